Context: an optimization exercise on an open-source flow, tuned for small area, a short achievable clock period and few clock cycles per item. The choices shown serve that exercise and are no tape-out recipe. At most, simulation tests tie the RTL to the original design; equivalence was not proved. Order is by start time. A run may have started before the one above it ended, and the first run may already hold edits. Some runs may be left out. An edit can pass the tests and still lose a function that they never use. No functional check of the RTL was part of runs 2 to 6, 8, 10, 11, 13 to 16, 18 to 20, 22 to 25 and 32. Power and IR drop assume default switching activity.

[flow/run.sh]
#!/bin/bash
# synth_recipe.tcl (not shown) runs the flow's synth.tcl, then flattens the netlist and writes it again
# the make line also repeats each setting of config.mk as NAME=value (left out here)
make -C /OpenROAD-flow-scripts/flow DESIGN_CONFIG=/design/flow/config.mk WORK_HOME=/design/flow/orfs CLKGATE_MAP_FILE= SYNTH_SCRIPT=/design/flow/synth_recipe.tcl finish
[flow/config.mk]
export PLATFORM = sky130hd
export DESIGN_NAME = jenc_backend
export DESIGN_NICKNAME = jenc_backend
export VERILOG_FILES = /design/flow/design.v
export SDC_FILE = /design/flow/constraint.sdc
export NUM_CORES = 4
export LEC_CHECK = 0
export CAP_MARGIN = 20
export CORE_MARGIN = 2
export CORE_UTILIZATION = 40
export PLACE_DENSITY = 0.6
export SLEW_MARGIN = 20
[flow/constraint.sdc]
create_clock -name core_clock -period 9.5 [get_ports {clk}]
set_input_delay 1.9000 -clock core_clock [delete_from_list [all_inputs] [get_ports {clk}]]
set_output_delay 1.9000 -clock core_clock [all_outputs]
set_load 0.01 [all_outputs]
[flow/design.v]
module huff_tables  (
    input   logic               clk,
    input   logic [1:0][3:0]    rl_p,
    input   logic [1:0][3:0]    coeff_length_p,
    input   logic               re,
    input   logic               chroma,
    input   logic [1:0]         ac,
    output  logic [1:0][4:0]    len_p,
    output  logic [1:0][15:0]   code_p
);
logic [3:0]         rl[1:0];
logic [3:0]         coeff_length[1:0];
logic [4:0]         len[1:0];
logic [15:0]        code[1:0];
always_comb for (int i=0; i<2; i++) begin
    rl[i] = rl_p[i];
    coeff_length[i] = coeff_length_p[i];
    len_p[i] = len[i];
    code_p[i] = code[i];
end
localparam N_ENTRIES = 2*(1 + 'h bb);  
logic [19:0] rom[N_ENTRIES-1:0]  ;  
logic [8:0] addr[1:0];
always @(*) for (int i=0; i<2; i++) begin
    if (ac[i])  addr[i] = {coeff_length[i],           rl[i], chroma};  
    else        addr[i] = {           4'hb, coeff_length[i], chroma};  
end
always @(posedge clk) for (int i=0; i<2; i++) begin
    if (re) len[i] <= rom[addr[i]][19:16] + 1;
    if (re) code[i] <= rom[addr[i]][15:0];
end
always_comb begin
    for (int a=0; a<N_ENTRIES; a++) rom[a] = '0;  
    rom[{4'h b, 4'h 0, 1'b0}] = {4'd  1, 12'b 00_0000000000, 4'h0};
    rom[{4'h b, 4'h 1, 1'b0}] = {4'd  2, 12'b 010_000000000, 4'h0};
    rom[{4'h b, 4'h 2, 1'b0}] = {4'd  2, 12'b 011_000000000, 4'h0};
    rom[{4'h b, 4'h 3, 1'b0}] = {4'd  2, 12'b 100_000000000, 4'h0};
    rom[{4'h b, 4'h 4, 1'b0}] = {4'd  2, 12'b 101_000000000, 4'h0};
    rom[{4'h b, 4'h 5, 1'b0}] = {4'd  2, 12'b 110_000000000, 4'h0};
    rom[{4'h b, 4'h 6, 1'b0}] = {4'd  3, 12'b 1110_00000000, 4'h0};
    rom[{4'h b, 4'h 7, 1'b0}] = {4'd  4, 12'b 11110_0000000, 4'h0};
    rom[{4'h b, 4'h 8, 1'b0}] = {4'd  5, 12'b 111110_000000, 4'h0};
    rom[{4'h b, 4'h 9, 1'b0}] = {4'd  6, 12'b 1111110_00000, 4'h0};
    rom[{4'h b, 4'h a, 1'b0}] = {4'd  7, 12'b 11111110_0000, 4'h0};
    rom[{4'h b, 4'h b, 1'b0}] = {4'd  8, 12'b 111111110_000, 4'h0};  
    rom[{4'h b, 4'h 0, 1'b1}] = {4'd  1, 12'b 00_0000000000, 4'h0};
    rom[{4'h b, 4'h 1, 1'b1}] = {4'd  1, 12'b 01_0000000000, 4'h0};
    rom[{4'h b, 4'h 2, 1'b1}] = {4'd  1, 12'b 10_0000000000, 4'h0};
    rom[{4'h b, 4'h 3, 1'b1}] = {4'd  2, 12'b 110_000000000, 4'h0};
    rom[{4'h b, 4'h 4, 1'b1}] = {4'd  3, 12'b 1110_00000000, 4'h0};
    rom[{4'h b, 4'h 5, 1'b1}] = {4'd  4, 12'b 11110_0000000, 4'h0};
    rom[{4'h b, 4'h 6, 1'b1}] = {4'd  5, 12'b 111110_000000, 4'h0};
    rom[{4'h b, 4'h 7, 1'b1}] = {4'd  6, 12'b 1111110_00000, 4'h0};
    rom[{4'h b, 4'h 8, 1'b1}] = {4'd  7, 12'b 11111110_0000, 4'h0};
    rom[{4'h b, 4'h 9, 1'b1}] = {4'd  8, 12'b 111111110_000, 4'h0};
    rom[{4'h b, 4'h a, 1'b1}] = {4'd  9, 12'b 1111111110_00, 4'h0};
    rom[{4'h b, 4'h b, 1'b1}] = {4'd 10, 12'b 11111111110_0, 4'h0};  
    rom[{8'h 10, 1'b0}] = {4'd  1, 16'b 00_00000000000000};
    rom[{8'h 20, 1'b0}] = {4'd  1, 16'b 01_00000000000000};
    rom[{8'h 30, 1'b0}] = {4'd  2, 16'b 100_0000000000000};
    rom[{8'h 00, 1'b0}] = {4'd  3, 16'b 1010_000000000000};
    rom[{8'h 40, 1'b0}] = {4'd  3, 16'b 1011_000000000000};
    rom[{8'h 11, 1'b0}] = {4'd  3, 16'b 1100_000000000000};
    rom[{8'h 50, 1'b0}] = {4'd  4, 16'b 11010_00000000000};
    rom[{8'h 21, 1'b0}] = {4'd  4, 16'b 11011_00000000000};
    rom[{8'h 12, 1'b0}] = {4'd  4, 16'b 11100_00000000000};
    rom[{8'h 13, 1'b0}] = {4'd  5, 16'b 111010_0000000000};
    rom[{8'h 14, 1'b0}] = {4'd  5, 16'b 111011_0000000000};
    rom[{8'h 60, 1'b0}] = {4'd  6, 16'b 1111000_000000000};
    rom[{8'h 31, 1'b0}] = {4'd  6, 16'b 1111001_000000000};
    rom[{8'h 15, 1'b0}] = {4'd  6, 16'b 1111010_000000000};
    rom[{8'h 16, 1'b0}] = {4'd  6, 16'b 1111011_000000000};
    rom[{8'h 70, 1'b0}] = {4'd  7, 16'b 11111000_00000000};
    rom[{8'h 22, 1'b0}] = {4'd  7, 16'b 11111001_00000000};
    rom[{8'h 17, 1'b0}] = {4'd  7, 16'b 11111010_00000000};
    rom[{8'h 41, 1'b0}] = {4'd  8, 16'b 111110110_0000000};
    rom[{8'h 23, 1'b0}] = {4'd  8, 16'b 111110111_0000000};
    rom[{8'h 18, 1'b0}] = {4'd  8, 16'b 111111000_0000000};
    rom[{8'h 19, 1'b0}] = {4'd  8, 16'b 111111001_0000000};
    rom[{8'h 1a, 1'b0}] = {4'd  8, 16'b 111111010_0000000};
    rom[{8'h 80, 1'b0}] = {4'd  9, 16'b 1111110110_000000};
    rom[{8'h 32, 1'b0}] = {4'd  9, 16'b 1111110111_000000};
    rom[{8'h 24, 1'b0}] = {4'd  9, 16'b 1111111000_000000};
    rom[{8'h 1b, 1'b0}] = {4'd  9, 16'b 1111111001_000000};
    rom[{8'h 1c, 1'b0}] = {4'd  9, 16'b 1111111010_000000};
    rom[{8'h 51, 1'b0}] = {4'd 10, 16'b 11111110110_00000};
    rom[{8'h 25, 1'b0}] = {4'd 10, 16'b 11111110111_00000};
    rom[{8'h 1d, 1'b0}] = {4'd 10, 16'b 11111111000_00000};
    rom[{8'h 0f, 1'b0}] = {4'd 10, 16'b 11111111001_00000};
    rom[{8'h 42, 1'b0}] = {4'd 11, 16'b 111111110100_0000};
    rom[{8'h 33, 1'b0}] = {4'd 11, 16'b 111111110101_0000};
    rom[{8'h 26, 1'b0}] = {4'd 11, 16'b 111111110110_0000};
    rom[{8'h 27, 1'b0}] = {4'd 11, 16'b 111111110111_0000};
    rom[{8'h 28, 1'b0}] = {4'd 14, 16'b 111111111000000_0};
    rom[{8'h 90, 1'b0}] = {4'd 15, 16'b 1111111110000010};
    rom[{8'h a0, 1'b0}] = {4'd 15, 16'b 1111111110000011};
    rom[{8'h 61, 1'b0}] = {4'd 15, 16'b 1111111110000100};
    rom[{8'h 71, 1'b0}] = {4'd 15, 16'b 1111111110000101};
    rom[{8'h 81, 1'b0}] = {4'd 15, 16'b 1111111110000110};
    rom[{8'h 91, 1'b0}] = {4'd 15, 16'b 1111111110000111};
    rom[{8'h a1, 1'b0}] = {4'd 15, 16'b 1111111110001000};
    rom[{8'h 52, 1'b0}] = {4'd 15, 16'b 1111111110001001};
    rom[{8'h 62, 1'b0}] = {4'd 15, 16'b 1111111110001010};
    rom[{8'h 72, 1'b0}] = {4'd 15, 16'b 1111111110001011};
    rom[{8'h 82, 1'b0}] = {4'd 15, 16'b 1111111110001100};
    rom[{8'h 92, 1'b0}] = {4'd 15, 16'b 1111111110001101};
    rom[{8'h a2, 1'b0}] = {4'd 15, 16'b 1111111110001110};
    rom[{8'h 43, 1'b0}] = {4'd 15, 16'b 1111111110001111};
    rom[{8'h 53, 1'b0}] = {4'd 15, 16'b 1111111110010000};
    rom[{8'h 63, 1'b0}] = {4'd 15, 16'b 1111111110010001};
    rom[{8'h 73, 1'b0}] = {4'd 15, 16'b 1111111110010010};
    rom[{8'h 83, 1'b0}] = {4'd 15, 16'b 1111111110010011};
    rom[{8'h 93, 1'b0}] = {4'd 15, 16'b 1111111110010100};
    rom[{8'h a3, 1'b0}] = {4'd 15, 16'b 1111111110010101};
    rom[{8'h 34, 1'b0}] = {4'd 15, 16'b 1111111110010110};
    rom[{8'h 44, 1'b0}] = {4'd 15, 16'b 1111111110010111};
    rom[{8'h 54, 1'b0}] = {4'd 15, 16'b 1111111110011000};
    rom[{8'h 64, 1'b0}] = {4'd 15, 16'b 1111111110011001};
    rom[{8'h 74, 1'b0}] = {4'd 15, 16'b 1111111110011010};
    rom[{8'h 84, 1'b0}] = {4'd 15, 16'b 1111111110011011};
    rom[{8'h 94, 1'b0}] = {4'd 15, 16'b 1111111110011100};
    rom[{8'h a4, 1'b0}] = {4'd 15, 16'b 1111111110011101};
    rom[{8'h 35, 1'b0}] = {4'd 15, 16'b 1111111110011110};
    rom[{8'h 45, 1'b0}] = {4'd 15, 16'b 1111111110011111};
    rom[{8'h 55, 1'b0}] = {4'd 15, 16'b 1111111110100000};
    rom[{8'h 65, 1'b0}] = {4'd 15, 16'b 1111111110100001};
    rom[{8'h 75, 1'b0}] = {4'd 15, 16'b 1111111110100010};
    rom[{8'h 85, 1'b0}] = {4'd 15, 16'b 1111111110100011};
    rom[{8'h 95, 1'b0}] = {4'd 15, 16'b 1111111110100100};
    rom[{8'h a5, 1'b0}] = {4'd 15, 16'b 1111111110100101};
    rom[{8'h 36, 1'b0}] = {4'd 15, 16'b 1111111110100110};
    rom[{8'h 46, 1'b0}] = {4'd 15, 16'b 1111111110100111};
    rom[{8'h 56, 1'b0}] = {4'd 15, 16'b 1111111110101000};
    rom[{8'h 66, 1'b0}] = {4'd 15, 16'b 1111111110101001};
    rom[{8'h 76, 1'b0}] = {4'd 15, 16'b 1111111110101010};
    rom[{8'h 86, 1'b0}] = {4'd 15, 16'b 1111111110101011};
    rom[{8'h 96, 1'b0}] = {4'd 15, 16'b 1111111110101100};
    rom[{8'h a6, 1'b0}] = {4'd 15, 16'b 1111111110101101};
    rom[{8'h 37, 1'b0}] = {4'd 15, 16'b 1111111110101110};
    rom[{8'h 47, 1'b0}] = {4'd 15, 16'b 1111111110101111};
    rom[{8'h 57, 1'b0}] = {4'd 15, 16'b 1111111110110000};
    rom[{8'h 67, 1'b0}] = {4'd 15, 16'b 1111111110110001};
    rom[{8'h 77, 1'b0}] = {4'd 15, 16'b 1111111110110010};
    rom[{8'h 87, 1'b0}] = {4'd 15, 16'b 1111111110110011};
    rom[{8'h 97, 1'b0}] = {4'd 15, 16'b 1111111110110100};
    rom[{8'h a7, 1'b0}] = {4'd 15, 16'b 1111111110110101};
    rom[{8'h 38, 1'b0}] = {4'd 15, 16'b 1111111110110110};
    rom[{8'h 48, 1'b0}] = {4'd 15, 16'b 1111111110110111};
    rom[{8'h 58, 1'b0}] = {4'd 15, 16'b 1111111110111000};
    rom[{8'h 68, 1'b0}] = {4'd 15, 16'b 1111111110111001};
    rom[{8'h 78, 1'b0}] = {4'd 15, 16'b 1111111110111010};
    rom[{8'h 88, 1'b0}] = {4'd 15, 16'b 1111111110111011};
    rom[{8'h 98, 1'b0}] = {4'd 15, 16'b 1111111110111100};
    rom[{8'h a8, 1'b0}] = {4'd 15, 16'b 1111111110111101};
    rom[{8'h 29, 1'b0}] = {4'd 15, 16'b 1111111110111110};
    rom[{8'h 39, 1'b0}] = {4'd 15, 16'b 1111111110111111};
    rom[{8'h 49, 1'b0}] = {4'd 15, 16'b 1111111111000000};
    rom[{8'h 59, 1'b0}] = {4'd 15, 16'b 1111111111000001};
    rom[{8'h 69, 1'b0}] = {4'd 15, 16'b 1111111111000010};
    rom[{8'h 79, 1'b0}] = {4'd 15, 16'b 1111111111000011};
    rom[{8'h 89, 1'b0}] = {4'd 15, 16'b 1111111111000100};
    rom[{8'h 99, 1'b0}] = {4'd 15, 16'b 1111111111000101};
    rom[{8'h a9, 1'b0}] = {4'd 15, 16'b 1111111111000110};
    rom[{8'h 2a, 1'b0}] = {4'd 15, 16'b 1111111111000111};
    rom[{8'h 3a, 1'b0}] = {4'd 15, 16'b 1111111111001000};
    rom[{8'h 4a, 1'b0}] = {4'd 15, 16'b 1111111111001001};
    rom[{8'h 5a, 1'b0}] = {4'd 15, 16'b 1111111111001010};
    rom[{8'h 6a, 1'b0}] = {4'd 15, 16'b 1111111111001011};
    rom[{8'h 7a, 1'b0}] = {4'd 15, 16'b 1111111111001100};
    rom[{8'h 8a, 1'b0}] = {4'd 15, 16'b 1111111111001101};
    rom[{8'h 9a, 1'b0}] = {4'd 15, 16'b 1111111111001110};
    rom[{8'h aa, 1'b0}] = {4'd 15, 16'b 1111111111001111};
    rom[{8'h 2b, 1'b0}] = {4'd 15, 16'b 1111111111010000};
    rom[{8'h 3b, 1'b0}] = {4'd 15, 16'b 1111111111010001};
    rom[{8'h 4b, 1'b0}] = {4'd 15, 16'b 1111111111010010};
    rom[{8'h 5b, 1'b0}] = {4'd 15, 16'b 1111111111010011};
    rom[{8'h 6b, 1'b0}] = {4'd 15, 16'b 1111111111010100};
    rom[{8'h 7b, 1'b0}] = {4'd 15, 16'b 1111111111010101};
    rom[{8'h 8b, 1'b0}] = {4'd 15, 16'b 1111111111010110};
    rom[{8'h 9b, 1'b0}] = {4'd 15, 16'b 1111111111010111};
    rom[{8'h ab, 1'b0}] = {4'd 15, 16'b 1111111111011000};
    rom[{8'h 2c, 1'b0}] = {4'd 15, 16'b 1111111111011001};
    rom[{8'h 3c, 1'b0}] = {4'd 15, 16'b 1111111111011010};
    rom[{8'h 4c, 1'b0}] = {4'd 15, 16'b 1111111111011011};
    rom[{8'h 5c, 1'b0}] = {4'd 15, 16'b 1111111111011100};
    rom[{8'h 6c, 1'b0}] = {4'd 15, 16'b 1111111111011101};
    rom[{8'h 7c, 1'b0}] = {4'd 15, 16'b 1111111111011110};
    rom[{8'h 8c, 1'b0}] = {4'd 15, 16'b 1111111111011111};
    rom[{8'h 9c, 1'b0}] = {4'd 15, 16'b 1111111111100000};
    rom[{8'h ac, 1'b0}] = {4'd 15, 16'b 1111111111100001};
    rom[{8'h 2d, 1'b0}] = {4'd 15, 16'b 1111111111100010};
    rom[{8'h 3d, 1'b0}] = {4'd 15, 16'b 1111111111100011};
    rom[{8'h 4d, 1'b0}] = {4'd 15, 16'b 1111111111100100};
    rom[{8'h 5d, 1'b0}] = {4'd 15, 16'b 1111111111100101};
    rom[{8'h 6d, 1'b0}] = {4'd 15, 16'b 1111111111100110};
    rom[{8'h 7d, 1'b0}] = {4'd 15, 16'b 1111111111100111};
    rom[{8'h 8d, 1'b0}] = {4'd 15, 16'b 1111111111101000};
    rom[{8'h 9d, 1'b0}] = {4'd 15, 16'b 1111111111101001};
    rom[{8'h ad, 1'b0}] = {4'd 15, 16'b 1111111111101010};
    rom[{8'h 1e, 1'b0}] = {4'd 15, 16'b 1111111111101011};
    rom[{8'h 2e, 1'b0}] = {4'd 15, 16'b 1111111111101100};
    rom[{8'h 3e, 1'b0}] = {4'd 15, 16'b 1111111111101101};
    rom[{8'h 4e, 1'b0}] = {4'd 15, 16'b 1111111111101110};
    rom[{8'h 5e, 1'b0}] = {4'd 15, 16'b 1111111111101111};
    rom[{8'h 6e, 1'b0}] = {4'd 15, 16'b 1111111111110000};
    rom[{8'h 7e, 1'b0}] = {4'd 15, 16'b 1111111111110001};
    rom[{8'h 8e, 1'b0}] = {4'd 15, 16'b 1111111111110010};
    rom[{8'h 9e, 1'b0}] = {4'd 15, 16'b 1111111111110011};
    rom[{8'h ae, 1'b0}] = {4'd 15, 16'b 1111111111110100};
    rom[{8'h 1f, 1'b0}] = {4'd 15, 16'b 1111111111110101};
    rom[{8'h 2f, 1'b0}] = {4'd 15, 16'b 1111111111110110};
    rom[{8'h 3f, 1'b0}] = {4'd 15, 16'b 1111111111110111};
    rom[{8'h 4f, 1'b0}] = {4'd 15, 16'b 1111111111111000};
    rom[{8'h 5f, 1'b0}] = {4'd 15, 16'b 1111111111111001};
    rom[{8'h 6f, 1'b0}] = {4'd 15, 16'b 1111111111111010};
    rom[{8'h 7f, 1'b0}] = {4'd 15, 16'b 1111111111111011};
    rom[{8'h 8f, 1'b0}] = {4'd 15, 16'b 1111111111111100};
    rom[{8'h 9f, 1'b0}] = {4'd 15, 16'b 1111111111111101};
    rom[{8'h af, 1'b0}] = {4'd 15, 16'b 1111111111111110};
    rom[{8'h 00, 1'b1}] = {4'd  1, 16'b 00_00000000000000};
    rom[{8'h 10, 1'b1}] = {4'd  1, 16'b 01_00000000000000};
    rom[{8'h 20, 1'b1}] = {4'd  2, 16'b 100_0000000000000};
    rom[{8'h 30, 1'b1}] = {4'd  3, 16'b 1010_000000000000};
    rom[{8'h 11, 1'b1}] = {4'd  3, 16'b 1011_000000000000};
    rom[{8'h 40, 1'b1}] = {4'd  4, 16'b 11000_00000000000};
    rom[{8'h 50, 1'b1}] = {4'd  4, 16'b 11001_00000000000};
    rom[{8'h 12, 1'b1}] = {4'd  4, 16'b 11010_00000000000};
    rom[{8'h 13, 1'b1}] = {4'd  4, 16'b 11011_00000000000};
    rom[{8'h 60, 1'b1}] = {4'd  5, 16'b 111000_0000000000};
    rom[{8'h 21, 1'b1}] = {4'd  5, 16'b 111001_0000000000};
    rom[{8'h 14, 1'b1}] = {4'd  5, 16'b 111010_0000000000};
    rom[{8'h 15, 1'b1}] = {4'd  5, 16'b 111011_0000000000};
    rom[{8'h 70, 1'b1}] = {4'd  6, 16'b 1111000_000000000};
    rom[{8'h 16, 1'b1}] = {4'd  6, 16'b 1111001_000000000};
    rom[{8'h 17, 1'b1}] = {4'd  6, 16'b 1111010_000000000};
    rom[{8'h 31, 1'b1}] = {4'd  7, 16'b 11110110_00000000};
    rom[{8'h 22, 1'b1}] = {4'd  7, 16'b 11110111_00000000};
    rom[{8'h 23, 1'b1}] = {4'd  7, 16'b 11111000_00000000};
    rom[{8'h 18, 1'b1}] = {4'd  7, 16'b 11111001_00000000};
    rom[{8'h 80, 1'b1}] = {4'd  8, 16'b 111110100_0000000};
    rom[{8'h 41, 1'b1}] = {4'd  8, 16'b 111110101_0000000};
    rom[{8'h 24, 1'b1}] = {4'd  8, 16'b 111110110_0000000};
    rom[{8'h 19, 1'b1}] = {4'd  8, 16'b 111110111_0000000};
    rom[{8'h 1a, 1'b1}] = {4'd  8, 16'b 111111000_0000000};
    rom[{8'h 1b, 1'b1}] = {4'd  8, 16'b 111111001_0000000};
    rom[{8'h 1c, 1'b1}] = {4'd  8, 16'b 111111010_0000000};
    rom[{8'h 90, 1'b1}] = {4'd  9, 16'b 1111110110_000000};
    rom[{8'h 32, 1'b1}] = {4'd  9, 16'b 1111110111_000000};
    rom[{8'h 33, 1'b1}] = {4'd  9, 16'b 1111111000_000000};
    rom[{8'h 25, 1'b1}] = {4'd  9, 16'b 1111111001_000000};
    rom[{8'h 0f, 1'b1}] = {4'd  9, 16'b 1111111010_000000};
    rom[{8'h 51, 1'b1}] = {4'd 10, 16'b 11111110110_00000};
    rom[{8'h 26, 1'b1}] = {4'd 10, 16'b 11111110111_00000};
    rom[{8'h 27, 1'b1}] = {4'd 10, 16'b 11111111000_00000};
    rom[{8'h 1d, 1'b1}] = {4'd 10, 16'b 11111111001_00000};
    rom[{8'h a0, 1'b1}] = {4'd 11, 16'b 111111110100_0000};
    rom[{8'h 61, 1'b1}] = {4'd 11, 16'b 111111110101_0000};
    rom[{8'h 42, 1'b1}] = {4'd 11, 16'b 111111110110_0000};
    rom[{8'h 43, 1'b1}] = {4'd 11, 16'b 111111110111_0000};
    rom[{8'h 1e, 1'b1}] = {4'd 13, 16'b 11111111100000_00};
    rom[{8'h 52, 1'b1}] = {4'd 14, 16'b 111111111000010_0};
    rom[{8'h 1f, 1'b1}] = {4'd 14, 16'b 111111111000011_0};
    rom[{8'h 71, 1'b1}] = {4'd 15, 16'b 1111111110001000};
    rom[{8'h 81, 1'b1}] = {4'd 15, 16'b 1111111110001001};
    rom[{8'h 91, 1'b1}] = {4'd 15, 16'b 1111111110001010};
    rom[{8'h a1, 1'b1}] = {4'd 15, 16'b 1111111110001011};
    rom[{8'h 62, 1'b1}] = {4'd 15, 16'b 1111111110001100};
    rom[{8'h 72, 1'b1}] = {4'd 15, 16'b 1111111110001101};
    rom[{8'h 82, 1'b1}] = {4'd 15, 16'b 1111111110001110};
    rom[{8'h 92, 1'b1}] = {4'd 15, 16'b 1111111110001111};
    rom[{8'h a2, 1'b1}] = {4'd 15, 16'b 1111111110010000};
    rom[{8'h 53, 1'b1}] = {4'd 15, 16'b 1111111110010001};
    rom[{8'h 63, 1'b1}] = {4'd 15, 16'b 1111111110010010};
    rom[{8'h 73, 1'b1}] = {4'd 15, 16'b 1111111110010011};
    rom[{8'h 83, 1'b1}] = {4'd 15, 16'b 1111111110010100};
    rom[{8'h 93, 1'b1}] = {4'd 15, 16'b 1111111110010101};
    rom[{8'h a3, 1'b1}] = {4'd 15, 16'b 1111111110010110};
    rom[{8'h 34, 1'b1}] = {4'd 15, 16'b 1111111110010111};
    rom[{8'h 44, 1'b1}] = {4'd 15, 16'b 1111111110011000};
    rom[{8'h 54, 1'b1}] = {4'd 15, 16'b 1111111110011001};
    rom[{8'h 64, 1'b1}] = {4'd 15, 16'b 1111111110011010};
    rom[{8'h 74, 1'b1}] = {4'd 15, 16'b 1111111110011011};
    rom[{8'h 84, 1'b1}] = {4'd 15, 16'b 1111111110011100};
    rom[{8'h 94, 1'b1}] = {4'd 15, 16'b 1111111110011101};
    rom[{8'h a4, 1'b1}] = {4'd 15, 16'b 1111111110011110};
    rom[{8'h 35, 1'b1}] = {4'd 15, 16'b 1111111110011111};
    rom[{8'h 45, 1'b1}] = {4'd 15, 16'b 1111111110100000};
    rom[{8'h 55, 1'b1}] = {4'd 15, 16'b 1111111110100001};
    rom[{8'h 65, 1'b1}] = {4'd 15, 16'b 1111111110100010};
    rom[{8'h 75, 1'b1}] = {4'd 15, 16'b 1111111110100011};
    rom[{8'h 85, 1'b1}] = {4'd 15, 16'b 1111111110100100};
    rom[{8'h 95, 1'b1}] = {4'd 15, 16'b 1111111110100101};
    rom[{8'h a5, 1'b1}] = {4'd 15, 16'b 1111111110100110};
    rom[{8'h 36, 1'b1}] = {4'd 15, 16'b 1111111110100111};
    rom[{8'h 46, 1'b1}] = {4'd 15, 16'b 1111111110101000};
    rom[{8'h 56, 1'b1}] = {4'd 15, 16'b 1111111110101001};
    rom[{8'h 66, 1'b1}] = {4'd 15, 16'b 1111111110101010};
    rom[{8'h 76, 1'b1}] = {4'd 15, 16'b 1111111110101011};
    rom[{8'h 86, 1'b1}] = {4'd 15, 16'b 1111111110101100};
    rom[{8'h 96, 1'b1}] = {4'd 15, 16'b 1111111110101101};
    rom[{8'h a6, 1'b1}] = {4'd 15, 16'b 1111111110101110};
    rom[{8'h 37, 1'b1}] = {4'd 15, 16'b 1111111110101111};
    rom[{8'h 47, 1'b1}] = {4'd 15, 16'b 1111111110110000};
    rom[{8'h 57, 1'b1}] = {4'd 15, 16'b 1111111110110001};
    rom[{8'h 67, 1'b1}] = {4'd 15, 16'b 1111111110110010};
    rom[{8'h 77, 1'b1}] = {4'd 15, 16'b 1111111110110011};
    rom[{8'h 87, 1'b1}] = {4'd 15, 16'b 1111111110110100};
    rom[{8'h 97, 1'b1}] = {4'd 15, 16'b 1111111110110101};
    rom[{8'h a7, 1'b1}] = {4'd 15, 16'b 1111111110110110};
    rom[{8'h 28, 1'b1}] = {4'd 15, 16'b 1111111110110111};
    rom[{8'h 38, 1'b1}] = {4'd 15, 16'b 1111111110111000};
    rom[{8'h 48, 1'b1}] = {4'd 15, 16'b 1111111110111001};
    rom[{8'h 58, 1'b1}] = {4'd 15, 16'b 1111111110111010};
    rom[{8'h 68, 1'b1}] = {4'd 15, 16'b 1111111110111011};
    rom[{8'h 78, 1'b1}] = {4'd 15, 16'b 1111111110111100};
    rom[{8'h 88, 1'b1}] = {4'd 15, 16'b 1111111110111101};
    rom[{8'h 98, 1'b1}] = {4'd 15, 16'b 1111111110111110};
    rom[{8'h a8, 1'b1}] = {4'd 15, 16'b 1111111110111111};
    rom[{8'h 29, 1'b1}] = {4'd 15, 16'b 1111111111000000};
    rom[{8'h 39, 1'b1}] = {4'd 15, 16'b 1111111111000001};
    rom[{8'h 49, 1'b1}] = {4'd 15, 16'b 1111111111000010};
    rom[{8'h 59, 1'b1}] = {4'd 15, 16'b 1111111111000011};
    rom[{8'h 69, 1'b1}] = {4'd 15, 16'b 1111111111000100};
    rom[{8'h 79, 1'b1}] = {4'd 15, 16'b 1111111111000101};
    rom[{8'h 89, 1'b1}] = {4'd 15, 16'b 1111111111000110};
    rom[{8'h 99, 1'b1}] = {4'd 15, 16'b 1111111111000111};
    rom[{8'h a9, 1'b1}] = {4'd 15, 16'b 1111111111001000};
    rom[{8'h 2a, 1'b1}] = {4'd 15, 16'b 1111111111001001};
    rom[{8'h 3a, 1'b1}] = {4'd 15, 16'b 1111111111001010};
    rom[{8'h 4a, 1'b1}] = {4'd 15, 16'b 1111111111001011};
    rom[{8'h 5a, 1'b1}] = {4'd 15, 16'b 1111111111001100};
    rom[{8'h 6a, 1'b1}] = {4'd 15, 16'b 1111111111001101};
    rom[{8'h 7a, 1'b1}] = {4'd 15, 16'b 1111111111001110};
    rom[{8'h 8a, 1'b1}] = {4'd 15, 16'b 1111111111001111};
    rom[{8'h 9a, 1'b1}] = {4'd 15, 16'b 1111111111010000};
    rom[{8'h aa, 1'b1}] = {4'd 15, 16'b 1111111111010001};
    rom[{8'h 2b, 1'b1}] = {4'd 15, 16'b 1111111111010010};
    rom[{8'h 3b, 1'b1}] = {4'd 15, 16'b 1111111111010011};
    rom[{8'h 4b, 1'b1}] = {4'd 15, 16'b 1111111111010100};
    rom[{8'h 5b, 1'b1}] = {4'd 15, 16'b 1111111111010101};
    rom[{8'h 6b, 1'b1}] = {4'd 15, 16'b 1111111111010110};
    rom[{8'h 7b, 1'b1}] = {4'd 15, 16'b 1111111111010111};
    rom[{8'h 8b, 1'b1}] = {4'd 15, 16'b 1111111111011000};
    rom[{8'h 9b, 1'b1}] = {4'd 15, 16'b 1111111111011001};
    rom[{8'h ab, 1'b1}] = {4'd 15, 16'b 1111111111011010};
    rom[{8'h 2c, 1'b1}] = {4'd 15, 16'b 1111111111011011};
    rom[{8'h 3c, 1'b1}] = {4'd 15, 16'b 1111111111011100};
    rom[{8'h 4c, 1'b1}] = {4'd 15, 16'b 1111111111011101};
    rom[{8'h 5c, 1'b1}] = {4'd 15, 16'b 1111111111011110};
    rom[{8'h 6c, 1'b1}] = {4'd 15, 16'b 1111111111011111};
    rom[{8'h 7c, 1'b1}] = {4'd 15, 16'b 1111111111100000};
    rom[{8'h 8c, 1'b1}] = {4'd 15, 16'b 1111111111100001};
    rom[{8'h 9c, 1'b1}] = {4'd 15, 16'b 1111111111100010};
    rom[{8'h ac, 1'b1}] = {4'd 15, 16'b 1111111111100011};
    rom[{8'h 2d, 1'b1}] = {4'd 15, 16'b 1111111111100100};
    rom[{8'h 3d, 1'b1}] = {4'd 15, 16'b 1111111111100101};
    rom[{8'h 4d, 1'b1}] = {4'd 15, 16'b 1111111111100110};
    rom[{8'h 5d, 1'b1}] = {4'd 15, 16'b 1111111111100111};
    rom[{8'h 6d, 1'b1}] = {4'd 15, 16'b 1111111111101000};
    rom[{8'h 7d, 1'b1}] = {4'd 15, 16'b 1111111111101001};
    rom[{8'h 8d, 1'b1}] = {4'd 15, 16'b 1111111111101010};
    rom[{8'h 9d, 1'b1}] = {4'd 15, 16'b 1111111111101011};
    rom[{8'h ad, 1'b1}] = {4'd 15, 16'b 1111111111101100};
    rom[{8'h 2e, 1'b1}] = {4'd 15, 16'b 1111111111101101};
    rom[{8'h 3e, 1'b1}] = {4'd 15, 16'b 1111111111101110};
    rom[{8'h 4e, 1'b1}] = {4'd 15, 16'b 1111111111101111};
    rom[{8'h 5e, 1'b1}] = {4'd 15, 16'b 1111111111110000};
    rom[{8'h 6e, 1'b1}] = {4'd 15, 16'b 1111111111110001};
    rom[{8'h 7e, 1'b1}] = {4'd 15, 16'b 1111111111110010};
    rom[{8'h 8e, 1'b1}] = {4'd 15, 16'b 1111111111110011};
    rom[{8'h 9e, 1'b1}] = {4'd 15, 16'b 1111111111110100};
    rom[{8'h ae, 1'b1}] = {4'd 15, 16'b 1111111111110101};
    rom[{8'h 2f, 1'b1}] = {4'd 15, 16'b 1111111111110110};
    rom[{8'h 3f, 1'b1}] = {4'd 15, 16'b 1111111111110111};
    rom[{8'h 4f, 1'b1}] = {4'd 15, 16'b 1111111111111000};
    rom[{8'h 5f, 1'b1}] = {4'd 15, 16'b 1111111111111001};
    rom[{8'h 6f, 1'b1}] = {4'd 15, 16'b 1111111111111010};
    rom[{8'h 7f, 1'b1}] = {4'd 15, 16'b 1111111111111011};
    rom[{8'h 8f, 1'b1}] = {4'd 15, 16'b 1111111111111100};
    rom[{8'h 9f, 1'b1}] = {4'd 15, 16'b 1111111111111101};
    rom[{8'h af, 1'b1}] = {4'd 15, 16'b 1111111111111110};
end
endmodule
module entropy (
    input   logic [1:0][10:0]       q_p,
    input   logic                   q_valid,
    output  logic                   q_hold,
    input   logic [4:0]             q_cnt,
    input   logic [1:0]             q_chroma,
    input   logic                   q_last_mcu,
    output  logic [5:0]             out_codecoeff_length,
    output  logic [51:0]            out_codecoeff,
    output  logic                   out_tlast,
    output  logic                   out_valid,
    input   logic                   out_hold,
    input   logic                   clk,
    input   logic                   resetn
);
always_comb q_hold = out_hold;
logic signed[10:0]          q[1:0];
always_comb for (int i=0; i<2; i++) q[i] = q_p[i];
function automatic [3:0] bit_length(input logic[11:0] coeff);
    bit_length = 0;
    for (int k = 0; k < 12; k++)
        if (coeff[k])
            bit_length = k + 1;
endfunction
logic signed[10:0]          previousDC[2:0];
always @(posedge clk)
if (!resetn)
    for (int c=0; c<3; c++)
        previousDC[c] <= '0;
else if (q_valid & !q_hold)
    if (q_last_mcu & &q_cnt)   
        for (int c=0; c<3; c++)
            previousDC[c] <= '0;
    else if (q_cnt == 0)
        previousDC[q_chroma] <= q[0];
logic unsigned[3:0]     rl[1:0], next_rl[1:0], rl_stored;
logic unsigned[1:0]     rl16[1:0], next_rl16[1:0], rl16_stored;
logic                   rl_valid[1:0];
always @(posedge clk)
if (!resetn) begin
    rl_stored <= 0;
    rl16_stored <= 0;
end
else if (q_valid & !q_hold) begin
    rl_stored <= next_rl[1];
    rl16_stored <= next_rl16[1];
end
always_comb
    for (int i=0; i<2; i++) begin
        rl[i] = i==0 ? rl_stored : next_rl[i-1];
        rl16[i] = i==0 ? rl16_stored : next_rl16[i-1];
        if (i==0 & q_cnt==0 || q[i] != 0) begin  
            rl_valid[i] = 1;
            next_rl[i] = 0;
            next_rl16[i] = 0;
        end
        else if(i==1 & &q_cnt) begin         
            rl_valid[i] = 1;
            next_rl[1] = 0;                  
            next_rl[0] = 0;                  
            next_rl16[1] = 0;
            next_rl16[0] = 0;
        end
        else if(rl[i]==15) begin             
            rl_valid[i] = 0;
            next_rl[i] = 0;
            next_rl16[i] = rl16[i] + 1;
        end
        else begin                           
            rl_valid[i] = 0;
            next_rl[i] = rl[i] + 1;
            next_rl16[i] = rl16[i];
        end
    end
logic signed[11:0]          tmp_coeff[1:0];      
logic unsigned[10:0]        coeff[1:0];          
logic unsigned[3:0]         coeff_length[1:0];
always_comb
    for (int i=0; i<2; i++) begin
        tmp_coeff[i] = (i==0 & q_cnt==0) ? q[i] - previousDC[q_chroma] : q[i];
        coeff_length[i] = bit_length(tmp_coeff[i] < 0 ? -tmp_coeff[i] : tmp_coeff[i]);
        if (tmp_coeff[i] < 0)
            coeff[i] = tmp_coeff[i] + ~('1 << coeff_length[i]);
        else 
            coeff[i] = tmp_coeff[i];
    end
logic [7:0]         ht_symbol[1:0];   
logic [3:0]         ht_rl[1:0], ht_coeff_length[1:0];
logic [1:0]         ht_re;
logic               ht_chroma;
logic [1:0]         ht_ac;
logic [4:0]         code_length0[1:0];
logic [15:0]        code0[1:0];
always_comb for (int i=0; i<2; i++) begin
    ht_rl[i]            =  rl_valid[i] ? ((q[i]==0 & i==1 & &q_cnt) ?  4'h0 :           rl[i]) : 8'hf;
    ht_coeff_length[i]  =  rl_valid[i] ? ((q[i]==0 & i==1 & &q_cnt) ?  4'h0 : coeff_length[i]) : 4'h0;
    ht_symbol[i] = {ht_rl[i], ht_coeff_length[i]};  
    ht_re[i] = q_valid & !q_hold & (rl_valid[i] | rl[i]==13-i | rl[i]==12-i);  
    ht_ac[i] = ~(i==0 & q_cnt==0);
end
always_comb ht_chroma = |q_chroma;
logic [1:0][3:0]    ht_rl_p, ht_coeff_length_p;
logic [1:0][4:0]    code_length0_p;
logic [1:0][15:0]   code0_p;
always_comb for (int i=0; i<2; i++) begin
    ht_rl_p[i] = ht_rl[i];
    ht_coeff_length_p[i] = ht_coeff_length[i];
    code_length0[i] = code_length0_p[i];
    code0[i] = code0_p[i];
end
huff_tables ht (
    .rl_p       (ht_rl_p),
    .coeff_length_p (ht_coeff_length_p),
    .re         (~out_hold),
    .chroma     (ht_chroma),
    .ac         (ht_ac),
    .len_p      (code_length0_p),
    .code_p     (code0_p),
    .clk
);
logic unsigned[10:0]        coeff0[1:0];         
logic unsigned[10:0]        coeff1[1:0];         
logic unsigned[10:0]        coeff2[1:0];         
logic unsigned[3:0]         coeff_length0[1:0];
logic unsigned[3:0]         coeff_length1[1:0];
logic unsigned[3:0]         coeff_length2[1:0];
logic unsigned[15:0]        code1[1:0];
logic unsigned[15:0]        code2[1:0];
logic unsigned[4:0]         code_length1[1:0];
logic unsigned[4:0]         code_length2[1:0];
logic [4:0]                 codecoeff_length3[1:0];
logic [25:0]                codecoeff3[1:0];
logic [1:0]                 out_valid0, out_valid1, out_valid2, out_valid3;
logic [3:0]                 last_mcu;
logic [4:0]                 tmp_codecoeff_length2[1:0];
always_comb for (int i=0; i<2; i++) tmp_codecoeff_length2[i] = code_length2[i] + coeff_length2[i];
always @(posedge clk)
for (int i=0; i<2; i++)
    if (!out_hold) begin
        if(q_valid & rl_valid[i]) begin
            coeff0[i] <= coeff[i];
            coeff_length0[i] <= coeff_length[i];
        end    
        if(out_valid0[i]) begin
            coeff1[i] <= coeff0[i];
            coeff_length1[i] <= coeff_length0[i];
        end else if (q_valid & (rl_valid[0] & q[0]!=0 & rl16[0][1]) | (rl_valid[1] & q[1]!=0 & rl16[1][1]))
            coeff_length1[i] <= 0;  
        if(out_valid1[i]) begin
            coeff2[i] <= coeff1[i];
            coeff_length2[i] <= coeff_length1[i];
        end else if (i==1 & q_valid & (rl_valid[0] & q[0]!=0 & rl16[0][0]) | (rl_valid[1] & q[1]!=0 & rl16[1][0]))
            coeff_length2[i] <= 0;  
        if (out_valid0[i] | (q_valid & (rl_valid[0] & q[0]!=0 & rl16[0][1]) | (rl_valid[1] & q[1]!=0 & rl16[1][1]))) begin   
            code1[i] <= code0[i];
            code_length1[i] <= code_length0[i];
        end
        if(out_valid1[i]) begin
            code2[i] <= code1[i];
            code_length2[i] <= code_length1[i];
        end
        else if(i==1 & q_valid & (rl_valid[0] & q[0]!=0 & rl16[0][0]) | (rl_valid[1] & q[1]!=0 & rl16[1][0])) begin  
            code2[i] <= code0[i];
            code_length2[i] <= code_length0[i];
        end
        if (out_valid2[i]) begin
            codecoeff_length3[i] <= tmp_codecoeff_length2[i];
            if (tmp_codecoeff_length2[i] > 26 | tmp_codecoeff_length2[i] < 1)
                codecoeff3[i] <= '0;
            else
                codecoeff3[i] <= (code_length2[i] != 0 ? (code2[i] << 10) : 0) | (coeff_length2[i] != 0 ? (coeff2[i] << (26 - tmp_codecoeff_length2[i])) : 0);
        end
    end
logic [4:0] tmp_codecoeff_length0;
logic [4:0] tmp_codecoeff_length1;
logic [5:0] tmp_codecoeff_length;
always_comb tmp_codecoeff_length0 = out_valid3[0] ? codecoeff_length3[0] : 0;
always_comb tmp_codecoeff_length1 = out_valid3[1] ? codecoeff_length3[1] : 0;
always_comb tmp_codecoeff_length = tmp_codecoeff_length0 + tmp_codecoeff_length1;
always @(posedge clk)
if (|out_valid3 & !out_hold) begin
    out_codecoeff_length <= tmp_codecoeff_length;
    if (tmp_codecoeff_length > 52 | tmp_codecoeff_length < 2)
        out_codecoeff <= '0;
    else
        out_codecoeff <= 
            (out_valid3[0] ? (codecoeff3[0] << 26) : 0) | 
            (out_valid3[1] ? (codecoeff3[1] << (26 - tmp_codecoeff_length0)) : 0);
end
always @(posedge clk)
if (!out_hold) begin
    if (q_valid) last_mcu[0] <= q_last_mcu & &q_cnt;
    if (out_valid0) last_mcu[1] <= last_mcu[0];
    if (out_valid1) last_mcu[2] <= last_mcu[1];
    if (out_valid2) last_mcu[3] <= last_mcu[2];
    if (out_valid3) out_tlast <= last_mcu[3];
end
always @(posedge clk)
if (!resetn)  begin
    out_valid0 <= 0;
    out_valid1 <= 0;
    out_valid2 <= 0;
    out_valid3 <= 0;
    out_valid <= 0;
end
else if (!out_hold) begin
    out_valid0[0] <= q_valid & rl_valid[0];
    out_valid0[1] <= q_valid & rl_valid[1];
    if (q_valid & ((rl_valid[0] & q[0]!=0 & rl16[0][1]) | (rl_valid[1] & q[1]!=0 & rl16[1][1])))  
        out_valid1 <= {1'b1, 1'b1};
    else
        out_valid1 <= out_valid0;
    if (q_valid & ((rl_valid[0] & q[0]!=0 & rl16[0][0]) | (rl_valid[1] & q[1]!=0 & rl16[1][0])))  
        out_valid2[1] <= '1;
    else
        out_valid2 <= out_valid1;
    out_valid3 <= out_valid2;
    out_valid <= |out_valid3;
end
endmodule
module bit_pack (
    input   logic [63:0]            in_data,
    input   logic [6:0]             in_nbits,
    input   logic                   in_tlast,
    input   logic                   in_valid,
    output  logic                   in_hold,
    output  logic [31:0]            out_data,
    output  logic [2:0]             out_nbytes,
    output  logic                   out_tlast,
    output  logic                   out_valid,
    input   logic                   out_hold,
    input   logic                   clk,
    input   logic                   resetn
);
logic [31:0]            in32_data;
logic [5:0]             in32_nbits;
logic                   in32_tlast;
logic                   in32_valid;
logic                   in32_hold;
logic                   long_in; 
always @(posedge clk)
if (!resetn) begin
    in32_valid <= 0;
    long_in <= 0;
end
else if (~(in32_hold & in32_valid)) begin
    in32_valid <= in_valid;
    if (long_in)
        long_in <= 0;
    else if (in_valid & in_nbits > 32)
        long_in <= 1;
end
always @(posedge clk)
if (~(in32_hold & in32_valid))
    if (long_in) begin
        in32_nbits <= in_nbits - 32;
        in32_data <= in_data;
        in32_tlast <= in_tlast;
    end
    else if (in_valid)
        if (in_nbits > 32)  begin
            in32_nbits <= 32;
            in32_data <= in_data >> 32;
            in32_tlast <= 0;
        end
        else begin
            in32_nbits <= in_nbits;
            in32_data <= in_data >> 32;
            in32_tlast <= in_tlast;
        end
always_comb in_hold = (in32_hold & in32_valid) | (~long_in & in_nbits > 32);  
logic [5:0]             bit_count, next_bit_count, next_bit_count_incr, next_bit_count_decr;
logic [63:0]            bit_packer, next_bit_packer, next_bit_packer_load;
logic [5:0]             next_bit_packer_shift;
logic                   tlast_cycle, next_tlast_cycle;
logic                   next_out_tlast;
always_comb out_data = (bit_packer >> 32) | (out_tlast ? (32'hffffffff >> bit_count) : 0);
always_comb next_bit_count = bit_count + next_bit_count_incr - next_bit_count_decr;
always_comb next_bit_packer = (out_tlast ? 64'h0 : (bit_packer << next_bit_packer_shift)) | (next_bit_packer_load << (32 + next_bit_count_decr - bit_count));
always_comb begin
    if (out_tlast) begin
        next_bit_count_decr = bit_count;
        next_bit_packer_shift = 32;
    end
    else if (bit_count >= 32) begin
        next_bit_count_decr = 32;
        next_bit_packer_shift = 32;
    end
    else begin
        next_bit_count_decr = 0;
        next_bit_packer_shift = 0;
    end
    if (in32_valid & ~in32_hold) begin
        next_bit_count_incr = in32_nbits;
        next_bit_packer_load = in32_data;
    end
    else begin
        next_bit_count_incr = 0;
        next_bit_packer_load = 0;
    end
    if (tlast_cycle)
        next_tlast_cycle = ~out_tlast | (in32_valid & ~in32_hold & in32_tlast);
    else if (in32_valid)
        next_tlast_cycle = in32_tlast;
    else
        next_tlast_cycle = tlast_cycle;
end
always @(posedge clk)
if (!resetn) begin
    bit_count <= 0;
    tlast_cycle <= 0;
    out_tlast <= 0;
    out_valid <= 0;
    bit_packer <= 0;
end
else if (~(out_hold & out_valid)) begin   
    bit_count <= next_bit_count;
    tlast_cycle <= next_tlast_cycle;
    out_tlast <= next_tlast_cycle & next_bit_count <= 32;
    out_valid <= (next_tlast_cycle & next_bit_count <= 32) | next_bit_count >= 32;  
    bit_packer <= next_bit_packer;
end
always @(posedge clk)
if (~(out_hold & out_valid))
    out_nbytes <= (next_tlast_cycle & next_bit_count <= 32) ? (next_bit_count + 7) >> 3 : 4;  
always_comb in32_hold = (out_hold & out_valid) | (tlast_cycle & ~out_tlast);
endmodule
module ff00 ( 
    input   logic [31:0]            in_data,
    input   logic [2:0]             in_nbytes,
    input   logic                   in_tlast,
    input   logic                   in_valid,
    output  logic                   in_hold,
    output  logic [63:0]            out_data,
    output  logic [3:0]             out_nbytes,
    output  logic                   out_tlast,
    output  logic                   out_valid,
    input   logic                   out_hold,
    input   logic                   clk,
    input   logic                   resetn
);
logic [3:0]             s_ff;
logic [63:0]            mask, data_0, data_1, data_2, data_3;
always_comb
    for (int i=0; i <= 3; i++)
        if (3 - i < in_nbytes)
            s_ff[i] = in_data[8*i +: 8] == 8'hff;
        else
            s_ff[i] = 0;
always_comb mask = '1 << 32;
always_comb data_0 = {in_data, 32'h0};
always_comb data_1 = s_ff[1] ? (data_0 & (mask <<  8)) | ((data_0 & ~(mask <<  8)) >> 8) : data_0;
always_comb data_2 = s_ff[2] ? (data_1 & (mask << 16)) | ((data_1 & ~(mask << 16)) >> 8) : data_1;
always_comb data_3 = s_ff[3] ? (data_2 & (mask << 24)) | ((data_2 & ~(mask << 24)) >> 8) : data_2;
always @(posedge clk)
if (!resetn)
    out_valid <= 0;
else if (~in_hold)
    out_valid <= in_valid;
always @(posedge clk)
if (~in_hold & in_valid) begin
        out_data <= data_3;
        out_nbytes <= in_nbytes + s_ff[0] + s_ff[1] + s_ff[2] + s_ff[3];
        out_tlast <= in_tlast;
end
always_comb in_hold = (out_hold & out_valid);
endmodule
module byte_pack (
    input   logic [5:0]             codecoeff_length,
    input   logic [51:0]            codecoeff,
    input   logic                   codecoeff_tlast,
    input   logic                   codecoeff_valid,
    output  logic                   codecoeff_hold,
    output  logic [31:0]            out_data,
    output  logic                   out_tlast,
    output  logic                   out_valid,
    input   logic                   out_hold,
    input   logic                   clk,
    input   logic                   resetn
);
logic [31:0]            data_0;
logic [2:0]             nbytes_0;
logic                   tlast_0;
logic                   valid_0;
logic                   hold_0;
bit_pack bit_pack_0 (
    .in_data                ({codecoeff, 12'h0}),
    .in_nbits               ({1'b0, codecoeff_length}),
    .in_tlast               (codecoeff_tlast),
    .in_valid               (codecoeff_valid),
    .in_hold                (codecoeff_hold),
    .out_data               (data_0),
    .out_nbytes             (nbytes_0),
    .out_tlast              (tlast_0),
    .out_valid              (valid_0),
    .out_hold               (hold_0 & valid_0),
    .*
);
logic [63:0]            data_1;
logic [3:0]             nbytes_1;
logic                   tlast_1;
logic                   valid_1;
logic                   hold_1;
ff00 ff00 ( 
    .in_data                (data_0),
    .in_nbytes              (nbytes_0),
    .in_tlast               (tlast_0),
    .in_valid               (valid_0),
    .in_hold                (hold_0),
    .out_data               (data_1),
    .out_nbytes             (nbytes_1),
    .out_tlast              (tlast_1),
    .out_valid              (valid_1),
    .out_hold               (hold_1 & valid_1),
    .*
);
bit_pack bit_pack_1 (
    .in_data                (data_1),
    .in_nbits               ({nbytes_1, 3'h0}),      
    .in_tlast               (tlast_1),
    .in_valid               (valid_1),
    .in_hold                (hold_1),
    .out_nbytes             ( ),     
    .out_hold               (out_hold & out_valid),
    .*
);
endmodule
module jenc_backend (
    input  logic               clk,
    input  logic               resetn,
    input  logic signed [10:0] q0,
    input  logic signed [10:0] q1,
    input  logic               q_valid,
    output logic               q_hold,
    input  logic [4:0]         q_cnt,
    input  logic [1:0]         q_chroma,
    input  logic               q_last_mcu,
    output logic [31:0]        out_data,
    output logic               out_tlast,
    output logic               out_valid,
    input  logic               out_hold
);
logic [5:0]             codecoeff_length;
logic [51:0]            codecoeff;
logic                   codecoeff_tlast;
logic                   codecoeff_valid;
logic                   codecoeff_hold;
entropy entropy(
    .q_p                    ({q1, q0}),
    .q_valid                (q_valid),
    .q_hold                 (q_hold),
    .q_cnt                  (q_cnt),
    .q_chroma               (q_chroma),
    .q_last_mcu             (q_last_mcu),
    .out_codecoeff_length   (codecoeff_length),
    .out_codecoeff          (codecoeff),
    .out_tlast              (codecoeff_tlast),
    .out_valid              (codecoeff_valid),
    .out_hold               (codecoeff_hold & codecoeff_valid),
    .clk                    (clk),
    .resetn                 (resetn)
);
byte_pack byte_pack(
    .codecoeff_length       (codecoeff_length),
    .codecoeff              (codecoeff),
    .codecoeff_tlast        (codecoeff_tlast),
    .codecoeff_valid        (codecoeff_valid),
    .codecoeff_hold         (codecoeff_hold),
    .out_data               (out_data),
    .out_tlast              (out_tlast),
    .out_valid              (out_valid),
    .out_hold               (out_hold & out_valid),
    .clk                    (clk),
    .resetn                 (resetn)
);
endmodule
==> key figures, run 1 <==
Die
  – Io pins: 69
  – Die height: 349.4 um
  – # rows: 126
  – Initial Utilization: 40.36%
  – Total die area: 122100 um^2
  – Die Wd: 349.4 um
  – Core ar.: 118200 um^2

Worst setup path
  – Worst EP arrival: 9.17 ns
  – Critical Path Source Type: input pin
  – Required time of the worst setup path: 9.91 ns
  – WS Path Type: in -> reg
  – Crit. End Element: flip-flop
  – Crit-path max FO: 12

Clocking
  – CTS tree: built
  – H-Tree Depth: 3
  – Inserted Clock Buffers: 79
  – Setup Fix Bufs, Post-CTS: 0
  – Max clock buf depth: 3
  – Clock sink count: 690
  – Clock network latency to the later pin of the worst-skew pair: 0.68 ns
  – # hold bufs at CTS: 0
  – Clock Pin Slew Worst Setup and Hold Paths: 0.06 ns
  – Clock root cell: clkbuf_16
  – Post_cts resized: 0

Pwr
  – Comb pwr share: 35.7%
  – Net Switching: 0.004137 W
  – LEAKAGE: 20.51 nW
  – Cell internal pwr: 0.006779 W
  – Clock share of power: 28.0%
  – Max VDD drop: 167.4 uV
  – Total power: 0.01092 W
  – Flop pwr share: 36.3%
  – Switching Share: 37.90%
  – Pwr Density: 198.0 nW/um^2

Finish
  – Most common cell after layout, fill and taps aside: nor2_1
  – Most frequent cells in the layout: nor2_1 (721), nand2_1 (540), edfxtp_1 (524), a21oi_1 (425), buf_4 (423)
  – Final Non-Filler Cells: 7294
  – Layout cells sized above 1: 14.09%
  – Nets: 5820
  – Synthesis-to-layout area growth: 15.52%
  – Design area: 55130 um^2

Synth
  – Yosys reg bits: 690
  – Post-synthesis sequential area ratio: 39.93%
  – Top FF cell, synth: edfxtp_1
  – Area leader, netlist: edfxtp_1
  – Synth warn: 37
  – Share of the synthesized area in the top cell type: 32.97%
  – Mapped Area: 47720 um^2
  – Post-synth EDFFs: 524
  – Main area contributors after synthesis: edfxtp_1 (33%), dfxtp_1 (7.0%), mux2i_1 (6.3%)
  – Synth unique cells: 118
  – Asr flop ratio synth: 0%
  – Avg Inst Size Synth: 8.718 um^2
  – Cells after synthesis: 5474

STA
  – Tcrit/Tclk final: 92.13%
  – Final hold vios: 0
  – Finish-stage setup viols: 0
  – RSZ-0062 raised after global routing: false
  – Worst slew pin tran: 1.109 ns
  – Min Tclk post-route: 8.752 ns
  – Final Skew: 0.04870 ns
  – Max-slew violation count: 0
  – Slew headroom: 25.28%
  – Fmax: 114.3 MHz

GRT
  – GRT Total Usage: 32.73%
  – Initial antenna violation count: 8
  – Largest net degree at the start of global routing: 72
  – Total gr overflow: 0
  – First-pass GRT wire length: 299.3 mm
  – Number of global-route vias before repair: 44.19k

Placed design
  – PortBufs: 68
  – DP Wirelength: 158.0 mm
  – Dpl cell area: 52450 um^2
  – GP Congestion: 1.058
  – Placed cells: 7145

Outcome
  – Status: timing/DRC/antenna clean

Routing
  – DRT antenna net count: 0
  – Detailed-route DRC error count: 0
  – Final WL: 205.1 mm
  – Initial DRC count: 5328
  – Pre-antenna DRT Iters: 6
  – Vias per inst: 6.329
  – Wire length per cell: 28.12 um
  – Vias: 46.16k

Job
  – Max-cap violation count: 0

Hold path
  – Worst Hold Class: reg -> reg
-- flip-flops by register name (all words and copies together) (netlist names), 44 cells and up --
signal	flops
entropy.out_codecoeff	52
byte_pack.ff00.out_data	56
byte_pack.bit_pack_0.bit_packer	64
byte_pack.bit_pack_1.bit_packer	64
entropy.previousDC	44
entropy.codecoeff3	52
-- stage by stage --
stage          TNS (ns)  util, %  hold WS, ns  setup slack (ns)
2_1_floorplan         0        -       0.4003            0.5738
3_3_place_gp          0    44.35       0.4044           0.05671
3_5_place_dp    -0.3155    44.36       0.4045          -0.09246
4_1_cts               0    46.54       0.4108            0.6573
5_1_grt               0    46.62       0.4220            0.4970
6_report              0    46.63       0.4117            0.7478
-- final timing paths --
path | cells after the start | slack [ns] | end | from
max reg2reg | 26 | 2.19 | entropy.ht.len[0][3] | entropy.previousDC[0][0]
min reg2reg | 0 | 0.41 | entropy.coeff1[1][7] | entropy.coeff0[1][7]
min | 0 | 0.41 | entropy.coeff1[1][7] | entropy.coeff0[1][7]
max | 27 | 0.75 | entropy.ht.len[0][3] | q_chroma[0]
-- per-layer routing --
layer | vias to the layer above | track usage [%] | part of all wire, %
met5 | - | 0 | 0.019
met4 | 6 | 17.29 | 5.8
met3 | 524 | 5.076 | 7.2
met2 | 2176 | 52.46 | 46
met1 | 22490 | 42.61 | 41
li1 | 20970 | - | -
-- synthesized netlist by cell type (all sizes together), types with 60 or more instances --
cell type / n
a21oi: 428
o21ai: 335
dfxtp: 166
clkbuf: 283
mux2: 99
nor3: 176
buf: 85
mux2i: 303
xnor2: 60
and2: 86
a21o: 64
and3: 61
inv: 103
nor2: 729
ha: 80
nor4: 65
nand3: 218
nand4: 63
o22ai: 119
a22oi: 133
nand2: 546
edfxtp: 524
-- critical path: stages --
cell and delay, ns:
clkdlybuf4s50_1 0.55, mux4_2 0.53, ha_1 0.24, fa_1 0.59, o21ai_0 0.16, inv_1 0.11
ha_1 0.16, nor4b_1 0.36, a41o_1 0.24, nand4_1 0.14, or3_1 0.44, o211a_2 0.33
buf_4 0.18, nor4_1 0.48, nand3_1 0.32, buf_4 0.23, nor3_1 0.64, buf_4 0.29
nand2_1 0.08, o221a_2 0.19, nand4_1 0.22, buf_4 0.16, nor2_1 0.05, nand3_1 0.13
nor4_4 0.07, a211oi_2 0.28, xnor2_1 0.11
-- cells by family after synthesis --
| family | Yosys count | share of synthesized area [%] |
|---|---|---|
| buffers and inverters | 474 | 3.969 |
| flip-flops | 690 | 39.93 |
| XOR/XNOR | 93 | 1.707 |
| multiplexers | 427 | 9.879 |
| AO/OA/AOI/OAI | 1505 | 20.30 |
| adder cells (fa/ha/maj) | 93 | 2.622 |
| AND/OR/NAND/NOR | 2190 | 21.57 |
| other | 2 | 0.01574 |
-- power groups by stage --
stage | Sequential, W | Combinational [W] | Clock (W)
after floorplan | 0.00390 | 0.00261 | 0
final | 0.00396 | 0.00390 | 0.00306
after detailed placement | 0.00402 | 0.00381 | 0
after global placement | 0.00401 | 0.00381 | 0
after CTS | 0.00396 | 0.00383 | 0.00312
after global routing | 0.00399 | 0.00423 | 0.00324
-- cell type report --
| type | instances | area, um^2 |
|---|---|---|
| sequential | 690 | 19060 |
| clock inverter | 45 | 480.5 |
| tap | 1536 | 1922 |
| inverter | 106 | 402.9 |
| timing repair buffer | 502 | 4050 |
| multi-input combinational | 4315 | 27110 |
| fill | 11500 | 63110 |
| clock buffer | 97 | 2098 |
| antenna | 3 | 7.507 |
Testbench counts, summed over its fixed seeds: cycles 24,894, blocks 768.
==> run 2: changes to the inputs <==
==> flow/design.v (replaced) <==
module huff_tables (
    input  logic [9:0]  addr,
    output logic [4:0]  len,
    output logic [15:0] code
);
always_comb begin
    case (addr)
    10'b1_0_0000_0000: begin len = 5'd2; code = 16'b0000000000000000; end
    10'b1_0_0000_0001: begin len = 5'd3; code = 16'b0000000000000010; end
    10'b1_0_0000_0010: begin len = 5'd3; code = 16'b0000000000000011; end
    10'b1_0_0000_0011: begin len = 5'd3; code = 16'b0000000000000100; end
    10'b1_0_0000_0100: begin len = 5'd3; code = 16'b0000000000000101; end
    10'b1_0_0000_0101: begin len = 5'd3; code = 16'b0000000000000110; end
    10'b1_0_0000_0110: begin len = 5'd4; code = 16'b0000000000001110; end
    10'b1_0_0000_0111: begin len = 5'd5; code = 16'b0000000000011110; end
    10'b1_0_0000_1000: begin len = 5'd6; code = 16'b0000000000111110; end
    10'b1_0_0000_1001: begin len = 5'd7; code = 16'b0000000001111110; end
    10'b1_0_0000_1010: begin len = 5'd8; code = 16'b0000000011111110; end
    10'b1_0_0000_1011: begin len = 5'd9; code = 16'b0000000111111110; end
    10'b0_0_0000_0000: begin len = 5'd4; code = 16'b0000000000001010; end
    10'b0_0_0000_0001: begin len = 5'd2; code = 16'b0000000000000000; end
    10'b0_0_0000_0010: begin len = 5'd2; code = 16'b0000000000000001; end
    10'b0_0_0000_0011: begin len = 5'd3; code = 16'b0000000000000100; end
    10'b0_0_0000_0100: begin len = 5'd4; code = 16'b0000000000001011; end
    10'b0_0_0000_0101: begin len = 5'd5; code = 16'b0000000000011010; end
    10'b0_0_0000_0110: begin len = 5'd7; code = 16'b0000000001111000; end
    10'b0_0_0000_0111: begin len = 5'd8; code = 16'b0000000011111000; end
    10'b0_0_0000_1000: begin len = 5'd10; code = 16'b0000001111110110; end
    10'b0_0_0000_1001: begin len = 5'd16; code = 16'b1111111110000010; end
    10'b0_0_0000_1010: begin len = 5'd16; code = 16'b1111111110000011; end
    10'b0_0_0001_0001: begin len = 5'd4; code = 16'b0000000000001100; end
    10'b0_0_0001_0010: begin len = 5'd5; code = 16'b0000000000011011; end
    10'b0_0_0001_0011: begin len = 5'd7; code = 16'b0000000001111001; end
    10'b0_0_0001_0100: begin len = 5'd9; code = 16'b0000000111110110; end
    10'b0_0_0001_0101: begin len = 5'd11; code = 16'b0000011111110110; end
    10'b0_0_0001_0110: begin len = 5'd16; code = 16'b1111111110000100; end
    10'b0_0_0001_0111: begin len = 5'd16; code = 16'b1111111110000101; end
    10'b0_0_0001_1000: begin len = 5'd16; code = 16'b1111111110000110; end
    10'b0_0_0001_1001: begin len = 5'd16; code = 16'b1111111110000111; end
    10'b0_0_0001_1010: begin len = 5'd16; code = 16'b1111111110001000; end
    10'b0_0_0010_0001: begin len = 5'd5; code = 16'b0000000000011100; end
    10'b0_0_0010_0010: begin len = 5'd8; code = 16'b0000000011111001; end
    10'b0_0_0010_0011: begin len = 5'd10; code = 16'b0000001111110111; end
    10'b0_0_0010_0100: begin len = 5'd12; code = 16'b0000111111110100; end
    10'b0_0_0010_0101: begin len = 5'd16; code = 16'b1111111110001001; end
    10'b0_0_0010_0110: begin len = 5'd16; code = 16'b1111111110001010; end
    10'b0_0_0010_0111: begin len = 5'd16; code = 16'b1111111110001011; end
    10'b0_0_0010_1000: begin len = 5'd16; code = 16'b1111111110001100; end
    10'b0_0_0010_1001: begin len = 5'd16; code = 16'b1111111110001101; end
    10'b0_0_0010_1010: begin len = 5'd16; code = 16'b1111111110001110; end
    10'b0_0_0011_0001: begin len = 5'd6; code = 16'b0000000000111010; end
    10'b0_0_0011_0010: begin len = 5'd9; code = 16'b0000000111110111; end
    10'b0_0_0011_0011: begin len = 5'd12; code = 16'b0000111111110101; end
    10'b0_0_0011_0100: begin len = 5'd16; code = 16'b1111111110001111; end
    10'b0_0_0011_0101: begin len = 5'd16; code = 16'b1111111110010000; end
    10'b0_0_0011_0110: begin len = 5'd16; code = 16'b1111111110010001; end
    10'b0_0_0011_0111: begin len = 5'd16; code = 16'b1111111110010010; end
    10'b0_0_0011_1000: begin len = 5'd16; code = 16'b1111111110010011; end
    10'b0_0_0011_1001: begin len = 5'd16; code = 16'b1111111110010100; end
    10'b0_0_0011_1010: begin len = 5'd16; code = 16'b1111111110010101; end
    10'b0_0_0100_0001: begin len = 5'd6; code = 16'b0000000000111011; end
    10'b0_0_0100_0010: begin len = 5'd10; code = 16'b0000001111111000; end
    10'b0_0_0100_0011: begin len = 5'd16; code = 16'b1111111110010110; end
    10'b0_0_0100_0100: begin len = 5'd16; code = 16'b1111111110010111; end
    10'b0_0_0100_0101: begin len = 5'd16; code = 16'b1111111110011000; end
    10'b0_0_0100_0110: begin len = 5'd16; code = 16'b1111111110011001; end
    10'b0_0_0100_0111: begin len = 5'd16; code = 16'b1111111110011010; end
    10'b0_0_0100_1000: begin len = 5'd16; code = 16'b1111111110011011; end
    10'b0_0_0100_1001: begin len = 5'd16; code = 16'b1111111110011100; end
    10'b0_0_0100_1010: begin len = 5'd16; code = 16'b1111111110011101; end
    10'b0_0_0101_0001: begin len = 5'd7; code = 16'b0000000001111010; end
    10'b0_0_0101_0010: begin len = 5'd11; code = 16'b0000011111110111; end
    10'b0_0_0101_0011: begin len = 5'd16; code = 16'b1111111110011110; end
    10'b0_0_0101_0100: begin len = 5'd16; code = 16'b1111111110011111; end
    10'b0_0_0101_0101: begin len = 5'd16; code = 16'b1111111110100000; end
    10'b0_0_0101_0110: begin len = 5'd16; code = 16'b1111111110100001; end
    10'b0_0_0101_0111: begin len = 5'd16; code = 16'b1111111110100010; end
    10'b0_0_0101_1000: begin len = 5'd16; code = 16'b1111111110100011; end
    10'b0_0_0101_1001: begin len = 5'd16; code = 16'b1111111110100100; end
    10'b0_0_0101_1010: begin len = 5'd16; code = 16'b1111111110100101; end
    10'b0_0_0110_0001: begin len = 5'd7; code = 16'b0000000001111011; end
    10'b0_0_0110_0010: begin len = 5'd12; code = 16'b0000111111110110; end
    10'b0_0_0110_0011: begin len = 5'd16; code = 16'b1111111110100110; end
    10'b0_0_0110_0100: begin len = 5'd16; code = 16'b1111111110100111; end
    10'b0_0_0110_0101: begin len = 5'd16; code = 16'b1111111110101000; end
    10'b0_0_0110_0110: begin len = 5'd16; code = 16'b1111111110101001; end
    10'b0_0_0110_0111: begin len = 5'd16; code = 16'b1111111110101010; end
    10'b0_0_0110_1000: begin len = 5'd16; code = 16'b1111111110101011; end
    10'b0_0_0110_1001: begin len = 5'd16; code = 16'b1111111110101100; end
    10'b0_0_0110_1010: begin len = 5'd16; code = 16'b1111111110101101; end
    10'b0_0_0111_0001: begin len = 5'd8; code = 16'b0000000011111010; end
    10'b0_0_0111_0010: begin len = 5'd12; code = 16'b0000111111110111; end
    10'b0_0_0111_0011: begin len = 5'd16; code = 16'b1111111110101110; end
    10'b0_0_0111_0100: begin len = 5'd16; code = 16'b1111111110101111; end
    10'b0_0_0111_0101: begin len = 5'd16; code = 16'b1111111110110000; end
    10'b0_0_0111_0110: begin len = 5'd16; code = 16'b1111111110110001; end
    10'b0_0_0111_0111: begin len = 5'd16; code = 16'b1111111110110010; end
    10'b0_0_0111_1000: begin len = 5'd16; code = 16'b1111111110110011; end
    10'b0_0_0111_1001: begin len = 5'd16; code = 16'b1111111110110100; end
    10'b0_0_0111_1010: begin len = 5'd16; code = 16'b1111111110110101; end
    10'b0_0_1000_0001: begin len = 5'd9; code = 16'b0000000111111000; end
    10'b0_0_1000_0010: begin len = 5'd15; code = 16'b0111111111000000; end
    10'b0_0_1000_0011: begin len = 5'd16; code = 16'b1111111110110110; end
    10'b0_0_1000_0100: begin len = 5'd16; code = 16'b1111111110110111; end
    10'b0_0_1000_0101: begin len = 5'd16; code = 16'b1111111110111000; end
    10'b0_0_1000_0110: begin len = 5'd16; code = 16'b1111111110111001; end
    10'b0_0_1000_0111: begin len = 5'd16; code = 16'b1111111110111010; end
    10'b0_0_1000_1000: begin len = 5'd16; code = 16'b1111111110111011; end
    10'b0_0_1000_1001: begin len = 5'd16; code = 16'b1111111110111100; end
    10'b0_0_1000_1010: begin len = 5'd16; code = 16'b1111111110111101; end
    10'b0_0_1001_0001: begin len = 5'd9; code = 16'b0000000111111001; end
    10'b0_0_1001_0010: begin len = 5'd16; code = 16'b1111111110111110; end
    10'b0_0_1001_0011: begin len = 5'd16; code = 16'b1111111110111111; end
    10'b0_0_1001_0100: begin len = 5'd16; code = 16'b1111111111000000; end
    10'b0_0_1001_0101: begin len = 5'd16; code = 16'b1111111111000001; end
    10'b0_0_1001_0110: begin len = 5'd16; code = 16'b1111111111000010; end
    10'b0_0_1001_0111: begin len = 5'd16; code = 16'b1111111111000011; end
    10'b0_0_1001_1000: begin len = 5'd16; code = 16'b1111111111000100; end
    10'b0_0_1001_1001: begin len = 5'd16; code = 16'b1111111111000101; end
    10'b0_0_1001_1010: begin len = 5'd16; code = 16'b1111111111000110; end
    10'b0_0_1010_0001: begin len = 5'd9; code = 16'b0000000111111010; end
    10'b0_0_1010_0010: begin len = 5'd16; code = 16'b1111111111000111; end
    10'b0_0_1010_0011: begin len = 5'd16; code = 16'b1111111111001000; end
    10'b0_0_1010_0100: begin len = 5'd16; code = 16'b1111111111001001; end
    10'b0_0_1010_0101: begin len = 5'd16; code = 16'b1111111111001010; end
    10'b0_0_1010_0110: begin len = 5'd16; code = 16'b1111111111001011; end
    10'b0_0_1010_0111: begin len = 5'd16; code = 16'b1111111111001100; end
    10'b0_0_1010_1000: begin len = 5'd16; code = 16'b1111111111001101; end
    10'b0_0_1010_1001: begin len = 5'd16; code = 16'b1111111111001110; end
    10'b0_0_1010_1010: begin len = 5'd16; code = 16'b1111111111001111; end
    10'b0_0_1011_0001: begin len = 5'd10; code = 16'b0000001111111001; end
    10'b0_0_1011_0010: begin len = 5'd16; code = 16'b1111111111010000; end
    10'b0_0_1011_0011: begin len = 5'd16; code = 16'b1111111111010001; end
    10'b0_0_1011_0100: begin len = 5'd16; code = 16'b1111111111010010; end
    10'b0_0_1011_0101: begin len = 5'd16; code = 16'b1111111111010011; end
    10'b0_0_1011_0110: begin len = 5'd16; code = 16'b1111111111010100; end
    10'b0_0_1011_0111: begin len = 5'd16; code = 16'b1111111111010101; end
    10'b0_0_1011_1000: begin len = 5'd16; code = 16'b1111111111010110; end
    10'b0_0_1011_1001: begin len = 5'd16; code = 16'b1111111111010111; end
    10'b0_0_1011_1010: begin len = 5'd16; code = 16'b1111111111011000; end
    10'b0_0_1100_0001: begin len = 5'd10; code = 16'b0000001111111010; end
    10'b0_0_1100_0010: begin len = 5'd16; code = 16'b1111111111011001; end
    10'b0_0_1100_0011: begin len = 5'd16; code = 16'b1111111111011010; end
    10'b0_0_1100_0100: begin len = 5'd16; code = 16'b1111111111011011; end
    10'b0_0_1100_0101: begin len = 5'd16; code = 16'b1111111111011100; end
    10'b0_0_1100_0110: begin len = 5'd16; code = 16'b1111111111011101; end
    10'b0_0_1100_0111: begin len = 5'd16; code = 16'b1111111111011110; end
    10'b0_0_1100_1000: begin len = 5'd16; code = 16'b1111111111011111; end
    10'b0_0_1100_1001: begin len = 5'd16; code = 16'b1111111111100000; end
    10'b0_0_1100_1010: begin len = 5'd16; code = 16'b1111111111100001; end
    10'b0_0_1101_0001: begin len = 5'd11; code = 16'b0000011111111000; end
    10'b0_0_1101_0010: begin len = 5'd16; code = 16'b1111111111100010; end
    10'b0_0_1101_0011: begin len = 5'd16; code = 16'b1111111111100011; end
    10'b0_0_1101_0100: begin len = 5'd16; code = 16'b1111111111100100; end
    10'b0_0_1101_0101: begin len = 5'd16; code = 16'b1111111111100101; end
    10'b0_0_1101_0110: begin len = 5'd16; code = 16'b1111111111100110; end
    10'b0_0_1101_0111: begin len = 5'd16; code = 16'b1111111111100111; end
    10'b0_0_1101_1000: begin len = 5'd16; code = 16'b1111111111101000; end
    10'b0_0_1101_1001: begin len = 5'd16; code = 16'b1111111111101001; end
    10'b0_0_1101_1010: begin len = 5'd16; code = 16'b1111111111101010; end
    10'b0_0_1110_0001: begin len = 5'd16; code = 16'b1111111111101011; end
    10'b0_0_1110_0010: begin len = 5'd16; code = 16'b1111111111101100; end
    10'b0_0_1110_0011: begin len = 5'd16; code = 16'b1111111111101101; end
    10'b0_0_1110_0100: begin len = 5'd16; code = 16'b1111111111101110; end
    10'b0_0_1110_0101: begin len = 5'd16; code = 16'b1111111111101111; end
    10'b0_0_1110_0110: begin len = 5'd16; code = 16'b1111111111110000; end
    10'b0_0_1110_0111: begin len = 5'd16; code = 16'b1111111111110001; end
    10'b0_0_1110_1000: begin len = 5'd16; code = 16'b1111111111110010; end
    10'b0_0_1110_1001: begin len = 5'd16; code = 16'b1111111111110011; end
    10'b0_0_1110_1010: begin len = 5'd16; code = 16'b1111111111110100; end
    10'b0_0_1111_0000: begin len = 5'd11; code = 16'b0000011111111001; end
    10'b0_0_1111_0001: begin len = 5'd16; code = 16'b1111111111110101; end
    10'b0_0_1111_0010: begin len = 5'd16; code = 16'b1111111111110110; end
    10'b0_0_1111_0011: begin len = 5'd16; code = 16'b1111111111110111; end
    10'b0_0_1111_0100: begin len = 5'd16; code = 16'b1111111111111000; end
    10'b0_0_1111_0101: begin len = 5'd16; code = 16'b1111111111111001; end
    10'b0_0_1111_0110: begin len = 5'd16; code = 16'b1111111111111010; end
    10'b0_0_1111_0111: begin len = 5'd16; code = 16'b1111111111111011; end
    10'b0_0_1111_1000: begin len = 5'd16; code = 16'b1111111111111100; end
    10'b0_0_1111_1001: begin len = 5'd16; code = 16'b1111111111111101; end
    10'b0_0_1111_1010: begin len = 5'd16; code = 16'b1111111111111110; end
    10'b1_1_0000_0000: begin len = 5'd2; code = 16'b0000000000000000; end
    10'b1_1_0000_0001: begin len = 5'd2; code = 16'b0000000000000001; end
    10'b1_1_0000_0010: begin len = 5'd2; code = 16'b0000000000000010; end
    10'b1_1_0000_0011: begin len = 5'd3; code = 16'b0000000000000110; end
    10'b1_1_0000_0100: begin len = 5'd4; code = 16'b0000000000001110; end
    10'b1_1_0000_0101: begin len = 5'd5; code = 16'b0000000000011110; end
    10'b1_1_0000_0110: begin len = 5'd6; code = 16'b0000000000111110; end
    10'b1_1_0000_0111: begin len = 5'd7; code = 16'b0000000001111110; end
    10'b1_1_0000_1000: begin len = 5'd8; code = 16'b0000000011111110; end
    10'b1_1_0000_1001: begin len = 5'd9; code = 16'b0000000111111110; end
    10'b1_1_0000_1010: begin len = 5'd10; code = 16'b0000001111111110; end
    10'b1_1_0000_1011: begin len = 5'd11; code = 16'b0000011111111110; end
    10'b0_1_0000_0000: begin len = 5'd2; code = 16'b0000000000000000; end
    10'b0_1_0000_0001: begin len = 5'd2; code = 16'b0000000000000001; end
    10'b0_1_0000_0010: begin len = 5'd3; code = 16'b0000000000000100; end
    10'b0_1_0000_0011: begin len = 5'd4; code = 16'b0000000000001010; end
    10'b0_1_0000_0100: begin len = 5'd5; code = 16'b0000000000011000; end
    10'b0_1_0000_0101: begin len = 5'd5; code = 16'b0000000000011001; end
    10'b0_1_0000_0110: begin len = 5'd6; code = 16'b0000000000111000; end
    10'b0_1_0000_0111: begin len = 5'd7; code = 16'b0000000001111000; end
    10'b0_1_0000_1000: begin len = 5'd9; code = 16'b0000000111110100; end
    10'b0_1_0000_1001: begin len = 5'd10; code = 16'b0000001111110110; end
    10'b0_1_0000_1010: begin len = 5'd12; code = 16'b0000111111110100; end
    10'b0_1_0001_0001: begin len = 5'd4; code = 16'b0000000000001011; end
    10'b0_1_0001_0010: begin len = 5'd6; code = 16'b0000000000111001; end
    10'b0_1_0001_0011: begin len = 5'd8; code = 16'b0000000011110110; end
    10'b0_1_0001_0100: begin len = 5'd9; code = 16'b0000000111110101; end
    10'b0_1_0001_0101: begin len = 5'd11; code = 16'b0000011111110110; end
    10'b0_1_0001_0110: begin len = 5'd12; code = 16'b0000111111110101; end
    10'b0_1_0001_0111: begin len = 5'd16; code = 16'b1111111110001000; end
    10'b0_1_0001_1000: begin len = 5'd16; code = 16'b1111111110001001; end
    10'b0_1_0001_1001: begin len = 5'd16; code = 16'b1111111110001010; end
    10'b0_1_0001_1010: begin len = 5'd16; code = 16'b1111111110001011; end
    10'b0_1_0010_0001: begin len = 5'd5; code = 16'b0000000000011010; end
    10'b0_1_0010_0010: begin len = 5'd8; code = 16'b0000000011110111; end
    10'b0_1_0010_0011: begin len = 5'd10; code = 16'b0000001111110111; end
    10'b0_1_0010_0100: begin len = 5'd12; code = 16'b0000111111110110; end
    10'b0_1_0010_0101: begin len = 5'd15; code = 16'b0111111111000010; end
    10'b0_1_0010_0110: begin len = 5'd16; code = 16'b1111111110001100; end
    10'b0_1_0010_0111: begin len = 5'd16; code = 16'b1111111110001101; end
    10'b0_1_0010_1000: begin len = 5'd16; code = 16'b1111111110001110; end
    10'b0_1_0010_1001: begin len = 5'd16; code = 16'b1111111110001111; end
    10'b0_1_0010_1010: begin len = 5'd16; code = 16'b1111111110010000; end
    10'b0_1_0011_0001: begin len = 5'd5; code = 16'b0000000000011011; end
    10'b0_1_0011_0010: begin len = 5'd8; code = 16'b0000000011111000; end
    10'b0_1_0011_0011: begin len = 5'd10; code = 16'b0000001111111000; end
    10'b0_1_0011_0100: begin len = 5'd12; code = 16'b0000111111110111; end
    10'b0_1_0011_0101: begin len = 5'd16; code = 16'b1111111110010001; end
    10'b0_1_0011_0110: begin len = 5'd16; code = 16'b1111111110010010; end
    10'b0_1_0011_0111: begin len = 5'd16; code = 16'b1111111110010011; end
    10'b0_1_0011_1000: begin len = 5'd16; code = 16'b1111111110010100; end
    10'b0_1_0011_1001: begin len = 5'd16; code = 16'b1111111110010101; end
    10'b0_1_0011_1010: begin len = 5'd16; code = 16'b1111111110010110; end
    10'b0_1_0100_0001: begin len = 5'd6; code = 16'b0000000000111010; end
    10'b0_1_0100_0010: begin len = 5'd9; code = 16'b0000000111110110; end
    10'b0_1_0100_0011: begin len = 5'd16; code = 16'b1111111110010111; end
    10'b0_1_0100_0100: begin len = 5'd16; code = 16'b1111111110011000; end
    10'b0_1_0100_0101: begin len = 5'd16; code = 16'b1111111110011001; end
    10'b0_1_0100_0110: begin len = 5'd16; code = 16'b1111111110011010; end
    10'b0_1_0100_0111: begin len = 5'd16; code = 16'b1111111110011011; end
    10'b0_1_0100_1000: begin len = 5'd16; code = 16'b1111111110011100; end
    10'b0_1_0100_1001: begin len = 5'd16; code = 16'b1111111110011101; end
    10'b0_1_0100_1010: begin len = 5'd16; code = 16'b1111111110011110; end
    10'b0_1_0101_0001: begin len = 5'd6; code = 16'b0000000000111011; end
    10'b0_1_0101_0010: begin len = 5'd10; code = 16'b0000001111111001; end
    10'b0_1_0101_0011: begin len = 5'd16; code = 16'b1111111110011111; end
    10'b0_1_0101_0100: begin len = 5'd16; code = 16'b1111111110100000; end
    10'b0_1_0101_0101: begin len = 5'd16; code = 16'b1111111110100001; end
    10'b0_1_0101_0110: begin len = 5'd16; code = 16'b1111111110100010; end
    10'b0_1_0101_0111: begin len = 5'd16; code = 16'b1111111110100011; end
    10'b0_1_0101_1000: begin len = 5'd16; code = 16'b1111111110100100; end
    10'b0_1_0101_1001: begin len = 5'd16; code = 16'b1111111110100101; end
    10'b0_1_0101_1010: begin len = 5'd16; code = 16'b1111111110100110; end
    10'b0_1_0110_0001: begin len = 5'd7; code = 16'b0000000001111001; end
    10'b0_1_0110_0010: begin len = 5'd11; code = 16'b0000011111110111; end
    10'b0_1_0110_0011: begin len = 5'd16; code = 16'b1111111110100111; end
    10'b0_1_0110_0100: begin len = 5'd16; code = 16'b1111111110101000; end
    10'b0_1_0110_0101: begin len = 5'd16; code = 16'b1111111110101001; end
    10'b0_1_0110_0110: begin len = 5'd16; code = 16'b1111111110101010; end
    10'b0_1_0110_0111: begin len = 5'd16; code = 16'b1111111110101011; end
    10'b0_1_0110_1000: begin len = 5'd16; code = 16'b1111111110101100; end
    10'b0_1_0110_1001: begin len = 5'd16; code = 16'b1111111110101101; end
    10'b0_1_0110_1010: begin len = 5'd16; code = 16'b1111111110101110; end
    10'b0_1_0111_0001: begin len = 5'd7; code = 16'b0000000001111010; end
    10'b0_1_0111_0010: begin len = 5'd11; code = 16'b0000011111111000; end
    10'b0_1_0111_0011: begin len = 5'd16; code = 16'b1111111110101111; end
    10'b0_1_0111_0100: begin len = 5'd16; code = 16'b1111111110110000; end
    10'b0_1_0111_0101: begin len = 5'd16; code = 16'b1111111110110001; end
    10'b0_1_0111_0110: begin len = 5'd16; code = 16'b1111111110110010; end
    10'b0_1_0111_0111: begin len = 5'd16; code = 16'b1111111110110011; end
    10'b0_1_0111_1000: begin len = 5'd16; code = 16'b1111111110110100; end
    10'b0_1_0111_1001: begin len = 5'd16; code = 16'b1111111110110101; end
    10'b0_1_0111_1010: begin len = 5'd16; code = 16'b1111111110110110; end
    10'b0_1_1000_0001: begin len = 5'd8; code = 16'b0000000011111001; end
    10'b0_1_1000_0010: begin len = 5'd16; code = 16'b1111111110110111; end
    10'b0_1_1000_0011: begin len = 5'd16; code = 16'b1111111110111000; end
    10'b0_1_1000_0100: begin len = 5'd16; code = 16'b1111111110111001; end
    10'b0_1_1000_0101: begin len = 5'd16; code = 16'b1111111110111010; end
    10'b0_1_1000_0110: begin len = 5'd16; code = 16'b1111111110111011; end
    10'b0_1_1000_0111: begin len = 5'd16; code = 16'b1111111110111100; end
    10'b0_1_1000_1000: begin len = 5'd16; code = 16'b1111111110111101; end
    10'b0_1_1000_1001: begin len = 5'd16; code = 16'b1111111110111110; end
    10'b0_1_1000_1010: begin len = 5'd16; code = 16'b1111111110111111; end
    10'b0_1_1001_0001: begin len = 5'd9; code = 16'b0000000111110111; end
    10'b0_1_1001_0010: begin len = 5'd16; code = 16'b1111111111000000; end
    10'b0_1_1001_0011: begin len = 5'd16; code = 16'b1111111111000001; end
    10'b0_1_1001_0100: begin len = 5'd16; code = 16'b1111111111000010; end
    10'b0_1_1001_0101: begin len = 5'd16; code = 16'b1111111111000011; end
    10'b0_1_1001_0110: begin len = 5'd16; code = 16'b1111111111000100; end
    10'b0_1_1001_0111: begin len = 5'd16; code = 16'b1111111111000101; end
    10'b0_1_1001_1000: begin len = 5'd16; code = 16'b1111111111000110; end
    10'b0_1_1001_1001: begin len = 5'd16; code = 16'b1111111111000111; end
    10'b0_1_1001_1010: begin len = 5'd16; code = 16'b1111111111001000; end
    10'b0_1_1010_0001: begin len = 5'd9; code = 16'b0000000111111000; end
    10'b0_1_1010_0010: begin len = 5'd16; code = 16'b1111111111001001; end
    10'b0_1_1010_0011: begin len = 5'd16; code = 16'b1111111111001010; end
    10'b0_1_1010_0100: begin len = 5'd16; code = 16'b1111111111001011; end
    10'b0_1_1010_0101: begin len = 5'd16; code = 16'b1111111111001100; end
    10'b0_1_1010_0110: begin len = 5'd16; code = 16'b1111111111001101; end
    10'b0_1_1010_0111: begin len = 5'd16; code = 16'b1111111111001110; end
    10'b0_1_1010_1000: begin len = 5'd16; code = 16'b1111111111001111; end
    10'b0_1_1010_1001: begin len = 5'd16; code = 16'b1111111111010000; end
    10'b0_1_1010_1010: begin len = 5'd16; code = 16'b1111111111010001; end
    10'b0_1_1011_0001: begin len = 5'd9; code = 16'b0000000111111001; end
    10'b0_1_1011_0010: begin len = 5'd16; code = 16'b1111111111010010; end
    10'b0_1_1011_0011: begin len = 5'd16; code = 16'b1111111111010011; end
    10'b0_1_1011_0100: begin len = 5'd16; code = 16'b1111111111010100; end
    10'b0_1_1011_0101: begin len = 5'd16; code = 16'b1111111111010101; end
    10'b0_1_1011_0110: begin len = 5'd16; code = 16'b1111111111010110; end
    10'b0_1_1011_0111: begin len = 5'd16; code = 16'b1111111111010111; end
    10'b0_1_1011_1000: begin len = 5'd16; code = 16'b1111111111011000; end
    10'b0_1_1011_1001: begin len = 5'd16; code = 16'b1111111111011001; end
    10'b0_1_1011_1010: begin len = 5'd16; code = 16'b1111111111011010; end
    10'b0_1_1100_0001: begin len = 5'd9; code = 16'b0000000111111010; end
    10'b0_1_1100_0010: begin len = 5'd16; code = 16'b1111111111011011; end
    10'b0_1_1100_0011: begin len = 5'd16; code = 16'b1111111111011100; end
    10'b0_1_1100_0100: begin len = 5'd16; code = 16'b1111111111011101; end
    10'b0_1_1100_0101: begin len = 5'd16; code = 16'b1111111111011110; end
    10'b0_1_1100_0110: begin len = 5'd16; code = 16'b1111111111011111; end
    10'b0_1_1100_0111: begin len = 5'd16; code = 16'b1111111111100000; end
    10'b0_1_1100_1000: begin len = 5'd16; code = 16'b1111111111100001; end
    10'b0_1_1100_1001: begin len = 5'd16; code = 16'b1111111111100010; end
    10'b0_1_1100_1010: begin len = 5'd16; code = 16'b1111111111100011; end
    10'b0_1_1101_0001: begin len = 5'd11; code = 16'b0000011111111001; end
    10'b0_1_1101_0010: begin len = 5'd16; code = 16'b1111111111100100; end
    10'b0_1_1101_0011: begin len = 5'd16; code = 16'b1111111111100101; end
    10'b0_1_1101_0100: begin len = 5'd16; code = 16'b1111111111100110; end
    10'b0_1_1101_0101: begin len = 5'd16; code = 16'b1111111111100111; end
    10'b0_1_1101_0110: begin len = 5'd16; code = 16'b1111111111101000; end
    10'b0_1_1101_0111: begin len = 5'd16; code = 16'b1111111111101001; end
    10'b0_1_1101_1000: begin len = 5'd16; code = 16'b1111111111101010; end
    10'b0_1_1101_1001: begin len = 5'd16; code = 16'b1111111111101011; end
    10'b0_1_1101_1010: begin len = 5'd16; code = 16'b1111111111101100; end
    10'b0_1_1110_0001: begin len = 5'd14; code = 16'b0011111111100000; end
    10'b0_1_1110_0010: begin len = 5'd16; code = 16'b1111111111101101; end
    10'b0_1_1110_0011: begin len = 5'd16; code = 16'b1111111111101110; end
    10'b0_1_1110_0100: begin len = 5'd16; code = 16'b1111111111101111; end
    10'b0_1_1110_0101: begin len = 5'd16; code = 16'b1111111111110000; end
    10'b0_1_1110_0110: begin len = 5'd16; code = 16'b1111111111110001; end
    10'b0_1_1110_0111: begin len = 5'd16; code = 16'b1111111111110010; end
    10'b0_1_1110_1000: begin len = 5'd16; code = 16'b1111111111110011; end
    10'b0_1_1110_1001: begin len = 5'd16; code = 16'b1111111111110100; end
    10'b0_1_1110_1010: begin len = 5'd16; code = 16'b1111111111110101; end
    10'b0_1_1111_0000: begin len = 5'd10; code = 16'b0000001111111010; end
    10'b0_1_1111_0001: begin len = 5'd15; code = 16'b0111111111000011; end
    10'b0_1_1111_0010: begin len = 5'd16; code = 16'b1111111111110110; end
    10'b0_1_1111_0011: begin len = 5'd16; code = 16'b1111111111110111; end
    10'b0_1_1111_0100: begin len = 5'd16; code = 16'b1111111111111000; end
    10'b0_1_1111_0101: begin len = 5'd16; code = 16'b1111111111111001; end
    10'b0_1_1111_0110: begin len = 5'd16; code = 16'b1111111111111010; end
    10'b0_1_1111_0111: begin len = 5'd16; code = 16'b1111111111111011; end
    10'b0_1_1111_1000: begin len = 5'd16; code = 16'b1111111111111100; end
    10'b0_1_1111_1001: begin len = 5'd16; code = 16'b1111111111111101; end
    10'b0_1_1111_1010: begin len = 5'd16; code = 16'b1111111111111110; end
    default: begin len = 5'd0; code = 16'd0; end
    endcase
end
endmodule
module entropy #(
    parameter int DEPTH = 4                 
) (
    input  logic signed [10:0]  q0,
    input  logic signed [10:0]  q1,
    input  logic                q_valid,
    output logic                q_hold,
    input  logic [4:0]          q_cnt,
    input  logic [1:0]          q_chroma,
    input  logic                q_last_mcu,
    output logic [25:0]         out_chunk,      
    output logic [4:0]          out_len,        
    output logic                out_last,       
    output logic                out_valid,
    input  logic                out_take,       
    input  logic                clk,
    input  logic                resetn
);
localparam int AW = $clog2(DEPTH);
typedef struct packed {
    logic               last;
    logic               dc;
    logic [1:0]         chroma;
    logic [1:0]         zrl;
    logic [3:0]         run;
    logic [10:0]        val;
} entry_t;
logic [5:0]     run_r;            
logic           take;
logic           is_dc, is_end, nz0, nz1;
logic           e0, e1;
logic [5:0]     run1;
entry_t         ent0, ent1;
always_comb begin
    take   = q_valid & ~q_hold;
    is_dc  = q_cnt == 5'd0;
    is_end = &q_cnt;
    nz0    = |q0;
    nz1    = |q1;
    e0     = is_dc | nz0;
    e1     = is_end | nz1;
    run1   = e0 ? 6'd0 : run_r + 6'd1;
    ent0.last   = 1'b0;
    ent0.dc     = is_dc;
    ent0.chroma = q_chroma;
    ent0.zrl    = is_dc ? 2'd0 : run_r[5:4];
    ent0.run    = is_dc ? 4'd0 : run_r[3:0];
    ent0.val    = q0;
    ent1.last   = is_end & q_last_mcu;
    ent1.dc     = 1'b0;
    ent1.chroma = q_chroma;
    ent1.zrl    = nz1 ? run1[5:4] : 2'd0;       
    ent1.run    = nz1 ? run1[3:0] : 4'd0;
    ent1.val    = q1;
end
always_ff @(posedge clk)
    if (take)
        run_r <= nz1 ? 6'd0 : run1 + 6'd1;
entry_t         mem [DEPTH];
logic [AW-1:0]  wp, rp;
logic [AW:0]    cnt, cnt_next;
logic           pop;
logic [1:0]     npush;
entry_t         first;
entry_t         head;
always_comb begin
    npush    = take ? {1'b0, e0} + {1'b0, e1} : 2'd0;
    first    = e0 ? ent0 : ent1;
    head     = mem[rp];
    cnt_next = cnt + {{(AW-1){1'b0}}, npush} - {{AW{1'b0}}, pop};
end
always_ff @(posedge clk) begin
    for (int i = 0; i < DEPTH; i++) begin
        if (take & (e0 | e1) & wp == AW'(i))
            mem[i] <= first;
        else if (take & e0 & e1 & wp + AW'(1) == AW'(i))
            mem[i] <= ent1;
    end
end
always_ff @(posedge clk)
    if (!resetn) begin
        wp     <= '0;
        rp     <= '0;
        cnt    <= '0;
        q_hold <= 1'b0;
    end else begin
        wp     <= wp + AW'(npush);
        rp     <= rp + AW'(pop);
        cnt    <= cnt_next;
        q_hold <= cnt_next > (AW+1)'(DEPTH - 2);
    end
function automatic [3:0] bit_length(input logic [10:0] m);
    bit_length = 0;
    for (int k = 0; k < 11; k++)
        if (m[k])
            bit_length = 4'(k + 1);
endfunction
logic signed [10:0] pred [3];
logic [1:0]         zc;           
logic               s_valid, s_ready;
logic               s_dc, s_chroma, s_last;
logic [3:0]         s_run, s_size;
logic [10:0]        s_amp;
logic               h_valid, h_zrl;
logic signed [11:0] v;
logic signed [10:0] p;
logic [10:0]        mag, smear;
logic [3:0]         size;
logic               c_ready;
always_comb begin
    h_valid = cnt != '0;
    h_zrl   = head.zrl != zc;
    p       = head.dc ? pred[head.chroma] : 11'sd0;
    v       = {head.val[10], head.val} - {p[10], p};
    mag     = v[11] ? 11'(-v) : v[10:0];
    size    = bit_length(mag);
    smear   = mag;
    for (int k = 9; k >= 0; k--)
        smear[k] = smear[k] | smear[k+1];
    s_ready = ~s_valid | c_ready;
    pop     = h_valid & s_ready & ~h_zrl;
end
always_ff @(posedge clk)
    if (!resetn) begin
        s_valid <= 1'b0;
        zc      <= 2'd0;
        for (int c = 0; c < 3; c++)
            pred[c] <= '0;
    end else if (s_ready) begin
        s_valid <= h_valid;
        if (h_valid) begin
            if (h_zrl)
                zc <= zc + 2'd1;
            else begin
                zc <= 2'd0;
                if (head.last)
                    for (int c = 0; c < 3; c++)
                        pred[c] <= '0;
                else if (head.dc)
                    pred[head.chroma] <= head.val;
            end
        end
    end
always_ff @(posedge clk)
    if (s_ready & h_valid) begin
        s_dc     <= head.dc;
        s_chroma <= |head.chroma;
        s_last   <= head.last & ~h_zrl;
        s_run    <= h_zrl ? 4'hf : head.run;
        s_size   <= h_zrl ? 4'h0 : size;
        s_amp    <= h_zrl ? 11'h0 : (v[11] ? mag ^ smear : mag);
    end
logic [4:0]     code_len;
logic [15:0]    code;
huff_tables ht (
    .addr   ({s_dc, s_chroma, s_run, s_size}),
    .len    (code_len),
    .code   (code)
);
always_comb c_ready = ~out_valid | out_take;
always_ff @(posedge clk)
    if (!resetn)
        out_valid <= 1'b0;
    else if (c_ready)
        out_valid <= s_valid;
always_ff @(posedge clk)
    if (c_ready & s_valid) begin
        out_chunk <= (26'(code) << s_size) | 26'(s_amp);
        out_len   <= code_len + 5'(s_size);
        out_last  <= s_last;
    end
endmodule
module byte_pack #(
    parameter int W = 33                    
) (
    input  logic [25:0]         chunk,          
    input  logic [4:0]          chunk_len,
    input  logic                chunk_last,
    input  logic                chunk_valid,
    output logic                chunk_take,
    output logic [31:0]         out_data,
    output logic                out_tlast,
    output logic                out_valid,
    input  logic                out_hold,
    input  logic                clk,
    input  logic                resetn
);
localparam int NW = $clog2(W + 1);
logic [W-1:0]   acc;             
logic [NW-1:0]  n;               
logic           flush;           
logic           stuffp;          
logic [23:0]    asm_r;           
logic [1:0]     k;               
logic [NW-4:0]  full;
logic           part;
logic [1:0]     avail;           
logic [15:0]    pad, tb;
logic [7:0]     b0, b1;
logic           ff0, ff1;
always_comb begin
    full  = n[NW-1:3];
    part  = flush & (n[2:0] != 3'd0);
    avail = (full >= 2) ? 2'd2 : 2'(full) + 2'(part);
    if (avail > 2'd2) avail = 2'd2;
    pad   = (flush && n < NW'(16)) ? (16'hffff >> n[3:0]) : 16'h0;
    tb    = acc[W-1 -: 16] | pad;
    b0    = tb[15:8];
    b1    = tb[7:0];
    ff0   = &b0;
    ff1   = &b1;
end
logic [1:0]     e;               
logic [1:0]     d;               
logic [7:0]     x0, x1;
logic           stuffp_n;
always_comb begin
    x0 = 8'h00; x1 = 8'h00; e = 2'd0; d = 2'd0; stuffp_n = 1'b0;
    if (stuffp) begin
        x0 = 8'h00;
        if (avail != 2'd0) begin
            x1 = b0; e = 2'd2; d = 2'd1; stuffp_n = ff0;
        end else begin
            e = 2'd1;
        end
    end else if (avail != 2'd0) begin
        x0 = b0;
        if (ff0) begin
            x1 = 8'h00; e = 2'd2; d = 2'd1;
        end else if (avail == 2'd2) begin
            x1 = b1; e = 2'd2; d = 2'd2; stuffp_n = ff1;
        end else begin
            e = 2'd1; d = 2'd1;
        end
    end
end
logic [NW-1:0]  n_d;
logic [2:0]     t;
logic           done, push, go;
logic [31:0]    word;
logic [3:0]     left_after;
always_comb begin
    n_d   = (n > NW'(8 * d)) ? n - NW'(8 * d) : '0;
    t     = {1'b0, k} + {1'b0, e};
    done  = flush & (n_d == '0) & ~stuffp_n;
    push  = (t >= 3'd4) | (done & (t != 3'd0));
    go    = ~(push & out_valid);
    case (k)
        2'd0: word = {x0, x1, 16'hffff};
        2'd1: word = {asm_r[23:16], x0, x1, 8'hff};
        2'd2: word = {asm_r[23:8], x0, x1};
        default: word = {asm_r, x0};
    endcase
    if (t < 3'd4) begin
        if (t <= 3'd1) word[23:16] = 8'hff;
        if (t <= 3'd2) word[15:8]  = 8'hff;
        if (t <= 3'd3) word[7:0]   = 8'hff;
    end
end
logic [W+15:0]  ext, ext_d;
logic           fit;
logic [NW:0]    nl;
always_comb begin
    nl    = (NW+1)'(n) + (NW+1)'(chunk_len);
    case (d)
        2'd0: fit = nl <= (NW+1)'(W);
        2'd1: fit = nl <= (NW+1)'(W + 8);
        default: fit = nl <= (NW+1)'(W + 16);
    endcase
    chunk_take = chunk_valid & ~flush & go & fit;
    ext   = {acc, 16'h0};
    if (chunk_take)
        ext = ext | ((W+16)'(chunk) << (W + 16 - nl));
    case (go ? d : 2'd0)
        2'd0: ext_d = ext;
        2'd1: ext_d = ext << 8;
        default: ext_d = ext << 16;
    endcase
end
always_ff @(posedge clk)
    if (!resetn) begin
        acc       <= '0;
        n         <= '0;
        flush     <= 1'b0;
        stuffp    <= 1'b0;
        k         <= 2'd0;
        out_valid <= 1'b0;
    end else begin
        if (out_valid & ~out_hold)
            out_valid <= 1'b0;
        if (go) begin
            acc    <= ext_d[W+15 -: W];
            n      <= n_d + (chunk_take ? NW'(chunk_len) : '0);
            stuffp <= stuffp_n;
            if (chunk_take & chunk_last)
                flush <= 1'b1;
            else if (done & (t <= 3'd4))
                flush <= 1'b0;
            if (push) begin
                out_valid <= 1'b1;
                k         <= (t == 3'd5) ? 2'd1 : 2'd0;
            end else
                k         <= t[1:0];
        end
    end
always_ff @(posedge clk)
    if (go) begin
        if (push) begin
            out_data  <= word;
            out_tlast <= done & (t <= 3'd4);
            asm_r[23:16] <= x1;           
        end else
            case (k)
                2'd0: asm_r[23:8] <= {x0, x1};
                2'd1: asm_r[15:0] <= {x0, x1};
                2'd2: asm_r[7:0] <= x0;
                default: ;
            endcase
    end
endmodule
module jenc_backend (
    input  logic               clk,
    input  logic               resetn,
    input  logic signed [10:0] q0,
    input  logic signed [10:0] q1,
    input  logic               q_valid,
    output logic               q_hold,
    input  logic [4:0]         q_cnt,
    input  logic [1:0]         q_chroma,
    input  logic               q_last_mcu,
    output logic [31:0]        out_data,
    output logic               out_tlast,
    output logic               out_valid,
    input  logic               out_hold
);
logic [25:0]    chunk;
logic [4:0]     chunk_len;
logic           chunk_last;
logic           chunk_valid;
logic           chunk_take;
entropy entropy (
    .q0             (q0),
    .q1             (q1),
    .q_valid        (q_valid),
    .q_hold         (q_hold),
    .q_cnt          (q_cnt),
    .q_chroma       (q_chroma),
    .q_last_mcu     (q_last_mcu),
    .out_chunk      (chunk),
    .out_len        (chunk_len),
    .out_last       (chunk_last),
    .out_valid      (chunk_valid),
    .out_take       (chunk_take),
    .clk            (clk),
    .resetn         (resetn)
);
byte_pack byte_pack (
    .chunk          (chunk),
    .chunk_len      (chunk_len),
    .chunk_last     (chunk_last),
    .chunk_valid    (chunk_valid),
    .chunk_take     (chunk_take),
    .out_data       (out_data),
    .out_tlast      (out_tlast),
    .out_valid      (out_valid),
    .out_hold       (out_hold),
    .clk            (clk),
    .resetn         (resetn)
);
endmodule
==> run 2 against run 1 <==
The flow now stops in 1_2_yosys.
==> key figures, run 2 <==
Outcome
  – Status: did not finish
  – Stop stage: 1_2_yosys
  – Log Error: ERROR: TCL interpreter returned an error: Source files actually used in the design:

Synth
  – Synth warn: 3 (-92%)
--- run 3: outline of the changes from run 2 ---
flow/design.v: 729 -> 797 lines; modules unchanged: 2
  huff_tables: edited, 359 -> 424 lines, shown in part
  entropy: edited, 172 -> 175 lines
==> module huff_tables, changes in run 3, first 30 of 775 lines <==
@@ -1,358 +1,423 @@
 module huff_tables (
-    input  logic [9:0]  addr,
+    input  logic        dc,
+    input  logic        chroma,
+    input  logic [3:0]  run,
+    input  logic [3:0]  size,
     output logic [4:0]  len,
     output logic [15:0] code
 );
 always_comb begin
-    case (addr)
-    10'b1_0_0000_0000: begin len = 5'd2; code = 16'b0000000000000000; end
-    10'b1_0_0000_0001: begin len = 5'd3; code = 16'b0000000000000010; end
-    10'b1_0_0000_0010: begin len = 5'd3; code = 16'b0000000000000011; end
-    10'b1_0_0000_0011: begin len = 5'd3; code = 16'b0000000000000100; end
-    10'b1_0_0000_0100: begin len = 5'd3; code = 16'b0000000000000101; end
-    10'b1_0_0000_0101: begin len = 5'd3; code = 16'b0000000000000110; end
-    10'b1_0_0000_0110: begin len = 5'd4; code = 16'b0000000000001110; end
-    10'b1_0_0000_0111: begin len = 5'd5; code = 16'b0000000000011110; end
-    10'b1_0_0000_1000: begin len = 5'd6; code = 16'b0000000000111110; end
-    10'b1_0_0000_1001: begin len = 5'd7; code = 16'b0000000001111110; end
-    10'b1_0_0000_1010: begin len = 5'd8; code = 16'b0000000011111110; end
-    10'b1_0_0000_1011: begin len = 5'd9; code = 16'b0000000111111110; end
-    10'b0_0_0000_0000: begin len = 5'd4; code = 16'b0000000000001010; end
-    10'b0_0_0000_0001: begin len = 5'd2; code = 16'b0000000000000000; end
-    10'b0_0_0000_0010: begin len = 5'd2; code = 16'b0000000000000001; end
-    10'b0_0_0000_0011: begin len = 5'd3; code = 16'b0000000000000100; end
-    10'b0_0_0000_0100: begin len = 5'd4; code = 16'b0000000000001011; end
-    10'b0_0_0000_0101: begin len = 5'd5; code = 16'b0000000000011010; end
==> module entropy, changes in run 3 <==
@@ -154,5 +154,8 @@
 logic [15:0]    code;
 huff_tables ht (
-    .addr   ({s_dc, s_chroma, s_run, s_size}),
+    .dc     (s_dc),
+    .chroma (s_chroma),
+    .run    (s_run),
+    .size   (s_size),
     .len    (code_len),
     .code   (code)
==> run 3 against run 2 <==
The run now finishes clean.
==> key figures, run 3 <==
Clocking
  – Clock root cell: clkbuf_16
  – Clock sink count: 137
  – Setup Fix Bufs, Post-CTS: 0
  – Max clock buf depth: 2
  – Inserted Clock Buffers: 17
  – CTS tree: built
  – # hold bufs at CTS: 0
  – Clock network latency to the later pin of the worst-skew pair: 0.44 ns
  – Post_cts resized: 0
  – Clock Pin Slew Worst Setup and Hold Paths: 0.07 ns
  – H-Tree Depth: 4

STA
  – Final hold vios: 0
  – RSZ-0062 raised after global routing: false
  – Tcrit/Tclk final: 57.54%
  – Slew headroom: 32.24%
  – Min Tclk post-route: 5.466 ns
  – Worst slew pin tran: 1.013 ns
  – Finish-stage setup viols: 0
  – Final Skew: 0.01679 ns
  – Setup TNS: 0 ns
  – Fmax: 182.9 MHz
  – Max-slew violation count: 0

Worst setup path
  – Required time of the worst setup path: 9.85 ns
  – Top delay family on crit path: compound AO/OA/AOI/OAI gates
  – Worst EP arrival: 5.82 ns
  – Worst path bufs/invs: 1
  – Crit. End Element: flip-flop
  – CP max stage delay: 0.80 ns
  – Slowest-stage cell, CP: fa_1
  – Critical Path Source Type: flip-flop
  – Reg2reg start: byte_pack.acc[29]
  – Crit-path max FO: 37
  – CP cell instances: nand4_1 -> o21bai_1 -> nand2_1 -> nand2_1 -> nor2_1 -> ha_1 -> fa_1 -> nand2_1 -> buf_4 -> nand3_2 -> a311o_4 -> nor2_1 -> ha_1 -> a21o_1 -> a21o_1 -> a21o_1 -> a21oi_1 -> xnor2_1 -> a21oi_1 -> a311oi_1
  – CP Launch Point: byte_pack.acc[29]
  – WS Path Type: reg -> reg

Routing
  – Vias: 8454
  – DRT antenna net count: 0
  – Detailed-route DRC error count: 0
  – Pre-antenna DRT Iters: 5
  – Wire length per cell: 20.04 um
  – Initial DRC count: 1084
  – Final WL: 27.42 mm
  – Vias per inst: 6.180

Die
  – Die height: 155.7 um
  – # rows: 55
  – Core ar.: 22640 um^2
  – Die Wd: 155.7 um
  – Total die area: 24240 um^2
  – Initial Utilization: 40.65%
  – Io pins: 69

GRT
  – Largest net degree at the start of global routing: 44
  – GRT Total Usage: 22.94%
  – First-pass GRT wire length: 43.80 mm
  – Initial antenna violation count: 0
  – Number of global-route vias before repair: 7774
  – Total gr overflow: 0

Job
  – Max-cap violation count: 0

Placed design
  – PortBufs: 64
  – GP Congestion: 0.9427
  – DP Wirelength: 19.70 mm

Finish
  – Largest regs: byte_pack.acc: 33 flops, byte_pack.out_data: 32 flops, byte_pack.asm_r: 24 flops
  – Most flops, register: byte_pack.acc
  – FILL cells: 2165
  – Nets: 1134
  – Max FFs per register: 33
  – Most common cell after layout, fill and taps aside: nand2_1
  – Synthesis-to-layout area growth: 16.17%
  – Diodes inserted: 0
  – Most frequent cells in the layout: nand2_1 (110), nor2_1 (96), edfxtp_1 (78), o21ai_0 (73), a21oi_1 (72)
  – Layout cells sized above 1: 9.049%

Synth
  – Share of the synthesized area in the top cell type: 25.45%
  – Post-synthesis sequential area ratio: 38.29%
  – Largest family of logic cells by synthesized area: compound AO/OA/AOI/OAI gates
  – Cells after synthesis: 1040
  – Post-synth top cells: nand2_1 (110), nor2_1 (97), edfxtp_1 (78)
  – Main area contributors after synthesis: edfxtp_1 (25%), dfxtp_1 (13%), nand2_1 (4.5%)
  – Most numerous cell in the Yosys netlist: nand2_1
  – Top FF cell, synth: edfxtp_1
  – Compound-cell area share of the yosys netlist: 27.29%
  – Area share of fa/ha/maj cells after synthesis: 4.487%
  – Asr flop ratio synth: 0%
  – Synth warn: 20 (+17)
  – XOR/XNOR Fraction of Synth Area: 1.713%
  – Post-synth EDFFs: 78
  – Mapped Area: 9203 um^2
  – Area leader, netlist: edfxtp_1
  – Avg Inst Size Synth: 8.849 um^2
  – Mux contribution to synthesized area: 4.963%
  – Synth unique cells: 85
  – Yosys reg bits: 137
  – Simple-Gate Fraction of Synth Area: 18.35%

Hold path
  – Worst Hold Class: reg -> reg
  – Hold_sp: byte_pack.acc[10]

Outcome
  – Status: timing/DRC/antenna clean
[run 3: final timing paths]
kind                            cells past startpoint  slack [ns]                 to
worst max-delay path                               20        4.03     byte_pack.n[5]
worst min-delay path                                2        0.46  byte_pack.acc[10]
worst max register to register                     20        4.03     byte_pack.n[5]
worst min register to register                      2        0.46  byte_pack.acc[10]
[run 3: cells by family after synthesis]
family                   Yosys count
buffers and inverters            114
adder cells (fa/ha/maj)           30
flip-flops                       137
AO/OA/AOI/OAI                    351
multiplexers                      36
XOR/XNOR                          14
other                              1
AND/OR/NAND/NOR                  357
[run 3: worst register-to-register path, stage by stage (launching register included)]
cell      delay [ns]
dfxtp_1         0.65
nand4_1         0.21
o21bai_1        0.22
nand2_1         0.07
nand2_1         0.12
nor2_1          0.06
ha_1            0.21
fa_1            0.80
nand2_1         0.17
buf_4           0.39
nand3_2         0.31
a311o_4         0.47
nor2_1          0.16
ha_1            0.26
a21o_1          0.17
a21o_1          0.19
a21o_1          0.19
a21oi_1         0.26
xnor2_1         0.16
a21oi_1         0.08
a311oi_1        0.24
[run 3: metal layers]
metal  global-route usage (%)  up-vias  wire length (um)
met5                        0        -                 0
met4                    9.742        0               899
met3                    3.722       72              2095
met2                    35.19      384             12420
met1                    32.13     3995             12000
li1                         -     4003                 -
[run 3: cell type report]
| cell class | count | area, um^2 | area share, % |
|---|---|---|---|
| sequential | 137 | 3523 | 32.96 |
| tap | 285 | 356.6 | 3.336 |
| multi-input combinational | 789 | 5234 | 48.96 |
| clock inverter | 15 | 198.9 | 1.861 |
| inverter | 39 | 146.4 | 1.369 |
| clock buffer | 17 | 425.4 | 3.979 |
| timing repair buffer | 86 | 805.8 | 7.537 |
[run 3: stage by stage]
stage / cell area, um^2 / hold WS, ns / std cells / util [%] / setup WS (ns)
floorplan: 9203 / 0.4244 / 1040 / - / 5.142
global placement: 10070 / 0.4436 / 1336 / 44.46 / 4.180
detailed placement: 10070 / 0.4497 / 1336 / 44.46 / 4.074
CTS: 10690 / 0.4595 / 1368 / 47.22 / 4.038
global route: 10690 / 0.4867 / 1368 / 47.22 / 3.613
finish: 10690 / 0.4633 / 1368 / 47.22 / 4.034
Power of run 3 is not shown: the default activity estimate is doubtful for this run.
==> run 4: changes to the inputs <==
--- a/flow/design.v
+++ b/flow/design.v
@@ -441,5 +441,5 @@
     input  logic                resetn
 );
-localparam int AW = $clog2(DEPTH);
+localparam int AW = 2;                   
 typedef struct packed {
     logic               last;
@@ -483,5 +483,6 @@
 entry_t         mem [DEPTH];
 logic [AW-1:0]  wp, rp;
-logic [AW:0]    cnt, cnt_next;
+logic [AW:0]    cnt, cnt_next, cnt_push, cnt_pop;
+logic           hold_next;
 logic           pop;
 logic [1:0]     npush;
@@ -492,5 +493,8 @@
     first    = e0 ? ent0 : ent1;
     head     = mem[rp];
-    cnt_next = cnt + {{(AW-1){1'b0}}, npush} - {{AW{1'b0}}, pop};
+    cnt_push = cnt + {{(AW-1){1'b0}}, npush};
+    cnt_pop  = cnt_push - (AW+1)'(1);
+    cnt_next = pop ? cnt_pop : cnt_push;
+    hold_next = pop ? (cnt_pop > (AW+1)'(DEPTH - 2)) : (cnt_push > (AW+1)'(DEPTH - 2));
 end
 always_ff @(posedge clk) begin
@@ -512,5 +516,5 @@
         rp     <= rp + AW'(pop);
         cnt    <= cnt_next;
-        q_hold <= cnt_next > (AW+1)'(DEPTH - 2);
+        q_hold <= hold_next;
     end
 function automatic [3:0] bit_length(input logic [10:0] m);
@@ -527,5 +531,5 @@
 logic [10:0]        s_amp;
 logic               h_valid, h_zrl;
-logic signed [11:0] v;
+logic signed [11:0] v, vn;
 logic signed [10:0] p;
 logic [10:0]        mag, smear;
@@ -537,5 +541,6 @@
     p       = head.dc ? pred[head.chroma] : 11'sd0;
     v       = {head.val[10], head.val} - {p[10], p};
-    mag     = v[11] ? 11'(-v) : v[10:0];
+    vn      = {p[10], p} - {head.val[10], head.val};
+    mag     = v[11] ? vn[10:0] : v[10:0];
     size    = bit_length(mag);
     smear   = mag;
@@ -613,5 +618,5 @@
     input  logic                resetn
 );
-localparam int NW = $clog2(W + 1);
+localparam int NW = 6;                   
 logic [W-1:0]   acc;             
 logic [NW-1:0]  n;               
@@ -666,7 +671,10 @@
 logic           done, push, go;
 logic [31:0]    word;
-logic [3:0]     left_after;
 always_comb begin
-    n_d   = (n > NW'(8 * d)) ? n - NW'(8 * d) : '0;
+    case (d)
+        2'd0: n_d = n;
+        2'd1: n_d = (n > NW'(8))  ? n - NW'(8)  : '0;
+        default: n_d = (n > NW'(16)) ? n - NW'(16) : '0;
+    endcase
     t     = {1'b0, k} + {1'b0, e};
     done  = flush & (n_d == '0) & ~stuffp_n;
@@ -685,18 +693,26 @@
     end
 end
-logic [W+15:0]  ext, ext_d;
+logic [W+15:0]  ext, ext_d, ins;
 logic           fit;
 logic [NW:0]    nl;
+logic [NW-1:0]  n_new;
+logic           fit0, fit1, fit2;
+logic [NW-1:0]  nl0, nl1, nl2;
 always_comb begin
     nl    = (NW+1)'(n) + (NW+1)'(chunk_len);
+    fit0  = nl <= (NW+1)'(W);
+    fit1  = nl <= (NW+1)'(W + 8);
+    fit2  = nl <= (NW+1)'(W + 16);
+    nl0   = NW'(nl);
+    nl1   = NW'(nl - (NW+1)'(8));
+    nl2   = NW'(nl - (NW+1)'(16));
     case (d)
-        2'd0: fit = nl <= (NW+1)'(W);
-        2'd1: fit = nl <= (NW+1)'(W + 8);
-        default: fit = nl <= (NW+1)'(W + 16);
+        2'd0: fit = fit0;
+        2'd1: fit = fit1;
+        default: fit = fit2;
     endcase
     chunk_take = chunk_valid & ~flush & go & fit;
-    ext   = {acc, 16'h0};
-    if (chunk_take)
-        ext = ext | ((W+16)'(chunk) << (W + 16 - nl));
+    ins   = (W+16)'(chunk) << (W + 16 - nl);
+    ext   = {acc, 16'h0} | (chunk_take ? ins : '0);
     case (go ? d : 2'd0)
         2'd0: ext_d = ext;
@@ -704,4 +720,12 @@
         default: ext_d = ext << 16;
     endcase
+    if (chunk_take)
+        case (d)
+            2'd0: n_new = nl0;
+            2'd1: n_new = nl1;
+            default: n_new = nl2;
+        endcase
+    else
+        n_new = n_d;
 end
 always_ff @(posedge clk)
@@ -718,5 +742,5 @@
         if (go) begin
             acc    <= ext_d[W+15 -: W];
-            n      <= n_d + (chunk_take ? NW'(chunk_len) : '0);
+            n      <= n_new;
             stuffp <= stuffp_n;
             if (chunk_take & chunk_last)
==> run 4 against run 3 <==
Critical path depth shrank 5; routed wire length down 2.2%; global-route usage decreased by 0.85 points; still clean; highest routed layer unchanged; cell count down 1.3%; clock-buffer cell count stayed put; largest cell class unchanged; setup slack gained 0.51 ns; register-to-register slack improved by 0.51 ns; die area rose by 0.94%; via count fell by 2.2%; first-iteration DRC count is 20% lower; critical endpoint is now byte_pack.acc[3].
==> key figures, run 4 <==
Outcome
  – Status: timing/DRC/antenna clean

GRT
  – First-pass GRT wire length: 42.26 mm (-3.5%)
  – Initial antenna violation count: 0 (unchanged)
  – Total gr overflow: 0 (unchanged)
  – Largest net degree at the start of global routing: 44 (unchanged)
  – GRT Total Usage: 22.10% (-0.85 points)
  – Number of global-route vias before repair: 7419 (-4.6%)

Finish
  – Most common cell after layout, fill and taps aside: nor2_1
  – FILL cells: 2177 (+0.55%)
  – Layout cells sized above 1: 11.36% (+2.3 points)
  – Synthesis-to-layout area growth: 14.48%
  – Most flops, register: byte_pack.acc
  – Nets: 1121 (-1.1%)
  – Diodes inserted: 0 (unchanged)
  – Register Area: 3523 um^2 (unchanged)
  – Largest regs: byte_pack.acc: 33 flops, byte_pack.out_data: 32 flops, byte_pack.asm_r: 24 flops
  – Max FFs per register: 33 (unchanged)
  – Multi-input logic area: 5325 um^2 (+1.7%)
  – Most frequent cells in the layout: nor2_1 (102), nand2_1 (83), a21oi_1 (78), edfxtp_1 (78), o21ai_0 (72)

Synth
  – Most numerous cell in the Yosys netlist: nor2_1
  – Synth unique cells: 96 (+13%)
  – Synth warn: 20 (unchanged)
  – Avg Inst Size Synth: 9.021 um^2 (+1.9%)
  – Cells after synthesis: 1030 (-0.96%)
  – Top FF cell, synth: edfxtp_1
  – Mapped Area: 9291 um^2 (+0.97%)
  – Yosys reg bits: 137 (unchanged)
  – Share of the synthesized area in the top cell type: 25.21% (-0.24 points)
  – Post-synthesis sequential area ratio: 37.92% (-0.37 points)
  – Post-synth EDFFs: 78 (unchanged)
  – Main area contributors after synthesis: edfxtp_1 (25%), dfxtp_1 (13%), ha_1 (4.3%)
  – Asr flop ratio synth: 0% (unchanged)
  – Post-synth top cells: nor2_1 (103), nand2_1 (83), a21oi_1 (78), edfxtp_1 (78), o21ai_0 (73)
  – Area leader, netlist: edfxtp_1

Job
  – Max-cap violation count: 0 (unchanged)

Clocking
  – Setup Fix Bufs, Post-CTS: 0 (unchanged)
  – Clock network latency to the later pin of the worst-skew pair: 0.43 ns (about the same)
  – Clock root cell: clkbuf_16
  – # hold bufs at CTS: 0 (unchanged)
  – CTS tree: built
  – Max clock buf depth: 2 (unchanged)
  – H-Tree Depth: 4 (unchanged)
  – Post_cts resized: 0 (unchanged)
  – Inserted Clock Buffers: 17 (unchanged)
  – Clock sink count: 137 (unchanged)
  – Clock Pin Slew Worst Setup and Hold Paths: 0.07 ns (about the same)

Die
  – # rows: 55 (unchanged)
  – Io pins: 69 (unchanged)
  – Die Wd: 156.4 um (+0.47%)
  – Core ar.: 22710 um^2 (+0.30%)
  – Initial Utilization: 40.91% (+0.27 points)
  – Die height: 156.4 um (+0.47%)
  – Total die area: 24460 um^2 (+0.94%)

STA
  – Final Skew: 0.01226 ns (-0.004529 ns)
  – Slew headroom: 25.95% (-6.3 points)
  – Final hold vios: 0 (unchanged)
  – Worst slew pin tran: 1.111 ns (+0.09723 ns)
  – Min Tclk post-route: 4.954 ns (-0.5120 ns)
  – Tcrit/Tclk final: 52.15% (-5.4 points)
  – RSZ-0062 raised after global routing: false
  – Finish-stage setup viols: 0 (unchanged)
  – Setup TNS: 0 ns (unchanged)
  – Fmax: 201.9 MHz (+10%)
  – Max-slew violation count: 0 (unchanged)

Placed design
  – DP Wirelength: 18.64 mm (-5.4%)
  – GP Congestion: 0.9919 (+5.2%)
  – PortBufs: 64 (unchanged)

Worst setup path
  – Top delay family on crit path: compound AO/OA/AOI/OAI gates
  – WS Path Type: reg -> reg
  – Required time of the worst setup path: 9.82 ns (-0.03 ns)
  – Worst path bufs/invs: 1 (unchanged)
  – Slowest-stage cell, CP: a211oi_1
  – Critical Path Source Type: flip-flop
  – Crit. End Element: flip-flop
  – CP max stage delay: 0.62 ns (-0.18 ns)
  – Crit-path max FO: 35 (-5.4%)
  – Worst EP arrival: 5.27 ns (-0.55 ns)
  – CP Launch Point: byte_pack.n[3]
  – CP cell instances: inv_1 -> ha_1 -> or3_1 -> a21oi_1 -> ha_1 -> fa_2 -> nand2_1 -> nand2_1 -> a311oi_4 -> and3_4 -> a31oi_4 -> nor2_2 -> a211oi_1 -> o32ai_1 -> o221a_2
  – Reg2reg start: byte_pack.n[3]

Routing
  – Final WL: 26.81 mm (-2.2%)
  – Vias per inst: 6.127 (-0.85%)
  – Vias: 8272 (-2.2%)
  – Detailed-route DRC error count: 0 (unchanged)
  – DRT antenna net count: 0 (unchanged)
  – Wire length per cell: 19.86 um (-0.89%)
  – Pre-antenna DRT Iters: 5 (unchanged)
  – Initial DRC count: 867 (-20%)

Hold path
  – Worst Hold Class: reg -> reg
  – Hold_sp: byte_pack.acc[8]
==> run 4: cells by family after synthesis <==
logic type,synth area share [%]
other,0.04036
AOI/OAI and AO/OA,26.69
adders and majority gates,4.956
xor gates and xnor gates,1.899
and+or+nand+nor,18.57
DFF,37.92
muxes,4.902
buffers and inverters,5.023
==> run 4: path summary, 6_finish.rpt <==
check                     endpoint  slack (ns)  depth (start not counted)
setup reg to reg  byte_pack.acc[3]        4.55                         15
hold reg to reg   byte_pack.acc[8]        0.48                          1
setup / recovery  byte_pack.acc[3]        4.55                         15
hold / removal    byte_pack.acc[8]        0.48                          1
==> run 4: per-layer routing <==
metal,vias to the layer above,global-route usage [%],wire [um]
met2,366,33.42,12220
met1,3901,32.55,12220
met4,0,5.941,439
met3,45,3.739,1935
li1,3960,-,-
met5,-,0,0
==> run 4: layout make-up <==
type | count | share of cell area, %
clock buffers | 17 | 4.000
clock inverters | 15 | 1.270
inverters | 35 | 1.247
multi-input cells | 784 | 50.06
flip-flops and latches | 137 | 33.13
well taps | 285 | 3.353
repair buffers | 77 | 6.940
==> run 4: worst reg2reg max path: cells and delay by family, from the launching register on <==
kind / cells / cell delay (ns)
fa+ha+maj: 3 / 1.09
compound gates: 6 / 1.80
buf+inv: 1 / 0.18
simple gates: 5 / 1.19
flops: 1 / 0.60
==> run 4: metrics by stage <==
| stage | cells | util [%] | area [um^2] | worst slack, ns | hold WS [ns] |
|---|---|---|---|---|---|
| 6_report | 1350 | 46.84 | 10640 | 4.546 | 0.4836 |
| 5_1_grt | 1350 | 46.84 | 10640 | 4.179 | 0.5153 |
| 4_1_cts | 1350 | 46.76 | 10620 | 4.286 | 0.4883 |
| 3_5_place_dp | 1318 | 44.29 | 10060 | 4.102 | 0.4653 |
| 3_3_place_gp | 1318 | 44.29 | 10060 | 4.097 | 0.4618 |
| 2_1_floorplan | 1031 | - | 9295 | 4.931 | 0.4256 |
Power of run 4 is not shown: the default activity estimate is doubtful for this run.
==> run 5: changes to the inputs <==
--- a/flow/design.v
+++ b/flow/design.v
@@ -481,5 +481,5 @@
     if (take)
         run_r <= nz1 ? 6'd0 : run1 + 6'd1;
-entry_t         mem [DEPTH];
+logic [DEPTH-1:0][20:0] mem;      
 logic [AW-1:0]  wp, rp;
 logic [AW:0]    cnt, cnt_next, cnt_push, cnt_pop;
==> run 5 against run 4 <==
Still clean on timing, DRC and antenna; clock-buffer cell count increased by 54; setup slack got worse by 2.4 ns; cell count rose to 2.8 times the previous value; register-to-register slack got worse by 2.4 ns; sequential share of layout area up 4.3 points; die area increased to 2.9 times the previous value.
==> key figures, run 5 <==
Outcome
  – Status: timing/DRC/antenna clean

GRT
  – Initial antenna violation count: 4 (+4)
  – GRT Total Usage: 24.49% (+2.4 points)
  – Total gr overflow: 0 (unchanged)
  – Number of global-route vias before repair: 22.52k (+200%)
  – First-pass GRT wire length: 136.5 mm (+220%)
  – Largest net degree at the start of global routing: 55 (+25%)

Worst setup path
  – Worst path bufs/invs: 4 (+3)
  – CP max stage delay: 0.80 ns (+0.18 ns)
  – Crit. End Element: flip-flop
  – Required time of the worst setup path: 9.96 ns (+0.14 ns)
  – Top delay family on crit path: simple AND/OR/NAND/NOR gates
  – WS Path Type: reg -> reg
  – Worst EP arrival: 7.86 ns (+2.59 ns)
  – Critical Path Source Type: flip-flop
  – Slowest-stage cell, CP: o311ai_0
  – CP cell instances: ha_1 -> o21ai_0 -> or4b_2 -> and3_1 -> inv_2 -> ha_1 -> nand3_1 -> o311ai_0 -> o41a_1 -> nand3_4 -> inv_2 -> mux2i_2 -> ha_1 -> buf_4 -> clkinv_1 -> nor2_1 -> o31ai_1
  – CP most frequent cell: ha_1
  – Crit-path max FO: 24 (-31%)

Synth
  – XOR/XNOR Fraction of Synth Area: 1.235% (-0.66 points)
  – Compound-cell area share of the yosys netlist: 20.57% (-6.1 points)
  – Simple-Gate Fraction of Synth Area: 17.35% (-1.2 points)
  – Post-synth EDFFs: 245 (+210%)
  – Largest family of logic cells by synthesized area: compound AO/OA/AOI/OAI gates
  – Main area contributors after synthesis: edfxtp_1 (27%), dfxtp_1 (15%), mux4_2 (4.8%)
  – Post-synth top cells: nand2_1 (257), edfxtp_1 (245), dfxtp_1 (201)
  – Avg Inst Size Synth: 9.617 um^2 (+6.6%)
  – Area share of fa/ha/maj cells after synthesis: 3.596% (-1.4 points)
  – Most numerous cell in the Yosys netlist: nand2_1
  – Synth unique cells: 98 (+2.1%)
  – Top FF cell, synth: edfxtp_1
  – Yosys reg bits: 446 (+230%)
  – Asr flop ratio synth: 0% (unchanged)
  – Post-synthesis sequential area ratio: 41.61% (+3.7 points)
  – Area leader, netlist: edfxtp_1
  – Mapped Area: 27350 um^2 (+190%)
  – Mux contribution to synthesized area: 11.06% (+6.2 points)
  – Cells after synthesis: 2844 (+180%)
  – Synth warn: 3 (-85%)
  – Share of the synthesized area in the top cell type: 26.90% (+1.7 points)

Clocking
  – Clock sink count: 446 (+230%)
  – Clock root cell: clkbuf_16
  – Post_cts resized: 0 (unchanged)
  – Inserted Clock Buffers: 50 (+33)
  – H-Tree Depth: 2 (-2)
  – Clock Pin Slew Worst Setup and Hold Paths: 0.06 ns (about the same)
  – Setup Fix Bufs, Post-CTS: 0 (unchanged)
  – Clock network latency to the later pin of the worst-skew pair: 0.62 ns (+0.19 ns)
  – Max clock buf depth: 3 (+1)
  – CTS tree: built
  – # hold bufs at CTS: 0 (unchanged)

Routing
  – Vias: 23.58k (+190%)
  – DRT antenna net count: 0 (unchanged)
  – Pre-antenna DRT Iters: 8 (+3)
  – Wire length per cell: 23.78 um (+20%)
  – Detailed-route DRC error count: 0 (unchanged)
  – Final WL: 88.47 mm (+230%)
  – Vias per inst: 6.339 (+3.5%)
  – Initial DRC count: 2621 (+200%)

Finish
  – Layout cells sized above 1: 11.45% (+0.089 points)
  – Nets: 2915 (+160%)
  – Synthesis-to-layout area growth: 11.30%
  – Diodes inserted: 0 (unchanged)
  – Design area: 30440 um^2 (+190%)
  – Multi-input logic area: 14780 um^2 (+180%)
  – FILL cells: 6368 (+190%)
  – Most common cell after layout, fill and taps aside: nand2_1
  – Register Area: 11380 um^2 (+220%)
  – Most frequent cells in the layout: nand2_1 (257), edfxtp_1 (245), dfxtp_1 (201), nor2_1 (180), a21oi_1 (163)

Die
  – # rows: 95 (+73%)
  – Total die area: 70480 um^2 (+190%)
  – Die height: 265.5 um (+70%)
  – Initial Utilization: 40.58% (-0.33 points)
  – Io pins: 69 (unchanged)
  – Die Wd: 265.5 um (+70%)
  – Core ar.: 67400 um^2 (+200%)

STA
  – Fmax: 135.2 MHz (-33%)
  – Max-slew violation count: 0 (unchanged)
  – RSZ-0062 raised after global routing: false
  – Min Tclk post-route: 7.397 ns (+2.443 ns)
  – Final Skew: 0.02594 ns (+0.01368 ns)
  – Final worst slack: 2.103 ns (-2.443 ns)
  – Tcrit/Tclk final: 77.86% (+26 points)
  – Setup TNS: 0 ns (unchanged)
  – Slew headroom: 26.25% (+0.29 points)
  – Worst slew pin tran: 1.106 ns (-0.004357 ns)
  – Final hold vios: 0 (unchanged)
  – Finish-stage setup viols: 0 (unchanged)

Placed design
  – Dpl cell area: 28700 um^2 (+190%)
  – GP Congestion: 0.9548 (-3.7%)
  – DP Wirelength: 62.50 mm (+240%)
  – PortBufs: 68 (+6.3%)
  – Pre-CTS setup slack: 2.087 ns (-2.015 ns)

Job
  – Max-cap violation count: 0 (unchanged)

Hold path
  – Worst Hold Class: reg -> reg
==> run 5: changes by cell type after synthesis, sizes merged, moves of 65 or more <==
| cell | delta |
|---|---|
| a21oi | +84 |
| inv | +65 |
| dfxtp | +142 |
| nor2 | +78 |
| edfxtp | +167 |
| nand2 | +172 |
| clkbuf | +111 |
| mux2i | +74 |
==> run 5: final timing paths <==
kind	slack [ns]	endpoint	depth (start not counted)	from
setup / recovery	2.10	flip-flop	17	byte_pack.n[3]
hold / removal	0.46	byte_pack.acc[5]	2	byte_pack.acc[5]
setup reg to reg	2.10	flip-flop	17	byte_pack.n[3]
hold reg to reg	0.46	byte_pack.acc[5]	2	byte_pack.acc[5]
==> run 5: final cells by class <==
type,count,area share [%]
Multi-Input combinational cell,2082,48.56
Inverter,104,1.282
Tap cell,873,3.588
Clock inverter,22,1.040
Clock buffer,71,4.567
Sequential cell,446,37.39
Timing Repair Buffer,122,3.580
==> run 5: kinds of logic after synthesis <==
kind of cell / after synthesis
XOR/XNOR: 37
buffers and inverters: 316
multiplexers: 219
AND/OR/NAND/NOR: 935
flip-flops: 446
AO/OA/AOI/OAI: 816
adder cells (fa/ha/maj): 75
==> run 5: metal layers <==
layer,global-route usage [%],wire (um),up-vias
met1,33.43,37220,11530
met3,3.981,7046,203
met4,9.498,3354,4
li1,-,-,10730
met5,0,23,-
met2,38.94,40820,1118
==> run 5: through the flow <==
step / hold WS, ns / std cells / utilization, %
after global placement: 0.4415 / 3626 / 42.58
after detailed placement: 0.4530 / 3626 / 42.59
final: 0.4621 / 3720 / 45.17
after floorplan: 0.4003 / 2844 / -
after global routing: 0.4870 / 3720 / 45.17
after CTS: 0.4590 / 3719 / 45.12
==> run 5: worst register-to-register path: stages, from the launching register on <==
cell	delay (ns)
dfxtp_1	0.67
ha_1	0.52
o21ai_0	0.25
or4b_2	0.64
and3_1	0.42
inv_2	0.29
ha_1	0.21
nand3_1	0.08
o311ai_0	0.80
o41a_1	0.48
nand3_4	0.37
inv_2	0.20
mux2i_2	0.71
ha_1	0.27
buf_4	0.30
clkinv_1	0.40
nor2_1	0.51
o31ai_1	0.15
Power of run 5 is not shown: the default activity estimate is doubtful for this run.
==> run 6: changes to the inputs <==
--- a/flow/design.v
+++ b/flow/design.v
@@ -623,5 +623,4 @@
 logic           flush;           
 logic           stuffp;          
-logic [23:0]    asm_r;           
 logic [1:0]     k;               
 logic [NW-4:0]  full;
@@ -647,9 +646,13 @@
 logic [7:0]     x0, x1;
 logic           stuffp_n;
+logic           one;             
 always_comb begin
+    one = &k;
     x0 = 8'h00; x1 = 8'h00; e = 2'd0; d = 2'd0; stuffp_n = 1'b0;
-    if (stuffp) begin
+    if (out_valid) begin
+        stuffp_n = stuffp;
+    end else if (stuffp) begin
         x0 = 8'h00;
-        if (avail != 2'd0) begin
+        if (avail != 2'd0 && !one) begin
             x1 = b0; e = 2'd2; d = 2'd1; stuffp_n = ff0;
         end else begin
@@ -658,7 +661,9 @@
     end else if (avail != 2'd0) begin
         x0 = b0;
-        if (ff0) begin
+        if (ff0 & one) begin
+            e = 2'd1; d = 2'd1; stuffp_n = 1'b1;
+        end else if (ff0) begin
             x1 = 8'h00; e = 2'd2; d = 2'd1;
-        end else if (avail == 2'd2) begin
+        end else if (avail == 2'd2 && !one) begin
             x1 = b1; e = 2'd2; d = 2'd2; stuffp_n = ff1;
         end else begin
@@ -680,12 +685,13 @@
     done  = flush & (n_d == '0) & ~stuffp_n;
     push  = (t >= 3'd4) | (done & (t != 3'd0));
-    go    = ~(push & out_valid);
+    go    = 1'b1;
+    word  = out_data;
     case (k)
-        2'd0: word = {x0, x1, 16'hffff};
-        2'd1: word = {asm_r[23:16], x0, x1, 8'hff};
-        2'd2: word = {asm_r[23:8], x0, x1};
-        default: word = {asm_r, x0};
+        2'd0: word[31:16] = {x0, x1};
+        2'd1: word[23:8]  = {x0, x1};
+        2'd2: word[15:0]  = {x0, x1};
+        default: word[7:0] = x0;
     endcase
-    if (t < 3'd4) begin
+    if (push & (t < 3'd4)) begin
         if (t <= 3'd1) word[23:16] = 8'hff;
         if (t <= 3'd2) word[15:8]  = 8'hff;
@@ -750,5 +756,5 @@
             if (push) begin
                 out_valid <= 1'b1;
-                k         <= (t == 3'd5) ? 2'd1 : 2'd0;
+                k         <= 2'd0;
             end else
                 k         <= t[1:0];
@@ -756,16 +762,7 @@
     end
 always_ff @(posedge clk)
-    if (go) begin
-        if (push) begin
-            out_data  <= word;
-            out_tlast <= done & (t <= 3'd4);
-            asm_r[23:16] <= x1;           
-        end else
-            case (k)
-                2'd0: asm_r[23:8] <= {x0, x1};
-                2'd1: asm_r[15:0] <= {x0, x1};
-                2'd2: asm_r[7:0] <= x0;
-                default: ;
-            endcase
+    if (e != 2'd0) begin
+        out_data  <= word;
+        out_tlast <= done;
     end
 endmodule
==> run 6 against run 5 <==
Clock-buffer cell count fell by 11; fmax rose by 2.8%; first-iteration DRC count fell by 5.7%; register-to-register slack improved by 0.20 ns; sequential cell count fell by 24; still clean; critical path depth rose by 5; non-clock buffer count fell by 8; cell count fell by 4.1%.
==> key figures, run 6 <==
Die
  – Die height: 256.0 um (-3.6%)
  – Total die area: 65530 um^2 (-7.0%)
  – Core ar.: 62970 um^2 (-6.6%)
  – Io pins: 69 (unchanged)
  – # rows: 92 (-3.2%)
  – Initial Utilization: 40.34% (-0.24 points)
  – Die Wd: 256.0 um (-3.6%)

Clocking
  – Post_cts resized: 0 (unchanged)
  – Clock network latency to the later pin of the worst-skew pair: 0.61 ns (about the same)
  – Clock root cell: clkbuf_16
  – Clock sink count: 422 (-5.4%)
  – Setup Fix Bufs, Post-CTS: 0 (unchanged)
  – Clock Pin Slew Worst Setup and Hold Paths: 0.06 ns (about the same)
  – CTS tree: built
  – # hold bufs at CTS: 0 (unchanged)
  – H-Tree Depth: 2 (unchanged)
  – Max clock buf depth: 3 (unchanged)
  – Inserted Clock Buffers: 48 (-4.0%)

Synth
  – Share of the synthesized area in the top cell type: 26.13% (-0.77 points)
  – Top FF cell, synth: edfxtp_1
  – Mux contribution to synthesized area: 9.262% (-1.8 points)
  – Compound-cell area share of the yosys netlist: 20.49% (-0.075 points)
  – Synth warn: 3 (unchanged)
  – Post-synth EDFFs: 221 (-9.8%)
  – Simple-Gate Fraction of Synth Area: 18.15% (+0.81 points)
  – Mapped Area: 25400 um^2 (-7.1%)
  – Asr flop ratio synth: 0% (unchanged)
  – Synth unique cells: 98 (unchanged)
  – Most numerous cell in the Yosys netlist: nand2_1
  – Area share of fa/ha/maj cells after synthesis: 4.118% (+0.52 points)
  – Avg Inst Size Synth: 9.344 um^2 (-2.8%)
  – Area leader, netlist: edfxtp_1
  – Cells after synthesis: 2718 (-4.4%)
  – Post-synthesis sequential area ratio: 41.97% (+0.36 points)
  – Yosys reg bits: 422 (-5.4%)
  – Largest family of logic cells by synthesized area: compound AO/OA/AOI/OAI gates
  – Main area contributors after synthesis: edfxtp_1 (26%), dfxtp_1 (16%), mux2i_1 (4.3%)
  – XOR/XNOR Fraction of Synth Area: 1.498% (+0.26 points)
  – Post-synth top cells: nand2_1 (288), edfxtp_1 (221), nor2_1 (205)

Worst setup path
  – Reg2reg start: byte_pack.n[0]
  – Crit. End Element: flip-flop
  – CP cell instances: ha_1 -> inv_1 -> fa_1 -> nand2b_1 -> a21oi_2 -> xor2_2 -> ha_1 -> nand3_1 -> a211o_1 -> o311a_1 -> or2_2 -> and3_1 -> a211oi_4 -> o21ai_4 -> inv_4 -> mux2i_1 -> buf_4 -> inv_1 -> ha_1 -> a21oi_1 -> or3_1 -> o21ai_1
  – Worst EP arrival: 7.73 ns (-0.13 ns)
  – Slowest-stage cell, CP: ha_1
  – CP most frequent cell: ha_1
  – CP max stage delay: 0.96 ns (+0.16 ns)
  – Required time of the worst setup path: 10.03 ns (+0.07 ns)
  – Top delay family on crit path: adder cells
  – WS Path Type: reg -> reg
  – Crit-path max FO: 39 (+63%)
  – Worst path bufs/invs: 4 (unchanged)
  – Critical Path Source Type: flip-flop
  – Reg2reg path depth: 22 (+5)
  – R2R Setup Slk: 2.31 ns (+0.20 ns)

Outcome
  – Status: timing/DRC/antenna clean

Finish
  – Register Area: 10660 um^2 (-6.3%)
  – Layout cells sized above 1: 10.11% (-1.3 points)
  – Synthesis-to-layout area growth: 11.85%
  – Diodes inserted: 0 (unchanged)
  – Nets: 2796 (-4.1%)
  – Multi-input logic area: 13640 um^2 (-7.7%)
  – Most common cell after layout, fill and taps aside: nand2_1
  – Most frequent cells in the layout: nand2_1 (288), edfxtp_1 (221), nor2_1 (203), dfxtp_1 (201), a21oi_1 (148)
  – FILL cells: 5977 (-6.1%)

STA
  – Slew headroom: 31.46% (+5.2 points)
  – Final Skew: 0.05052 ns (+0.02458 ns)
  – Min Tclk post-route: 7.194 ns (-0.2028 ns)
  – Fmax: 139.0 MHz (+2.8%)
  – Worst slew pin tran: 0.9995 ns (-0.1069 ns)
  – WHS: 0.4731 ns (+0.01096 ns)
  – Max-slew violation count: 0 (unchanged)
  – RSZ-0062 raised after global routing: false
  – Tcrit/Tclk final: 75.73% (-2.1 points)
  – Finish-stage setup viols: 0 (unchanged)
  – Setup TNS: 0 ns (unchanged)
  – Final hold vios: 0 (unchanged)

Routing
  – Detailed-route DRC error count: 0 (unchanged)
  – DRT antenna net count: 0 (unchanged)
  – Vias: 21.69k (-8.0%)
  – Pre-antenna DRT Iters: 6 (-2)
  – Wire length per cell: 22.98 um (-3.4%)
  – Initial DRC count: 2471 (-5.7%)
  – Final WL: 81.96 mm (-7.4%)
  – Vias per inst: 6.081 (-4.1%)

Hold path
  – Worst Hold Class: reg -> reg
  – Hold EP: entropy.out_last
  – Hold Path Depth: 0 (-2)
  – Hold_sp: entropy.s_last

GRT
  – Initial antenna violation count: 0 (-4)
  – Number of global-route vias before repair: 20.93k (-7.0%)
  – First-pass GRT wire length: 125.8 mm (-7.8%)
  – Total gr overflow: 0 (unchanged)
  – GRT Total Usage: 24.18% (-0.31 points)
  – Largest net degree at the start of global routing: 56 (+1.8%)

Placed design
  – DP Wirelength: 58.67 mm (-6.1%)
  – GP Congestion: 0.9697 (+1.6%)
  – PortBufs: 68 (unchanged)

Job
  – Max-cap violation count: 0 (unchanged)
run 6: logic make-up after synthesis:
logic type	after synthesis
AO/OA/AOI/OAI	760
AND/OR/NAND/NOR	936
XOR/XNOR	41
flip-flops	422
adder cells (fa/ha/maj)	80
buffers and inverters	283
multiplexers	196
run 6: per-stage QoR:
stage	setup WS, ns	area, um^2	utilization (%)	cells
finish	2.306	28410	45.12	3566
global route	1.876	28410	45.12	3566
CTS	2.414	28380	45.08	3564
detailed placement	2.476	26670	42.36	3476
global placement	2.680	26670	42.36	3476
floorplan	3.854	25400	-	2718
run 6: layout make-up:
type                    count  share of cell area, %
flip-flops and latches    422                  37.53
clock buffers              60                  4.563
multi-input cells        2013                  48.00
well taps                 846                  3.726
clock inverters            28                  1.453
repair buffers            114                  3.612
inverters                  83                  1.114
run 6: worst max path at each step:
stage | slack [ns] | start | endpoint | cells past startpoint
after CTS | 2.41 | byte_pack.n[0] | flip-flop | 22
final | 2.31 | byte_pack.n[0] | flip-flop | 22
after global routing | 1.88 | byte_pack.n[0] | flip-flop | 22
after global placement | 2.68 | byte_pack.n[0] | flip-flop | 22
after floorplan | 3.85 | byte_pack.n[1] | flip-flop | 21
after detailed placement | 2.48 | byte_pack.n[0] | flip-flop | 22
run 6: per-layer routing:
metal | track usage [%] | part of all wire (%)
met5 | 0 | 0
met1 | 32.44 | 42
met4 | 8.934 | 3.6
met3 | 3.951 | 7.3
met2 | 39.29 | 47
Power of run 6 is not shown: default switching activity piles up to over one toggle a cycle in this logic, so the estimate is an artifact.
==> run 7: changes to the inputs <==
--- a/flow/design.v
+++ b/flow/design.v
@@ -524,8 +524,9 @@
             bit_length = 4'(k + 1);
 endfunction
-logic signed [10:0] pred [3];
+logic signed [10:0] pred0, pred1, pred2;    
 logic [1:0]         zc;           
 logic               s_valid, s_ready;
-logic               s_dc, s_chroma, s_last;
+logic               s_dc, s_chroma, s_last, s_zrl;
+logic [3:0]         a_run, a_size;
 logic [3:0]         s_run, s_size;
 logic [10:0]        s_amp;
@@ -539,5 +540,10 @@
     h_valid = cnt != '0;
     h_zrl   = head.zrl != zc;
-    p       = head.dc ? pred[head.chroma] : 11'sd0;
+    case (head.dc ? head.chroma : 2'd3)
+        2'd0: p = pred0;
+        2'd1: p = pred1;
+        2'd2: p = pred2;
+        default: p = 11'sd0;
+    endcase
     v       = {head.val[10], head.val} - {p[10], p};
     vn      = {p[10], p} - {head.val[10], head.val};
@@ -554,6 +560,7 @@
         s_valid <= 1'b0;
         zc      <= 2'd0;
-        for (int c = 0; c < 3; c++)
-            pred[c] <= '0;
+        pred0   <= '0;
+        pred1   <= '0;
+        pred2   <= '0;
     end else if (s_ready) begin
         s_valid <= h_valid;
@@ -563,9 +570,14 @@
             else begin
                 zc <= 2'd0;
-                if (head.last)
-                    for (int c = 0; c < 3; c++)
-                        pred[c] <= '0;
-                else if (head.dc)
-                    pred[head.chroma] <= head.val;
+                if (head.last) begin
+                    pred0 <= '0;
+                    pred1 <= '0;
+                    pred2 <= '0;
+                end else if (head.dc)
+                    case (head.chroma)
+                        2'd0: pred0 <= head.val;
+                        2'd1: pred1 <= head.val;
+                        default: pred2 <= head.val;
+                    endcase
             end
         end
@@ -576,15 +588,20 @@
         s_chroma <= |head.chroma;
         s_last   <= head.last & ~h_zrl;
-        s_run    <= h_zrl ? 4'hf : head.run;
-        s_size   <= h_zrl ? 4'h0 : size;
+        s_zrl    <= h_zrl;
+        s_run    <= head.run;
+        s_size   <= size;
         s_amp    <= h_zrl ? 11'h0 : (v[11] ? mag ^ smear : mag);
     end
 logic [4:0]     code_len;
 logic [15:0]    code;
+always_comb begin
+    a_run  = s_zrl ? 4'hf : s_run;
+    a_size = s_zrl ? 4'h0 : s_size;
+end
 huff_tables ht (
     .dc     (s_dc),
     .chroma (s_chroma),
-    .run    (s_run),
-    .size   (s_size),
+    .run    (a_run),
+    .size   (a_size),
     .len    (code_len),
     .code   (code)
@@ -598,6 +615,6 @@
 always_ff @(posedge clk)
     if (c_ready & s_valid) begin
-        out_chunk <= (26'(code) << s_size) | 26'(s_amp);
-        out_len   <= code_len + 5'(s_size);
+        out_chunk <= (26'(code) << a_size) | 26'(s_amp);
+        out_len   <= code_len + 5'(a_size);
         out_last  <= s_last;
     end
==> run 7 against run 6 <==
Cell count is 9.6% lower; still clean; sequential cell count fell by 155; via count down 2.4%; highest routed layer unchanged; sequential share of layout area is 8.1 points lower.
==> key figures, run 7 <==
Synth
  – Avg Inst Size Synth: 8.615 um^2 (-7.8%)
  – Share of the synthesized area in the top cell type: 24.33% (-1.8 points)
  – Most numerous cell in the Yosys netlist: nor2_1
  – Mapped Area: 21970 um^2 (-14%)
  – Top FF cell, synth: edfxtp_1
  – Area leader, netlist: edfxtp_1
  – Synth warn: 3 (unchanged)
  – Post-synth top cells: nor2_1 (248), nand2_1 (227), edfxtp_1 (178)
  – Synth unique cells: 93 (-5.1%)
  – Cells after synthesis: 2550 (-6.2%)
  – Yosys reg bits: 267 (-37%)
  – Post-synthesis sequential area ratio: 32.44% (-9.5 points)
  – Main area contributors after synthesis: edfxtp_1 (24%), dfxtp_1 (8.1%), mux2i_1 (5.5%)
  – Asr flop ratio synth: 0% (unchanged)
  – Post-synth EDFFs: 178 (-19%)

STA
  – Slew headroom: 14.44% (-17 points)
  – Setup TNS: 0 ns (unchanged)
  – Final hold vios: 0 (unchanged)
  – Final Skew: 0.01224 ns (-0.03828 ns)
  – RSZ-0062 raised after global routing: false
  – Worst slew pin tran: 1.272 ns (+0.2725 ns)
  – Max-slew violation count: 0 (unchanged)
  – Min Tclk post-route: 6.240 ns (-0.9539 ns)
  – Fmax: 160.3 MHz (+15%)
  – Tcrit/Tclk final: 65.69% (-10 points)
  – Finish-stage setup viols: 0 (unchanged)

Placed design
  – PortBufs: 68 (unchanged)
  – GP Congestion: 1.026 (+5.8%)
  – DP Wirelength: 59.63 mm (+1.6%)

Routing
  – DRT antenna net count: 0 (unchanged)
  – Wire length per cell: 25.60 um (+11%)
  – Detailed-route DRC error count: 0 (unchanged)
  – Final WL: 82.55 mm (+0.73%)
  – Vias per inst: 6.561 (+7.9%)
  – Initial DRC count: 2459 (-0.49%)
  – Pre-antenna DRT Iters: 6 (unchanged)
  – Vias: 21.16k (-2.4%)

Worst setup path
  – Worst path bufs/invs: 2 (-2)
  – Crit-path max FO: 22 (-44%)
  – Crit. End Element: flip-flop
  – Top delay family on crit path: simple AND/OR/NAND/NOR gates
  – CP max stage delay: 0.79 ns (-0.17 ns)
  – CP cell instances: buf_4 -> mux4_2 -> nor2b_1 -> nand2_1 -> o21ai_0 -> nand2_1 -> inv_1 -> ha_1 -> nor2b_1 -> o31ai_1 -> a211oi_1 -> o31ai_4 -> mux2i_1 -> xor2_1 -> nand4b_1 -> nor3_1 -> a311oi_1
  – Slowest-stage cell, CP: mux4_2
  – WS Path Type: reg -> reg
  – Worst EP arrival: 6.54 ns (-1.19 ns)
  – R2R Setup Slk: 3.26 ns (+0.95 ns)
  – Critical Path Source Type: flip-flop
  – Required time of the worst setup path: 9.80 ns (-0.23 ns)

Finish
  – Synthesis-to-layout area growth: 10.09%
  – Most common cell after layout, fill and taps aside: nor2_1
  – Max FFs per register: 84
  – Layout cells sized above 1: 10.40% (+0.29 points)
  – Nets: 2617 (-6.4%)
  – Most flops, register: entropy.mem
  – Most frequent cells in the layout: nor2_1 (245), nand2_1 (227), edfxtp_1 (178), o21ai_0 (167), a21oi_1 (159)
  – Largest regs: entropy.mem: 84 flops, byte_pack.acc: 33 flops, byte_pack.out_data: 32 flops

GRT
  – Grt met1 use: 39.03% (+6.6 points)
  – Routing usage on met3: 5.599% (+1.6 points)
  – GR peak layer: met2
  – Largest net degree at the start of global routing: 62 (+11%)
  – Number of global-route vias before repair: 20.20k (-3.5%)
  – Initial antenna violation count: 0 (unchanged)
  – First-pass GRT wire length: 125.4 mm (-0.34%)
  – Total gr overflow: 0 (unchanged)
  – GRT Total Usage: 28.35% (+4.2 points)
  – Met2 Use GR: 44.65% (+5.4 points)

Clocking
  – Setup Fix Bufs, Post-CTS: 0 (unchanged)
  – Post_cts resized: 0 (unchanged)
  – Max clock buf depth: 3 (unchanged)
  – H-Tree Depth: 1 (-1)
  – Clock Pin Slew Worst Setup and Hold Paths: 0.06 ns (about the same)
  – CTS tree: built
  – Clock network latency to the later pin of the worst-skew pair: 0.58 ns (-0.03 ns)
  – Clock sink count: 267 (-37%)
  – Clock root cell: clkbuf_16
  – # hold bufs at CTS: 0 (unchanged)
  – Inserted Clock Buffers: 29 (-40%)

Hold path
  – Worst Hold Class: reg -> reg

Die
  – # rows: 85 (-7.6%)
  – Die Wd: 238.3 um (-6.9%)
  – Total die area: 56810 um^2 (-13%)
  – Core ar.: 54030 um^2 (-14%)
  – Die height: 238.3 um (-6.9%)
  – Initial Utilization: 40.66% (+0.32 points)
  – Io pins: 69 (unchanged)

Outcome
  – Status: timing/DRC/antenna clean

Job
  – Max-cap violation count: 0 (unchanged)
-- run 7: cells by family (layout without fill, tap and decap cells) --
| kind of cell | after synthesis | count (layout) | share of synthesized area [%] |
|---|---|---|---|
| other | 0 | 1 | 0 |
| adders and majority gates | 78 | 78 | 4.648 |
| xor gates and xnor gates | 47 | 47 | 1.999 |
| DFF | 267 | 267 | 32.44 |
| AOI/OAI and AO/OA | 800 | 800 | 24.87 |
| muxes | 207 | 207 | 11.82 |
| and+or+nand+nor | 857 | 857 | 18.93 |
| buffers and inverters | 294 | 272 | 5.291 |
-- run 7: layer usage --
metal,up-vias,wire length (um),part of all wire [%]
met2,1088,37010,45
li1,9559,-,-
met1,10310,35180,43
met5,-,0,0
met3,206,7228,8.8
met4,0,3139,3.8
-- run 7: final cells by class --
cell class / count / area [um^2]
repair buffers: 125 / 1109
fillers: 5299 / 29840
diodes: 1 / 2.502
clock buffers: 42 / 818.3
flip-flops and latches: 267 / 7127
well taps: 696 / 870.8
multi-input cells: 1989 / 13780
clock inverters: 12 / 132.6
inverters: 93 / 349.1
-- run 7: through the flow --
step                      instance area [um^2]  cells  hold WS, ns  setup WS, ns  util (%)
after CTS                                24160   3224       0.4406         2.944     44.73
after global placement                   23210   3170       0.4068         3.106     42.96
after global routing                     24180   3224       0.4422         2.734     44.76
after floorplan                          21970   2550       0.4003         3.513         -
final                                    24180   3225       0.4299         3.260     44.76
after detailed placement                 23210   3170       0.4227         2.965     42.97
-- run 7: path summary, 6_finish.rpt --
| path | endpoint | from | depth (start not counted) |
|---|---|---|---|
| setup reg to reg | entropy.s_amp[1] | entropy.rp[0] | 17 |
| setup / recovery | entropy.s_amp[1] | entropy.rp[0] | 17 |
| hold reg to reg | entropy.out_last | entropy.s_last | 0 |
| hold / removal | entropy.out_last | entropy.s_last | 0 |
Testbench counts for the RTL of run 7, summed over its fixed seeds: cycles 25,848, blocks 768.
Power of run 7 is not shown: the default activity estimate is doubtful for this run.
==> run 8: changes to the inputs <==
--- a/flow/design.v
+++ b/flow/design.v
@@ -640,4 +640,5 @@
 logic           flush;           
 logic           stuffp;          
+logic [23:0]    asm_r;           
 logic [1:0]     k;               
 logic [NW-4:0]  full;
@@ -663,13 +664,9 @@
 logic [7:0]     x0, x1;
 logic           stuffp_n;
-logic           one;             
 always_comb begin
-    one = &k;
     x0 = 8'h00; x1 = 8'h00; e = 2'd0; d = 2'd0; stuffp_n = 1'b0;
-    if (out_valid) begin
-        stuffp_n = stuffp;
-    end else if (stuffp) begin
+    if (stuffp) begin
         x0 = 8'h00;
-        if (avail != 2'd0 && !one) begin
+        if (avail != 2'd0) begin
             x1 = b0; e = 2'd2; d = 2'd1; stuffp_n = ff0;
         end else begin
@@ -678,9 +675,7 @@
     end else if (avail != 2'd0) begin
         x0 = b0;
-        if (ff0 & one) begin
-            e = 2'd1; d = 2'd1; stuffp_n = 1'b1;
-        end else if (ff0) begin
+        if (ff0) begin
             x1 = 8'h00; e = 2'd2; d = 2'd1;
-        end else if (avail == 2'd2 && !one) begin
+        end else if (avail == 2'd2) begin
             x1 = b1; e = 2'd2; d = 2'd2; stuffp_n = ff1;
         end else begin
@@ -702,13 +697,12 @@
     done  = flush & (n_d == '0) & ~stuffp_n;
     push  = (t >= 3'd4) | (done & (t != 3'd0));
-    go    = 1'b1;
-    word  = out_data;
+    go    = ~(push & out_valid);
     case (k)
-        2'd0: word[31:16] = {x0, x1};
-        2'd1: word[23:8]  = {x0, x1};
-        2'd2: word[15:0]  = {x0, x1};
-        default: word[7:0] = x0;
+        2'd0: word = {x0, x1, 16'hffff};
+        2'd1: word = {asm_r[23:16], x0, x1, 8'hff};
+        2'd2: word = {asm_r[23:8], x0, x1};
+        default: word = {asm_r, x0};
     endcase
-    if (push & (t < 3'd4)) begin
+    if (t < 3'd4) begin
         if (t <= 3'd1) word[23:16] = 8'hff;
         if (t <= 3'd2) word[15:8]  = 8'hff;
@@ -773,5 +767,5 @@
             if (push) begin
                 out_valid <= 1'b1;
-                k         <= 2'd0;
+                k         <= (t == 3'd5) ? 2'd1 : 2'd0;
             end else
                 k         <= t[1:0];
@@ -779,7 +773,16 @@
     end
 always_ff @(posedge clk)
-    if (e != 2'd0) begin
-        out_data  <= word;
-        out_tlast <= done;
+    if (go) begin
+        if (push) begin
+            out_data  <= word;
+            out_tlast <= done & (t <= 3'd4);
+            asm_r[23:16] <= x1;           
+        end else
+            case (k)
+                2'd0: asm_r[23:8] <= {x0, x1};
+                2'd1: asm_r[15:0] <= {x0, x1};
+                2'd2: asm_r[7:0] <= x0;
+                default: ;
+            endcase
     end
 endmodule
==> run 8 against run 7 <==
Worst hold slack gained 0.0055 ns; setup slack better by 0.23 ns; global-route usage about the same; critical path type unchanged; critical endpoint is now entropy.out_chunk[7]; highest routed layer unchanged.
==> key figures, run 8 <==
Finish
  – Nets: 2786 (+6.5%)
  – Most flops, register: entropy.mem
  – Core Util, Final: 44.65% (-0.12 points)
  – Synthesis-to-layout area growth: 10.11% (about the same)
  – Most common cell after layout, fill and taps aside: nand2_1
  – Layout cells sized above 1: 10.03% (-0.37 points)
  – Largest regs: entropy.mem: 84 flops, byte_pack.acc: 33 flops, byte_pack.out_data: 32 flops
  – Diodes inserted: 0 (-1)
  – Most frequent cells in the layout: nand2_1 (316), nor2_1 (211), edfxtp_1 (202), a21oi_1 (183), o21ai_0 (175)
  – Max FFs per register: 84 (unchanged)

GRT
  – Total gr overflow: 0 (unchanged)
  – GRT Total Usage: 28.36% (about the same)
  – Number of global-route vias before repair: 21.80k (+7.9%)
  – Initial antenna violation count: 1 (+1)
  – Largest net degree at the start of global routing: 77 (+24%)
  – First-pass GRT wire length: 133.6 mm (+6.5%)

Hold path
  – Worst Hold Class: reg -> reg

Synth
  – Top FF cell, synth: edfxtp_1
  – Yosys reg bits: 291 (+9.0%)
  – Post-synthesis sequential area ratio: 33.42% (+0.97 points)
  – Post-synth top cells: nand2_1 (316), nor2_1 (215), edfxtp_1 (202)
  – Most numerous cell in the Yosys netlist: nand2_1
  – Asr flop ratio synth: 0% (unchanged)
  – Share of the synthesized area in the top cell type: 25.83% (+1.5 points)
  – Synth warn: 3 (unchanged)
  – Post-synth EDFFs: 202 (+13%)
  – Synth unique cells: 95 (+2.2%)
  – Avg Inst Size Synth: 8.580 um^2 (-0.40%)
  – Mapped Area: 23480 um^2 (+6.9%)
  – Cells after synthesis: 2737 (+7.3%)
  – Area leader, netlist: edfxtp_1
  – Main area contributors after synthesis: edfxtp_1 (26%), dfxtp_1 (7.6%), nand2_1 (5.1%)

Clocking
  – Clock root cell: clkbuf_16
  – # hold bufs at CTS: 0 (unchanged)
  – Inserted Clock Buffers: 34 (+17%)
  – Clock Pin Slew Worst Setup and Hold Paths: 0.06 ns (about the same)
  – Post_cts resized: 0 (unchanged)
  – Clock sink count: 291 (+9.0%)
  – Clock network latency to the later pin of the worst-skew pair: 0.56 ns (-0.02 ns)
  – Max clock buf depth: 3 (unchanged)
  – CTS tree: built
  – Setup Fix Bufs, Post-CTS: 0 (unchanged)
  – H-Tree Depth: 2 (+1)

Job
  – Max-cap violation count: 0 (unchanged)

Routing
  – DRT antenna net count: 0 (unchanged)
  – Vias per inst: 6.657 (+1.5%)
  – Final WL: 88.23 mm (+6.9%)
  – Vias: 23.07k (+9.0%)
  – Detailed-route DRC error count: 0 (unchanged)
  – Wire length per cell: 25.46 um (-0.55%)
  – Initial DRC count: 2967 (+21%)
  – Pre-antenna DRT Iters: 6 (unchanged)

Worst setup path
  – Crit. End Element: flip-flop
  – Required time of the worst setup path: 9.80 ns (about the same)
  – Critical Path Source Type: flip-flop
  – WS Path Type: reg -> reg
  – Worst EP arrival: 6.31 ns (-0.23 ns)
  – Crit-path max FO: 34 (+55%)

STA
  – Max-slew violation count: 0 (unchanged)
  – Worst slew pin tran: 1.187 ns (-0.08510 ns)
  – Slew headroom: 20.67% (+6.2 points)
  – Final hold vios: 0 (unchanged)
  – Finish-stage setup viols: 0 (unchanged)
  – Final Skew: 0.02764 ns (+0.01540 ns)
  – Fmax: 166.3 MHz (+3.7%)
  – Tcrit/Tclk final: 63.31% (-2.4 points)
  – RSZ-0062 raised after global routing: false
  – Setup TNS: 0 ns (unchanged)
  – Final worst slack: 3.485 ns (+0.2254 ns)
  – Min Tclk post-route: 6.015 ns (-0.2254 ns)
  – WHS: 0.4354 ns (+0.005523 ns)

Die
  – Die height: 246.3 um (+3.3%)
  – # rows: 88 (+3.5%)
  – Total die area: 60660 um^2 (+6.8%)
  – Core ar.: 57920 um^2 (+7.2%)
  – Die Wd: 246.3 um (+3.3%)
  – Io pins: 69 (unchanged)
  – Initial Utilization: 40.55% (-0.11 points)

Placed design
  – DP Wirelength: 61.87 mm (+3.7%)
  – PortBufs: 68 (unchanged)
  – GP Congestion: 0.9876 (-3.7%)
  – Pre-CTS setup slack: 3.216 ns (+0.2507 ns)

Outcome
  – Status: timing/DRC/antenna clean
-- run 8: cell count changes in the layout (fill, tap and decap cells not counted), sizes merged, moves of 21 or more --
cell    previous run  this run
a21oi            162       183
mux2i            121        89
nand3             62        86
o22a              24         3
nand2            227       316
edfxtp           178       202
nor2             249       216
inv               91        65
-- run 8: cell type report --
type	count	area (um^2)
clock inverter	17	128.9
sequential	291	7848
fill	5684	32060
multi-input combinational	2149	14580
inverter	67	251.5
clock buffer	45	933.4
timing repair buffer	132	1156
tap	765	957.2
-- run 8: critical path, cell delays in order (launching register included) --
cell	delay, ns
edfxtp_1	0.36
buf_4	0.28
or2_2	0.44
inv_1	0.27
ha_1	0.65
buf_4	0.39
and2_1	0.17
o21ai_0	0.18
nand2_1	0.41
or4_1	0.17
a41oi_1	0.22
o41ai_1	1.10
a2bb2oi_1	0.35
mux2_2	0.39
a221o_1	0.34
-- run 8: per-layer routing --
layer | track usage [%] | share of wire (%)
met2 | 44.82 | 45
met1 | 37.53 | 41
met3 | 5.251 | 9.0
met5 | 0 | 0
met4 | 13.18 | 5.1
-- run 8: path summary, 6_finish.rpt --
path | startpoint | cells after the start | endpoint | slack [ns]
worst min register to register | entropy.s_last | 0 | entropy.out_last | 0.44
worst max register to register | entropy.s_zrl | 14 | entropy.out_chunk[7] | 3.49
worst min-delay path | entropy.s_last | 0 | entropy.out_last | 0.44
worst max-delay path | entropy.s_zrl | 14 | entropy.out_chunk[7] | 3.49
-- run 8: cells by family (layout without fill, tap and decap cells) --
logic type / count (synthesis) / count (layout) / share of synthesized area (%)
simple gates: 969 / 969 / 20.02
compound gates: 882 / 882 / 25.62
buf+inv: 297 / 261 / 4.870
flops: 291 / 291 / 33.42
mux: 183 / 183 / 10.36
fa+ha+maj: 78 / 78 / 4.337
xor+xnor: 37 / 37 / 1.380
-- run 8: through the flow --
step           cells  instance area (um^2)
2_1_floorplan   2737                 23480
3_3_place_gp    3404                 24790
3_5_place_dp    3404                 24790
4_1_cts         3466                 25850
5_1_grt         3466                 25860
6_report        3466                 25860
Power of run 8 is not shown: the default activity estimate is doubtful for this run.
==> run 9: changes to the inputs <==
==> flow/design.v: back to that of run 7 <==
--- a/flow/config.mk
+++ b/flow/config.mk
@@ -10,3 +10,4 @@
 export CORE_UTILIZATION = 40
 export PLACE_DENSITY = 0.6
+export SETUP_SLACK_MARGIN = 4
 export SLEW_MARGIN = 20
==> run 9 against run 8 <==
Critical path depth fell by 3; routed wire length shrank 6.0%; clock-buffer cell count is 3 lower; highest routed layer is now met5; non-clock buffer count fell by 3; clock skew fell by 0.0060 ns; core utilization rose by 0.38 points; register-to-register slack better by 0.52 ns; via count down 6.8%; first-iteration DRC count is 13% lower; critical path type unchanged; setup slack improved by 0.52 ns.
==> key figures, run 9 <==
Synth
  – Synth warn: 3 (unchanged)
  – Asr flop ratio synth: 0% (unchanged)
  – Synth unique cells: 93 (-2.1%)
  – Share of the synthesized area in the top cell type: 24.33% (-1.5 points)
  – Avg Inst Size Synth: 8.615 um^2 (+0.40%)
  – Main area contributors after synthesis: edfxtp_1 (24%), dfxtp_1 (8.1%), mux2i_1 (5.5%)
  – Post-synthesis sequential area ratio: 32.44% (-0.97 points)
  – Most numerous cell in the Yosys netlist: nor2_1
  – Yosys reg bits: 267 (-8.2%)
  – Area leader, netlist: edfxtp_1
  – Post-synth EDFFs: 178 (-12%)
  – Cells after synthesis: 2550 (-6.8%)
  – Top FF cell, synth: edfxtp_1
  – Post-synth top cells: nor2_1 (248), nand2_1 (227), edfxtp_1 (178)
  – Mapped Area: 21970 um^2 (-6.5%)

Die
  – Total die area: 56810 um^2 (-6.4%)
  – Core ar.: 54030 um^2 (-6.7%)
  – Die Wd: 238.3 um (-3.2%)
  – # rows: 85 (-3.4%)
  – Initial Utilization: 40.66% (+0.11 points)
  – Io pins: 69 (unchanged)
  – Die height: 238.3 um (-3.2%)

Worst setup path
  – Slowest-stage cell, CP: edfxtp_1
  – Crit-path max FO: 20 (-41%)
  – Required time of the worst setup path: 9.83 ns (+0.03 ns)
  – Top delay family on crit path: compound AO/OA/AOI/OAI gates
  – Worst path bufs/invs: 1 (-2)
  – CP cell instances: nor2_1 -> inv_1 -> ha_1 -> o211a_1 -> a21boi_0 -> o311ai_0 -> nor4_2 -> a221oi_1 -> a211oi_1 -> a31oi_1 -> a221o_1
  – CP max stage delay: 0.76 ns (-0.34 ns)
  – CP Launch Point: entropy.s_run[1]
  – Critical Path Source Type: flip-flop
  – Reg2reg start: entropy.s_run[1]
  – Worst EP arrival: 5.82 ns (-0.49 ns)
  – Crit. End Element: flip-flop
  – WS Path Type: reg -> reg

Finish
  – Most common cell after layout, fill and taps aside: nor2_1
  – Most frequent cells in the layout: nor2_1 (245), nand2_1 (227), edfxtp_1 (178), o21ai_0 (167), a21oi_1 (159)
  – FILL cells: 5249 (-7.7%)
  – Largest regs: entropy.mem: 84 flops, byte_pack.acc: 33 flops, byte_pack.out_data: 32 flops
  – Synthesis-to-layout area growth: 10.75%
  – Most flops, register: entropy.mem
  – Nets: 2622 (-5.9%)
  – Max FFs per register: 84 (unchanged)
  – Layout cells sized above 1: 11.09% (+1.1 points)

STA
  – Min Tclk post-route: 5.493 ns (-0.5220 ns)
  – Tcrit/Tclk final: 57.82% (-5.5 points)
  – RSZ-0062 raised after global routing: true
  – Fmax: 182.1 MHz (+9.5%)
  – Slew headroom: 23.23% (+2.6 points)
  – Final hold vios: 0 (unchanged)
  – Worst slew pin tran: 1.123 ns (-0.06437 ns)
  – Finish-stage setup viols: 0 (unchanged)
  – Final Skew: 0.02162 ns (-0.006020 ns)
  – Setup TNS: 0 ns (unchanged)
  – Max-slew violation count: 0 (unchanged)

Hold path
  – Hold_sp: entropy.s_last
  – Worst Hold Class: reg -> reg

Clocking
  – Clock sink count: 267 (-8.2%)
  – # hold bufs at CTS: 0 (unchanged)
  – CTS tree: built
  – Clock root cell: clkbuf_16
  – Clock Pin Slew Worst Setup and Hold Paths: 0.06 ns (about the same)
  – Inserted Clock Buffers: 29 (-15%)
  – H-Tree Depth: 1 (-1)
  – Clock network latency to the later pin of the worst-skew pair: 0.59 ns (+0.03 ns)
  – Max clock buf depth: 3 (unchanged)

Outcome
  – Status: timing/DRC/antenna clean

Routing
  – Pre-antenna DRT Iters: 5 (-1)
  – Initial DRC count: 2590 (-13%)
  – Wire length per cell: 25.65 um (+0.76%)
  – Detailed-route DRC error count: 0 (unchanged)
  – Final WL: 82.90 mm (-6.0%)
  – Vias per inst: 6.654 (about the same)
  – DRT antenna net count: 0 (unchanged)
  – Vias: 21.51k (-6.8%)

Job
  – Max-cap violation count: 0 (unchanged)

Placed design
  – DP Wirelength: 58.72 mm (-5.1%)
  – GP Congestion: 1.034 (+4.7%)
  – PortBufs: 68 (unchanged)

GRT
  – Total gr overflow: 0 (unchanged)
  – First-pass GRT wire length: 125.2 mm (-6.3%)
  – Largest net degree at the start of global routing: 69 (-10%)
  – Initial antenna violation count: 2 (+1)
  – Number of global-route vias before repair: 20.33k (-6.7%)
  – GRT Total Usage: 28.18% (-0.18 points)
[run 9: path summary, 6_finish.rpt]
path | to | slack [ns] | cells after the start
worst min register to register | entropy.out_last | 0.45 | 0
worst min-delay path | entropy.out_last | 0.45 | 0
worst max register to register | entropy.out_chunk[8] | 4.01 | 11
worst max-delay path | entropy.out_chunk[8] | 4.01 | 11
[run 9: repair_timing]
action,CTS,global route
setup buffers,4,2
pin swaps,2,1
hold endpoints to repair,0,0
gates resized for setup,6,10
setup endpoints to repair,23,62
gates cloned,0,1
[run 9: layout make-up]
class                           count  area [um^2]  area share (%)
Timing Repair inverter              1        7.507         0.03086
Inverter                           93        352.8           1.450
Multi-Input combinational cell   1989        13830           56.83
Antenna cell                        3        7.507         0.03086
Clock buffer                       42        872.1           3.584
Clock inverter                     12        103.9          0.4268
Timing Repair Buffer              129         1162           4.778
Tap cell                          696        870.8           3.579
Sequential cell                   267         7127           29.29
[run 9: metrics by stage]
| stage | utilization [%] | instances | area (um^2) | hold slack (ns) | setup WS (ns) |
|---|---|---|---|---|---|
| after floorplan | - | 2550 | 21970 | 0.4003 | 4.354 |
| after global placement | 42.91 | 3167 | 23180 | 0.4083 | 3.180 |
| after detailed placement | 42.91 | 3167 | 23180 | 0.4190 | 2.951 |
| after CTS | 44.83 | 3225 | 24220 | 0.4418 | 4.035 |
| after global routing | 45.02 | 3229 | 24320 | 0.4608 | 3.985 |
| final | 45.03 | 3232 | 24330 | 0.4490 | 4.007 |
[run 9: layer usage]
metal,global-route usage [%],wire (um)
met1,38.94,35180
met2,44.31,37180
met3,5.530,7393
met4,9.072,3135
met5,0,19
[run 9: cell families after synthesis]
family	count (synthesis)	share of synthesized area (%)
and+or+nand+nor	857	18.93
AOI/OAI and AO/OA	800	24.87
buffers and inverters	294	5.291
DFF	267	32.44
muxes	207	11.82
adders and majority gates	78	4.648
xor gates and xnor gates	47	1.999
Testbench counts for the RTL of run 9, summed over its fixed seeds: cycles 25,848, blocks 768.
Power of run 9 is not shown: the default activity estimate is doubtful for this run.
==> run 10: changes to the inputs <==
--- a/flow/design.v
+++ b/flow/design.v
@@ -518,22 +518,13 @@
         q_hold <= hold_next;
     end
-function automatic [3:0] bit_length(input logic [10:0] m);
-    bit_length = 0;
-    for (int k = 0; k < 11; k++)
-        if (m[k])
-            bit_length = 4'(k + 1);
-endfunction
 logic signed [10:0] pred0, pred1, pred2;    
 logic [1:0]         zc;           
 logic               s_valid, s_ready;
-logic               s_dc, s_chroma, s_last, s_zrl;
-logic [3:0]         a_run, a_size;
-logic [3:0]         s_run, s_size;
-logic [10:0]        s_amp;
+logic               s_dc, s_chroma, s_last, s_zrl, s_neg;
+logic [3:0]         s_run;
+logic [10:0]        s_mag;
 logic               h_valid, h_zrl;
 logic signed [11:0] v, vn;
 logic signed [10:0] p;
-logic [10:0]        mag, smear;
-logic [3:0]         size;
 logic               c_ready;
 always_comb begin
@@ -548,9 +539,4 @@
     v       = {head.val[10], head.val} - {p[10], p};
     vn      = {p[10], p} - {head.val[10], head.val};
-    mag     = v[11] ? vn[10:0] : v[10:0];
-    size    = bit_length(mag);
-    smear   = mag;
-    for (int k = 9; k >= 0; k--)
-        smear[k] = smear[k] | smear[k+1];
     s_ready = ~s_valid | c_ready;
     pop     = h_valid & s_ready & ~h_zrl;
@@ -590,12 +576,24 @@
         s_zrl    <= h_zrl;
         s_run    <= head.run;
-        s_size   <= size;
-        s_amp    <= h_zrl ? 11'h0 : (v[11] ? mag ^ smear : mag);
+        s_neg    <= v[11];
+        s_mag    <= h_zrl ? 11'h0 : (v[11] ? vn[10:0] : v[10:0]);
     end
+function automatic [3:0] bit_length(input logic [10:0] m);
+    bit_length = 0;
+    for (int k = 0; k < 11; k++)
+        if (m[k])
+            bit_length = 4'(k + 1);
+endfunction
+logic [3:0]     size, a_run;
+logic [10:0]    smear, amp;
 logic [4:0]     code_len;
 logic [15:0]    code;
 always_comb begin
-    a_run  = s_zrl ? 4'hf : s_run;
-    a_size = s_zrl ? 4'h0 : s_size;
+    size  = bit_length(s_mag);
+    smear = s_mag;
+    for (int k = 9; k >= 0; k--)
+        smear[k] = smear[k] | smear[k+1];
+    amp   = s_neg ? s_mag ^ smear : s_mag;
+    a_run = s_zrl ? 4'hf : s_run;
 end
 huff_tables ht (
@@ -603,5 +601,5 @@
     .chroma (s_chroma),
     .run    (a_run),
-    .size   (a_size),
+    .size   (size),
     .len    (code_len),
     .code   (code)
@@ -615,11 +613,11 @@
 always_ff @(posedge clk)
     if (c_ready & s_valid) begin
-        out_chunk <= (26'(code) << a_size) | 26'(s_amp);
-        out_len   <= code_len + 5'(a_size);
+        out_chunk <= (26'(code) << size) | 26'(amp);
+        out_len   <= code_len + 5'(size);
         out_last  <= s_last;
     end
 endmodule
 module byte_pack #(
-    parameter int W = 33                    
+    parameter int W = 40                    
 ) (
     input  logic [25:0]         chunk,          
@@ -636,22 +634,29 @@
 );
 localparam int NW = 6;                   
-logic [W-1:0]   acc;             
+logic [W-1:0]   acc;
 logic [NW-1:0]  n;               
 logic           flush;           
 logic           stuffp;          
 logic [1:0]     k;               
+logic [W+15:0]  accx;
+logic [15:0]    win, pad, tb;
 logic [NW-4:0]  full;
 logic           part;
 logic [1:0]     avail;           
-logic [15:0]    pad, tb;
 logic [7:0]     b0, b1;
 logic           ff0, ff1;
 always_comb begin
+    accx  = {acc, 16'h0};
+    win   = accx[n +: 16];
     full  = n[NW-1:3];
     part  = flush & (n[2:0] != 3'd0);
-    avail = (full >= 2) ? 2'd2 : 2'(full) + 2'(part);
-    if (avail > 2'd2) avail = 2'd2;
+    if (full >= 2)
+        avail = 2'd2;
+    else if (full == 1)
+        avail = part ? 2'd2 : 2'd1;
+    else
+        avail = {1'b0, part};
     pad   = (flush && n < NW'(16)) ? (16'hffff >> n[3:0]) : 16'h0;
-    tb    = acc[W-1 -: 16] | pad;
+    tb    = win | pad;
     b0    = tb[15:8];
     b1    = tb[7:0];
@@ -659,6 +664,5 @@
     ff1   = &b1;
 end
-logic [1:0]     e;               
-logic [1:0]     d;               
+logic [1:0]     e, d;
 logic [7:0]     x0, x1;
 logic           stuffp_n;
@@ -666,31 +670,28 @@
 always_comb begin
     one = &k;
-    x0 = 8'h00; x1 = 8'h00; e = 2'd0; d = 2'd0; stuffp_n = 1'b0;
+    x0 = 8'h00; x1 = 8'h00; e = 2'd0; d = 2'd0; stuffp_n = stuffp;
     if (out_valid) begin
-        stuffp_n = stuffp;
     end else if (stuffp) begin
-        x0 = 8'h00;
+        x0 = 8'h00; e = 2'd1; stuffp_n = 1'b0;
         if (avail != 2'd0 && !one) begin
             x1 = b0; e = 2'd2; d = 2'd1; stuffp_n = ff0;
-        end else begin
-            e = 2'd1;
         end
     end else if (avail != 2'd0) begin
-        x0 = b0;
+        x0 = b0; e = 2'd1; d = 2'd1;
         if (ff0 & one) begin
-            e = 2'd1; d = 2'd1; stuffp_n = 1'b1;
+            stuffp_n = 1'b1;
         end else if (ff0) begin
-            x1 = 8'h00; e = 2'd2; d = 2'd1;
+            x1 = 8'h00; e = 2'd2;
         end else if (avail == 2'd2 && !one) begin
             x1 = b1; e = 2'd2; d = 2'd2; stuffp_n = ff1;
-        end else begin
-            e = 2'd1; d = 2'd1;
         end
     end
 end
-logic [NW-1:0]  n_d;
+logic [NW-1:0]  n_d, n_new;
 logic [2:0]     t;
-logic           done, push, go;
+logic           done, push;
 logic [31:0]    word;
+logic [NW:0]    nl;
+logic           fit;
 always_comb begin
     case (d)
@@ -702,5 +703,4 @@
     done  = flush & (n_d == '0) & ~stuffp_n;
     push  = (t >= 3'd4) | (done & (t != 3'd0));
-    go    = 1'b1;
     word  = out_data;
     case (k)
@@ -715,44 +715,14 @@
         if (t <= 3'd3) word[7:0]   = 8'hff;
     end
+    nl         = (NW+1)'(n) + (NW+1)'(chunk_len);
+    fit        = nl <= (NW+1)'(W);
+    chunk_take = chunk_valid & ~flush & fit;
+    n_new      = chunk_take ? NW'(nl - (NW+1)'(8 * d)) : n_d;
 end
-logic [W+15:0]  ext, ext_d, ins;
-logic           fit;
-logic [NW:0]    nl;
-logic [NW-1:0]  n_new;
-logic           fit0, fit1, fit2;
-logic [NW-1:0]  nl0, nl1, nl2;
-always_comb begin
-    nl    = (NW+1)'(n) + (NW+1)'(chunk_len);
-    fit0  = nl <= (NW+1)'(W);
-    fit1  = nl <= (NW+1)'(W + 8);
-    fit2  = nl <= (NW+1)'(W + 16);
-    nl0   = NW'(nl);
-    nl1   = NW'(nl - (NW+1)'(8));
-    nl2   = NW'(nl - (NW+1)'(16));
-    case (d)
-        2'd0: fit = fit0;
-        2'd1: fit = fit1;
-        default: fit = fit2;
-    endcase
-    chunk_take = chunk_valid & ~flush & go & fit;
-    ins   = (W+16)'(chunk) << (W + 16 - nl);
-    ext   = {acc, 16'h0} | (chunk_take ? ins : '0);
-    case (go ? d : 2'd0)
-        2'd0: ext_d = ext;
-        2'd1: ext_d = ext << 8;
-        default: ext_d = ext << 16;
-    endcase
+always_ff @(posedge clk)
     if (chunk_take)
-        case (d)
-            2'd0: n_new = nl0;
-            2'd1: n_new = nl1;
-            default: n_new = nl2;
-        endcase
-    else
-        n_new = n_d;
-end
+        acc <= (acc << chunk_len) | W'(chunk);
 always_ff @(posedge clk)
     if (!resetn) begin
-        acc       <= '0;
         n         <= '0;
         flush     <= 1'b0;
@@ -763,18 +733,15 @@
         if (out_valid & ~out_hold)
             out_valid <= 1'b0;
-        if (go) begin
-            acc    <= ext_d[W+15 -: W];
-            n      <= n_new;
-            stuffp <= stuffp_n;
-            if (chunk_take & chunk_last)
-                flush <= 1'b1;
-            else if (done & (t <= 3'd4))
-                flush <= 1'b0;
-            if (push) begin
-                out_valid <= 1'b1;
-                k         <= 2'd0;
-            end else
-                k         <= t[1:0];
-        end
+        n      <= n_new;
+        stuffp <= stuffp_n;
+        if (chunk_take & chunk_last)
+            flush <= 1'b1;
+        else if (done & push)
+            flush <= 1'b0;
+        if (push) begin
+            out_valid <= 1'b1;
+            k         <= 2'd0;
+        end else
+            k         <= t[1:0];
     end
 always_ff @(posedge clk)
--- a/flow/config.mk
+++ b/flow/config.mk
@@ -6,4 +6,5 @@
 export NUM_CORES = 4
 export LEC_CHECK = 0
+export ABC_AREA = 1
 export CAP_MARGIN = 20
 export CORE_MARGIN = 2
==> run 10 against run 9 <==
Critical path depth grew 4; cell count is 23% higher; routed wire length fell by 2.0%; global-route usage down 0.10 points; via count up 7.2%; sequential share of layout area up 1.8 points; die area is essentially flat; register-to-register slack improved by 0.39 ns; final area barely moved; sequential cell count up 4; clock-buffer cell count fell by 8; largest cell class unchanged.
==> key figures, run 10 <==
Pwr
  – LEAKAGE: 10.68 nW
  – Max VDD drop: 149.9 uV
  – Clock share of power: 14.2%
  – Comb pwr share: 61.9%
  – Switching Share: 52.25%
  – Net Switching: 0.004758 W
  – Pwr Density: 374.3 nW/um^2
  – Flop pwr share: 23.9%
  – Cell internal pwr: 0.004349 W

Worst setup path
  – Worst EP arrival: 5.74 ns (-0.08 ns)
  – Crit path depth: 15 (+4)
  – CP cell instances: clkdlybuf4s50_1 -> or4_1 -> nor4_2 -> inv_2 -> nor2_1 -> ha_1 -> inv_1 -> nor2_1 -> ha_1 -> fa_1 -> ha_1 -> or2_2 -> o22ai_1 -> nand2_1 -> nand2_1
  – CP most frequent cell: ha_1
  – Reg2reg start: entropy.s_run[3]
  – Critical Path Source Type: input pin
  – Reg2reg path depth: 18 (+7)
  – Crit-path max FO: 10 (-50%)
  – Top delay family on crit path: simple AND/OR/NAND/NOR gates
  – Required time of the worst setup path: 10.01 ns (+0.18 ns)
  – CP Launch Point: q1[5]
  – Critical R2R Capture: entropy.out_chunk[13]
  – CP max stage delay: 0.60 ns (-0.16 ns)
  – R2R Setup Slk: 4.40 ns (+0.39 ns)
  – WS Path Type: in -> reg
  – Slowest-stage cell, CP: or4_1
  – Crit. End Element: flip-flop
  – Worst path bufs/invs: 3 (+2)
  – Worst Setup EP: entropy.q_hold

Finish
  – Diodes inserted: 0 (-3)
  – Synthesis-to-layout area growth: 10.70% (about the same)
  – Most common cell after layout, fill and taps aside: nand2_1
  – Layout cells sized above 1: 5.566% (-5.5 points)
  – Max FFs per register: 84 (unchanged)
  – Most flops, register: entropy.mem
  – Final Non-Filler Cells: 3966 (+23%)
  – FILL cells: 5616 (+7.0%)
  – Largest regs: entropy.mem: 84 flops, byte_pack.acc: 40 flops, byte_pack.out_data: 32 flops
  – Nets: 3355 (+28%)
  – Most frequent cells in the layout: nand2_1 (834), nand3_1 (395), nor2_1 (349), inv_1 (308), o21ai_0 (298)

Routing
  – Wire length per cell: 20.49 um (-20%)
  – DRT antenna net count: 0 (unchanged)
  – Vias: 23.05k (+7.2%)
  – Final WL: 81.26 mm (-2.0%)
  – Pre-antenna DRT Iters: 8 (+3)
  – Detailed-route DRC error count: 0 (unchanged)
  – Initial DRC count: 2121 (-18%)
  – Vias per inst: 5.812 (-13%)

Synth
  – Synth unique cells: 67 (-28%)
  – Post-synth top cells: nand2_1 (835), nand3_1 (395), nor2_1 (355)
  – Main area contributors after synthesis: edfxtp_1 (29%), nand2_1 (14%), nand3_1 (9.0%)
  – Most numerous cell in the Yosys netlist: nand2_1
  – Synth warn: 3 (unchanged)
  – Area leader, netlist: edfxtp_1
  – Avg Inst Size Synth: 6.754 um^2 (-22%)
  – Post-synthesis sequential area ratio: 34.48% (+2.0 points)
  – Mapped Area: 21980 um^2 (about the same)
  – Cells after synthesis: 3254 (+28%)
  – Share of the synthesized area in the top cell type: 29.37% (+5.0 points)
  – Top FF cell, synth: edfxtp_1
  – Post-synth EDFFs: 215 (+21%)
  – Yosys reg bits: 271 (+1.5%)
  – Asr flop ratio synth: 0% (unchanged)

STA
  – Final Skew: 0.02008 ns (-0.001533 ns)
  – Max-slew violation count: 0 (unchanged)
  – Final hold vios: 0 (unchanged)
  – Fmax: 190.9 MHz (+4.9%)
  – Min Tclk post-route: 5.238 ns (-0.2553 ns)
  – Slew headroom: 25.22% (+2.0 points)
  – Worst slew pin tran: 1.118 ns (-0.004868 ns)
  – Setup TNS: 0 ns (unchanged)
  – Tcrit/Tclk final: 55.13% (-2.7 points)
  – Finish-stage setup viols: 0 (unchanged)
  – RSZ-0062 raised after global routing: false

Clocking
  – Inserted Clock Buffers: 31 (+6.9%)
  – # hold bufs at CTS: 0 (unchanged)
  – Clock Pin Slew Worst Setup and Hold Paths: 0.06 ns (about the same)
  – Clock root cell: clkbuf_16
  – H-Tree Depth: 1 (unchanged)
  – CTS tree: built
  – Clock sink count: 271 (+1.5%)
  – Max clock buf depth: 3 (unchanged)
  – Clock network latency to the later pin of the worst-skew pair: 0.58 ns (about the same)

Die
  – Die Wd: 238.4 um (about the same)
  – Io pins: 69 (unchanged)
  – Die height: 238.4 um (about the same)
  – Core ar.: 54030 um^2 (unchanged)
  – Initial Utilization: 40.68% (about the same)
  – # rows: 85 (unchanged)
  – Total die area: 56840 um^2 (about the same)

Outcome
  – Status: timing/DRC/antenna clean

Placed design
  – GP Congestion: 1.036 (+0.27%)
  – PortBufs: 68 (unchanged)
  – Placed cells: 3908 (+23%)
  – DP Wirelength: 61.06 mm (+4.0%)

GRT
  – GRT Total Usage: 28.08% (-0.10 points)
  – Total gr overflow: 0 (unchanged)
  – First-pass GRT wire length: 125.5 mm (+0.19%)
  – Initial antenna violation count: 0 (-2)
  – Number of global-route vias before repair: 21.77k (+7.1%)
  – Largest net degree at the start of global routing: 50 (-28%)

Job
  – Max-cap violation count: 0 (unchanged)

Hold path
  – Worst Hold Class: reg -> reg
## run 10: cell types whose count changed in the layout (fill, tap and decap cells not counted), sizes merged, moves of 113 or more
cell	previous run	this run
nor2	249	372
mux2i	121	8
inv	90	327
o21ai	169	312
nand3	62	400
nand2	227	858
## run 10: cells by family (layout without fill, tap and decap cells)
logic type | count (synthesis) | count (layout) | share of synthesized area [%]
buffers and inverters | 478 | 494 | 8.579
multiplexers | 8 | 8 | 0.3644
AO/OA/AOI/OAI | 670 | 670 | 17.42
adder cells (fa/ha/maj) | 74 | 74 | 4.452
XOR/XNOR | 19 | 19 | 0.7571
flip-flops | 271 | 271 | 34.48
AND/OR/NAND/NOR | 1734 | 1734 | 33.95
## run 10: how the worst min path moves through the flow
stage | start | end | slack (ns) | cells past startpoint
5_1_grt | entropy.s_last | entropy.out_last | 0.44 | 0
2_1_floorplan | entropy.s_last | entropy.out_last | 0.40 | 0
6_report | entropy.s_last | entropy.out_last | 0.43 | 0
3_5_place_dp | entropy.s_last | entropy.out_last | 0.42 | 0
3_3_place_gp | entropy.s_last | entropy.out_last | 0.43 | 0
4_1_cts | entropy.s_last | entropy.out_last | 0.43 | 0
## run 10: stage by stage
stage          worst slack [ns]  hold WS (ns)  total power [W]  instance area (um^2)  util (%)
2_1_floorplan             4.317        0.4003         0.005963                 21980         -
3_3_place_gp              3.298        0.4315         0.007691                 23200     42.94
3_5_place_dp              3.195        0.4177         0.007724                 23210     42.96
4_1_cts                   4.049        0.4320         0.009034                 24310     45.00
5_1_grt                   3.993        0.4379         0.009847                 24330     45.03
6_report                  4.262        0.4294         0.009107                 24330     45.03
## run 10: worst register-to-register path: stages, from the launching register on
cell,delay [ns]
edfxtp_1,0.53
nor2_2,0.15
buf_4,0.41
inv_1,0.09
buf_4,0.32
nor2_2,0.54
inv_2,0.26
nor2_1,0.75
inv_1,0.40
nand2_1,0.16
nand4_1,0.09
nor2_1,0.17
nand2_1,0.14
nor2_1,0.18
nand3_1,0.09
nand2_1,0.15
nand3_1,0.14
nand3_1,0.13
o211ai_1,0.14
## run 10: cell type report
type,instances,area (um^2),area share [%]
Multi-Input combinational cell,2505,12570,51.66
Sequential cell,271,7577,31.14
Tap cell,696,870.8,3.579
Timing Repair inverter,1,5.005,0.02057
Clock inverter,22,300.3,1.234
Timing Repair Buffer,107,977.2,4.016
Inverter,330,1244,5.112
Clock buffer,34,787.0,3.235
## run 10: per-layer routing
metal | global-route usage (%) | vias to the layer above | share of wire, %
li1 | - | 11070 | -
met1 | 36.68 | 10780 | 42
met2 | 47.03 | 974 | 46
met3 | 3.864 | 230 | 7.0
met4 | 11.00 | 0 | 4.3
met5 | 0 | - | 0
## run 10: power by group through the flow
stage	clock network, W	logic [W]	registers (W)
after floorplan	0	0.00384	0.00213
after global placement	0	0.00550	0.00219
after detailed placement	0	0.00552	0.00220
after CTS	0.00131	0.00555	0.00218
after global routing	0.00135	0.00628	0.00222
final	0.00129	0.00564	0.00218
## run 10: what timing repair did
action                     4_1_cts  5_1_grt
gates cloned                     1        0
resized for setup                3        6
setup endpoints to repair        7       13
pin swaps                        0        0
setup buffers                    0        1
==> run 11: changes to the inputs <==
--- a/flow/config.mk
+++ b/flow/config.mk
@@ -10,4 +10,6 @@
 export CORE_MARGIN = 2
 export CORE_UTILIZATION = 40
+export CTS_BUF_LIST = sky130_fd_sc_hd__clkbuf_4 sky130_fd_sc_hd__clkbuf_8
+export CTS_CLUSTER_SIZE = 30
 export PLACE_DENSITY = 0.6
 export SETUP_SLACK_MARGIN = 4
==> run 11 against run 10 <==
Area after synthesis did not move; global-route usage rose by 0.29 points; critical path depth did not move; clock power fell by 9%; largest cell class unchanged; setup slack improved by 0.048 ns; sequential cell count did not move.
==> key figures, run 11 <==
Outcome
  – Status: timing/DRC/antenna clean

Routing
  – Final WL: 81.87 mm (+0.75%)
  – M1 WL: 34.64 mm (+0.74%)
  – Initial DRC count: 2081 (-1.9%)
  – Vias per inst: 5.818 (+0.11%)
  – Uppermost layer routed: met5
  – Pre-antenna DRT Iters: 6 (-2)
  – DR WL met2: 38.24 mm (+1.4%)
  – DRT antenna net count: 0 (unchanged)
  – Vias: 23.27k (+0.95%)
  – Detailed-route DRC error count: 0 (unchanged)
  – DR WL met3: 5.513 mm (-2.8%)
  – Wire length per cell: 20.47 um (about the same)

Worst setup path
  – WS Path Type: in -> reg
  – Critical Path Source Type: input pin
  – Crit. End Element: flip-flop
  – Worst EP arrival: 5.74 ns (about the same)
  – Required time of the worst setup path: 10.05 ns (+0.04 ns)
  – Crit-path max FO: 10 (unchanged)

Clocking
  – Max clock buf depth: 3 (unchanged)
  – Inserted Clock Buffers: 49 (+58%)
  – H-Tree Depth: 2 (+1)
  – CTS tree: built
  – Clock root cell: clkbuf_8
  – Clock network latency to the later pin of the worst-skew pair: 0.62 ns (+0.04 ns)
  – Clock sink count: 271 (unchanged)
  – Clock Pin Slew Worst Setup and Hold Paths: 0.06 ns (about the same)

Finish
  – Max FFs per register: 84 (unchanged)
  – Layout cells sized above 1: 6.451% (+0.88 points)
  – Multi-input logic area: 12570 um^2 (unchanged)
  – Most common cell after layout, fill and taps aside: nand2_1
  – Synthesis-to-layout area growth: 10.51%
  – Largest regs: entropy.mem: 84 flops, byte_pack.acc: 40 flops, byte_pack.out_data: 32 flops
  – FILL cells: 5641 (+0.45%)
  – Most flops, register: entropy.mem
  – Register Area: 7577 um^2 (unchanged)
  – Nets: 3373 (+0.54%)
  – Most frequent cells in the layout: nand2_1 (834), nand3_1 (395), nor2_1 (349), inv_1 (308), o21ai_0 (298)

Synth
  – Post-synth EDFFs: 215 (unchanged)
  – Mapped Area: 21980 um^2 (unchanged)
  – Share of the synthesized area in the top cell type: 29.37% (unchanged)
  – Synth warn: 3 (unchanged)
  – Avg Inst Size Synth: 6.754 um^2 (unchanged)
  – Post-synth top cells: nand2_1 (835), nand3_1 (395), nor2_1 (355)
  – Post-synthesis sequential area ratio: 34.48% (unchanged)
  – Main area contributors after synthesis: edfxtp_1 (29%), nand2_1 (14%), nand3_1 (9.0%)
  – Most numerous cell in the Yosys netlist: nand2_1
  – Synth unique cells: 67 (unchanged)
  – Top FF cell, synth: edfxtp_1
  – Asr flop ratio synth: 0% (unchanged)
  – Cells after synthesis: 3254 (unchanged)
  – Area leader, netlist: edfxtp_1
  – Yosys reg bits: 271 (unchanged)

STA
  – Tcrit/Tclk final: 54.62% (-0.51 points)
  – Final Skew: 0.02317 ns (+0.003085 ns)
  – Min Tclk post-route: 5.189 ns (-0.04828 ns)
  – Worst slew pin tran: 1.155 ns (+0.03722 ns)
  – Slew headroom: 22.72% (-2.5 points)
  – Setup TNS: 0 ns (unchanged)
  – Max-slew violation count: 0 (unchanged)
  – Fmax: 192.7 MHz (+0.93%)
  – Final hold vios: 0 (unchanged)
  – Finish-stage setup viols: 0 (unchanged)
  – RSZ-0062 raised after global routing: false
  – WHS: 0.4271 ns (-0.002317 ns)

Die
  – Die height: 238.4 um (unchanged)
  – Die Wd: 238.4 um (unchanged)
  – Io pins: 69 (unchanged)
  – Initial Utilization: 40.68% (unchanged)
  – Core ar.: 54030 um^2 (unchanged)
  – Total die area: 56840 um^2 (unchanged)
  – # rows: 85 (unchanged)

GRT
  – First-pass GRT wire length: 126.1 mm (+0.51%)
  – GRT Total Usage: 28.37% (+0.29 points)
  – Largest net degree at the start of global routing: 50 (unchanged)
  – Total gr overflow: 0 (unchanged)
  – Initial antenna violation count: 3 (+3)
  – Number of global-route vias before repair: 21.95k (+0.84%)

Pwr
  – Max VDD drop: 141.4 uV (-5.7%)
  – LEAKAGE: 10.70 nW (+0.18%)
  – Pwr Density: 371.3 nW/um^2 (-0.80%)

Job
  – Max-cap violation count: 0 (unchanged)

Placed design
  – PortBufs: 68 (unchanged)
  – GP Congestion: 1.036 (unchanged)
  – DP Wirelength: 61.06 mm (unchanged)

Hold path
  – Worst Hold Class: reg -> reg
run 11: cell count changes in the layout (fill, tap and decap cells not counted), sizes merged:
cell	previous run	this run
clkbuf	34	72
clkinvlp	4	3
clkinv	15	16
inv	327	325
bufinv	7	3
diode	0	1
run 11: metal layers:
metal | up-vias | track usage, %
met2 | 1022 | 47.37
li1 | 11110 | -
met1 | 10900 | 36.87
met5 | - | 0
met3 | 230 | 4.014
met4 | 4 | 11.76
run 11: through the flow:
stage | total power [W] | util, % | cells | setup slack, ns | cell area (um^2)
6_report | 0.009018 | 44.96 | 3999 | 4.311 | 24290
5_1_grt | 0.009753 | 44.96 | 3999 | 3.997 | 24290
4_1_cts | 0.008935 | 44.92 | 3997 | 4.150 | 24270
3_5_place_dp | 0.007724 | 42.96 | 3908 | 3.195 | 23210
3_3_place_gp | 0.007691 | 42.94 | 3908 | 3.298 | 23200
2_1_floorplan | 0.005963 | - | 3254 | 4.317 | 21980
run 11: power by group:
part | switching, W | internal [W]
Combinational | 0.00400 | 0.00166
Clock | 0.000501 | 0.000680
Sequential | 0.000273 | 0.00191
Total | 0.00477 | 0.00424
run 11: cell families (layout without fill, tap and decap cells):
group	after synthesis	count (layout)	synth area share, %
simple gates	1734	1734	33.95
mux	8	8	0.3644
compound gates	670	670	17.42
buf+inv	478	526	8.579
xor+xnor	19	19	0.7571
fa+ha+maj	74	74	4.452
flops	271	271	34.48
other cells	0	1	0
run 11: final cells by class:
type,count,area share (%)
Timing Repair Buffer,107,4.023
Clock inverter,16,0.6233
Sequential cell,271,31.20
Timing Repair inverter,1,0.02061
Clock buffer,72,3.668
Multi-Input combinational cell,2505,51.75
Inverter,330,5.121
Tap cell,696,3.585
Antenna cell,1,0.01030
run 11: what timing repair did:
action / 4_1_cts / 5_1_grt
cloned: 1 / 0
gates resized for setup: 4 / 5
setup buffers: 0 / 1
hold buffers: 0 / 0
endpoints found under the setup margin: 6 / 9
run 11: critical path: stages:
cell and delay, ns:
clkdlybuf4s50_1 0.50, or4_1 0.61, nor4_2 0.39, inv_2 0.20, nor2_1 0.18, ha_1 0.25, inv_1 0.06, nor2_1 0.06
ha_1 0.20, fa_1 0.57, ha_1 0.24, or2_2 0.30, o22ai_1 0.13, nand2_1 0.07, nand2_1 0.08
run 11: final timing paths:
| path | from | to | slack, ns | depth (start not counted) |
|---|---|---|---|---|
| worst max-delay path | q1[5] | entropy.q_hold | 4.31 | 15 |
| worst min register to register | entropy.s_last | entropy.out_last | 0.43 | 0 |
| worst min-delay path | entropy.s_last | entropy.out_last | 0.43 | 0 |
| worst max register to register | entropy.s_run[3] | entropy.out_chunk[13] | 4.35 | 18 |
==> run 12: changes to the inputs <==
==> flow/design.v: back to that of run 7 <==
--- a/flow/config.mk
+++ b/flow/config.mk
@@ -10,6 +10,4 @@
 export CORE_MARGIN = 2
 export CORE_UTILIZATION = 40
-export CTS_BUF_LIST = sky130_fd_sc_hd__clkbuf_4 sky130_fd_sc_hd__clkbuf_8
-export CTS_CLUSTER_SIZE = 30
 export PLACE_DENSITY = 0.6
 export SETUP_SLACK_MARGIN = 4
==> run 12 against run 11 <==
Worst hold slack improved by 0.0042 ns; sequential share of layout area decreased by 0.29 points; routed wire length shrank 6.8%; synthesized cell count shrank 6.1%; via count is 6.3% lower; sequential cell count down 4; fmax grew 0.14%; setup slack better by 0.0073 ns; clock-buffer cell count decreased by 33; global-route usage decreased by 0.32 points; cell count down 6.1%; core utilization is essentially flat; critical path type unchanged; highest routed layer is now met4.
==> key figures, run 12 <==
Outcome
  – Status: timing/DRC/antenna clean

Placed design
  – PortBufs: 68 (unchanged)
  – DP Wirelength: 57.04 mm (-6.6%)
  – GP Congestion: 1.006 (-2.9%)
  – Dpl cell area: 21990 um^2 (-5.2%)

Hold path
  – Worst Hold Class: reg -> reg

Worst setup path
  – Worst EP arrival: 5.59 ns (-0.15 ns)
  – WS Path Type: in -> reg
  – Crit-path max FO: 9 (-1)
  – Critical Path Source Type: input pin
  – Crit. End Element: flip-flop
  – Required time of the worst setup path: 9.91 ns (-0.14 ns)

STA
  – Final Skew: 0.04696 ns (+0.02379 ns)
  – Finish-stage setup viols: 0 (unchanged)
  – Slew headroom: 26.73% (+4.0 points)
  – Setup TNS: 0 ns (unchanged)
  – WHS: 0.4313 ns (+0.004175 ns)
  – Fmax: 193.0 MHz (+0.14%)
  – Max-slew violation count: 0 (unchanged)
  – RSZ-0062 raised after global routing: false
  – Tcrit/Tclk final: 54.55% (-0.076 points)
  – Min Tclk post-route: 5.182 ns (-0.007260 ns)
  – Worst slew pin tran: 1.095 ns (-0.05982 ns)
  – Final hold vios: 0 (unchanged)

GRT
  – Total gr overflow: 0 (unchanged)
  – First-pass GRT wire length: 118.6 mm (-5.9%)
  – Number of global-route vias before repair: 20.89k (-4.8%)
  – GRT Total Usage: 28.05% (-0.32 points)
  – Largest net degree at the start of global routing: 64 (+28%)
  – Initial antenna violation count: 1 (-2)

Finish
  – Max FFs per register: 84 (unchanged)
  – Nets: 3162 (-6.3%)
  – Register Area: 7128 um^2 (-5.9%)
  – Diodes inserted: 0 (-1)
  – Most frequent cells in the layout: nand2_1 (727), nand3_1 (361), inv_1 (341), nor2_1 (283), o21ai_0 (219)
  – Design area: 23060 um^2 (-5.0%)
  – FILL cells: 5327 (-5.6%)
  – Core Util, Final: 44.95% (about the same)
  – Layout cells sized above 1: 5.496% (-0.95 points)
  – Most flops, register: entropy.mem
  – Synthesis-to-layout area growth: 10.96%
  – Multi-input logic area: 11790 um^2 (-6.2%)
  – Most common cell after layout, fill and taps aside: nand2_1
  – Largest regs: entropy.mem: 84 flops, byte_pack.acc: 33 flops, byte_pack.out_data: 32 flops

Die
  – Die height: 231.9 um (-2.7%)
  – Io pins: 69 (unchanged)
  – Die Wd: 231.9 um (-2.7%)
  – Initial Utilization: 40.51% (-0.17 points)
  – Total die area: 53800 um^2 (-5.3%)
  – Core ar.: 51300 um^2 (-5.0%)
  – # rows: 83 (-2.4%)

Synth
  – Top FF cell, synth: edfxtp_1
  – Post-synthesis sequential area ratio: 34.29% (-0.19 points)
  – Mapped Area: 20780 um^2 (-5.4%)
  – Asr flop ratio synth: 0% (unchanged)
  – Yosys reg bits: 267 (-1.5%)
  – Post-synth top cells: nand2_1 (730), nand3_1 (361), inv_1 (342)
  – Synth warn: 3 (unchanged)
  – Cells after synthesis: 3057 (-6.1%)
  – Most numerous cell in the Yosys netlist: nand2_1
  – Avg Inst Size Synth: 6.799 um^2 (+0.66%)
  – Synth unique cells: 70 (+4.5%)
  – Post-synth EDFFs: 178 (-17%)
  – Area leader, netlist: edfxtp_1
  – Share of the synthesized area in the top cell type: 25.72% (-3.7 points)
  – Main area contributors after synthesis: edfxtp_1 (26%), nand2_1 (13%), nand3_1 (8.7%)

Routing
  – Vias per inst: 5.809 (-0.16%)
  – Wire length per cell: 20.33 um (-0.69%)
  – Vias: 21.81k (-6.3%)
  – Initial DRC count: 2464 (+18%)
  – DRT antenna net count: 0 (unchanged)
  – Final WL: 76.35 mm (-6.8%)
  – Pre-antenna DRT Iters: 6 (unchanged)
  – Detailed-route DRC error count: 0 (unchanged)

Clocking
  – Max clock buf depth: 3 (unchanged)
  – # hold bufs at CTS: 0 (unchanged)
  – Clock sink count: 267 (-1.5%)
  – Clock root cell: clkbuf_16
  – Clock network latency to the later pin of the worst-skew pair: 0.60 ns (-0.02 ns)
  – H-Tree Depth: 1 (-1)
  – Clock Pin Slew Worst Setup and Hold Paths: 0.06 ns (about the same)
  – CTS tree: built
  – Inserted Clock Buffers: 31 (-37%)

Job
  – Max-cap violation count: 0 (unchanged)
## run 12: cell families after synthesis
kind of cell | synth area share, %
AO/OA/AOI/OAI | 16.90
adder cells (fa/ha/maj) | 4.912
AND/OR/NAND/NOR | 33.30
flip-flops | 34.29
XOR/XNOR | 1.138
buffers and inverters | 9.458
## run 12: worst max-delay path, cell delays in order
cell and delay [ns]:
clkdlybuf4s50_1 0.48, or4_1 0.62, nor4_4 0.28, inv_2 0.15
nor2_1 0.18, inv_1 0.08, ha_1 0.28, inv_1 0.06
nor2_1 0.06, ha_1 0.22, fa_1 0.58, inv_1 0.07
ha_1 0.20, xor2_1 0.18, o21ai_0 0.11, nand2_1 0.07
a21oi_1 0.06
## run 12: worst paths after layout
path                                        from                    end  slack (ns)  cells after the start
worst max-delay path                       q1[5]         entropy.q_hold        4.32                     17
worst max register to register  entropy.s_run[3]  entropy.out_chunk[16]        4.50                     16
worst min register to register    entropy.s_last       entropy.out_last        0.43                      0
worst min-delay path              entropy.s_last       entropy.out_last        0.43                      0
## run 12: what timing repair did
action                                  in CTS  in global routing
cloned                                       0                  0
endpoints found under the setup margin      41                 45
pin swaps                                    0                  0
resized for setup                            6                 19
buffers inserted                             0                  0
## run 12: cell type report
type	instances	area share (%)
multi-input cells	2283	51.12
flip-flops and latches	267	30.91
repair buffers	99	4.036
clock inverters	19	0.4937
inverters	368	6.033
clock buffers	39	3.716
well taps	680	3.689
## run 12: per-layer routing
metal / track usage (%) / wire length, um
met5: 0 / 0
met4: 12.28 / 3603
met3: 4.015 / 5171
met2: 46.49 / 35220
met1: 36.35 / 32350
## run 12: per-stage QoR
stage | setup WS (ns) | instances
final | 4.318 | 3755
after global routing | 4.023 | 3755
after detailed placement | 3.046 | 3696
after global placement | 3.012 | 3696
after CTS | 4.032 | 3754
after floorplan | 4.265 | 3057
Testbench counts for the RTL of run 12, summed over its fixed seeds: cycles 25,848, blocks 768.
Power of run 12 is not shown: the default activity estimate is doubtful for this run.
==> run 13: changes to the inputs <==
--- a/flow/design.v
+++ b/flow/design.v
@@ -518,22 +518,13 @@
         q_hold <= hold_next;
     end
-function automatic [3:0] bit_length(input logic [10:0] m);
-    bit_length = 0;
-    for (int k = 0; k < 11; k++)
-        if (m[k])
-            bit_length = 4'(k + 1);
-endfunction
 logic signed [10:0] pred0, pred1, pred2;    
 logic [1:0]         zc;           
 logic               s_valid, s_ready;
-logic               s_dc, s_chroma, s_last, s_zrl;
-logic [3:0]         a_run, a_size;
-logic [3:0]         s_run, s_size;
-logic [10:0]        s_amp;
+logic               s_dc, s_chroma, s_last, s_zrl, s_neg;
+logic [3:0]         s_run;
+logic [10:0]        s_mag;
 logic               h_valid, h_zrl;
 logic signed [11:0] v, vn;
 logic signed [10:0] p;
-logic [10:0]        mag, smear;
-logic [3:0]         size;
 logic               c_ready;
 always_comb begin
@@ -548,9 +539,4 @@
     v       = {head.val[10], head.val} - {p[10], p};
     vn      = {p[10], p} - {head.val[10], head.val};
-    mag     = v[11] ? vn[10:0] : v[10:0];
-    size    = bit_length(mag);
-    smear   = mag;
-    for (int k = 9; k >= 0; k--)
-        smear[k] = smear[k] | smear[k+1];
     s_ready = ~s_valid | c_ready;
     pop     = h_valid & s_ready & ~h_zrl;
@@ -590,12 +576,24 @@
         s_zrl    <= h_zrl;
         s_run    <= head.run;
-        s_size   <= size;
-        s_amp    <= h_zrl ? 11'h0 : (v[11] ? mag ^ smear : mag);
+        s_neg    <= v[11];
+        s_mag    <= h_zrl ? 11'h0 : (v[11] ? vn[10:0] : v[10:0]);
     end
+function automatic [3:0] bit_length(input logic [10:0] m);
+    bit_length = 0;
+    for (int k = 0; k < 11; k++)
+        if (m[k])
+            bit_length = 4'(k + 1);
+endfunction
+logic [3:0]     size, a_run;
+logic [10:0]    smear, amp;
 logic [4:0]     code_len;
 logic [15:0]    code;
 always_comb begin
-    a_run  = s_zrl ? 4'hf : s_run;
-    a_size = s_zrl ? 4'h0 : s_size;
+    size  = bit_length(s_mag);
+    smear = s_mag;
+    for (int k = 9; k >= 0; k--)
+        smear[k] = smear[k] | smear[k+1];
+    amp   = s_neg ? s_mag ^ smear : s_mag;
+    a_run = s_zrl ? 4'hf : s_run;
 end
 huff_tables ht (
@@ -603,5 +601,5 @@
     .chroma (s_chroma),
     .run    (a_run),
-    .size   (a_size),
+    .size   (size),
     .len    (code_len),
     .code   (code)
@@ -615,6 +613,6 @@
 always_ff @(posedge clk)
     if (c_ready & s_valid) begin
-        out_chunk <= (26'(code) << a_size) | 26'(s_amp);
-        out_len   <= code_len + 5'(a_size);
+        out_chunk <= (26'(code) << size) | 26'(amp);
+        out_len   <= code_len + 5'(size);
         out_last  <= s_last;
     end
==> run 13 against run 12 <==
Clock-buffer cell count is the same; core utilization grew 0.39 points; register-to-register slack lost 0.02 ns; die area is essentially flat; first-iteration DRC count shrank 3.7%; clock skew shrank 0.023 ns; via count grew 1.1%; largest cell class unchanged.
==> key figures, run 13 <==
STA
  – Fmax: 190.1 MHz (-1.5%)
  – Tcrit/Tclk final: 55.38% (+0.83 points)
  – Finish-stage setup viols: 0 (unchanged)
  – Min Tclk post-route: 5.261 ns (+0.07886 ns)
  – Slew headroom: 21.11% (-5.6 points)
  – RSZ-0062 raised after global routing: true
  – Final Skew: 0.02419 ns (-0.02277 ns)
  – Final hold vios: 0 (unchanged)
  – Max-slew violation count: 0 (unchanged)
  – Worst slew pin tran: 1.179 ns (+0.08395 ns)
  – Setup TNS: 0 ns (unchanged)

Synth
  – Cells after synthesis: 3154 (+3.2%)
  – Post-synth EDFFs: 175 (-1.7%)
  – Avg Inst Size Synth: 6.595 um^2 (-3.0%)
  – Synth warn: 3 (unchanged)
  – Main area contributors after synthesis: edfxtp_1 (25%), nand2_1 (15%), dfxtp_1 (8.6%)
  – Synth unique cells: 65 (-7.1%)
  – Asr flop ratio synth: 0% (unchanged)
  – Post-synth top cells: nand2_1 (806), nor2_1 (391), inv_1 (370)
  – Post-synthesis sequential area ratio: 33.83% (-0.46 points)
  – Top FF cell, synth: edfxtp_1
  – Area leader, netlist: edfxtp_1
  – Mapped Area: 20800 um^2 (about the same)
  – Share of the synthesized area in the top cell type: 25.26% (-0.45 points)
  – Yosys reg bits: 264 (-1.1%)
  – Most numerous cell in the Yosys netlist: nand2_1

Placed design
  – DP Wirelength: 57.70 mm (+1.2%)
  – GP Congestion: 0.9973 (-0.90%)
  – PortBufs: 68 (unchanged)

Clocking
  – Inserted Clock Buffers: 31 (unchanged)
  – H-Tree Depth: 1 (unchanged)
  – Clock sink count: 264 (-1.1%)
  – Clock network latency to the later pin of the worst-skew pair: 0.59 ns (about the same)
  – # hold bufs at CTS: 0 (unchanged)
  – Clock root cell: clkbuf_16
  – CTS tree: built
  – Max clock buf depth: 3 (unchanged)
  – Clock Pin Slew Worst Setup and Hold Paths: 0.06 ns (about the same)

Worst setup path
  – Critical Path Source Type: input pin
  – Required time of the worst setup path: 9.93 ns (+0.02 ns)
  – Crit-path max FO: 7 (-2)
  – WS Path Type: in -> reg
  – Worst EP arrival: 5.70 ns (+0.11 ns)
  – Crit. End Element: flip-flop

Routing
  – Vias: 22.05k (+1.1%)
  – DRT antenna net count: 0 (unchanged)
  – Initial DRC count: 2374 (-3.7%)
  – Vias per inst: 5.688 (-2.1%)
  – Detailed-route DRC error count: 0 (unchanged)
  – Pre-antenna DRT Iters: 6 (unchanged)
  – Final WL: 77.58 mm (+1.6%)
  – Wire length per cell: 20.02 um (-1.5%)

GRT
  – Largest net degree at the start of global routing: 56 (-13%)
  – GRT Total Usage: 28.25% (+0.20 points)
  – Initial antenna violation count: 2 (+1)
  – Number of global-route vias before repair: 21.06k (+0.80%)
  – First-pass GRT wire length: 119.0 mm (+0.30%)
  – Total gr overflow: 0 (unchanged)

Finish
  – Layout cells sized above 1: 5.194% (-0.30 points)
  – Most frequent cells in the layout: nand2_1 (805), nor2_1 (385), inv_1 (369), nand3_1 (345), o21ai_0 (234)
  – Nets: 3285 (+3.9%)
  – Synthesis-to-layout area growth: 12.05%
  – Diodes inserted: 0 (unchanged)
  – Most flops, register: entropy.mem
  – Max FFs per register: 84 (unchanged)
  – Largest regs: entropy.mem: 84 flops, byte_pack.acc: 33 flops, byte_pack.out_data: 32 flops
  – Most common cell after layout, fill and taps aside: nand2_1

Job
  – Max-cap violation count: 0 (unchanged)

Die
  – Initial Utilization: 40.46% (-0.048 points)
  – Io pins: 69 (unchanged)
  – Total die area: 53840 um^2 (about the same)
  – Die Wd: 232.0 um (about the same)
  – Die height: 232.0 um (about the same)
  – # rows: 83 (unchanged)
  – Core ar.: 51410 um^2 (+0.20%)

Hold path
  – Worst Hold Class: reg -> reg

Outcome
  – Status: timing/DRC/antenna clean
## run 13: stage by stage
stage | utilization, % | hold slack, ns | cell area [um^2] | std cells | worst slack (ns)
after floorplan | - | 0.4003 | 20800 | 3154 | 4.435
after CTS | 45.14 | 0.4164 | 23200 | 3870 | 4.021
after global placement | 43.01 | 0.4063 | 22110 | 3813 | 3.312
final | 45.34 | 0.4186 | 23310 | 3876 | 4.239
after global routing | 45.34 | 0.4220 | 23310 | 3876 | 3.988
after detailed placement | 43.01 | 0.4045 | 22110 | 3813 | 3.339
## run 13: kinds of logic (layout without fill, tap and decap cells)
group / after synthesis / after routing / share of synthesized area [%]
multiplexers: 2 / 2 / 0.09624
buffers and inverters: 514 / 556 / 9.504
AO/OA/AOI/OAI: 578 / 578 / 15.72
AND/OR/NAND/NOR: 1697 / 1697 / 35.04
adder cells (fa/ha/maj): 79 / 79 / 4.968
flip-flops: 264 / 264 / 33.83
XOR/XNOR: 20 / 20 / 0.8421
## run 13: cell type report
class	count	area, um^2
clock inverter	18	214.0
timing repair buffer	108	985.9
fill	5329	28100
multi-input combinational	2376	11870
sequential	264	7038
inverter	391	1484
clock buffer	39	868.3
tap	680	850.8
## run 13: repair_timing
action                                  CTS  global route
buffers inserted                          0             6
gates resized for setup                   2            17
endpoints found under the setup margin    2            14
## run 13: critical path: stages
cell,delay [ns]
clkdlybuf4s50_1,0.48
or4_4,0.59
nor4_4,0.19
and3_4,0.27
clkinvlp_4,0.15
nor2_2,0.13
inv_1,0.06
ha_1,0.26
inv_1,0.05
nor2_1,0.05
ha_1,0.21
fa_1,0.60
inv_1,0.08
ha_1,0.22
inv_1,0.08
xor2_1,0.13
o21ai_0,0.09
nand2_1,0.07
a21oi_1,0.06
## run 13: final timing paths
| check | end | start | cells past startpoint | slack [ns] |
|---|---|---|---|---|
| max | entropy.q_hold | q1[5] | 19 | 4.24 |
| min | entropy.out_last | entropy.s_last | 0 | 0.42 |
| min reg2reg | entropy.out_last | entropy.s_last | 0 | 0.42 |
| max reg2reg | entropy.out_len[4] | entropy.s_mag[3] | 18 | 4.48 |
## run 13: routing by layer
metal  share of wire [%]  up-vias  global-route usage, %
li1                    -    10570                      -
met2                  47      961                  47.33
met3                 6.4      220                  3.119
met4                 4.4        4                  11.56
met5               0.039        -                      0
met1                  43    10290                  37.06
Power of run 13 is not shown: the default activity estimate is doubtful for this run.
==> run 14: changes to the inputs <==
--- a/flow/design.v
+++ b/flow/design.v
@@ -500,7 +500,7 @@
 always_ff @(posedge clk) begin
     for (int i = 0; i < DEPTH; i++) begin
-        if (take & (e0 | e1) & wp == AW'(i))
+        if (take & wp == AW'(i))
             mem[i] <= first;
-        else if (take & e0 & e1 & wp + AW'(1) == AW'(i))
+        else if (take & wp + AW'(1) == AW'(i))
             mem[i] <= ent1;
     end
@@ -718,5 +718,5 @@
 logic [NW:0]    nl;
 logic [NW-1:0]  n_new;
-logic           fit0, fit1, fit2;
+logic           fit0, fit1, fit2, dge1;
 logic [NW-1:0]  nl0, nl1, nl2;
 always_comb begin
@@ -725,12 +725,9 @@
     fit1  = nl <= (NW+1)'(W + 8);
     fit2  = nl <= (NW+1)'(W + 16);
+    dge1  = ~out_valid & (avail != 2'd0) & ~(stuffp & one);
     nl0   = NW'(nl);
     nl1   = NW'(nl - (NW+1)'(8));
     nl2   = NW'(nl - (NW+1)'(16));
-    case (d)
-        2'd0: fit = fit0;
-        2'd1: fit = fit1;
-        default: fit = fit2;
-    endcase
+    fit   = fit0 | (dge1 & fit1);
     chunk_take = chunk_valid & ~flush & go & fit;
     ins   = (W+16)'(chunk) << (W + 16 - nl);
==> run 14 against run 13 <==
Still clean; worst hold slack improved by 0.012 ns; sequential share of layout area is 0.061 points higher; non-clock buffer count shrank 2; area after synthesis barely moved; register-to-register slack worse by 0.09 ns; final area down 0.22%; first-iteration DRC count up 9.5%; sequential cell count stayed put; critical endpoint unchanged.
==> key figures, run 14 <==
Clocking
  – Clock sink count: 264 (unchanged)
  – # hold bufs at CTS: 0 (unchanged)
  – Clock root cell: clkbuf_16
  – Clock Pin Slew Worst Setup and Hold Paths: 0.06 ns (about the same)
  – Clock network latency to the later pin of the worst-skew pair: 0.58 ns (about the same)
  – H-Tree Depth: 1 (unchanged)
  – CTS tree: built
  – Max clock buf depth: 3 (unchanged)
  – Inserted Clock Buffers: 31 (unchanged)

Worst setup path
  – Reg2reg start: entropy.s_zrl
  – WS Path Type: in -> reg
  – Required time of the worst setup path: 10.00 ns (+0.07 ns)
  – Reg2reg path depth: 17 (-1)
  – Worst EP arrival: 5.67 ns (-0.03 ns)
  – Critical R2R Capture: entropy.out_len[4]
  – Worst Setup EP: entropy.q_hold
  – R2R Setup Slk: 4.39 ns (-0.09 ns)
  – Slowest-stage cell, CP: or4_1
  – Critical Path Source Type: input pin
  – CP max stage delay: 0.59 ns (about the same)
  – CP most frequent cell: ha_1
  – CP Launch Point: q1[5]
  – Crit-path max FO: 6 (-1)
  – CP cell instances: clkdlybuf4s50_1 -> or4_1 -> nor4_2 -> o21ai_0 -> ha_1 -> inv_1 -> nor2_1 -> ha_1 -> fa_1 -> ha_1 -> or2_1 -> o22ai_1 -> nand2_1 -> nand2_1
  – Crit. End Element: flip-flop

Finish
  – Max FFs per register: 84 (unchanged)
  – Layout cells sized above 1: 5.924% (+0.73 points)
  – Largest regs: entropy.mem: 84 flops, byte_pack.acc: 33 flops, byte_pack.out_data: 32 flops
  – Multi-input logic area: 12000 um^2 (+1.1%)
  – Most flops, register: entropy.mem
  – Most frequent cells in the layout: nand2_1 (755), nand3_1 (382), nor2_1 (360), inv_1 (325), o21ai_0 (231)
  – Register Area: 7037 um^2 (about the same)
  – FILL cells: 5220 (-2.0%)
  – Most common cell after layout, fill and taps aside: nand2_1
  – Nets: 3235 (-1.5%)
  – Diodes inserted: 0 (unchanged)
  – Synthesis-to-layout area growth: 11.88%
  – Core Util, Final: 45.33% (about the same)

Placed design
  – PortBufs: 68 (unchanged)
  – Pre-CTS setup slack: 3.372 ns (+0.03369 ns)
  – DP Wirelength: 58.16 mm (+0.80%)
  – GP Congestion: 1.004 (+0.67%)

Routing
  – Vias: 22.05k (+0.018%)
  – Detailed-route DRC error count: 0 (unchanged)
  – Vias per inst: 5.772 (+1.5%)
  – DRT antenna net count: 0 (unchanged)
  – Final WL: 77.59 mm (about the same)
  – Wire length per cell: 20.31 um (+1.5%)
  – Initial DRC count: 2599 (+9.5%)
  – Pre-antenna DRT Iters: 8 (+2)

Die
  – Die Wd: 232.0 um (about the same)
  – Total die area: 53810 um^2 (about the same)
  – Die height: 232.0 um (about the same)
  – Initial Utilization: 40.52% (+0.053 points)
  – Core ar.: 51300 um^2 (-0.20%)
  – Io pins: 69 (unchanged)
  – # rows: 83 (unchanged)

GRT
  – Initial antenna violation count: 0 (-2)
  – First-pass GRT wire length: 119.9 mm (+0.77%)
  – Number of global-route vias before repair: 20.62k (-2.1%)
  – GRT Total Usage: 28.36% (+0.11 points)
  – Largest net degree at the start of global routing: 55 (-1.8%)
  – Total gr overflow: 0 (unchanged)

Synth
  – Post-synthesis sequential area ratio: 33.85% (about the same)
  – Mapped Area: 20790 um^2 (about the same)
  – Post-synth top cells: nand2_1 (757), nand3_1 (382), nor2_1 (367)
  – Most numerous cell in the Yosys netlist: nand2_1
  – Main area contributors after synthesis: edfxtp_1 (25%), nand2_1 (14%), nand3_1 (9.2%)
  – Avg Inst Size Synth: 6.718 um^2 (+1.9%)
  – Asr flop ratio synth: 0% (unchanged)
  – Post-synth EDFFs: 175 (unchanged)
  – Area leader, netlist: edfxtp_1
  – Cells after synthesis: 3094 (-1.9%)
  – Synth unique cells: 65 (unchanged)
  – Share of the synthesized area in the top cell type: 25.28% (about the same)
  – Yosys reg bits: 264 (unchanged)
  – Top FF cell, synth: edfxtp_1
  – Synth warn: 3 (unchanged)

STA
  – RSZ-0062 raised after global routing: false
  – Setup TNS: 0 ns (unchanged)
  – Tcrit/Tclk final: 54.43% (-0.95 points)
  – Finish-stage setup viols: 0 (unchanged)
  – Worst slew pin tran: 1.110 ns (-0.06926 ns)
  – Final Skew: 0.03067 ns (+0.006480 ns)
  – Fmax: 193.4 MHz (+1.7%)
  – Min Tclk post-route: 5.171 ns (-0.09037 ns)
  – WHS: 0.4302 ns (+0.01160 ns)
  – Final worst slack: 4.329 ns (+0.09037 ns)
  – Slew headroom: 25.74% (+4.6 points)
  – Final hold vios: 0 (unchanged)
  – Max-slew violation count: 0 (unchanged)

Outcome
  – Status: timing/DRC/antenna clean

Job
  – Max-cap violation count: 0 (unchanged)

Hold path
  – Worst Hold Class: reg -> reg
## run 14: cell types whose count changed after synthesis, moves of 17 or more
cell / delta
inv_1: -43
nor2_1: -24
nor3_1: -17
nand2_1: -49
nand3_1: +37
## run 14: cells by family after synthesis
group / count (synthesis) / share of synthesized area (%)
adders and majority gates: 86 / 5.393
muxes: 1 / 0.04816
DFF: 264 / 33.85
and+or+nand+nor: 1674 / 35.35
buffers and inverters: 475 / 8.800
xor gates and xnor gates: 20 / 0.8789
AOI/OAI and AO/OA: 574 / 15.67
## run 14: through the flow
step / cell area [um^2] / std cells
final: 23260 / 3820
after global routing: 23260 / 3820
after CTS: 23130 / 3814
after detailed placement: 22100 / 3756
after global placement: 22100 / 3756
after floorplan: 20790 / 3094
## run 14: what timing repair did
item	CTS	global route
hold endpoints to repair	0	0
pin swaps	0	0
gates cloned	0	0
endpoints found under the setup margin	7	11
setup buffers	0	5
resized for setup	3	12
## run 14: worst min-delay path by stage
| stage | start | to | cells after the start |
|---|---|---|---|
| floorplan | entropy.s_last | entropy.out_last | 0 |
| global placement | entropy.s_last | entropy.out_last | 0 |
| detailed placement | entropy.s_last | entropy.out_last | 0 |
| CTS | entropy.s_last | entropy.out_last | 0 |
| global route | entropy.s_last | entropy.out_last | 0 |
| finish | entropy.s_last | entropy.out_last | 0 |
## run 14: layout make-up
class | instances | share of cell area [%]
Inverter | 357 | 5.832
Tap cell | 680 | 3.658
Sequential cell | 264 | 30.26
Multi-Input combinational cell | 2355 | 51.60
Timing Repair Buffer | 106 | 4.283
Clock buffer | 40 | 3.739
Clock inverter | 18 | 0.6349
## run 14: metal layers
metal	track usage, %	vias to the layer above	routed length, um
li1	-	10520	-
met1	37.85	10350	33100
met2	46.92	999	36140
met3	3.671	182	5387
met4	10.34	0	2964
met5	0	-	0
## run 14: worst max-delay path: cells and delay by family
kind            cells  cell delay (ns)
buf+inv             2             0.52
compound gates      2             0.36
fa+ha+maj           4             1.30
simple gates        6             1.58
Power of run 14 is not shown: the default activity estimate is doubtful for this run.
==> run 15: changes to the inputs <==
--- a/flow/design.v
+++ b/flow/design.v
@@ -619,5 +619,5 @@
 endmodule
 module byte_pack #(
-    parameter int W = 33                    
+    parameter int W = 40                    
 ) (
     input  logic [25:0]         chunk,          
==> run 15 against run 14 <==
Still clean; area after synthesis is 2.0% higher; fmax is 2.1% lower; sequential share of layout area is 0.14 points lower; critical endpoint unchanged.
==> key figures, run 15 <==
Outcome
  – Status: timing/DRC/antenna clean

Synth
  – Asr flop ratio synth: 0% (unchanged)
  – Cells after synthesis: 3180 (+2.8%)
  – Top FF cell, synth: edfxtp_1
  – Most numerous cell in the Yosys netlist: nand2_1
  – Post-synthesis sequential area ratio: 33.85% (about the same)
  – Share of the synthesized area in the top cell type: 24.79% (-0.49 points)
  – Synth unique cells: 67 (+3.1%)
  – Yosys reg bits: 271 (+2.7%)
  – Post-synth EDFFs: 175 (unchanged)
  – Mapped Area: 21200 um^2 (+2.0%)
  – Avg Inst Size Synth: 6.667 um^2 (-0.77%)
  – Synth warn: 3 (unchanged)
  – Area leader, netlist: edfxtp_1
  – Post-synth top cells: nand2_1 (761), nand3_1 (419), nor2_1 (368)
  – Main area contributors after synthesis: edfxtp_1 (25%), nand2_1 (13%), nand3_1 (9.9%)

Worst setup path
  – Required time of the worst setup path: 9.98 ns (-0.02 ns)
  – Critical Path Source Type: input pin
  – Slowest-stage cell, CP: or4_1
  – Worst path bufs/invs: 2 (unchanged)
  – WS Path Type: in -> reg
  – Worst EP arrival: 5.76 ns (+0.09 ns)
  – R2R Setup Slk: 4.32 ns (-0.07 ns)
  – CP cell instances: clkdlybuf4s50_1 -> or4_1 -> nor4_4 -> o21ai_0 -> ha_1 -> inv_1 -> nor2_1 -> ha_1 -> fa_1 -> ha_1 -> or2_2 -> o22ai_1 -> a21o_1
  – Crit-path max FO: 6 (unchanged)
  – CP max stage delay: 0.60 ns (about the same)
  – Reg2reg path depth: 16 (-1)
  – Reg2reg start: byte_pack.n[0]
  – Crit. End Element: flip-flop
  – Critical R2R Capture: byte_pack.acc[18]
  – CP most frequent cell: ha_1
  – Crit path depth: 13 (-1)
  – Top delay family on crit path: simple AND/OR/NAND/NOR gates

Hold path
  – Worst Hold Class: reg -> reg
  – Hold Path Depth: 0 (unchanged)
  – Hold EP: entropy.out_last
  – Hold_sp: entropy.s_last

Die
  – Initial Utilization: 40.42% (-0.094 points)
  – Core ar.: 52450 um^2 (+2.2%)
  – Die height: 234.2 um (+0.97%)
  – # rows: 84 (+1.2%)
  – Total die area: 54860 um^2 (+2.0%)
  – Io pins: 69 (unchanged)
  – Die Wd: 234.2 um (+0.97%)

Routing
  – Final WL: 82.48 mm (+6.3%)
  – Pre-antenna DRT Iters: 8 (unchanged)
  – DRT antenna net count: 0 (unchanged)
  – Detailed-route DRC error count: 0 (unchanged)
  – Vias: 22.79k (+3.3%)
  – Initial DRC count: 2532 (-2.6%)
  – Wire length per cell: 21.15 um (+4.1%)
  – Vias per inst: 5.842 (+1.2%)

Finish
  – Largest regs: entropy.mem: 84 flops, byte_pack.acc: 40 flops, byte_pack.out_data: 32 flops
  – Most flops, register: entropy.mem
  – Most frequent cells in the layout: nand2_1 (759), nand3_1 (419), nor2_1 (358), inv_1 (335), o21ai_0 (235)
  – Most common cell after layout, fill and taps aside: nand2_1
  – Synthesis-to-layout area growth: 12.43%
  – Final Non-Filler Cells: 3900 (+2.1%)
  – Nets: 3298 (+1.9%)
  – Max FFs per register: 84 (unchanged)
  – Design area: 23840 um^2 (+2.5%)
  – Layout cells sized above 1: 5.419% (-0.50 points)
  – FILL cells: 5447 (+4.3%)

Clocking
  – Clock Pin Slew Worst Setup and Hold Paths: 0.06 ns (about the same)
  – Max clock buf depth: 3 (unchanged)
  – # hold bufs at CTS: 0 (unchanged)
  – H-Tree Depth: 2 (+1)
  – Clock network latency to the later pin of the worst-skew pair: 0.56 ns (-0.02 ns)
  – Inserted Clock Buffers: 34 (+9.7%)
  – Clock sink count: 271 (+2.7%)
  – CTS tree: built
  – Clock root cell: clkbuf_16

STA
  – RSZ-0062 raised after global routing: true
  – Final hold vios: 0 (unchanged)
  – Tcrit/Tclk final: 55.62% (+1.2 points)
  – Finish-stage setup viols: 0 (unchanged)
  – Worst slew pin tran: 1.181 ns (+0.07115 ns)
  – Final Skew: 0.03455 ns (+0.003887 ns)
  – Slew headroom: 21.27% (-4.5 points)
  – Setup TNS: 0 ns (unchanged)
  – Max-slew violation count: 0 (unchanged)
  – Final worst slack: 4.216 ns (-0.1133 ns)
  – Fmax: 189.3 MHz (-2.1%)
  – Min Tclk post-route: 5.284 ns (+0.1133 ns)

Placed design
  – DP Wirelength: 61.42 mm (+5.6%)
  – Dpl cell area: 22460 um^2 (+1.6%)
  – GP Congestion: 1.032 (+2.8%)
  – Placed cells: 3834 (+2.1%)
  – Pre-CTS setup slack: 3.307 ns (-0.06485 ns)
  – PortBufs: 68 (unchanged)

GRT
  – First-pass GRT wire length: 126.3 mm (+5.4%)
  – GRT Total Usage: 29.77% (+1.4 points)
  – Number of global-route vias before repair: 21.45k (+4.0%)
  – Largest net degree at the start of global routing: 56 (+1.8%)
  – Initial antenna violation count: 1 (+1)
  – Total gr overflow: 0 (unchanged)

Job
  – Max-cap violation count: 0 (unchanged)
run 15: area by class of cell:
type	count	area [um^2]	share of cell area, %
multi-input cells	2414	12200	51.18
flip-flops and latches	271	7178	30.12
inverters	357	1351	5.669
repair buffers	107	982.2	4.121
clock buffers	41	950.9	3.989
well taps	688	860.8	3.612
clock inverters	20	305.3	1.281
repair inverters	1	5.005	0.02100
diodes	1	2.502	0.01050
run 15: cell families (layout without fill, tap and decap cells):
family | count (synthesis) | count (layout) | share of synthesized area (%)
fa+ha+maj | 78 | 78 | 4.816
flops | 271 | 271 | 33.85
xor+xnor | 19 | 19 | 0.8204
compound gates | 576 | 576 | 15.45
mux | 2 | 2 | 0.09443
simple gates | 1739 | 1739 | 35.94
other cells | 0 | 1 | 0
buf+inv | 495 | 526 | 9.024
run 15: routing by layer:
metal / routed length (um) / vias to the layer above / GRT usage, %
met5: 0 / - / 0
met4: 3784 / 0 / 13.23
met3: 5567 / 235 / 4.280
met2: 38180 / 1069 / 49.02
met1: 34950 / 10640 / 38.73
li1: - / 10840 / -
run 15: timing repair:
action / CTS / global route
setup endpoints to repair: 4 / 48
gates cloned: 0 / 1
gates resized for setup: 3 / 20
setup buffers: 0 / 3
run 15: worst reg2reg max path, stage by stage (launching register included):
cell and delay, ns:
dfxtp_1 0.39, ha_1 1.01, clkinvlp_4 0.67, ha_1 0.42, ha_1 0.28, buf_4 0.25, inv_1 0.81, nand3_1 0.26
nand3_1 0.17, nand2_1 0.15, nand2_1 0.11, nand2_1 0.06, o21bai_1 0.24, nand2_1 0.09, nand3_1 0.11, nand2_1 0.05
inv_1 0.06
run 15: through the flow:
stage / hold WS (ns) / util [%]
global placement: 0.4035 / 42.80
detailed placement: 0.4062 / 42.83
floorplan: 0.4003 / -
CTS: 0.4198 / 45.25
finish: 0.4173 / 45.45
global route: 0.4312 / 45.44
run 15: worst max path at each step:
| stage | from | endpoint | slack, ns |
|---|---|---|---|
| after floorplan | q1[5] | entropy.q_hold | 4.52 |
| after global placement | q1[5] | entropy.q_hold | 3.40 |
| after detailed placement | q1[5] | entropy.q_hold | 3.31 |
| after CTS | entropy.rp[0] | entropy.s_mag[6] | 4.01 |
| after global routing | entropy.rp[0] | entropy.s_mag[6] | 4.00 |
| final | q1[5] | entropy.q_hold | 4.22 |
Power of run 15 is not shown: the default activity estimate is doubtful for this run.
==> run 16: changes to the inputs <==
--- a/flow/design.v
+++ b/flow/design.v
@@ -483,18 +483,29 @@
 logic [DEPTH-1:0][20:0] mem;      
 logic [AW-1:0]  wp, rp;
-logic [AW:0]    cnt, cnt_next, cnt_push, cnt_pop;
+logic [AW:0]    cnt, cnt_next;
+logic [AW:0]    cnt_c [4];
+logic [3:0]     hold_c;
+logic           push1, push2;
 logic           hold_next;
 logic           pop;
-logic [1:0]     npush;
 entry_t         first;
 entry_t         head;
 always_comb begin
-    npush    = take ? {1'b0, e0} + {1'b0, e1} : 2'd0;
     first    = e0 ? ent0 : ent1;
     head     = mem[rp];
-    cnt_push = cnt + {{(AW-1){1'b0}}, npush};
-    cnt_pop  = cnt_push - (AW+1)'(1);
-    cnt_next = pop ? cnt_pop : cnt_push;
-    hold_next = pop ? (cnt_pop > (AW+1)'(DEPTH - 2)) : (cnt_push > (AW+1)'(DEPTH - 2));
+    push1    = take & (e0 ^ e1);
+    push2    = take & e0 & e1;
+    for (int j = 0; j < 4; j++) begin
+        cnt_c[j]  = cnt + (AW+1)'(j) - (AW+1)'(1);
+        hold_c[j] = cnt_c[j] > (AW+1)'(DEPTH - 2);
+    end
+    case ({push2, push1, pop})
+        3'b000: begin cnt_next = cnt_c[1]; hold_next = hold_c[1]; end
+        3'b001: begin cnt_next = cnt_c[0]; hold_next = hold_c[0]; end
+        3'b010: begin cnt_next = cnt_c[2]; hold_next = hold_c[2]; end
+        3'b011: begin cnt_next = cnt_c[1]; hold_next = hold_c[1]; end
+        3'b100: begin cnt_next = cnt_c[3]; hold_next = hold_c[3]; end
+        default: begin cnt_next = cnt_c[2]; hold_next = hold_c[2]; end
+    endcase
 end
 always_ff @(posedge clk) begin
@@ -513,9 +524,20 @@
         q_hold <= 1'b0;
     end else begin
-        wp     <= wp + AW'(npush);
+        if (push2)
+            wp <= wp + AW'(2);
+        else if (push1)
+            wp <= wp + AW'(1);
         rp     <= rp + AW'(pop);
         cnt    <= cnt_next;
         q_hold <= hold_next;
     end
+function automatic [11:0] sub12(input logic [11:0] a, input logic [11:0] b);
+    logic [6:0] lo;
+    logic [5:0] hi0, hi1;
+    lo  = {1'b0, a[5:0]} + {1'b0, ~b[5:0]} + 7'd1;
+    hi0 = a[11:6] + ~b[11:6];
+    hi1 = a[11:6] + ~b[11:6] + 6'd1;
+    sub12 = {lo[6] ? hi1 : hi0, lo[5:0]};
+endfunction
 logic signed [10:0] pred0, pred1, pred2;    
 logic [1:0]         zc;           
@@ -537,6 +559,6 @@
         default: p = 11'sd0;
     endcase
-    v       = {head.val[10], head.val} - {p[10], p};
-    vn      = {p[10], p} - {head.val[10], head.val};
+    v       = sub12({head.val[10], head.val}, {p[10], p});
+    vn      = sub12({p[10], p}, {head.val[10], head.val});
     s_ready = ~s_valid | c_ready;
     pop     = h_valid & s_ready & ~h_zrl;
@@ -619,5 +641,5 @@
 endmodule
 module byte_pack #(
-    parameter int W = 40                    
+    parameter int W = 33                    
 ) (
     input  logic [25:0]         chunk,          
==> run 16 against run 15 <==
Synthesized cell count down 2.0%; routed wire length down 3.0%; first-iteration DRC count down 17%.
==> key figures, run 16 <==
Clocking
  – Clock network latency to the later pin of the worst-skew pair: 0.57 ns (about the same)
  – Max clock buf depth: 3 (unchanged)
  – Setup Fix Bufs, Post-CTS: 0 (unchanged)
  – H-Tree Depth: 1 (-1)
  – Inserted Clock Buffers: 31 (-8.8%)
  – Clock sink count: 264 (-2.6%)
  – Clock root cell: clkbuf_16
  – Clock Pin Slew Worst Setup and Hold Paths: 0.06 ns (about the same)
  – CTS tree: built
  – # hold bufs at CTS: 0 (unchanged)

Worst setup path
  – Worst EP arrival: 5.28 ns (-0.48 ns)
  – Required time of the worst setup path: 9.81 ns (-0.17 ns)
  – WS Path Type: reg -> reg
  – Crit. End Element: flip-flop
  – Critical Path Source Type: flip-flop
  – Crit-path max FO: 27 (+21)

Routing
  – Wire length per cell: 20.87 um (-1.3%)
  – DRT antenna net count: 0 (unchanged)
  – Vias: 21.93k (-3.7%)
  – Pre-antenna DRT Iters: 6 (-2)
  – Final WL: 79.98 mm (-3.0%)
  – Initial DRC count: 2114 (-17%)
  – Uppermost layer routed: met5
  – Detailed-route DRC error count: 0 (unchanged)
  – Vias per inst: 5.722 (-2.1%)
  – DR WL met3: 4.098 mm (-26%)
  – DR WL met2: 37.52 mm (-1.7%)
  – M1 WL: 34.83 mm (-0.35%)

Synth
  – Cells after synthesis: 3117 (-2.0%)
  – Avg Inst Size Synth: 6.717 um^2 (+0.75%)
  – Share of the synthesized area in the top cell type: 25.10% (+0.31 points)
  – Area leader, netlist: edfxtp_1
  – Yosys reg bits: 264 (-2.6%)
  – Asr flop ratio synth: 0% (unchanged)
  – Top FF cell, synth: edfxtp_1
  – Most numerous cell in the Yosys netlist: nand2_1
  – Post-synthesis sequential area ratio: 33.61% (-0.24 points)
  – Mapped Area: 20940 um^2 (-1.2%)
  – Post-synth EDFFs: 175 (unchanged)
  – Post-synth top cells: nand2_1 (761), nor2_1 (370), inv_1 (360)
  – Main area contributors after synthesis: edfxtp_1 (25%), nand2_1 (14%), dfxtp_1 (8.5%)
  – Synth unique cells: 73 (+9.0%)
  – Synth warn: 4 (+1)

Job
  – Max-cap violation count: 0 (unchanged)

STA
  – Finish-stage setup viols: 0 (unchanged)
  – Tcrit/Tclk final: 52.37% (-3.2 points)
  – Final hold vios: 0 (unchanged)
  – Fmax: 201.0 MHz (+6.2%)
  – Min Tclk post-route: 4.975 ns (-0.3086 ns)
  – Slew headroom: 31.14% (+9.9 points)
  – Final Skew: 0.01255 ns (-0.02200 ns)
  – RSZ-0062 raised after global routing: false
  – WHS: 0.4216 ns (+0.004323 ns)
  – Max-slew violation count: 0 (unchanged)
  – Worst slew pin tran: 1.030 ns (-0.1505 ns)
  – Setup TNS: 0 ns (unchanged)

Finish
  – Max FFs per register: 84 (unchanged)
  – Synthesis-to-layout area growth: 11.25%
  – Core Util, Final: 45.22% (-0.23 points)
  – Nets: 3249 (-1.5%)
  – Largest regs: entropy.mem: 84 flops, byte_pack.acc: 33 flops, byte_pack.out_data: 32 flops
  – Diodes inserted: 0 (-1)
  – Most common cell after layout, fill and taps aside: nand2_1
  – Most frequent cells in the layout: nand2_1 (759), nor2_1 (368), inv_1 (359), nand3_1 (345), o21ai_0 (237)
  – Layout cells sized above 1: 5.677% (+0.26 points)
  – Most flops, register: entropy.mem

GRT
  – Number of global-route vias before repair: 20.71k (-3.5%)
  – Total gr overflow: 0 (unchanged)
  – First-pass GRT wire length: 121.6 mm (-3.8%)
  – GRT Total Usage: 29.01% (-0.77 points)
  – Initial antenna violation count: 2 (+1)
  – Largest net degree at the start of global routing: 54 (-3.6%)

Outcome
  – Status: timing/DRC/antenna clean

Placed design
  – DP Wirelength: 60.69 mm (-1.2%)
  – PortBufs: 68 (unchanged)
  – GP Congestion: 1.005 (-2.6%)

Die
  – Io pins: 69 (unchanged)
  – Total die area: 54190 um^2 (-1.2%)
  – Die Wd: 232.8 um (-0.61%)
  – # rows: 83 (-1.2%)
  – Core ar.: 51510 um^2 (-1.8%)
  – Die height: 232.8 um (-0.61%)
  – Initial Utilization: 40.65% (+0.22 points)

Hold path
  – Worst Hold Class: reg -> reg
[run 16: cell families after synthesis]
family	after synthesis	synth area share, %
AOI/OAI and AO/OA	572	15.56
xor gates and xnor gates	25	1.082
adders and majority gates	87	5.450
buffers and inverters	502	9.311
DFF	264	33.61
muxes	2	0.09562
and+or+nand+nor	1665	34.90
[run 16: routing by layer]
metal	vias to the layer above	global-route usage, %
li1	10510	-
met3	201	2.819
met2	767	48.91
met4	4	11.39
met5	-	0
met1	10450	38.21
[run 16: layout make-up]
type,instances,area [um^2]
Timing Repair Buffer,97,912.1
Sequential cell,264,7037
Fill cell,5339,28220
Tap cell,680,850.8
Clock inverter,25,246.5
Multi-Input combinational cell,2351,11980
Inverter,383,1448
Clock buffer,33,814.5
[run 16: timing repair]
action,in CTS,in global routing
endpoints found under the setup margin,1,10
gates resized for setup,1,6
cloned,0,0
[run 16: worst max-delay path: stages, from the launching register on]
cell and delay [ns]:
edfxtp_1 0.42, nor2_1 0.27, nand2_1 0.09, nand2_1 0.10
nand2_1 0.09, nand2_2 0.51, inv_2 0.44, nand4_1 0.71
nand2_1 0.26, inv_1 0.29, a31oi_1 0.11, or4_1 0.64
ha_1 0.37, a21oi_1 0.14, o21ai_0 0.11, xnor2_1 0.14
[run 16: through the flow]
stage / worst slack (ns) / instances / cell area [um^2]
floorplan: 5.126 / 3117 / 20940
global route: 3.988 / 3833 / 23290
finish: 4.525 / 3833 / 23290
detailed placement: 4.005 / 3774 / 22190
global placement: 4.168 / 3774 / 22190
CTS: 4.075 / 3832 / 23250
[run 16: final timing paths]
kind,start,endpoint,slack [ns],depth (start not counted)
worst max register to register,entropy.s_mag[3],entropy.out_len[4],4.52,15
worst max-delay path,entropy.s_mag[3],entropy.out_len[4],4.52,15
worst min-delay path,entropy.s_last,entropy.out_last,0.42,0
worst min register to register,entropy.s_last,entropy.out_last,0.42,0
Power of run 16 is not shown: the default activity estimate is doubtful for this run.
==> run 17: changes to the inputs <==
--- a/flow/design.v
+++ b/flow/design.v
@@ -736,9 +736,9 @@
     end
 end
-logic [W+15:0]  ext, ext_d, ins;
+logic [W+7:0]   ext, ext_d, ins;
 logic           fit;
 logic [NW:0]    nl;
 logic [NW-1:0]  n_new;
-logic           fit0, fit1, fit2, dge1;
+logic           fit0, fit1, dge1;
 logic [NW-1:0]  nl0, nl1, nl2;
 always_comb begin
@@ -746,5 +746,4 @@
     fit0  = nl <= (NW+1)'(W);
     fit1  = nl <= (NW+1)'(W + 8);
-    fit2  = nl <= (NW+1)'(W + 16);
     dge1  = ~out_valid & (avail != 2'd0) & ~(stuffp & one);
     nl0   = NW'(nl);
@@ -753,6 +752,6 @@
     fit   = fit0 | (dge1 & fit1);
     chunk_take = chunk_valid & ~flush & go & fit;
-    ins   = (W+16)'(chunk) << (W + 16 - nl);
-    ext   = {acc, 16'h0} | (chunk_take ? ins : '0);
+    ins   = (W+8)'(chunk) << (W + 8 - nl);
+    ext   = {acc, 8'h0} | (chunk_take ? ins : '0);
     case (go ? d : 2'd0)
         2'd0: ext_d = ext;
@@ -781,5 +780,5 @@
             out_valid <= 1'b0;
         if (go) begin
-            acc    <= ext_d[W+15 -: W];
+            acc    <= ext_d[W+7 -: W];
             n      <= n_new;
             stuffp <= stuffp_n;
==> run 17 against run 16 <==
Still clean on timing, DRC and antenna; first-iteration DRC count grew 4.6%; die area shrank 1.1%; core utilization shrank 0.20 points.
==> key figures, run 17 <==
Clocking
  – # hold bufs at CTS: 0 (unchanged)
  – Inserted Clock Buffers: 30 (-3.2%)
  – Clock network latency to the later pin of the worst-skew pair: 0.58 ns (about the same)
  – H-Tree Depth: 1 (unchanged)
  – CTS tree: built
  – Max clock buf depth: 3 (unchanged)
  – Clock root cell: clkbuf_16
  – Clock Pin Slew Worst Setup and Hold Paths: 0.06 ns (about the same)
  – Clock sink count: 264 (unchanged)

Placed design
  – DP Wirelength: 57.26 mm (-5.7%)
  – PortBufs: 68 (unchanged)
  – GP Congestion: 1.062 (+5.7%)

Die
  – Core ar.: 51200 um^2 (-0.60%)
  – Initial Utilization: 40.44% (-0.21 points)
  – # rows: 83 (unchanged)
  – Total die area: 53590 um^2 (-1.1%)
  – Io pins: 69 (unchanged)
  – Die height: 231.5 um (-0.55%)
  – Die Wd: 231.5 um (-0.55%)

Synth
  – Yosys reg bits: 264 (unchanged)
  – Most numerous cell in the Yosys netlist: nand2_1
  – Avg Inst Size Synth: 6.719 um^2 (about the same)
  – Synth unique cells: 70 (-4.1%)
  – Post-synth top cells: nand2_1 (751), nor2_1 (384), inv_1 (355)
  – Synth warn: 4 (unchanged)
  – Main area contributors after synthesis: edfxtp_1 (25%), nand2_1 (14%), dfxtp_1 (8.6%)
  – Share of the synthesized area in the top cell type: 25.38% (+0.28 points)
  – Asr flop ratio synth: 0% (unchanged)
  – Cells after synthesis: 3081 (-1.2%)
  – Post-synth EDFFs: 175 (unchanged)
  – Post-synthesis sequential area ratio: 33.99% (+0.38 points)
  – Area leader, netlist: edfxtp_1
  – Mapped Area: 20700 um^2 (-1.1%)
  – Top FF cell, synth: edfxtp_1

Worst setup path
  – CP Launch Point: entropy.rp[0]
  – Crit-path max FO: 44 (+63%)
  – Worst EP arrival: 5.37 ns (+0.09 ns)
  – CP max stage delay: 0.45 ns (-0.26 ns)
  – R2R Setup Slk: 4.45 ns (-0.08 ns)
  – Critical R2R Capture: entropy.s_mag[4]
  – WS Path Type: reg -> reg
  – Required time of the worst setup path: 9.82 ns (about the same)
  – Critical Path Source Type: flip-flop
  – Reg2reg start: entropy.rp[0]
  – Slowest-stage cell, CP: fa_1
  – Crit. End Element: flip-flop
  – Reg2reg path depth: 28 (+13)

Routing
  – Final WL: 76.49 mm (-4.4%)
  – Vias: 21.78k (-0.69%)
  – Pre-antenna DRT Iters: 6 (unchanged)
  – Initial DRC count: 2212 (+4.6%)
  – DRT antenna net count: 0 (unchanged)
  – Detailed-route DRC error count: 0 (unchanged)
  – Wire length per cell: 20.15 um (-3.5%)
  – Vias per inst: 5.736 (+0.25%)

STA
  – RSZ-0062 raised after global routing: true
  – Fmax: 197.9 MHz (-1.6%)
  – Tcrit/Tclk final: 53.20% (+0.83 points)
  – Slew headroom: 29.78% (-1.4 points)
  – Setup TNS: 0 ns (unchanged)
  – Finish-stage setup viols: 0 (unchanged)
  – Max-slew violation count: 0 (unchanged)
  – Min Tclk post-route: 5.054 ns (+0.07875 ns)
  – Final hold vios: 0 (unchanged)
  – Final Skew: 0.01113 ns (-0.001418 ns)
  – Worst slew pin tran: 1.051 ns (+0.02034 ns)

GRT
  – Routing usage on met3: 3.986% (+1.2 points)
  – GRT Total Usage: 27.91% (-1.1 points)
  – GR peak layer: met2
  – Met2 Use GR: 45.69% (-3.2 points)
  – Grt met1 use: 36.91% (-1.3 points)
  – Total gr overflow: 0 (unchanged)
  – Initial antenna violation count: 1 (-1)
  – Largest net degree at the start of global routing: 51 (-5.6%)
  – First-pass GRT wire length: 117.4 mm (-3.4%)
  – Number of global-route vias before repair: 20.64k (-0.33%)

Finish
  – Most frequent cells in the layout: nand2_1 (747), nor2_1 (383), inv_1 (353), nand3_1 (336), o21ai_0 (226)
  – Layout cells sized above 1: 5.488% (-0.19 points)
  – Nets: 3211 (-1.2%)
  – Most common cell after layout, fill and taps aside: nand2_1
  – FILL cells: 5388 (+0.92%)
  – Largest regs: entropy.mem: 84 flops, byte_pack.acc: 33 flops, byte_pack.out_data: 32 flops
  – Most flops, register: entropy.mem
  – Max FFs per register: 84 (unchanged)
  – Register Area: 7037 um^2 (unchanged)
  – Multi-input logic area: 11740 um^2 (-2.0%)
  – Synthesis-to-layout area growth: 11.33% (about the same)

Hold path
  – Hold EP: entropy.out_last
  – Hold Path Depth: 0 (unchanged)
  – Hold_sp: entropy.s_last
  – Worst Hold Class: reg -> reg

Job
  – Max-cap violation count: 0 (unchanged)

Outcome
  – Status: timing/DRC/antenna clean
## run 17: cell count changes in the layout (fill, tap and decap cells not counted), sizes merged, moves of 5 or more
| cell | previous run | this run |
|---|---|---|
| nand4 | 62 | 52 |
| a21oi | 183 | 165 |
| nand2 | 787 | 773 |
| o211ai | 13 | 20 |
| a211oi | 12 | 7 |
| nand3b | 21 | 9 |
| nor2 | 388 | 398 |
| o21ai | 245 | 239 |
| nand3 | 348 | 341 |
| xor2 | 16 | 21 |
| nor3 | 33 | 45 |
## run 17: critical path, delay by kind of cell, from the launching register on
kind,cells,cell delay (ns)
and+or+nand+nor,12,1.33
buffers and inverters,8,1.31
AOI/OAI and AO/OA,6,1.11
adders and majority gates,2,0.69
DFF,1,0.32
## run 17: worst max-delay path by stage
stage                        to  slack, ns  depth (start not counted)
2_1_floorplan  entropy.s_mag[2]       5.24                         23
3_3_place_gp   entropy.s_mag[4]       4.34                         28
3_5_place_dp   entropy.s_mag[4]       4.26                         28
4_1_cts        entropy.s_mag[4]       4.26                         28
5_1_grt        entropy.s_mag[4]       3.94                         28
6_report       entropy.s_mag[4]       4.45                         28
## run 17: final cells by class
| type | count | share of cell area [%] |
|---|---|---|
| clock inverters | 21 | 0.9446 |
| well taps | 680 | 3.692 |
| repair inverters | 1 | 0.02172 |
| repair buffers | 98 | 3.947 |
| multi-input cells | 2316 | 50.94 |
| clock buffers | 34 | 3.594 |
| inverters | 382 | 6.319 |
| flip-flops and latches | 264 | 30.53 |
| diodes | 1 | 0.01086 |
## run 17: per-layer routing
layer  part of all wire [%]  up-vias
met5                      0        -
met2                     46      911
met1                     43    10330
li1                       -    10360
met3                    6.8      183
met4                    4.4        0
## run 17: logic make-up after synthesis
group           count (synthesis)  share of synthesized area (%)
simple gates                 1642                          34.46
compound gates                558                          15.49
buf+inv                       501                          9.362
flops                         264                          33.99
fa+ha+maj                      84                          5.331
xor+xnor                       30                          1.269
mux                             2                        0.09670
## run 17: stage by stage
step                area [um^2]  hold slack (ns)  std cells  utilization, %  setup WS [ns]
floorplan                 20700           0.4003       3081               -          5.235
global placement          21950           0.4067       3737           42.87          4.345
detailed placement        21950           0.4092       3737           42.87          4.263
CTS                       22990           0.4241       3792           44.91          4.257
global route              23040           0.4410       3796           45.01          3.938
finish                    23050           0.4203       3797           45.02          4.446
## run 17: what timing repair did
item / CTS / global route
buffers inserted: 0 / 3
setup endpoints to repair: 0 / 29
resized for setup: 0 / 7
Testbench counts for the RTL of run 17, summed over its fixed seeds: cycles 26,041, blocks 768.
Power of run 17 is not shown: the default activity estimate is doubtful for this run.
==> run 18: changes to the inputs <==
--- a/flow/design.v
+++ b/flow/design.v
@@ -11,22 +11,22 @@
     code = 16'd0;
     case ({dc, chroma, size})
-    6'b0_0_0000: if (&run) begin len = 5'd11; code = 16'b0000011111111001; end
-        else begin len = 5'd4; code = 16'b0000000000001010; end
+    6'b0_0_0000: if (&run) begin len = 5'd11; code = 16'b1111111100100000; end
+        else begin len = 5'd4; code = 16'b1010000000000000; end
     6'b0_0_0001:
         case (run)
         4'd0: begin len = 5'd2; code = 16'b0000000000000000; end
-        4'd1: begin len = 5'd4; code = 16'b0000000000001100; end
-        4'd2: begin len = 5'd5; code = 16'b0000000000011100; end
-        4'd3: begin len = 5'd6; code = 16'b0000000000111010; end
-        4'd4: begin len = 5'd6; code = 16'b0000000000111011; end
-        4'd5: begin len = 5'd7; code = 16'b0000000001111010; end
-        4'd6: begin len = 5'd7; code = 16'b0000000001111011; end
-        4'd7: begin len = 5'd8; code = 16'b0000000011111010; end
-        4'd8: begin len = 5'd9; code = 16'b0000000111111000; end
-        4'd9: begin len = 5'd9; code = 16'b0000000111111001; end
-        4'd10: begin len = 5'd9; code = 16'b0000000111111010; end
-        4'd11: begin len = 5'd10; code = 16'b0000001111111001; end
-        4'd12: begin len = 5'd10; code = 16'b0000001111111010; end
-        4'd13: begin len = 5'd11; code = 16'b0000011111111000; end
+        4'd1: begin len = 5'd4; code = 16'b1100000000000000; end
+        4'd2: begin len = 5'd5; code = 16'b1110000000000000; end
+        4'd3: begin len = 5'd6; code = 16'b1110100000000000; end
+        4'd4: begin len = 5'd6; code = 16'b1110110000000000; end
+        4'd5: begin len = 5'd7; code = 16'b1111010000000000; end
+        4'd6: begin len = 5'd7; code = 16'b1111011000000000; end
+        4'd7: begin len = 5'd8; code = 16'b1111101000000000; end
+        4'd8: begin len = 5'd9; code = 16'b1111110000000000; end
+        4'd9: begin len = 5'd9; code = 16'b1111110010000000; end
+        4'd10: begin len = 5'd9; code = 16'b1111110100000000; end
+        4'd11: begin len = 5'd10; code = 16'b1111111001000000; end
+        4'd12: begin len = 5'd10; code = 16'b1111111010000000; end
+        4'd13: begin len = 5'd11; code = 16'b1111111100000000; end
         4'd14: begin len = 5'd16; code = 16'b1111111111101011; end
         4'd15: begin len = 5'd16; code = 16'b1111111111110101; end
@@ -34,13 +34,13 @@
     6'b0_0_0010:
         case (run)
-        4'd0: begin len = 5'd2; code = 16'b0000000000000001; end
-        4'd1: begin len = 5'd5; code = 16'b0000000000011011; end
-        4'd2: begin len = 5'd8; code = 16'b0000000011111001; end
-        4'd3: begin len = 5'd9; code = 16'b0000000111110111; end
-        4'd4: begin len = 5'd10; code = 16'b0000001111111000; end
-        4'd5: begin len = 5'd11; code = 16'b0000011111110111; end
-        4'd6: begin len = 5'd12; code = 16'b0000111111110110; end
-        4'd7: begin len = 5'd12; code = 16'b0000111111110111; end
-        4'd8: begin len = 5'd15; code = 16'b0111111111000000; end
+        4'd0: begin len = 5'd2; code = 16'b0100000000000000; end
+        4'd1: begin len = 5'd5; code = 16'b1101100000000000; end
+        4'd2: begin len = 5'd8; code = 16'b1111100100000000; end
+        4'd3: begin len = 5'd9; code = 16'b1111101110000000; end
+        4'd4: begin len = 5'd10; code = 16'b1111111000000000; end
+        4'd5: begin len = 5'd11; code = 16'b1111111011100000; end
+        4'd6: begin len = 5'd12; code = 16'b1111111101100000; end
+        4'd7: begin len = 5'd12; code = 16'b1111111101110000; end
+        4'd8: begin len = 5'd15; code = 16'b1111111110000000; end
         4'd9: begin len = 5'd16; code = 16'b1111111110111110; end
         4'd10: begin len = 5'd16; code = 16'b1111111111000111; end
@@ -53,8 +53,8 @@
     6'b0_0_0011:
         case (run)
-        4'd0: begin len = 5'd3; code = 16'b0000000000000100; end
-        4'd1: begin len = 5'd7; code = 16'b0000000001111001; end
-        4'd2: begin len = 5'd10; code = 16'b0000001111110111; end
-        4'd3: begin len = 5'd12; code = 16'b0000111111110101; end
+        4'd0: begin len = 5'd3; code = 16'b1000000000000000; end
+        4'd1: begin len = 5'd7; code = 16'b1111001000000000; end
+        4'd2: begin len = 5'd10; code = 16'b1111110111000000; end
+        4'd3: begin len = 5'd12; code = 16'b1111111101010000; end
         4'd4: begin len = 5'd16; code = 16'b1111111110010110; end
         4'd5: begin len = 5'd16; code = 16'b1111111110011110; end
@@ -72,7 +72,7 @@
     6'b0_0_0100:
         case (run)
-        4'd0: begin len = 5'd4; code = 16'b0000000000001011; end
-        4'd1: begin len = 5'd9; code = 16'b0000000111110110; end
-        4'd2: begin len = 5'd12; code = 16'b0000111111110100; end
+        4'd0: begin len = 5'd4; code = 16'b1011000000000000; end
+        4'd1: begin len = 5'd9; code = 16'b1111101100000000; end
+        4'd2: begin len = 5'd12; code = 16'b1111111101000000; end
         4'd3: begin len = 5'd16; code = 16'b1111111110001111; end
         4'd4: begin len = 5'd16; code = 16'b1111111110010111; end
@@ -91,6 +91,6 @@
     6'b0_0_0101:
         case (run)
-        4'd0: begin len = 5'd5; code = 16'b0000000000011010; end
-        4'd1: begin len = 5'd11; code = 16'b0000011111110110; end
+        4'd0: begin len = 5'd5; code = 16'b1101000000000000; end
+        4'd1: begin len = 5'd11; code = 16'b1111111011000000; end
         4'd2: begin len = 5'd16; code = 16'b1111111110001001; end
         4'd3: begin len = 5'd16; code = 16'b1111111110010000; end
@@ -110,5 +110,5 @@
     6'b0_0_0110:
         case (run)
-        4'd0: begin len = 5'd7; code = 16'b0000000001111000; end
+        4'd0: begin len = 5'd7; code = 16'b1111000000000000; end
         4'd1: begin len = 5'd16; code = 16'b1111111110000100; end
         4'd2: begin len = 5'd16; code = 16'b1111111110001010; end
@@ -129,5 +129,5 @@
     6'b0_0_0111:
         case (run)
-        4'd0: begin len = 5'd8; code = 16'b0000000011111000; end
+        4'd0: begin len = 5'd8; code = 16'b1111100000000000; end
         4'd1: begin len = 5'd16; code = 16'b1111111110000101; end
         4'd2: begin len = 5'd16; code = 16'b1111111110001011; end
@@ -148,5 +148,5 @@
     6'b0_0_1000:
         case (run)
-        4'd0: begin len = 5'd10; code = 16'b0000001111110110; end
+        4'd0: begin len = 5'd10; code = 16'b1111110110000000; end
         4'd1: begin len = 5'd16; code = 16'b1111111110000110; end
         4'd2: begin len = 5'd16; code = 16'b1111111110001100; end
@@ -203,35 +203,35 @@
         4'd15: begin len = 5'd16; code = 16'b1111111111111110; end
         endcase
-    6'b0_1_0000: if (&run) begin len = 5'd10; code = 16'b0000001111111010; end
+    6'b0_1_0000: if (&run) begin len = 5'd10; code = 16'b1111111010000000; end
         else begin len = 5'd2; code = 16'b0000000000000000; end
     6'b0_1_0001:
         case (run)
-        4'd0: begin len = 5'd2; code = 16'b0000000000000001; end
-        4'd1: begin len = 5'd4; code = 16'b0000000000001011; end
-        4'd2: begin len = 5'd5; code = 16'b0000000000011010; end
-        4'd3: begin len = 5'd5; code = 16'b0000000000011011; end
-        4'd4: begin len = 5'd6; code = 16'b0000000000111010; end
-        4'd5: begin len = 5'd6; code = 16'b0000000000111011; end
-        4'd6: begin len = 5'd7; code = 16'b0000000001111001; end
-        4'd7: begin len = 5'd7; code = 16'b0000000001111010; end
-        4'd8: begin len = 5'd8; code = 16'b0000000011111001; end
-        4'd9: begin len = 5'd9; code = 16'b0000000111110111; end
-        4'd10: begin len = 5'd9; code = 16'b0000000111111000; end
-        4'd11: begin len = 5'd9; code = 16'b0000000111111001; end
-        4'd12: begin len = 5'd9; code = 16'b0000000111111010; end
-        4'd13: begin len = 5'd11; code = 16'b0000011111111001; end
-        4'd14: begin len = 5'd14; code = 16'b0011111111100000; end
-        4'd15: begin len = 5'd15; code = 16'b0111111111000011; end
+        4'd0: begin len = 5'd2; code = 16'b0100000000000000; end
+        4'd1: begin len = 5'd4; code = 16'b1011000000000000; end
+        4'd2: begin len = 5'd5; code = 16'b1101000000000000; end
+        4'd3: begin len = 5'd5; code = 16'b1101100000000000; end
+        4'd4: begin len = 5'd6; code = 16'b1110100000000000; end
+        4'd5: begin len = 5'd6; code = 16'b1110110000000000; end
+        4'd6: begin len = 5'd7; code = 16'b1111001000000000; end
+        4'd7: begin len = 5'd7; code = 16'b1111010000000000; end
+        4'd8: begin len = 5'd8; code = 16'b1111100100000000; end
+        4'd9: begin len = 5'd9; code = 16'b1111101110000000; end
+        4'd10: begin len = 5'd9; code = 16'b1111110000000000; end
+        4'd11: begin len = 5'd9; code = 16'b1111110010000000; end
+        4'd12: begin len = 5'd9; code = 16'b1111110100000000; end
+        4'd13: begin len = 5'd11; code = 16'b1111111100100000; end
+        4'd14: begin len = 5'd14; code = 16'b1111111110000000; end
+        4'd15: begin len = 5'd15; code = 16'b1111111110000110; end
         endcase
     6'b0_1_0010:
         case (run)
-        4'd0: begin len = 5'd3; code = 16'b0000000000000100; end
-        4'd1: begin len = 5'd6; code = 16'b0000000000111001; end
-        4'd2: begin len = 5'd8; code = 16'b0000000011110111; end
-        4'd3: begin len = 5'd8; code = 16'b0000000011111000; end
-        4'd4: begin len = 5'd9; code = 16'b0000000111110110; end
-        4'd5: begin len = 5'd10; code = 16'b0000001111111001; end
-        4'd6: begin len = 5'd11; code = 16'b0000011111110111; end
-        4'd7: begin len = 5'd11; code = 16'b0000011111111000; end
+        4'd0: begin len = 5'd3; code = 16'b1000000000000000; end
+        4'd1: begin len = 5'd6; code = 16'b1110010000000000; end
+        4'd2: begin len = 5'd8; code = 16'b1111011100000000; end
+        4'd3: begin len = 5'd8; code = 16'b1111100000000000; end
+        4'd4: begin len = 5'd9; code = 16'b1111101100000000; end
+        4'd5: begin len = 5'd10; code = 16'b1111111001000000; end
+        4'd6: begin len = 5'd11; code = 16'b1111111011100000; end
+        4'd7: begin len = 5'd11; code = 16'b1111111100000000; end
         4'd8: begin len = 5'd16; code = 16'b1111111110110111; end
         4'd9: begin len = 5'd16; code = 16'b1111111111000000; end
@@ -245,8 +245,8 @@
     6'b0_1_0011:
         case (run)
-        4'd0: begin len = 5'd4; code = 16'b0000000000001010; end
-        4'd1: begin len = 5'd8; code = 16'b0000000011110110; end
-        4'd2: begin len = 5'd10; code = 16'b0000001111110111; end
-        4'd3: begin len = 5'd10; code = 16'b0000001111111000; end
+        4'd0: begin len = 5'd4; code = 16'b1010000000000000; end
+        4'd1: begin len = 5'd8; code = 16'b1111011000000000; end
+        4'd2: begin len = 5'd10; code = 16'b1111110111000000; end
+        4'd3: begin len = 5'd10; code = 16'b1111111000000000; end
         4'd4: begin len = 5'd16; code = 16'b1111111110010111; end
         4'd5: begin len = 5'd16; code = 16'b1111111110011111; end
@@ -264,8 +264,8 @@
     6'b0_1_0100:
         case (run)
-        4'd0: begin len = 5'd5; code = 16'b0000000000011000; end
-        4'd1: begin len = 5'd9; code = 16'b0000000111110101; end
-        4'd2: begin len = 5'd12; code = 16'b0000111111110110; end
-        4'd3: begin len = 5'd12; code = 16'b0000111111110111; end
+        4'd0: begin len = 5'd5; code = 16'b1100000000000000; end
+        4'd1: begin len = 5'd9; code = 16'b1111101010000000; end
+        4'd2: begin len = 5'd12; code = 16'b1111111101100000; end
+        4'd3: begin len = 5'd12; code = 16'b1111111101110000; end
         4'd4: begin len = 5'd16; code = 16'b1111111110011000; end
         4'd5: begin len = 5'd16; code = 16'b1111111110100000; end
@@ -283,7 +283,7 @@
     6'b0_1_0101:
         case (run)
-        4'd0: begin len = 5'd5; code = 16'b0000000000011001; end
-        4'd1: begin len = 5'd11; code = 16'b0000011111110110; end
-        4'd2: begin len = 5'd15; code = 16'b0111111111000010; end
+        4'd0: begin len = 5'd5; code = 16'b1100100000000000; end
+        4'd1: begin len = 5'd11; code = 16'b1111111011000000; end
+        4'd2: begin len = 5'd15; code = 16'b1111111110000100; end
         4'd3: begin len = 5'd16; code = 16'b1111111110010001; end
         4'd4: begin len = 5'd16; code = 16'b1111111110011001; end
@@ -302,6 +302,6 @@
     6'b0_1_0110:
         case (run)
-        4'd0: begin len = 5'd6; code = 16'b0000000000111000; end
-        4'd1: begin len = 5'd12; code = 16'b0000111111110101; end
+        4'd0: begin len = 5'd6; code = 16'b1110000000000000; end
+        4'd1: begin len = 5'd12; code = 16'b1111111101010000; end
         4'd2: begin len = 5'd16; code = 16'b1111111110001100; end
         4'd3: begin len = 5'd16; code = 16'b1111111110010010; end
@@ -321,5 +321,5 @@
     6'b0_1_0111:
         case (run)
-        4'd0: begin len = 5'd7; code = 16'b0000000001111000; end
+        4'd0: begin len = 5'd7; code = 16'b1111000000000000; end
         4'd1: begin len = 5'd16; code = 16'b1111111110001000; end
         4'd2: begin len = 5'd16; code = 16'b1111111110001101; end
@@ -340,5 +340,5 @@
     6'b0_1_1000:
         case (run)
-        4'd0: begin len = 5'd9; code = 16'b0000000111110100; end
+        4'd0: begin len = 5'd9; code = 16'b1111101000000000; end
         4'd1: begin len = 5'd16; code = 16'b1111111110001001; end
         4'd2: begin len = 5'd16; code = 16'b1111111110001110; end
@@ -359,5 +359,5 @@
     6'b0_1_1001:
         case (run)
-        4'd0: begin len = 5'd10; code = 16'b0000001111110110; end
+        4'd0: begin len = 5'd10; code = 16'b1111110110000000; end
         4'd1: begin len = 5'd16; code = 16'b1111111110001010; end
         4'd2: begin len = 5'd16; code = 16'b1111111110001111; end
@@ -378,5 +378,5 @@
     6'b0_1_1010:
         case (run)
-        4'd0: begin len = 5'd12; code = 16'b0000111111110100; end
+        4'd0: begin len = 5'd12; code = 16'b1111111101000000; end
         4'd1: begin len = 5'd16; code = 16'b1111111110001011; end
         4'd2: begin len = 5'd16; code = 16'b1111111110010000; end
@@ -396,27 +396,27 @@
         endcase
     6'b1_0_0000: begin len = 5'd2; code = 16'b0000000000000000; end
-    6'b1_0_0001: begin len = 5'd3; code = 16'b0000000000000010; end
-    6'b1_0_0010: begin len = 5'd3; code = 16'b0000000000000011; end
-    6'b1_0_0011: begin len = 5'd3; code = 16'b0000000000000100; end
-    6'b1_0_0100: begin len = 5'd3; code = 16'b0000000000000101; end
-    6'b1_0_0101: begin len = 5'd3; code = 16'b0000000000000110; end
-    6'b1_0_0110: begin len = 5'd4; code = 16'b0000000000001110; end
-    6'b1_0_0111: begin len = 5'd5; code = 16'b0000000000011110; end
-    6'b1_0_1000: begin len = 5'd6; code = 16'b0000000000111110; end
-    6'b1_0_1001: begin len = 5'd7; code = 16'b0000000001111110; end
-    6'b1_0_1010: begin len = 5'd8; code = 16'b0000000011111110; end
-    6'b1_0_1011: begin len = 5'd9; code = 16'b0000000111111110; end
+    6'b1_0_0001: begin len = 5'd3; code = 16'b0100000000000000; end
+    6'b1_0_0010: begin len = 5'd3; code = 16'b0110000000000000; end
+    6'b1_0_0011: begin len = 5'd3; code = 16'b1000000000000000; end
+    6'b1_0_0100: begin len = 5'd3; code = 16'b1010000000000000; end
+    6'b1_0_0101: begin len = 5'd3; code = 16'b1100000000000000; end
+    6'b1_0_0110: begin len = 5'd4; code = 16'b1110000000000000; end
+    6'b1_0_0111: begin len = 5'd5; code = 16'b1111000000000000; end
+    6'b1_0_1000: begin len = 5'd6; code = 16'b1111100000000000; end
+    6'b1_0_1001: begin len = 5'd7; code = 16'b1111110000000000; end
+    6'b1_0_1010: begin len = 5'd8; code = 16'b1111111000000000; end
+    6'b1_0_1011: begin len = 5'd9; code = 16'b1111111100000000; end
     6'b1_1_0000: begin len = 5'd2; code = 16'b0000000000000000; end
-    6'b1_1_0001: begin len = 5'd2; code = 16'b0000000000000001; end
-    6'b1_1_0010: begin len = 5'd2; code = 16'b0000000000000010; end
-    6'b1_1_0011: begin len = 5'd3; code = 16'b0000000000000110; end
-    6'b1_1_0100: begin len = 5'd4; code = 16'b0000000000001110; end
-    6'b1_1_0101: begin len = 5'd5; code = 16'b0000000000011110; end
-    6'b1_1_0110: begin len = 5'd6; code = 16'b0000000000111110; end
-    6'b1_1_0111: begin len = 5'd7; code = 16'b0000000001111110; end
-    6'b1_1_1000: begin len = 5'd8; code = 16'b0000000011111110; end
-    6'b1_1_1001: begin len = 5'd9; code = 16'b0000000111111110; end
-    6'b1_1_1010: begin len = 5'd10; code = 16'b0000001111111110; end
-    6'b1_1_1011: begin len = 5'd11; code = 16'b0000011111111110; end
+    6'b1_1_0001: begin len = 5'd2; code = 16'b0100000000000000; end
+    6'b1_1_0010: begin len = 5'd2; code = 16'b1000000000000000; end
+    6'b1_1_0011: begin len = 5'd3; code = 16'b1100000000000000; end
+    6'b1_1_0100: begin len = 5'd4; code = 16'b1110000000000000; end
+    6'b1_1_0101: begin len = 5'd5; code = 16'b1111000000000000; end
+    6'b1_1_0110: begin len = 5'd6; code = 16'b1111100000000000; end
+    6'b1_1_0111: begin len = 5'd7; code = 16'b1111110000000000; end
+    6'b1_1_1000: begin len = 5'd8; code = 16'b1111111000000000; end
+    6'b1_1_1001: begin len = 5'd9; code = 16'b1111111100000000; end
+    6'b1_1_1010: begin len = 5'd10; code = 16'b1111111110000000; end
+    6'b1_1_1011: begin len = 5'd11; code = 16'b1111111111000000; end
     default: ;
     endcase
@@ -608,13 +608,12 @@
 endfunction
 logic [3:0]     size, a_run;
-logic [10:0]    smear, amp;
+logic [10:0]    norm, top, amp_l;
 logic [4:0]     code_len;
 logic [15:0]    code;
 always_comb begin
     size  = bit_length(s_mag);
-    smear = s_mag;
-    for (int k = 9; k >= 0; k--)
-        smear[k] = smear[k] | smear[k+1];
-    amp   = s_neg ? s_mag ^ smear : s_mag;
+    norm  = s_mag << (4'd11 - size);
+    top   = ~(11'h7ff >> size);
+    amp_l = s_neg ? norm ^ top : norm;
     a_run = s_zrl ? 4'hf : s_run;
 end
@@ -635,5 +634,5 @@
 always_ff @(posedge clk)
     if (c_ready & s_valid) begin
-        out_chunk <= (26'(code) << size) | 26'(amp);
+        out_chunk <= {code, 10'h0} | ({amp_l, 15'h0} >> code_len);
         out_len   <= code_len + 5'(size);
         out_last  <= s_last;
@@ -752,5 +751,5 @@
     fit   = fit0 | (dge1 & fit1);
     chunk_take = chunk_valid & ~flush & go & fit;
-    ins   = (W+8)'(chunk) << (W + 8 - nl);
+    ins   = {chunk, (W-18)'(0)} >> n;
     ext   = {acc, 8'h0} | (chunk_take ? ins : '0);
     case (go ? d : 2'd0)
==> run 18 against run 17 <==
Largest cell class unchanged; core utilization decreased by 0.32 points; clock-buffer cell count up 7; die area decreased by 0.64%; final area is 0.92% lower; critical path depth shrank 12; area after synthesis is 0.65% lower; non-clock buffer count shrank 5; still clean on timing, DRC and antenna; routed wire length decreased by 5.2%; cell count shrank 2.8%; via count is 0.93% lower; worst hold slack improved by 0.029 ns.
==> key figures, run 18 <==
STA
  – Fmax: 194.7 MHz (-1.6%)
  – Setup TNS: 0 ns (unchanged)
  – RSZ-0062 raised after global routing: false
  – Max-slew violation count: 0 (unchanged)
  – Slew headroom: 19.39% (-10 points)
  – Worst slew pin tran: 1.179 ns (+0.1280 ns)
  – Final worst slack: 4.365 ns (-0.08144 ns)
  – Tcrit/Tclk final: 54.06% (+0.86 points)
  – Finish-stage setup viols: 0 (unchanged)
  – Final Skew: 0.02828 ns (+0.01715 ns)
  – Min Tclk post-route: 5.135 ns (+0.08144 ns)
  – Final hold vios: 0 (unchanged)

Worst setup path
  – WS Path Type: reg -> reg
  – R2R Setup Slk: 4.36 ns (-0.08 ns)
  – Worst EP arrival: 5.46 ns (+0.09 ns)
  – CP Launch Point: entropy.s_mag[10]
  – CP most frequent cell: nand3_1
  – Crit. End Element: flip-flop
  – CP cell instances: nor2_1 -> nand2_1 -> nor2_2 -> inv_1 -> ha_1 -> nand3_1 -> nor2_1 -> buf_4 -> nand2_1 -> o211ai_1 -> nor3_1 -> nand3b_1 -> nor2_4 -> nand3_1 -> nand3_1 -> inv_1
  – Reg2reg path depth: 16 (-43%)
  – Reg2reg start: entropy.s_mag[10]
  – Critical R2R Capture: entropy.out_chunk[9]
  – Critical Path Source Type: flip-flop
  – Worst Setup EP: entropy.out_chunk[9]
  – Slowest-stage cell, CP: nand3b_1
  – CP max stage delay: 0.64 ns (+0.19 ns)
  – Required time of the worst setup path: 9.83 ns (about the same)
  – Crit-path max FO: 16 (-64%)

Clocking
  – CTS tree: built
  – Clock root cell: clkbuf_16
  – Clock network latency to the later pin of the worst-skew pair: 0.59 ns (about the same)
  – H-Tree Depth: 1 (unchanged)
  – Inserted Clock Buffers: 30 (unchanged)
  – Clock sink count: 264 (unchanged)
  – Clock Pin Slew Worst Setup and Hold Paths: 0.06 ns (about the same)
  – Max clock buf depth: 3 (unchanged)

GRT
  – Initial antenna violation count: 0 (-1)
  – Largest net degree at the start of global routing: 61 (+20%)
  – Routing usage on met3: 4.558% (+0.57 points)
  – Grt met1 use: 35.43% (-1.5 points)
  – First-pass GRT wire length: 112.3 mm (-4.4%)
  – GRT Total Usage: 26.44% (-1.5 points)
  – Met2 Use GR: 42.10% (-3.6 points)
  – Number of global-route vias before repair: 19.99k (-3.1%)
  – Total gr overflow: 0 (unchanged)
  – GR peak layer: met2

Placed design
  – GP Congestion: 1.091 (+2.7%)
  – Pre-CTS setup slack: 4.000 ns (-0.2623 ns)
  – Placed cells: 3632 (-2.8%)
  – PortBufs: 68 (unchanged)
  – DP Wirelength: 54.82 mm (-4.3%)

Die
  – Core ar.: 51090 um^2 (-0.20%)
  – Die height: 230.8 um (-0.32%)
  – Die Wd: 230.8 um (-0.32%)
  – Initial Utilization: 40.25% (-0.18 points)
  – # rows: 83 (unchanged)
  – Total die area: 53250 um^2 (-0.64%)
  – Io pins: 69 (unchanged)

Synth
  – XOR/XNOR Fraction of Synth Area: 1.107% (-0.16 points)
  – Main area contributors after synthesis: edfxtp_1 (26%), nand2_1 (13%), dfxtp_1 (8.7%)
  – Area leader, netlist: edfxtp_1
  – Yosys reg bits: 264 (unchanged)
  – Post-synth EDFFs: 175 (unchanged)
  – Compound-cell area share of the yosys netlist: 19.30% (+3.8 points)
  – Mapped Area: 20570 um^2 (-0.65%)
  – Share of the synthesized area in the top cell type: 25.55% (+0.17 points)
  – Simple-Gate Fraction of Synth Area: 29.29% (-5.2 points)
  – Post-synthesis sequential area ratio: 34.21% (+0.22 points)
  – Mux contribution to synthesized area: 0.9247% (+0.83 points)
  – Most numerous cell in the Yosys netlist: nand2_1
  – Top FF cell, synth: edfxtp_1
  – Post-synth top cells: nand2_1 (686), inv_1 (359), nor2_1 (326)
  – Avg Inst Size Synth: 6.899 um^2 (+2.7%)
  – Asr flop ratio synth: 0% (unchanged)
  – Cells after synthesis: 2981 (-3.2%)
  – Area share of fa/ha/maj cells after synthesis: 5.791% (+0.46 points)
  – Synth unique cells: 68 (-2.9%)
  – Synth warn: 4 (unchanged)
  – Largest family of logic cells by synthesized area: simple AND/OR/NAND/NOR gates

Finish
  – Core Util, Final: 44.69% (-0.32 points)
  – Nets: 3110 (-3.1%)
  – Synthesis-to-layout area growth: 11.03%
  – Register Area: 7037 um^2 (unchanged)
  – Layout cells sized above 1: 5.085% (-0.40 points)
  – Most flops, register: entropy.mem
  – FILL cells: 5231 (-2.9%)
  – Largest regs: entropy.mem: 84 flops, byte_pack.acc: 33 flops, byte_pack.out_data: 32 flops
  – Max FFs per register: 84 (unchanged)
  – Most frequent cells in the layout: nand2_1 (684), inv_1 (358), nor2_1 (322), o21ai_0 (297), nand3_1 (213)
  – Final Non-Filler Cells: 3690 (-2.8%)
  – Most common cell after layout, fill and taps aside: nand2_1
  – Multi-input logic area: 11650 um^2 (-0.74%)

Routing
  – Detailed-route DRC error count: 0 (unchanged)
  – DRT antenna net count: 0 (unchanged)
  – Vias per inst: 5.848 (+1.9%)
  – Vias: 21.58k (-0.93%)
  – Initial DRC count: 2524 (+14%)
  – Wire length per cell: 19.65 um (-2.5%)
  – Final WL: 72.50 mm (-5.2%)
  – Pre-antenna DRT Iters: 9 (+3)

Hold path
  – Worst Hold Class: reg -> reg
  – Hold_sp: entropy.s_last

Job
  – Max-cap violation count: 0 (unchanged)

Outcome
  – Status: timing/DRC/antenna clean
-- run 18: logic make-up (layout without fill, tap and decap cells) --
logic type | after synthesis | after routing
xor+xnor | 26 | 26
flops | 264 | 264
simple gates | 1400 | 1401
fa+ha+maj | 91 | 91
compound gates | 681 | 681
other cells | 0 | 1
mux | 19 | 19
buf+inv | 500 | 527
-- run 18: repair_timing --
item	in CTS	in global routing
resized for setup	1	9
pin swaps	0	1
endpoints found under the hold margin	0	0
cloned	0	1
hold buffers	0	0
setup endpoints to repair	1	32
setup buffers	0	0
-- run 18: final cells by class --
cell class / count / area share [%]
antenna: 1 / 0.01096
multi-input combinational: 2218 / 51.03
timing repair buffer: 93 / 3.781
clock buffer: 41 / 3.813
sequential: 264 / 30.81
tap: 680 / 3.726
inverter: 378 / 6.263
clock inverter: 15 / 0.5589
-- run 18: worst min path at each step --
stage	end	slack, ns	cells past startpoint
6_report	entropy.out_last	0.45	0
3_5_place_dp	entropy.out_last	0.42	0
5_1_grt	entropy.out_last	0.46	0
2_1_floorplan	entropy.out_last	0.40	0
4_1_cts	entropy.out_last	0.46	0
3_3_place_gp	entropy.out_last	0.41	0
-- run 18: routing by layer --
layer,vias up,wire length (um)
li1,10130,-
met4,0,3339
met5,-,0
met2,1219,32290
met3,213,6916
met1,10020,29960
-- run 18: stage by stage --
step | cell area [um^2] | hold slack [ns]
6_report | 22840 | 0.4488
2_1_floorplan | 20570 | 0.4003
3_3_place_gp | 21780 | 0.4053
4_1_cts | 22780 | 0.4577
5_1_grt | 22830 | 0.4590
3_5_place_dp | 21780 | 0.4205
-- run 18: worst max-delay path: cells and delay by family, from the launching register on --
kind / cells / cell delay [ns]
AND/OR/NAND/NOR: 11 / 3.37
adder cells (fa/ha/maj): 1 / 0.38
AO/OA/AOI/OAI: 1 / 0.14
buffers and inverters: 3 / 0.52
flip-flops: 1 / 0.43
Power of run 18 is not shown: the default activity estimate is doubtful for this run.
==> run 19: changes to the inputs <==
==> flow/design.v: back to that of run 14 <==
--- a/flow/config.mk
+++ b/flow/config.mk
@@ -9,6 +9,8 @@
 export CAP_MARGIN = 20
 export CORE_MARGIN = 2
-export CORE_UTILIZATION = 40
-export PLACE_DENSITY = 0.6
+export CORE_UTILIZATION = 55
+export CTS_CLUSTER_DIAMETER = 100
+export CTS_CLUSTER_SIZE = 20
+export PLACE_DENSITY = 0.7
 export SETUP_SLACK_MARGIN = 4
 export SLEW_MARGIN = 20
==> run 19 against run 18 <==
Area after synthesis rose by 1.1%; critical path depth fell by 2; via count rose by 3.1%.
==> key figures, run 19 <==
Worst setup path
  – Worst Setup EP: entropy.q_hold
  – Worst EP arrival: 5.68 ns (+0.22 ns)
  – CP cell instances: clkdlybuf4s50_1 -> or4_1 -> nor4_4 -> o21ai_0 -> ha_1 -> inv_1 -> nor2_1 -> ha_1 -> fa_1 -> ha_1 -> or2_1 -> o22ai_1 -> nand2_1 -> nand2_1
  – Slowest-stage cell, CP: or4_1
  – Crit path depth: 14 (-2)
  – Reg2reg path depth: 24 (+8)
  – CP most frequent cell: ha_1
  – R2R Setup Slk: 4.37 ns (about the same)
  – Reg2reg start: entropy.rp[0]
  – CP Launch Point: q1[5]
  – Worst path bufs/invs: 2 (-1)
  – WS Path Type: in -> reg
  – Crit-path max FO: 6 (-10)
  – CP max stage delay: 0.60 ns (-0.04 ns)
  – Critical Path Source Type: input pin
  – Critical R2R Capture: entropy.s_mag[6]
  – Crit. End Element: flip-flop
  – Top delay family on crit path: simple AND/OR/NAND/NOR gates
  – Required time of the worst setup path: 9.97 ns (+0.14 ns)

Placed design
  – Dpl cell area: 21870 um^2 (+0.40%)
  – GP Congestion: 1.078 (-1.2%)
  – Placed cells: 3585 (-1.3%)
  – DP Wirelength: 54.34 mm (-0.88%)
  – PortBufs: 68 (unchanged)

Clocking
  – Clock Pin Slew Worst Setup and Hold Paths: 0.08 ns (+0.02 ns)
  – Inserted Clock Buffers: 17 (-43%)
  – Max clock buf depth: 3 (unchanged)
  – Clock sink count: 264 (unchanged)
  – Setup Fix Bufs, Post-CTS: 0 (unchanged)
  – CTS tree: built
  – Clock network latency to the later pin of the worst-skew pair: 0.53 ns (-0.06 ns)
  – H-Tree Depth: 1 (unchanged)
  – Clock root cell: clkbuf_16

Die
  – Io pins: 69 (unchanged)
  – Die Wd: 198.4 um (-14%)
  – Initial Utilization: 55.58% (+15 points)
  – Core ar.: 37400 um^2 (-27%)
  – Total die area: 39360 um^2 (-26%)
  – Die height: 198.4 um (-14%)
  – # rows: 71 (-14%)

Synth
  – Area leader, netlist: edfxtp_1
  – Main area contributors after synthesis: edfxtp_1 (25%), nand2_1 (14%), nand3_1 (9.2%)
  – Avg Inst Size Synth: 6.718 um^2 (-2.6%)
  – Yosys reg bits: 264 (unchanged)
  – Share of the synthesized area in the top cell type: 25.28% (-0.27 points)
  – Most numerous cell in the Yosys netlist: nand2_1
  – Post-synth EDFFs: 175 (unchanged)
  – Asr flop ratio synth: 0% (unchanged)
  – Synth warn: 3 (-1)
  – Mapped Area: 20790 um^2 (+1.1%)
  – Synth unique cells: 65 (-4.4%)
  – Post-synth top cells: nand2_1 (757), nand3_1 (382), nor2_1 (367)
  – Cells after synthesis: 3094 (+3.8%)
  – Top FF cell, synth: edfxtp_1
  – Post-synthesis sequential area ratio: 33.85% (-0.36 points)

GRT
  – Number of global-route vias before repair: 20.41k (+2.1%)
  – First-pass GRT wire length: 113.4 mm (+1.0%)
  – Grt met1 use: 48.05% (+13 points)
  – GR peak layer: met2
  – Total gr overflow: 0 (unchanged)
  – Largest net degree at the start of global routing: 71 (+16%)
  – GRT Total Usage: 37.05% (+11 points)
  – Routing usage on met3: 6.646% (+2.1 points)
  – Initial antenna violation count: 1 (+1)
  – Met2 Use GR: 59.58% (+17 points)

Finish
  – Synthesis-to-layout area growth: 8.030%
  – Largest regs: entropy.mem: 84 flops, byte_pack.acc: 33 flops, byte_pack.out_data: 32 flops
  – Nets: 3213 (+3.3%)
  – Most flops, register: entropy.mem
  – Most frequent cells in the layout: nand2_1 (756), nand3_1 (382), nor2_1 (361), inv_1 (327), o21ai_0 (231)
  – Most common cell after layout, fill and taps aside: nand2_1
  – Diodes inserted: 0 (-1)
  – Final Non-Filler Cells: 3615 (-2.0%)
  – Design area: 22460 um^2 (-1.7%)
  – Max FFs per register: 84 (unchanged)
  – Layout cells sized above 1: 4.639% (-0.45 points)

STA
  – Worst slew pin tran: 1.191 ns (+0.01237 ns)
  – Max-slew violation count: 0 (unchanged)
  – Slew headroom: 20.30% (+0.91 points)
  – Setup TNS: 0 ns (unchanged)
  – RSZ-0062 raised after global routing: true
  – Finish-stage setup viols: 0 (unchanged)
  – Tcrit/Tclk final: 54.87% (+0.81 points)
  – Min Tclk post-route: 5.212 ns (+0.07678 ns)
  – Fmax: 191.9 MHz (-1.5%)
  – Final Skew: 0.02328 ns (-0.005002 ns)
  – Final hold vios: 0 (unchanged)

Routing
  – Wire length per cell: 20.46 um (+4.1%)
  – Pre-antenna DRT Iters: 9 (unchanged)
  – Vias per inst: 6.157 (+5.3%)
  – DRT antenna net count: 0 (unchanged)
  – Initial DRC count: 2521 (-0.12%)
  – Vias: 22.26k (+3.1%)
  – Final WL: 73.97 mm (+2.0%)
  – Detailed-route DRC error count: 0 (unchanged)

Hold path
  – Worst Hold Class: reg -> reg

Outcome
  – Status: timing/DRC/antenna clean

Job
  – Max-cap violation count: 0 (unchanged)
run 19: timing repair:
action / in CTS / in global routing
resized for setup: 2 / 10
endpoints found under the hold margin: 0 / 0
hold buffers: 0 / 0
setup endpoints to repair: 6 / 12
run 19: how the worst min path moves through the flow:
stage / from / to / slack, ns / depth (start not counted)
2_1_floorplan: entropy.s_last / entropy.out_last / 0.40 / 0
3_3_place_gp: entropy.s_last / entropy.out_last / 0.41 / 0
3_5_place_dp: entropy.s_last / entropy.out_last / 0.42 / 0
4_1_cts: entropy.s_last / entropy.out_last / 0.44 / 0
5_1_grt: entropy.s_last / entropy.out_last / 0.45 / 0
6_report: entropy.s_last / entropy.out_last / 0.43 / 0
run 19: routing by layer:
metal / routed length (um) / share of wire, %
met5: 13 / 0.018
met4: 4327 / 5.8
met3: 7439 / 10
met2: 33080 / 45
met1: 29110 / 39
run 19: logic make-up (layout without fill, tap and decap cells):
logic type	count (synthesis)	after routing	share of synthesized area (%)
muxes	1	1	0.04816
buffers and inverters	475	485	8.800
adders and majority gates	86	86	5.393
xor gates and xnor gates	20	20	0.8789
DFF	264	264	33.85
AOI/OAI and AO/OA	574	574	15.67
and+or+nand+nor	1674	1674	35.35
run 19: metrics by stage:
| step | hold WS [ns] | utilization, % | setup WS [ns] |
|---|---|---|---|
| 2_1_floorplan | 0.4003 | - | 4.588 |
| 3_3_place_gp | 0.4090 | 58.47 | 3.576 |
| 3_5_place_dp | 0.4182 | 58.47 | 3.338 |
| 4_1_cts | 0.4387 | 59.89 | 4.096 |
| 5_1_grt | 0.4509 | 60.04 | 3.977 |
| 6_report | 0.4315 | 60.04 | 4.288 |
run 19: final cells by class:
| class | count | area, um^2 |
|---|---|---|
| well taps | 511 | 639.4 |
| inverters | 357 | 1353 |
| clock inverters | 3 | 55.05 |
| clock buffers | 27 | 462.9 |
| flip-flops and latches | 264 | 7037 |
| multi-input cells | 2355 | 12000 |
| repair buffers | 98 | 909.6 |
| fillers | 3490 | 14940 |
Power of run 19 is not shown: the default activity estimate is doubtful for this run.
==> run 20: changes to the inputs <==
==> flow/design.v: back to that of run 18 <==
==> run 20 against run 19 <==
Via count down 2.3%; final area down 1.9%; core utilization about the same; first-iteration DRC count up 19%; sequential cell count unchanged; non-clock buffer count down 8; critical path depth up 1; worst hold slack better by 0.011 ns; highest routed layer is now met4.
==> key figures, run 20 <==
Routing
  – Detailed-route DRC error count: 0 (unchanged)
  – DRT antenna net count: 0 (unchanged)
  – Pre-antenna DRT Iters: 8 (-1)
  – Vias per inst: 6.306 (+2.4%)
  – Final WL: 72.83 mm (-1.5%)
  – Initial DRC count: 3004 (+19%)
  – Wire length per cell: 21.13 um (+3.3%)
  – Vias: 21.74k (-2.3%)

Worst setup path
  – Required time of the worst setup path: 9.83 ns (-0.14 ns)
  – Crit. End Element: flip-flop
  – CP most frequent cell: nor2_1
  – CP max stage delay: 0.69 ns (+0.09 ns)
  – Slowest-stage cell, CP: nor2_1
  – Critical Path Source Type: flip-flop
  – Reg2reg path depth: 15 (-38%)
  – Top delay family on crit path: simple AND/OR/NAND/NOR gates
  – WS Path Type: reg -> reg
  – Worst EP arrival: 5.72 ns (+0.04 ns)
  – Worst path bufs/invs: 5 (+3)
  – CP cell instances: nor2_4 -> buf_4 -> clkinv_1 -> buf_4 -> nor2_1 -> inv_1 -> nor2_1 -> inv_1 -> o22ai_1 -> nor2_1 -> nand4_1 -> ha_1 -> a21oi_1 -> nand2_1 -> xor2_1
  – Crit-path max FO: 52 (+46)
  – Crit path depth: 15 (+1)

Synth
  – Yosys reg bits: 264 (unchanged)
  – Compound-cell area share of the yosys netlist: 19.30% (+3.6 points)
  – Synth unique cells: 68 (+4.6%)
  – Share of the synthesized area in the top cell type: 25.55% (+0.27 points)
  – Mapped Area: 20570 um^2 (-1.1%)
  – Most numerous cell in the Yosys netlist: nand2_1
  – Post-synthesis sequential area ratio: 34.21% (+0.36 points)
  – Main area contributors after synthesis: edfxtp_1 (26%), nand2_1 (13%), dfxtp_1 (8.7%)
  – Post-synth EDFFs: 175 (unchanged)
  – Area leader, netlist: edfxtp_1
  – Top FF cell, synth: edfxtp_1
  – Area share of fa/ha/maj cells after synthesis: 5.791% (+0.40 points)
  – Asr flop ratio synth: 0% (unchanged)
  – Synth warn: 4 (+1)
  – Post-synth top cells: nand2_1 (686), inv_1 (359), nor2_1 (326)
  – XOR/XNOR Fraction of Synth Area: 1.107% (+0.23 points)
  – Simple-Gate Fraction of Synth Area: 29.29% (-6.1 points)
  – Mux contribution to synthesized area: 0.9247% (+0.88 points)
  – Largest family of logic cells by synthesized area: simple AND/OR/NAND/NOR gates
  – Avg Inst Size Synth: 6.899 um^2 (+2.7%)
  – Cells after synthesis: 2981 (-3.7%)

STA
  – Min Tclk post-route: 5.388 ns (+0.1759 ns)
  – Tcrit/Tclk final: 56.72% (+1.9 points)
  – Slew headroom: 29.20% (+8.9 points)
  – Final hold vios: 0 (unchanged)
  – Setup TNS: 0 ns (unchanged)
  – Fmax: 185.6 MHz (-3.3%)
  – Max-slew violation count: 0 (unchanged)
  – Finish-stage setup viols: 0 (unchanged)
  – RSZ-0062 raised after global routing: true
  – Final Skew: 0.02826 ns (+0.004988 ns)
  – Worst slew pin tran: 1.058 ns (-0.1330 ns)

GRT
  – Number of global-route vias before repair: 19.98k (-2.1%)
  – Grt met1 use: 49.86% (+1.8 points)
  – Total gr overflow: 0 (unchanged)
  – Initial antenna violation count: 0 (-1)
  – GR peak layer: met2
  – Largest net degree at the start of global routing: 61 (-14%)
  – Met2 Use GR: 59.08% (-0.51 points)
  – GRT Total Usage: 36.77% (-0.28 points)
  – First-pass GRT wire length: 111.9 mm (-1.3%)
  – Routing usage on met3: 5.498% (-1.1 points)

Placed design
  – DP Wirelength: 54.37 mm (about the same)
  – GP Congestion: 1.045 (-3.1%)
  – Dpl cell area: 21480 um^2 (-1.8%)
  – Placed cells: 3415 (-4.7%)
  – PortBufs: 68 (unchanged)

Die
  – Die Wd: 197.4 um (-0.52%)
  – Total die area: 38960 um^2 (-1.0%)
  – # rows: 70 (-1.4%)
  – Io pins: 69 (unchanged)
  – Initial Utilization: 56.05% (+0.47 points)
  – Core ar.: 36700 um^2 (-1.9%)
  – Die height: 197.4 um (-0.52%)

Finish
  – Most common cell after layout, fill and taps aside: nand2_1
  – Nets: 3093 (-3.7%)
  – Layout cells sized above 1: 4.028% (-0.61 points)
  – Largest regs: entropy.mem: 84 flops, byte_pack.acc: 33 flops, byte_pack.out_data: 32 flops
  – Design area: 22030 um^2 (-1.9%)
  – Diodes inserted: 0 (unchanged)
  – Synthesis-to-layout area growth: 7.136%
  – Final Non-Filler Cells: 3447 (-4.6%)
  – Most flops, register: entropy.mem
  – Core Util, Final: 60.04% (about the same)
  – Max FFs per register: 84 (unchanged)
  – FILL cells: 3410 (-2.3%)
  – Most frequent cells in the layout: nand2_1 (685), inv_1 (358), nor2_1 (323), o21ai_0 (297), nand3_1 (213)

Clocking
  – Inserted Clock Buffers: 17 (unchanged)
  – # hold bufs at CTS: 0 (unchanged)
  – Post_cts resized: 1 (-1)
  – Clock network latency to the later pin of the worst-skew pair: 0.53 ns (about the same)
  – Max clock buf depth: 3 (unchanged)
  – CTS tree: built
  – Clock sink count: 264 (unchanged)
  – Clock root cell: clkbuf_16
  – H-Tree Depth: 1 (unchanged)
  – Clock Pin Slew Worst Setup and Hold Paths: 0.08 ns (about the same)
  – Setup Fix Bufs, Post-CTS: 0 (unchanged)

Hold path
  – Hold Path Depth: 0 (unchanged)
  – Worst Hold Class: reg -> reg

Outcome
  – Status: timing/DRC/antenna clean

Job
  – Max-cap violation count: 0 (unchanged)
==> run 20: changes by cell type in the layout (fill, tap and decap cells not counted), sizes merged, moves of 11 or more <==
| cell | previous run | this run |
|---|---|---|
| nand3 | 387 | 219 |
| nand2 | 773 | 698 |
| o21ai | 238 | 310 |
| nor2 | 390 | 343 |
| nor3 | 29 | 64 |
| inv | 347 | 374 |
| a21oi | 182 | 156 |
| nand4 | 58 | 37 |
| mux2i | 1 | 19 |
| a22oi | 1 | 15 |
| a211oi | 9 | 22 |
| nand3b | 19 | 6 |
| o22ai | 43 | 54 |
==> run 20: logic make-up (layout without fill, tap and decap cells) <==
logic type / Yosys count / count (layout)
mux: 19 / 19
flops: 264 / 264
xor+xnor: 26 / 26
simple gates: 1400 / 1400
fa+ha+maj: 91 / 91
compound gates: 681 / 681
buf+inv: 500 / 498
==> run 20: stage by stage <==
stage / setup WS, ns / hold slack [ns]
after floorplan: 5.004 / 0.4003
after global placement: 4.105 / 0.4102
after detailed placement: 3.961 / 0.4125
after CTS: 4.059 / 0.4452
after global routing: 3.879 / 0.4407
final: 4.112 / 0.4428
==> run 20: per-layer routing <==
layer  vias to the layer above  wire, um
li1                      10080         -
met1                     10040     29250
met2                      1378     32800
met3                       233      7425
met4                         0      3352
met5                         -         0
==> run 20: worst reg2reg max path: cells and delay by family (launching register included) <==
family	cells	cell delay [ns]
AO/OA/AOI/OAI	2	0.34
XOR/XNOR	1	0.25
adder cells (fa/ha/maj)	1	0.43
buffers and inverters	5	1.73
flip-flops	1	0.68
AND/OR/NAND/NOR	6	1.74
==> run 20: path summary, 6_finish.rpt <==
kind	from	to	slack, ns
min reg2reg	entropy.s_last	entropy.out_last	0.44
max	entropy.s_run[3]	entropy.out_len[3]	4.11
min	entropy.s_last	entropy.out_last	0.44
max reg2reg	entropy.s_run[3]	entropy.out_len[3]	4.11
==> run 20: layout make-up <==
class                           instances  area (um^2)  share of cell area [%]
Multi-Input combinational cell       2217        11610                   52.71
Inverter                              378         1430                   6.490
Clock buffer                           27        462.9                   2.101
Sequential cell                       264         7039                   31.95
Clock inverter                          3        30.03                  0.1363
Tap cell                              468        585.6                   2.657
Timing Repair Buffer                   90        872.1                   3.958
Power of run 20 is not shown: the default activity estimate is doubtful for this run.
==> run 21: changes to the inputs <==
==> flow/design.v: back to that of run 17 <==
==> run 21 against run 20 <==
Global-route usage fell by 1.3 points; clock-buffer cell count did not move; via count rose by 1.0%; final area rose by 1.3%; largest cell class unchanged; highest routed layer unchanged; critical path type unchanged; first-iteration DRC count fell by 16%; critical endpoint is now entropy.s_mag[4].
==> key figures, run 21 <==
STA
  – Setup TNS: 0 ns (unchanged)
  – Tcrit/Tclk final: 53.06% (-3.7 points)
  – Slew headroom: 29.06% (-0.14 points)
  – Max-slew violation count: 0 (unchanged)
  – Worst slew pin tran: 1.062 ns (+0.003392 ns)
  – Final hold vios: 0 (unchanged)
  – Finish-stage setup viols: 0 (unchanged)
  – RSZ-0062 raised after global routing: false
  – Min Tclk post-route: 5.041 ns (-0.3472 ns)
  – Fmax: 198.4 MHz (+6.9%)
  – Final Skew: 0.04866 ns (+0.02040 ns)

Hold path
  – Worst Hold Class: reg -> reg

Routing
  – Vias per inst: 6.100 (-3.3%)
  – Final WL: 71.09 mm (-2.4%)
  – Vias: 21.95k (+1.0%)
  – Detailed-route DRC error count: 0 (unchanged)
  – Initial DRC count: 2536 (-16%)
  – Wire length per cell: 19.75 um (-6.5%)
  – DRT antenna net count: 0 (unchanged)
  – Pre-antenna DRT Iters: 7 (-1)

Synth
  – Synth warn: 4 (unchanged)
  – Share of the synthesized area in the top cell type: 25.38% (-0.17 points)
  – Mapped Area: 20700 um^2 (+0.66%)
  – Top FF cell, synth: edfxtp_1
  – Main area contributors after synthesis: edfxtp_1 (25%), nand2_1 (14%), dfxtp_1 (8.6%)
  – Asr flop ratio synth: 0% (unchanged)
  – Post-synthesis sequential area ratio: 33.99% (-0.22 points)
  – Area leader, netlist: edfxtp_1
  – Post-synth top cells: nand2_1 (751), nor2_1 (384), inv_1 (355)
  – Synth unique cells: 70 (+2.9%)
  – Most numerous cell in the Yosys netlist: nand2_1
  – Cells after synthesis: 3081 (+3.4%)
  – Avg Inst Size Synth: 6.719 um^2 (-2.6%)
  – Yosys reg bits: 264 (unchanged)
  – Post-synth EDFFs: 175 (unchanged)

GRT
  – Total gr overflow: 0 (unchanged)
  – First-pass GRT wire length: 108.7 mm (-2.9%)
  – Met2 Use GR: 56.68% (-2.4 points)
  – GRT Total Usage: 35.47% (-1.3 points)
  – Grt met1 use: 46.08% (-3.8 points)
  – Initial antenna violation count: 0 (unchanged)
  – Routing usage on met3: 6.370% (+0.87 points)
  – GR peak layer: met2
  – Largest net degree at the start of global routing: 51 (-16%)
  – Number of global-route vias before repair: 20.15k (+0.88%)

Clocking
  – Clock sink count: 264 (unchanged)
  – # hold bufs at CTS: 0 (unchanged)
  – Clock network latency to the later pin of the worst-skew pair: 0.53 ns (about the same)
  – Clock root cell: clkbuf_16
  – Clock Pin Slew Worst Setup and Hold Paths: 0.09 ns (about the same)
  – CTS tree: built
  – H-Tree Depth: 1 (unchanged)
  – Max clock buf depth: 3 (unchanged)
  – Inserted Clock Buffers: 18 (+1)

Worst setup path
  – Slowest-stage cell, CP: fa_1
  – Worst path bufs/invs: 9 (+4)
  – Required time of the worst setup path: 9.76 ns (-0.07 ns)
  – Top delay family on crit path: buffers and inverters
  – CP max stage delay: 0.47 ns (-0.22 ns)
  – Critical Path Source Type: flip-flop
  – Worst EP arrival: 5.30 ns (-0.42 ns)
  – Crit. End Element: flip-flop
  – Crit-path max FO: 44 (-15%)
  – WS Path Type: reg -> reg

Die
  – Io pins: 69 (unchanged)
  – Core ar.: 37400 um^2 (+1.9%)
  – Initial Utilization: 55.35% (-0.69 points)
  – Die Wd: 198.0 um (+0.32%)
  – Total die area: 39210 um^2 (+0.64%)
  – # rows: 71 (+1.4%)
  – Die height: 198.0 um (+0.32%)

Placed design
  – DP Wirelength: 52.93 mm (-2.6%)
  – PortBufs: 68 (unchanged)
  – GP Congestion: 1.104 (+5.6%)

Job
  – Max-cap violation count: 0 (unchanged)

Finish
  – Multi-input logic area: 11750 um^2 (+1.2%)
  – Register Area: 7037 um^2 (about the same)
  – Diodes inserted: 0 (unchanged)
  – FILL cells: 3541 (+3.8%)
  – Most common cell after layout, fill and taps aside: nand2_1
  – Max FFs per register: 84 (unchanged)
  – Nets: 3195 (+3.3%)
  – Most frequent cells in the layout: nand2_1 (750), nor2_1 (383), inv_1 (354), nand3_1 (336), o21ai_0 (226)
  – Synthesis-to-layout area growth: 7.772%
  – Layout cells sized above 1: 4.372% (+0.34 points)
  – Largest regs: entropy.mem: 84 flops, byte_pack.acc: 33 flops, byte_pack.out_data: 32 flops
  – Most flops, register: entropy.mem

Outcome
  – Status: timing/DRC/antenna clean
[run 21: cell count changes in the layout (fill, tap and decap cells not counted), moves of 8 or more]
cell and delta:
nand3_1 +123, o21ai_0 -71, nand2_1 +65, nor2_1 +60, nor3_1 -21, nand4_1 +20, mux2i_1 -17, a211oi_1 -15
o22ai_1 -15, a22oi_1 -9, a21oi_1 +8, nor4_1 -8, o21a_1 -8
[run 21: worst register-to-register path, delay by kind of cell, from the launching register on]
kind            cells  cell delay, ns
compound gates      6            1.09
fa+ha+maj           2            0.70
buf+inv             9            1.44
flops               1            0.32
simple gates       12            1.24
[run 21: worst paths after layout]
| kind | start | endpoint | slack (ns) | cells past startpoint |
|---|---|---|---|---|
| max | entropy.rp[0] | entropy.s_mag[4] | 4.46 | 29 |
| min | entropy.s_last | entropy.out_last | 0.44 | 0 |
| max reg2reg | entropy.rp[0] | entropy.s_mag[4] | 4.46 | 29 |
| min reg2reg | entropy.s_last | entropy.out_last | 0.44 | 0 |
[run 21: metal layers]
layer	vias up	part of all wire, %
li1	10320	-
met1	10030	39
met2	1332	45
met3	273	10
met4	0	5.8
met5	-	0
[run 21: timing repair]
item,4_1_cts,5_1_grt
setup endpoints to repair,1,11
resized for setup,1,7
setup buffers,0,2
hold endpoints to repair,0,0
[run 21: final cells by class]
class / count / area share [%]
Tap cell: 511 / 2.866
Inverter: 382 / 6.500
Timing Repair Buffer: 95 / 3.987
Clock buffer: 27 / 2.170
Multi-Input combinational cell: 2316 / 52.68
Clock inverter: 4 / 0.2580
Sequential cell: 264 / 31.54
[run 21: cell families after synthesis]
| family | Yosys count | share of synthesized area, % |
|---|---|---|
| buffers and inverters | 501 | 9.362 |
| and+or+nand+nor | 1642 | 34.46 |
| muxes | 2 | 0.09670 |
| DFF | 264 | 33.99 |
| xor gates and xnor gates | 30 | 1.269 |
| adders and majority gates | 84 | 5.331 |
| AOI/OAI and AO/OA | 558 | 15.49 |
[run 21: stage by stage]
stage	util [%]	std cells	hold slack, ns	setup WS, ns	instance area (um^2)
after floorplan	-	3081	0.4003	5.235	20700
after global placement	58.08	3566	0.4130	4.152	21720
after detailed placement	58.08	3566	0.4224	3.960	21720
after CTS	59.53	3597	0.4425	4.095	22270
after global routing	59.66	3599	0.4491	3.957	22310
final	59.66	3599	0.4378	4.459	22310
Testbench counts for the RTL of run 21, summed over its fixed seeds: cycles 26,041, blocks 768.
Power of run 21 is not shown: the default activity estimate is doubtful for this run.
==> run 22: changes to the inputs <==
--- a/flow/design.v
+++ b/flow/design.v
@@ -11,22 +11,22 @@
     code = 16'd0;
     case ({dc, chroma, size})
-    6'b0_0_0000: if (&run) begin len = 5'd11; code = 16'b0000011111111001; end
-        else begin len = 5'd4; code = 16'b0000000000001010; end
+    6'b0_0_0000: if (&run) begin len = 5'd11; code = 16'b1111111100100000; end
+        else begin len = 5'd4; code = 16'b1010000000000000; end
     6'b0_0_0001:
         case (run)
         4'd0: begin len = 5'd2; code = 16'b0000000000000000; end
-        4'd1: begin len = 5'd4; code = 16'b0000000000001100; end
-        4'd2: begin len = 5'd5; code = 16'b0000000000011100; end
-        4'd3: begin len = 5'd6; code = 16'b0000000000111010; end
-        4'd4: begin len = 5'd6; code = 16'b0000000000111011; end
-        4'd5: begin len = 5'd7; code = 16'b0000000001111010; end
-        4'd6: begin len = 5'd7; code = 16'b0000000001111011; end
-        4'd7: begin len = 5'd8; code = 16'b0000000011111010; end
-        4'd8: begin len = 5'd9; code = 16'b0000000111111000; end
-        4'd9: begin len = 5'd9; code = 16'b0000000111111001; end
-        4'd10: begin len = 5'd9; code = 16'b0000000111111010; end
-        4'd11: begin len = 5'd10; code = 16'b0000001111111001; end
-        4'd12: begin len = 5'd10; code = 16'b0000001111111010; end
-        4'd13: begin len = 5'd11; code = 16'b0000011111111000; end
+        4'd1: begin len = 5'd4; code = 16'b1100000000000000; end
+        4'd2: begin len = 5'd5; code = 16'b1110000000000000; end
+        4'd3: begin len = 5'd6; code = 16'b1110100000000000; end
+        4'd4: begin len = 5'd6; code = 16'b1110110000000000; end
+        4'd5: begin len = 5'd7; code = 16'b1111010000000000; end
+        4'd6: begin len = 5'd7; code = 16'b1111011000000000; end
+        4'd7: begin len = 5'd8; code = 16'b1111101000000000; end
+        4'd8: begin len = 5'd9; code = 16'b1111110000000000; end
+        4'd9: begin len = 5'd9; code = 16'b1111110010000000; end
+        4'd10: begin len = 5'd9; code = 16'b1111110100000000; end
+        4'd11: begin len = 5'd10; code = 16'b1111111001000000; end
+        4'd12: begin len = 5'd10; code = 16'b1111111010000000; end
+        4'd13: begin len = 5'd11; code = 16'b1111111100000000; end
         4'd14: begin len = 5'd16; code = 16'b1111111111101011; end
         4'd15: begin len = 5'd16; code = 16'b1111111111110101; end
@@ -34,13 +34,13 @@
     6'b0_0_0010:
         case (run)
-        4'd0: begin len = 5'd2; code = 16'b0000000000000001; end
-        4'd1: begin len = 5'd5; code = 16'b0000000000011011; end
-        4'd2: begin len = 5'd8; code = 16'b0000000011111001; end
-        4'd3: begin len = 5'd9; code = 16'b0000000111110111; end
-        4'd4: begin len = 5'd10; code = 16'b0000001111111000; end
-        4'd5: begin len = 5'd11; code = 16'b0000011111110111; end
-        4'd6: begin len = 5'd12; code = 16'b0000111111110110; end
-        4'd7: begin len = 5'd12; code = 16'b0000111111110111; end
-        4'd8: begin len = 5'd15; code = 16'b0111111111000000; end
+        4'd0: begin len = 5'd2; code = 16'b0100000000000000; end
+        4'd1: begin len = 5'd5; code = 16'b1101100000000000; end
+        4'd2: begin len = 5'd8; code = 16'b1111100100000000; end
+        4'd3: begin len = 5'd9; code = 16'b1111101110000000; end
+        4'd4: begin len = 5'd10; code = 16'b1111111000000000; end
+        4'd5: begin len = 5'd11; code = 16'b1111111011100000; end
+        4'd6: begin len = 5'd12; code = 16'b1111111101100000; end
+        4'd7: begin len = 5'd12; code = 16'b1111111101110000; end
+        4'd8: begin len = 5'd15; code = 16'b1111111110000000; end
         4'd9: begin len = 5'd16; code = 16'b1111111110111110; end
         4'd10: begin len = 5'd16; code = 16'b1111111111000111; end
@@ -53,8 +53,8 @@
     6'b0_0_0011:
         case (run)
-        4'd0: begin len = 5'd3; code = 16'b0000000000000100; end
-        4'd1: begin len = 5'd7; code = 16'b0000000001111001; end
-        4'd2: begin len = 5'd10; code = 16'b0000001111110111; end
-        4'd3: begin len = 5'd12; code = 16'b0000111111110101; end
+        4'd0: begin len = 5'd3; code = 16'b1000000000000000; end
+        4'd1: begin len = 5'd7; code = 16'b1111001000000000; end
+        4'd2: begin len = 5'd10; code = 16'b1111110111000000; end
+        4'd3: begin len = 5'd12; code = 16'b1111111101010000; end
         4'd4: begin len = 5'd16; code = 16'b1111111110010110; end
         4'd5: begin len = 5'd16; code = 16'b1111111110011110; end
@@ -72,7 +72,7 @@
     6'b0_0_0100:
         case (run)
-        4'd0: begin len = 5'd4; code = 16'b0000000000001011; end
-        4'd1: begin len = 5'd9; code = 16'b0000000111110110; end
-        4'd2: begin len = 5'd12; code = 16'b0000111111110100; end
+        4'd0: begin len = 5'd4; code = 16'b1011000000000000; end
+        4'd1: begin len = 5'd9; code = 16'b1111101100000000; end
+        4'd2: begin len = 5'd12; code = 16'b1111111101000000; end
         4'd3: begin len = 5'd16; code = 16'b1111111110001111; end
         4'd4: begin len = 5'd16; code = 16'b1111111110010111; end
@@ -91,6 +91,6 @@
     6'b0_0_0101:
         case (run)
-        4'd0: begin len = 5'd5; code = 16'b0000000000011010; end
-        4'd1: begin len = 5'd11; code = 16'b0000011111110110; end
+        4'd0: begin len = 5'd5; code = 16'b1101000000000000; end
+        4'd1: begin len = 5'd11; code = 16'b1111111011000000; end
         4'd2: begin len = 5'd16; code = 16'b1111111110001001; end
         4'd3: begin len = 5'd16; code = 16'b1111111110010000; end
@@ -110,5 +110,5 @@
     6'b0_0_0110:
         case (run)
-        4'd0: begin len = 5'd7; code = 16'b0000000001111000; end
+        4'd0: begin len = 5'd7; code = 16'b1111000000000000; end
         4'd1: begin len = 5'd16; code = 16'b1111111110000100; end
         4'd2: begin len = 5'd16; code = 16'b1111111110001010; end
@@ -129,5 +129,5 @@
     6'b0_0_0111:
         case (run)
-        4'd0: begin len = 5'd8; code = 16'b0000000011111000; end
+        4'd0: begin len = 5'd8; code = 16'b1111100000000000; end
         4'd1: begin len = 5'd16; code = 16'b1111111110000101; end
         4'd2: begin len = 5'd16; code = 16'b1111111110001011; end
@@ -148,5 +148,5 @@
     6'b0_0_1000:
         case (run)
-        4'd0: begin len = 5'd10; code = 16'b0000001111110110; end
+        4'd0: begin len = 5'd10; code = 16'b1111110110000000; end
         4'd1: begin len = 5'd16; code = 16'b1111111110000110; end
         4'd2: begin len = 5'd16; code = 16'b1111111110001100; end
@@ -203,35 +203,35 @@
         4'd15: begin len = 5'd16; code = 16'b1111111111111110; end
         endcase
-    6'b0_1_0000: if (&run) begin len = 5'd10; code = 16'b0000001111111010; end
+    6'b0_1_0000: if (&run) begin len = 5'd10; code = 16'b1111111010000000; end
         else begin len = 5'd2; code = 16'b0000000000000000; end
     6'b0_1_0001:
         case (run)
-        4'd0: begin len = 5'd2; code = 16'b0000000000000001; end
-        4'd1: begin len = 5'd4; code = 16'b0000000000001011; end
-        4'd2: begin len = 5'd5; code = 16'b0000000000011010; end
-        4'd3: begin len = 5'd5; code = 16'b0000000000011011; end
-        4'd4: begin len = 5'd6; code = 16'b0000000000111010; end
-        4'd5: begin len = 5'd6; code = 16'b0000000000111011; end
-        4'd6: begin len = 5'd7; code = 16'b0000000001111001; end
-        4'd7: begin len = 5'd7; code = 16'b0000000001111010; end
-        4'd8: begin len = 5'd8; code = 16'b0000000011111001; end
-        4'd9: begin len = 5'd9; code = 16'b0000000111110111; end
-        4'd10: begin len = 5'd9; code = 16'b0000000111111000; end
-        4'd11: begin len = 5'd9; code = 16'b0000000111111001; end
-        4'd12: begin len = 5'd9; code = 16'b0000000111111010; end
-        4'd13: begin len = 5'd11; code = 16'b0000011111111001; end
-        4'd14: begin len = 5'd14; code = 16'b0011111111100000; end
-        4'd15: begin len = 5'd15; code = 16'b0111111111000011; end
+        4'd0: begin len = 5'd2; code = 16'b0100000000000000; end
+        4'd1: begin len = 5'd4; code = 16'b1011000000000000; end
+        4'd2: begin len = 5'd5; code = 16'b1101000000000000; end
+        4'd3: begin len = 5'd5; code = 16'b1101100000000000; end
+        4'd4: begin len = 5'd6; code = 16'b1110100000000000; end
+        4'd5: begin len = 5'd6; code = 16'b1110110000000000; end
+        4'd6: begin len = 5'd7; code = 16'b1111001000000000; end
+        4'd7: begin len = 5'd7; code = 16'b1111010000000000; end
+        4'd8: begin len = 5'd8; code = 16'b1111100100000000; end
+        4'd9: begin len = 5'd9; code = 16'b1111101110000000; end
+        4'd10: begin len = 5'd9; code = 16'b1111110000000000; end
+        4'd11: begin len = 5'd9; code = 16'b1111110010000000; end
+        4'd12: begin len = 5'd9; code = 16'b1111110100000000; end
+        4'd13: begin len = 5'd11; code = 16'b1111111100100000; end
+        4'd14: begin len = 5'd14; code = 16'b1111111110000000; end
+        4'd15: begin len = 5'd15; code = 16'b1111111110000110; end
         endcase
     6'b0_1_0010:
         case (run)
-        4'd0: begin len = 5'd3; code = 16'b0000000000000100; end
-        4'd1: begin len = 5'd6; code = 16'b0000000000111001; end
-        4'd2: begin len = 5'd8; code = 16'b0000000011110111; end
-        4'd3: begin len = 5'd8; code = 16'b0000000011111000; end
-        4'd4: begin len = 5'd9; code = 16'b0000000111110110; end
-        4'd5: begin len = 5'd10; code = 16'b0000001111111001; end
-        4'd6: begin len = 5'd11; code = 16'b0000011111110111; end
-        4'd7: begin len = 5'd11; code = 16'b0000011111111000; end
+        4'd0: begin len = 5'd3; code = 16'b1000000000000000; end
+        4'd1: begin len = 5'd6; code = 16'b1110010000000000; end
+        4'd2: begin len = 5'd8; code = 16'b1111011100000000; end
+        4'd3: begin len = 5'd8; code = 16'b1111100000000000; end
+        4'd4: begin len = 5'd9; code = 16'b1111101100000000; end
+        4'd5: begin len = 5'd10; code = 16'b1111111001000000; end
+        4'd6: begin len = 5'd11; code = 16'b1111111011100000; end
+        4'd7: begin len = 5'd11; code = 16'b1111111100000000; end
         4'd8: begin len = 5'd16; code = 16'b1111111110110111; end
         4'd9: begin len = 5'd16; code = 16'b1111111111000000; end
@@ -245,8 +245,8 @@
     6'b0_1_0011:
         case (run)
-        4'd0: begin len = 5'd4; code = 16'b0000000000001010; end
-        4'd1: begin len = 5'd8; code = 16'b0000000011110110; end
-        4'd2: begin len = 5'd10; code = 16'b0000001111110111; end
-        4'd3: begin len = 5'd10; code = 16'b0000001111111000; end
+        4'd0: begin len = 5'd4; code = 16'b1010000000000000; end
+        4'd1: begin len = 5'd8; code = 16'b1111011000000000; end
+        4'd2: begin len = 5'd10; code = 16'b1111110111000000; end
+        4'd3: begin len = 5'd10; code = 16'b1111111000000000; end
         4'd4: begin len = 5'd16; code = 16'b1111111110010111; end
         4'd5: begin len = 5'd16; code = 16'b1111111110011111; end
@@ -264,8 +264,8 @@
     6'b0_1_0100:
         case (run)
-        4'd0: begin len = 5'd5; code = 16'b0000000000011000; end
-        4'd1: begin len = 5'd9; code = 16'b0000000111110101; end
-        4'd2: begin len = 5'd12; code = 16'b0000111111110110; end
-        4'd3: begin len = 5'd12; code = 16'b0000111111110111; end
+        4'd0: begin len = 5'd5; code = 16'b1100000000000000; end
+        4'd1: begin len = 5'd9; code = 16'b1111101010000000; end
+        4'd2: begin len = 5'd12; code = 16'b1111111101100000; end
+        4'd3: begin len = 5'd12; code = 16'b1111111101110000; end
         4'd4: begin len = 5'd16; code = 16'b1111111110011000; end
         4'd5: begin len = 5'd16; code = 16'b1111111110100000; end
@@ -283,7 +283,7 @@
     6'b0_1_0101:
         case (run)
-        4'd0: begin len = 5'd5; code = 16'b0000000000011001; end
-        4'd1: begin len = 5'd11; code = 16'b0000011111110110; end
-        4'd2: begin len = 5'd15; code = 16'b0111111111000010; end
+        4'd0: begin len = 5'd5; code = 16'b1100100000000000; end
+        4'd1: begin len = 5'd11; code = 16'b1111111011000000; end
+        4'd2: begin len = 5'd15; code = 16'b1111111110000100; end
         4'd3: begin len = 5'd16; code = 16'b1111111110010001; end
         4'd4: begin len = 5'd16; code = 16'b1111111110011001; end
@@ -302,6 +302,6 @@
     6'b0_1_0110:
         case (run)
-        4'd0: begin len = 5'd6; code = 16'b0000000000111000; end
-        4'd1: begin len = 5'd12; code = 16'b0000111111110101; end
+        4'd0: begin len = 5'd6; code = 16'b1110000000000000; end
+        4'd1: begin len = 5'd12; code = 16'b1111111101010000; end
         4'd2: begin len = 5'd16; code = 16'b1111111110001100; end
         4'd3: begin len = 5'd16; code = 16'b1111111110010010; end
@@ -321,5 +321,5 @@
     6'b0_1_0111:
         case (run)
-        4'd0: begin len = 5'd7; code = 16'b0000000001111000; end
+        4'd0: begin len = 5'd7; code = 16'b1111000000000000; end
         4'd1: begin len = 5'd16; code = 16'b1111111110001000; end
         4'd2: begin len = 5'd16; code = 16'b1111111110001101; end
@@ -340,5 +340,5 @@
     6'b0_1_1000:
         case (run)
-        4'd0: begin len = 5'd9; code = 16'b0000000111110100; end
+        4'd0: begin len = 5'd9; code = 16'b1111101000000000; end
         4'd1: begin len = 5'd16; code = 16'b1111111110001001; end
         4'd2: begin len = 5'd16; code = 16'b1111111110001110; end
@@ -359,5 +359,5 @@
     6'b0_1_1001:
         case (run)
-        4'd0: begin len = 5'd10; code = 16'b0000001111110110; end
+        4'd0: begin len = 5'd10; code = 16'b1111110110000000; end
         4'd1: begin len = 5'd16; code = 16'b1111111110001010; end
         4'd2: begin len = 5'd16; code = 16'b1111111110001111; end
@@ -378,5 +378,5 @@
     6'b0_1_1010:
         case (run)
-        4'd0: begin len = 5'd12; code = 16'b0000111111110100; end
+        4'd0: begin len = 5'd12; code = 16'b1111111101000000; end
         4'd1: begin len = 5'd16; code = 16'b1111111110001011; end
         4'd2: begin len = 5'd16; code = 16'b1111111110010000; end
@@ -396,27 +396,27 @@
         endcase
     6'b1_0_0000: begin len = 5'd2; code = 16'b0000000000000000; end
-    6'b1_0_0001: begin len = 5'd3; code = 16'b0000000000000010; end
-    6'b1_0_0010: begin len = 5'd3; code = 16'b0000000000000011; end
-    6'b1_0_0011: begin len = 5'd3; code = 16'b0000000000000100; end
-    6'b1_0_0100: begin len = 5'd3; code = 16'b0000000000000101; end
-    6'b1_0_0101: begin len = 5'd3; code = 16'b0000000000000110; end
-    6'b1_0_0110: begin len = 5'd4; code = 16'b0000000000001110; end
-    6'b1_0_0111: begin len = 5'd5; code = 16'b0000000000011110; end
-    6'b1_0_1000: begin len = 5'd6; code = 16'b0000000000111110; end
-    6'b1_0_1001: begin len = 5'd7; code = 16'b0000000001111110; end
-    6'b1_0_1010: begin len = 5'd8; code = 16'b0000000011111110; end
-    6'b1_0_1011: begin len = 5'd9; code = 16'b0000000111111110; end
+    6'b1_0_0001: begin len = 5'd3; code = 16'b0100000000000000; end
+    6'b1_0_0010: begin len = 5'd3; code = 16'b0110000000000000; end
+    6'b1_0_0011: begin len = 5'd3; code = 16'b1000000000000000; end
+    6'b1_0_0100: begin len = 5'd3; code = 16'b1010000000000000; end
+    6'b1_0_0101: begin len = 5'd3; code = 16'b1100000000000000; end
+    6'b1_0_0110: begin len = 5'd4; code = 16'b1110000000000000; end
+    6'b1_0_0111: begin len = 5'd5; code = 16'b1111000000000000; end
+    6'b1_0_1000: begin len = 5'd6; code = 16'b1111100000000000; end
+    6'b1_0_1001: begin len = 5'd7; code = 16'b1111110000000000; end
+    6'b1_0_1010: begin len = 5'd8; code = 16'b1111111000000000; end
+    6'b1_0_1011: begin len = 5'd9; code = 16'b1111111100000000; end
     6'b1_1_0000: begin len = 5'd2; code = 16'b0000000000000000; end
-    6'b1_1_0001: begin len = 5'd2; code = 16'b0000000000000001; end
-    6'b1_1_0010: begin len = 5'd2; code = 16'b0000000000000010; end
-    6'b1_1_0011: begin len = 5'd3; code = 16'b0000000000000110; end
-    6'b1_1_0100: begin len = 5'd4; code = 16'b0000000000001110; end
-    6'b1_1_0101: begin len = 5'd5; code = 16'b0000000000011110; end
-    6'b1_1_0110: begin len = 5'd6; code = 16'b0000000000111110; end
-    6'b1_1_0111: begin len = 5'd7; code = 16'b0000000001111110; end
-    6'b1_1_1000: begin len = 5'd8; code = 16'b0000000011111110; end
-    6'b1_1_1001: begin len = 5'd9; code = 16'b0000000111111110; end
-    6'b1_1_1010: begin len = 5'd10; code = 16'b0000001111111110; end
-    6'b1_1_1011: begin len = 5'd11; code = 16'b0000011111111110; end
+    6'b1_1_0001: begin len = 5'd2; code = 16'b0100000000000000; end
+    6'b1_1_0010: begin len = 5'd2; code = 16'b1000000000000000; end
+    6'b1_1_0011: begin len = 5'd3; code = 16'b1100000000000000; end
+    6'b1_1_0100: begin len = 5'd4; code = 16'b1110000000000000; end
+    6'b1_1_0101: begin len = 5'd5; code = 16'b1111000000000000; end
+    6'b1_1_0110: begin len = 5'd6; code = 16'b1111100000000000; end
+    6'b1_1_0111: begin len = 5'd7; code = 16'b1111110000000000; end
+    6'b1_1_1000: begin len = 5'd8; code = 16'b1111111000000000; end
+    6'b1_1_1001: begin len = 5'd9; code = 16'b1111111100000000; end
+    6'b1_1_1010: begin len = 5'd10; code = 16'b1111111110000000; end
+    6'b1_1_1011: begin len = 5'd11; code = 16'b1111111111000000; end
     default: ;
     endcase
@@ -482,5 +482,10 @@
         run_r <= nz1 ? 6'd0 : run1 + 6'd1;
 logic [DEPTH-1:0][20:0] mem;      
-logic [AW-1:0]  wp, rp;
+logic [DEPTH-1:0] wp, rp;         
+function automatic [20:0] rd_mux(input logic [DEPTH-1:0][20:0] m, input logic [DEPTH-1:0] sel);
+    rd_mux = '0;
+    for (int i = 0; i < DEPTH; i++)
+        rd_mux = rd_mux | (m[i] & {21{sel[i]}});
+endfunction
 logic [AW:0]    cnt, cnt_next;
 logic [AW:0]    cnt_c [4];
@@ -493,5 +498,5 @@
 always_comb begin
     first    = e0 ? ent0 : ent1;
-    head     = mem[rp];
+    head     = rd_mux(mem, rp);
     push1    = take & (e0 ^ e1);
     push2    = take & e0 & e1;
@@ -511,7 +516,7 @@
 always_ff @(posedge clk) begin
     for (int i = 0; i < DEPTH; i++) begin
-        if (take & wp == AW'(i))
+        if (take & wp[i])
             mem[i] <= first;
-        else if (take & wp + AW'(1) == AW'(i))
+        else if (take & wp[(i + DEPTH - 1) % DEPTH])
             mem[i] <= ent1;
     end
@@ -519,14 +524,15 @@
 always_ff @(posedge clk)
     if (!resetn) begin
-        wp     <= '0;
-        rp     <= '0;
+        wp     <= DEPTH'(1);
+        rp     <= DEPTH'(1);
         cnt    <= '0;
         q_hold <= 1'b0;
     end else begin
         if (push2)
-            wp <= wp + AW'(2);
+            wp <= {wp[DEPTH-3:0], wp[DEPTH-1:DEPTH-2]};
         else if (push1)
-            wp <= wp + AW'(1);
-        rp     <= rp + AW'(pop);
+            wp <= {wp[DEPTH-2:0], wp[DEPTH-1]};
+        if (pop)
+            rp <= {rp[DEPTH-2:0], rp[DEPTH-1]};
         cnt    <= cnt_next;
         q_hold <= hold_next;
@@ -608,13 +614,12 @@
 endfunction
 logic [3:0]     size, a_run;
-logic [10:0]    smear, amp;
+logic [10:0]    norm, top, amp_l;
 logic [4:0]     code_len;
 logic [15:0]    code;
 always_comb begin
     size  = bit_length(s_mag);
-    smear = s_mag;
-    for (int k = 9; k >= 0; k--)
-        smear[k] = smear[k] | smear[k+1];
-    amp   = s_neg ? s_mag ^ smear : s_mag;
+    norm  = s_mag << (4'd11 - size);
+    top   = ~(11'h7ff >> size);
+    amp_l = s_neg ? norm ^ top : norm;
     a_run = s_zrl ? 4'hf : s_run;
 end
@@ -635,5 +640,5 @@
 always_ff @(posedge clk)
     if (c_ready & s_valid) begin
-        out_chunk <= (26'(code) << size) | 26'(amp);
+        out_chunk <= {code, 10'h0} | ({amp_l, 15'h0} >> code_len);
         out_len   <= code_len + 5'(size);
         out_last  <= s_last;
@@ -752,5 +757,5 @@
     fit   = fit0 | (dge1 & fit1);
     chunk_take = chunk_valid & ~flush & go & fit;
-    ins   = (W+8)'(chunk) << (W + 8 - nl);
+    ins   = {chunk, (W-18)'(0)} >> n;
     ext   = {acc, 8'h0} | (chunk_take ? ins : '0);
     case (go ? d : 2'd0)
==> run 22 against run 21 <==
Clock skew fell by 0.021 ns; routed wire length rose by 1.1%; setup slack got worse by 0.046 ns; global-route usage grew 0.61 points; fmax shrank 0.91%; non-clock buffer count decreased by 9; clock-buffer cell count increased by 1; register-to-register slack worse by 0.05 ns; core utilization decreased by 0.22 points; still clean; final area shrank 0.37%; synthesized cell count decreased by 2.1%.
==> key figures, run 22 <==
Outcome
  – Status: timing/DRC/antenna clean

Finish
  – Max FFs per register: 84 (unchanged)
  – Most common cell after layout, fill and taps aside: nand2_1
  – Largest regs: entropy.mem: 84 flops, byte_pack.acc: 33 flops, byte_pack.out_data: 32 flops
  – Layout cells sized above 1: 4.456% (+0.085 points)
  – Synthesis-to-layout area growth: 6.979%
  – Most frequent cells in the layout: nand2_1 (713), nor2_1 (350), inv_1 (342), o21ai_0 (284), nand3_1 (220)
  – Nets: 3120 (-2.3%)
  – Most flops, register: entropy.mem
  – Diodes inserted: 0 (unchanged)

Worst setup path
  – Worst EP arrival: 5.35 ns (+0.05 ns)
  – Required time of the worst setup path: 9.76 ns (about the same)
  – Critical Path Source Type: flip-flop
  – Crit. End Element: flip-flop
  – Crit-path max FO: 16 (-64%)
  – WS Path Type: reg -> reg

Synth
  – Most numerous cell in the Yosys netlist: nand2_1
  – Cells after synthesis: 3015 (-2.1%)
  – Mapped Area: 20780 um^2 (+0.37%)
  – Area leader, netlist: edfxtp_1
  – Main area contributors after synthesis: edfxtp_1 (25%), nand2_1 (13%), dfxtp_1 (9.0%)
  – Share of the synthesized area in the top cell type: 25.29% (-0.093 points)
  – Top FF cell, synth: edfxtp_1
  – Synth warn: 4 (unchanged)
  – Post-synthesis sequential area ratio: 34.25% (+0.26 points)
  – Synth unique cells: 68 (-2.9%)
  – Post-synth top cells: nand2_1 (713), nor2_1 (354), inv_1 (343)
  – Yosys reg bits: 268 (+1.5%)
  – Avg Inst Size Synth: 6.892 um^2 (+2.6%)
  – Asr flop ratio synth: 0% (unchanged)
  – Post-synth EDFFs: 175 (unchanged)

Clocking
  – CTS tree: built
  – Clock Pin Slew Worst Setup and Hold Paths: 0.09 ns (about the same)
  – Max clock buf depth: 3 (unchanged)
  – Clock network latency to the later pin of the worst-skew pair: 0.51 ns (-0.02 ns)
  – # hold bufs at CTS: 0 (unchanged)
  – Clock sink count: 268 (+1.5%)
  – H-Tree Depth: 1 (unchanged)
  – Clock root cell: clkbuf_16
  – Setup Fix Bufs, Post-CTS: 0 (unchanged)
  – Inserted Clock Buffers: 17 (-1)

STA
  – RSZ-0062 raised after global routing: false
  – Final worst slack: 4.413 ns (-0.04623 ns)
  – Finish-stage setup viols: 0 (unchanged)
  – Tcrit/Tclk final: 53.55% (+0.49 points)
  – Min Tclk post-route: 5.087 ns (+0.04623 ns)
  – Final hold vios: 0 (unchanged)
  – Fmax: 196.6 MHz (-0.91%)
  – Final Skew: 0.02773 ns (-0.02093 ns)
  – Max-slew violation count: 0 (unchanged)
  – Slew headroom: 26.75% (-2.3 points)
  – Worst slew pin tran: 1.095 ns (+0.03320 ns)
  – Setup TNS: 0 ns (unchanged)

Routing
  – Final WL: 71.87 mm (+1.1%)
  – Wire length per cell: 20.43 um (+3.4%)
  – Pre-antenna DRT Iters: 10 (+3)
  – Vias per inst: 6.218 (+1.9%)
  – Detailed-route DRC error count: 0 (unchanged)
  – Initial DRC count: 2646 (+4.3%)
  – DRT antenna net count: 0 (unchanged)
  – Vias: 21.88k (-0.35%)

Die
  – Io pins: 69 (unchanged)
  – # rows: 71 (unchanged)
  – Initial Utilization: 55.56% (+0.20 points)
  – Die height: 198.4 um (+0.18%)
  – Die Wd: 198.4 um (+0.18%)
  – Core ar.: 37400 um^2 (unchanged)
  – Total die area: 39350 um^2 (+0.36%)

Placed design
  – PortBufs: 68 (unchanged)
  – GP Congestion: 1.118 (+1.3%)
  – Pre-CTS setup slack: 4.306 ns (+0.3455 ns)
  – DP Wirelength: 52.76 mm (-0.32%)

Hold path
  – Worst Hold Class: reg -> reg

GRT
  – Total gr overflow: 0 (unchanged)
  – Number of global-route vias before repair: 20.18k (+0.13%)
  – Largest net degree at the start of global routing: 66 (+29%)
  – Initial antenna violation count: 0 (unchanged)
  – GRT Total Usage: 36.08% (+0.61 points)
  – First-pass GRT wire length: 111.3 mm (+2.4%)

Job
  – Max-cap violation count: 0 (unchanged)
==> run 22: repair_timing <==
item | in CTS | in global routing
resized for setup | 0 | 12
endpoints found under the hold margin | 0 | 0
setup endpoints to repair | 0 | 25
==> run 22: cells by family after synthesis <==
kind of cell | synth area share, %
XOR/XNOR | 1.012
AO/OA/AOI/OAI | 18.29
buffers and inverters | 9.285
adder cells (fa/ha/maj) | 5.612
multiplexers | 0.8189
flip-flops | 34.25
AND/OR/NAND/NOR | 30.73
==> run 22: worst max-delay path, cell delays in order (launching register included) <==
cell      delay (ns)
edfxtp_1        0.43
nor2_1          0.19
nand2_1         0.19
nor2_1          0.50
inv_1           0.27
ha_1            0.47
nand4_1         0.31
nor2_1          0.14
nand2_1         0.13
inv_2           0.11
nor2_1          0.25
nand2_1         0.11
nor2_2          0.15
nand3_1         0.36
ha_1            0.40
fa_1            0.47
nand2_1         0.09
nand2_1         0.05
a21oi_1         0.15
xnor2_1         0.09
==> run 22: per-stage QoR <==
step / util [%] / instances / cell area, um^2 / hold slack [ns]
floorplan: - / 3015 / 20780 / 0.4003
global placement: 58.00 / 3487 / 21690 / 0.4054
detailed placement: 58.01 / 3488 / 21700 / 0.4045
CTS: 59.32 / 3517 / 22190 / 0.4066
global route: 59.44 / 3518 / 22230 / 0.4142
finish: 59.44 / 3518 / 22230 / 0.4050
==> run 22: path summary, 6_finish.rpt <==
check | from | endpoint | slack (ns) | cells after the start
hold / removal | entropy.s_last | entropy.out_last | 0.41 | 0
setup reg to reg | entropy.s_mag[10] | entropy.out_len[4] | 4.41 | 19
setup / recovery | entropy.s_mag[10] | entropy.out_len[4] | 4.41 | 19
hold reg to reg | entropy.s_last | entropy.out_last | 0.41 | 0
==> run 22: layer usage <==
metal	routed length [um]	GRT usage, %	vias to the layer above
met5	0	0	-
met4	4200	16.90	0
met3	6967	6.358	309
met2	32610	58.84	1370
met1	28090	46.59	10050
li1	-	-	10150
==> run 22: cell type report <==
type | count | area (um^2)
Clock buffer | 28 | 476.7
Sequential cell | 268 | 7121
Fill cell | 3502 | 15170
Clock inverter | 1 | 11.26
Multi-Input combinational cell | 2253 | 11770
Tap cell | 511 | 639.4
Timing Repair inverter | 1 | 5.005
Timing Repair Buffer | 86 | 807.0
Inverter | 370 | 1403
Power of run 22 is not shown: the default activity estimate is doubtful for this run.
==> run 23: changes to the inputs <==
--- a/flow/design.v
+++ b/flow/design.v
@@ -692,5 +692,5 @@
     one = &k;
     x0 = 8'h00; x1 = 8'h00; e = 2'd0; d = 2'd0; stuffp_n = 1'b0;
-    if (out_valid) begin
+    if (out_valid & out_hold) begin
         stuffp_n = stuffp;
     end else if (stuffp) begin
==> run 23 against run 22 <==
Global-route usage fell by 1.8 points; fmax rose by 2.0%; clock skew is essentially flat; die area rose by 1.7%.
==> key figures, run 23 <==
Routing
  – Wire length per cell: 19.77 um (-3.2%)
  – Final WL: 69.70 mm (-3.0%)
  – Vias: 21.58k (-1.4%)
  – Pre-antenna DRT Iters: 7 (-3)
  – Initial DRC count: 2412 (-8.8%)
  – Detailed-route DRC error count: 0 (unchanged)
  – Vias per inst: 6.119 (-1.6%)
  – DRT antenna net count: 0 (unchanged)

Finish
  – Max FFs per register: 84 (unchanged)
  – Layout cells sized above 1: 5.307% (+0.85 points)
  – Diodes inserted: 0 (unchanged)
  – Register Area: 7119 um^2 (about the same)
  – Core Util, Final: 59.73% (+0.29 points)
  – Most flops, register: entropy.mem
  – Multi-input logic area: 11990 um^2 (+1.9%)
  – FILL cells: 3474 (-0.80%)
  – Most frequent cells in the layout: nand2_1 (698), nor2_1 (357), inv_1 (341), o21ai_0 (303), nand3_1 (227)
  – Nets: 3126 (+0.19%)
  – Largest regs: entropy.mem: 84 flops, byte_pack.acc: 33 flops, byte_pack.out_data: 32 flops
  – Synthesis-to-layout area growth: 6.658%
  – Most common cell after layout, fill and taps aside: nand2_1

GRT
  – GRT Total Usage: 34.29% (-1.8 points)
  – Total gr overflow: 0 (unchanged)
  – Number of global-route vias before repair: 20.15k (-0.17%)
  – Initial antenna violation count: 0 (unchanged)
  – Largest net degree at the start of global routing: 75 (+14%)
  – First-pass GRT wire length: 107.4 mm (-3.5%)

Synth
  – Asr flop ratio synth: 0% (unchanged)
  – Synth warn: 4 (unchanged)
  – Main area contributors after synthesis: edfxtp_1 (25%), nand2_1 (12%), dfxtp_1 (8.8%)
  – Post-synth EDFFs: 175 (unchanged)
  – Compound-cell area share of the yosys netlist: 18.33% (+0.034 points)
  – Synth unique cells: 76 (+12%)
  – Post-synth top cells: nand2_1 (698), nor2_1 (359), inv_1 (342)
  – Top FF cell, synth: edfxtp_1
  – Mux contribution to synthesized area: 1.089% (+0.27 points)
  – Largest family of logic cells by synthesized area: simple AND/OR/NAND/NOR gates
  – XOR/XNOR Fraction of Synth Area: 1.160% (+0.15 points)
  – Cells after synthesis: 3029 (+0.46%)
  – Mapped Area: 21140 um^2 (+1.8%)
  – Area share of fa/ha/maj cells after synthesis: 5.515% (-0.097 points)
  – Share of the synthesized area in the top cell type: 24.86% (-0.44 points)
  – Simple-Gate Fraction of Synth Area: 30.60% (-0.13 points)
  – Most numerous cell in the Yosys netlist: nand2_1
  – Post-synthesis sequential area ratio: 33.66% (-0.59 points)
  – Yosys reg bits: 268 (unchanged)
  – Avg Inst Size Synth: 6.980 um^2 (+1.3%)
  – Area leader, netlist: edfxtp_1

Clocking
  – Max clock buf depth: 3 (unchanged)
  – Inserted Clock Buffers: 18 (+1)
  – Clock Pin Slew Worst Setup and Hold Paths: 0.09 ns (about the same)
  – Setup Fix Bufs, Post-CTS: 0 (unchanged)
  – Clock sink count: 268 (unchanged)
  – H-Tree Depth: 1 (unchanged)
  – Clock root cell: clkbuf_16
  – CTS tree: built
  – Clock network latency to the later pin of the worst-skew pair: 0.52 ns (about the same)

Die
  – Io pins: 69 (unchanged)
  – Die Wd: 200.1 um (+0.85%)
  – Core ar.: 37760 um^2 (+0.95%)
  – Initial Utilization: 56.00% (+0.44 points)
  – # rows: 71 (unchanged)
  – Die height: 200.1 um (+0.85%)
  – Total die area: 40030 um^2 (+1.7%)

Hold path
  – Hold_sp: entropy.pred1[10]
  – Worst Hold Class: reg -> reg
  – Hold EP: entropy.pred1[10]
  – Hold Path Depth: 2 (+2)

Job
  – Max-cap violation count: 0 (unchanged)

Worst setup path
  – Worst EP arrival: 5.25 ns (-0.10 ns)
  – R2R Setup Slk: 4.51 ns (+0.10 ns)
  – Critical R2R Capture: entropy.out_len[4]
  – Reg2reg path depth: 19 (unchanged)
  – CP cell instances: nor2_1 -> nand2_1 -> nor2_1 -> inv_1 -> ha_1 -> inv_1 -> nor2_2 -> nand2_1 -> inv_1 -> nor2_1 -> nand2_1 -> nand2_1 -> nand3_2 -> ha_1 -> fa_1 -> nand2_1 -> nand2_1 -> a21oi_1 -> xnor2_1
  – Crit. End Element: flip-flop
  – CP max stage delay: 0.46 ns (-0.04 ns)
  – WS Path Type: reg -> reg
  – Crit-path max FO: 14 (-2)
  – Required time of the worst setup path: 9.77 ns (about the same)
  – Slowest-stage cell, CP: fa_1
  – Critical Path Source Type: flip-flop
  – CP most frequent cell: nand2_1
  – Reg2reg start: entropy.s_mag[10]

STA
  – Slew headroom: 27.05% (+0.31 points)
  – Min Tclk post-route: 4.986 ns (-0.1016 ns)
  – Finish-stage setup viols: 0 (unchanged)
  – RSZ-0062 raised after global routing: false
  – Fmax: 200.6 MHz (+2.0%)
  – Final Skew: 0.02779 ns (+0.00006260 ns)
  – Tcrit/Tclk final: 52.48% (-1.1 points)
  – Worst slew pin tran: 1.092 ns (-0.003188 ns)
  – Final hold vios: 0 (unchanged)
  – Max-slew violation count: 0 (unchanged)
  – Setup TNS: 0 ns (unchanged)

Outcome
  – Status: timing/DRC/antenna clean

Placed design
  – DP Wirelength: 52.26 mm (-0.95%)
  – PortBufs: 68 (unchanged)
  – GP Congestion: 1.037 (-7.3%)
==> run 23: cell families after synthesis <==
family                   after synthesis
AND/OR/NAND/NOR                     1459
flip-flops                           268
multiplexers                          23
XOR/XNOR                              28
AO/OA/AOI/OAI                        653
adder cells (fa/ha/maj)               89
buffers and inverters                509
==> run 23: worst max-delay path by stage <==
stage | from | to | slack [ns]
2_1_floorplan | entropy.out_len[0] | entropy.out_chunk[0] | 5.46
3_3_place_gp | entropy.rp[0] | entropy.s_mag[5] | 4.32
3_5_place_dp | entropy.rp[0] | entropy.s_mag[5] | 4.17
4_1_cts | entropy.rp[0] | entropy.s_mag[5] | 4.23
5_1_grt | entropy.rp[0] | entropy.s_mag[5] | 4.11
6_report | entropy.s_mag[10] | entropy.out_len[4] | 4.51
==> run 23: layout make-up <==
class,instances,share of cell area [%]
multi-input combinational,2252,53.17
sequential,268,31.57
inverter,374,6.270
timing repair buffer,89,3.695
tap,511,2.835
clock buffer,29,2.275
clock inverter,3,0.1831
==> run 23: through the flow <==
stage                     hold WS (ns)  cell area (um^2)  std cells  setup WS (ns)
after floorplan                 0.4003             21140       3029          5.461
after detailed placement        0.4479             21990       3494          4.169
after global placement          0.4422             21990       3494          4.323
after CTS                       0.4588             22550       3526          4.227
final                           0.4596             22550       3526          4.514
after global routing            0.4766             22550       3526          4.109
==> run 23: per-layer routing <==
layer / vias up / track usage [%] / part of all wire [%]
met5: - / 0 / 0
met4: 0 / 15.75 / 4.8
met3: 235 / 5.309 / 8.5
met2: 1161 / 57.61 / 47
met1: 9991 / 43.54 / 40
li1: 10190 / - / -
==> run 23: repair_timing <==
action / in CTS / in global routing
endpoints found under the setup margin: 0 / 7
resized for setup: 0 / 3
endpoints found under the hold margin: 0 / 0
hold buffers: 0 / 0
==> run 23: worst max-delay path: cells and delay by family, from the launching register on <==
kind	cells	cell delay [ns]
compound gates	1	0.15
simple gates	11	2.17
fa+ha+maj	3	1.21
flops	1	0.45
buf+inv	3	0.65
xor+xnor	1	0.09
Power of run 23 is not shown: the default activity estimate is doubtful for this run.
==> run 24: changes to the inputs <==
--- a/flow/design.v
+++ b/flow/design.v
@@ -11,22 +11,22 @@
     code = 16'd0;
     case ({dc, chroma, size})
-    6'b0_0_0000: if (&run) begin len = 5'd11; code = 16'b1111111100100000; end
-        else begin len = 5'd4; code = 16'b1010000000000000; end
+    6'b0_0_0000: if (&run) begin len = 5'd11; code = 16'b0000011111111001; end
+        else begin len = 5'd4; code = 16'b0000000000001010; end
     6'b0_0_0001:
         case (run)
         4'd0: begin len = 5'd2; code = 16'b0000000000000000; end
-        4'd1: begin len = 5'd4; code = 16'b1100000000000000; end
-        4'd2: begin len = 5'd5; code = 16'b1110000000000000; end
-        4'd3: begin len = 5'd6; code = 16'b1110100000000000; end
-        4'd4: begin len = 5'd6; code = 16'b1110110000000000; end
-        4'd5: begin len = 5'd7; code = 16'b1111010000000000; end
-        4'd6: begin len = 5'd7; code = 16'b1111011000000000; end
-        4'd7: begin len = 5'd8; code = 16'b1111101000000000; end
-        4'd8: begin len = 5'd9; code = 16'b1111110000000000; end
-        4'd9: begin len = 5'd9; code = 16'b1111110010000000; end
-        4'd10: begin len = 5'd9; code = 16'b1111110100000000; end
-        4'd11: begin len = 5'd10; code = 16'b1111111001000000; end
-        4'd12: begin len = 5'd10; code = 16'b1111111010000000; end
-        4'd13: begin len = 5'd11; code = 16'b1111111100000000; end
+        4'd1: begin len = 5'd4; code = 16'b0000000000001100; end
+        4'd2: begin len = 5'd5; code = 16'b0000000000011100; end
+        4'd3: begin len = 5'd6; code = 16'b0000000000111010; end
+        4'd4: begin len = 5'd6; code = 16'b0000000000111011; end
+        4'd5: begin len = 5'd7; code = 16'b0000000001111010; end
+        4'd6: begin len = 5'd7; code = 16'b0000000001111011; end
+        4'd7: begin len = 5'd8; code = 16'b0000000011111010; end
+        4'd8: begin len = 5'd9; code = 16'b0000000111111000; end
+        4'd9: begin len = 5'd9; code = 16'b0000000111111001; end
+        4'd10: begin len = 5'd9; code = 16'b0000000111111010; end
+        4'd11: begin len = 5'd10; code = 16'b0000001111111001; end
+        4'd12: begin len = 5'd10; code = 16'b0000001111111010; end
+        4'd13: begin len = 5'd11; code = 16'b0000011111111000; end
         4'd14: begin len = 5'd16; code = 16'b1111111111101011; end
         4'd15: begin len = 5'd16; code = 16'b1111111111110101; end
@@ -34,13 +34,13 @@
     6'b0_0_0010:
         case (run)
-        4'd0: begin len = 5'd2; code = 16'b0100000000000000; end
-        4'd1: begin len = 5'd5; code = 16'b1101100000000000; end
-        4'd2: begin len = 5'd8; code = 16'b1111100100000000; end
-        4'd3: begin len = 5'd9; code = 16'b1111101110000000; end
-        4'd4: begin len = 5'd10; code = 16'b1111111000000000; end
-        4'd5: begin len = 5'd11; code = 16'b1111111011100000; end
-        4'd6: begin len = 5'd12; code = 16'b1111111101100000; end
-        4'd7: begin len = 5'd12; code = 16'b1111111101110000; end
-        4'd8: begin len = 5'd15; code = 16'b1111111110000000; end
+        4'd0: begin len = 5'd2; code = 16'b0000000000000001; end
+        4'd1: begin len = 5'd5; code = 16'b0000000000011011; end
+        4'd2: begin len = 5'd8; code = 16'b0000000011111001; end
+        4'd3: begin len = 5'd9; code = 16'b0000000111110111; end
+        4'd4: begin len = 5'd10; code = 16'b0000001111111000; end
+        4'd5: begin len = 5'd11; code = 16'b0000011111110111; end
+        4'd6: begin len = 5'd12; code = 16'b0000111111110110; end
+        4'd7: begin len = 5'd12; code = 16'b0000111111110111; end
+        4'd8: begin len = 5'd15; code = 16'b0111111111000000; end
         4'd9: begin len = 5'd16; code = 16'b1111111110111110; end
         4'd10: begin len = 5'd16; code = 16'b1111111111000111; end
@@ -53,8 +53,8 @@
     6'b0_0_0011:
         case (run)
-        4'd0: begin len = 5'd3; code = 16'b1000000000000000; end
-        4'd1: begin len = 5'd7; code = 16'b1111001000000000; end
-        4'd2: begin len = 5'd10; code = 16'b1111110111000000; end
-        4'd3: begin len = 5'd12; code = 16'b1111111101010000; end
+        4'd0: begin len = 5'd3; code = 16'b0000000000000100; end
+        4'd1: begin len = 5'd7; code = 16'b0000000001111001; end
+        4'd2: begin len = 5'd10; code = 16'b0000001111110111; end
+        4'd3: begin len = 5'd12; code = 16'b0000111111110101; end
         4'd4: begin len = 5'd16; code = 16'b1111111110010110; end
         4'd5: begin len = 5'd16; code = 16'b1111111110011110; end
@@ -72,7 +72,7 @@
     6'b0_0_0100:
         case (run)
-        4'd0: begin len = 5'd4; code = 16'b1011000000000000; end
-        4'd1: begin len = 5'd9; code = 16'b1111101100000000; end
-        4'd2: begin len = 5'd12; code = 16'b1111111101000000; end
+        4'd0: begin len = 5'd4; code = 16'b0000000000001011; end
+        4'd1: begin len = 5'd9; code = 16'b0000000111110110; end
+        4'd2: begin len = 5'd12; code = 16'b0000111111110100; end
         4'd3: begin len = 5'd16; code = 16'b1111111110001111; end
         4'd4: begin len = 5'd16; code = 16'b1111111110010111; end
@@ -91,6 +91,6 @@
     6'b0_0_0101:
         case (run)
-        4'd0: begin len = 5'd5; code = 16'b1101000000000000; end
-        4'd1: begin len = 5'd11; code = 16'b1111111011000000; end
+        4'd0: begin len = 5'd5; code = 16'b0000000000011010; end
+        4'd1: begin len = 5'd11; code = 16'b0000011111110110; end
         4'd2: begin len = 5'd16; code = 16'b1111111110001001; end
         4'd3: begin len = 5'd16; code = 16'b1111111110010000; end
@@ -110,5 +110,5 @@
     6'b0_0_0110:
         case (run)
-        4'd0: begin len = 5'd7; code = 16'b1111000000000000; end
+        4'd0: begin len = 5'd7; code = 16'b0000000001111000; end
         4'd1: begin len = 5'd16; code = 16'b1111111110000100; end
         4'd2: begin len = 5'd16; code = 16'b1111111110001010; end
@@ -129,5 +129,5 @@
     6'b0_0_0111:
         case (run)
-        4'd0: begin len = 5'd8; code = 16'b1111100000000000; end
+        4'd0: begin len = 5'd8; code = 16'b0000000011111000; end
         4'd1: begin len = 5'd16; code = 16'b1111111110000101; end
         4'd2: begin len = 5'd16; code = 16'b1111111110001011; end
@@ -148,5 +148,5 @@
     6'b0_0_1000:
         case (run)
-        4'd0: begin len = 5'd10; code = 16'b1111110110000000; end
+        4'd0: begin len = 5'd10; code = 16'b0000001111110110; end
         4'd1: begin len = 5'd16; code = 16'b1111111110000110; end
         4'd2: begin len = 5'd16; code = 16'b1111111110001100; end
@@ -203,35 +203,35 @@
         4'd15: begin len = 5'd16; code = 16'b1111111111111110; end
         endcase
-    6'b0_1_0000: if (&run) begin len = 5'd10; code = 16'b1111111010000000; end
+    6'b0_1_0000: if (&run) begin len = 5'd10; code = 16'b0000001111111010; end
         else begin len = 5'd2; code = 16'b0000000000000000; end
     6'b0_1_0001:
         case (run)
-        4'd0: begin len = 5'd2; code = 16'b0100000000000000; end
-        4'd1: begin len = 5'd4; code = 16'b1011000000000000; end
-        4'd2: begin len = 5'd5; code = 16'b1101000000000000; end
-        4'd3: begin len = 5'd5; code = 16'b1101100000000000; end
-        4'd4: begin len = 5'd6; code = 16'b1110100000000000; end
-        4'd5: begin len = 5'd6; code = 16'b1110110000000000; end
-        4'd6: begin len = 5'd7; code = 16'b1111001000000000; end
-        4'd7: begin len = 5'd7; code = 16'b1111010000000000; end
-        4'd8: begin len = 5'd8; code = 16'b1111100100000000; end
-        4'd9: begin len = 5'd9; code = 16'b1111101110000000; end
-        4'd10: begin len = 5'd9; code = 16'b1111110000000000; end
-        4'd11: begin len = 5'd9; code = 16'b1111110010000000; end
-        4'd12: begin len = 5'd9; code = 16'b1111110100000000; end
-        4'd13: begin len = 5'd11; code = 16'b1111111100100000; end
-        4'd14: begin len = 5'd14; code = 16'b1111111110000000; end
-        4'd15: begin len = 5'd15; code = 16'b1111111110000110; end
+        4'd0: begin len = 5'd2; code = 16'b0000000000000001; end
+        4'd1: begin len = 5'd4; code = 16'b0000000000001011; end
+        4'd2: begin len = 5'd5; code = 16'b0000000000011010; end
+        4'd3: begin len = 5'd5; code = 16'b0000000000011011; end
+        4'd4: begin len = 5'd6; code = 16'b0000000000111010; end
+        4'd5: begin len = 5'd6; code = 16'b0000000000111011; end
+        4'd6: begin len = 5'd7; code = 16'b0000000001111001; end
+        4'd7: begin len = 5'd7; code = 16'b0000000001111010; end
+        4'd8: begin len = 5'd8; code = 16'b0000000011111001; end
+        4'd9: begin len = 5'd9; code = 16'b0000000111110111; end
+        4'd10: begin len = 5'd9; code = 16'b0000000111111000; end
+        4'd11: begin len = 5'd9; code = 16'b0000000111111001; end
+        4'd12: begin len = 5'd9; code = 16'b0000000111111010; end
+        4'd13: begin len = 5'd11; code = 16'b0000011111111001; end
+        4'd14: begin len = 5'd14; code = 16'b0011111111100000; end
+        4'd15: begin len = 5'd15; code = 16'b0111111111000011; end
         endcase
     6'b0_1_0010:
         case (run)
-        4'd0: begin len = 5'd3; code = 16'b1000000000000000; end
-        4'd1: begin len = 5'd6; code = 16'b1110010000000000; end
-        4'd2: begin len = 5'd8; code = 16'b1111011100000000; end
-        4'd3: begin len = 5'd8; code = 16'b1111100000000000; end
-        4'd4: begin len = 5'd9; code = 16'b1111101100000000; end
-        4'd5: begin len = 5'd10; code = 16'b1111111001000000; end
-        4'd6: begin len = 5'd11; code = 16'b1111111011100000; end
-        4'd7: begin len = 5'd11; code = 16'b1111111100000000; end
+        4'd0: begin len = 5'd3; code = 16'b0000000000000100; end
+        4'd1: begin len = 5'd6; code = 16'b0000000000111001; end
+        4'd2: begin len = 5'd8; code = 16'b0000000011110111; end
+        4'd3: begin len = 5'd8; code = 16'b0000000011111000; end
+        4'd4: begin len = 5'd9; code = 16'b0000000111110110; end
+        4'd5: begin len = 5'd10; code = 16'b0000001111111001; end
+        4'd6: begin len = 5'd11; code = 16'b0000011111110111; end
+        4'd7: begin len = 5'd11; code = 16'b0000011111111000; end
         4'd8: begin len = 5'd16; code = 16'b1111111110110111; end
         4'd9: begin len = 5'd16; code = 16'b1111111111000000; end
@@ -245,8 +245,8 @@
     6'b0_1_0011:
         case (run)
-        4'd0: begin len = 5'd4; code = 16'b1010000000000000; end
-        4'd1: begin len = 5'd8; code = 16'b1111011000000000; end
-        4'd2: begin len = 5'd10; code = 16'b1111110111000000; end
-        4'd3: begin len = 5'd10; code = 16'b1111111000000000; end
+        4'd0: begin len = 5'd4; code = 16'b0000000000001010; end
+        4'd1: begin len = 5'd8; code = 16'b0000000011110110; end
+        4'd2: begin len = 5'd10; code = 16'b0000001111110111; end
+        4'd3: begin len = 5'd10; code = 16'b0000001111111000; end
         4'd4: begin len = 5'd16; code = 16'b1111111110010111; end
         4'd5: begin len = 5'd16; code = 16'b1111111110011111; end
@@ -264,8 +264,8 @@
     6'b0_1_0100:
         case (run)
-        4'd0: begin len = 5'd5; code = 16'b1100000000000000; end
-        4'd1: begin len = 5'd9; code = 16'b1111101010000000; end
-        4'd2: begin len = 5'd12; code = 16'b1111111101100000; end
-        4'd3: begin len = 5'd12; code = 16'b1111111101110000; end
+        4'd0: begin len = 5'd5; code = 16'b0000000000011000; end
+        4'd1: begin len = 5'd9; code = 16'b0000000111110101; end
+        4'd2: begin len = 5'd12; code = 16'b0000111111110110; end
+        4'd3: begin len = 5'd12; code = 16'b0000111111110111; end
         4'd4: begin len = 5'd16; code = 16'b1111111110011000; end
         4'd5: begin len = 5'd16; code = 16'b1111111110100000; end
@@ -283,7 +283,7 @@
     6'b0_1_0101:
         case (run)
-        4'd0: begin len = 5'd5; code = 16'b1100100000000000; end
-        4'd1: begin len = 5'd11; code = 16'b1111111011000000; end
-        4'd2: begin len = 5'd15; code = 16'b1111111110000100; end
+        4'd0: begin len = 5'd5; code = 16'b0000000000011001; end
+        4'd1: begin len = 5'd11; code = 16'b0000011111110110; end
+        4'd2: begin len = 5'd15; code = 16'b0111111111000010; end
         4'd3: begin len = 5'd16; code = 16'b1111111110010001; end
         4'd4: begin len = 5'd16; code = 16'b1111111110011001; end
@@ -302,6 +302,6 @@
     6'b0_1_0110:
         case (run)
-        4'd0: begin len = 5'd6; code = 16'b1110000000000000; end
-        4'd1: begin len = 5'd12; code = 16'b1111111101010000; end
+        4'd0: begin len = 5'd6; code = 16'b0000000000111000; end
+        4'd1: begin len = 5'd12; code = 16'b0000111111110101; end
         4'd2: begin len = 5'd16; code = 16'b1111111110001100; end
         4'd3: begin len = 5'd16; code = 16'b1111111110010010; end
@@ -321,5 +321,5 @@
     6'b0_1_0111:
         case (run)
-        4'd0: begin len = 5'd7; code = 16'b1111000000000000; end
+        4'd0: begin len = 5'd7; code = 16'b0000000001111000; end
         4'd1: begin len = 5'd16; code = 16'b1111111110001000; end
         4'd2: begin len = 5'd16; code = 16'b1111111110001101; end
@@ -340,5 +340,5 @@
     6'b0_1_1000:
         case (run)
-        4'd0: begin len = 5'd9; code = 16'b1111101000000000; end
+        4'd0: begin len = 5'd9; code = 16'b0000000111110100; end
         4'd1: begin len = 5'd16; code = 16'b1111111110001001; end
         4'd2: begin len = 5'd16; code = 16'b1111111110001110; end
@@ -359,5 +359,5 @@
     6'b0_1_1001:
         case (run)
-        4'd0: begin len = 5'd10; code = 16'b1111110110000000; end
+        4'd0: begin len = 5'd10; code = 16'b0000001111110110; end
         4'd1: begin len = 5'd16; code = 16'b1111111110001010; end
         4'd2: begin len = 5'd16; code = 16'b1111111110001111; end
@@ -378,5 +378,5 @@
     6'b0_1_1010:
         case (run)
-        4'd0: begin len = 5'd12; code = 16'b1111111101000000; end
+        4'd0: begin len = 5'd12; code = 16'b0000111111110100; end
         4'd1: begin len = 5'd16; code = 16'b1111111110001011; end
         4'd2: begin len = 5'd16; code = 16'b1111111110010000; end
@@ -396,27 +396,27 @@
         endcase
     6'b1_0_0000: begin len = 5'd2; code = 16'b0000000000000000; end
-    6'b1_0_0001: begin len = 5'd3; code = 16'b0100000000000000; end
-    6'b1_0_0010: begin len = 5'd3; code = 16'b0110000000000000; end
-    6'b1_0_0011: begin len = 5'd3; code = 16'b1000000000000000; end
-    6'b1_0_0100: begin len = 5'd3; code = 16'b1010000000000000; end
-    6'b1_0_0101: begin len = 5'd3; code = 16'b1100000000000000; end
-    6'b1_0_0110: begin len = 5'd4; code = 16'b1110000000000000; end
-    6'b1_0_0111: begin len = 5'd5; code = 16'b1111000000000000; end
-    6'b1_0_1000: begin len = 5'd6; code = 16'b1111100000000000; end
-    6'b1_0_1001: begin len = 5'd7; code = 16'b1111110000000000; end
-    6'b1_0_1010: begin len = 5'd8; code = 16'b1111111000000000; end
-    6'b1_0_1011: begin len = 5'd9; code = 16'b1111111100000000; end
+    6'b1_0_0001: begin len = 5'd3; code = 16'b0000000000000010; end
+    6'b1_0_0010: begin len = 5'd3; code = 16'b0000000000000011; end
+    6'b1_0_0011: begin len = 5'd3; code = 16'b0000000000000100; end
+    6'b1_0_0100: begin len = 5'd3; code = 16'b0000000000000101; end
+    6'b1_0_0101: begin len = 5'd3; code = 16'b0000000000000110; end
+    6'b1_0_0110: begin len = 5'd4; code = 16'b0000000000001110; end
+    6'b1_0_0111: begin len = 5'd5; code = 16'b0000000000011110; end
+    6'b1_0_1000: begin len = 5'd6; code = 16'b0000000000111110; end
+    6'b1_0_1001: begin len = 5'd7; code = 16'b0000000001111110; end
+    6'b1_0_1010: begin len = 5'd8; code = 16'b0000000011111110; end
+    6'b1_0_1011: begin len = 5'd9; code = 16'b0000000111111110; end
     6'b1_1_0000: begin len = 5'd2; code = 16'b0000000000000000; end
-    6'b1_1_0001: begin len = 5'd2; code = 16'b0100000000000000; end
-    6'b1_1_0010: begin len = 5'd2; code = 16'b1000000000000000; end
-    6'b1_1_0011: begin len = 5'd3; code = 16'b1100000000000000; end
-    6'b1_1_0100: begin len = 5'd4; code = 16'b1110000000000000; end
-    6'b1_1_0101: begin len = 5'd5; code = 16'b1111000000000000; end
-    6'b1_1_0110: begin len = 5'd6; code = 16'b1111100000000000; end
-    6'b1_1_0111: begin len = 5'd7; code = 16'b1111110000000000; end
-    6'b1_1_1000: begin len = 5'd8; code = 16'b1111111000000000; end
-    6'b1_1_1001: begin len = 5'd9; code = 16'b1111111100000000; end
-    6'b1_1_1010: begin len = 5'd10; code = 16'b1111111110000000; end
-    6'b1_1_1011: begin len = 5'd11; code = 16'b1111111111000000; end
+    6'b1_1_0001: begin len = 5'd2; code = 16'b0000000000000001; end
+    6'b1_1_0010: begin len = 5'd2; code = 16'b0000000000000010; end
+    6'b1_1_0011: begin len = 5'd3; code = 16'b0000000000000110; end
+    6'b1_1_0100: begin len = 5'd4; code = 16'b0000000000001110; end
+    6'b1_1_0101: begin len = 5'd5; code = 16'b0000000000011110; end
+    6'b1_1_0110: begin len = 5'd6; code = 16'b0000000000111110; end
+    6'b1_1_0111: begin len = 5'd7; code = 16'b0000000001111110; end
+    6'b1_1_1000: begin len = 5'd8; code = 16'b0000000011111110; end
+    6'b1_1_1001: begin len = 5'd9; code = 16'b0000000111111110; end
+    6'b1_1_1010: begin len = 5'd10; code = 16'b0000001111111110; end
+    6'b1_1_1011: begin len = 5'd11; code = 16'b0000011111111110; end
     default: ;
     endcase
@@ -482,10 +482,5 @@
         run_r <= nz1 ? 6'd0 : run1 + 6'd1;
 logic [DEPTH-1:0][20:0] mem;      
-logic [DEPTH-1:0] wp, rp;         
-function automatic [20:0] rd_mux(input logic [DEPTH-1:0][20:0] m, input logic [DEPTH-1:0] sel);
-    rd_mux = '0;
-    for (int i = 0; i < DEPTH; i++)
-        rd_mux = rd_mux | (m[i] & {21{sel[i]}});
-endfunction
+logic [AW-1:0]  wp, rp;
 logic [AW:0]    cnt, cnt_next;
 logic [AW:0]    cnt_c [4];
@@ -498,5 +493,5 @@
 always_comb begin
     first    = e0 ? ent0 : ent1;
-    head     = rd_mux(mem, rp);
+    head     = mem[rp];
     push1    = take & (e0 ^ e1);
     push2    = take & e0 & e1;
@@ -516,7 +511,7 @@
 always_ff @(posedge clk) begin
     for (int i = 0; i < DEPTH; i++) begin
-        if (take & wp[i])
+        if (take & wp == AW'(i))
             mem[i] <= first;
-        else if (take & wp[(i + DEPTH - 1) % DEPTH])
+        else if (take & wp + AW'(1) == AW'(i))
             mem[i] <= ent1;
     end
@@ -524,15 +519,14 @@
 always_ff @(posedge clk)
     if (!resetn) begin
-        wp     <= DEPTH'(1);
-        rp     <= DEPTH'(1);
+        wp     <= '0;
+        rp     <= '0;
         cnt    <= '0;
         q_hold <= 1'b0;
     end else begin
         if (push2)
-            wp <= {wp[DEPTH-3:0], wp[DEPTH-1:DEPTH-2]};
+            wp <= wp + AW'(2);
         else if (push1)
-            wp <= {wp[DEPTH-2:0], wp[DEPTH-1]};
-        if (pop)
-            rp <= {rp[DEPTH-2:0], rp[DEPTH-1]};
+            wp <= wp + AW'(1);
+        rp     <= rp + AW'(pop);
         cnt    <= cnt_next;
         q_hold <= hold_next;
@@ -614,12 +608,13 @@
 endfunction
 logic [3:0]     size, a_run;
-logic [10:0]    norm, top, amp_l;
+logic [10:0]    smear, amp;
 logic [4:0]     code_len;
 logic [15:0]    code;
 always_comb begin
     size  = bit_length(s_mag);
-    norm  = s_mag << (4'd11 - size);
-    top   = ~(11'h7ff >> size);
-    amp_l = s_neg ? norm ^ top : norm;
+    smear = s_mag;
+    for (int k = 9; k >= 0; k--)
+        smear[k] = smear[k] | smear[k+1];
+    amp   = s_neg ? s_mag ^ smear : s_mag;
     a_run = s_zrl ? 4'hf : s_run;
 end
@@ -640,5 +635,5 @@
 always_ff @(posedge clk)
     if (c_ready & s_valid) begin
-        out_chunk <= {code, 10'h0} | ({amp_l, 15'h0} >> code_len);
+        out_chunk <= (26'(code) << size) | 26'(amp);
         out_len   <= code_len + 5'(size);
         out_last  <= s_last;
@@ -757,5 +752,5 @@
     fit   = fit0 | (dge1 & fit1);
     chunk_take = chunk_valid & ~flush & go & fit;
-    ins   = {chunk, (W-18)'(0)} >> n;
+    ins   = (W+8)'(chunk) << (W + 8 - nl);
     ext   = {acc, 8'h0} | (chunk_take ? ins : '0);
     case (go ? d : 2'd0)
==> run 24 against run 23 <==
Setup slack worse by 0.14 ns; critical path depth grew 7; first-iteration DRC count increased by 12%; sequential share of layout area fell by 0.29 points; final area shrank 0.23%; core utilization increased by 0.15 points.
==> key figures, run 24 <==
Worst setup path
  – Critical Path Source Type: flip-flop
  – Crit-path max FO: 45 (+31)
  – WS Path Type: reg -> reg
  – Required time of the worst setup path: 9.75 ns (-0.02 ns)
  – R2R Setup Slk: 4.37 ns (-0.14 ns)
  – Crit. End Element: flip-flop
  – Worst EP arrival: 5.38 ns (+0.13 ns)

Placed design
  – DP Wirelength: 56.39 mm (+7.9%)
  – PortBufs: 68 (unchanged)
  – GP Congestion: 1.044 (+0.75%)
  – Placed cells: 3617 (+3.5%)

Synth
  – Mapped Area: 20920 um^2 (-1.0%)
  – Main area contributors after synthesis: edfxtp_1 (25%), nand2_1 (14%), nand3_1 (8.9%)
  – Top FF cell, synth: edfxtp_1
  – Yosys reg bits: 264 (-1.5%)
  – Post-synth EDFFs: 175 (unchanged)
  – Synth warn: 4 (unchanged)
  – Post-synth top cells: nand2_1 (784), nor2_1 (378), nand3_1 (372)
  – Cells after synthesis: 3141 (+3.7%)
  – Avg Inst Size Synth: 6.662 um^2 (-4.6%)
  – Synth unique cells: 68 (-11%)
  – Post-synthesis sequential area ratio: 33.63% (about the same)
  – Most numerous cell in the Yosys netlist: nand2_1
  – Asr flop ratio synth: 0% (unchanged)
  – Area leader, netlist: edfxtp_1
  – Share of the synthesized area in the top cell type: 25.12% (+0.26 points)

STA
  – Final hold vios: 0 (unchanged)
  – RSZ-0062 raised after global routing: false
  – Worst slew pin tran: 1.092 ns (+0.0006056 ns)
  – Min Tclk post-route: 5.129 ns (+0.1434 ns)
  – Max-slew violation count: 0 (unchanged)
  – Final Skew: 0.02636 ns (-0.001433 ns)
  – Tcrit/Tclk final: 53.99% (+1.5 points)
  – Slew headroom: 27.01% (-0.040 points)
  – Finish-stage setup viols: 0 (unchanged)
  – WHS: 0.4467 ns (-0.01291 ns)
  – Fmax: 195.0 MHz (-2.8%)
  – Setup TNS: 0 ns (unchanged)

Die
  – Io pins: 69 (unchanged)
  – Die Wd: 199.0 um (-0.51%)
  – # rows: 71 (unchanged)
  – Initial Utilization: 55.68% (-0.32 points)
  – Die height: 199.0 um (-0.51%)
  – Core ar.: 37580 um^2 (-0.47%)
  – Total die area: 39620 um^2 (-1.0%)

Clocking
  – H-Tree Depth: 1 (unchanged)
  – Max clock buf depth: 3 (unchanged)
  – # hold bufs at CTS: 0 (unchanged)
  – Clock Pin Slew Worst Setup and Hold Paths: 0.09 ns (about the same)
  – Inserted Clock Buffers: 17 (-1)
  – Clock network latency to the later pin of the worst-skew pair: 0.52 ns (about the same)
  – CTS tree: built
  – Clock root cell: clkbuf_16
  – Clock sink count: 264 (-1.5%)

Finish
  – Largest regs: entropy.mem: 84 flops, byte_pack.acc: 33 flops, byte_pack.out_data: 32 flops
  – Nets: 3253 (+4.1%)
  – Most flops, register: entropy.mem
  – Multi-input logic area: 11970 um^2 (-0.17%)
  – Register Area: 7038 um^2 (-1.1%)
  – FILL cells: 3567 (+2.7%)
  – Layout cells sized above 1: 4.323% (-0.98 points)
  – Most common cell after layout, fill and taps aside: nand2_1
  – Final Non-Filler Cells: 3657 (+3.7%)
  – Most frequent cells in the layout: nand2_1 (782), nor2_1 (377), nand3_1 (372), inv_1 (355), o21ai_0 (209)
  – Diodes inserted: 0 (unchanged)
  – Synthesis-to-layout area growth: 7.529%
  – Max FFs per register: 84 (unchanged)

GRT
  – Number of global-route vias before repair: 21.38k (+6.1%)
  – Total gr overflow: 0 (unchanged)
  – GRT Total Usage: 38.29% (+4.0 points)
  – Largest net degree at the start of global routing: 55 (-27%)
  – Initial antenna violation count: 0 (unchanged)
  – First-pass GRT wire length: 117.6 mm (+9.5%)

Routing
  – Vias per inst: 6.179 (+0.98%)
  – Pre-antenna DRT Iters: 9 (+2)
  – Initial DRC count: 2696 (+12%)
  – Detailed-route DRC error count: 0 (unchanged)
  – DRT antenna net count: 0 (unchanged)
  – Wire length per cell: 20.93 um (+5.9%)
  – Vias: 22.60k (+4.7%)
  – Final WL: 76.56 mm (+9.8%)

Hold path
  – Worst Hold Class: reg -> reg

Outcome
  – Status: timing/DRC/antenna clean

Job
  – Max-cap violation count: 0 (unchanged)
-- run 24: changes by cell type in the layout (fill, tap and decap cells not counted), sizes merged, moves of 22 or more --
cell | before | now
a21oi | 128 | 195
nand3 | 238 | 379
nand2 | 717 | 799
o21ai | 316 | 219
mux2i | 23 | 1
a22o | 23 | 1
-- run 24: final cells by class --
| class | count | share of cell area [%] |
|---|---|---|
| Timing Repair inverter | 3 | 0.06673 |
| Tap cell | 511 | 2.842 |
| Sequential cell | 264 | 31.28 |
| Multi-Input combinational cell | 2377 | 53.20 |
| Clock buffer | 27 | 2.058 |
| Timing Repair Buffer | 97 | 4.087 |
| Clock inverter | 3 | 0.1335 |
| Inverter | 375 | 6.329 |
-- run 24: worst paths after layout --
check / end / from / depth (start not counted)
setup / recovery: entropy.s_mag[4] / entropy.rp[0] / 26
setup reg to reg: entropy.s_mag[4] / entropy.rp[0] / 26
hold / removal: entropy.out_last / entropy.s_last / 0
hold reg to reg: entropy.out_last / entropy.s_last / 0
-- run 24: per-stage QoR --
stage	worst slack [ns]	util [%]	area, um^2
after detailed placement	3.491	58.25	21890
after global placement	3.597	58.25	21890
after CTS	4.007	59.73	22450
after global routing	3.964	59.87	22500
after floorplan	5.184	-	20920
final	4.371	59.87	22500
-- run 24: critical path: stages (launching register included) --
cell and delay, ns:
dfxtp_1 0.31, clkbuf_8 0.25, clkinvlp_4 0.18, buf_4 0.16
nand2_1 0.06, a32oi_1 0.33, nor2_1 0.09, inv_1 0.07
nor2_1 0.10, inv_2 0.18, nor2_1 0.06, a221oi_1 0.31
inv_1 0.08, ha_1 0.24, fa_1 0.45, o31ai_1 0.40
a21oi_1 0.14, o21bai_2 0.25, nand4_1 0.20, nor2_1 0.17
nand3_1 0.10, nand2_2 0.25, inv_2 0.14, nand2_1 0.08
nand2_1 0.06, o21ai_0 0.14, a21oi_1 0.07
-- run 24: logic make-up after synthesis --
kind of cell,after synthesis,share of synthesized area [%]
fa+ha+maj,84,5.274
flops,264,33.63
mux,1,0.04784
compound gates,550,14.84
xor+xnor,30,1.256
simple gates,1711,35.64
buf+inv,501,9.311
-- run 24: what timing repair did --
action	CTS	global route
endpoints found under the setup margin	43	43
gates resized for setup	5	7
buffers inserted	4	1
pin swaps	0	1
cloned	3	1
-- run 24: routing by layer --
layer,vias up,GRT usage [%],wire length [um],part of all wire [%]
met3,280,5.968,7252,9.5
met1,10430,50.06,30060,39
met5,-,0,0,0
met2,1382,61.35,34960,46
met4,0,19.68,4287,5.6
li1,10510,-,-,-
Power of run 24 is not shown: the default activity estimate is doubtful for this run.
==> run 25: changes to the inputs <==
--- a/flow/design.v
+++ b/flow/design.v
@@ -11,22 +11,22 @@
     code = 16'd0;
     case ({dc, chroma, size})
-    6'b0_0_0000: if (&run) begin len = 5'd11; code = 16'b0000011111111001; end
-        else begin len = 5'd4; code = 16'b0000000000001010; end
+    6'b0_0_0000: if (&run) begin len = 5'd11; code = 16'b1111111100100000; end
+        else begin len = 5'd4; code = 16'b1010000000000000; end
     6'b0_0_0001:
         case (run)
         4'd0: begin len = 5'd2; code = 16'b0000000000000000; end
-        4'd1: begin len = 5'd4; code = 16'b0000000000001100; end
-        4'd2: begin len = 5'd5; code = 16'b0000000000011100; end
-        4'd3: begin len = 5'd6; code = 16'b0000000000111010; end
-        4'd4: begin len = 5'd6; code = 16'b0000000000111011; end
-        4'd5: begin len = 5'd7; code = 16'b0000000001111010; end
-        4'd6: begin len = 5'd7; code = 16'b0000000001111011; end
-        4'd7: begin len = 5'd8; code = 16'b0000000011111010; end
-        4'd8: begin len = 5'd9; code = 16'b0000000111111000; end
-        4'd9: begin len = 5'd9; code = 16'b0000000111111001; end
-        4'd10: begin len = 5'd9; code = 16'b0000000111111010; end
-        4'd11: begin len = 5'd10; code = 16'b0000001111111001; end
-        4'd12: begin len = 5'd10; code = 16'b0000001111111010; end
-        4'd13: begin len = 5'd11; code = 16'b0000011111111000; end
+        4'd1: begin len = 5'd4; code = 16'b1100000000000000; end
+        4'd2: begin len = 5'd5; code = 16'b1110000000000000; end
+        4'd3: begin len = 5'd6; code = 16'b1110100000000000; end
+        4'd4: begin len = 5'd6; code = 16'b1110110000000000; end
+        4'd5: begin len = 5'd7; code = 16'b1111010000000000; end
+        4'd6: begin len = 5'd7; code = 16'b1111011000000000; end
+        4'd7: begin len = 5'd8; code = 16'b1111101000000000; end
+        4'd8: begin len = 5'd9; code = 16'b1111110000000000; end
+        4'd9: begin len = 5'd9; code = 16'b1111110010000000; end
+        4'd10: begin len = 5'd9; code = 16'b1111110100000000; end
+        4'd11: begin len = 5'd10; code = 16'b1111111001000000; end
+        4'd12: begin len = 5'd10; code = 16'b1111111010000000; end
+        4'd13: begin len = 5'd11; code = 16'b1111111100000000; end
         4'd14: begin len = 5'd16; code = 16'b1111111111101011; end
         4'd15: begin len = 5'd16; code = 16'b1111111111110101; end
@@ -34,13 +34,13 @@
     6'b0_0_0010:
         case (run)
-        4'd0: begin len = 5'd2; code = 16'b0000000000000001; end
-        4'd1: begin len = 5'd5; code = 16'b0000000000011011; end
-        4'd2: begin len = 5'd8; code = 16'b0000000011111001; end
-        4'd3: begin len = 5'd9; code = 16'b0000000111110111; end
-        4'd4: begin len = 5'd10; code = 16'b0000001111111000; end
-        4'd5: begin len = 5'd11; code = 16'b0000011111110111; end
-        4'd6: begin len = 5'd12; code = 16'b0000111111110110; end
-        4'd7: begin len = 5'd12; code = 16'b0000111111110111; end
-        4'd8: begin len = 5'd15; code = 16'b0111111111000000; end
+        4'd0: begin len = 5'd2; code = 16'b0100000000000000; end
+        4'd1: begin len = 5'd5; code = 16'b1101100000000000; end
+        4'd2: begin len = 5'd8; code = 16'b1111100100000000; end
+        4'd3: begin len = 5'd9; code = 16'b1111101110000000; end
+        4'd4: begin len = 5'd10; code = 16'b1111111000000000; end
+        4'd5: begin len = 5'd11; code = 16'b1111111011100000; end
+        4'd6: begin len = 5'd12; code = 16'b1111111101100000; end
+        4'd7: begin len = 5'd12; code = 16'b1111111101110000; end
+        4'd8: begin len = 5'd15; code = 16'b1111111110000000; end
         4'd9: begin len = 5'd16; code = 16'b1111111110111110; end
         4'd10: begin len = 5'd16; code = 16'b1111111111000111; end
@@ -53,8 +53,8 @@
     6'b0_0_0011:
         case (run)
-        4'd0: begin len = 5'd3; code = 16'b0000000000000100; end
-        4'd1: begin len = 5'd7; code = 16'b0000000001111001; end
-        4'd2: begin len = 5'd10; code = 16'b0000001111110111; end
-        4'd3: begin len = 5'd12; code = 16'b0000111111110101; end
+        4'd0: begin len = 5'd3; code = 16'b1000000000000000; end
+        4'd1: begin len = 5'd7; code = 16'b1111001000000000; end
+        4'd2: begin len = 5'd10; code = 16'b1111110111000000; end
+        4'd3: begin len = 5'd12; code = 16'b1111111101010000; end
         4'd4: begin len = 5'd16; code = 16'b1111111110010110; end
         4'd5: begin len = 5'd16; code = 16'b1111111110011110; end
@@ -72,7 +72,7 @@
     6'b0_0_0100:
         case (run)
-        4'd0: begin len = 5'd4; code = 16'b0000000000001011; end
-        4'd1: begin len = 5'd9; code = 16'b0000000111110110; end
-        4'd2: begin len = 5'd12; code = 16'b0000111111110100; end
+        4'd0: begin len = 5'd4; code = 16'b1011000000000000; end
+        4'd1: begin len = 5'd9; code = 16'b1111101100000000; end
+        4'd2: begin len = 5'd12; code = 16'b1111111101000000; end
         4'd3: begin len = 5'd16; code = 16'b1111111110001111; end
         4'd4: begin len = 5'd16; code = 16'b1111111110010111; end
@@ -91,6 +91,6 @@
     6'b0_0_0101:
         case (run)
-        4'd0: begin len = 5'd5; code = 16'b0000000000011010; end
-        4'd1: begin len = 5'd11; code = 16'b0000011111110110; end
+        4'd0: begin len = 5'd5; code = 16'b1101000000000000; end
+        4'd1: begin len = 5'd11; code = 16'b1111111011000000; end
         4'd2: begin len = 5'd16; code = 16'b1111111110001001; end
         4'd3: begin len = 5'd16; code = 16'b1111111110010000; end
@@ -110,5 +110,5 @@
     6'b0_0_0110:
         case (run)
-        4'd0: begin len = 5'd7; code = 16'b0000000001111000; end
+        4'd0: begin len = 5'd7; code = 16'b1111000000000000; end
         4'd1: begin len = 5'd16; code = 16'b1111111110000100; end
         4'd2: begin len = 5'd16; code = 16'b1111111110001010; end
@@ -129,5 +129,5 @@
     6'b0_0_0111:
         case (run)
-        4'd0: begin len = 5'd8; code = 16'b0000000011111000; end
+        4'd0: begin len = 5'd8; code = 16'b1111100000000000; end
         4'd1: begin len = 5'd16; code = 16'b1111111110000101; end
         4'd2: begin len = 5'd16; code = 16'b1111111110001011; end
@@ -148,5 +148,5 @@
     6'b0_0_1000:
         case (run)
-        4'd0: begin len = 5'd10; code = 16'b0000001111110110; end
+        4'd0: begin len = 5'd10; code = 16'b1111110110000000; end
         4'd1: begin len = 5'd16; code = 16'b1111111110000110; end
         4'd2: begin len = 5'd16; code = 16'b1111111110001100; end
@@ -203,35 +203,35 @@
         4'd15: begin len = 5'd16; code = 16'b1111111111111110; end
         endcase
-    6'b0_1_0000: if (&run) begin len = 5'd10; code = 16'b0000001111111010; end
+    6'b0_1_0000: if (&run) begin len = 5'd10; code = 16'b1111111010000000; end
         else begin len = 5'd2; code = 16'b0000000000000000; end
     6'b0_1_0001:
         case (run)
-        4'd0: begin len = 5'd2; code = 16'b0000000000000001; end
-        4'd1: begin len = 5'd4; code = 16'b0000000000001011; end
-        4'd2: begin len = 5'd5; code = 16'b0000000000011010; end
-        4'd3: begin len = 5'd5; code = 16'b0000000000011011; end
-        4'd4: begin len = 5'd6; code = 16'b0000000000111010; end
-        4'd5: begin len = 5'd6; code = 16'b0000000000111011; end
-        4'd6: begin len = 5'd7; code = 16'b0000000001111001; end
-        4'd7: begin len = 5'd7; code = 16'b0000000001111010; end
-        4'd8: begin len = 5'd8; code = 16'b0000000011111001; end
-        4'd9: begin len = 5'd9; code = 16'b0000000111110111; end
-        4'd10: begin len = 5'd9; code = 16'b0000000111111000; end
-        4'd11: begin len = 5'd9; code = 16'b0000000111111001; end
-        4'd12: begin len = 5'd9; code = 16'b0000000111111010; end
-        4'd13: begin len = 5'd11; code = 16'b0000011111111001; end
-        4'd14: begin len = 5'd14; code = 16'b0011111111100000; end
-        4'd15: begin len = 5'd15; code = 16'b0111111111000011; end
+        4'd0: begin len = 5'd2; code = 16'b0100000000000000; end
+        4'd1: begin len = 5'd4; code = 16'b1011000000000000; end
+        4'd2: begin len = 5'd5; code = 16'b1101000000000000; end
+        4'd3: begin len = 5'd5; code = 16'b1101100000000000; end
+        4'd4: begin len = 5'd6; code = 16'b1110100000000000; end
+        4'd5: begin len = 5'd6; code = 16'b1110110000000000; end
+        4'd6: begin len = 5'd7; code = 16'b1111001000000000; end
+        4'd7: begin len = 5'd7; code = 16'b1111010000000000; end
+        4'd8: begin len = 5'd8; code = 16'b1111100100000000; end
+        4'd9: begin len = 5'd9; code = 16'b1111101110000000; end
+        4'd10: begin len = 5'd9; code = 16'b1111110000000000; end
+        4'd11: begin len = 5'd9; code = 16'b1111110010000000; end
+        4'd12: begin len = 5'd9; code = 16'b1111110100000000; end
+        4'd13: begin len = 5'd11; code = 16'b1111111100100000; end
+        4'd14: begin len = 5'd14; code = 16'b1111111110000000; end
+        4'd15: begin len = 5'd15; code = 16'b1111111110000110; end
         endcase
     6'b0_1_0010:
         case (run)
-        4'd0: begin len = 5'd3; code = 16'b0000000000000100; end
-        4'd1: begin len = 5'd6; code = 16'b0000000000111001; end
-        4'd2: begin len = 5'd8; code = 16'b0000000011110111; end
-        4'd3: begin len = 5'd8; code = 16'b0000000011111000; end
-        4'd4: begin len = 5'd9; code = 16'b0000000111110110; end
-        4'd5: begin len = 5'd10; code = 16'b0000001111111001; end
-        4'd6: begin len = 5'd11; code = 16'b0000011111110111; end
-        4'd7: begin len = 5'd11; code = 16'b0000011111111000; end
+        4'd0: begin len = 5'd3; code = 16'b1000000000000000; end
+        4'd1: begin len = 5'd6; code = 16'b1110010000000000; end
+        4'd2: begin len = 5'd8; code = 16'b1111011100000000; end
+        4'd3: begin len = 5'd8; code = 16'b1111100000000000; end
+        4'd4: begin len = 5'd9; code = 16'b1111101100000000; end
+        4'd5: begin len = 5'd10; code = 16'b1111111001000000; end
+        4'd6: begin len = 5'd11; code = 16'b1111111011100000; end
+        4'd7: begin len = 5'd11; code = 16'b1111111100000000; end
         4'd8: begin len = 5'd16; code = 16'b1111111110110111; end
         4'd9: begin len = 5'd16; code = 16'b1111111111000000; end
@@ -245,8 +245,8 @@
     6'b0_1_0011:
         case (run)
-        4'd0: begin len = 5'd4; code = 16'b0000000000001010; end
-        4'd1: begin len = 5'd8; code = 16'b0000000011110110; end
-        4'd2: begin len = 5'd10; code = 16'b0000001111110111; end
-        4'd3: begin len = 5'd10; code = 16'b0000001111111000; end
+        4'd0: begin len = 5'd4; code = 16'b1010000000000000; end
+        4'd1: begin len = 5'd8; code = 16'b1111011000000000; end
+        4'd2: begin len = 5'd10; code = 16'b1111110111000000; end
+        4'd3: begin len = 5'd10; code = 16'b1111111000000000; end
         4'd4: begin len = 5'd16; code = 16'b1111111110010111; end
         4'd5: begin len = 5'd16; code = 16'b1111111110011111; end
@@ -264,8 +264,8 @@
     6'b0_1_0100:
         case (run)
-        4'd0: begin len = 5'd5; code = 16'b0000000000011000; end
-        4'd1: begin len = 5'd9; code = 16'b0000000111110101; end
-        4'd2: begin len = 5'd12; code = 16'b0000111111110110; end
-        4'd3: begin len = 5'd12; code = 16'b0000111111110111; end
+        4'd0: begin len = 5'd5; code = 16'b1100000000000000; end
+        4'd1: begin len = 5'd9; code = 16'b1111101010000000; end
+        4'd2: begin len = 5'd12; code = 16'b1111111101100000; end
+        4'd3: begin len = 5'd12; code = 16'b1111111101110000; end
         4'd4: begin len = 5'd16; code = 16'b1111111110011000; end
         4'd5: begin len = 5'd16; code = 16'b1111111110100000; end
@@ -283,7 +283,7 @@
     6'b0_1_0101:
         case (run)
-        4'd0: begin len = 5'd5; code = 16'b0000000000011001; end
-        4'd1: begin len = 5'd11; code = 16'b0000011111110110; end
-        4'd2: begin len = 5'd15; code = 16'b0111111111000010; end
+        4'd0: begin len = 5'd5; code = 16'b1100100000000000; end
+        4'd1: begin len = 5'd11; code = 16'b1111111011000000; end
+        4'd2: begin len = 5'd15; code = 16'b1111111110000100; end
         4'd3: begin len = 5'd16; code = 16'b1111111110010001; end
         4'd4: begin len = 5'd16; code = 16'b1111111110011001; end
@@ -302,6 +302,6 @@
     6'b0_1_0110:
         case (run)
-        4'd0: begin len = 5'd6; code = 16'b0000000000111000; end
-        4'd1: begin len = 5'd12; code = 16'b0000111111110101; end
+        4'd0: begin len = 5'd6; code = 16'b1110000000000000; end
+        4'd1: begin len = 5'd12; code = 16'b1111111101010000; end
         4'd2: begin len = 5'd16; code = 16'b1111111110001100; end
         4'd3: begin len = 5'd16; code = 16'b1111111110010010; end
@@ -321,5 +321,5 @@
     6'b0_1_0111:
         case (run)
-        4'd0: begin len = 5'd7; code = 16'b0000000001111000; end
+        4'd0: begin len = 5'd7; code = 16'b1111000000000000; end
         4'd1: begin len = 5'd16; code = 16'b1111111110001000; end
         4'd2: begin len = 5'd16; code = 16'b1111111110001101; end
@@ -340,5 +340,5 @@
     6'b0_1_1000:
         case (run)
-        4'd0: begin len = 5'd9; code = 16'b0000000111110100; end
+        4'd0: begin len = 5'd9; code = 16'b1111101000000000; end
         4'd1: begin len = 5'd16; code = 16'b1111111110001001; end
         4'd2: begin len = 5'd16; code = 16'b1111111110001110; end
@@ -359,5 +359,5 @@
     6'b0_1_1001:
         case (run)
-        4'd0: begin len = 5'd10; code = 16'b0000001111110110; end
+        4'd0: begin len = 5'd10; code = 16'b1111110110000000; end
         4'd1: begin len = 5'd16; code = 16'b1111111110001010; end
         4'd2: begin len = 5'd16; code = 16'b1111111110001111; end
@@ -378,5 +378,5 @@
     6'b0_1_1010:
         case (run)
-        4'd0: begin len = 5'd12; code = 16'b0000111111110100; end
+        4'd0: begin len = 5'd12; code = 16'b1111111101000000; end
         4'd1: begin len = 5'd16; code = 16'b1111111110001011; end
         4'd2: begin len = 5'd16; code = 16'b1111111110010000; end
@@ -396,27 +396,27 @@
         endcase
     6'b1_0_0000: begin len = 5'd2; code = 16'b0000000000000000; end
-    6'b1_0_0001: begin len = 5'd3; code = 16'b0000000000000010; end
-    6'b1_0_0010: begin len = 5'd3; code = 16'b0000000000000011; end
-    6'b1_0_0011: begin len = 5'd3; code = 16'b0000000000000100; end
-    6'b1_0_0100: begin len = 5'd3; code = 16'b0000000000000101; end
-    6'b1_0_0101: begin len = 5'd3; code = 16'b0000000000000110; end
-    6'b1_0_0110: begin len = 5'd4; code = 16'b0000000000001110; end
-    6'b1_0_0111: begin len = 5'd5; code = 16'b0000000000011110; end
-    6'b1_0_1000: begin len = 5'd6; code = 16'b0000000000111110; end
-    6'b1_0_1001: begin len = 5'd7; code = 16'b0000000001111110; end
-    6'b1_0_1010: begin len = 5'd8; code = 16'b0000000011111110; end
-    6'b1_0_1011: begin len = 5'd9; code = 16'b0000000111111110; end
+    6'b1_0_0001: begin len = 5'd3; code = 16'b0100000000000000; end
+    6'b1_0_0010: begin len = 5'd3; code = 16'b0110000000000000; end
+    6'b1_0_0011: begin len = 5'd3; code = 16'b1000000000000000; end
+    6'b1_0_0100: begin len = 5'd3; code = 16'b1010000000000000; end
+    6'b1_0_0101: begin len = 5'd3; code = 16'b1100000000000000; end
+    6'b1_0_0110: begin len = 5'd4; code = 16'b1110000000000000; end
+    6'b1_0_0111: begin len = 5'd5; code = 16'b1111000000000000; end
+    6'b1_0_1000: begin len = 5'd6; code = 16'b1111100000000000; end
+    6'b1_0_1001: begin len = 5'd7; code = 16'b1111110000000000; end
+    6'b1_0_1010: begin len = 5'd8; code = 16'b1111111000000000; end
+    6'b1_0_1011: begin len = 5'd9; code = 16'b1111111100000000; end
     6'b1_1_0000: begin len = 5'd2; code = 16'b0000000000000000; end
-    6'b1_1_0001: begin len = 5'd2; code = 16'b0000000000000001; end
-    6'b1_1_0010: begin len = 5'd2; code = 16'b0000000000000010; end
-    6'b1_1_0011: begin len = 5'd3; code = 16'b0000000000000110; end
-    6'b1_1_0100: begin len = 5'd4; code = 16'b0000000000001110; end
-    6'b1_1_0101: begin len = 5'd5; code = 16'b0000000000011110; end
-    6'b1_1_0110: begin len = 5'd6; code = 16'b0000000000111110; end
-    6'b1_1_0111: begin len = 5'd7; code = 16'b0000000001111110; end
-    6'b1_1_1000: begin len = 5'd8; code = 16'b0000000011111110; end
-    6'b1_1_1001: begin len = 5'd9; code = 16'b0000000111111110; end
-    6'b1_1_1010: begin len = 5'd10; code = 16'b0000001111111110; end
-    6'b1_1_1011: begin len = 5'd11; code = 16'b0000011111111110; end
+    6'b1_1_0001: begin len = 5'd2; code = 16'b0100000000000000; end
+    6'b1_1_0010: begin len = 5'd2; code = 16'b1000000000000000; end
+    6'b1_1_0011: begin len = 5'd3; code = 16'b1100000000000000; end
+    6'b1_1_0100: begin len = 5'd4; code = 16'b1110000000000000; end
+    6'b1_1_0101: begin len = 5'd5; code = 16'b1111000000000000; end
+    6'b1_1_0110: begin len = 5'd6; code = 16'b1111100000000000; end
+    6'b1_1_0111: begin len = 5'd7; code = 16'b1111110000000000; end
+    6'b1_1_1000: begin len = 5'd8; code = 16'b1111111000000000; end
+    6'b1_1_1001: begin len = 5'd9; code = 16'b1111111100000000; end
+    6'b1_1_1010: begin len = 5'd10; code = 16'b1111111110000000; end
+    6'b1_1_1011: begin len = 5'd11; code = 16'b1111111111000000; end
     default: ;
     endcase
@@ -481,6 +481,15 @@
     if (take)
         run_r <= nz1 ? 6'd0 : run1 + 6'd1;
-logic [DEPTH-1:0][20:0] mem;      
-logic [AW-1:0]  wp, rp;
+localparam int NS = DEPTH - 1;
+logic [NS-1:0][20:0] mem;         
+logic [NS-1:0]  wp, rp;           
+logic [1:0]     sc, sc_next;      
+logic           hv;               
+logic           refill;
+function automatic [20:0] rd_mux(input logic [NS-1:0][20:0] m, input logic [NS-1:0] sel);
+    rd_mux = '0;
+    for (int i = 0; i < NS; i++)
+        rd_mux = rd_mux | (m[i] & {21{sel[i]}});
+endfunction
 logic [AW:0]    cnt, cnt_next;
 logic [AW:0]    cnt_c [4];
@@ -490,8 +499,7 @@
 logic           pop;
 entry_t         first;
-entry_t         head;
+entry_t         head, head_next;
 always_comb begin
     first    = e0 ? ent0 : ent1;
-    head     = mem[rp];
     push1    = take & (e0 ^ e1);
     push2    = take & e0 & e1;
@@ -508,25 +516,42 @@
         default: begin cnt_next = cnt_c[2]; hold_next = hold_c[2]; end
     endcase
+    refill    = (~hv | pop) & ((sc != 2'd0) | push1 | push2);
+    head_next = (sc != 2'd0) ? rd_mux(mem, rp) : first;
+    case ({push2, push1, refill})
+        3'b000: sc_next = sc;
+        3'b001: sc_next = sc - 2'd1;
+        3'b010: sc_next = sc + 2'd1;
+        3'b011: sc_next = sc;
+        3'b100: sc_next = sc + 2'd2;
+        default: sc_next = sc + 2'd1;
+    endcase
 end
 always_ff @(posedge clk) begin
-    for (int i = 0; i < DEPTH; i++) begin
-        if (take & wp == AW'(i))
+    for (int i = 0; i < NS; i++) begin
+        if (take & wp[i])
             mem[i] <= first;
-        else if (take & wp + AW'(1) == AW'(i))
+        else if (take & wp[(i + NS - 1) % NS])
             mem[i] <= ent1;
     end
+    if (refill)
+        head <= head_next;
 end
 always_ff @(posedge clk)
     if (!resetn) begin
-        wp     <= '0;
-        rp     <= '0;
+        wp     <= NS'(1);
+        rp     <= NS'(1);
+        sc     <= 2'd0;
+        hv     <= 1'b0;
         cnt    <= '0;
         q_hold <= 1'b0;
     end else begin
         if (push2)
-            wp <= wp + AW'(2);
+            wp <= {wp[NS-3:0], wp[NS-1:NS-2]};
         else if (push1)
-            wp <= wp + AW'(1);
-        rp     <= rp + AW'(pop);
+            wp <= {wp[NS-2:0], wp[NS-1]};
+        if (refill)
+            rp <= {rp[NS-2:0], rp[NS-1]};
+        sc     <= sc_next;
+        hv     <= refill | (hv & ~pop);
         cnt    <= cnt_next;
         q_hold <= hold_next;
@@ -551,5 +576,5 @@
 logic               c_ready;
 always_comb begin
-    h_valid = cnt != '0;
+    h_valid = hv;
     h_zrl   = head.zrl != zc;
     case (head.dc ? head.chroma : 2'd3)
@@ -608,13 +633,12 @@
 endfunction
 logic [3:0]     size, a_run;
-logic [10:0]    smear, amp;
+logic [10:0]    norm, top, amp_l;
 logic [4:0]     code_len;
 logic [15:0]    code;
 always_comb begin
     size  = bit_length(s_mag);
-    smear = s_mag;
-    for (int k = 9; k >= 0; k--)
-        smear[k] = smear[k] | smear[k+1];
-    amp   = s_neg ? s_mag ^ smear : s_mag;
+    norm  = s_mag << (4'd11 - size);
+    top   = ~(11'h7ff >> size);
+    amp_l = s_neg ? norm ^ top : norm;
     a_run = s_zrl ? 4'hf : s_run;
 end
@@ -635,5 +659,5 @@
 always_ff @(posedge clk)
     if (c_ready & s_valid) begin
-        out_chunk <= (26'(code) << size) | 26'(amp);
+        out_chunk <= {code, 10'h0} | ({amp_l, 15'h0} >> code_len);
         out_len   <= code_len + 5'(size);
         out_last  <= s_last;
@@ -752,5 +776,5 @@
     fit   = fit0 | (dge1 & fit1);
     chunk_take = chunk_valid & ~flush & go & fit;
-    ins   = (W+8)'(chunk) << (W + 8 - nl);
+    ins   = {chunk, (W-18)'(0)} >> n;
     ext   = {acc, 8'h0} | (chunk_take ? ins : '0);
     case (go ? d : 2'd0)
==> run 25 against run 24 <==
Area after synthesis fell by 0.67%; via count fell by 3.0%; non-clock buffer count fell by 4; core utilization fell by 0.39 points; routed wire length fell by 6.5%; sequential share of layout area rose by 0.81 points; die area fell by 0.66%; sequential cell count rose by 5; setup slack got worse by 0.082 ns; critical endpoint is now entropy.out_len[4].
==> key figures, run 25 <==
Outcome
  – Status: timing/DRC/antenna clean

Routing
  – Detailed-route DRC error count: 0 (unchanged)
  – Pre-antenna DRT Iters: 14 (+5)
  – Vias per inst: 6.199 (+0.32%)
  – Wire length per cell: 20.25 um (-3.3%)
  – Final WL: 71.60 mm (-6.5%)
  – DRT antenna net count: 0 (unchanged)
  – Initial DRC count: 2665 (-1.1%)
  – Vias: 21.92k (-3.0%)

Finish
  – FILL cells: 3525 (-1.2%)
  – Most frequent cells in the layout: nand2_1 (762), inv_1 (345), nor2_1 (320), o21ai_0 (258), nand3_1 (212)
  – Most common cell after layout, fill and taps aside: nand2_1
  – Most flops, register: entropy.mem
  – Layout cells sized above 1: 4.233% (-0.090 points)
  – Synthesis-to-layout area growth: 7.044%
  – Max FFs per register: 63 (-25%)
  – Largest regs: entropy.mem: 63 flops, byte_pack.acc: 33 flops, byte_pack.out_data: 32 flops
  – Nets: 3133 (-3.7%)

Clocking
  – Clock root cell: clkbuf_16
  – Inserted Clock Buffers: 17 (unchanged)
  – Setup Fix Bufs, Post-CTS: 0 (-4)
  – Max clock buf depth: 3 (unchanged)
  – H-Tree Depth: 1 (unchanged)
  – Clock network latency to the later pin of the worst-skew pair: 0.54 ns (+0.02 ns)
  – # hold bufs at CTS: 0 (unchanged)
  – Clock sink count: 269 (+1.9%)
  – Clock Pin Slew Worst Setup and Hold Paths: 0.09 ns (about the same)
  – Post_cts resized: 0 (-5)
  – CTS tree: built

Synth
  – Most numerous cell in the Yosys netlist: nand2_1
  – Cells after synthesis: 3027 (-3.6%)
  – Avg Inst Size Synth: 6.866 um^2 (+3.1%)
  – Area leader, netlist: edfxtp_1
  – Yosys reg bits: 269 (+1.9%)
  – Synth warn: 4 (unchanged)
  – Post-synth top cells: nand2_1 (762), inv_1 (345), nor2_1 (321)
  – Synth unique cells: 68 (unchanged)
  – Asr flop ratio synth: 0% (unchanged)
  – Top FF cell, synth: edfxtp_1
  – Post-synth EDFFs: 175 (unchanged)
  – Main area contributors after synthesis: edfxtp_1 (25%), nand2_1 (14%), dfxtp_1 (9.1%)
  – Share of the synthesized area in the top cell type: 25.28% (+0.17 points)
  – Post-synthesis sequential area ratio: 34.34% (+0.71 points)
  – Mapped Area: 20780 um^2 (-0.67%)

Placed design
  – GP Congestion: 1.070 (+2.5%)
  – PortBufs: 68 (unchanged)
  – DP Wirelength: 53.98 mm (-4.3%)

STA
  – Finish-stage setup viols: 0 (unchanged)
  – Fmax: 191.9 MHz (-1.6%)
  – Worst slew pin tran: 1.094 ns (+0.002066 ns)
  – Setup TNS: 0 ns (unchanged)
  – Max-slew violation count: 0 (unchanged)
  – Slew headroom: 26.88% (-0.14 points)
  – RSZ-0062 raised after global routing: false
  – Tcrit/Tclk final: 54.85% (+0.86 points)
  – Min Tclk post-route: 5.211 ns (+0.08185 ns)
  – Final hold vios: 0 (unchanged)
  – Final Skew: 0.03160 ns (+0.005235 ns)

Hold path
  – Worst Hold Class: reg -> reg

Die
  – Total die area: 39360 um^2 (-0.66%)
  – Die Wd: 198.4 um (-0.33%)
  – # rows: 71 (unchanged)
  – Core ar.: 37400 um^2 (-0.47%)
  – Initial Utilization: 55.57% (-0.11 points)
  – Die height: 198.4 um (-0.33%)
  – Io pins: 69 (unchanged)

Worst setup path
  – Crit-path max FO: 14 (-69%)
  – CP cell instances: nor2_1 -> nand2_1 -> nor2_1 -> inv_2 -> ha_1 -> nand4_1 -> nor2_1 -> nor4_1 -> nand2_1 -> nor2_2 -> inv_2 -> ha_1 -> a21oi_1 -> xnor2_1
  – CP max stage delay: 0.72 ns (+0.27 ns)
  – Crit. End Element: flip-flop
  – Worst EP arrival: 5.47 ns (+0.09 ns)
  – Critical Path Source Type: flip-flop
  – WS Path Type: reg -> reg
  – Required time of the worst setup path: 9.76 ns (about the same)
  – Slowest-stage cell, CP: nor2_1
  – CP most frequent cell: nor2_1

GRT
  – First-pass GRT wire length: 110.6 mm (-6.0%)
  – Total gr overflow: 0 (unchanged)
  – Number of global-route vias before repair: 20.09k (-6.0%)
  – GRT Total Usage: 35.85% (-2.4 points)
  – Initial antenna violation count: 0 (unchanged)
  – Largest net degree at the start of global routing: 57 (+3.6%)

Job
  – Max-cap violation count: 0 (unchanged)
[run 25: per-layer routing]
metal	wire length (um)	GRT usage, %
met1	28990	48.86
met2	31440	55.82
met3	7713	6.070
met4	3461	16.35
met5	0	0
[run 25: kinds of logic after synthesis]
logic type / synth area share [%]
simple gates: 30.33
compound gates: 18.45
buf+inv: 9.343
flops: 34.34
fa+ha+maj: 5.430
xor+xnor: 1.054
mux: 1.060
[run 25: per-stage QoR]
step	hold slack [ns]	instances	util, %	worst slack [ns]	area (um^2)
after floorplan	0.4003	3027	-	5.524	20780
after global placement	0.4340	3505	58.11	4.239	21730
after detailed placement	0.4286	3505	58.11	4.082	21730
after CTS	0.4434	3535	59.45	4.064	22230
after global routing	0.4505	3535	59.48	4.044	22250
final	0.4361	3536	59.49	4.289	22250
[run 25: layout make-up]
cell class	instances	area, um^2	share of cell area (%)
clock buffer	27	462.9	2.081
timing repair buffer	93	863.3	3.881
clock inverter	3	37.54	0.1687
antenna	1	2.502	0.01125
multi-input combinational	2265	11710	52.65
tap	511	639.4	2.874
sequential	269	7139	32.09
inverter	367	1389	6.243
[run 25: critical path: cells and delay by family (launching register included)]
| family | cells | cell delay (ns) |
|---|---|---|
| AOI/OAI and AO/OA | 1 | 0.19 |
| and+or+nand+nor | 8 | 3.01 |
| xor gates and xnor gates | 1 | 0.09 |
| DFF | 1 | 0.44 |
| buffers and inverters | 2 | 0.45 |
| adders and majority gates | 2 | 0.75 |
[run 25: final timing paths]
path / start / slack, ns / cells past startpoint / end
setup / recovery: entropy.s_mag[10] / 4.29 / 14 / entropy.out_len[4]
hold / removal: entropy.s_last / 0.44 / 0 / entropy.out_last
setup reg to reg: entropy.s_mag[10] / 4.29 / 14 / entropy.out_len[4]
hold reg to reg: entropy.s_last / 0.44 / 0 / entropy.out_last
Power of run 25 is not shown: the default activity estimate is doubtful for this run.
==> run 26: too many edits to list; what changed since run 25 <==
flow/design.v: 875 -> 876 lines; modules unchanged: 1
  huff_tables: edited, 424 -> 424 lines, shown in part
  entropy: edited, 241 -> 242 lines, not shown
  byte_pack: edited, 160 -> 160 lines
==> module huff_tables, changes in run 26, first 26 of 758 lines <==
@@ -11,412 +11,412 @@
     code = 16'd0;
     case ({dc, chroma, size})
-    6'b0_0_0000: if (&run) begin len = 5'd11; code = 16'b1111111100100000; end
-        else begin len = 5'd4; code = 16'b1010000000000000; end
+    6'b0_0_0000: if (&run) begin len = 5'd11; code = 16'b0000011111111001; end
+        else begin len = 5'd4; code = 16'b0000000000001010; end
     6'b0_0_0001:
         case (run)
-        4'd0: begin len = 5'd2; code = 16'b0000000000000000; end
-        4'd1: begin len = 5'd4; code = 16'b1100000000000000; end
-        4'd2: begin len = 5'd5; code = 16'b1110000000000000; end
-        4'd3: begin len = 5'd6; code = 16'b1110100000000000; end
-        4'd4: begin len = 5'd6; code = 16'b1110110000000000; end
-        4'd5: begin len = 5'd7; code = 16'b1111010000000000; end
-        4'd6: begin len = 5'd7; code = 16'b1111011000000000; end
-        4'd7: begin len = 5'd8; code = 16'b1111101000000000; end
-        4'd8: begin len = 5'd9; code = 16'b1111110000000000; end
-        4'd9: begin len = 5'd9; code = 16'b1111110010000000; end
-        4'd10: begin len = 5'd9; code = 16'b1111110100000000; end
-        4'd11: begin len = 5'd10; code = 16'b1111111001000000; end
-        4'd12: begin len = 5'd10; code = 16'b1111111010000000; end
-        4'd13: begin len = 5'd11; code = 16'b1111111100000000; end
-        4'd14: begin len = 5'd16; code = 16'b1111111111101011; end
-        4'd15: begin len = 5'd16; code = 16'b1111111111110101; end
+        4'd0: begin len = 5'd3; code = 16'b0000000000000000; end
==> module byte_pack, changes in run 26 <==
@@ -111,5 +111,5 @@
     fit   = fit0 | (dge1 & fit1);
     chunk_take = chunk_valid & ~flush & go & fit;
-    ins   = {chunk, (W-18)'(0)} >> n;
+    ins   = (W+8)'(chunk) << (W + 8 - nl);
     ext   = {acc, 8'h0} | (chunk_take ? ins : '0);
     case (go ? d : 2'd0)
==> run 26 against run 25 <==
Still clean; clock skew rose by 0.0034 ns; routed wire length rose by 1.4%; non-clock buffer count shrank 1; global-route usage up 0.45 points; area after synthesis is 0.48% higher; setup slack improved by 0.013 ns; fmax is 0.24% higher; critical path type is now in -> reg.
==> key figures, run 26 <==
Clocking
  – CTS tree: built
  – Max clock buf depth: 3 (unchanged)
  – # hold bufs at CTS: 0 (unchanged)
  – Clock Pin Slew Worst Setup and Hold Paths: 0.08 ns (about the same)
  – Clock root cell: clkbuf_16
  – Clock sink count: 269 (unchanged)
  – Setup Fix Bufs, Post-CTS: 0 (unchanged)
  – Inserted Clock Buffers: 17 (unchanged)
  – Clock network latency to the later pin of the worst-skew pair: 0.51 ns (-0.03 ns)
  – H-Tree Depth: 1 (unchanged)
  – Post_cts resized: 0 (unchanged)

Worst setup path
  – Crit. End Element: flip-flop
  – Worst EP arrival: 5.31 ns (-0.16 ns)
  – Worst path bufs/invs: 3 (+1)
  – Required time of the worst setup path: 9.61 ns (-0.15 ns)
  – Critical Path Source Type: input pin
  – WS Path Type: in -> reg
  – Crit-path max FO: 24 (+10)
  – CP max stage delay: 0.74 ns (+0.02 ns)
  – Reg2reg path depth: 19 (+5)
  – Reg2reg start: byte_pack.n[0]
  – CP cell instances: clkdlybuf4s50_1 -> nor3_1 -> nand3_1 -> nand3_1 -> nor2_1 -> nor2_1 -> inv_1 -> nand2_1 -> nand2_4 -> inv_1
  – Slowest-stage cell, CP: nand3_1
  – Top delay family on crit path: simple AND/OR/NAND/NOR gates
  – R2R Setup Slk: 4.75 ns (+0.46 ns)
  – Critical R2R Capture: byte_pack.acc[9]

Die
  – Core ar.: 37490 um^2 (+0.24%)
  – Initial Utilization: 55.71% (+0.14 points)
  – Die Wd: 198.9 um (+0.24%)
  – Total die area: 39550 um^2 (+0.47%)
  – Io pins: 69 (unchanged)
  – # rows: 71 (unchanged)
  – Die height: 198.9 um (+0.24%)

Synth
  – Avg Inst Size Synth: 6.711 um^2 (-2.3%)
  – Area share of fa/ha/maj cells after synthesis: 5.069% (-0.36 points)
  – Synth unique cells: 67 (-1.5%)
  – Simple-Gate Fraction of Synth Area: 36.53% (+6.2 points)
  – Top FF cell, synth: edfxtp_1
  – Cells after synthesis: 3112 (+2.8%)
  – Post-synthesis sequential area ratio: 34.17% (-0.16 points)
  – Mapped Area: 20880 um^2 (+0.48%)
  – Yosys reg bits: 269 (unchanged)
  – Share of the synthesized area in the top cell type: 25.16% (-0.12 points)
  – Synth warn: 4 (unchanged)
  – Area leader, netlist: edfxtp_1
  – Largest family of logic cells by synthesized area: simple AND/OR/NAND/NOR gates
  – Compound-cell area share of the yosys netlist: 14.46% (-4.0 points)
  – XOR/XNOR Fraction of Synth Area: 0.8328% (-0.22 points)
  – Mux contribution to synthesized area: 0.1438% (-0.92 points)
  – Main area contributors after synthesis: edfxtp_1 (25%), nand2_1 (14%), nand3_1 (9.3%)
  – Post-synth EDFFs: 175 (unchanged)
  – Most numerous cell in the Yosys netlist: nand2_1
  – Asr flop ratio synth: 0% (unchanged)
  – Post-synth top cells: nand2_1 (773), nand3_1 (387), nor2_1 (383)

Placed design
  – PortBufs: 68 (unchanged)
  – Pre-CTS setup slack: 3.914 ns (-0.1683 ns)
  – GP Congestion: 1.075 (+0.48%)
  – DP Wirelength: 53.14 mm (-1.6%)

Hold path
  – Hold Path Depth: 0 (unchanged)
  – Hold EP: entropy.s_run[3]
  – Hold_sp: entropy.head[14]
  – Worst Hold Class: reg -> reg

GRT
  – Grt met1 use: 47.92% (-0.94 points)
  – GR peak layer: met2
  – Initial antenna violation count: 0 (unchanged)
  – Routing usage on met3: 5.816% (-0.25 points)
  – First-pass GRT wire length: 112.9 mm (+2.1%)
  – Total gr overflow: 0 (unchanged)
  – GRT Total Usage: 36.29% (+0.45 points)
  – Met2 Use GR: 59.03% (+3.2 points)
  – Largest net degree at the start of global routing: 60 (+5.3%)
  – Number of global-route vias before repair: 20.50k (+2.0%)

Routing
  – Vias: 22.35k (+2.0%)
  – Detailed-route DRC error count: 0 (unchanged)
  – Wire length per cell: 20.06 um (-0.92%)
  – Pre-antenna DRT Iters: 6 (-8)
  – Final WL: 72.63 mm (+1.4%)
  – Vias per inst: 6.174 (-0.40%)
  – Initial DRC count: 3150 (+18%)
  – DRT antenna net count: 0 (unchanged)

STA
  – Final hold vios: 0 (unchanged)
  – Slew headroom: 26.02% (-0.86 points)
  – Final worst slack: 4.302 ns (+0.01272 ns)
  – WHS: 0.4373 ns (+0.001136 ns)
  – Tcrit/Tclk final: 54.72% (-0.13 points)
  – Max-slew violation count: 0 (unchanged)
  – Setup TNS: 0 ns (unchanged)
  – Fmax: 192.4 MHz (+0.24%)
  – Final Skew: 0.03501 ns (+0.003418 ns)
  – RSZ-0062 raised after global routing: false
  – Min Tclk post-route: 5.198 ns (-0.01272 ns)
  – Worst slew pin tran: 1.108 ns (+0.01397 ns)
  – Finish-stage setup viols: 0 (unchanged)

Job
  – Max-cap violation count: 0 (unchanged)

Finish
  – FILL cells: 3572 (+1.3%)
  – Nets: 3214 (+2.6%)
  – Max FFs per register: 63 (unchanged)
  – Layout cells sized above 1: 4.053% (-0.18 points)
  – Most common cell after layout, fill and taps aside: nand2_1
  – Most frequent cells in the layout: nand2_1 (773), nand3_1 (387), nor2_1 (380), inv_1 (326), a21oi_1 (186)
  – Most flops, register: entropy.mem
  – Diodes inserted: 0 (-1)
  – Synthesis-to-layout area growth: 7.022% (about the same)
  – Largest regs: entropy.mem: 63 flops, byte_pack.acc: 33 flops, byte_pack.out_data: 32 flops

Outcome
  – Status: timing/DRC/antenna clean
[run 26: cell count changes in the layout (fill, tap and decap cells not counted), sizes merged, moves of 9 or more]
cell / change
o221ai: -13
mux2i: -19
nand2: +15
nand4: +21
nor2: +61
nand3: +170
nor4: -11
o21ai: -78
o22ai: -9
inv: -24
[run 26: kinds of logic after synthesis]
| kind of cell | count (synthesis) |
|---|---|
| and+or+nand+nor | 1737 |
| AOI/OAI and AO/OA | 531 |
| buffers and inverters | 472 |
| DFF | 269 |
| adders and majority gates | 81 |
| xor gates and xnor gates | 19 |
| muxes | 3 |
[run 26: how the worst max path moves through the flow]
stage | start | to | slack (ns) | cells past startpoint
after global routing | q_cnt[4] | entropy.head[15] | 4.01 | 10
after CTS | q_cnt[4] | entropy.head[15] | 4.41 | 10
final | q_cnt[4] | entropy.head[15] | 4.30 | 10
after floorplan | byte_pack.n[0] | entropy.out_chunk[0] | 5.21 | 12
after detailed placement | q_cnt[4] | entropy.head[12] | 3.91 | 10
after global placement | q_cnt[4] | entropy.head[14] | 3.97 | 10
[run 26: final cells by class]
cell class                      instances  area, um^2  area share, %
Sequential cell                       269        7137          31.93
Clock buffer                           27       462.9          2.071
Inverter                              348        1311          5.867
Tap cell                              511       639.4          2.861
Clock inverter                          2       13.76        0.06158
Timing Repair Buffer                   92       855.8          3.829
Multi-Input combinational cell       2371       11930          53.38
[run 26: stage by stage]
step | utilization, % | area, um^2 | instances
floorplan | - | 20880 | 3112
global placement | 58.35 | 21870 | 3591
detailed placement | 58.35 | 21870 | 3591
CTS | 59.62 | 22350 | 3620
global route | 59.62 | 22350 | 3620
finish | 59.62 | 22350 | 3620
[run 26: per-layer routing]
metal | part of all wire [%] | routed length (um)
met4 | 5.0 | 3615
met5 | 0 | 0
met1 | 40 | 28910
met2 | 45 | 32920
met3 | 9.9 | 7176
Testbench counts for the RTL of run 26, summed over its fixed seeds: cycles 25,756, blocks 768.
Power of run 26 is not shown: the default activity estimate is doubtful for this run.
==> run 27: changes to the inputs <==
--- a/flow/config.mk
+++ b/flow/config.mk
@@ -13,4 +13,4 @@
 export CTS_CLUSTER_SIZE = 20
 export PLACE_DENSITY = 0.7
-export SETUP_SLACK_MARGIN = 4
+export SETUP_SLACK_MARGIN = 5
 export SLEW_MARGIN = 20
==> run 27 against run 26 <==
Sequential cell count did not move; worst hold slack got worse by 0.00056 ns; fmax rose by 16%; routed wire length rose by 0.57%; die area did not move; non-clock buffer count rose by 14; synthesized cell count did not move; global-route usage rose by 0.099 points; critical endpoint is now entropy.out_chunk[5]; largest cell class unchanged; critical path type is now reg -> reg; setup slack improved by 0.73 ns.
==> key figures, run 27 <==
STA
  – Min Tclk post-route: 4.466 ns (-0.7323 ns)
  – Setup TNS: 0 ns (unchanged)
  – Final Skew: 0.02940 ns (-0.005612 ns)
  – Max-slew violation count: 0 (unchanged)
  – Slew headroom: 29.37% (+3.4 points)
  – Tcrit/Tclk final: 47.01% (-7.7 points)
  – Fmax: 223.9 MHz (+16%)
  – Worst slew pin tran: 1.058 ns (-0.05018 ns)
  – Final hold vios: 0 (unchanged)
  – Finish-stage setup viols: 0 (unchanged)
  – RSZ-0062 raised after global routing: true

Worst setup path
  – CP most frequent cell: nor2_1
  – Crit-path max FO: 25 (+4.2%)
  – Critical Path Source Type: flip-flop
  – Crit. End Element: flip-flop
  – WS Path Type: reg -> reg
  – CP cell instances: nor2_2 -> buf_4 -> inv_1 -> nor2_1 -> inv_1 -> nor2_1 -> inv_1 -> nand2_1 -> nand3b_1 -> nor2_1 -> nand3b_1 -> nor2_1 -> nand3_1 -> nand2_1 -> nand2_1 -> nand3_1 -> nand3_1
  – Required time of the worst setup path: 9.76 ns (+0.15 ns)
  – Worst EP arrival: 4.72 ns (-0.59 ns)
  – CP max stage delay: 0.54 ns (-0.20 ns)
  – Slowest-stage cell, CP: edfxtp_1

Clocking
  – Clock Pin Slew Worst Setup and Hold Paths: 0.09 ns (about the same)
  – Clock root cell: clkbuf_16
  – H-Tree Depth: 1 (unchanged)
  – Max clock buf depth: 3 (unchanged)
  – # hold bufs at CTS: 0 (unchanged)
  – Inserted Clock Buffers: 17 (unchanged)
  – CTS tree: built
  – Clock network latency to the later pin of the worst-skew pair: 0.51 ns (about the same)
  – Clock sink count: 269 (unchanged)

Synth
  – Compound-cell area share of the yosys netlist: 14.46% (unchanged)
  – Most numerous cell in the Yosys netlist: nand2_1
  – Main area contributors after synthesis: edfxtp_1 (25%), nand2_1 (14%), nand3_1 (9.3%)
  – Top FF cell, synth: edfxtp_1
  – Asr flop ratio synth: 0% (unchanged)
  – Mapped Area: 20880 um^2 (unchanged)
  – Share of the synthesized area in the top cell type: 25.16% (unchanged)
  – Area leader, netlist: edfxtp_1
  – Area share of fa/ha/maj cells after synthesis: 5.069% (unchanged)
  – Synth warn: 4 (unchanged)
  – Avg Inst Size Synth: 6.711 um^2 (unchanged)
  – Post-synth top cells: nand2_1 (773), nand3_1 (387), nor2_1 (383)
  – Simple-Gate Fraction of Synth Area: 36.53% (unchanged)
  – Post-synthesis sequential area ratio: 34.17% (unchanged)
  – Yosys reg bits: 269 (unchanged)
  – Post-synth EDFFs: 175 (unchanged)
  – XOR/XNOR Fraction of Synth Area: 0.8328% (unchanged)
  – Cells after synthesis: 3112 (unchanged)
  – Largest family of logic cells by synthesized area: simple AND/OR/NAND/NOR gates
  – Mux contribution to synthesized area: 0.1438% (unchanged)
  – Synth unique cells: 67 (unchanged)

Die
  – Io pins: 69 (unchanged)
  – Total die area: 39550 um^2 (unchanged)
  – Die height: 198.9 um (unchanged)
  – Initial Utilization: 55.71% (unchanged)
  – # rows: 71 (unchanged)
  – Core ar.: 37490 um^2 (unchanged)
  – Die Wd: 198.9 um (unchanged)

GRT
  – First-pass GRT wire length: 113.2 mm (+0.27%)
  – Total gr overflow: 0 (unchanged)
  – Initial antenna violation count: 0 (unchanged)
  – GRT Total Usage: 36.39% (+0.099 points)
  – Largest net degree at the start of global routing: 60 (unchanged)
  – Number of global-route vias before repair: 20.51k (+0.078%)

Job
  – Max-cap violation count: 0 (unchanged)

Routing
  – Initial DRC count: 2938 (-6.7%)
  – Wire length per cell: 20.09 um (+0.12%)
  – Detailed-route DRC error count: 0 (unchanged)
  – Pre-antenna DRT Iters: 8 (+2)
  – Vias per inst: 6.151 (-0.37%)
  – Final WL: 73.04 mm (+0.57%)
  – DRT antenna net count: 0 (unchanged)
  – Vias: 22.37k (+0.067%)

Hold path
  – Worst Hold Class: reg -> reg

Placed design
  – GP Congestion: 1.075 (unchanged)
  – PortBufs: 68 (unchanged)
  – DP Wirelength: 53.14 mm (unchanged)

Finish
  – Most flops, register: entropy.mem
  – Largest regs: entropy.mem: 63 flops, byte_pack.acc: 33 flops, byte_pack.out_data: 32 flops
  – Max FFs per register: 63 (unchanged)
  – Core Util, Final: 60.37% (+0.75 points)
  – Most frequent cells in the layout: nand2_1 (769), nand3_1 (385), nor2_1 (372), inv_1 (322), a21oi_1 (186)
  – Most common cell after layout, fill and taps aside: nand2_1
  – Layout cells sized above 1: 5.376% (+1.3 points)
  – Synthesis-to-layout area growth: 8.370%
  – Diodes inserted: 0 (unchanged)
  – Nets: 3230 (+0.50%)

Outcome
  – Status: timing/DRC/antenna clean
## run 27: cell type report
| cell class | count | area (um^2) |
|---|---|---|
| Timing Repair inverter | 1 | 7.507 |
| Tap cell | 511 | 639.4 |
| Multi-Input combinational cell | 2372 | 12030 |
| Inverter | 348 | 1338 |
| Clock buffer | 27 | 462.9 |
| Fill cell | 3537 | 14860 |
| Timing Repair Buffer | 106 | 1002 |
| Clock inverter | 2 | 13.76 |
| Sequential cell | 269 | 7137 |
## run 27: worst paths after layout
kind,start,to,slack [ns],cells past startpoint
min reg2reg,entropy.head[14],entropy.s_run[3],0.44,0
max,entropy.s_run[2],entropy.out_chunk[5],5.03,17
min,entropy.head[14],entropy.s_run[3],0.44,0
max reg2reg,entropy.s_run[2],entropy.out_chunk[5],5.03,17
## run 27: worst max-delay path, delay by kind of cell, from the launching register on
family                 cells  cell delay (ns)
flip-flops                 1             0.54
AND/OR/NAND/NOR           13             2.40
buffers and inverters      4             1.29
## run 27: metal layers
metal | up-vias | wire length, um | global-route usage, %
li1 | 10480 | - | -
met1 | 10310 | 28810 | 48.13
met2 | 1328 | 33590 | 59.38
met3 | 245 | 7093 | 5.646
met4 | 0 | 3547 | 15.26
met5 | - | 0 | 0
## run 27: kinds of logic (layout without fill, tap and decap cells)
| family | Yosys count | after routing |
|---|---|---|
| mux | 3 | 3 |
| simple gates | 1737 | 1738 |
| flops | 269 | 269 |
| fa+ha+maj | 81 | 81 |
| buf+inv | 472 | 484 |
| compound gates | 531 | 531 |
| xor+xnor | 19 | 19 |
## run 27: what timing repair did
| item | 4_1_cts | 5_1_grt |
|---|---|---|
| pin swaps | 2 | 4 |
| setup endpoints to repair | 127 | 196 |
| endpoints found under the hold margin | 0 | 0 |
| cloned | 2 | 0 |
| resized for setup | 6 | 33 |
| buffers inserted | 3 | 11 |
## run 27: per-stage QoR
step / setup slack [ns] / hold WS, ns / cells / cell area, um^2
after floorplan: 5.209 / 0.4003 / 3112 / 20880
after global placement: 3.975 / 0.4055 / 3591 / 21870
after detailed placement: 3.914 / 0.4202 / 3591 / 21870
after CTS: 4.835 / 0.4390 / 3625 / 22420
after global routing: 4.962 / 0.4530 / 3636 / 22630
final: 5.034 / 0.4367 / 3636 / 22630
Power of run 27 is not shown: the default activity estimate is doubtful for this run.
==> run 28: changes to the inputs <==
==> flow/design.v: back to that of run 17 <==
==> run 28 against run 27 <==
Worst hold slack gained 0.0023 ns; clock-buffer cell count is the same; cell count is essentially flat; core utilization grew 1.0 points; register-to-register slack gained 0.08 ns; fmax grew 1.9%; clock skew grew 0.017 ns; highest routed layer unchanged; sequential share of layout area shrank 0.86 points; area after synthesis shrank 0.87%; largest cell class unchanged; setup slack gained 0.082 ns; non-clock buffer count grew 18; critical path depth grew 10.
==> key figures, run 28 <==
Worst setup path
  – Slowest-stage cell, CP: fa_2
  – Required time of the worst setup path: 9.88 ns (+0.12 ns)
  – WS Path Type: reg -> reg
  – Crit-path max FO: 15 (-40%)
  – Crit. End Element: flip-flop
  – CP most frequent cell: nor2_1
  – Critical Path Source Type: flip-flop
  – Worst EP arrival: 4.76 ns (+0.04 ns)
  – CP max stage delay: 0.39 ns (-0.15 ns)

Placed design
  – Placed cells: 3566 (-0.70%)
  – DP Wirelength: 52.93 mm (-0.39%)
  – PortBufs: 68 (unchanged)
  – Dpl cell area: 21720 um^2 (-0.70%)
  – GP Congestion: 1.104 (+2.6%)

Synth
  – Yosys reg bits: 264 (-1.9%)
  – Area leader, netlist: edfxtp_1
  – Main area contributors after synthesis: edfxtp_1 (25%), nand2_1 (14%), dfxtp_1 (8.6%)
  – Post-synth EDFFs: 175 (unchanged)
  – Synth warn: 4 (unchanged)
  – Avg Inst Size Synth: 6.719 um^2 (+0.13%)
  – Post-synth top cells: nand2_1 (751), nor2_1 (384), inv_1 (355)
  – Mapped Area: 20700 um^2 (-0.87%)
  – Post-synthesis sequential area ratio: 33.99% (-0.18 points)
  – Top FF cell, synth: edfxtp_1
  – Synth unique cells: 70 (+4.5%)
  – Share of the synthesized area in the top cell type: 25.38% (+0.22 points)
  – Asr flop ratio synth: 0% (unchanged)
  – Most numerous cell in the Yosys netlist: nand2_1
  – Cells after synthesis: 3081 (-1.0%)

Finish
  – Max FFs per register: 84 (+33%)
  – Most flops, register: entropy.mem
  – Register Area: 7042 um^2 (-1.3%)
  – Most frequent cells in the layout: nand2_1 (741), nor2_1 (372), inv_1 (347), nand3_1 (331), o21ai_0 (215)
  – FILL cells: 3450 (-2.5%)
  – Synthesis-to-layout area growth: 10.88%
  – Multi-input logic area: 12010 um^2 (-0.19%)
  – Nets: 3231 (+0.031%)
  – Design area: 22950 um^2 (+1.4%)
  – Largest regs: entropy.mem: 84 flops, byte_pack.acc: 33 flops, byte_pack.out_data: 32 flops
  – Most common cell after layout, fill and taps aside: nand2_1
  – Layout cells sized above 1: 7.042% (+1.7 points)
  – Diodes inserted: 0 (unchanged)
  – Final Non-Filler Cells: 3635 (-0.028%)

Die
  – Io pins: 69 (unchanged)
  – Die Wd: 198.0 um (-0.43%)
  – Core ar.: 37400 um^2 (-0.24%)
  – Die height: 198.0 um (-0.43%)
  – # rows: 71 (unchanged)
  – Initial Utilization: 55.35% (-0.35 points)
  – Total die area: 39210 um^2 (-0.85%)

GRT
  – Number of global-route vias before repair: 20.33k (-0.88%)
  – First-pass GRT wire length: 109.7 mm (-3.1%)
  – GRT Total Usage: 35.81% (-0.58 points)
  – Total gr overflow: 0 (unchanged)
  – Largest net degree at the start of global routing: 51 (-15%)
  – Initial antenna violation count: 1 (+1)

Routing
  – Vias per inst: 6.119 (-0.53%)
  – Uppermost layer routed: met4
  – Vias: 22.24k (-0.55%)
  – Final WL: 72.95 mm (-0.13%)
  – Pre-antenna DRT Iters: 8 (unchanged)
  – DR WL met3: 7.359 mm (+3.8%)
  – DR WL met2: 32.83 mm (-2.3%)
  – M1 WL: 28.64 mm (-0.62%)
  – DRT antenna net count: 0 (unchanged)
  – Detailed-route DRC error count: 0 (unchanged)
  – Initial DRC count: 2707 (-7.9%)
  – Wire length per cell: 20.07 um (-0.10%)

Clocking
  – # hold bufs at CTS: 0 (unchanged)
  – Clock network latency to the later pin of the worst-skew pair: 0.53 ns (+0.02 ns)
  – H-Tree Depth: 1 (unchanged)
  – CTS tree: built
  – Inserted Clock Buffers: 18 (+1)
  – Max clock buf depth: 3 (unchanged)
  – Clock Pin Slew Worst Setup and Hold Paths: 0.09 ns (about the same)
  – Clock root cell: clkbuf_16
  – Clock sink count: 264 (-1.9%)

STA
  – Final hold vios: 0 (unchanged)
  – Min Tclk post-route: 4.384 ns (-0.08190 ns)
  – RSZ-0062 raised after global routing: true
  – Final Skew: 0.04608 ns (+0.01668 ns)
  – Finish-stage setup viols: 0 (unchanged)
  – Fmax: 228.1 MHz (+1.9%)
  – Tcrit/Tclk final: 46.15% (-0.86 points)
  – Slew headroom: 29.61% (+0.24 points)
  – Max-slew violation count: 0 (unchanged)
  – Setup TNS: 0 ns (unchanged)
  – Worst slew pin tran: 1.053 ns (-0.004712 ns)

Hold path
  – Worst Hold Class: reg -> reg

Outcome
  – Status: timing/DRC/antenna clean

Job
  – Max-cap violation count: 0 (unchanged)
run 28: cells by family (layout without fill, tap and decap cells):
group / after synthesis / after routing / share of synthesized area [%]
mux: 2 / 2 / 0.09670
flops: 264 / 264 / 33.99
simple gates: 1642 / 1645 / 34.46
buf+inv: 501 / 541 / 9.362
xor+xnor: 30 / 30 / 1.269
compound gates: 558 / 558 / 15.49
fa+ha+maj: 84 / 84 / 5.331
run 28: routing by layer:
layer  up-vias  GRT usage, %
met4         0         18.38
met5         -             0
met3       275         6.813
met1     10160         46.10
li1      10400             -
met2      1409         57.47
run 28: per-stage QoR:
step	utilization [%]	worst slack, ns	hold WS (ns)
4_1_cts	60.11	4.997	0.4425
6_report	61.38	5.116	0.4390
3_3_place_gp	58.08	4.152	0.4130
5_1_grt	61.38	4.878	0.4491
3_5_place_dp	58.08	3.960	0.4224
2_1_floorplan	-	5.235	0.4003
run 28: layout make-up:
| class | count | area share [%] |
|---|---|---|
| Clock inverter | 4 | 0.2507 |
| Multi-Input combinational cell | 2319 | 52.32 |
| Timing Repair inverter | 4 | 0.09811 |
| Clock buffer | 27 | 2.109 |
| Tap cell | 511 | 2.785 |
| Timing Repair Buffer | 124 | 5.320 |
| Inverter | 382 | 6.443 |
| Sequential cell | 264 | 30.68 |
run 28: final timing paths:
| path | from | to | slack [ns] | cells past startpoint |
|---|---|---|---|---|
| worst max-delay path | entropy.rp[0] | entropy.s_mag[3] | 5.12 | 27 |
| worst min-delay path | entropy.s_last | entropy.out_last | 0.44 | 0 |
| worst max register to register | entropy.rp[0] | entropy.s_mag[3] | 5.12 | 27 |
| worst min register to register | entropy.s_last | entropy.out_last | 0.44 | 0 |
run 28: repair_timing:
action / CTS / global route
pin swaps: 5 / 14
gates cloned: 3 / 7
endpoints found under the setup margin: 50 / 194
gates resized for setup: 21 / 80
buffers inserted: 13 / 15
run 28: critical path, delay by kind of cell (launching register included):
kind                     cells  cell delay, ns
AO/OA/AOI/OAI                6            1.11
AND/OR/NAND/NOR             10            1.02
multiplexers                 1            0.24
flip-flops                   1            0.35
buffers and inverters        8            0.89
adder cells (fa/ha/maj)      2            0.59
Testbench counts for the RTL of run 28, summed over its fixed seeds: cycles 26,041, blocks 768.
Power of run 28 is not shown: the default activity estimate is doubtful for this run.
==> run 29: changes to the inputs <==
==> flow/flow/run.sh (new file) <==
#!/bin/bash
set -euo pipefail
sed 's/SETUP_SLACK_MARGIN=[0-9.]*/SETUP_SLACK_MARGIN=6/' standard.sh > standard_m.sh
grep -q 'SETUP_SLACK_MARGIN=6 ' standard_m.sh
bash standard_m.sh > standard.log 2>&1
==> flow/standard.sh (new file) <==
#!/bin/bash
# synth_recipe.tcl (not shown) runs the flow's synth.tcl, then flattens the netlist and writes it again
# the make line also repeats each setting of config.mk as NAME=value (left out here)
make -C /OpenROAD-flow-scripts/flow DESIGN_CONFIG=/design/flow/config.mk WORK_HOME=/design/flow/orfs CLKGATE_MAP_FILE= SYNTH_SCRIPT=/design/flow/synth_recipe.tcl "${@:-finish}"
removed: flow/run.sh
==> run 29 against run 28 <==
Sequential cell count unchanged; area after synthesis stayed put; die area unchanged; worst hold slack better by 0.049 ns; routed wire length rose by 21%; highest routed layer is now met5; core utilization up 11 points; largest cell class unchanged; global-route usage grew 5.1 points.
==> key figures, run 29 <==
STA
  – Slew headroom: 19.87% (-9.7 points)
  – Tcrit/Tclk final: 48.92% (+2.8 points)
  – WHS: 0.4878 ns (+0.04879 ns)
  – RSZ-0062 raised after global routing: true
  – Finish-stage setup viols: 0 (unchanged)
  – Max-slew violation count: 0 (unchanged)
  – Worst slew pin tran: 1.202 ns (+0.1487 ns)
  – Final hold vios: 0 (unchanged)
  – Min Tclk post-route: 4.647 ns (+0.2633 ns)
  – Fmax: 215.2 MHz (-5.7%)
  – Final worst slack: 4.853 ns (-0.2633 ns)
  – Setup TNS: 0 ns (unchanged)
  – Final Skew: 0.04572 ns (-0.0003574 ns)

Outcome
  – Status: timing/DRC/antenna clean

Synth
  – Area leader, netlist: edfxtp_1
  – Post-synth top cells: nand2_1 (751), nor2_1 (384), inv_1 (355)
  – Mapped Area: 20700 um^2 (unchanged)
  – Post-synth EDFFs: 175 (unchanged)
  – Synth warn: 4 (unchanged)
  – Top FF cell, synth: edfxtp_1
  – Main area contributors after synthesis: edfxtp_1 (25%), nand2_1 (14%), dfxtp_1 (8.6%)
  – Asr flop ratio synth: 0% (unchanged)
  – Synth unique cells: 70 (unchanged)
  – Yosys reg bits: 264 (unchanged)
  – Post-synthesis sequential area ratio: 33.99% (unchanged)
  – Share of the synthesized area in the top cell type: 25.38% (unchanged)
  – Cells after synthesis: 3081 (unchanged)
  – Most numerous cell in the Yosys netlist: nand2_1
  – Avg Inst Size Synth: 6.719 um^2 (unchanged)

GRT
  – GRT Total Usage: 40.87% (+5.1 points)
  – Total gr overflow: 0 (unchanged)
  – Largest net degree at the start of global routing: 51 (unchanged)
  – Initial antenna violation count: 2 (+1)
  – First-pass GRT wire length: 124.6 mm (+14%)
  – Number of global-route vias before repair: 22.32k (+9.8%)

Routing
  – Vias per inst: 6.407 (+4.7%)
  – Detailed-route DRC error count: 0 (unchanged)
  – DRT antenna net count: 0 (unchanged)
  – Initial DRC count: 3215 (+19%)
  – Pre-antenna DRT Iters: 6 (-2)
  – Wire length per cell: 22.87 um (+14%)
  – Final WL: 88.53 mm (+21%)
  – Vias: 24.81k (+12%)

Placed design
  – DP Wirelength: 54.83 mm (+3.6%)
  – PortBufs: 68 (unchanged)
  – Pre-CTS setup slack: 4.314 ns (+0.3533 ns)
  – GP Congestion: 1.073 (-2.8%)

Finish
  – Layout cells sized above 1: 25.32% (+18 points)
  – Diodes inserted: 0 (unchanged)
  – Most flops, register: entropy.mem
  – Most frequent cells in the layout: nand2_1 (661), nor2_1 (308), inv_1 (293), nand3_1 (255), buf_4 (226)
  – Largest regs: entropy.mem: 84 flops, byte_pack.acc: 33 flops, byte_pack.out_data: 32 flops
  – FILL cells: 2775 (-20%)
  – Synthesis-to-layout area growth: 31.08%
  – Max FFs per register: 84 (unchanged)
  – Nets: 3470 (+7.4%)
  – Core Util, Final: 72.56% (+11 points)
  – Most common cell after layout, fill and taps aside: nand2_1

Die
  – Io pins: 69 (unchanged)
  – Initial Utilization: 55.35% (unchanged)
  – Total die area: 39210 um^2 (unchanged)
  – Die height: 198.0 um (unchanged)
  – # rows: 71 (unchanged)
  – Core ar.: 37400 um^2 (unchanged)
  – Die Wd: 198.0 um (unchanged)

Clocking
  – CTS tree: built
  – Clock root cell: clkbuf_16
  – Max clock buf depth: 3 (unchanged)
  – Clock sink count: 264 (unchanged)
  – Clock Pin Slew Worst Setup and Hold Paths: 0.10 ns (about the same)
  – Clock network latency to the later pin of the worst-skew pair: 0.55 ns (+0.02 ns)
  – H-Tree Depth: 1 (unchanged)
  – Inserted Clock Buffers: 17 (-1)

Worst setup path
  – Required time of the worst setup path: 9.92 ns (+0.04 ns)
  – Worst Setup EP: byte_pack.acc[14]
  – Critical R2R Capture: byte_pack.acc[14]
  – CP Launch Point: entropy.out_len[0]
  – Reg2reg path depth: 21 (-22%)
  – Critical Path Source Type: flip-flop
  – Reg2reg start: entropy.out_len[0]
  – Crit-path max FO: 11 (-4)
  – Crit. End Element: flip-flop
  – Worst EP arrival: 5.07 ns (+0.31 ns)
  – R2R Setup Slk: 4.85 ns (-0.26 ns)
  – WS Path Type: reg -> reg

Hold path
  – Hold Path Depth: 0 (unchanged)
  – Worst Hold Class: reg -> reg

Job
  – Max-cap violation count: 0 (unchanged)
-- run 29: cell count changes in the layout (fill, tap and decap cells not counted), moves of 35 or more --
cell     change
inv_1       -54
inv_2       +35
nand3_2     +69
nor2_1      -64
a21oi_1     -35
nand2_1     -80
nand3_1     -76
nand2_2     +59
buf_4      +180
nor2_4      +42
-- run 29: cells by family (layout without fill, tap and decap cells) --
group | after synthesis | after routing | share of synthesized area, %
AO/OA/AOI/OAI | 558 | 558 | 15.49
XOR/XNOR | 30 | 30 | 1.269
adder cells (fa/ha/maj) | 84 | 84 | 5.331
buffers and inverters | 501 | 770 | 9.362
flip-flops | 264 | 264 | 33.99
multiplexers | 2 | 2 | 0.09670
AND/OR/NAND/NOR | 1642 | 1653 | 34.46
-- run 29: how the worst min path moves through the flow --
stage                              start          endpoint
after global placement    entropy.s_last  entropy.out_last
final                     entropy.s_last  entropy.out_last
after CTS                 entropy.s_last  entropy.out_last
after detailed placement  entropy.s_last  entropy.out_last
after global routing      entropy.s_last  entropy.out_last
after floorplan           entropy.s_last  entropy.out_last
-- run 29: timing repair --
item / in CTS / in global routing
hold buffers: 0 / 0
setup buffers: 148 / 107
endpoints found under the setup margin: 393 / 221
pin swaps: 118 / 155
hold endpoints to repair: 0 / 0
cloned: 17 / 9
gates resized for setup: 387 / 319
-- run 29: critical path: stages, from the launching register on --
cell	delay, ns
edfxtp_1	0.39
ha_2	0.21
fa_2	0.56
buf_12	0.15
clkinvlp_4	0.13
ha_2	0.23
inv_2	0.08
o21ai_1	0.09
a211oi_2	0.55
nand2_1	0.39
nand2_4	0.22
inv_8	0.05
buf_6	0.11
nand3_4	0.18
buf_6	0.16
nor2_4	0.04
buf_12	0.15
nand2_2	0.05
nand3b_1	0.34
buf_4	0.29
nand2_2	0.06
a31oi_1	0.08
-- run 29: layout make-up --
type / count / area, um^2 / area share (%)
Tap cell: 511 / 639.4 / 2.356
Clock buffer: 27 / 494.2 / 1.821
Multi-Input combinational cell: 2327 / 13980 / 51.51
Inverter: 382 / 1597 / 5.883
Clock inverter: 1 / 11.26 / 0.04150
Timing Repair inverter: 8 / 57.56 / 0.2121
Sequential cell: 264 / 7063 / 26.03
Timing Repair Buffer: 352 / 3298 / 12.15
-- run 29: metrics by stage --
stage | area [um^2] | std cells
after floorplan | 20840 | 3081
after global placement | 21790 | 3563
after detailed placement | 21790 | 3563
after CTS | 24980 | 3756
after global routing | 27140 | 3872
final | 27140 | 3872
-- run 29: metal layers --
layer	wire [um]	vias to the layer above	track usage [%]	part of all wire [%]
met5	21	-	0	0.024
met4	7668	4	25.87	8.7
met3	9936	610	8.057	11
met2	39720	1893	66.42	45
met1	31190	11380	49.84	35
li1	-	10920	-	-
Power of run 29 is not shown: the default activity estimate is doubtful for this run.
==> run 30: changes to the inputs <==
==> flow/flow/run.sh (replaced) <==
#!/bin/bash
set -euo pipefail
sed 's/SETUP_SLACK_MARGIN=[0-9.]*/SETUP_SLACK_MARGIN=7/' standard.sh > standard_m.sh
grep -q 'SETUP_SLACK_MARGIN=7 ' standard_m.sh
bash standard_m.sh > standard.log 2>&1
==> run 30 against run 29 <==
The run now fails in 5_1_grt; synthesized cell count unchanged; area after synthesis did not move.
==> key figures, run 30 <==
Outcome
  – Status: did not finish
  – Stop stage: 5_1_grt
  – Log Error: [ERROR GRT-0232] Routing congestion too high. Check the congestion heatmap in the GUI.

Clocking
  – H-Tree Depth: 1 (unchanged)
  – Clock root cell: clkbuf_16
  – # hold bufs at CTS: 0 (unchanged)
  – Clock sink count: 264 (unchanged)
  – Max clock buf depth: 3 (unchanged)
  – Inserted Clock Buffers: 17 (unchanged)

Placed design
  – PortBufs: 68 (unchanged)
  – DP Wirelength: 55.56 mm (+1.3%)
  – GP Congestion: 1.045 (-2.6%)

STA
  – Worst endpoint type: sequential cell input
  – Post-GRT worst EP: byte_pack.acc[25]$_SDFF_PN0_/D

Synth
  – Post-synth top cells: nand2_1 (751), nor2_1 (384), inv_1 (355)
  – Post-synthesis sequential area ratio: 33.99% (unchanged)
  – Post-synth EDFFs: 175 (unchanged)
  – Mapped Area: 20700 um^2 (unchanged)
  – Cells after synthesis: 3081 (unchanged)
  – Area leader, netlist: edfxtp_1
  – Synth warn: 4 (unchanged)
  – Avg Inst Size Synth: 6.719 um^2 (unchanged)
  – Top FF cell, synth: edfxtp_1
  – Yosys reg bits: 264 (unchanged)
  – Synth unique cells: 70 (unchanged)
  – Share of the synthesized area in the top cell type: 25.38% (unchanged)
  – Main area contributors after synthesis: edfxtp_1 (25%), nand2_1 (14%), dfxtp_1 (8.6%)
  – Most numerous cell in the Yosys netlist: nand2_1
  – Asr flop ratio synth: 0% (unchanged)

Die
  – Initial Utilization: 55.35% (unchanged)
  – # rows: 71 (unchanged)
  – Die Wd: 198.0 um (unchanged)
  – Io pins: 69 (unchanged)
  – Die height: 198.0 um (unchanged)

GRT
  – Total gr overflow: 72
  – Largest net degree at the start of global routing: 50
  – GRT Total Usage: 73.78%
## run 30: cell counts after synthesis
Identical to the previous run, type by type.
## run 30: kinds of logic after synthesis
kind of cell,after synthesis,share of synthesized area [%]
simple gates,1642,34.46
compound gates,558,15.49
buf+inv,501,9.362
flops,264,33.99
fa+ha+maj,84,5.331
xor+xnor,30,1.269
mux,2,0.09670
## run 30: worst max-delay path by stage
stage	slack [ns]	depth (start not counted)	end	startpoint
floorplan	5.69	25	entropy.s_mag[2]	entropy.rp[1]
global placement	4.57	23	entropy.s_mag[4]	entropy.rp[0]
detailed placement	4.38	23	entropy.s_mag[4]	entropy.rp[0]
CTS	5.68	24	entropy.s_mag[3]	entropy.rp[0]
## run 30: layer usage
layer  GRT overflow  global-route usage [%]
met3              4                   56.99
met1              1                   74.40
met5              0                   22.99
met2             27                   91.97
met4             40                   71.87
## run 30: metrics by stage
stage,utilization (%),hold WS (ns),setup WS (ns),cells,cell area (um^2)
after detailed placement,60.28,0.4221,4.380,3559,22550
after floorplan,-,0.4003,5.686,3081,21890
after CTS,77.31,0.4427,5.680,3911,28910
after global placement,60.28,0.4070,4.572,3559,22550
## run 30: what timing repair did
action | in CTS
hold endpoints to repair | 0
gates resized for setup | 1061
buffers inserted | 279
pin swaps | 295
gates cloned | 43
endpoints found under the setup margin | 451
==> run 31: changes to the inputs <==
==> flow/run.sh (new file) <==
#!/bin/bash
# synth_recipe.tcl (not shown) runs the flow's synth.tcl, then flattens the netlist and writes it again
# the make line also repeats each setting of config.mk as NAME=value (left out here)
make -C /OpenROAD-flow-scripts/flow DESIGN_CONFIG=/design/flow/config.mk WORK_HOME=/design/flow/orfs CLKGATE_MAP_FILE= SYNTH_SCRIPT=/design/flow/synth_recipe.tcl finish
--- a/flow/config.mk
+++ b/flow/config.mk
@@ -9,8 +9,8 @@
 export CAP_MARGIN = 20
 export CORE_MARGIN = 2
-export CORE_UTILIZATION = 55
+export CORE_UTILIZATION = 65
 export CTS_CLUSTER_DIAMETER = 100
 export CTS_CLUSTER_SIZE = 20
-export PLACE_DENSITY = 0.7
+export PLACE_DENSITY = 0.8
 export SETUP_SLACK_MARGIN = 5
 export SLEW_MARGIN = 20
removed: flow/flow/run.sh
removed: flow/standard.sh
==> run 31 against run 30 <==
The run now finishes clean; synthesized cell count did not move; area after synthesis did not move.
==> key figures, run 31 <==
Placed design
  – DP Wirelength: 53.69 mm (-3.4%)
  – PortBufs: 68 (unchanged)
  – GP Congestion: 1.110 (+6.2%)

STA
  – Fmax: 222.6 MHz
  – Final hold vios: 0
  – Slew headroom: 22.01%
  – Tcrit/Tclk final: 47.28%
  – Finish-stage setup viols: 0
  – WHS: 0.4234 ns
  – Final Skew: 0.02977 ns
  – Worst slew pin tran: 1.166 ns
  – Max-slew violation count: 0
  – Setup TNS: 0 ns
  – Min Tclk post-route: 4.492 ns
  – RSZ-0062 raised after global routing: true

Finish
  – Nets: 3256
  – Register Area: 7043 um^2
  – Multi-input logic area: 12100 um^2
  – Layout cells sized above 1: 8.603%
  – Synthesis-to-layout area growth: 11.80%
  – Most frequent cells in the layout: nand2_1 (739), nor2_1 (367), inv_1 (339), nand3_1 (325), o21ai_0 (220)
  – Max FFs per register: 84
  – Most flops, register: entropy.mem
  – Largest regs: entropy.mem: 84 flops, byte_pack.acc: 33 flops, byte_pack.out_data: 32 flops
  – FILL cells: 2368
  – Most common cell after layout, fill and taps aside: nand2_1

GRT
  – First-pass GRT wire length: 120.9 mm
  – Initial antenna violation count: 5
  – Total gr overflow: 0
  – GRT Total Usage: 46.40%
  – Number of global-route vias before repair: 22.14k
  – Largest net degree at the start of global routing: 51

Job
  – Max-cap violation count: 0

Routing
  – DRT antenna net count: 0
  – Vias per inst: 6.857
  – Wire length per cell: 22.75 um
  – Vias: 24.38k
  – Detailed-route DRC error count: 0
  – Pre-antenna DRT Iters: 11
  – Final WL: 80.89 mm
  – Initial DRC count: 4651

Clocking
  – CTS tree: built
  – Clock Pin Slew Worst Setup and Hold Paths: 0.09 ns
  – Clock sink count: 264 (unchanged)
  – Clock root cell: clkbuf_16
  – H-Tree Depth: 1 (unchanged)
  – Clock network latency to the later pin of the worst-skew pair: 0.53 ns
  – Inserted Clock Buffers: 18 (+1)
  – Max clock buf depth: 3 (unchanged)

Synth
  – Mux contribution to synthesized area: 0.09670% (unchanged)
  – Synth warn: 4 (unchanged)
  – XOR/XNOR Fraction of Synth Area: 1.269% (unchanged)
  – Post-synth top cells: nand2_1 (751), nor2_1 (384), inv_1 (355)
  – Cells after synthesis: 3081 (unchanged)
  – Area share of fa/ha/maj cells after synthesis: 5.331% (unchanged)
  – Asr flop ratio synth: 0% (unchanged)
  – Main area contributors after synthesis: edfxtp_1 (25%), nand2_1 (14%), dfxtp_1 (8.6%)
  – Share of the synthesized area in the top cell type: 25.38% (unchanged)
  – Area leader, netlist: edfxtp_1
  – Compound-cell area share of the yosys netlist: 15.49% (unchanged)
  – Post-synth EDFFs: 175 (unchanged)
  – Synth unique cells: 70 (unchanged)
  – Avg Inst Size Synth: 6.719 um^2 (unchanged)
  – Top FF cell, synth: edfxtp_1
  – Post-synthesis sequential area ratio: 33.99% (unchanged)
  – Mapped Area: 20700 um^2 (unchanged)
  – Simple-Gate Fraction of Synth Area: 34.46% (unchanged)
  – Yosys reg bits: 264 (unchanged)
  – Largest family of logic cells by synthesized area: simple AND/OR/NAND/NOR gates
  – Most numerous cell in the Yosys netlist: nand2_1

Hold path
  – Worst Hold Class: reg -> reg

Die
  – Io pins: 69 (unchanged)
  – Core ar.: 31470 um^2
  – Initial Utilization: 65.78% (+10 points)
  – Total die area: 33290 um^2
  – Die height: 182.5 um (-7.9%)
  – Die Wd: 182.5 um (-7.9%)
  – # rows: 65 (-8.5%)

Worst setup path
  – Critical Path Source Type: input pin
  – Required time of the worst setup path: 9.73 ns
  – Crit. End Element: flip-flop
  – WS Path Type: in -> reg
  – Worst EP arrival: 4.72 ns
  – Crit-path max FO: 15

Outcome
  – Status: timing/DRC/antenna clean
[run 31: cell counts after synthesis]
Identical to the previous run, type by type.
[run 31: cells by family (layout without fill, tap and decap cells)]
kind of cell,after synthesis,count (layout)
AOI/OAI and AO/OA,558,558
xor gates and xnor gates,30,30
adders and majority gates,84,84
buffers and inverters,501,565
DFF,264,264
muxes,2,2
other,0,3
and+or+nand+nor,1642,1647
[run 31: final cells by class]
class,count,area share [%]
antenna,3,0.03244
clock buffer,29,2.216
clock inverter,3,0.1784
inverter,382,6.455
multi-input combinational,2321,52.30
sequential,264,30.43
tap,402,2.173
timing repair buffer,147,6.130
timing repair inverter,4,0.08650
[run 31: through the flow]
step	utilization (%)	std cells	worst slack [ns]	instance area, um^2
3_5_place_dp	68.46	3452	3.856	21550
3_3_place_gp	68.46	3452	4.097	21550
6_report	73.54	3555	5.008	23140
5_1_grt	73.51	3552	4.883	23140
4_1_cts	71.29	3500	5.000	22440
2_1_floorplan	-	3081	5.235	20700
[run 31: worst paths after layout]
check / startpoint / endpoint / slack [ns] / cells past startpoint
hold reg to reg: entropy.s_last / entropy.out_last / 0.42 / 0
hold / removal: entropy.s_last / entropy.out_last / 0.42 / 0
setup reg to reg: entropy.out_len[0] / byte_pack.acc[26] / 5.05 / 18
setup / recovery: q_valid / entropy.mem[73] / 5.01 / 8
[run 31: what timing repair did]
action	CTS	global route
cloned	7	6
pin swaps	9	18
setup endpoints to repair	144	173
hold buffers	0	0
gates resized for setup	37	79
buffers inserted	9	45
[run 31: per-layer routing]
layer | up-vias | share of wire (%) | GRT usage, %
li1 | 10480 | - | -
met2 | 2333 | 44 | 73.00
met1 | 10910 | 34 | 56.92
met3 | 647 | 14 | 12.73
met4 | 4 | 8.3 | 28.16
met5 | - | 0.038 | 0
[run 31: critical path, cell delays in order]
cell and delay (ns):
clkdlybuf4s50_1 0.45, inv_1 0.03, nor2_1 0.64, nand2_1 0.63, inv_1 0.19, nand2_1 0.34, inv_1 0.35, o22ai_1 0.16
Power of run 31 is not shown: the default activity estimate is doubtful for this run.
==> run 32: changes to the inputs <==
==> flow/design.v: back to that of run 23 <==
--- a/flow/config.mk
+++ b/flow/config.mk
@@ -9,8 +9,8 @@
 export CAP_MARGIN = 20
 export CORE_MARGIN = 2
-export CORE_UTILIZATION = 65
+export CORE_UTILIZATION = 55
 export CTS_CLUSTER_DIAMETER = 100
 export CTS_CLUSTER_SIZE = 20
-export PLACE_DENSITY = 0.8
+export PLACE_DENSITY = 0.7
 export SETUP_SLACK_MARGIN = 5
 export SLEW_MARGIN = 20
==> run 32 against run 31 <==
Still clean on timing, DRC and antenna; core utilization is 13 points lower; die area is 20% higher; fmax decreased by 0.60%; non-clock buffer count is 45 lower; cell count down 0.34%; via count is 11% lower; critical path depth up 2; first-iteration DRC count down 46%; worst hold slack gained 0.037 ns; synthesized cell count down 1.7%; area after synthesis up 2.1%; critical endpoint is now entropy.out_chunk[14]; largest cell class unchanged.
==> key figures, run 32 <==
Outcome
  – Status: timing/DRC/antenna clean

Clocking
  – Clock Pin Slew Worst Setup and Hold Paths: 0.08 ns (about the same)
  – CTS tree: built
  – Clock sink count: 268 (+1.5%)
  – Inserted Clock Buffers: 18 (unchanged)
  – Max clock buf depth: 3 (unchanged)
  – Clock network latency to the later pin of the worst-skew pair: 0.52 ns (about the same)
  – # hold bufs at CTS: 0 (unchanged)
  – H-Tree Depth: 1 (unchanged)
  – Clock root cell: clkbuf_16

STA
  – Final hold vios: 0 (unchanged)
  – Max-slew violation count: 0 (unchanged)
  – Worst slew pin tran: 1.055 ns (-0.1101 ns)
  – Finish-stage setup viols: 0 (unchanged)
  – RSZ-0062 raised after global routing: true
  – Setup TNS: 0 ns (unchanged)
  – Slew headroom: 29.56% (+7.5 points)
  – Final Skew: 0.03030 ns (+0.0005312 ns)
  – Fmax: 221.3 MHz (-0.60%)
  – Min Tclk post-route: 4.519 ns (+0.02710 ns)
  – Tcrit/Tclk final: 47.57% (+0.29 points)

Synth
  – Yosys reg bits: 268 (+1.5%)
  – Top FF cell, synth: edfxtp_1
  – Synth warn: 4 (unchanged)
  – Asr flop ratio synth: 0% (unchanged)
  – Area leader, netlist: edfxtp_1
  – Avg Inst Size Synth: 6.980 um^2 (+3.9%)
  – Most numerous cell in the Yosys netlist: nand2_1
  – Post-synth top cells: nand2_1 (698), nor2_1 (359), inv_1 (342)
  – Main area contributors after synthesis: edfxtp_1 (25%), nand2_1 (12%), dfxtp_1 (8.8%)
  – Post-synth EDFFs: 175 (unchanged)
  – Share of the synthesized area in the top cell type: 24.86% (-0.53 points)
  – Synth unique cells: 76 (+8.6%)
  – Mapped Area: 21140 um^2 (+2.1%)
  – Post-synthesis sequential area ratio: 33.66% (-0.33 points)
  – Cells after synthesis: 3029 (-1.7%)

Die
  – Core ar.: 37760 um^2 (+20%)
  – Io pins: 69 (unchanged)
  – Die height: 200.1 um (+9.6%)
  – # rows: 71 (+9.2%)
  – Total die area: 40030 um^2 (+20%)
  – Initial Utilization: 56.00% (-9.8 points)
  – Die Wd: 200.1 um (+9.6%)

Worst setup path
  – Crit-path max FO: 38 (+23)
  – WS Path Type: reg -> reg
  – Required time of the worst setup path: 9.76 ns (+0.03 ns)
  – Reg2reg start: entropy.s_zrl
  – Critical Path Source Type: flip-flop
  – CP Launch Point: entropy.s_zrl
  – Worst EP arrival: 4.78 ns (+0.06 ns)
  – Crit. End Element: flip-flop
  – Reg2reg path depth: 10 (-8)

GRT
  – Largest net degree at the start of global routing: 75 (+47%)
  – Initial antenna violation count: 1 (-4)
  – Total gr overflow: 0 (unchanged)
  – Number of global-route vias before repair: 20.23k (-8.6%)
  – First-pass GRT wire length: 107.6 mm (-11%)
  – GRT Total Usage: 34.38% (-12 points)

Placed design
  – GP Congestion: 1.037 (-6.6%)
  – Dpl cell area: 21990 um^2 (+2.1%)
  – Placed cells: 3494 (+1.2%)
  – PortBufs: 68 (unchanged)
  – DP Wirelength: 52.26 mm (-2.7%)

Finish
  – Nets: 3142 (-3.5%)
  – Final Non-Filler Cells: 3543 (-0.34%)
  – Most common cell after layout, fill and taps aside: nand2_1
  – Design area: 22880 um^2 (-1.2%)
  – Largest regs: entropy.mem: 84 flops, byte_pack.acc: 33 flops, byte_pack.out_data: 32 flops
  – Most frequent cells in the layout: nand2_1 (686), nor2_1 (352), inv_1 (338), o21ai_0 (301), nand3_1 (226)
  – Layout cells sized above 1: 6.796% (-1.8 points)
  – Max FFs per register: 84 (unchanged)
  – Most flops, register: entropy.mem
  – Synthesis-to-layout area growth: 8.202%

Job
  – Max-cap violation count: 0 (unchanged)

Routing
  – Initial DRC count: 2496 (-46%)
  – Pre-antenna DRT Iters: 6 (-5)
  – Vias per inst: 6.127 (-11%)
  – Detailed-route DRC error count: 0 (unchanged)
  – DRT antenna net count: 0 (unchanged)
  – Final WL: 70.56 mm (-13%)
  – Vias: 21.71k (-11%)
  – Wire length per cell: 19.91 um (-12%)

Hold path
  – Hold_sp: entropy.pred1[10]
  – Worst Hold Class: reg -> reg
  – Hold Path Depth: 2 (+2)
run 32: repair_timing:
action,4_1_cts,5_1_grt
resized for setup,14,43
gates cloned,1,2
buffers inserted,1,11
endpoints found under the setup margin,46,197
pin swaps,1,3
endpoints found under the hold margin,0,0
run 32: worst max-delay path, stage by stage, from the launching register on:
cell and delay, ns:
edfxtp_1 0.51, nor2_2 0.14, buf_4 0.39, inv_1 0.29, buf_4 0.34, nor3_1 0.85, a211oi_1 0.19, a2111oi_0 0.85
nand3_1 0.15, a21oi_1 0.44, nand2_1 0.10
run 32: kinds of logic (layout without fill, tap and decap cells):
logic type | Yosys count | count (layout) | share of synthesized area [%]
simple gates | 1459 | 1460 | 30.60
xor+xnor | 28 | 28 | 1.160
buf+inv | 509 | 510 | 9.652
other cells | 0 | 1 | 0
mux | 23 | 23 | 1.089
flops | 268 | 268 | 33.66
fa+ha+maj | 89 | 89 | 5.515
compound gates | 653 | 653 | 18.33
run 32: metal layers:
metal	track usage, %	vias to the layer above	wire, um
li1	-	10220	-
met5	0	-	0
met1	43.54	10040	28160
met2	57.59	1193	32690
met3	5.561	257	6035
met4	16.10	0	3670
run 32: final timing paths:
| kind | to | slack [ns] |
|---|---|---|
| min reg2reg | entropy.pred1[10] | 0.46 |
| min | entropy.pred1[10] | 0.46 |
| max reg2reg | entropy.out_chunk[14] | 4.98 |
| max | entropy.out_chunk[14] | 4.98 |
run 32: cell type report:
type,instances,area (um^2)
repair inverters,2,10.01
inverters,374,1441
fillers,3439,14880
diodes,1,2.502
clock inverters,3,41.29
repair buffers,102,959.7
well taps,511,639.4
flip-flops and latches,268,7124
multi-input cells,2253,12150
clock buffers,29,513.0
run 32: per-stage QoR:
step / utilization, % / setup WS, ns / hold slack (ns)
3_3_place_gp: 58.25 / 4.323 / 0.4422
4_1_cts: 59.84 / 4.936 / 0.4588
5_1_grt: 60.59 / 4.859 / 0.4766
2_1_floorplan: - / 5.461 / 0.4003
6_report: 60.59 / 4.981 / 0.4603
3_5_place_dp: 58.25 / 4.169 / 0.4479
Power of run 32 is not shown: the default activity estimate is doubtful for this run.
==> run 33: changes to the inputs <==
==> flow/design.v: back to that of run 17 <==
--- a/flow/config.mk
+++ b/flow/config.mk
@@ -15,2 +15,3 @@
 export SETUP_SLACK_MARGIN = 5
 export SLEW_MARGIN = 20
+export TNS_END_PERCENT = 10
==> run 33 against run 32 <==
Final area fell by 0.17%; fmax is 1.4% higher; register-to-register slack gained 0.06 ns; largest cell class unchanged.
==> key figures, run 33 <==
Outcome
  – Status: timing/DRC/antenna clean

Synth
  – Main area contributors after synthesis: edfxtp_1 (25%), nand2_1 (14%), dfxtp_1 (8.6%)
  – Simple-Gate Fraction of Synth Area: 34.46% (+3.9 points)
  – Largest family of logic cells by synthesized area: simple AND/OR/NAND/NOR gates
  – Mux contribution to synthesized area: 0.09670% (-0.99 points)
  – Compound-cell area share of the yosys netlist: 15.49% (-2.8 points)
  – Post-synthesis sequential area ratio: 33.99% (+0.33 points)
  – Synth warn: 4 (unchanged)
  – Area leader, netlist: edfxtp_1
  – Yosys reg bits: 264 (-1.5%)
  – Cells after synthesis: 3081 (+1.7%)
  – Area share of fa/ha/maj cells after synthesis: 5.331% (-0.18 points)
  – Asr flop ratio synth: 0% (unchanged)
  – Top FF cell, synth: edfxtp_1
  – XOR/XNOR Fraction of Synth Area: 1.269% (+0.11 points)
  – Post-synth top cells: nand2_1 (751), nor2_1 (384), inv_1 (355)
  – Most numerous cell in the Yosys netlist: nand2_1
  – Synth unique cells: 70 (-7.9%)
  – Mapped Area: 20700 um^2 (-2.1%)
  – Avg Inst Size Synth: 6.719 um^2 (-3.7%)
  – Post-synth EDFFs: 175 (unchanged)
  – Share of the synthesized area in the top cell type: 25.38% (+0.53 points)

Finish
  – Most frequent cells in the layout: nand2_1 (747), nor2_1 (374), inv_1 (347), nand3_1 (331), o21ai_0 (218)
  – Final Non-Filler Cells: 3633 (+2.5%)
  – Nets: 3229 (+2.8%)
  – Max FFs per register: 84 (unchanged)
  – Layout cells sized above 1: 6.598% (-0.20 points)
  – Design area: 22840 um^2 (-0.17%)
  – Most common cell after layout, fill and taps aside: nand2_1
  – Synthesis-to-layout area growth: 10.32%
  – Largest regs: entropy.mem: 84 flops, byte_pack.acc: 33 flops, byte_pack.out_data: 32 flops
  – Most flops, register: entropy.mem
  – Core Util, Final: 61.07% (+0.47 points)
  – Diodes inserted: 0 (-1)

STA
  – Max-slew violation count: 0 (unchanged)
  – Worst slew pin tran: 1.056 ns (+0.0006459 ns)
  – Setup TNS: 0 ns (unchanged)
  – Final Skew: 0.04674 ns (+0.01644 ns)
  – Slew headroom: 29.42% (-0.14 points)
  – Final hold vios: 0 (unchanged)
  – RSZ-0062 raised after global routing: true
  – Fmax: 224.3 MHz (+1.4%)
  – Tcrit/Tclk final: 46.93% (-0.64 points)
  – Min Tclk post-route: 4.458 ns (-0.06098 ns)
  – Finish-stage setup viols: 0 (unchanged)

Routing
  – Vias per inst: 6.145 (+0.29%)
  – Vias: 22.32k (+2.8%)
  – Wire length per cell: 20.08 um (+0.81%)
  – Pre-antenna DRT Iters: 7 (+1)
  – Final WL: 72.93 mm (+3.4%)
  – Detailed-route DRC error count: 0 (unchanged)
  – DRT antenna net count: 0 (unchanged)
  – Initial DRC count: 2696 (+8.0%)

Die
  – Initial Utilization: 55.35% (-0.65 points)
  – # rows: 71 (unchanged)
  – Die Wd: 198.0 um (-1.0%)
  – Io pins: 69 (unchanged)
  – Total die area: 39210 um^2 (-2.0%)
  – Core ar.: 37400 um^2 (-0.94%)
  – Die height: 198.0 um (-1.0%)

GRT
  – GRT Total Usage: 35.75% (+1.4 points)
  – Total gr overflow: 0 (unchanged)
  – Largest net degree at the start of global routing: 51 (-32%)
  – Initial antenna violation count: 0 (-1)
  – Number of global-route vias before repair: 20.27k (+0.16%)
  – First-pass GRT wire length: 109.4 mm (+1.7%)

Hold path
  – Worst Hold Class: reg -> reg

Clocking
  – # hold bufs at CTS: 0 (unchanged)
  – Max clock buf depth: 3 (unchanged)
  – Clock sink count: 264 (-1.5%)
  – H-Tree Depth: 1 (unchanged)
  – Clock network latency to the later pin of the worst-skew pair: 0.53 ns (about the same)
  – CTS tree: built
  – Clock root cell: clkbuf_16
  – Inserted Clock Buffers: 18 (unchanged)
  – Clock Pin Slew Worst Setup and Hold Paths: 0.09 ns (about the same)

Worst setup path
  – WS Path Type: reg -> reg
  – CP most frequent cell: nor2_1
  – CP max stage delay: 0.39 ns (-0.46 ns)
  – Crit. End Element: flip-flop
  – Crit-path max FO: 30 (-21%)
  – Worst EP arrival: 4.83 ns (+0.05 ns)
  – Slowest-stage cell, CP: fa_2
  – Critical Path Source Type: flip-flop
  – Required time of the worst setup path: 9.88 ns (+0.12 ns)

Placed design
  – PortBufs: 68 (unchanged)
  – DP Wirelength: 52.93 mm (+1.3%)
  – Dpl cell area: 21720 um^2 (-1.2%)
  – GP Congestion: 1.104 (+6.5%)
  – Placed cells: 3566 (+2.1%)

Job
  – Max-cap violation count: 0 (unchanged)
==> run 33: worst paths after layout <==
| check | from | to | depth (start not counted) | slack (ns) |
|---|---|---|---|---|
| max reg2reg | entropy.rp[0] | entropy.s_mag[3] | 27 | 5.04 |
| min | entropy.s_last | entropy.out_last | 0 | 0.46 |
| min reg2reg | entropy.s_last | entropy.out_last | 0 | 0.46 |
| max | entropy.rp[0] | entropy.s_mag[3] | 27 | 5.04 |
==> run 33: kinds of logic (layout without fill, tap and decap cells) <==
family / Yosys count / count (layout)
multiplexers: 2 / 2
flip-flops: 264 / 264
AND/OR/NAND/NOR: 1642 / 1646
XOR/XNOR: 30 / 30
adder cells (fa/ha/maj): 84 / 84
AO/OA/AOI/OAI: 558 / 558
buffers and inverters: 501 / 538
==> run 33: critical path, delay by kind of cell (launching register included) <==
family	cells	cell delay [ns]
AO/OA/AOI/OAI	6	1.14
AND/OR/NAND/NOR	10	1.02
buffers and inverters	8	0.90
adder cells (fa/ha/maj)	2	0.59
flip-flops	1	0.35
multiplexers	1	0.28
==> run 33: area by class of cell <==
cell class / count / area, um^2
Clock buffer: 27 / 484.2
Fill cell: 3474 / 14560
Tap cell: 511 / 639.4
Clock inverter: 4 / 57.56
Sequential cell: 264 / 7042
Timing Repair Buffer: 121 / 1165
Timing Repair inverter: 4 / 22.52
Multi-Input combinational cell: 2320 / 11960
Inverter: 382 / 1470
==> run 33: timing repair <==
action,CTS,global route
pin swaps,2,14
resized for setup,18,62
endpoints found under the setup margin,50,195
cloned,1,9
buffers inserted,4,22
==> run 33: layer usage <==
metal  vias up  global-route usage [%]  routed length [um]
li1      10390                       -                   -
met1     10260                   46.33               28640
met2      1399                   57.38               32760
met3       270                   6.404                7400
met4         0                   18.18                4136
met5         -                       0                   0
==> run 33: per-stage QoR <==
stage	hold WS (ns)	worst slack [ns]
6_report	0.4558	5.042
5_1_grt	0.4604	4.759
4_1_cts	0.4425	4.835
3_5_place_dp	0.4224	3.960
3_3_place_gp	0.4130	4.152
2_1_floorplan	0.4003	5.235
Testbench counts for the RTL of run 33, summed over its fixed seeds: cycles 26,041, blocks 768.
Power of run 33 is not shown: the default activity estimate is doubtful for this run.
==> run 34: changes to the inputs <==
==> flow/design.v: back to that of run 26 <==
--- a/flow/config.mk
+++ b/flow/config.mk
@@ -11,7 +11,6 @@
 export CORE_UTILIZATION = 55
 export CTS_CLUSTER_DIAMETER = 100
-export CTS_CLUSTER_SIZE = 20
+export CTS_CLUSTER_SIZE = 26
 export PLACE_DENSITY = 0.7
 export SETUP_SLACK_MARGIN = 5
 export SLEW_MARGIN = 20
-export TNS_END_PERCENT = 10
==> run 34 against run 33 <==
Still clean on timing, DRC and antenna; clock skew is 0.020 ns lower; routed wire length is 0.18% lower; area after synthesis rose by 0.88%; setup slack improved by 0.036 ns; synthesized cell count up 1.0%; clock-buffer cell count decreased by 7; via count rose by 0.83%; register-to-register slack improved by 0.04 ns; cell count about the same.
==> key figures, run 34 <==
Outcome
  – Status: timing/DRC/antenna clean

Worst setup path
  – Worst path bufs/invs: 4 (-4)
  – CP max stage delay: 0.54 ns (+0.15 ns)
  – Required time of the worst setup path: 9.75 ns (-0.13 ns)
  – Critical Path Source Type: flip-flop
  – Slowest-stage cell, CP: edfxtp_1
  – Top delay family on crit path: simple AND/OR/NAND/NOR gates
  – WS Path Type: reg -> reg
  – Crit-path max FO: 25 (-17%)
  – CP cell instances: nor2_2 -> buf_4 -> inv_1 -> nor2_1 -> inv_1 -> nor2_1 -> inv_1 -> nand3_1 -> nand2_1 -> nor2_1 -> nand3_1 -> nor2_1 -> nand4_1 -> nand2_1 -> nand2_1 -> nand3_1 -> nand3_1
  – Crit. End Element: flip-flop
  – Worst EP arrival: 4.67 ns (-0.16 ns)

STA
  – Tcrit/Tclk final: 46.55% (-0.38 points)
  – Worst slew pin tran: 1.047 ns (-0.009403 ns)
  – Final Skew: 0.02653 ns (-0.02021 ns)
  – Max-slew violation count: 0 (unchanged)
  – Finish-stage setup viols: 0 (unchanged)
  – Fmax: 226.1 MHz (+0.81%)
  – RSZ-0062 raised after global routing: true
  – Min Tclk post-route: 4.422 ns (-0.03587 ns)
  – Slew headroom: 30.13% (+0.70 points)
  – Final hold vios: 0 (unchanged)
  – Setup TNS: 0 ns (unchanged)

Die
  – Core ar.: 37490 um^2 (+0.24%)
  – # rows: 71 (unchanged)
  – Die Wd: 198.9 um (+0.43%)
  – Initial Utilization: 55.71% (+0.35 points)
  – Io pins: 69 (unchanged)
  – Die height: 198.9 um (+0.43%)
  – Total die area: 39550 um^2 (+0.86%)

Hold path
  – Worst Hold Class: reg -> reg

Synth
  – Compound-cell area share of the yosys netlist: 14.46% (-1.0 points)
  – Cells after synthesis: 3112 (+1.0%)
  – Share of the synthesized area in the top cell type: 25.16% (-0.22 points)
  – Largest family of logic cells by synthesized area: simple AND/OR/NAND/NOR gates
  – Area share of fa/ha/maj cells after synthesis: 5.069% (-0.26 points)
  – Post-synthesis sequential area ratio: 34.17% (+0.18 points)
  – Post-synth EDFFs: 175 (unchanged)
  – Asr flop ratio synth: 0% (unchanged)
  – XOR/XNOR Fraction of Synth Area: 0.8328% (-0.44 points)
  – Post-synth top cells: nand2_1 (773), nand3_1 (387), nor2_1 (383)
  – Yosys reg bits: 269 (+1.9%)
  – Area leader, netlist: edfxtp_1
  – Mapped Area: 20880 um^2 (+0.88%)
  – Main area contributors after synthesis: edfxtp_1 (25%), nand2_1 (14%), nand3_1 (9.3%)
  – Top FF cell, synth: edfxtp_1
  – Simple-Gate Fraction of Synth Area: 36.53% (+2.1 points)
  – Synth warn: 4 (unchanged)
  – Synth unique cells: 67 (-4.3%)
  – Avg Inst Size Synth: 6.711 um^2 (-0.13%)
  – Most numerous cell in the Yosys netlist: nand2_1
  – Mux contribution to synthesized area: 0.1438% (+0.047 points)

Finish
  – Diodes inserted: 0 (unchanged)
  – Most common cell after layout, fill and taps aside: nand2_1
  – Largest regs: entropy.mem: 63 flops, byte_pack.acc: 33 flops, byte_pack.out_data: 32 flops
  – Nets: 3232 (+0.093%)
  – Most flops, register: entropy.mem
  – Most frequent cells in the layout: nand2_1 (769), nand3_1 (385), nor2_1 (372), inv_1 (322), a21oi_1 (186)
  – Max FFs per register: 63 (-25%)
  – Synthesis-to-layout area growth: 8.358%
  – Design area: 22630 um^2 (-0.92%)
  – Layout cells sized above 1: 5.568% (-1.0 points)

GRT
  – Total gr overflow: 0 (unchanged)
  – Largest net degree at the start of global routing: 60 (+18%)
  – GRT Total Usage: 36.31% (+0.57 points)
  – First-pass GRT wire length: 113.0 mm (+3.3%)
  – Number of global-route vias before repair: 20.43k (+0.81%)
  – Initial antenna violation count: 0 (unchanged)

Placed design
  – DP Wirelength: 53.14 mm (+0.39%)
  – Dpl cell area: 21870 um^2 (+0.70%)
  – PortBufs: 68 (unchanged)
  – GP Congestion: 1.075 (-2.6%)

Routing
  – Pre-antenna DRT Iters: 7 (unchanged)
  – Final WL: 72.80 mm (-0.18%)
  – Vias per inst: 6.190 (+0.75%)
  – Wire length per cell: 20.02 um (-0.26%)
  – Detailed-route DRC error count: 0 (unchanged)
  – DRT antenna net count: 0 (unchanged)
  – Initial DRC count: 2930 (+8.7%)
  – Vias: 22.51k (+0.83%)

Clocking
  – Max clock buf depth: 3 (unchanged)
  – Clock Pin Slew Worst Setup and Hold Paths: 0.09 ns (about the same)
  – Clock sink count: 269 (+1.9%)
  – Inserted Clock Buffers: 15 (-3)
  – Clock network latency to the later pin of the worst-skew pair: 0.51 ns (-0.02 ns)
  – Clock root cell: clkbuf_16
  – CTS tree: built
  – H-Tree Depth: 1 (unchanged)
  – # hold bufs at CTS: 0 (unchanged)

Job
  – Max-cap violation count: 0 (unchanged)
-- run 34: cell count changes after synthesis, sizes merged, moves of 8 or more --
cell / change
o22ai: -18
nand4: +15
xor2: -10
a31oi: +18
a32oi: -10
o21ai: -48
inv: -37
o211ai: -8
nand3: +48
a21oi: +24
o21a: +8
nand2: +21
-- run 34: worst paths after layout --
kind | start | endpoint | slack, ns | depth (start not counted)
setup / recovery | entropy.s_run[2] | entropy.out_chunk[11] | 5.08 | 17
hold / removal | entropy.head[13] | entropy.s_run[2] | 0.45 | 0
setup reg to reg | entropy.s_run[2] | entropy.out_chunk[11] | 5.08 | 17
hold reg to reg | entropy.head[13] | entropy.s_run[2] | 0.45 | 0
-- run 34: worst register-to-register path, stage by stage, from the launching register on --
cell	delay, ns
edfxtp_1	0.54
nor2_2	0.13
buf_4	0.31
inv_1	0.43
nor2_1	0.38
inv_1	0.14
nor2_1	0.52
inv_1	0.42
nand3_1	0.19
nand2_1	0.07
nor2_1	0.18
nand3_1	0.10
nor2_1	0.22
nand4_1	0.15
nand2_1	0.13
nand2_1	0.10
nand3_1	0.10
nand3_1	0.07
-- run 34: final cells by class --
cell class / instances / area (um^2)
sequential: 269 / 7137
clock inverter: 5 / 58.81
clock buffer: 20 / 394.1
timing repair buffer: 110 / 1020
inverter: 348 / 1341
timing repair inverter: 1 / 7.507
tap: 511 / 639.4
fill: 3547 / 14860
multi-input combinational: 2372 / 12030
-- run 34: cells by family after synthesis --
group | after synthesis
xor+xnor | 19
compound gates | 531
fa+ha+maj | 81
flops | 269
mux | 3
simple gates | 1737
buf+inv | 472
-- run 34: what timing repair did --
action	4_1_cts	5_1_grt
buffers inserted	3	15
pin swaps	2	4
gates cloned	2	0
resized for setup	6	34
hold endpoints to repair	0	0
endpoints found under the setup margin	128	196
-- run 34: layer usage --
metal	up-vias	global-route usage (%)	routed length, um
met3	246	5.731	7218
met2	1367	58.82	33210
met4	0	15.28	3500
met1	10410	48.30	28880
li1	10480	-	-
met5	-	0	0
-- run 34: stage by stage --
step	hold WS [ns]	instances	utilization [%]	worst slack (ns)
final	0.4478	3636	60.36	5.078
after global routing	0.4560	3636	60.36	4.934
after CTS	0.4529	3621	59.74	4.853
after detailed placement	0.4202	3591	58.35	3.914
after global placement	0.4055	3591	58.35	3.975
after floorplan	0.4003	3112	-	5.209
Testbench counts for the RTL of run 34, summed over its fixed seeds: cycles 25,756, blocks 768.
Power of run 34 is not shown: the default activity estimate is doubtful for this run.
==> run 35: changes to the inputs <==
--- a/flow/config.mk
+++ b/flow/config.mk
@@ -7,5 +7,5 @@
 export LEC_CHECK = 0
 export ABC_AREA = 1
-export CAP_MARGIN = 20
+export CAP_MARGIN = 5
 export CORE_MARGIN = 2
 export CORE_UTILIZATION = 55
@@ -14,3 +14,3 @@
 export PLACE_DENSITY = 0.7
 export SETUP_SLACK_MARGIN = 5
-export SLEW_MARGIN = 20
+export SLEW_MARGIN = 5
==> run 35 against run 34 <==
First-iteration DRC count unchanged; critical path depth unchanged; area after synthesis unchanged; die area unchanged; synthesized cell count unchanged; core utilization unchanged; clock skew unchanged; sequential cell count unchanged; non-clock buffer count unchanged; critical path type unchanged.
==> key figures, run 35 <==
Synth
  – Avg Inst Size Synth: 6.711 um^2 (unchanged)
  – Post-synth top cells: nand2_1 (773), nand3_1 (387), nor2_1 (383)
  – Asr flop ratio synth: 0% (unchanged)
  – Yosys reg bits: 269 (unchanged)
  – Area share of fa/ha/maj cells after synthesis: 5.069% (unchanged)
  – Synth unique cells: 67 (unchanged)
  – Area leader, netlist: edfxtp_1
  – Compound-cell area share of the yosys netlist: 14.46% (unchanged)
  – Mapped Area: 20880 um^2 (unchanged)
  – Synth warn: 4 (unchanged)
  – Post-synthesis sequential area ratio: 34.17% (unchanged)
  – XOR/XNOR Fraction of Synth Area: 0.8328% (unchanged)
  – Largest family of logic cells by synthesized area: simple AND/OR/NAND/NOR gates
  – Cells after synthesis: 3112 (unchanged)
  – Mux contribution to synthesized area: 0.1438% (unchanged)
  – Most numerous cell in the Yosys netlist: nand2_1
  – Simple-Gate Fraction of Synth Area: 36.53% (unchanged)
  – Top FF cell, synth: edfxtp_1
  – Main area contributors after synthesis: edfxtp_1 (25%), nand2_1 (14%), nand3_1 (9.3%)
  – Share of the synthesized area in the top cell type: 25.16% (unchanged)
  – Post-synth EDFFs: 175 (unchanged)

Die
  – Core ar.: 37490 um^2 (unchanged)
  – Total die area: 39550 um^2 (unchanged)
  – Io pins: 69 (unchanged)
  – Die height: 198.9 um (unchanged)
  – # rows: 71 (unchanged)
  – Die Wd: 198.9 um (unchanged)
  – Initial Utilization: 55.71% (unchanged)

Worst setup path
  – Critical Path Source Type: flip-flop
  – Critical R2R Capture: entropy.out_chunk[11]
  – Required time of the worst setup path: 9.75 ns (about the same)
  – Reg2reg path depth: 17 (unchanged)
  – R2R Setup Slk: 5.08 ns (about the same)
  – Worst EP arrival: 4.67 ns (about the same)
  – Crit-path max FO: 25 (unchanged)
  – WS Path Type: reg -> reg
  – Reg2reg start: entropy.s_run[2]
  – Crit. End Element: flip-flop

Clocking
  – Max clock buf depth: 3 (unchanged)
  – Clock network latency to the later pin of the worst-skew pair: 0.51 ns (about the same)
  – H-Tree Depth: 1 (unchanged)
  – Clock root cell: clkbuf_16
  – # hold bufs at CTS: 0 (unchanged)
  – Inserted Clock Buffers: 15 (unchanged)
  – Clock Pin Slew Worst Setup and Hold Paths: 0.09 ns (about the same)
  – CTS tree: built
  – Clock sink count: 269 (unchanged)

Routing
  – Vias per inst: 6.190 (unchanged)
  – Final WL: 72.80 mm (unchanged)
  – Vias: 22.51k (unchanged)
  – Detailed-route DRC error count: 0 (unchanged)
  – Pre-antenna DRT Iters: 7 (unchanged)
  – Wire length per cell: 20.02 um (unchanged)
  – DRT antenna net count: 0 (unchanged)
  – Initial DRC count: 2930 (unchanged)

Finish
  – Layout cells sized above 1: 5.568% (unchanged)
  – Most flops, register: entropy.mem
  – Nets: 3232 (unchanged)
  – Diodes inserted: 0 (unchanged)
  – Synthesis-to-layout area growth: 8.358% (unchanged)
  – Max FFs per register: 63 (unchanged)
  – Final Non-Filler Cells: 3636 (unchanged)
  – Largest regs: entropy.mem: 63 flops, byte_pack.acc: 33 flops, byte_pack.out_data: 32 flops
  – Most frequent cells in the layout: nand2_1 (769), nand3_1 (385), nor2_1 (372), inv_1 (322), a21oi_1 (186)
  – Most common cell after layout, fill and taps aside: nand2_1

STA
  – Slew headroom: 30.13% (unchanged)
  – Worst slew pin tran: 1.047 ns (unchanged)
  – Finish-stage setup viols: 0 (unchanged)
  – Fmax: 226.1 MHz (unchanged)
  – Final Skew: 0.02653 ns (unchanged)
  – WHS: 0.4478 ns (unchanged)
  – Max-slew violation count: 0 (unchanged)
  – Min Tclk post-route: 4.422 ns (unchanged)
  – Final hold vios: 0 (unchanged)
  – Setup TNS: 0 ns (unchanged)
  – Tcrit/Tclk final: 46.55% (unchanged)
  – RSZ-0062 raised after global routing: true

Hold path
  – Hold Path Depth: 0 (unchanged)
  – Hold_sp: entropy.head[13]
  – Worst Hold Class: reg -> reg
  – Hold EP: entropy.s_run[2]

GRT
  – Initial antenna violation count: 0 (unchanged)
  – Number of global-route vias before repair: 20.43k (unchanged)
  – GRT Total Usage: 36.31% (unchanged)
  – Total gr overflow: 0 (unchanged)
  – First-pass GRT wire length: 113.0 mm (unchanged)
  – Largest net degree at the start of global routing: 60 (unchanged)

Placed design
  – GP Congestion: 1.075 (unchanged)
  – Placed cells: 3591 (unchanged)
  – PortBufs: 68 (unchanged)
  – DP Wirelength: 53.14 mm (unchanged)

Job
  – Max-cap violation count: 0 (unchanged)

Outcome
  – Status: timing/DRC/antenna clean
-- run 35: cell counts in the layout (fill, tap and decap cells not counted) --
Identical to the previous run, type by type.
-- run 35: area by class of cell --
cell class / instances / area, um^2
multi-input cells: 2372 / 12030
inverters: 348 / 1341
clock buffers: 20 / 394.1
repair inverters: 1 / 7.507
fillers: 3547 / 14860
clock inverters: 5 / 58.81
repair buffers: 110 / 1020
flip-flops and latches: 269 / 7137
well taps: 511 / 639.4
-- run 35: repair_timing --
| item | in CTS | in global routing |
|---|---|---|
| resized for setup | 6 | 34 |
| setup buffers | 3 | 15 |
| hold endpoints to repair | 0 | 0 |
| gates cloned | 2 | 0 |
| endpoints found under the setup margin | 128 | 196 |
| pin swaps | 2 | 4 |
-- run 35: worst max path at each step --
stage	from	end	slack (ns)	cells past startpoint
CTS	q_valid	entropy.mem[14]	4.85	5
global route	byte_pack.n[0]	byte_pack.acc[28]	4.93	22
global placement	q_cnt[4]	entropy.head[14]	3.97	10
floorplan	byte_pack.n[0]	entropy.out_chunk[0]	5.21	12
detailed placement	q_cnt[4]	entropy.head[12]	3.91	10
finish	entropy.s_run[2]	entropy.out_chunk[11]	5.08	17
-- run 35: cell families (layout without fill, tap and decap cells) --
group / after synthesis / in the layout
AOI/OAI and AO/OA: 531 / 531
xor gates and xnor gates: 19 / 19
adders and majority gates: 81 / 81
buffers and inverters: 472 / 484
DFF: 269 / 269
muxes: 3 / 3
and+or+nand+nor: 1737 / 1738
-- run 35: critical path, stage by stage, from the launching register on --
cell and delay, ns:
edfxtp_1 0.54, nor2_2 0.13, buf_4 0.31, inv_1 0.41, nor2_1 0.38, inv_1 0.14
nor2_1 0.52, inv_1 0.42, nand3_1 0.18, nand2_1 0.07, nor2_1 0.18, nand3_1 0.10
nor2_1 0.22, nand4_1 0.15, nand2_1 0.13, nand2_1 0.10, nand3_1 0.10, nand3_1 0.07
-- run 35: routing by layer --
layer | wire (um) | up-vias | global-route usage, %
met5 | 0 | - | 0
met4 | 3500 | 0 | 15.28
met3 | 7218 | 246 | 5.731
met2 | 33210 | 1367 | 58.82
met1 | 28880 | 10410 | 48.30
li1 | - | 10480 | -
-- run 35: metrics by stage --
| stage | util (%) | cell area, um^2 | setup WS [ns] |
|---|---|---|---|
| 3_3_place_gp | 58.35 | 21870 | 3.975 |
| 4_1_cts | 59.74 | 22400 | 4.853 |
| 5_1_grt | 60.36 | 22630 | 4.934 |
| 3_5_place_dp | 58.35 | 21870 | 3.914 |
| 6_report | 60.36 | 22630 | 5.078 |
| 2_1_floorplan | - | 20880 | 5.209 |
Power of run 35 is not shown: the default activity estimate is doubtful for this run.

-- what the ideal ports hide --
The results above use ideal ports. As a check the final layouts listed here were re-extracted and re-timed, cells and wires unchanged.
Step 1 assumes that a clkbuf_16 drives the clock port and a buf_2 every other input.
Step 2 moves the port delays by t, midway between the first and last clock arrival at a register: inputs arrive t later, outputs are due t later. That takes back most of the time a late clock gives input paths.
a / b / c = ideal ports / drivers / drivers and shift; a / b = the first two.
run	t (ns)	slack for setup (ns)	worst register clock-pin slew, ns
run 1	0.726	0.748 / 0.788 / 0.061	0.07 / 0.07
run 3	0.481	4.034 / 4.034 / 4.034	0.07 / 0.07
run 4	0.466	4.546 / 4.546 / 4.115	0.07 / 0.07
run 5	0.669	2.103 / 2.103 / 2.103	0.06 / 0.06
run 6	0.649	2.306 / 2.306 / 2.306	0.06 / 0.06
run 7	0.629	3.260 / 3.260 / 3.260	0.07 / 0.07
run 8	0.606	3.485 / 3.485 / 3.421	0.06 / 0.06
run 9	0.632	4.007 / 4.007 / 3.632	0.07 / 0.07
run 10	0.633	4.262 / 4.306 / 3.673	0.06 / 0.06
run 11	0.671	4.311 / 4.347 / 3.680	0.07 / 0.07
run 12	0.637	4.318 / 4.355 / 3.718	0.07 / 0.07
run 13	0.639	4.239 / 4.279 / 3.641	0.06 / 0.06
run 14	0.626	4.329 / 4.369 / 3.743	0.07 / 0.07
run 15	0.603	4.216 / 4.254 / 3.651	0.06 / 0.06
run 16	0.625	4.525 / 4.525 / 4.525	0.07 / 0.07
run 17	0.627	4.446 / 4.446 / 4.446	0.07 / 0.07
run 18	0.637	4.365 / 4.365 / 4.289	0.06 / 0.06
run 19	0.565	4.288 / 4.319 / 3.754	0.09 / 0.09
run 20	0.569	4.112 / 4.112 / 4.112	0.10 / 0.10
run 21	0.564	4.459 / 4.459 / 4.436	0.09 / 0.09
run 22	0.552	4.413 / 4.413 / 4.413	0.10 / 0.10
run 23	0.571	4.514 / 4.514 / 4.442	0.09 / 0.09
run 24	0.564	4.371 / 4.371 / 4.371	0.09 / 0.09
run 25	0.581	4.289 / 4.289 / 4.102	0.09 / 0.09
run 26	0.547	4.302 / 4.333 / 3.785	0.10 / 0.10
run 27	0.546	5.034 / 5.034 / 4.675	0.09 / 0.09
run 28	0.565	5.116 / 5.116 / 4.627	0.09 / 0.09
run 29	0.589	4.853 / 4.853 / 4.853	0.10 / 0.10
run 31	0.574	5.008 / 5.043 / 4.469	0.09 / 0.09
run 32	0.569	4.981 / 4.981 / 4.669	0.09 / 0.09
run 33	0.566	5.042 / 5.042 / 4.610	0.09 / 0.09
run 34	0.549	5.078 / 5.078 / 4.706	0.11 / 0.11
run 35	0.549	5.078 / 5.078 / 4.706	0.11 / 0.11
After both steps setup and hold are still met in every run listed. For run 1, which loses most, drivers alone change the setup slack by +0.040 ns; drivers and shift together by -0.687 ns.
